Background: an optimization exercise with open tools, aiming at small area, a short achievable clock period and few clock cycles. Do not read the settings as production practice.
At most, simulation tests tie the RTL to the original design; equivalence was not proved.
Order is by start time. A run may have started before the one above it ended, and the first run may already hold edits.
Some runs may be left out. An edit can pass the tests and still lose a function that they never use.
Function not checked in runs 1 to 9 and 22: the RTL went through the layout flow alone.

$ cat flow/run.sh
#!/bin/bash
# synth_recipe.tcl (not shown) runs the flow's synth.tcl, then flattens the netlist and writes it again
# the make line also repeats each setting of config.mk as NAME=value (left out here)
make -C /OpenROAD-flow-scripts/flow DESIGN_CONFIG=/design/flow/config.mk WORK_HOME=/design/flow/orfs CLKGATE_MAP_FILE= SYNTH_SCRIPT=/design/flow/synth_recipe.tcl finish
$ cat flow/config.mk
export PLATFORM = sky130hd
export DESIGN_NAME = kmeans_top
export DESIGN_NICKNAME = kmeans_top
export VERILOG_FILES = /design/flow/design.v
export SDC_FILE = /design/flow/constraint.sdc
export NUM_CORES = 8
export LEC_CHECK = 0
export CAP_MARGIN = 20
export CORE_MARGIN = 2
export CORE_UTILIZATION = 40
export SLEW_MARGIN = 20
$ cat flow/constraint.sdc
create_clock -name core_clock -period 40.0 [get_ports {clk}]
set_input_delay 8.0000 -clock core_clock [delete_from_list [all_inputs] [get_ports {clk}]]
set_output_delay 8.0000 -clock core_clock [all_outputs]
set_load 0.01 [all_outputs]
$ cat flow/design.v
module kmeans_fsm #
(
    parameter N = 128
)
(
    input  wire        clk,
    input  wire        rst,
    input  wire        start,
    input  wire        converged,
    output reg         valid,
    output reg         compute_mean,
    output reg         clear_acc,
    output reg         done,
    output reg         load,
    output reg  [6:0]  point_idx
);
    localparam IDLE   = 2'd0,
               ASSIGN = 2'd1,
               UPDATE = 2'd2,
               CHECK  = 2'd3;
    reg [1:0] state, next_state;
    always @(posedge clk) begin
        if (rst) begin
            state     <= IDLE;
            point_idx <= 0;
        end else begin
            state <= next_state;
            if (state == IDLE && start)
                point_idx <= 0;
            else if (state == ASSIGN) begin
                if (point_idx < N-1)
                    point_idx <= point_idx + 1;
                else point_idx <= 0;    
            end
            else if (state == CHECK && !converged)
                point_idx <= 0;    
        end
    end
    always @(*) begin
        next_state = state;
        case (state)
            IDLE: begin
                if (start)
                    next_state = ASSIGN;
            end
            ASSIGN: begin
                if (point_idx == N-1)
                    next_state = UPDATE;
                else next_state = ASSIGN;    
            end
            UPDATE: begin
                next_state = CHECK;
            end
            CHECK: begin
                if (converged)
                    next_state = IDLE;
                else
                    next_state = ASSIGN;
            end
        endcase
    end
    always @(*) begin
        valid        = 0;
        compute_mean = 0;
        clear_acc    = 0;
        done         = 0;
        load         = 0;
        case (state)
            IDLE: begin
                load = start;        
            end
            ASSIGN: begin
                valid = 1;           
            end
            UPDATE: begin
                compute_mean = 1;    
            end
            CHECK: begin
                clear_acc = ~converged;
                done      = converged;  
            end
        endcase
    end
endmodule
module centroid_compare #
(
    parameter K = 8,
    parameter D = 4,
    parameter W = 8
)
(
    input  signed [K*D*W-1:0] old_c,
    input  signed [K*D*W-1:0] new_c,
    output reg converged
);
    integer i;
    always @(*) begin
        converged = 1;
        for (i=0;i<K*D;i=i+1)
            if (old_c[i*W +: W] != new_c[i*W +: W])
                converged = 0;
    end
endmodule
module distance_unit #
(
    parameter K = 8,
    parameter D = 4,
    parameter W = 8
)
(
    input  signed [D*W-1:0] point_flat,
    input  signed [K*D*W-1:0] centroid_flat,
    output reg [$clog2(K)-1:0] min_cluster
);
    integer i, j;
    reg signed [W-1:0] point   [0:D-1];
    reg signed [W-1:0] centroid[0:K-1][0:D-1];
    reg signed [2*W+4:0] min_dist;
    reg signed [2*W-1:0] diff;
    reg signed [W:0] diff_p1 [0:K-1][0:D-1];
    reg signed [2*W+4:0] dist_p2 [0:K-1];
    always @(*) begin
        for (j = 0; j < D; j = j + 1)
            point[j] = point_flat[j*W +: W];
        for (i = 0; i < K; i = i + 1)
            for (j = 0; j < D; j = j + 1)
                centroid[i][j] = centroid_flat[(i*D + j)*W +: W];
    end
    always @(*) begin
        for (i = 0; i < K; i = i + 1)
            for (j = 0; j < D; j = j + 1)
                diff_p1[i][j] = point[j] - centroid[i][j];
    end
    always @(*) begin
        for (i = 0; i < K; i = i + 1) begin
            dist_p2[i] =
                  diff_p1[i][0] * diff_p1[i][0]
                + diff_p1[i][1] * diff_p1[i][1]
                + diff_p1[i][2] * diff_p1[i][2]
                + diff_p1[i][3] * diff_p1[i][3];
        end
    end
    always @(*) begin
        min_dist    = dist_p2[0];
        min_cluster = 0;
        for (i = 1; i < K; i = i + 1) begin
            if (dist_p2[i] < min_dist) begin
                min_dist    = dist_p2[i];
                min_cluster = i[$clog2(K)-1:0];
            end
        end
    end
endmodule
module mean_accumulator #
(
    parameter K = 8,
    parameter D = 4,
    parameter W = 8
)
(
    input clk,
    input rst,
    input valid,
    input clear,
    input compute_mean,
    input load,
    input signed [K*D*W-1:0] init_centroids, 
    input [$clog2(K)-1:0] cluster_id,
    input signed [D*W-1:0] point_flat,
    output reg signed [K*D*W-1:0] centroid_flat
);
    integer i,j;
    reg signed [W-1:0] point[0:D-1];
    reg signed [W+7:0] sum[0:K-1][0:D-1];
    reg [7:0] count[0:K-1];
    always @(*) begin
        for (j=0;j<D;j=j+1)
            point[j] = point_flat[j*W +: W];
    end
    always @(posedge clk) begin
        if (rst) begin
            centroid_flat <= init_centroids; 
            for (i=0;i<K;i=i+1) begin
                count[i] <= 0;
                for (j=0;j<D;j=j+1)
                    sum[i][j] <= 0;
            end
        end
        else if (load) begin
            centroid_flat <= init_centroids;
            for (i=0;i<K;i=i+1) begin
                count[i] <= 0;
                for (j=0;j<D;j=j+1)
                    sum[i][j] <= 0;
            end
        end
        else if (clear) begin
            for (i=0;i<K;i=i+1) begin
                count[i] <= 0;
                for (j=0;j<D;j=j+1)
                    sum[i][j] <= 0;
            end
        end
        else if (valid) begin       
            count[cluster_id] <= count[cluster_id] + 1;
            for (j=0;j<D;j=j+1)
                sum[cluster_id][j] <= sum[cluster_id][j] + point[j];
        end
        else if (compute_mean) begin   
            for (i=0;i<K;i=i+1)
                for (j=0;j<D;j=j+1)
                    if (count[i] != 0)
                        centroid_flat[(i*D+j)*W +: W] <= sum[i][j] / $signed({1'b0, count[i]});
        end
    end
endmodule
module kmeans_top #
(
    parameter K = 8,
    parameter D = 4,
    parameter W = 8,
    parameter N = 128
)
(
    input clk,
    input rst,
    input start,
    input signed [D*W-1:0] point_flat,
    input signed [K*D*W-1:0] init_centroid_flat,
    output done,
    output [6:0] point_addr,
    output signed [K*D*W-1:0] final_centroid_flat
);
    wire [$clog2(K)-1:0] cluster_id;
    wire valid, compute_mean, clear_acc, converged, load;
    wire [6:0] point_idx;
    reg signed [K*D*W-1:0] old_centroid_flat;
    wire signed [K*D*W-1:0] centroid_flat;
    always @(posedge clk)
        old_centroid_flat <= centroid_flat;
    distance_unit DU (
        .point_flat(point_flat),
        .centroid_flat(centroid_flat),
        .min_cluster(cluster_id)
    );
    mean_accumulator MA (
        .clk(clk),
        .rst(rst),
        .valid(valid),
        .clear(clear_acc),
        .compute_mean(compute_mean),
        .load(load),
        .init_centroids(init_centroid_flat),
        .cluster_id(cluster_id),
        .point_flat(point_flat),
        .centroid_flat(centroid_flat)
    );
    centroid_compare CC (
        .old_c(old_centroid_flat),
        .new_c(centroid_flat),
        .converged(converged)
    );
    kmeans_fsm FSM (
        .clk(clk),
        .rst(rst),
        .start(start),
        .converged(converged),
        .valid(valid),
        .compute_mean(compute_mean),
        .clear_acc(clear_acc),
        .done(done),
        .load(load),
        .point_idx(point_idx)
    );
    assign point_addr = point_idx;
    assign final_centroid_flat = centroid_flat;
endmodule
==> results of run 1 <==
[sequential cells by signal, indices dropped and copies added, names as in the netlist, named ones only]
register and flops:
MA.sum 512, FSM.point_idx 7, old_centroid_flat 256, MA.centroid_flat 256, MA.count 64, FSM.state 1
[layout by cell type (no fill, tap or decap), types with 486 or more instances in the layout]
cell	n
sky130_fd_sc_hd__nor2_1	3932
sky130_fd_sc_hd__clkdlybuf4s50_1	526
sky130_fd_sc_hd__nor3_1	2121
sky130_fd_sc_hd__inv_1	4067
sky130_fd_sc_hd__o31ai_1	842
sky130_fd_sc_hd__o21ai_0	1868
sky130_fd_sc_hd__a21oi_1	1984
sky130_fd_sc_hd__a21o_1	784
sky130_fd_sc_hd__fa_1	2156
sky130_fd_sc_hd__xor2_1	734
sky130_fd_sc_hd__nand2_1	3133
sky130_fd_sc_hd__edfxtp_1	832
sky130_fd_sc_hd__buf_4	1407
sky130_fd_sc_hd__mux2_2	753
sky130_fd_sc_hd__nand3_1	486
sky130_fd_sc_hd__nand2b_1	503
sky130_fd_sc_hd__ha_1	5234
sky130_fd_sc_hd__xnor2_1	1642
sky130_fd_sc_hd__o21a_1	2033
[worst paths after layout]
check                                           from                     to  slack (ns)  depth (start not counted)
worst max register to register        MA.count[4][4]  MA.centroid_flat[134]        2.22                        155
worst max-delay path                  point_flat[16]          MA.sum[8][15]        1.85                        161
worst min register to register  MA.centroid_flat[23]  old_centroid_flat[23]        0.49                          0
worst min-delay path            MA.centroid_flat[23]  old_centroid_flat[23]        0.49                          0
[logic make-up (layout without fill, tap and decap cells)]
group           count (synthesis)  in the layout
compound gates              10450          10450
xor+xnor                     2474           2474
fa+ha+maj                    7405           7405
buf+inv                      4990           6456
flops                        1097           1097
mux                          1201           1201
other cells                     0            185
simple gates                13030          13030
[cell type report]
class / instances / area [µm²]
Antenna cell: 185 / 462.9
Timing Repair Buffer: 2032 / 17320
Tap cell: 10790 / 13500
Clock buffer: 163 / 3587
Clock inverter: 84 / 719.4
Multi-Input combinational cell: 34560 / 278000
Fill cell: 80410 / 448400
Inverter: 4177 / 15700
Sequential cell: 1097 / 30290
[routing by layer]
layer / GRT usage, % / vias up / part of all wire (%)
met4: 23.82 / 78 / 8.6
met1: 40.85 / 154300 / 40
met2: 50.84 / 12100 / 43
met3: 7.041 / 2803 / 8.6
met5: 0 / - / 0.039
li1: - / 148600 / -
[worst max-delay path, delay by kind of cell]
| family | cells | cell delay, ns |
|---|---|---|
| xor+xnor | 4 | 0.93 |
| buf+inv | 31 | 5.18 |
| simple gates | 30 | 4.51 |
| fa+ha+maj | 19 | 6.80 |
| mux | 4 | 1.10 |
| compound gates | 73 | 12.15 |
[timing repair]
item	CTS	global route
hold buffers	0	0
gates resized for setup	0	347
setup endpoints to repair	0	678
buffers inserted	0	106
[through the flow]
| stage | utilization [%] | setup TNS, ns | std cells | hold WS, ns |
|---|---|---|---|---|
| 3_5_place_dp | 43.62 | -24.91 | 52550 | 0.4678 |
| 5_1_grt | 44.45 | -0.5327 | 52920 | 0.5000 |
| 3_3_place_gp | 43.61 | -85.84 | 52540 | 0.4440 |
| 4_1_cts | 44.15 | 0 | 52790 | 0.4893 |
| 6_report | 44.50 | 0 | 53090 | 0.4934 |
| 2_1_floorplan | - | 0 | 40650 | 0.4354 |
==> results.txt, run 1 <==
GRT:
- The via count of the first global-routing pass is 304400.
- The total grt overflow is 0.
- The number of antenna violations at the first check in global routing is 224.
- For this run, the total global-route usage over all layers was measured as 32.99%.
- The global-route wire length before repair is 2023000 µm.
- The pin count of the biggest net entering global routing is 108.

Placement:
- The cell area after placement is 352500 µm².
- The detailed placer's ending HPWL is 1194000 µm.
- At the end of routability-driven placement, the weighted congestion stood at 1.032.
- Port buffering added 554 buffers.
- Before CTS, the worst setup slack after placement is -0.4574 ns.

Logic synthesis:
- In the post-synthesis netlist, the cell with the most instances is sky130_fd_sc_hd__ha_1.
- In the synthesized netlist, the cells that appear most often are sky130_fd_sc_hd__ha_1 (5234), sky130_fd_sc_hd__inv_1 (4135), sky130_fd_sc_hd__nor2_1 (3975), sky130_fd_sc_hd__nand2_1 (3166), sky130_fd_sc_hd__fa_1 (2156).
- The post-synthesis share of cell area spent on xor and xnor gates is 6.675%.
- The cell area after synthesis is 324600 µm².
- The synthesized design contains 1097 register bits.
- Yosys attributes the largest share of cell area to sky130_fd_sc_hd__ha_1 (20%), sky130_fd_sc_hd__fa_1 (13%), sky130_fd_sc_hd__edfxtp_1 (7.7%), sky130_fd_sc_hd__inv_1 (4.8%), sky130_fd_sc_hd__o21a_1 (4.7%).
- The fraction of post-synthesis cell area in the top cell type by area is 20.17%.
- The main combinational cell family by area after synthesis is adder cells.
- In the synthesized netlist the dominant register cell turns out to be sky130_fd_sc_hd__edfxtp_1.
- Summing the areas of all compound-gate instances in the mapped netlist gives 21.67% of the synthesized area.
- The mean post-synth cell area is 7.986 µm².
- The synthesized netlist devotes 33.52% of its cell area to adder and majority cells.
- Multiplexer cells account for 3.995% of the synthesized area.
- The number of nets in the synthesized netlist is 48330.
- The number of unique standard cell types used by synthesis is 129.
- After synthesis, flip-flops and latches occupy 9.331% of the total area.
- The cell taking the most area after synthesis is sky130_fd_sc_hd__ha_1.
- In this run, synthesis inferred 832 flip-flops with an integrated enable.
- The share of async-settable or async-resettable flops after synthesis is 0%.
- The synthesis warning total is 10.
- After Yosys synthesis, and, or, nand and nor cells account for 19.03% of the synthesized area.
- Synthesis produced 40650 cells.

Clocking:
- The tree is rooted in a sky130_fd_sc_hd__clkbuf_16.
- The clock tree from TritonCTS is built.
- TritonCTS created 137 clock buffers.
- The maximum level of the CTS H-tree is 4.
- The sink count of the clock tree is 1097.
- The clock passes through at most 4 buffers.
- The clock edge transition at the registers on the reported setup and hold paths is 0.07 ns.
- Clock latency on the worst-skew pair, taken at its later pin, is 0.97 ns.

Floorplan:
- The initial standard-cell utilization of the core is 40.17%.
- The floorplan step defined a die boundary enclosing 818800 µm².
- The floorplan has 330 rows.
- The placeable core region is 808000 µm².
- The count of boundary I/O pins is 555.
- The chip width is 904.9 µm.
- From bottom edge to top edge, the die measures 904.9 µm.

STA:
- The maximum clock rate is 0.02621 GHz.
- Subtracting the final worst setup slack from the clock period gives 38.15 ns.
- Setup repair after global routing could not meet its margin everywhere.
- The final hold violation count is 0.
- The max-slew violation count is 0.
- The actual slew at the worst max-slew pin is 1.347 ns.
- In the post-route analysis, the smallest setup slack over all paths is 1.850 ns.
- The worst path uses 95.38% of the clock period.
- The maximum clock skew at final layout is 0.1078 ns.
- Headroom to the max-slew limit came out at 9.557%.
- Setup violations remaining at the end of the flow were counted as 0.

Routing:
- The first-pass iteration count of the detailed router is 6.
- The number of antenna-violating nets in the routed design is 0.
- The routed design has 1408000 µm of wire.
- Using the TritonRoute via totals, the vias-per-cell ratio works out to 5.989.
- In the final routed layout, each cell accounts on average for 26.52 µm.
- In the routed design, unresolved DRC markers number 0.
- The DRC marker count from the first detailed-route iteration is 28060.
- The total via count in the routed design is 317900.

Setup path:
- The most numerous cell type found on the critical path is sky130_fd_sc_hd__a21o_1.
- STA puts the critical path data required time at 40.61 ns.
- The worst setup path is launched from a primary input.
- On the worst path, the slowest cell contributes a delay of 0.55 ns.
- The critical path arrival is 38.76 ns.
- The worst setup path is captured at a flip-flop.
- The highest-delay cell along the critical path is sky130_fd_sc_hd__fa_1.
- The maximum fanout along the worst path is 45.
- The type of the worst setup path is primary input to flip-flop.

Flow run:
- The max-capacitance violation count is 0.

Final layout:
- The net count of the finished layout is 49690.
- After routing the design area is 359600 µm².
- Compared with the post-synthesis result, the final layout area differs by 10.78%.
- Of the cells placed in the final design, the portion with a size suffix greater than 1 is 8.404%.

Run status:
- The run finished with no timing, DRC or antenna violations.

Hold path:
- The type of the tightest min-delay check is flip-flop to flip-flop.
Power of run 1 is not shown: default switching activity piles up to over one toggle a cycle in this logic, so the estimate is an artifact.
==> run 2: changes to the inputs <==
==> flow/design.v (replaced) <==
module sqdist (
    input  [31:0] p,
    input  [31:0] c,
    output [17:0] d
);
    wire [8:0] x0 = {p[7], p[7:0]} - {c[7], c[7:0]};
    wire [8:0] x1 = {p[15], p[15:8]} - {c[15], c[15:8]};
    wire [8:0] x2 = {p[23], p[23:16]} - {c[23], c[23:16]};
    wire [8:0] x3 = {p[31], p[31:24]} - {c[31], c[31:24]};
    wire w1 = x0[0] & x0[1];
    wire w2 = x0[0] & x0[2];
    wire w3 = x0[0] & x0[3];
    wire w4 = x0[0] & x0[4];
    wire w5 = x0[0] & x0[5];
    wire w6 = x0[0] & x0[6];
    wire w7 = x0[0] & x0[7];
    wire w8 = x0[1] & x0[2];
    wire w9 = x0[1] & x0[3];
    wire w10 = x0[1] & x0[4];
    wire w11 = x0[1] & x0[5];
    wire w12 = x0[1] & x0[6];
    wire w13 = x0[1] & x0[7];
    wire w14 = x0[2] & x0[3];
    wire w15 = x0[2] & x0[4];
    wire w16 = x0[2] & x0[5];
    wire w17 = x0[2] & x0[6];
    wire w18 = x0[2] & x0[7];
    wire w19 = x0[3] & x0[4];
    wire w20 = x0[3] & x0[5];
    wire w21 = x0[3] & x0[6];
    wire w22 = x0[3] & x0[7];
    wire w23 = x0[4] & x0[5];
    wire w24 = x0[4] & x0[6];
    wire w25 = x0[4] & x0[7];
    wire w26 = x0[5] & x0[6];
    wire w27 = x0[5] & x0[7];
    wire w28 = x0[6] & x0[7];
    wire w29 = ~(x0[8] & x0[0]);
    wire w30 = ~(x0[8] & x0[1]);
    wire w31 = ~(x0[8] & x0[2]);
    wire w32 = ~(x0[8] & x0[3]);
    wire w33 = ~(x0[8] & x0[4]);
    wire w34 = ~(x0[8] & x0[5]);
    wire w35 = ~(x0[8] & x0[6]);
    wire w36 = ~(x0[8] & x0[7]);
    wire w37 = x1[0] & x1[1];
    wire w38 = x1[0] & x1[2];
    wire w39 = x1[0] & x1[3];
    wire w40 = x1[0] & x1[4];
    wire w41 = x1[0] & x1[5];
    wire w42 = x1[0] & x1[6];
    wire w43 = x1[0] & x1[7];
    wire w44 = x1[1] & x1[2];
    wire w45 = x1[1] & x1[3];
    wire w46 = x1[1] & x1[4];
    wire w47 = x1[1] & x1[5];
    wire w48 = x1[1] & x1[6];
    wire w49 = x1[1] & x1[7];
    wire w50 = x1[2] & x1[3];
    wire w51 = x1[2] & x1[4];
    wire w52 = x1[2] & x1[5];
    wire w53 = x1[2] & x1[6];
    wire w54 = x1[2] & x1[7];
    wire w55 = x1[3] & x1[4];
    wire w56 = x1[3] & x1[5];
    wire w57 = x1[3] & x1[6];
    wire w58 = x1[3] & x1[7];
    wire w59 = x1[4] & x1[5];
    wire w60 = x1[4] & x1[6];
    wire w61 = x1[4] & x1[7];
    wire w62 = x1[5] & x1[6];
    wire w63 = x1[5] & x1[7];
    wire w64 = x1[6] & x1[7];
    wire w65 = ~(x1[8] & x1[0]);
    wire w66 = ~(x1[8] & x1[1]);
    wire w67 = ~(x1[8] & x1[2]);
    wire w68 = ~(x1[8] & x1[3]);
    wire w69 = ~(x1[8] & x1[4]);
    wire w70 = ~(x1[8] & x1[5]);
    wire w71 = ~(x1[8] & x1[6]);
    wire w72 = ~(x1[8] & x1[7]);
    wire w73 = x2[0] & x2[1];
    wire w74 = x2[0] & x2[2];
    wire w75 = x2[0] & x2[3];
    wire w76 = x2[0] & x2[4];
    wire w77 = x2[0] & x2[5];
    wire w78 = x2[0] & x2[6];
    wire w79 = x2[0] & x2[7];
    wire w80 = x2[1] & x2[2];
    wire w81 = x2[1] & x2[3];
    wire w82 = x2[1] & x2[4];
    wire w83 = x2[1] & x2[5];
    wire w84 = x2[1] & x2[6];
    wire w85 = x2[1] & x2[7];
    wire w86 = x2[2] & x2[3];
    wire w87 = x2[2] & x2[4];
    wire w88 = x2[2] & x2[5];
    wire w89 = x2[2] & x2[6];
    wire w90 = x2[2] & x2[7];
    wire w91 = x2[3] & x2[4];
    wire w92 = x2[3] & x2[5];
    wire w93 = x2[3] & x2[6];
    wire w94 = x2[3] & x2[7];
    wire w95 = x2[4] & x2[5];
    wire w96 = x2[4] & x2[6];
    wire w97 = x2[4] & x2[7];
    wire w98 = x2[5] & x2[6];
    wire w99 = x2[5] & x2[7];
    wire w100 = x2[6] & x2[7];
    wire w101 = ~(x2[8] & x2[0]);
    wire w102 = ~(x2[8] & x2[1]);
    wire w103 = ~(x2[8] & x2[2]);
    wire w104 = ~(x2[8] & x2[3]);
    wire w105 = ~(x2[8] & x2[4]);
    wire w106 = ~(x2[8] & x2[5]);
    wire w107 = ~(x2[8] & x2[6]);
    wire w108 = ~(x2[8] & x2[7]);
    wire w109 = x3[0] & x3[1];
    wire w110 = x3[0] & x3[2];
    wire w111 = x3[0] & x3[3];
    wire w112 = x3[0] & x3[4];
    wire w113 = x3[0] & x3[5];
    wire w114 = x3[0] & x3[6];
    wire w115 = x3[0] & x3[7];
    wire w116 = x3[1] & x3[2];
    wire w117 = x3[1] & x3[3];
    wire w118 = x3[1] & x3[4];
    wire w119 = x3[1] & x3[5];
    wire w120 = x3[1] & x3[6];
    wire w121 = x3[1] & x3[7];
    wire w122 = x3[2] & x3[3];
    wire w123 = x3[2] & x3[4];
    wire w124 = x3[2] & x3[5];
    wire w125 = x3[2] & x3[6];
    wire w126 = x3[2] & x3[7];
    wire w127 = x3[3] & x3[4];
    wire w128 = x3[3] & x3[5];
    wire w129 = x3[3] & x3[6];
    wire w130 = x3[3] & x3[7];
    wire w131 = x3[4] & x3[5];
    wire w132 = x3[4] & x3[6];
    wire w133 = x3[4] & x3[7];
    wire w134 = x3[5] & x3[6];
    wire w135 = x3[5] & x3[7];
    wire w136 = x3[6] & x3[7];
    wire w137 = ~(x3[8] & x3[0]);
    wire w138 = ~(x3[8] & x3[1]);
    wire w139 = ~(x3[8] & x3[2]);
    wire w140 = ~(x3[8] & x3[3]);
    wire w141 = ~(x3[8] & x3[4]);
    wire w142 = ~(x3[8] & x3[5]);
    wire w143 = ~(x3[8] & x3[6]);
    wire w144 = ~(x3[8] & x3[7]);
    wire w145 = x0[0] ^ x1[0] ^ x2[0];
    wire w146 = (x0[0] & x1[0]) | (x0[0] & x2[0]) | (x1[0] & x2[0]);
    wire w147 = x0[1] ^ x1[1] ^ x2[1];
    wire w148 = (x0[1] & x1[1]) | (x0[1] & x2[1]) | (x1[1] & x2[1]);
    wire w149 = x3[1] ^ w1 ^ w37;
    wire w150 = (x3[1] & w1) | (x3[1] & w37) | (w1 & w37);
    wire w151 = w73 ^ w109 ^ w147;
    wire w152 = (w73 & w109) | (w73 & w147) | (w109 & w147);
    wire w153 = w148 ^ w150 ^ w2;
    wire w154 = (w148 & w150) | (w148 & w2) | (w150 & w2);
    wire w155 = w38 ^ w74 ^ w110;
    wire w156 = (w38 & w74) | (w38 & w110) | (w74 & w110);
    wire w157 = w152 ^ w153 ^ w155;
    wire w158 = (w152 & w153) | (w152 & w155) | (w153 & w155);
    wire w159 = x0[2] ^ x1[2] ^ x2[2];
    wire w160 = (x0[2] & x1[2]) | (x0[2] & x2[2]) | (x1[2] & x2[2]);
    wire w161 = x3[2] ^ w8 ^ w44;
    wire w162 = (x3[2] & w8) | (x3[2] & w44) | (w8 & w44);
    wire w163 = w80 ^ w116 ^ w159;
    wire w164 = (w80 & w116) | (w80 & w159) | (w116 & w159);
    wire w165 = w3 ^ w39 ^ w75;
    wire w166 = (w3 & w39) | (w3 & w75) | (w39 & w75);
    wire w167 = w111 ^ w154 ^ w156;
    wire w168 = (w111 & w154) | (w111 & w156) | (w154 & w156);
    wire w169 = w161 ^ w163 ^ w158;
    wire w170 = (w161 & w163) | (w161 & w158) | (w163 & w158);
    wire w171 = w165 ^ w167 ^ w169;
    wire w172 = (w165 & w167) | (w165 & w169) | (w167 & w169);
    wire w173 = w160 ^ w9 ^ w45;
    wire w174 = (w160 & w9) | (w160 & w45) | (w9 & w45);
    wire w175 = w81 ^ w117 ^ w162;
    wire w176 = (w81 & w117) | (w81 & w162) | (w117 & w162);
    wire w177 = w164 ^ w4 ^ w40;
    wire w178 = (w164 & w4) | (w164 & w40) | (w4 & w40);
    wire w179 = w76 ^ w112 ^ w166;
    wire w180 = (w76 & w112) | (w76 & w166) | (w112 & w166);
    wire w181 = w168 ^ w173 ^ w175;
    wire w182 = (w168 & w173) | (w168 & w175) | (w173 & w175);
    wire w183 = w170 ^ w177 ^ w179;
    wire w184 = (w170 & w177) | (w170 & w179) | (w177 & w179);
    wire w185 = w181 ^ w172 ^ w183;
    wire w186 = (w181 & w172) | (w181 & w183) | (w172 & w183);
    wire w187 = x0[3] ^ x1[3] ^ x2[3];
    wire w188 = (x0[3] & x1[3]) | (x0[3] & x2[3]) | (x1[3] & x2[3]);
    wire w189 = x3[3] ^ w14 ^ w50;
    wire w190 = (x3[3] & w14) | (x3[3] & w50) | (w14 & w50);
    wire w191 = w86 ^ w122 ^ w187;
    wire w192 = (w86 & w122) | (w86 & w187) | (w122 & w187);
    wire w193 = w10 ^ w46 ^ w82;
    wire w194 = (w10 & w46) | (w10 & w82) | (w46 & w82);
    wire w195 = w118 ^ w174 ^ w176;
    wire w196 = (w118 & w174) | (w118 & w176) | (w174 & w176);
    wire w197 = w189 ^ w178 ^ w180;
    wire w198 = (w189 & w178) | (w189 & w180) | (w178 & w180);
    wire w199 = w5 ^ w41 ^ w77;
    wire w200 = (w5 & w41) | (w5 & w77) | (w41 & w77);
    wire w201 = w113 ^ w191 ^ w182;
    wire w202 = (w113 & w191) | (w113 & w182) | (w191 & w182);
    wire w203 = w193 ^ w195 ^ w184;
    wire w204 = (w193 & w195) | (w193 & w184) | (w195 & w184);
    wire w205 = w197 ^ w199 ^ w201;
    wire w206 = (w197 & w199) | (w197 & w201) | (w199 & w201);
    wire w207 = w186 ^ w203 ^ w205;
    wire w208 = (w186 & w203) | (w186 & w205) | (w203 & w205);
    wire w209 = w188 ^ w15 ^ w51;
    wire w210 = (w188 & w15) | (w188 & w51) | (w15 & w51);
    wire w211 = w87 ^ w123 ^ w190;
    wire w212 = (w87 & w123) | (w87 & w190) | (w123 & w190);
    wire w213 = w192 ^ w194 ^ w196;
    wire w214 = (w192 & w194) | (w192 & w196) | (w194 & w196);
    wire w215 = w11 ^ w47 ^ w83;
    wire w216 = (w11 & w47) | (w11 & w83) | (w47 & w83);
    wire w217 = w119 ^ w209 ^ w211;
    wire w218 = (w119 & w209) | (w119 & w211) | (w209 & w211);
    wire w219 = w198 ^ w6 ^ w42;
    wire w220 = (w198 & w6) | (w198 & w42) | (w6 & w42);
    wire w221 = w78 ^ w114 ^ w200;
    wire w222 = (w78 & w114) | (w78 & w200) | (w114 & w200);
    wire w223 = w202 ^ w213 ^ w215;
    wire w224 = (w202 & w213) | (w202 & w215) | (w213 & w215);
    wire w225 = w217 ^ w204 ^ w219;
    wire w226 = (w217 & w204) | (w217 & w219) | (w204 & w219);
    wire w227 = w221 ^ w206 ^ w223;
    wire w228 = (w221 & w206) | (w221 & w223) | (w206 & w223);
    wire w229 = w225 ^ w208 ^ w227;
    wire w230 = (w225 & w208) | (w225 & w227) | (w208 & w227);
    wire w231 = x0[4] ^ x1[4] ^ x2[4];
    wire w232 = (x0[4] & x1[4]) | (x0[4] & x2[4]) | (x1[4] & x2[4]);
    wire w233 = x3[4] ^ w19 ^ w55;
    wire w234 = (x3[4] & w19) | (x3[4] & w55) | (w19 & w55);
    wire w235 = w91 ^ w127 ^ w231;
    wire w236 = (w91 & w127) | (w91 & w231) | (w127 & w231);
    wire w237 = w210 ^ w212 ^ w16;
    wire w238 = (w210 & w212) | (w210 & w16) | (w212 & w16);
    wire w239 = w52 ^ w88 ^ w124;
    wire w240 = (w52 & w88) | (w52 & w124) | (w88 & w124);
    wire w241 = w233 ^ w214 ^ w12;
    wire w242 = (w233 & w214) | (w233 & w12) | (w214 & w12);
    wire w243 = w48 ^ w84 ^ w120;
    wire w244 = (w48 & w84) | (w48 & w120) | (w84 & w120);
    wire w245 = w216 ^ w235 ^ w218;
    wire w246 = (w216 & w235) | (w216 & w218) | (w235 & w218);
    wire w247 = w237 ^ w239 ^ w7;
    wire w248 = (w237 & w239) | (w237 & w7) | (w239 & w7);
    wire w249 = w43 ^ w79 ^ w115;
    wire w250 = (w43 & w79) | (w43 & w115) | (w79 & w115);
    wire w251 = w220 ^ w222 ^ w224;
    wire w252 = (w220 & w222) | (w220 & w224) | (w222 & w224);
    wire w253 = w241 ^ w243 ^ w245;
    wire w254 = (w241 & w243) | (w241 & w245) | (w243 & w245);
    wire w255 = w226 ^ w247 ^ w249;
    wire w256 = (w226 & w247) | (w226 & w249) | (w247 & w249);
    wire w257 = w228 ^ w251 ^ w253;
    wire w258 = (w228 & w251) | (w228 & w253) | (w251 & w253);
    wire w259 = w255 ^ w230 ^ w257;
    wire w260 = (w255 & w230) | (w255 & w257) | (w230 & w257);
    wire w261 = w232 ^ w234 ^ w20;
    wire w262 = (w232 & w234) | (w232 & w20) | (w234 & w20);
    wire w263 = w56 ^ w92 ^ w128;
    wire w264 = (w56 & w92) | (w56 & w128) | (w92 & w128);
    wire w265 = w236 ^ w17 ^ w53;
    wire w266 = (w236 & w17) | (w236 & w53) | (w17 & w53);
    wire w267 = w89 ^ w125 ^ w238;
    wire w268 = (w89 & w125) | (w89 & w238) | (w125 & w238);
    wire w269 = w240 ^ w261 ^ w263;
    wire w270 = (w240 & w261) | (w240 & w263) | (w261 & w263);
    wire w271 = w13 ^ w49 ^ w85;
    wire w272 = (w13 & w49) | (w13 & w85) | (w49 & w85);
    wire w273 = w121 ^ w242 ^ w244;
    wire w274 = (w121 & w242) | (w121 & w244) | (w242 & w244);
    wire w275 = w246 ^ w265 ^ w267;
    wire w276 = (w246 & w265) | (w246 & w267) | (w265 & w267);
    wire w277 = w269 ^ w29 ^ w65;
    wire w278 = (w269 & w29) | (w269 & w65) | (w29 & w65);
    wire w279 = w101 ^ w137 ^ w248;
    wire w280 = (w101 & w137) | (w101 & w248) | (w137 & w248);
    wire w281 = w250 ^ w252 ^ w271;
    wire w282 = (w250 & w252) | (w250 & w271) | (w252 & w271);
    wire w283 = w273 ^ w254 ^ w275;
    wire w284 = (w273 & w254) | (w273 & w275) | (w254 & w275);
    wire w285 = w256 ^ w277 ^ w279;
    wire w286 = (w256 & w277) | (w256 & w279) | (w277 & w279);
    wire w287 = w281 ^ w258 ^ w283;
    wire w288 = (w281 & w258) | (w281 & w283) | (w258 & w283);
    wire w289 = w285 ^ w260 ^ w287;
    wire w290 = (w285 & w260) | (w285 & w287) | (w260 & w287);
    wire w291 = x0[5] ^ x1[5] ^ x2[5];
    wire w292 = (x0[5] & x1[5]) | (x0[5] & x2[5]) | (x1[5] & x2[5]);
    wire w293 = x3[5] ^ w23 ^ w59;
    wire w294 = (x3[5] & w23) | (x3[5] & w59) | (w23 & w59);
    wire w295 = w95 ^ w131 ^ w291;
    wire w296 = (w95 & w131) | (w95 & w291) | (w131 & w291);
    wire w297 = w21 ^ w57 ^ w93;
    wire w298 = (w21 & w57) | (w21 & w93) | (w57 & w93);
    wire w299 = w129 ^ w262 ^ w264;
    wire w300 = (w129 & w262) | (w129 & w264) | (w262 & w264);
    wire w301 = w293 ^ w18 ^ w54;
    wire w302 = (w293 & w18) | (w293 & w54) | (w18 & w54);
    wire w303 = w90 ^ w126 ^ w266;
    wire w304 = (w90 & w126) | (w90 & w266) | (w126 & w266);
    wire w305 = w268 ^ w295 ^ w270;
    wire w306 = (w268 & w295) | (w268 & w270) | (w295 & w270);
    wire w307 = w297 ^ w299 ^ w30;
    wire w308 = (w297 & w299) | (w297 & w30) | (w299 & w30);
    wire w309 = w66 ^ w102 ^ w138;
    wire w310 = (w66 & w102) | (w66 & w138) | (w102 & w138);
    wire w311 = w272 ^ w274 ^ w276;
    wire w312 = (w272 & w274) | (w272 & w276) | (w274 & w276);
    wire w313 = w301 ^ w303 ^ w305;
    wire w314 = (w301 & w303) | (w301 & w305) | (w303 & w305);
    wire w315 = w278 ^ w280 ^ w282;
    wire w316 = (w278 & w280) | (w278 & w282) | (w280 & w282);
    wire w317 = w307 ^ w309 ^ w311;
    wire w318 = (w307 & w309) | (w307 & w311) | (w309 & w311);
    wire w319 = w284 ^ w313 ^ w286;
    wire w320 = (w284 & w313) | (w284 & w286) | (w313 & w286);
    wire w321 = w315 ^ w317 ^ w288;
    wire w322 = (w315 & w317) | (w315 & w288) | (w317 & w288);
    wire w323 = w319 ^ w290 ^ w321;
    wire w324 = (w319 & w290) | (w319 & w321) | (w290 & w321);
    wire w325 = 1'b1 ^ w292 ^ w24;
    wire w326 = (1'b1 & w292) | (1'b1 & w24) | (w292 & w24);
    wire w327 = w60 ^ w96 ^ w132;
    wire w328 = (w60 & w96) | (w60 & w132) | (w96 & w132);
    wire w329 = w294 ^ w296 ^ w22;
    wire w330 = (w294 & w296) | (w294 & w22) | (w296 & w22);
    wire w331 = w58 ^ w94 ^ w130;
    wire w332 = (w58 & w94) | (w58 & w130) | (w94 & w130);
    wire w333 = w298 ^ w300 ^ w325;
    wire w334 = (w298 & w300) | (w298 & w325) | (w300 & w325);
    wire w335 = w327 ^ w31 ^ w67;
    wire w336 = (w327 & w31) | (w327 & w67) | (w31 & w67);
    wire w337 = w103 ^ w139 ^ w302;
    wire w338 = (w103 & w139) | (w103 & w302) | (w139 & w302);
    wire w339 = w304 ^ w306 ^ w329;
    wire w340 = (w304 & w306) | (w304 & w329) | (w306 & w329);
    wire w341 = w331 ^ w333 ^ w308;
    wire w342 = (w331 & w333) | (w331 & w308) | (w333 & w308);
    wire w343 = w310 ^ w312 ^ w335;
    wire w344 = (w310 & w312) | (w310 & w335) | (w312 & w335);
    wire w345 = w337 ^ w339 ^ w314;
    wire w346 = (w337 & w339) | (w337 & w314) | (w339 & w314);
    wire w347 = w316 ^ w341 ^ w318;
    wire w348 = (w316 & w341) | (w316 & w318) | (w341 & w318);
    wire w349 = w343 ^ w345 ^ w320;
    wire w350 = (w343 & w345) | (w343 & w320) | (w345 & w320);
    wire w351 = w347 ^ w322 ^ w349;
    wire w352 = (w347 & w322) | (w347 & w349) | (w322 & w349);
    wire w353 = x0[6] ^ x1[6] ^ x2[6];
    wire w354 = (x0[6] & x1[6]) | (x0[6] & x2[6]) | (x1[6] & x2[6]);
    wire w355 = x3[6] ^ w26 ^ w62;
    wire w356 = (x3[6] & w26) | (x3[6] & w62) | (w26 & w62);
    wire w357 = w98 ^ w134 ^ w353;
    wire w358 = (w98 & w134) | (w98 & w353) | (w134 & w353);
    wire w359 = w25 ^ w61 ^ w97;
    wire w360 = (w25 & w61) | (w25 & w97) | (w61 & w97);
    wire w361 = w133 ^ w326 ^ w328;
    wire w362 = (w133 & w326) | (w133 & w328) | (w326 & w328);
    wire w363 = w355 ^ w32 ^ w68;
    wire w364 = (w355 & w32) | (w355 & w68) | (w32 & w68);
    wire w365 = w104 ^ w140 ^ w330;
    wire w366 = (w104 & w140) | (w104 & w330) | (w140 & w330);
    wire w367 = w332 ^ w357 ^ w334;
    wire w368 = (w332 & w357) | (w332 & w334) | (w357 & w334);
    wire w369 = w359 ^ w361 ^ w336;
    wire w370 = (w359 & w361) | (w359 & w336) | (w361 & w336);
    wire w371 = w338 ^ w340 ^ w363;
    wire w372 = (w338 & w340) | (w338 & w363) | (w340 & w363);
    wire w373 = w365 ^ w367 ^ w342;
    wire w374 = (w365 & w367) | (w365 & w342) | (w367 & w342);
    wire w375 = w344 ^ w369 ^ w371;
    wire w376 = (w344 & w369) | (w344 & w371) | (w369 & w371);
    wire w377 = w346 ^ w373 ^ w348;
    wire w378 = (w346 & w373) | (w346 & w348) | (w373 & w348);
    wire w379 = w375 ^ w350 ^ w377;
    wire w380 = (w375 & w350) | (w375 & w377) | (w350 & w377);
    wire w381 = w354 ^ w27 ^ w63;
    wire w382 = (w354 & w27) | (w354 & w63) | (w27 & w63);
    wire w383 = w99 ^ w135 ^ w356;
    wire w384 = (w99 & w135) | (w99 & w356) | (w135 & w356);
    wire w385 = w358 ^ w33 ^ w69;
    wire w386 = (w358 & w33) | (w358 & w69) | (w33 & w69);
    wire w387 = w105 ^ w141 ^ w360;
    wire w388 = (w105 & w141) | (w105 & w360) | (w141 & w360);
    wire w389 = w362 ^ w381 ^ w383;
    wire w390 = (w362 & w381) | (w362 & w383) | (w381 & w383);
    wire w391 = w364 ^ w366 ^ w368;
    wire w392 = (w364 & w366) | (w364 & w368) | (w366 & w368);
    wire w393 = w385 ^ w387 ^ w389;
    wire w394 = (w385 & w387) | (w385 & w389) | (w387 & w389);
    wire w395 = w370 ^ w372 ^ w391;
    wire w396 = (w370 & w372) | (w370 & w391) | (w372 & w391);
    wire w397 = w393 ^ w374 ^ w376;
    wire w398 = (w393 & w374) | (w393 & w376) | (w374 & w376);
    wire w399 = w395 ^ w378 ^ w397;
    wire w400 = (w395 & w378) | (w395 & w397) | (w378 & w397);
    wire w401 = x0[7] ^ x1[7] ^ x2[7];
    wire w402 = (x0[7] & x1[7]) | (x0[7] & x2[7]) | (x1[7] & x2[7]);
    wire w403 = x3[7] ^ w28 ^ w64;
    wire w404 = (x3[7] & w28) | (x3[7] & w64) | (w28 & w64);
    wire w405 = w100 ^ w136 ^ w401;
    wire w406 = (w100 & w136) | (w100 & w401) | (w136 & w401);
    wire w407 = w34 ^ w70 ^ w106;
    wire w408 = (w34 & w70) | (w34 & w106) | (w70 & w106);
    wire w409 = w142 ^ w382 ^ w384;
    wire w410 = (w142 & w382) | (w142 & w384) | (w382 & w384);
    wire w411 = w403 ^ w386 ^ w388;
    wire w412 = (w403 & w386) | (w403 & w388) | (w386 & w388);
    wire w413 = w405 ^ w390 ^ w407;
    wire w414 = (w405 & w390) | (w405 & w407) | (w390 & w407);
    wire w415 = w409 ^ w392 ^ w411;
    wire w416 = (w409 & w392) | (w409 & w411) | (w392 & w411);
    wire w417 = w394 ^ w413 ^ w396;
    wire w418 = (w394 & w413) | (w394 & w396) | (w413 & w396);
    wire w419 = w415 ^ w398 ^ w417;
    wire w420 = (w415 & w398) | (w415 & w417) | (w398 & w417);
    wire w421 = w402 ^ w35 ^ w71;
    wire w422 = (w402 & w35) | (w402 & w71) | (w35 & w71);
    wire w423 = w107 ^ w143 ^ w404;
    wire w424 = (w107 & w143) | (w107 & w404) | (w143 & w404);
    wire w425 = w406 ^ w408 ^ w410;
    wire w426 = (w406 & w408) | (w406 & w410) | (w408 & w410);
    wire w427 = w421 ^ w423 ^ w412;
    wire w428 = (w421 & w423) | (w421 & w412) | (w423 & w412);
    wire w429 = w414 ^ w425 ^ w416;
    wire w430 = (w414 & w425) | (w414 & w416) | (w425 & w416);
    wire w431 = w427 ^ w418 ^ w429;
    wire w432 = (w427 & w418) | (w427 & w429) | (w418 & w429);
    wire w433 = x0[8] ^ x1[8] ^ x2[8];
    wire w434 = (x0[8] & x1[8]) | (x0[8] & x2[8]) | (x1[8] & x2[8]);
    wire w435 = x3[8] ^ w36 ^ w72;
    wire w436 = (x3[8] & w36) | (x3[8] & w72) | (w36 & w72);
    wire w437 = w108 ^ w144 ^ w433;
    wire w438 = (w108 & w144) | (w108 & w433) | (w144 & w433);
    wire w439 = w422 ^ w424 ^ w435;
    wire w440 = (w422 & w424) | (w422 & w435) | (w424 & w435);
    wire w441 = w437 ^ w426 ^ w439;
    wire w442 = (w437 & w426) | (w437 & w439) | (w426 & w439);
    wire w443 = w428 ^ w441 ^ w430;
    wire w444 = (w428 & w441) | (w428 & w430) | (w441 & w430);
    wire w445 = w434 ^ w436 ^ w438;
    wire w446 = (w434 & w436) | (w434 & w438) | (w436 & w438);
    wire w447 = w440 ^ w445 ^ w442;
    wire w448 = (w440 & w445) | (w440 & w442) | (w445 & w442);
    wire [17:0] ra = {w444, w432, w420, w400, w380, w352, w324, w323, w289, w259, w229, w207, w185, w171, w157, w149, w146, x3[0]};
    wire [17:0] rb = {w447, w443, w431, w419, w399, w379, w351, 1'b0, 1'b0, 1'b0, 1'b0, 1'b0, 1'b0, 1'b0, 1'b0, w151, 1'b0, w145};
    assign d = ra + rb;
endmodule
module kmeans_top #
(
    parameter K = 8,
    parameter D = 4,
    parameter W = 8,
    parameter N = 128
)
(
    input clk,
    input rst,
    input start,
    input signed [D*W-1:0] point_flat,
    input signed [K*D*W-1:0] init_centroid_flat,
    output done,
    output [6:0] point_addr,
    output signed [K*D*W-1:0] final_centroid_flat
);
    localparam PASS_LEN = 139;    
    reg        run;        
    reg        done_r;
    reg [7:0]  t;          
    wire idle = ~run & ~done_r;
    wire load = idle & start;
    reg [K*D*W-1:0] cen;
    assign final_centroid_flat = cen;
    assign done = done_r;
    assign point_addr = t[6:0];
    reg [31:0] p0;
    reg        v1;         
    always @(posedge clk) p0 <= point_flat;
    wire [17:0] dst [0:K-1];
    genvar gk, gd;
    generate for (gk = 0; gk < K; gk = gk + 1) begin : g_dist
        sqdist u_sq (.p(p0), .c(cen[gk*32 +: 32]), .d(dst[gk]));
    end endgenerate
    reg [17:0] l1d [0:3];
    reg        l1s [0:3];
    reg [31:0] p1;
    reg        v2;
    integer i;
    always @(posedge clk) begin
        for (i = 0; i < 4; i = i + 1) begin
            if (dst[2*i+1] < dst[2*i]) begin
                l1d[i] <= dst[2*i+1]; l1s[i] <= 1'b1;
            end else begin
                l1d[i] <= dst[2*i];   l1s[i] <= 1'b0;
            end
        end
        p1 <= p0;
    end
    wire        c2a = l1d[1] < l1d[0];
    wire        c2b = l1d[3] < l1d[2];
    wire [17:0] m2a = c2a ? l1d[1] : l1d[0];
    wire [17:0] m2b = c2b ? l1d[3] : l1d[2];
    wire [1:0]  i2a = c2a ? {1'b1, l1s[1]} : {1'b0, l1s[0]};
    wire [1:0]  i2b = c2b ? {1'b1, l1s[3]} : {1'b0, l1s[2]};
    wire        c3  = m2b < m2a;
    wire [2:0]  best = c3 ? {1'b1, i2b} : {1'b0, i2a};
    reg  [2:0]  id;
    reg  [31:0] p2;
    reg         v3;
    always @(posedge clk) begin
        id <= best;
        p2 <= p1;
    end
    reg [14:0] sum [0:K-1][0:D-1];
    reg [6:0]  m   [0:K-1];
    reg [K-1:0] fresh;
    wire [2:0] rsel;               
    wire       dr = run & (t >= 131) & (t <= 138);
    wire [2:0] dj = t[2:0] - 3'd3;    
    assign rsel = v3 ? id : dj;
    wire [14:0] rs [0:D-1];
    generate for (gd = 0; gd < D; gd = gd + 1) begin : g_rs
        assign rs[gd] = sum[rsel][gd];
    end endgenerate
    wire [6:0] rm = m[rsel];
    wire       rf = fresh[rsel];
    integer k, d;
    always @(posedge clk) begin
        if (v3) begin
            for (d = 0; d < D; d = d + 1)
                sum[id][d] <= (rf ? 15'd0 : rs[d]) + {7'd0, p2[d*8+7] ^ 1'b1, p2[d*8 +: 7]};
            m[id] <= rf ? 7'd0 : rm + 7'd1;
        end
    end
    function [14:0] divstep;    
        input [14:0] r;        
        input [6:0]  mm;       
        reg [8:0] diff;
        begin
            diff = {1'b0, r[14:7]} + {1'b0, ~{1'b0, mm}};
            if (diff[8]) divstep = {diff[6:0], r[6:0], 1'b1};
            else         divstep = {r[13:7], r[6:0], 1'b0};
        end
    endfunction
    reg [14:0] dva [0:D-1];
    reg [6:0]  dvm;
    reg        dve;
    reg        dvv;
    reg [2:0]  dvj;
    always @(posedge clk) begin : g_dva
        reg [14:0] r;
        integer s;
        for (d = 0; d < D; d = d + 1) begin
            r = rs[d];
            for (s = 0; s < 4; s = s + 1) r = divstep(r, rm);
            dva[d] <= r;
        end
        dvm <= rm;
        dve <= rf;
        dvj <= dj;
    end
    reg [7:0] cnew [0:D-1];
    reg       chg;         
    wire [31:0] c0 = cen[31:0];
    reg [31:0] cin;
    always @(*) begin : g_dvb
        reg [14:0] r;
        reg [7:0]  q;
        integer s;
        for (d = 0; d < D; d = d + 1) begin
            r = dva[d];
            for (s = 0; s < 4; s = s + 1) r = divstep(r, dvm);
            q = r[7:0];
            cnew[d] = {~q[7], q[6:0]} + {7'd0, ~q[7] & (r[14:8] != 7'd0)};
            cin[d*8 +: 8] = dve ? c0[d*8 +: 8] : cnew[d];
        end
    end
    wire cmp_now = (cin != c0);
    wire last_shift = dvv & (dvj == 3'd7);
    always @(posedge clk) begin
        if (load)
            cen <= init_centroid_flat;
        else if (dvv)
            cen <= {cin, cen[K*D*W-1:32]};
    end
    always @(posedge clk) begin
        if (rst) begin
            run <= 1'b0; done_r <= 1'b0; t <= 8'd0;
            v1 <= 1'b0; v2 <= 1'b0; v3 <= 1'b0; dvv <= 1'b0;
        end else begin
            done_r <= 1'b0;
            if (load) begin
                run <= 1'b1; t <= 8'd0;
                v1 <= 1'b0; v2 <= 1'b0; v3 <= 1'b0; dvv <= 1'b0;
            end else if (run) begin
                if (last_shift && !(chg | cmp_now)) begin
                    run <= 1'b0; done_r <= 1'b1;
                    v1 <= 1'b0; v2 <= 1'b0; v3 <= 1'b0; dvv <= 1'b0;
                end else begin
                    t  <= (t == PASS_LEN-1) ? 8'd0 : t + 8'd1;
                    v1 <= (t < 128);
                    v2 <= v1;
                    v3 <= v2;
                    dvv <= dr;
                end
            end
        end
    end
    always @(posedge clk) begin
        if (run && t == 0) fresh <= {K{1'b1}};
        else if (v3) fresh[id] <= 1'b0;
        if (dvv) chg <= (dvj == 3'd0) ? cmp_now : (chg | cmp_now);
    end
endmodule
--- a/flow/config.mk
+++ b/flow/config.mk
@@ -7,2 +7,3 @@
 export LEC_CHECK = 0
+export ABC_CLOCK_PERIOD_IN_PS = 9000
 export CAP_MARGIN = 20
==> run 2 against run 1 <==
  * Still clean
  * First-iteration DRC count is 76% lower
  * Global-route usage is 2.9 points lower
  * Synthesized area is 69% lower
  * Worst setup slack better by 25 ns
  * Via count is 76% lower
  * Worst hold slack worse by 0.19 ns
  * Critical endpoint is now t[5]
  * Highest routed layer unchanged
==> results.txt, run 2 <==
Run status:
- Status: no timing/DRC/antenna violations (unchanged).

Hold path:
- The cell depth of the worst hold path is 0 (unchanged).
- The type of the tightest min-delay check is flip-flop to flip-flop (unchanged).

Logic synthesis:
- Most numerous cell types in the synthesized netlist: sky130_fd_sc_hd__inv_1 (1909), sky130_fd_sc_hd__fa_1 (1260), sky130_fd_sc_hd__nor2_1 (913), sky130_fd_sc_hd__nand2_1 (850), sky130_fd_sc_hd__edfxtp_1 (793) (was sky130_fd_sc_hd__ha_1 (5234), sky130_fd_sc_hd__inv_1 (4135), sky130_fd_sc_hd__nor2_1 (3975), sky130_fd_sc_hd__nand2_1 (3166), sky130_fd_sc_hd__fa_1 (2156)).
- The number of unique standard cell types used by synthesis is 93 (was 129).
- The number of synthesized flops with an enable pin was 793 (was 832).
- Biggest area contributors in the synthesized netlist: sky130_fd_sc_hd__fa_1 (25%), sky130_fd_sc_hd__edfxtp_1 (23%), sky130_fd_sc_hd__ha_1 (8.9%), sky130_fd_sc_hd__inv_1 (7.1%), sky130_fd_sc_hd__dfxtp_1 (5.3%) (was sky130_fd_sc_hd__ha_1 (20%), sky130_fd_sc_hd__fa_1 (13%), sky130_fd_sc_hd__edfxtp_1 (7.7%), sky130_fd_sc_hd__inv_1 (4.8%), sky130_fd_sc_hd__o21a_1 (4.7%)).
- The net count of the mapped netlist is 12170 (was 48330).
- The cell taking the most area after synthesis was sky130_fd_sc_hd__fa_1 (was sky130_fd_sc_hd__ha_1).
- The instance count of the mapped netlist is 9892 (was 40650).
- The synthesis warning total is 9 (was 10).
- The share of async-settable or async-resettable flops after synthesis was 0% (unchanged).
- The part of the Yosys area used for sequential elements is 28.75% (was 9.331%).
- The cell area after synthesis is 101500 µm² (was 324600 µm²).
- The commonest register cell after synthesis is sky130_fd_sc_hd__edfxtp_1 (unchanged).
- The most repeated cell in the gate-level netlist after synthesis is sky130_fd_sc_hd__inv_1 (was sky130_fd_sc_hd__ha_1).
- The mean post-synth cell area is 10.26 µm² (was 7.986 µm²).
- The fraction of post-synthesis cell area in the top cell type by area is 24.85% (was 20.17%).
- The post-synthesis sequential element count came to 1061 (was 1097).

Setup path:
- The data required time of the worst path is 40.73 ns (was 40.61 ns).
- The cell repeated most along the worst path is sky130_fd_sc_hd__ha_1 (was sky130_fd_sc_hd__a21o_1).
- The startpoint type of the worst setup path is a flip-flop (was primary input).
- The maximum fanout along the worst path is 18 (was 45).
- The highest-delay cell along the critical path is sky130_fd_sc_hd__nor4_1 (was sky130_fd_sc_hd__fa_1).
- The critical path arrival is 13.39 ns (was 38.76 ns).
- The type of the worst setup path is flip-flop to flip-flop (was primary input to flip-flop).
- The type of destination of the critical path was a flip-flop (unchanged).
- The longest individual stage delay on the worst path came to 0.65 ns (was 0.55 ns).
- The depth of the most critical reg-to-reg path is 44 (was 155).

STA:
- The final clock period utilization by the worst path was 31.65% (was 95.38%).
- The maximum clock skew at final layout is 0.1261 ns (was 0.1078 ns).
- The actual slew at the worst max-slew pin was 1.329 ns (was 1.347 ns).
- The final-layout setup total negative slack is 0 ns (unchanged).
- The final hold violation count is 0 (unchanged).
- The max-slew violation count was 0 (unchanged).
- The relative slew slack is 10.45% (was 9.557%).
- Unrepaired setup endpoints after global routing: false (was true).
- The final worst-path setup slack came to 27.34 ns (was 1.850 ns).
- The setup violation total in the final timing report is 0 (unchanged).
- The maximum clock rate is 0.07899 GHz (was 0.02621 GHz).
- The final period demand of the worst path was 12.66 ns (was 38.15 ns).

GRT:
- The total routing resource utilization after global routing was 30.13% (was 32.99%).
- The via count of the first global-routing pass was 78870 (was 304400).
- The number of antenna violations at the first check in global routing is 45 (was 224).
- The pin count of the biggest net entering global routing is 193 (was 108).
- The global-route wire length before repair is 556800 µm (was 2023000 µm).
- The total grt overflow came to 0 (unchanged).

Floorplan:
- The chip width is 507.7 µm (was 904.9 µm).
- The initial standard-cell utilization of the core is 40.30% (was 40.17%).
- The number of rows created at floorplan is 184 (was 330).
- The count of boundary I/O pins is 555 (unchanged).
- The placeable core region is 251900 µm² (was 808000 µm²).
- The chip height is 507.7 µm (was 904.9 µm).
- The total die area is 257800 µm² (was 818800 µm²).

Clocking:
- The number of buffers inserted for hold repair after clock tree synthesis is 0 (unchanged).
- The sink count of the clock tree is 1061 (was 1097).
- The maximum level of the CTS H-tree is 3 (was 4).
- The number of gates resized after cts is 0 (unchanged).
- The clock edge transition at the registers on the reported setup and hold paths is 0.07 ns (about the same).
- The clock tree from TritonCTS was built (unchanged).
- The maximum root-to-sink buffer count was 3 (was 4).
- The setup fix buffers added after clock tree synthesis came to 0 (unchanged).
- The clock latency on the worst-skew pair is 0.85 ns (was 0.97 ns).
- The number of CTS-inserted buffers is 116 (was 137).
- The clock tree root driver cell is sky130_fd_sc_hd__clkbuf_16 (unchanged).

Routing:
- The number of design rule violations left after detail routing is 0 (unchanged).
- The first-pass iteration count of the detailed router is 6 (unchanged).
- The total via count in the routed design is 76340 (was 317900).
- The routed via count divided by cell count came to 5.413 (was 5.989).
- The routed length per instance came to 27.72 µm (was 26.52 µm).
- The DRC marker count from the first detailed-route iteration is 6761 (was 28060).
- The wire length reported by the detailed router came to 390900 µm (was 1408000 µm).
- The number of antenna-violating nets in the routed design is 0 (unchanged).

Placement:
- The quantity of I/O buffers inserted on ports came to 554 (unchanged).
- The weighted congestion at the end of routability-driven global placement was 0.9944 (was 1.032).
- The worst slack after detailed placement came to 27.62 ns (was -0.4574 ns).
- The detailed placer's ending HPWL came to 313000 µm (was 1194000 µm).

Final layout:
- The share of cells above drive strength 1 was 7.358% (was 8.404%).
- Largest registers: sum x480, cen x256, l1d x72 (was MA.sum x512, MA.centroid_flat x256, old_centroid_flat x256).
- The area of the multi-input gates is 64610 µm² (was 278000 µm²).
- The most common cell after layout, fill and taps aside is sky130_fd_sc_hd__inv_1 (was sky130_fd_sc_hd__ha_1).
- The fill cell instance count of the final layout is 23600 (was 80410).
- The flip-flop count of the largest register after layout was 480 (was 512).
- The largest register by flop count is sum (was MA.sum).
- Most frequent cells in the layout: sky130_fd_sc_hd__inv_1 (1909), sky130_fd_sc_hd__fa_1 (1260), sky130_fd_sc_hd__nor2_1 (907), sky130_fd_sc_hd__nand2_1 (848), sky130_fd_sc_hd__edfxtp_1 (793) (was sky130_fd_sc_hd__ha_1 (5234), sky130_fd_sc_hd__inv_1 (4067), sky130_fd_sc_hd__nor2_1 (3932), sky130_fd_sc_hd__nand2_1 (3133), sky130_fd_sc_hd__fa_1 (2156)).
- The number of nets in the finished design was 12900 (was 49690).
- The area added between synthesis and finish is 14.80% (was 10.78%).
- The final core utilization is 46.26% (was 44.50%).
- The area taken by flip-flops and latches came to 29200 µm² (was 30290 µm²).

Flow run:
- The max-capacitance violation count is 0 (unchanged).
==> run 2: cell types whose count changed in the layout (fill, tap and decap cells not counted), moves of 1512 or more <==
cell / change
sky130_fd_sc_hd__nor2_1: -3025
sky130_fd_sc_hd__ha_1: -4508
sky130_fd_sc_hd__inv_1: -2158
sky130_fd_sc_hd__a21oi_1: -1538
sky130_fd_sc_hd__nor3_1: -2036
sky130_fd_sc_hd__o21ai_0: -1512
sky130_fd_sc_hd__nand2_1: -2285
sky130_fd_sc_hd__o21a_1: -2000
==> run 2: critical path: cells and delay by family, from the launching register on <==
family          cells  cell delay (ns)
compound gates     16             4.48
simple gates       12             3.42
fa+ha+maj           7             2.41
mux                 3             0.89
buf+inv             4             0.77
flops               1             0.30
xor+xnor            2             0.24
==> run 2: cell type report <==
type | count | area share, %
antenna | 31 | 0.06658
clock buffer | 146 | 2.683
clock inverter | 71 | 0.6883
inverter | 1911 | 6.156
multi-input combinational | 6745 | 55.45
sequential | 1061 | 25.06
tap | 3348 | 3.595
timing repair buffer | 789 | 6.295
==> run 2: final timing paths <==
check	start	endpoint	slack, ns
worst max-delay path	dvm[0]	t[5]	27.34
worst max register to register	dvm[0]	t[5]	27.34
worst min-delay path	p1[12]	p2[12]	0.30
worst min register to register	p1[12]	p2[12]	0.30
==> run 2: logic make-up after synthesis <==
logic type | count (synthesis) | share of synthesized area (%)
and+or+nand+nor | 2367 | 10.18
xor gates and xnor gates | 583 | 5.112
adders and majority gates | 1987 | 33.81
buffers and inverters | 2086 | 7.809
AOI/OAI and AO/OA | 1401 | 8.573
DFF | 1061 | 28.75
muxes | 407 | 5.762
==> run 2: routing by layer <==
layer | up-vias | global-route usage [%] | part of all wire [%]
met2 | 3147 | 48.24 | 46
met5 | - | 0 | 0.026
met3 | 747 | 5.478 | 7.4
met4 | 16 | 18.05 | 7.0
met1 | 38870 | 38.04 | 39
li1 | 33560 | - | -
==> run 2: metrics by stage <==
step,hold slack [ns],cells,cell area (µm²)
final,0.2989,14100,116500
after global routing,0.2881,14080,116500
after CTS,0.2799,14070,116400
after detailed placement,0.3121,13850,112500
after global placement,0.3100,13850,112500
after floorplan,0.3096,9892,101500
Power of run 2 is left out for the same reason.
==> run 3: changes to the inputs <==
==> flow/design.v (replaced) <==
module sqdist (
    input  [31:0] pn,    
    input  [31:0] c,
    output [17:0] d
);
    wire w1 = ~(c[0] ^ pn[0]);
    wire w2 = c[0] | pn[0];
    wire w3, w4;
    kfa f5 (.a(c[1]), .b(pn[1]), .c(w2), .s(w3), .co(w4));
    wire w6, w7;
    kfa f8 (.a(c[2]), .b(pn[2]), .c(w4), .s(w6), .co(w7));
    wire w9, w10;
    kfa f11 (.a(c[3]), .b(pn[3]), .c(w7), .s(w9), .co(w10));
    wire w12, w13;
    kfa f14 (.a(c[4]), .b(pn[4]), .c(w10), .s(w12), .co(w13));
    wire w15, w16;
    kfa f17 (.a(c[5]), .b(pn[5]), .c(w13), .s(w15), .co(w16));
    wire w18, w19;
    kfa f20 (.a(c[6]), .b(pn[6]), .c(w16), .s(w18), .co(w19));
    wire w21, w22;
    kfa f23 (.a(c[7]), .b(pn[7]), .c(w19), .s(w21), .co(w22));
    wire w24 = c[7] ^ pn[7] ^ w22;
    wire w25 = w1 & w3;
    wire w26 = w1 & w6;
    wire w27 = w1 & w9;
    wire w28 = w1 & w12;
    wire w29 = w1 & w15;
    wire w30 = w1 & w18;
    wire w31 = w1 & w21;
    wire w32 = w3 & w6;
    wire w33 = w3 & w9;
    wire w34 = w3 & w12;
    wire w35 = w3 & w15;
    wire w36 = w3 & w18;
    wire w37 = w3 & w21;
    wire w38 = w6 & w9;
    wire w39 = w6 & w12;
    wire w40 = w6 & w15;
    wire w41 = w6 & w18;
    wire w42 = w6 & w21;
    wire w43 = w9 & w12;
    wire w44 = w9 & w15;
    wire w45 = w9 & w18;
    wire w46 = w9 & w21;
    wire w47 = w12 & w15;
    wire w48 = w12 & w18;
    wire w49 = w12 & w21;
    wire w50 = w15 & w18;
    wire w51 = w15 & w21;
    wire w52 = w18 & w21;
    wire w53 = ~(w24 & w1);
    wire w54 = ~(w24 & w3);
    wire w55 = ~(w24 & w6);
    wire w56 = ~(w24 & w9);
    wire w57 = ~(w24 & w12);
    wire w58 = ~(w24 & w15);
    wire w59 = ~(w24 & w18);
    wire w60 = ~(w24 & w21);
    wire w61 = ~(c[8] ^ pn[8]);
    wire w62 = c[8] | pn[8];
    wire w63, w64;
    kfa f65 (.a(c[9]), .b(pn[9]), .c(w62), .s(w63), .co(w64));
    wire w66, w67;
    kfa f68 (.a(c[10]), .b(pn[10]), .c(w64), .s(w66), .co(w67));
    wire w69, w70;
    kfa f71 (.a(c[11]), .b(pn[11]), .c(w67), .s(w69), .co(w70));
    wire w72, w73;
    kfa f74 (.a(c[12]), .b(pn[12]), .c(w70), .s(w72), .co(w73));
    wire w75, w76;
    kfa f77 (.a(c[13]), .b(pn[13]), .c(w73), .s(w75), .co(w76));
    wire w78, w79;
    kfa f80 (.a(c[14]), .b(pn[14]), .c(w76), .s(w78), .co(w79));
    wire w81, w82;
    kfa f83 (.a(c[15]), .b(pn[15]), .c(w79), .s(w81), .co(w82));
    wire w84 = c[15] ^ pn[15] ^ w82;
    wire w85 = w61 & w63;
    wire w86 = w61 & w66;
    wire w87 = w61 & w69;
    wire w88 = w61 & w72;
    wire w89 = w61 & w75;
    wire w90 = w61 & w78;
    wire w91 = w61 & w81;
    wire w92 = w63 & w66;
    wire w93 = w63 & w69;
    wire w94 = w63 & w72;
    wire w95 = w63 & w75;
    wire w96 = w63 & w78;
    wire w97 = w63 & w81;
    wire w98 = w66 & w69;
    wire w99 = w66 & w72;
    wire w100 = w66 & w75;
    wire w101 = w66 & w78;
    wire w102 = w66 & w81;
    wire w103 = w69 & w72;
    wire w104 = w69 & w75;
    wire w105 = w69 & w78;
    wire w106 = w69 & w81;
    wire w107 = w72 & w75;
    wire w108 = w72 & w78;
    wire w109 = w72 & w81;
    wire w110 = w75 & w78;
    wire w111 = w75 & w81;
    wire w112 = w78 & w81;
    wire w113 = ~(w84 & w61);
    wire w114 = ~(w84 & w63);
    wire w115 = ~(w84 & w66);
    wire w116 = ~(w84 & w69);
    wire w117 = ~(w84 & w72);
    wire w118 = ~(w84 & w75);
    wire w119 = ~(w84 & w78);
    wire w120 = ~(w84 & w81);
    wire w121 = ~(c[16] ^ pn[16]);
    wire w122 = c[16] | pn[16];
    wire w123, w124;
    kfa f125 (.a(c[17]), .b(pn[17]), .c(w122), .s(w123), .co(w124));
    wire w126, w127;
    kfa f128 (.a(c[18]), .b(pn[18]), .c(w124), .s(w126), .co(w127));
    wire w129, w130;
    kfa f131 (.a(c[19]), .b(pn[19]), .c(w127), .s(w129), .co(w130));
    wire w132, w133;
    kfa f134 (.a(c[20]), .b(pn[20]), .c(w130), .s(w132), .co(w133));
    wire w135, w136;
    kfa f137 (.a(c[21]), .b(pn[21]), .c(w133), .s(w135), .co(w136));
    wire w138, w139;
    kfa f140 (.a(c[22]), .b(pn[22]), .c(w136), .s(w138), .co(w139));
    wire w141, w142;
    kfa f143 (.a(c[23]), .b(pn[23]), .c(w139), .s(w141), .co(w142));
    wire w144 = c[23] ^ pn[23] ^ w142;
    wire w145 = w121 & w123;
    wire w146 = w121 & w126;
    wire w147 = w121 & w129;
    wire w148 = w121 & w132;
    wire w149 = w121 & w135;
    wire w150 = w121 & w138;
    wire w151 = w121 & w141;
    wire w152 = w123 & w126;
    wire w153 = w123 & w129;
    wire w154 = w123 & w132;
    wire w155 = w123 & w135;
    wire w156 = w123 & w138;
    wire w157 = w123 & w141;
    wire w158 = w126 & w129;
    wire w159 = w126 & w132;
    wire w160 = w126 & w135;
    wire w161 = w126 & w138;
    wire w162 = w126 & w141;
    wire w163 = w129 & w132;
    wire w164 = w129 & w135;
    wire w165 = w129 & w138;
    wire w166 = w129 & w141;
    wire w167 = w132 & w135;
    wire w168 = w132 & w138;
    wire w169 = w132 & w141;
    wire w170 = w135 & w138;
    wire w171 = w135 & w141;
    wire w172 = w138 & w141;
    wire w173 = ~(w144 & w121);
    wire w174 = ~(w144 & w123);
    wire w175 = ~(w144 & w126);
    wire w176 = ~(w144 & w129);
    wire w177 = ~(w144 & w132);
    wire w178 = ~(w144 & w135);
    wire w179 = ~(w144 & w138);
    wire w180 = ~(w144 & w141);
    wire w181 = ~(c[24] ^ pn[24]);
    wire w182 = c[24] | pn[24];
    wire w183, w184;
    kfa f185 (.a(c[25]), .b(pn[25]), .c(w182), .s(w183), .co(w184));
    wire w186, w187;
    kfa f188 (.a(c[26]), .b(pn[26]), .c(w184), .s(w186), .co(w187));
    wire w189, w190;
    kfa f191 (.a(c[27]), .b(pn[27]), .c(w187), .s(w189), .co(w190));
    wire w192, w193;
    kfa f194 (.a(c[28]), .b(pn[28]), .c(w190), .s(w192), .co(w193));
    wire w195, w196;
    kfa f197 (.a(c[29]), .b(pn[29]), .c(w193), .s(w195), .co(w196));
    wire w198, w199;
    kfa f200 (.a(c[30]), .b(pn[30]), .c(w196), .s(w198), .co(w199));
    wire w201, w202;
    kfa f203 (.a(c[31]), .b(pn[31]), .c(w199), .s(w201), .co(w202));
    wire w204 = c[31] ^ pn[31] ^ w202;
    wire w205 = w181 & w183;
    wire w206 = w181 & w186;
    wire w207 = w181 & w189;
    wire w208 = w181 & w192;
    wire w209 = w181 & w195;
    wire w210 = w181 & w198;
    wire w211 = w181 & w201;
    wire w212 = w183 & w186;
    wire w213 = w183 & w189;
    wire w214 = w183 & w192;
    wire w215 = w183 & w195;
    wire w216 = w183 & w198;
    wire w217 = w183 & w201;
    wire w218 = w186 & w189;
    wire w219 = w186 & w192;
    wire w220 = w186 & w195;
    wire w221 = w186 & w198;
    wire w222 = w186 & w201;
    wire w223 = w189 & w192;
    wire w224 = w189 & w195;
    wire w225 = w189 & w198;
    wire w226 = w189 & w201;
    wire w227 = w192 & w195;
    wire w228 = w192 & w198;
    wire w229 = w192 & w201;
    wire w230 = w195 & w198;
    wire w231 = w195 & w201;
    wire w232 = w198 & w201;
    wire w233 = ~(w204 & w181);
    wire w234 = ~(w204 & w183);
    wire w235 = ~(w204 & w186);
    wire w236 = ~(w204 & w189);
    wire w237 = ~(w204 & w192);
    wire w238 = ~(w204 & w195);
    wire w239 = ~(w204 & w198);
    wire w240 = ~(w204 & w201);
    wire w241, w242;
    kfa f243 (.a(w1), .b(w61), .c(w121), .s(w241), .co(w242));
    wire w244, w245;
    kfa f246 (.a(w3), .b(w63), .c(w123), .s(w244), .co(w245));
    wire w247, w248;
    kfa f249 (.a(w183), .b(w25), .c(w85), .s(w247), .co(w248));
    wire w250, w251;
    kfa f252 (.a(w145), .b(w205), .c(w244), .s(w250), .co(w251));
    wire w253, w254;
    kfa f255 (.a(w245), .b(w248), .c(w26), .s(w253), .co(w254));
    wire w256, w257;
    kfa f258 (.a(w86), .b(w146), .c(w206), .s(w256), .co(w257));
    wire w259, w260;
    kfa f261 (.a(w251), .b(w253), .c(w256), .s(w259), .co(w260));
    wire w262, w263;
    kfa f264 (.a(w6), .b(w66), .c(w126), .s(w262), .co(w263));
    wire w265, w266;
    kfa f267 (.a(w186), .b(w32), .c(w92), .s(w265), .co(w266));
    wire w268, w269;
    kfa f270 (.a(w152), .b(w212), .c(w262), .s(w268), .co(w269));
    wire w271, w272;
    kfa f273 (.a(w27), .b(w87), .c(w147), .s(w271), .co(w272));
    wire w274, w275;
    kfa f276 (.a(w207), .b(w254), .c(w257), .s(w274), .co(w275));
    wire w277, w278;
    kfa f279 (.a(w265), .b(w268), .c(w260), .s(w277), .co(w278));
    wire w280, w281;
    kfa f282 (.a(w271), .b(w274), .c(w277), .s(w280), .co(w281));
    wire w283, w284;
    kfa f285 (.a(w263), .b(w33), .c(w93), .s(w283), .co(w284));
    wire w286, w287;
    kfa f288 (.a(w153), .b(w213), .c(w266), .s(w286), .co(w287));
    wire w289, w290;
    kfa f291 (.a(w269), .b(w28), .c(w88), .s(w289), .co(w290));
    wire w292, w293;
    kfa f294 (.a(w148), .b(w208), .c(w272), .s(w292), .co(w293));
    wire w295, w296;
    kfa f297 (.a(w275), .b(w283), .c(w286), .s(w295), .co(w296));
    wire w298, w299;
    kfa f300 (.a(w278), .b(w289), .c(w292), .s(w298), .co(w299));
    wire w301, w302;
    kfa f303 (.a(w295), .b(w281), .c(w298), .s(w301), .co(w302));
    wire w304, w305;
    kfa f306 (.a(w9), .b(w69), .c(w129), .s(w304), .co(w305));
    wire w307, w308;
    kfa f309 (.a(w189), .b(w38), .c(w98), .s(w307), .co(w308));
    wire w310, w311;
    kfa f312 (.a(w158), .b(w218), .c(w304), .s(w310), .co(w311));
    wire w313, w314;
    kfa f315 (.a(w34), .b(w94), .c(w154), .s(w313), .co(w314));
    wire w316, w317;
    kfa f318 (.a(w214), .b(w284), .c(w287), .s(w316), .co(w317));
    wire w319, w320;
    kfa f321 (.a(w307), .b(w29), .c(w89), .s(w319), .co(w320));
    wire w322, w323;
    kfa f324 (.a(w149), .b(w209), .c(w290), .s(w322), .co(w323));
    wire w325, w326;
    kfa f327 (.a(w293), .b(w310), .c(w296), .s(w325), .co(w326));
    wire w328, w329;
    kfa f330 (.a(w313), .b(w316), .c(w299), .s(w328), .co(w329));
    wire w331, w332;
    kfa f333 (.a(w319), .b(w322), .c(w325), .s(w331), .co(w332));
    wire w334, w335;
    kfa f336 (.a(w302), .b(w328), .c(w331), .s(w334), .co(w335));
    wire w337, w338;
    kfa f339 (.a(w305), .b(w39), .c(w99), .s(w337), .co(w338));
    wire w340, w341;
    kfa f342 (.a(w159), .b(w219), .c(w308), .s(w340), .co(w341));
    wire w343, w344;
    kfa f345 (.a(w311), .b(w35), .c(w95), .s(w343), .co(w344));
    wire w346, w347;
    kfa f348 (.a(w155), .b(w215), .c(w314), .s(w346), .co(w347));
    wire w349, w350;
    kfa f351 (.a(w317), .b(w337), .c(w340), .s(w349), .co(w350));
    wire w352, w353;
    kfa f354 (.a(w30), .b(w90), .c(w150), .s(w352), .co(w353));
    wire w355, w356;
    kfa f357 (.a(w210), .b(w320), .c(w323), .s(w355), .co(w356));
    wire w358, w359;
    kfa f360 (.a(w326), .b(w343), .c(w346), .s(w358), .co(w359));
    wire w361, w362;
    kfa f363 (.a(w349), .b(w329), .c(w352), .s(w361), .co(w362));
    wire w364, w365;
    kfa f366 (.a(w355), .b(w332), .c(w358), .s(w364), .co(w365));
    wire w367, w368;
    kfa f369 (.a(w361), .b(w335), .c(w364), .s(w367), .co(w368));
    wire w370, w371;
    kfa f372 (.a(w12), .b(w72), .c(w132), .s(w370), .co(w371));
    wire w373, w374;
    kfa f375 (.a(w192), .b(w43), .c(w103), .s(w373), .co(w374));
    wire w376, w377;
    kfa f378 (.a(w163), .b(w223), .c(w370), .s(w376), .co(w377));
    wire w379, w380;
    kfa f381 (.a(w40), .b(w100), .c(w160), .s(w379), .co(w380));
    wire w382, w383;
    kfa f384 (.a(w220), .b(w338), .c(w341), .s(w382), .co(w383));
    wire w385, w386;
    kfa f387 (.a(w373), .b(w36), .c(w96), .s(w385), .co(w386));
    wire w388, w389;
    kfa f390 (.a(w156), .b(w216), .c(w344), .s(w388), .co(w389));
    wire w391, w392;
    kfa f393 (.a(w347), .b(w376), .c(w350), .s(w391), .co(w392));
    wire w394, w395;
    kfa f396 (.a(w379), .b(w382), .c(w31), .s(w394), .co(w395));
    wire w397, w398;
    kfa f399 (.a(w91), .b(w151), .c(w211), .s(w397), .co(w398));
    wire w400, w401;
    kfa f402 (.a(w353), .b(w356), .c(w359), .s(w400), .co(w401));
    wire w403, w404;
    kfa f405 (.a(w385), .b(w388), .c(w391), .s(w403), .co(w404));
    wire w406, w407;
    kfa f408 (.a(w362), .b(w394), .c(w397), .s(w406), .co(w407));
    wire w409, w410;
    kfa f411 (.a(w365), .b(w400), .c(w403), .s(w409), .co(w410));
    wire w412, w413;
    kfa f414 (.a(w406), .b(w368), .c(w409), .s(w412), .co(w413));
    wire w415, w416;
    kfa f417 (.a(w371), .b(w44), .c(w104), .s(w415), .co(w416));
    wire w418, w419;
    kfa f420 (.a(w164), .b(w224), .c(w374), .s(w418), .co(w419));
    wire w421, w422;
    kfa f423 (.a(w377), .b(w41), .c(w101), .s(w421), .co(w422));
    wire w424, w425;
    kfa f426 (.a(w161), .b(w221), .c(w380), .s(w424), .co(w425));
    wire w427, w428;
    kfa f429 (.a(w383), .b(w415), .c(w418), .s(w427), .co(w428));
    wire w430, w431;
    kfa f432 (.a(w37), .b(w97), .c(w157), .s(w430), .co(w431));
    wire w433, w434;
    kfa f435 (.a(w217), .b(w386), .c(w389), .s(w433), .co(w434));
    wire w436, w437;
    kfa f438 (.a(w392), .b(w421), .c(w424), .s(w436), .co(w437));
    wire w439, w440;
    kfa f441 (.a(w427), .b(w53), .c(w113), .s(w439), .co(w440));
    wire w442, w443;
    kfa f444 (.a(w173), .b(w233), .c(w395), .s(w442), .co(w443));
    wire w445, w446;
    kfa f447 (.a(w398), .b(w401), .c(w430), .s(w445), .co(w446));
    wire w448, w449;
    kfa f450 (.a(w433), .b(w404), .c(w436), .s(w448), .co(w449));
    wire w451, w452;
    kfa f453 (.a(w439), .b(w442), .c(w407), .s(w451), .co(w452));
    wire w454, w455;
    kfa f456 (.a(w445), .b(w448), .c(w410), .s(w454), .co(w455));
    wire w457, w458;
    kfa f459 (.a(w451), .b(w413), .c(w454), .s(w457), .co(w458));
    wire w460, w461;
    kfa f462 (.a(w15), .b(w75), .c(w135), .s(w460), .co(w461));
    wire w463, w464;
    kfa f465 (.a(w195), .b(w47), .c(w107), .s(w463), .co(w464));
    wire w466, w467;
    kfa f468 (.a(w167), .b(w227), .c(w460), .s(w466), .co(w467));
    wire w469, w470;
    kfa f471 (.a(w45), .b(w105), .c(w165), .s(w469), .co(w470));
    wire w472, w473;
    kfa f474 (.a(w225), .b(w416), .c(w419), .s(w472), .co(w473));
    wire w475, w476;
    kfa f477 (.a(w463), .b(w42), .c(w102), .s(w475), .co(w476));
    wire w478, w479;
    kfa f480 (.a(w162), .b(w222), .c(w422), .s(w478), .co(w479));
    wire w481, w482;
    kfa f483 (.a(w425), .b(w466), .c(w428), .s(w481), .co(w482));
    wire w484, w485;
    kfa f486 (.a(w469), .b(w472), .c(w54), .s(w484), .co(w485));
    wire w487, w488;
    kfa f489 (.a(w114), .b(w174), .c(w234), .s(w487), .co(w488));
    wire w490, w491;
    kfa f492 (.a(w431), .b(w434), .c(w437), .s(w490), .co(w491));
    wire w493, w494;
    kfa f495 (.a(w475), .b(w478), .c(w481), .s(w493), .co(w494));
    wire w496, w497;
    kfa f498 (.a(w440), .b(w443), .c(w484), .s(w496), .co(w497));
    wire w499, w500;
    kfa f501 (.a(w487), .b(w446), .c(w449), .s(w499), .co(w500));
    wire w502, w503;
    kfa f504 (.a(w490), .b(w493), .c(w452), .s(w502), .co(w503));
    wire w505, w506;
    kfa f507 (.a(w496), .b(w499), .c(w455), .s(w505), .co(w506));
    wire w508, w509;
    kfa f510 (.a(w502), .b(w458), .c(w505), .s(w508), .co(w509));
    wire w511, w512;
    kfa f513 (.a(1'b1), .b(w461), .c(w48), .s(w511), .co(w512));
    wire w514, w515;
    kfa f516 (.a(w108), .b(w168), .c(w228), .s(w514), .co(w515));
    wire w517, w518;
    kfa f519 (.a(w464), .b(w467), .c(w46), .s(w517), .co(w518));
    wire w520, w521;
    kfa f522 (.a(w106), .b(w166), .c(w226), .s(w520), .co(w521));
    wire w523, w524;
    kfa f525 (.a(w470), .b(w473), .c(w511), .s(w523), .co(w524));
    wire w526, w527;
    kfa f528 (.a(w514), .b(w55), .c(w115), .s(w526), .co(w527));
    wire w529, w530;
    kfa f531 (.a(w175), .b(w235), .c(w476), .s(w529), .co(w530));
    wire w532, w533;
    kfa f534 (.a(w479), .b(w482), .c(w517), .s(w532), .co(w533));
    wire w535, w536;
    kfa f537 (.a(w520), .b(w523), .c(w485), .s(w535), .co(w536));
    wire w538, w539;
    kfa f540 (.a(w488), .b(w526), .c(w529), .s(w538), .co(w539));
    wire w541, w542;
    kfa f543 (.a(w491), .b(w494), .c(w532), .s(w541), .co(w542));
    wire w544, w545;
    kfa f546 (.a(w497), .b(w535), .c(w538), .s(w544), .co(w545));
    wire w547, w548;
    kfa f549 (.a(w500), .b(w541), .c(w503), .s(w547), .co(w548));
    wire w550, w551;
    kfa f552 (.a(w544), .b(w506), .c(w547), .s(w550), .co(w551));
    wire w553, w554;
    kfa f555 (.a(w18), .b(w78), .c(w138), .s(w553), .co(w554));
    wire w556, w557;
    kfa f558 (.a(w198), .b(w50), .c(w110), .s(w556), .co(w557));
    wire w559, w560;
    kfa f561 (.a(w170), .b(w230), .c(w553), .s(w559), .co(w560));
    wire w562, w563;
    kfa f564 (.a(w49), .b(w109), .c(w169), .s(w562), .co(w563));
    wire w565, w566;
    kfa f567 (.a(w229), .b(w512), .c(w515), .s(w565), .co(w566));
    wire w568, w569;
    kfa f570 (.a(w556), .b(w56), .c(w116), .s(w568), .co(w569));
    wire w571, w572;
    kfa f573 (.a(w176), .b(w236), .c(w518), .s(w571), .co(w572));
    wire w574, w575;
    kfa f576 (.a(w521), .b(w559), .c(w524), .s(w574), .co(w575));
    wire w577, w578;
    kfa f579 (.a(w562), .b(w565), .c(w527), .s(w577), .co(w578));
    wire w580, w581;
    kfa f582 (.a(w530), .b(w568), .c(w571), .s(w580), .co(w581));
    wire w583, w584;
    kfa f585 (.a(w533), .b(w574), .c(w536), .s(w583), .co(w584));
    wire w586, w587;
    kfa f588 (.a(w539), .b(w577), .c(w580), .s(w586), .co(w587));
    wire w589, w590;
    kfa f591 (.a(w542), .b(w583), .c(w545), .s(w589), .co(w590));
    wire w592, w593;
    kfa f594 (.a(w586), .b(w548), .c(w589), .s(w592), .co(w593));
    wire w595, w596;
    kfa f597 (.a(w554), .b(w51), .c(w111), .s(w595), .co(w596));
    wire w598, w599;
    kfa f600 (.a(w171), .b(w231), .c(w557), .s(w598), .co(w599));
    wire w601, w602;
    kfa f603 (.a(w560), .b(w57), .c(w117), .s(w601), .co(w602));
    wire w604, w605;
    kfa f606 (.a(w177), .b(w237), .c(w563), .s(w604), .co(w605));
    wire w607, w608;
    kfa f609 (.a(w566), .b(w595), .c(w598), .s(w607), .co(w608));
    wire w610, w611;
    kfa f612 (.a(w569), .b(w572), .c(w601), .s(w610), .co(w611));
    wire w613, w614;
    kfa f615 (.a(w604), .b(w575), .c(w607), .s(w613), .co(w614));
    wire w616, w617;
    kfa f618 (.a(w578), .b(w581), .c(w610), .s(w616), .co(w617));
    wire w619, w620;
    kfa f621 (.a(w613), .b(w584), .c(w587), .s(w619), .co(w620));
    wire w622, w623;
    kfa f624 (.a(w616), .b(w590), .c(w619), .s(w622), .co(w623));
    wire w625, w626;
    kfa f627 (.a(w21), .b(w81), .c(w141), .s(w625), .co(w626));
    wire w628, w629;
    kfa f630 (.a(w201), .b(w52), .c(w112), .s(w628), .co(w629));
    wire w631, w632;
    kfa f633 (.a(w172), .b(w232), .c(w625), .s(w631), .co(w632));
    wire w634, w635;
    kfa f636 (.a(w58), .b(w118), .c(w178), .s(w634), .co(w635));
    wire w637, w638;
    kfa f639 (.a(w238), .b(w596), .c(w599), .s(w637), .co(w638));
    wire w640, w641;
    kfa f642 (.a(w628), .b(w602), .c(w605), .s(w640), .co(w641));
    wire w643, w644;
    kfa f645 (.a(w631), .b(w634), .c(w637), .s(w643), .co(w644));
    wire w646, w647;
    kfa f648 (.a(w608), .b(w611), .c(w640), .s(w646), .co(w647));
    wire w649, w650;
    kfa f651 (.a(w643), .b(w614), .c(w617), .s(w649), .co(w650));
    wire w652, w653;
    kfa f654 (.a(w646), .b(w620), .c(w649), .s(w652), .co(w653));
    wire w655, w656;
    kfa f657 (.a(w626), .b(w59), .c(w119), .s(w655), .co(w656));
    wire w658, w659;
    kfa f660 (.a(w179), .b(w239), .c(w629), .s(w658), .co(w659));
    wire w661, w662;
    kfa f663 (.a(w632), .b(w635), .c(w638), .s(w661), .co(w662));
    wire w664, w665;
    kfa f666 (.a(w655), .b(w658), .c(w641), .s(w664), .co(w665));
    wire w667, w668;
    kfa f669 (.a(w644), .b(w661), .c(w647), .s(w667), .co(w668));
    wire w670, w671;
    kfa f672 (.a(w664), .b(w650), .c(w667), .s(w670), .co(w671));
    wire w673, w674;
    kfa f675 (.a(w24), .b(w84), .c(w144), .s(w673), .co(w674));
    wire w676, w677;
    kfa f678 (.a(w204), .b(w60), .c(w120), .s(w676), .co(w677));
    wire w679, w680;
    kfa f681 (.a(w180), .b(w240), .c(w673), .s(w679), .co(w680));
    wire w682, w683;
    kfa f684 (.a(w656), .b(w659), .c(w676), .s(w682), .co(w683));
    wire w685, w686;
    kfa f687 (.a(w662), .b(w679), .c(w682), .s(w685), .co(w686));
    wire w688, w689;
    kfa f690 (.a(w665), .b(w685), .c(w668), .s(w688), .co(w689));
    wire w691, w692;
    kfa f693 (.a(w674), .b(w677), .c(w680), .s(w691), .co(w692));
    wire w694, w695;
    kfa f696 (.a(w683), .b(w691), .c(w686), .s(w694), .co(w695));
    wire [17:0] ra = {w689, w671, w653, w623, w593, w551, w509, w508, w457, w412, w367, w334, w301, w280, w259, w247, w242, w181};
    wire [17:0] rb = {w694, w688, w670, w652, w622, w592, w550, 1'b0, 1'b0, 1'b0, 1'b0, 1'b0, 1'b0, 1'b0, 1'b0, w250, 1'b0, w241};
    assign d = ra + rb;
endmodule
module kfa (input a, input b, input c, output s, output co);
    assign s = a ^ b ^ c;
    assign co = (a & b) | (a & c) | (b & c);
endmodule
module kmeans_top #
(
    parameter K = 8,
    parameter D = 4,
    parameter W = 8,
    parameter N = 128
)
(
    input clk,
    input rst,
    input start,
    input signed [D*W-1:0] point_flat,
    input signed [K*D*W-1:0] init_centroid_flat,
    output done,
    output [6:0] point_addr,
    output signed [K*D*W-1:0] final_centroid_flat
);
    localparam PASS_LEN = 139;    
    reg        run;        
    reg        done_r;
    reg        conv_q;     
    reg [7:0]  t;          
    wire idle = ~run & ~done_r;
    wire load = idle & start;
    reg [K*D*W-1:0] cen;   
    assign final_centroid_flat = cen;
    assign done = done_r;
    assign point_addr = t[6:0];
    reg [31:0] p0;
    reg        v1;         
    always @(posedge clk) p0 <= point_flat;
    wire [31:0] pn = ~p0;
    wire [17:0] dst [0:K-1];
    genvar gk, gd;
    generate for (gk = 0; gk < K; gk = gk + 1) begin : g_dist
        sqdist u_sq (.pn(pn), .c(cen[gk*32 +: 32]), .d(dst[gk]));
    end endgenerate
    reg [17:0] l1d [0:3];
    reg        l1s [0:3];
    reg [31:0] p1;
    reg        v2;
    integer i;
    always @(posedge clk) begin
        for (i = 0; i < 4; i = i + 1) begin
            if (dst[2*i+1] < dst[2*i]) begin
                l1d[i] <= dst[2*i+1]; l1s[i] <= 1'b1;
            end else begin
                l1d[i] <= dst[2*i];   l1s[i] <= 1'b0;
            end
        end
        p1 <= p0;
    end
    wire        c2a = l1d[1] < l1d[0];
    wire        c2b = l1d[3] < l1d[2];
    wire [17:0] m2a = c2a ? l1d[1] : l1d[0];
    wire [17:0] m2b = c2b ? l1d[3] : l1d[2];
    wire [1:0]  i2a = c2a ? {1'b1, l1s[1]} : {1'b0, l1s[0]};
    wire [1:0]  i2b = c2b ? {1'b1, l1s[3]} : {1'b0, l1s[2]};
    wire        c3  = m2b < m2a;
    wire [2:0]  best = c3 ? {1'b1, i2b} : {1'b0, i2a};
    reg  [2:0]  rsel;
    reg  [31:0] p2;
    reg         v3;
    reg         drv;       
    always @(posedge clk) begin
        rsel <= v2 ? best : (t[2:0] - 3'd2);    
        p2 <= p1;
    end
    reg [14:0]  sum [0:K-1][0:D-1];
    reg [6:0]   m   [0:K-1];
    reg [K-1:0] fresh;
    wire [14:0] rs [0:D-1];
    generate for (gd = 0; gd < D; gd = gd + 1) begin : g_rs
        assign rs[gd] = sum[rsel][gd];
    end endgenerate
    wire [6:0] rm = m[rsel];
    wire       rf = fresh[rsel];
    integer d;
    always @(posedge clk) begin
        if (v3) begin
            for (d = 0; d < D; d = d + 1)
                sum[rsel][d] <= (rf ? 15'd0 : rs[d]) + {7'd0, ~p2[d*8+7], p2[d*8 +: 7]};
            m[rsel] <= rf ? 7'd0 : rm + 7'd1;
        end
    end
    function [14:0] divstep;
        input [14:0] r;
        input [6:0]  mm;       
        reg [8:0] diff;
        begin
            diff = {1'b0, r[14:7]} + {1'b0, ~{1'b0, mm}};    
            if (diff[8]) divstep = {diff[6:0], r[6:0], 1'b1};
            else         divstep = {r[13:7],   r[6:0], 1'b0};
        end
    endfunction
    reg [14:0] dva [0:D-1];
    reg [6:0]  dvm;
    reg        dve;        
    reg        dvv;
    reg [2:0]  dvj;
    always @(posedge clk) begin : g_dva
        reg [14:0] r;
        integer s;
        for (d = 0; d < D; d = d + 1) begin
            r = rs[d];
            for (s = 0; s < 4; s = s + 1) r = divstep(r, rm);
            dva[d] <= r;
        end
        dvm <= rm;
        dve <= rf;
        dvj <= rsel;
    end
    wire [31:0] c0 = cen[31:0];
    reg  [31:0] cin;
    always @(*) begin : g_dvb
        reg [14:0] r;
        reg [7:0]  q;
        integer s;
        for (d = 0; d < D; d = d + 1) begin
            r = dva[d];
            for (s = 0; s < 4; s = s + 1) r = divstep(r, dvm);
            q = r[7:0];    
            cin[d*8 +: 8] = dve ? c0[d*8 +: 8]
                          : {~q[7], q[6:0]} + {7'd0, ~q[7] & (r[14:8] != 7'd0)};
        end
    end
    reg  chg;              
    wire cmp_now = (cin != c0);
    wire last_shift = dvv & (dvj == 3'd7);
    always @(posedge clk) begin
        if (load)
            cen <= init_centroid_flat;
        else if (dvv)
            cen <= {cin, cen[K*D*W-1:32]};
    end
    always @(posedge clk) begin
        if (rst) begin
            run <= 1'b0; done_r <= 1'b0; conv_q <= 1'b0; t <= 8'd0;
            v1 <= 1'b0; v2 <= 1'b0; v3 <= 1'b0; drv <= 1'b0; dvv <= 1'b0;
        end else begin
            done_r <= 1'b0;
            conv_q <= run & last_shift & ~(chg | cmp_now);
            if (load) begin
                run <= 1'b1; t <= 8'd0;
                v1 <= 1'b0; v2 <= 1'b0; v3 <= 1'b0; drv <= 1'b0; dvv <= 1'b0;
            end else if (run) begin
                if (conv_q) begin
                    run <= 1'b0; done_r <= 1'b1;
                    v1 <= 1'b0; v2 <= 1'b0; v3 <= 1'b0; drv <= 1'b0; dvv <= 1'b0;
                end else begin
                    t   <= (t == PASS_LEN-1) ? 8'd0 : t + 8'd1;
                    v1  <= (t < 128);
                    v2  <= v1;
                    v3  <= v2;
                    drv <= (t >= 130) & (t <= 137);
                    dvv <= drv;
                end
            end
        end
    end
    always @(posedge clk) begin
        if (run && t == 0) fresh <= {K{1'b1}};
        else if (v3) fresh[rsel] <= 1'b0;
        if (dvv) chg <= (dvj == 3'd0) ? cmp_now : (chg | cmp_now);
    end
endmodule
--- a/flow/config.mk
+++ b/flow/config.mk
@@ -12 +12,2 @@
 export SLEW_MARGIN = 20
+export SYNTH_HIERARCHICAL = 1
==> run 3 against run 2 <==
  * Via count down 8.1%
  * Routed wire length is 4.9% lower
  * Die area is 3.9% lower
  * Clock-buffer cell count rose by 10
  * Design area shrank 3.9%
  * Maximum frequency up 4.1%
  * Still clean on timing, DRC and antenna
  * Worst hold slack improved by 0.019 ns
  * Clock skew decreased by 0.039 ns
  * Register-to-register slack better by 0.49 ns
  * Sequential cell count increased by 2
  * Critical endpoint is now chg
  * Global-route usage is 0.30 points lower
==> results.txt, run 3 <==
Run status:
- Status: no timing/DRC/antenna violations (unchanged).

Final layout:
- The share of cells above drive strength 1 is 7.893% (was 7.358%).
- The area added between synthesis and finish is 14.80% (about the same).
- The number of nets in the finished design is 11410 (was 12900).
- The largest register by flop count is sum (unchanged).
- Most frequent cells in the layout: sky130_fd_sc_hd__fa_1 (1476), sky130_fd_sc_hd__nand2_1 (1191), sky130_fd_sc_hd__edfxtp_1 (793), sky130_fd_sc_hd__and2_1 (723), sky130_fd_sc_hd__clkdlybuf4s50_1 (554) (was sky130_fd_sc_hd__inv_1 (1909), sky130_fd_sc_hd__fa_1 (1260), sky130_fd_sc_hd__nor2_1 (907), sky130_fd_sc_hd__nand2_1 (848), sky130_fd_sc_hd__edfxtp_1 (793)).
- The most common cell after layout, fill and taps aside is sky130_fd_sc_hd__fa_1 (was sky130_fd_sc_hd__inv_1).
- The final standard cell count with taps included and fillers excluded is 12470 (was 14100).
- The fill cell instance count of the final layout is 22230 (was 23600).
- The flip-flop count of the largest register after layout came to 480 (unchanged).
- Largest registers: sum x480, cen x256, l1d x72 (unchanged).

Logic synthesis:
- The cell area after synthesis was 97550 µm² (was 101500 µm²).
- The number of unique standard cell types used by synthesis was 101 (was 93).
- The number of synthesized flops with an enable pin came to 793 (unchanged).
- The cell taking the most area after synthesis is sky130_fd_sc_hd__fa_1 (unchanged).
- The share of async-settable or async-resettable flops after synthesis is 0% (unchanged).
- Biggest area contributors in the synthesized netlist: sky130_fd_sc_hd__fa_1 (30%), sky130_fd_sc_hd__edfxtp_1 (24%), sky130_fd_sc_hd__ha_1 (6.4%), sky130_fd_sc_hd__dfxtp_1 (5.5%), sky130_fd_sc_hd__and2_1 (4.6%) (was sky130_fd_sc_hd__fa_1 (25%), sky130_fd_sc_hd__edfxtp_1 (23%), sky130_fd_sc_hd__ha_1 (8.9%), sky130_fd_sc_hd__inv_1 (7.1%), sky130_fd_sc_hd__dfxtp_1 (5.3%)).
- The most repeated cell in the gate-level netlist after synthesis is sky130_fd_sc_hd__fa_1 (was sky130_fd_sc_hd__inv_1).
- The post-synthesis sequential element count came to 1063 (was 1061).
- The synthesis warning total came to 13 (was 9).
- The commonest register cell after synthesis was sky130_fd_sc_hd__edfxtp_1 (unchanged).
- Most numerous cell types in the synthesized netlist: sky130_fd_sc_hd__fa_1 (1476), sky130_fd_sc_hd__nand2_1 (1192), sky130_fd_sc_hd__edfxtp_1 (793), sky130_fd_sc_hd__and2_1 (725), sky130_fd_sc_hd__ha_1 (499) (was sky130_fd_sc_hd__inv_1 (1909), sky130_fd_sc_hd__fa_1 (1260), sky130_fd_sc_hd__nor2_1 (913), sky130_fd_sc_hd__nand2_1 (850), sky130_fd_sc_hd__edfxtp_1 (793)).
- The instance count of the mapped netlist is 8501 (was 9892).
- The net count of the mapped netlist was 10770 (was 12170).
- The mean post-synth cell area is 11.48 µm² (was 10.26 µm²).
- The fraction of post-synthesis cell area in the top cell type by area is 30.29% (was 24.85%).
- The part of the Yosys area used for sequential elements is 29.95% (was 28.75%).

GRT:
- The total grt overflow was 0 (unchanged).
- The pin count of the biggest net entering global routing is 94 (was 193).
- The number of antenna violations at the first check in global routing is 19 (was 45).
- The total routing resource utilization after global routing is 29.83% (was 30.13%).
- The global-route wire length before repair is 529000 µm (was 556800 µm).
- The via count of the first global-routing pass came to 73940 (was 78870).

Clocking:
- The maximum root-to-sink buffer count is 3 (unchanged).
- The clock latency on the worst-skew pair came to 0.83 ns (was 0.85 ns).
- The number of CTS-inserted buffers is 120 (was 116).
- The clock edge transition at the registers on the reported setup and hold paths is 0.07 ns (about the same).
- The clock tree from TritonCTS was built (unchanged).
- The number of buffers inserted for hold repair after clock tree synthesis is 0 (unchanged).
- The number of gates resized after cts was 0 (unchanged).
- The maximum level of the CTS H-tree was 3 (unchanged).
- The setup fix buffers added after clock tree synthesis is 0 (unchanged).
- The clock tree root driver cell is sky130_fd_sc_hd__clkbuf_16 (unchanged).
- The sink count of the clock tree came to 1063 (was 1061).

Hold path:
- The cell depth of the worst hold path was 0 (unchanged).
- The capture endpoint of the worst hold path is p2[27] (was p2[12]).
- The type of the tightest min-delay check is flip-flop to flip-flop (unchanged).
- The launch point of the worst hold path is p1[27] (was p1[12]).

Floorplan:
- The number of rows created at floorplan came to 181 (was 184).
- The placeable core region is 242800 µm² (was 251900 µm²).
- The initial standard-cell utilization of the core came to 40.18% (was 40.30%).
- The chip height is 497.8 µm (was 507.7 µm).
- The chip width was 497.8 µm (was 507.7 µm).
- The count of boundary I/O pins was 555 (unchanged).
- The total die area is 247900 µm² (was 257800 µm²).

Setup path:
- The depth of the most critical reg-to-reg path is 42 (was 44).
- The type of destination of the critical path was a flip-flop (unchanged).
- The worst reg2reg path endpoint is chg (was t[5]).
- The flop-to-flop setup slack is 27.83 ns (was 27.34 ns).
- The highest-delay cell along the critical path is sky130_fd_sc_hd__nor4_2 (was sky130_fd_sc_hd__nor4_1).
- The critical path arrival came to 12.64 ns (was 13.39 ns).
- The beginning of the worst register-to-register path is dvm[0] (unchanged).
- The startpoint type of the worst setup path was a flip-flop (unchanged).
- The maximum fanout along the worst path is 16 (was 18).
- The longest individual stage delay on the worst path is 0.88 ns (was 0.65 ns).
- The data required time of the worst path came to 40.47 ns (was 40.73 ns).
- The type of the worst setup path is flip-flop to flip-flop (unchanged).

STA:
- The final period demand of the worst path is 12.17 ns (was 12.66 ns).
- The worst-case hold slack is 0.3183 ns (was 0.2989 ns).
- The final hold violation count is 0 (unchanged).
- The final-layout setup total negative slack is 0 ns (unchanged).
- Unrepaired setup endpoints after global routing: false (unchanged).
- The setup violation total in the final timing report came to 0 (unchanged).
- The maximum clock skew at final layout is 0.08757 ns (was 0.1261 ns).
- The max-slew violation count is 0 (unchanged).
- The maximum clock rate came to 0.08219 GHz (was 0.07899 GHz).
- The relative slew slack is 19.94% (was 10.45%).
- The actual slew at the worst max-slew pin was 1.192 ns (was 1.329 ns).
- The final clock period utilization by the worst path is 30.42% (was 31.65%).

Routing:
- The first-pass iteration count of the detailed router is 6 (unchanged).
- The total via count in the routed design is 70170 (was 76340).
- The wire length reported by the detailed router is 371900 µm (was 390900 µm).
- The routed via count divided by cell count was 5.629 (was 5.413).
- The routed length per instance is 29.83 µm (was 27.72 µm).
- The DRC marker count from the first detailed-route iteration is 6182 (was 6761).
- The number of design rule violations left after detail routing is 0 (unchanged).
- The number of antenna-violating nets in the routed design was 0 (unchanged).

Placement:
- The quantity of I/O buffers inserted on ports is 554 (unchanged).
- The instance count after placement with tap cells included is 12220 (was 13850).
- The detailed placer's ending HPWL was 286800 µm (was 313000 µm).
- The weighted congestion at the end of routability-driven global placement is 0.9708 (was 0.9944).

Flow run:
- The max-capacitance violation count was 0 (unchanged).
-- run 3: changes by cell type after synthesis, moves of 178 or more --
cell	change
sky130_fd_sc_hd__o21ai_0	-178
sky130_fd_sc_hd__fa_1	+216
sky130_fd_sc_hd__nor2_1	-535
sky130_fd_sc_hd__inv_1	-1441
sky130_fd_sc_hd__and2_1	+686
sky130_fd_sc_hd__nand2_1	+342
sky130_fd_sc_hd__ha_1	-227
-- run 3: how the worst max path moves through the flow --
stage          startpoint  endpoint  slack, ns  cells after the start
2_1_floorplan       start    cen[0]      25.20                      3
3_3_place_gp       dvm[0]       chg      28.04                     42
3_5_place_dp       dvm[0]       chg      28.01                     42
4_1_cts            dvm[0]       chg      27.88                     42
5_1_grt            dvm[0]       chg      26.84                     47
6_report           dvm[0]       chg      27.83                     42
-- run 3: cell families after synthesis --
family,Yosys count,share of synthesized area [%]
flops,1063,29.95
mux,424,4.853
simple gates,2918,15.01
xor+xnor,418,3.796
fa+ha+maj,1975,36.69
other cells,8,0.03078
buf+inv,655,2.687
compound gates,1040,6.986
-- run 3: layer usage --
layer	routed length, µm	vias up	global-route usage (%)	share of wire (%)
li1	-	30020	-	-
met1	136200	36080	35.23	37
met2	169700	3150	47.01	46
met3	31870	913	7.338	8.6
met4	34000	6	22.57	9.1
met5	157	-	0.3666	0.042
-- run 3: worst max-delay path: cells and delay by family, from the launching register on --
kind | cells | cell delay [ns]
AOI/OAI and AO/OA | 18 | 4.55
and+or+nand+nor | 10 | 2.82
adders and majority gates | 7 | 2.41
muxes | 3 | 1.24
buffers and inverters | 3 | 0.38
DFF | 1 | 0.30
xor gates and xnor gates | 1 | 0.15
-- run 3: metrics by stage --
| step | utilization [%] | setup WS [ns] | area (µm²) |
|---|---|---|---|
| global route | 46.12 | 26.84 | 112000 |
| floorplan | - | 25.20 | 97550 |
| CTS | 46.09 | 27.88 | 111900 |
| finish | 46.13 | 27.83 | 112000 |
| global placement | 44.30 | 28.04 | 107500 |
| detailed placement | 44.32 | 28.01 | 107600 |
-- run 3: layout make-up --
cell class                      instances  area, µm²  area share [%]
Multi-Input combinational cell       6783      65970           58.91
Tap cell                             3202       4006           3.578
Inverter                              471       1768           1.579
Sequential cell                      1063      29230           26.10
Clock inverter                         72       1023          0.9139
Antenna cell                           15      37.54         0.03352
Clock buffer                          156       3283           2.932
Timing Repair Buffer                  704       6671           5.957
-- run 3: Yosys stat by module (local to each module, per instance) --
| module | cells | flip-flops and latches | area (µm²) | copies in the design |
|---|---|---|---|---|
| kmeans_top | 5093 | 1063 | 56050 | 1 |
| kfa | 1 | 0 | 20.02 | 1440 |
| sqdist | 246 | 0 | 1584 | 8 |
Power of run 3 is left out for the same reason.
==> run 4: changes to the inputs <==
==> flow/flow/run.sh (new file) <==
#!/bin/bash
# Layout flow: the standard synthesis unchanged, then the standard
# layout steps with the timing repair asked to leave setup slack
# SETUP_SLACK_MARGIN ns, i.e. to aim at a shorter period than the clock's.
set -euo pipefail
MARGIN=${MARGIN:-30}
bash standard.sh synth > synth.log 2>&1
sed "s|CLKGATE_MAP_FILE= |CLKGATE_MAP_FILE= SETUP_SLACK_MARGIN=$MARGIN |" standard.sh > layout.sh
bash layout.sh > layout.log 2>&1
==> flow/standard.sh (new file) <==
#!/bin/bash
# synth_recipe.tcl (not shown) runs the flow's synth.tcl, then flattens the netlist and writes it again
# the make line also repeats each setting of config.mk as NAME=value (left out here)
make -C /OpenROAD-flow-scripts/flow DESIGN_CONFIG=/design/flow/config.mk WORK_HOME=/design/flow/orfs CLKGATE_MAP_FILE= SYNTH_SCRIPT=/design/flow/synth_recipe.tcl "${@:-finish}"
removed: flow/run.sh
==> run 4 against run 3 <==
  * Sequential share of layout area shrank 1.4 points
  * Clock skew rose by 0.0016 ns
  * Critical path depth down 41
  * Non-clock buffer count increased by 441
  * Global-route usage increased by 0.32 points
  * First-iteration DRC count decreased by 3.4%
==> results.txt, run 4 <==
Routing:
- The number of antenna-violating nets in the routed design is 0 (unchanged).
- The number of design rule violations left after detail routing is 0 (unchanged).
- The wire length reported by the detailed router is 379100 µm (was 371900 µm).
- The total via count in the routed design is 72360 (was 70170).
- The routed via count divided by cell count was 5.603 (was 5.629).
- The routed length per instance is 29.36 µm (was 29.83 µm).
- The first-pass iteration count of the detailed router is 8 (was 6).
- The DRC marker count from the first detailed-route iteration was 5973 (was 6182).

STA:
- The final period demand of the worst path is 9.980 ns (was 12.17 ns).
- The actual slew at the worst max-slew pin is 1.135 ns (was 1.192 ns).
- The relative slew slack was 24.33% (was 19.94%).
- The final hold violation count is 0 (unchanged).
- The maximum clock rate is 0.1002 GHz (was 0.08219 GHz).
- Unrepaired setup endpoints after global routing: true (was false).
- The max-slew violation count was 0 (unchanged).
- The final-layout setup total negative slack is 0 ns (unchanged).
- The maximum clock skew at final layout came to 0.08916 ns (was 0.08757 ns).
- The final clock period utilization by the worst path is 24.95% (was 30.42%).
- The setup violation total in the final timing report came to 0 (unchanged).

Floorplan:
- The count of boundary I/O pins is 555 (unchanged).
- The initial standard-cell utilization of the core came to 40.18% (unchanged).
- The chip width is 497.8 µm (unchanged).
- The placeable core region is 242800 µm² (unchanged).
- The total die area is 247900 µm² (unchanged).
- The chip height was 497.8 µm (unchanged).
- The number of rows created at floorplan is 181 (unchanged).

Logic synthesis:
- Most numerous cell types in the synthesized netlist: sky130_fd_sc_hd__fa_1 (1476), sky130_fd_sc_hd__nand2_1 (1192), sky130_fd_sc_hd__edfxtp_1 (793), sky130_fd_sc_hd__and2_1 (725), sky130_fd_sc_hd__ha_1 (499) (unchanged).
- The synthesis warning total is 13 (unchanged).
- The part of the Yosys area used for sequential elements came to 29.95% (unchanged).
- The number of unique standard cell types used by synthesis is 101 (unchanged).
- The most repeated cell in the gate-level netlist after synthesis is sky130_fd_sc_hd__fa_1 (unchanged).
- The instance count of the mapped netlist is 8501 (unchanged).
- The fraction of post-synthesis cell area in the top cell type by area was 30.29% (unchanged).
- The net count of the mapped netlist is 10770 (unchanged).
- The number of synthesized flops with an enable pin was 793 (unchanged).
- The cell area after synthesis is 97550 µm² (unchanged).
- The post-synthesis sequential element count is 1063 (unchanged).
- The commonest register cell after synthesis is sky130_fd_sc_hd__edfxtp_1 (unchanged).
- The cell taking the most area after synthesis is sky130_fd_sc_hd__fa_1 (unchanged).
- The share of async-settable or async-resettable flops after synthesis was 0% (unchanged).
- Biggest area contributors in the synthesized netlist: sky130_fd_sc_hd__fa_1 (30%), sky130_fd_sc_hd__edfxtp_1 (24%), sky130_fd_sc_hd__ha_1 (6.4%), sky130_fd_sc_hd__dfxtp_1 (5.5%), sky130_fd_sc_hd__and2_1 (4.6%) (unchanged).
- The mean post-synth cell area was 11.48 µm² (unchanged).

Clocking:
- The number of CTS-inserted buffers is 119 (was 120).
- The sink count of the clock tree is 1063 (unchanged).
- The clock edge transition at the registers on the reported setup and hold paths is 0.07 ns (about the same).
- The maximum level of the CTS H-tree came to 3 (unchanged).
- The clock tree root driver cell is sky130_fd_sc_hd__clkbuf_16 (unchanged).
- The number of buffers inserted for hold repair after clock tree synthesis is 0 (unchanged).
- The clock latency on the worst-skew pair is 0.84 ns (was 0.83 ns).
- The maximum root-to-sink buffer count is 3 (unchanged).
- The clock tree from TritonCTS is built (unchanged).

Setup path:
- The startpoint type of the worst setup path is a flip-flop (unchanged).
- Walking the worst path, the cells encountered are clkdlybuf4s50_1.
- The type of the worst setup path is flip-flop to output port (was flip-flop to flip-flop).
- The beginning of the worst register-to-register path is p0[0] (was dvm[0]).
- The start point of the critical path is cen[124] (was dvm[0]).
- The data required time of the worst path is 32.00 ns (was 40.47 ns).
- The sum of buffers and inverters on the critical path is 1 (was 3).
- The family with the most delay on the worst path is buffers and inverters (was compound AO/OA/AOI/OAI gates).
- The longest individual stage delay on the worst path came to 0.62 ns (was 0.88 ns).
- The type of destination of the critical path is an output port (was flip-flop).
- The highest-delay cell along the critical path is sky130_fd_sc_hd__clkdlybuf4s50_1 (was sky130_fd_sc_hd__nor4_2).
- The maximum fanout along the worst path was 2 (was 16).
- The critical path arrival was 1.98 ns (was 12.64 ns).

GRT:
- The via count of the first global-routing pass is 75270 (was 73940).
- The global-route wire length before repair is 535000 µm (was 529000 µm).
- The total grt overflow is 0 (unchanged).
- The pin count of the biggest net entering global routing came to 92 (was 94).
- The total routing resource utilization after global routing was 30.15% (was 29.83%).
- The number of antenna violations at the first check in global routing came to 39 (was 19).

Placement:
- The detailed placer's ending HPWL came to 276700 µm (was 286800 µm).
- The quantity of I/O buffers inserted on ports is 554 (unchanged).
- The weighted congestion at the end of routability-driven global placement came to 0.9592 (was 0.9708).

Final layout:
- The most common cell after layout, fill and taps aside is sky130_fd_sc_hd__fa_1 (unchanged).
- The largest register by flop count is sum (unchanged).
- Most frequent cells in the layout: sky130_fd_sc_hd__fa_1 (1275), sky130_fd_sc_hd__nand2_1 (1191), sky130_fd_sc_hd__edfxtp_1 (793), sky130_fd_sc_hd__and2_1 (722), sky130_fd_sc_hd__clkdlybuf4s50_1 (524) (was sky130_fd_sc_hd__fa_1 (1476), sky130_fd_sc_hd__nand2_1 (1191), sky130_fd_sc_hd__edfxtp_1 (793), sky130_fd_sc_hd__and2_1 (723), sky130_fd_sc_hd__clkdlybuf4s50_1 (554)).
- Largest registers: sum x480, cen x256, l1d x72 (unchanged).
- The area added between synthesis and finish was 21.40% (was 14.80%).
- The flip-flop count of the largest register after layout was 480 (unchanged).
- The number of nets in the finished design is 11850 (was 11410).
- The share of cells above drive strength 1 is 16.09% (was 7.893%).

Hold path:
- The launch point of the worst hold path is p1[8] (was p1[27]).
- The type of the tightest min-delay check is flip-flop to flip-flop (unchanged).

Flow run:
- The max-capacitance violation count came to 0 (unchanged).

Run status:
- Status: no timing/DRC/antenna violations (unchanged).
-- run 4: cell counts after synthesis --
Identical to the previous run, type by type.
-- run 4: final cells by class --
type | instances | area, µm²
Antenna cell | 22 | 55.05
Clock buffer | 172 | 3402
Inverter | 471 | 1785
Clock inverter | 55 | 598.1
Sequential cell | 1063 | 29240
Fill cell | 21750 | 124300
Timing Repair Buffer | 1145 | 11310
Multi-Input combinational cell | 6785 | 68040
Tap cell | 3202 | 4006
-- run 4: final timing paths --
kind | cells past startpoint | end | slack [ns]
worst max-delay path | 1 | final_centroid_flat[124] | 30.02
worst min-delay path | 0 | p2[8] | 0.30
worst max register to register | 34 | l1d[0][9] | 30.12
worst min register to register | 0 | p2[8] | 0.30
-- run 4: metrics by stage --
stage | utilization (%) | instances | instance area, µm² | hold WS, ns | setup WS, ns
3_5_place_dp | 44.34 | 12210 | 107700 | 0.3121 | 27.84
3_3_place_gp | 44.33 | 12210 | 107600 | 0.3130 | 28.00
5_1_grt | 48.76 | 12900 | 118400 | 0.2900 | 29.85
2_1_floorplan | - | 8501 | 97790 | 0.3096 | 29.59
6_report | 48.78 | 12920 | 118400 | 0.2972 | 30.02
4_1_cts | 47.53 | 12730 | 115400 | 0.2798 | 29.76
-- run 4: timing repair --
item | 4_1_cts | 5_1_grt
endpoints found under the setup margin | 617 | 200
gates cloned | 3 | 9
pin swaps | 40 | 164
buffers inserted | 288 | 153
gates resized for setup | 233 | 425
-- run 4: cells by family (layout without fill, tap and decap cells) --
family,Yosys count,in the layout,share of synthesized area (%)
compound gates,1040,1040,6.986
xor+xnor,418,418,3.796
fa+ha+maj,1975,1975,36.69
buf+inv,655,1843,2.687
flops,1063,1063,29.95
mux,424,424,4.853
other cells,8,30,0.03078
simple gates,2918,2920,15.01
-- run 4: per-layer routing --
layer / vias up / wire length, µm / track usage, %
met5: - / 116 / 0
met3: 909 / 29410 / 6.485
met4: 20 / 34940 / 23.63
met1: 37430 / 136600 / 34.87
li1: 30930 / - / -
met2: 3072 / 178100 / 48.74
-- run 4: per-module statistics from Yosys, one instance, submodules excluded --
module      copies in the design  flip-flops and latches
sqdist                         8                       0
kmeans_top                     1                    1063
kfa                         1440                       0
Power of run 4 is left out for the same reason.
==> run 5: changes to the inputs <==
==> flow/flow/run.sh (replaced) <==
#!/bin/bash
# Layout flow: the standard synthesis unchanged, then the standard
# layout steps, with
#  - the timing repair asked to leave SETUP_SLACK_MARGIN ns of setup slack,
#    i.e. to aim at a shorter period than the constraint's 40 ns;
#  - small port buffers (every port still gets its own buffer).
set -euo pipefail
MARGIN=31.5
bash standard.sh synth > synth.log 2>&1
sed "s|CLKGATE_MAP_FILE= |CLKGATE_MAP_FILE= SETUP_SLACK_MARGIN=$MARGIN 'BUFFER_PORTS_ARGS=-buffer_cell sky130_fd_sc_hd__buf_1' |" standard.sh > layout.sh
bash layout.sh > layout.log 2>&1
--- a/flow/config.mk
+++ b/flow/config.mk
@@ -10,3 +10,5 @@
 export CORE_MARGIN = 2
-export CORE_UTILIZATION = 40
+export CORE_UTILIZATION = 55
+export CTS_BUF_LIST = sky130_fd_sc_hd__clkbuf_8
+export CTS_CLUSTER_SIZE = 20
 export SLEW_MARGIN = 20
==> run 5 against run 4 <==
  * Critical path depth stayed put
  * Highest routed layer unchanged
  * Still clean
  * Sequential cell count stayed put
  * Clock skew is 0.010 ns lower
  * Worst setup slack better by 0.21 ns
  * Non-clock buffer count is 681 higher
  * Sequential share of layout area is 1.1 points lower
  * Utilization is 22 points higher
  * Routed wire length is 1.9% higher
==> results.txt, run 5 <==
Clocking:
- The number of buffers inserted for hold repair after clock tree synthesis is 0 (unchanged).
- The maximum level of the CTS H-tree is 4 (was 3).
- The number of CTS-inserted buffers was 183 (was 119).
- The maximum root-to-sink buffer count is 3 (unchanged).
- The clock latency on the worst-skew pair is 0.99 ns (was 0.84 ns).
- The clock edge transition at the registers on the reported setup and hold paths is 0.06 ns (was 0.07 ns).
- The sink count of the clock tree came to 1063 (unchanged).
- The clock tree root driver cell was sky130_fd_sc_hd__clkbuf_8 (was sky130_fd_sc_hd__clkbuf_16).
- The clock tree from TritonCTS was built (unchanged).

Setup path:
- The highest-delay cell along the critical path is sky130_fd_sc_hd__edfxtp_1 (was sky130_fd_sc_hd__clkdlybuf4s50_1).
- The critical path capture point is final_centroid_flat[218] (was final_centroid_flat[124]).
- The critical path arrival was 1.77 ns (was 1.98 ns).
- The sum of buffers and inverters on the critical path came to 1 (unchanged).
- The flop-to-flop setup slack was 30.30 ns (was 30.12 ns).
- The startpoint type of the worst setup path is a flip-flop (unchanged).
- The maximum fanout along the worst path is 2 (unchanged).
- The worst reg2reg path endpoint was l1d[0][15] (was l1d[0][9]).
- The data required time of the worst path is 32.00 ns (about the same).
- Cells along the critical path: buf_2 (was clkdlybuf4s50_1).
- The type of destination of the critical path was an output port (unchanged).
- The type of the worst setup path is flip-flop to output port (unchanged).
- The start point of the critical path is cen[218] (was cen[124]).
- The depth of the most critical reg-to-reg path came to 34 (unchanged).
- The beginning of the worst register-to-register path is p0[16] (was p0[0]).
- The family with the most delay on the worst path is flip-flops (was buffers and inverters).
- The number of gates on the worst path with buffers counted is 1 (unchanged).
- The longest individual stage delay on the worst path is 0.59 ns (was 0.62 ns).

Floorplan:
- The chip width came to 425.2 µm (was 497.8 µm).
- The initial standard-cell utilization of the core is 55.39% (was 40.18%).
- The placeable core region came to 176100 µm² (was 242800 µm²).
- The number of rows created at floorplan is 154 (was 181).
- The chip height was 425.2 µm (was 497.8 µm).
- The count of boundary I/O pins was 555 (unchanged).
- The total die area is 180800 µm² (was 247900 µm²).

STA:
- The maximum clock rate is 0.1023 GHz (was 0.1002 GHz).
- The final period demand of the worst path is 9.772 ns (was 9.980 ns).
- Unrepaired setup endpoints after global routing: true (unchanged).
- The worst-case hold slack is 0.3240 ns (was 0.2972 ns).
- The relative slew slack is 12.78% (was 24.33%).
- The max-slew violation count is 0 (unchanged).
- The final-layout setup total negative slack is 0 ns (unchanged).
- The maximum clock skew at final layout is 0.07895 ns (was 0.08916 ns).
- The setup violation total in the final timing report was 0 (unchanged).
- The final clock period utilization by the worst path came to 24.43% (was 24.95%).
- The actual slew at the worst max-slew pin is 1.308 ns (was 1.135 ns).
- The final hold violation count is 0 (unchanged).

Hold path:
- The type of the tightest min-delay check is flip-flop to flip-flop (unchanged).
- The cell depth of the worst hold path is 0 (unchanged).

Final layout:
- The largest register by flop count is sum (unchanged).
- Largest registers: sum x480, cen x256, l1d x72 (unchanged).
- Most frequent cells in the layout: sky130_fd_sc_hd__nand2_1 (1180), sky130_fd_sc_hd__fa_1 (1080), sky130_fd_sc_hd__buf_4 (1005), sky130_fd_sc_hd__edfxtp_1 (793), sky130_fd_sc_hd__and2_1 (712) (was sky130_fd_sc_hd__fa_1 (1275), sky130_fd_sc_hd__nand2_1 (1191), sky130_fd_sc_hd__edfxtp_1 (793), sky130_fd_sc_hd__and2_1 (722), sky130_fd_sc_hd__clkdlybuf4s50_1 (524)).
- The share of cells above drive strength 1 came to 30.00% (was 16.09%).
- The flip-flop count of the largest register after layout is 480 (unchanged).
- The most common cell after layout, fill and taps aside was sky130_fd_sc_hd__nand2_1 (was sky130_fd_sc_hd__fa_1).
- The area added between synthesis and finish is 27.52% (was 21.40%).
- The number of nets in the finished design is 12600 (was 11850).

GRT:
- The number of antenna violations at the first check in global routing is 25 (was 39).
- The total grt overflow is 0 (unchanged).
- The global-route wire length before repair is 539700 µm (was 535000 µm).
- The pin count of the biggest net entering global routing is 106 (was 92).
- The total routing resource utilization after global routing is 42.08% (was 30.15%).
- The via count of the first global-routing pass is 77790 (was 75270).

Logic synthesis:
- The cell area after synthesis came to 97550 µm² (unchanged).
- Most numerous cell types in the synthesized netlist: sky130_fd_sc_hd__fa_1 (1476), sky130_fd_sc_hd__nand2_1 (1192), sky130_fd_sc_hd__edfxtp_1 (793), sky130_fd_sc_hd__and2_1 (725), sky130_fd_sc_hd__ha_1 (499) (unchanged).
- The commonest register cell after synthesis is sky130_fd_sc_hd__edfxtp_1 (unchanged).
- The most repeated cell in the gate-level netlist after synthesis is sky130_fd_sc_hd__fa_1 (unchanged).
- Biggest area contributors in the synthesized netlist: sky130_fd_sc_hd__fa_1 (30%), sky130_fd_sc_hd__edfxtp_1 (24%), sky130_fd_sc_hd__ha_1 (6.4%), sky130_fd_sc_hd__dfxtp_1 (5.5%), sky130_fd_sc_hd__and2_1 (4.6%) (unchanged).
- The number of synthesized flops with an enable pin is 793 (unchanged).
- The instance count of the mapped netlist is 8501 (unchanged).
- The post-synthesis sequential element count is 1063 (unchanged).
- The net count of the mapped netlist was 10770 (unchanged).
- The synthesis warning total is 13 (unchanged).
- The mean post-synth cell area is 11.48 µm² (unchanged).
- The cell taking the most area after synthesis is sky130_fd_sc_hd__fa_1 (unchanged).
- The fraction of post-synthesis cell area in the top cell type by area is 30.29% (unchanged).
- The part of the Yosys area used for sequential elements is 29.95% (unchanged).
- The share of async-settable or async-resettable flops after synthesis came to 0% (unchanged).
- The number of unique standard cell types used by synthesis came to 101 (unchanged).

Placement:
- The weighted congestion at the end of routability-driven global placement came to 0.9985 (was 0.9592).
- The quantity of I/O buffers inserted on ports is 554 (unchanged).
- The detailed placer's ending HPWL is 261900 µm (was 276700 µm).

Routing:
- The DRC marker count from the first detailed-route iteration was 7590 (was 5973).
- The number of design rule violations left after detail routing was 0 (unchanged).
- The routed via count divided by cell count came to 6.037 (was 5.603).
- The first-pass iteration count of the detailed router is 8 (unchanged).
- The routed length per instance is 30.08 µm (was 29.36 µm).
- The number of antenna-violating nets in the routed design is 0 (unchanged).
- The wire length reported by the detailed router is 386400 µm (was 379100 µm).
- The total via count in the routed design came to 77550 (was 72360).

Flow run:
- The max-capacitance violation count is 0 (unchanged).

Run status:
- Status: no timing/DRC/antenna violations (unchanged).
run 5: cell count changes in the layout (fill, tap and decap cells not counted), sizes merged, moves of 5 or more:
cell           delta
clkbuf          +160
clkinvlp          +5
inv              +63
bufbuf           +23
clkinv            +8
clkdlybuf4s50   -524
buf            +1081
dlygate4sd2      -28
run 5: kinds of logic (layout without fill, tap and decap cells):
family / count (synthesis) / count (layout) / synth area share (%)
other: 8 / 30 / 0.03078
XOR/XNOR: 418 / 418 / 3.796
flip-flops: 1063 / 1063 / 29.95
buffers and inverters: 655 / 2629 / 2.687
AND/OR/NAND/NOR: 2918 / 2927 / 15.01
multiplexers: 424 / 424 / 4.853
AO/OA/AOI/OAI: 1040 / 1040 / 6.986
adder cells (fa/ha/maj): 1975 / 1975 / 36.69
run 5: per-stage QoR:
stage | utilization [%] | cells | setup slack, ns | instance area (µm²)
2_1_floorplan | - | 8501 | 29.59 | 100400
3_3_place_gp | 59.66 | 11330 | 28.40 | 105100
3_5_place_dp | 59.67 | 11330 | 28.40 | 105100
4_1_cts | 67.64 | 12470 | 30.18 | 119100
5_1_grt | 70.63 | 12840 | 30.11 | 124400
6_report | 70.64 | 12850 | 30.23 | 124400
run 5: worst min-delay path by stage:
stage                     slack [ns]     end  startpoint
final                           0.32   p2[6]       p1[6]
after global routing            0.32  p2[18]      p1[18]
after CTS                       0.32   p2[6]       p1[6]
after floorplan                 0.31   p2[0]       p1[0]
after global placement          0.31  p2[27]      p1[27]
after detailed placement        0.31   p2[3]       p1[3]
run 5: per-module statistics from Yosys, one instance, submodules excluded:
module	flops+latches	times used	cells inside	area (µm²)
kfa	0	1440	1	20.02
kmeans_top	1063	1	5093	56050
sqdist	0	8	246	1584
run 5: layout make-up:
class,instances,area [µm²]
Antenna cell,22,55.05
Clock inverter,131,894.6
Tap cell,2340,2928
Multi-Input combinational cell,6792,71640
Sequential cell,1063,29280
Clock buffer,201,2766
Timing Repair Buffer,1826,14960
Fill cell,12840,51710
Inverter,471,1877
run 5: per-layer routing:
metal  track usage [%]  vias up  wire length (µm)
met5                 0        -                99
met4             35.27       14             41400
met3             11.66     1363             39520
met2             63.91     4286            172400
met1             49.84    39410            133000
li1                  -    32480                 -
run 5: what timing repair did:
action,4_1_cts,5_1_grt
buffers inserted,771,348
gates cloned,39,2
endpoints found under the setup margin,884,438
resized for setup,759,671
pin swaps,243,382
Power of run 5 is left out for the same reason.
==> run 6: changes to the inputs <==
--- a/flow/config.mk
+++ b/flow/config.mk
@@ -10,5 +10,3 @@
 export CORE_MARGIN = 2
-export CORE_UTILIZATION = 55
-export CTS_BUF_LIST = sky130_fd_sc_hd__clkbuf_8
-export CTS_CLUSTER_SIZE = 20
+export CORE_UTILIZATION = 40
 export SLEW_MARGIN = 20
==> run 6 against run 5 <==
  * Still clean on timing, DRC and antenna
  * Worst setup slack gained 0.14 ns
  * Synthesized area is the same
  * Routed wire length grew 7.7%
  * Cell count grew 6.3%
==> results.txt, run 6 <==
Logic synthesis:
- The cell area after synthesis is 97550 µm² (unchanged).
- The commonest register cell after synthesis was sky130_fd_sc_hd__edfxtp_1 (unchanged).
- The fraction of post-synthesis cell area in the top cell type by area came to 30.29% (unchanged).
- Most numerous cell types in the synthesized netlist: sky130_fd_sc_hd__fa_1 (1476), sky130_fd_sc_hd__nand2_1 (1192), sky130_fd_sc_hd__edfxtp_1 (793), sky130_fd_sc_hd__and2_1 (725), sky130_fd_sc_hd__ha_1 (499) (unchanged).
- The part of the Yosys area used for sequential elements is 29.95% (unchanged).
- Biggest area contributors in the synthesized netlist: sky130_fd_sc_hd__fa_1 (30%), sky130_fd_sc_hd__edfxtp_1 (24%), sky130_fd_sc_hd__ha_1 (6.4%), sky130_fd_sc_hd__dfxtp_1 (5.5%), sky130_fd_sc_hd__and2_1 (4.6%) (unchanged).
- The share of async-settable or async-resettable flops after synthesis was 0% (unchanged).
- The number of synthesized flops with an enable pin came to 793 (unchanged).
- The mean post-synth cell area is 11.48 µm² (unchanged).
- The number of unique standard cell types used by synthesis is 101 (unchanged).
- The instance count of the mapped netlist is 8501 (unchanged).
- The post-synthesis sequential element count is 1063 (unchanged).
- The synthesis warning total was 13 (unchanged).
- The cell taking the most area after synthesis is sky130_fd_sc_hd__fa_1 (unchanged).
- The most repeated cell in the gate-level netlist after synthesis is sky130_fd_sc_hd__fa_1 (unchanged).
- The net count of the mapped netlist is 10770 (unchanged).

Setup path:
- The beginning of the worst register-to-register path was p0[16] (unchanged).
- The sum of buffers and inverters on the critical path was 2 (was 1).
- The startpoint type of the worst setup path is a flip-flop (unchanged).
- The longest individual stage delay on the worst path is 0.53 ns (was 0.59 ns).
- The critical path capture point is final_centroid_flat[160] (was final_centroid_flat[218]).
- The start point of the critical path is cen[160] (was cen[218]).
- The type of the worst setup path is flip-flop to output port (unchanged).
- The highest-delay cell along the critical path was sky130_fd_sc_hd__edfxtp_1 (unchanged).
- The family with the most delay on the worst path is flip-flops (unchanged).
- Cells along the critical path: buf_6 -> buf_6 (was buf_2).
- The worst reg2reg path endpoint is l1d[1][9] (was l1d[0][15]).
- The maximum fanout along the worst path is 3 (was 2).
- The depth of the most critical reg-to-reg path is 34 (unchanged).
- The number of gates on the worst path with buffers counted came to 2 (was 1).
- The flop-to-flop setup slack is 30.37 ns (was 30.30 ns).
- The type of destination of the critical path is an output port (unchanged).
- Among the stages of the critical path, the cell type that occurs most often is sky130_fd_sc_hd__buf_6.
- The data required time of the worst path was 32.00 ns (about the same).
- The critical path arrival is 1.63 ns (was 1.77 ns).

STA:
- The setup violation total in the final timing report is 0 (unchanged).
- The maximum clock skew at final layout is 0.08016 ns (was 0.07895 ns).
- The final hold violation count is 0 (unchanged).
- The final-layout setup total negative slack is 0 ns (unchanged).
- The final clock period utilization by the worst path is 24.09% (was 24.43%).
- Unrepaired setup endpoints after global routing: true (unchanged).
- The relative slew slack is 23.21% (was 12.78%).
- The actual slew at the worst max-slew pin is 1.140 ns (was 1.308 ns).
- The final period demand of the worst path was 9.634 ns (was 9.772 ns).
- The maximum clock rate is 0.1038 GHz (was 0.1023 GHz).
- The max-slew violation count is 0 (unchanged).

GRT:
- The pin count of the biggest net entering global routing is 90 (was 106).
- The via count of the first global-routing pass came to 79280 (was 77790).
- The global-route wire length before repair came to 576500 µm (was 539700 µm).
- The total grt overflow was 0 (unchanged).
- The number of antenna violations at the first check in global routing is 27 (was 25).
- The total routing resource utilization after global routing is 32.57% (was 42.08%).

Flow run:
- The max-capacitance violation count was 0 (unchanged).

Floorplan:
- The count of boundary I/O pins is 555 (unchanged).
- The placeable core region came to 242800 µm² (was 176100 µm²).
- The number of rows created at floorplan was 181 (was 154).
- The chip width is 497.8 µm (was 425.2 µm).
- The total die area is 247900 µm² (was 180800 µm²).
- The initial standard-cell utilization of the core is 40.18% (was 55.39%).
- The chip height is 497.8 µm (was 425.2 µm).

Clocking:
- The clock latency on the worst-skew pair is 0.85 ns (was 0.99 ns).
- The clock tree from TritonCTS is built (unchanged).
- The clock edge transition at the registers on the reported setup and hold paths was 0.07 ns (was 0.06 ns).
- The maximum root-to-sink buffer count was 3 (unchanged).
- The clock tree root driver cell is sky130_fd_sc_hd__clkbuf_16 (was sky130_fd_sc_hd__clkbuf_8).
- The number of buffers inserted for hold repair after clock tree synthesis was 0 (unchanged).
- The maximum level of the CTS H-tree is 3 (was 4).
- The sink count of the clock tree is 1063 (unchanged).
- The number of CTS-inserted buffers is 118 (was 183).

Hold path:
- The type of the tightest min-delay check is flip-flop to flip-flop (unchanged).

Final layout:
- The area added between synthesis and finish came to 31.39% (was 27.52%).
- The share of cells above drive strength 1 is 31.18% (was 30.00%).
- Largest registers: sum x480, cen x256, l1d x72 (unchanged).
- The fill cell instance count of the final layout is 20610 (was 12840).
- Most frequent cells in the layout: sky130_fd_sc_hd__nand2_1 (1129), sky130_fd_sc_hd__fa_1 (1027), sky130_fd_sc_hd__buf_4 (1003), sky130_fd_sc_hd__edfxtp_1 (793), sky130_fd_sc_hd__and2_1 (707) (was sky130_fd_sc_hd__nand2_1 (1180), sky130_fd_sc_hd__fa_1 (1080), sky130_fd_sc_hd__buf_4 (1005), sky130_fd_sc_hd__edfxtp_1 (793), sky130_fd_sc_hd__and2_1 (712)).
- The flip-flop count of the largest register after layout is 480 (unchanged).
- The largest register by flop count is sum (unchanged).
- The number of nets in the finished design is 12620 (was 12600).
- The most common cell after layout, fill and taps aside is sky130_fd_sc_hd__nand2_1 (unchanged).

Routing:
- The DRC marker count from the first detailed-route iteration was 7627 (was 7590).
- The routed length per instance came to 30.48 µm (was 30.08 µm).
- The number of design rule violations left after detail routing is 0 (unchanged).
- The routed via count divided by cell count is 5.673 (was 6.037).
- The number of antenna-violating nets in the routed design is 0 (unchanged).
- The wire length reported by the detailed router is 416300 µm (was 386400 µm).
- The first-pass iteration count of the detailed router is 6 (was 8).
- The total via count in the routed design was 77510 (was 77550).

Placement:
- The quantity of I/O buffers inserted on ports is 554 (unchanged).
- The weighted congestion at the end of routability-driven global placement is 0.9567 (was 0.9985).
- The detailed placer's ending HPWL came to 279000 µm (was 261900 µm).

Run status:
- Status: no timing/DRC/antenna violations (unchanged).
-- run 6: cell counts after synthesis --
Identical to the previous run, type by type.
-- run 6: timing repair --
item,in CTS,in global routing
resized for setup,938,684
pin swaps,321,368
cloned,58,21
setup buffers,862,307
setup endpoints to repair,894,650
-- run 6: per-module statistics from Yosys (local to each module, per instance) --
module / cells / area (µm²)
kmeans_top: 5093 / 56050
sqdist: 246 / 1584
kfa: 1 / 20.02
-- run 6: area by class of cell --
class                   count  area [µm²]  share of cell area [%]
multi-input cells        6792       72150                   56.28
flip-flops and latches   1063       29280                   22.84
repair buffers           1903       16670                   13.00
well taps                3202        4006                   3.126
clock buffers             141        3133                   2.444
inverters                 471        1911                   1.491
clock inverters            82        1018                  0.7946
diodes                      7       17.52                 0.01367
-- run 6: worst register-to-register path: cells and delay by family, from the launching register on --
kind	cells	cell delay [ns]
flops	1	0.33
fa+ha+maj	16	6.10
compound gates	3	0.74
mux	1	0.31
simple gates	5	0.94
buf+inv	9	1.03
-- run 6: how the worst min path moves through the flow --
stage           start     end  slack [ns]  cells after the start
2_1_floorplan   p1[0]   p2[0]        0.31                      0
3_5_place_dp    p1[5]   p2[5]        0.31                      0
6_report       p1[28]  p2[28]        0.28                      0
3_3_place_gp   p1[29]  p2[29]        0.32                      0
4_1_cts        p1[28]  p2[28]        0.30                      0
5_1_grt        p1[28]  p2[28]        0.29                      0
-- run 6: routing by layer --
layer  vias to the layer above  GRT usage (%)  share of wire (%)
met2                      3936          50.10                 45
met4                        22          25.48                 10
met5                         -              0              0.037
met3                      1272          8.436                9.5
met1                     39790          38.94                 36
li1                      32490              -                  -
-- run 6: logic make-up (layout without fill, tap and decap cells) --
group	Yosys count	count (layout)	share of synthesized area, %
compound gates	1040	1040	6.986
buf+inv	655	2597	2.687
xor+xnor	418	418	3.796
mux	424	424	4.853
other cells	8	15	0.03078
fa+ha+maj	1975	1975	36.69
flops	1063	1063	29.95
simple gates	2918	2927	15.01
-- run 6: per-stage QoR --
step	setup WS, ns	cell area (µm²)	utilization (%)	hold WS [ns]	cells
after floorplan	29.59	100400	-	0.3096	8501
after global placement	28.34	106100	43.69	0.3150	12180
after detailed placement	28.32	106100	43.69	0.3128	12180
after CTS	30.36	122700	50.53	0.2973	13330
after global routing	30.20	128200	52.79	0.2917	13660
final	30.37	128200	52.80	0.2806	13660
Power of run 6 is left out for the same reason.
==> run 7: changes to the inputs <==
--- a/flow/design.v
+++ b/flow/design.v
@@ -546,3 +546,3 @@
 );
-    localparam PASS_LEN = 139;    
+    localparam PASS_LEN = 140;    
     reg        run;        
@@ -566,4 +566,3 @@
     end endgenerate
-    reg [17:0] l1d [0:3];
-    reg        l1s [0:3];
+    reg [17:0] dq [0:K-1];
     reg [31:0] p1;
@@ -572,17 +571,19 @@
     always @(posedge clk) begin
-        for (i = 0; i < 4; i = i + 1) begin
-            if (dst[2*i+1] < dst[2*i]) begin
-                l1d[i] <= dst[2*i+1]; l1s[i] <= 1'b1;
-            end else begin
-                l1d[i] <= dst[2*i];   l1s[i] <= 1'b0;
-            end
-        end
+        for (i = 0; i < K; i = i + 1) dq[i] <= dst[i];
         p1 <= p0;
     end
-    wire        c2a = l1d[1] < l1d[0];
-    wire        c2b = l1d[3] < l1d[2];
-    wire [17:0] m2a = c2a ? l1d[1] : l1d[0];
-    wire [17:0] m2b = c2b ? l1d[3] : l1d[2];
-    wire [1:0]  i2a = c2a ? {1'b1, l1s[1]} : {1'b0, l1s[0]};
-    wire [1:0]  i2b = c2b ? {1'b1, l1s[3]} : {1'b0, l1s[2]};
+    wire        c1a = dq[1] < dq[0];
+    wire        c1b = dq[3] < dq[2];
+    wire        c1c = dq[5] < dq[4];
+    wire        c1d = dq[7] < dq[6];
+    wire [17:0] m1a = c1a ? dq[1] : dq[0];
+    wire [17:0] m1b = c1b ? dq[3] : dq[2];
+    wire [17:0] m1c = c1c ? dq[5] : dq[4];
+    wire [17:0] m1d = c1d ? dq[7] : dq[6];
+    wire        c2a = m1b < m1a;
+    wire        c2b = m1d < m1c;
+    wire [17:0] m2a = c2a ? m1b : m1a;
+    wire [17:0] m2b = c2b ? m1d : m1c;
+    wire [1:0]  i2a = c2a ? {1'b1, c1b} : {1'b0, c1a};
+    wire [1:0]  i2b = c2b ? {1'b1, c1d} : {1'b0, c1c};
     wire        c3  = m2b < m2a;
@@ -624,8 +625,8 @@
     endfunction
-    reg [14:0] dva [0:D-1];
-    reg [6:0]  dvm;
-    reg        dve;        
-    reg        dvv;
-    reg [2:0]  dvj;
-    always @(posedge clk) begin : g_dva
+    reg [14:0] da [0:D-1];
+    reg [6:0]  dam;
+    reg        dae;        
+    reg        dav;
+    reg [2:0]  daj;
+    always @(posedge clk) begin : g_da
         reg [14:0] r;
@@ -634,8 +635,25 @@
             r = rs[d];
-            for (s = 0; s < 4; s = s + 1) r = divstep(r, rm);
-            dva[d] <= r;
+            for (s = 0; s < 3; s = s + 1) r = divstep(r, rm);
+            da[d] <= r;
         end
-        dvm <= rm;
-        dve <= rf;
-        dvj <= rsel;
+        dam <= rm;
+        dae <= rf;
+        daj <= rsel;
+    end
+    reg [14:0] db [0:D-1];
+    reg [6:0]  dbm;
+    reg        dbe;
+    reg        dbv;
+    reg [2:0]  dbj;
+    always @(posedge clk) begin : g_db
+        reg [14:0] r;
+        integer s;
+        for (d = 0; d < D; d = d + 1) begin
+            r = da[d];
+            for (s = 0; s < 3; s = s + 1) r = divstep(r, dam);
+            db[d] <= r;
+        end
+        dbm <= dam;
+        dbe <= dae;
+        dbj <= daj;
     end
@@ -643,3 +661,3 @@
     reg  [31:0] cin;
-    always @(*) begin : g_dvb
+    always @(*) begin : g_dc
         reg [14:0] r;
@@ -648,6 +666,6 @@
         for (d = 0; d < D; d = d + 1) begin
-            r = dva[d];
-            for (s = 0; s < 4; s = s + 1) r = divstep(r, dvm);
+            r = db[d];
+            for (s = 0; s < 2; s = s + 1) r = divstep(r, dbm);
             q = r[7:0];    
-            cin[d*8 +: 8] = dve ? c0[d*8 +: 8]
+            cin[d*8 +: 8] = dbe ? c0[d*8 +: 8]
                           : {~q[7], q[6:0]} + {7'd0, ~q[7] & (r[14:8] != 7'd0)};
@@ -657,3 +675,3 @@
     wire cmp_now = (cin != c0);
-    wire last_shift = dvv & (dvj == 3'd7);
+    wire last_shift = dbv & (dbj == 3'd7);
     always @(posedge clk) begin
@@ -661,3 +679,3 @@
             cen <= init_centroid_flat;
-        else if (dvv)
+        else if (dbv)
             cen <= {cin, cen[K*D*W-1:32]};
@@ -667,3 +685,3 @@
             run <= 1'b0; done_r <= 1'b0; conv_q <= 1'b0; t <= 8'd0;
-            v1 <= 1'b0; v2 <= 1'b0; v3 <= 1'b0; drv <= 1'b0; dvv <= 1'b0;
+            v1 <= 1'b0; v2 <= 1'b0; v3 <= 1'b0; drv <= 1'b0; dav <= 1'b0; dbv <= 1'b0;
         end else begin
@@ -673,3 +691,3 @@
                 run <= 1'b1; t <= 8'd0;
-                v1 <= 1'b0; v2 <= 1'b0; v3 <= 1'b0; drv <= 1'b0; dvv <= 1'b0;
+                v1 <= 1'b0; v2 <= 1'b0; v3 <= 1'b0; drv <= 1'b0; dav <= 1'b0; dbv <= 1'b0;
             end else if (run) begin
@@ -677,3 +695,3 @@
                     run <= 1'b0; done_r <= 1'b1;
-                    v1 <= 1'b0; v2 <= 1'b0; v3 <= 1'b0; drv <= 1'b0; dvv <= 1'b0;
+                    v1 <= 1'b0; v2 <= 1'b0; v3 <= 1'b0; drv <= 1'b0; dav <= 1'b0; dbv <= 1'b0;
                 end else begin
@@ -684,3 +702,4 @@
                     drv <= (t >= 130) & (t <= 137);
-                    dvv <= drv;
+                    dav <= drv;
+                    dbv <= dav;
                 end
@@ -692,3 +711,3 @@
         else if (v3) fresh[rsel] <= 1'b0;
-        if (dvv) chg <= (dvj == 3'd0) ? cmp_now : (chg | cmp_now);
+        if (dbv) chg <= (dbj == 3'd0) ? cmp_now : (chg | cmp_now);
     end
--- a/flow/flow/run.sh
+++ b/flow/flow/run.sh
@@ -7,3 +7,3 @@
 set -euo pipefail
-MARGIN=31.5
+MARGIN=30.5
 bash standard.sh synth > synth.log 2>&1
==> run 7 against run 6 <==
  * Still clean on timing, DRC and antenna
  * Worst hold slack gained 0.019 ns
  * Design area down 11%
  * Worst setup slack worse by 0.097 ns
  * Register-to-register slack gained 0.68 ns
  * Sequential cell count increased by 140
  * Clock skew grew 0.0069 ns
  * Synthesized cell count shrank 8.9%
  * Critical path depth decreased by 1
  * Global-route usage fell by 5.2 points
==> results.txt, run 7 <==
Setup path:
- The type of the worst setup path is flip-flop to output port (unchanged).
- The critical path arrival was 1.73 ns (was 1.63 ns).
- The longest individual stage delay on the worst path came to 0.69 ns (was 0.53 ns).
- The worst reg2reg path endpoint is dq[5][17] (was l1d[1][9]).
- The type of destination of the critical path is an output port (unchanged).
- The maximum fanout along the worst path is 2 (was 3).
- Cells along the critical path: buf_1 (was buf_6 -> buf_6).
- The startpoint type of the worst setup path is a flip-flop (unchanged).
- The data required time of the worst path is 32.00 ns (about the same).
- The highest-delay cell along the critical path is sky130_fd_sc_hd__edfxtp_1 (unchanged).
- The flop-to-flop setup slack came to 31.05 ns (was 30.37 ns).
- The sum of buffers and inverters on the critical path is 1 (was 2).
- The critical path capture point is final_centroid_flat[38] (was final_centroid_flat[160]).
- The depth of the most critical reg-to-reg path was 22 (was 34).
- The beginning of the worst register-to-register path is p0[1] (was p0[16]).
- The number of gates on the worst path with buffers counted is 1 (was 2).
- The start point of the critical path is cen[38] (was cen[160]).
- The family with the most delay on the worst path is flip-flops (unchanged).

Final layout:
- The share of cells above drive strength 1 is 14.71% (was 31.18%).
- The area added between synthesis and finish is 15.09% (was 31.39%).
- The most common cell after layout, fill and taps aside is sky130_fd_sc_hd__fa_1 (was sky130_fd_sc_hd__nand2_1).
- Most frequent cells in the layout: sky130_fd_sc_hd__fa_1 (1476), sky130_fd_sc_hd__edfxtp_1 (793), sky130_fd_sc_hd__and2_1 (697), sky130_fd_sc_hd__nand2_1 (587) (was sky130_fd_sc_hd__nand2_1 (1129), sky130_fd_sc_hd__fa_1 (1027), sky130_fd_sc_hd__buf_4 (1003), sky130_fd_sc_hd__edfxtp_1 (793), sky130_fd_sc_hd__and2_1 (707)).
- The flip-flop count of the largest register after layout is 480 (unchanged).
- The number of nets in the finished design is 10980 (was 12620).
- The largest register by flop count is sum (unchanged).
- Largest registers: sum x480, cen x256, dq x144 (was sum x480, cen x256, l1d x72).

Placement:
- The weighted congestion at the end of routability-driven global placement is 0.9598 (was 0.9567).
- The detailed placer's ending HPWL came to 255300 µm (was 279000 µm).
- The quantity of I/O buffers inserted on ports is 554 (unchanged).

Clocking:
- The number of CTS-inserted buffers is 142 (was 118).
- The maximum root-to-sink buffer count is 3 (unchanged).
- The clock tree root driver cell is sky130_fd_sc_hd__clkbuf_16 (unchanged).
- The maximum level of the CTS H-tree is 4 (was 3).
- The sink count of the clock tree is 1203 (was 1063).
- The clock tree from TritonCTS is built (unchanged).
- The clock latency on the worst-skew pair is 0.87 ns (was 0.85 ns).
- The clock edge transition at the registers on the reported setup and hold paths was 0.06 ns (was 0.07 ns).
- The number of buffers inserted for hold repair after clock tree synthesis is 0 (unchanged).

Routing:
- The DRC marker count from the first detailed-route iteration is 5227 (was 7627).
- The routed length per instance is 27.96 µm (was 30.48 µm).
- The total via count in the routed design is 66250 (was 77510).
- The first-pass iteration count of the detailed router is 6 (unchanged).
- The routed via count divided by cell count came to 5.446 (was 5.673).
- The number of antenna-violating nets in the routed design is 0 (unchanged).
- The wire length reported by the detailed router came to 340100 µm (was 416300 µm).
- The number of design rule violations left after detail routing is 0 (unchanged).

STA:
- The final hold violation count was 0 (unchanged).
- The worst-case hold slack is 0.2997 ns (was 0.2806 ns).
- The maximum clock skew at final layout is 0.08705 ns (was 0.08016 ns).
- The final-layout setup total negative slack was 0 ns (unchanged).
- The actual slew at the worst max-slew pin came to 1.189 ns (was 1.140 ns).
- The relative slew slack came to 20.19% (was 23.21%).
- Unrepaired setup endpoints after global routing: true (unchanged).
- The final period demand of the worst path came to 9.731 ns (was 9.634 ns).
- The max-slew violation count is 0 (unchanged).
- The maximum clock rate is 0.1028 GHz (was 0.1038 GHz).
- The setup violation total in the final timing report is 0 (unchanged).
- The final clock period utilization by the worst path is 24.33% (was 24.09%).

Hold path:
- The type of the tightest min-delay check is flip-flop to flip-flop (unchanged).

Logic synthesis:
- The number of synthesized flops with an enable pin was 793 (unchanged).
- Biggest area contributors in the synthesized netlist: sky130_fd_sc_hd__fa_1 (30%), sky130_fd_sc_hd__edfxtp_1 (24%), sky130_fd_sc_hd__dfxtp_1 (8.3%), sky130_fd_sc_hd__ha_1 (6.3%), sky130_fd_sc_hd__and2_1 (4.4%) (was sky130_fd_sc_hd__fa_1 (30%), sky130_fd_sc_hd__edfxtp_1 (24%), sky130_fd_sc_hd__ha_1 (6.4%), sky130_fd_sc_hd__dfxtp_1 (5.5%), sky130_fd_sc_hd__and2_1 (4.6%)).
- The post-synthesis sequential element count is 1203 (was 1063).
- The number of unique standard cell types used by synthesis is 87 (was 101).
- The cell taking the most area after synthesis was sky130_fd_sc_hd__fa_1 (unchanged).
- The part of the Yosys area used for sequential elements came to 32.33% (was 29.95%).
- The commonest register cell after synthesis is sky130_fd_sc_hd__edfxtp_1 (unchanged).
- The mean post-synth cell area is 12.79 µm² (was 11.48 µm²).
- The most repeated cell in the gate-level netlist after synthesis was sky130_fd_sc_hd__fa_1 (unchanged).
- The instance count of the mapped netlist was 7741 (was 8501).
- Most numerous cell types in the synthesized netlist: sky130_fd_sc_hd__fa_1 (1476), sky130_fd_sc_hd__edfxtp_1 (793), sky130_fd_sc_hd__and2_1 (698), sky130_fd_sc_hd__nand2_1 (587), sky130_fd_sc_hd__inv_1 (507) (was sky130_fd_sc_hd__fa_1 (1476), sky130_fd_sc_hd__nand2_1 (1192), sky130_fd_sc_hd__edfxtp_1 (793), sky130_fd_sc_hd__and2_1 (725), sky130_fd_sc_hd__ha_1 (499)).
- The share of async-settable or async-resettable flops after synthesis is 0% (unchanged).
- The net count of the mapped netlist is 10010 (was 10770).
- The fraction of post-synthesis cell area in the top cell type by area came to 29.84% (was 30.29%).
- The synthesis warning total came to 13 (unchanged).
- The cell area after synthesis is 99040 µm² (was 97550 µm²).

Run status:
- Status: no timing/DRC/antenna violations (unchanged).

GRT:
- The total routing resource utilization after global routing is 27.35% (was 32.57%).
- The via count of the first global-routing pass is 71770 (was 79280).
- The pin count of the biggest net entering global routing is 141 (was 90).
- The total grt overflow is 0 (unchanged).
- The number of antenna violations at the first check in global routing is 21 (was 27).
- The global-route wire length before repair came to 493200 µm (was 576500 µm).

Floorplan:
- The chip width is 501.6 µm (was 497.8 µm).
- The count of boundary I/O pins is 555 (unchanged).
- The placeable core region came to 246200 µm² (was 242800 µm²).
- The number of rows created at floorplan is 182 (was 181).
- The chip height is 501.6 µm (was 497.8 µm).
- The total die area is 251600 µm² (was 247900 µm²).
- The initial standard-cell utilization of the core is 40.23% (was 40.18%).

Flow run:
- The max-capacitance violation count is 0 (unchanged).
run 7: changes by cell type after synthesis, moves of 22 or more:
cell / previous run / this run
sky130_fd_sc_hd__and2_1: 725 / 698
sky130_fd_sc_hd__nor2_1: 378 / 242
sky130_fd_sc_hd__mux2i_1: 167 / 132
sky130_fd_sc_hd__a21oi_1: 393 / 275
sky130_fd_sc_hd__o21ai_0: 181 / 154
sky130_fd_sc_hd__inv_1: 468 / 507
sky130_fd_sc_hd__nand2_1: 1192 / 587
sky130_fd_sc_hd__mux2_2: 211 / 365
sky130_fd_sc_hd__dfxtp_1: 270 / 410
sky130_fd_sc_hd__mux4_2: 8 / 127
sky130_fd_sc_hd__o221ai_1: 51 / 2
sky130_fd_sc_hd__a21o_1: 119 / 97
sky130_fd_sc_hd__clkbuf_1: 117 / 64
run 7: worst min-delay path by stage:
stage          startpoint       end  depth (start not counted)
2_1_floorplan    da[0][0]  db[0][3]                          0
3_3_place_gp     da[1][4]  db[1][7]                          0
3_5_place_dp        p1[3]     p2[3]                          0
4_1_cts            p1[29]    p2[29]                          0
5_1_grt            p1[29]    p2[29]                          0
6_report           p1[29]    p2[29]                          0
run 7: logic make-up after synthesis:
family | Yosys count | share of synthesized area [%]
xor+xnor | 424 | 3.833
other cells | 8 | 0.03032
compound gates | 749 | 4.921
simple gates | 2122 | 11.68
mux | 633 | 8.611
fa+ha+maj | 1973 | 36.11
buf+inv | 629 | 2.484
flops | 1203 | 32.33
run 7: what timing repair did:
action                                  in CTS  in global routing
buffers inserted                           261                 35
pin swaps                                    0                  2
gates cloned                                 0                  1
endpoints found under the hold margin        0                  0
endpoints found under the setup margin     468                234
resized for setup                          145                 42
run 7: layout make-up:
class | instances | area, µm²
sequential | 1203 | 32040
timing repair buffer | 950 | 6091
antenna | 16 | 40.04
clock inverter | 74 | 1070
inverter | 510 | 1918
tap | 3312 | 4144
multi-input combinational | 5910 | 64790
fill | 22140 | 132200
clock buffer | 190 | 3890
run 7: layer usage:
layer | track usage, % | routed length [µm]
met5 | 0 | 86
met4 | 22.77 | 32950
met3 | 6.653 | 24700
met2 | 43.70 | 159700
met1 | 31.02 | 122700
run 7: metrics by stage:
step                      utilization, %  setup WS [ns]  cells  instance area, µm²
final                              46.30          30.27  12170              114000
after global placement             42.90          29.39  11580              105600
after CTS                          46.10          30.33  12110              113500
after global routing               46.29          30.28  12150              113900
after detailed placement           42.94          29.39  11590              105700
after floorplan                        -          29.05   7741               99090
run 7: per-module statistics from Yosys, one instance, submodules excluded:
module | flip-flops and latches | times used | area, µm²
sqdist | 0 | 8 | 1584
kfa | 0 | 1440 | 20.02
kmeans_top | 1203 | 1 | 57540
Power of run 7 is left out for the same reason.
==> run 8: changes to the inputs <==
--- a/flow/flow/run.sh
+++ b/flow/flow/run.sh
@@ -7,3 +7,3 @@
 set -euo pipefail
-MARGIN=30.5
+MARGIN=31
 bash standard.sh synth > synth.log 2>&1
==> run 8 against run 7 <==
  * Via count grew 1.6%
  * Critical path depth unchanged
  * Maximum frequency down 0.41%
  * Largest cell class unchanged
==> results.txt, run 8 <==
Logic synthesis:
- The part of the Yosys area used for sequential elements is 32.33% (unchanged).
- The synthesis warning total is 13 (unchanged).
- The fraction of post-synthesis cell area in the top cell type by area came to 29.84% (unchanged).
- The post-synthesis sequential element count is 1203 (unchanged).
- The share of async-settable or async-resettable flops after synthesis came to 0% (unchanged).
- The instance count of the mapped netlist was 7741 (unchanged).
- The number of synthesized flops with an enable pin is 793 (unchanged).
- The cell area after synthesis is 99040 µm² (unchanged).
- The number of unique standard cell types used by synthesis was 87 (unchanged).
- Biggest area contributors in the synthesized netlist: sky130_fd_sc_hd__fa_1 (30%), sky130_fd_sc_hd__edfxtp_1 (24%), sky130_fd_sc_hd__dfxtp_1 (8.3%), sky130_fd_sc_hd__ha_1 (6.3%), sky130_fd_sc_hd__and2_1 (4.4%) (unchanged).
- Most numerous cell types in the synthesized netlist: sky130_fd_sc_hd__fa_1 (1476), sky130_fd_sc_hd__edfxtp_1 (793), sky130_fd_sc_hd__and2_1 (698), sky130_fd_sc_hd__nand2_1 (587), sky130_fd_sc_hd__inv_1 (507) (unchanged).
- The net count of the mapped netlist is 10010 (unchanged).
- The most repeated cell in the gate-level netlist after synthesis was sky130_fd_sc_hd__fa_1 (unchanged).
- The mean post-synth cell area is 12.79 µm² (unchanged).
- The commonest register cell after synthesis was sky130_fd_sc_hd__edfxtp_1 (unchanged).
- The cell taking the most area after synthesis is sky130_fd_sc_hd__fa_1 (unchanged).

Final layout:
- The final core utilization came to 46.81% (was 46.30%).
- The number of nets in the finished design is 11100 (was 10980).
- The share of cells above drive strength 1 was 17.82% (was 14.71%).
- The area added between synthesis and finish is 16.35% (was 15.09%).
- The fill cell instance count of the final layout is 21790 (was 22140).
- The largest register by flop count is sum (unchanged).
- The flip-flop count of the largest register after layout is 480 (unchanged).
- Largest registers: sum x480, cen x256, dq x144 (unchanged).
- The final standard cell count with taps included and fillers excluded is 12280 (was 12170).
- The most common cell after layout, fill and taps aside is sky130_fd_sc_hd__fa_1 (unchanged).
- Most frequent cells in the layout: sky130_fd_sc_hd__fa_1 (1476), sky130_fd_sc_hd__edfxtp_1 (793), sky130_fd_sc_hd__and2_1 (697), sky130_fd_sc_hd__nand2_1 (586), sky130_fd_sc_hd__ha_1 (497) (was sky130_fd_sc_hd__fa_1 (1476), sky130_fd_sc_hd__edfxtp_1 (793), sky130_fd_sc_hd__and2_1 (697), sky130_fd_sc_hd__nand2_1 (587)).

Setup path:
- The maximum fanout along the worst path came to 2 (unchanged).
- The sum of buffers and inverters on the critical path is 1 (unchanged).
- The data required time of the worst path is 32.00 ns (about the same).
- The beginning of the worst register-to-register path is cen[48] (was p0[1]).
- The type of the worst setup path was flip-flop to output port (unchanged).
- The flop-to-flop setup slack is 31.20 ns (was 31.05 ns).
- The depth of the most critical reg-to-reg path was 24 (was 22).
- The family with the most delay on the worst path is flip-flops (unchanged).
- Cells along the critical path: buf_1 (unchanged).
- The critical path arrival is 1.77 ns (was 1.73 ns).
- The longest individual stage delay on the worst path is 0.70 ns (was 0.69 ns).
- The type of destination of the critical path is an output port (unchanged).
- The highest-delay cell along the critical path is sky130_fd_sc_hd__edfxtp_1 (unchanged).
- The worst reg2reg path endpoint was dq[1][16] (was dq[5][17]).
- The number of gates on the worst path with buffers counted is 1 (unchanged).
- The start point of the critical path is cen[45] (was cen[38]).
- The critical path capture point is final_centroid_flat[45] (was final_centroid_flat[38]).
- The startpoint type of the worst setup path is a flip-flop (unchanged).

GRT:
- The highest-utilization routing layer at the global route stage is met2 (unchanged).
- The met2 usage is 43.73% (was 43.70%).
- The via count of the first global-routing pass is 71230 (was 71770).
- The total routing resource utilization after global routing was 27.44% (was 27.35%).
- The total grt overflow is 0 (unchanged).
- The global-route wire length before repair was 494800 µm (was 493200 µm).
- The global routing met1 resource utilization is 31.25% (was 31.02%).
- The number of antenna violations at the first check in global routing is 30 (was 21).
- The pin count of the biggest net entering global routing is 85 (was 141).
- The met3 global-route usage is 6.535% (was 6.653%).

Clocking:
- The clock tree root driver cell is sky130_fd_sc_hd__clkbuf_16 (unchanged).
- The clock latency on the worst-skew pair is 0.87 ns (about the same).
- The maximum level of the CTS H-tree is 4 (unchanged).
- The sink count of the clock tree was 1203 (unchanged).
- The maximum root-to-sink buffer count is 3 (unchanged).
- The number of CTS-inserted buffers is 142 (unchanged).
- The number of buffers inserted for hold repair after clock tree synthesis came to 0 (unchanged).
- The clock edge transition at the registers on the reported setup and hold paths was 0.07 ns (was 0.06 ns).
- The clock tree from TritonCTS was built (unchanged).

Floorplan:
- The chip width is 501.6 µm (unchanged).
- The total die area came to 251600 µm² (unchanged).
- The initial standard-cell utilization of the core was 40.23% (unchanged).
- The number of rows created at floorplan is 182 (unchanged).
- The count of boundary I/O pins came to 555 (unchanged).
- The chip height was 501.6 µm (unchanged).
- The placeable core region came to 246200 µm² (unchanged).

STA:
- The max-slew violation count was 0 (unchanged).
- The setup violation total in the final timing report came to 0 (unchanged).
- The final hold violation count came to 0 (unchanged).
- The actual slew at the worst max-slew pin is 1.211 ns (was 1.189 ns).
- The final period demand of the worst path is 9.770 ns (was 9.731 ns).
- Unrepaired setup endpoints after global routing: true (unchanged).
- The relative slew slack is 19.25% (was 20.19%).
- The maximum clock rate is 0.1023 GHz (was 0.1028 GHz).
- The final-layout setup total negative slack was 0 ns (unchanged).
- The final worst-path setup slack is 30.23 ns (was 30.27 ns).
- The maximum clock skew at final layout is 0.1146 ns (was 0.08705 ns).
- The final clock period utilization by the worst path is 24.43% (was 24.33%).

Routing:
- The DRC marker count from the first detailed-route iteration was 5470 (was 5227).
- The number of design rule violations left after detail routing was 0 (unchanged).
- The first-pass iteration count of the detailed router is 6 (unchanged).
- The routed via count divided by cell count is 5.482 (was 5.446).
- The wire length reported by the detailed router came to 346000 µm (was 340100 µm).
- The routed length per instance is 28.18 µm (was 27.96 µm).
- The number of antenna-violating nets in the routed design is 0 (unchanged).
- The total via count in the routed design came to 67310 (was 66250).

Flow run:
- The max-capacitance violation count was 0 (unchanged).

Placement:
- The weighted congestion at the end of routability-driven global placement is 0.9453 (was 0.9598).
- The worst slack after detailed placement came to 28.54 ns (was 29.39 ns).
- The instance count after placement with tap cells included is 11590 (about the same).
- The quantity of I/O buffers inserted on ports is 554 (unchanged).
- The detailed placer's ending HPWL is 254700 µm (was 255300 µm).

Run status:
- Status: no timing/DRC/antenna violations (unchanged).

Hold path:
- The launch point of the worst hold path is p1[24] (was p1[29]).
- The type of the tightest min-delay check is flip-flop to flip-flop (unchanged).
## run 8: stage by stage
step | hold WS [ns] | instance area, µm²
2_1_floorplan | 0.3096 | 99120
3_3_place_gp | 0.3140 | 105600
3_5_place_dp | 0.3128 | 105700
4_1_cts | 0.2945 | 113700
5_1_grt | 0.3051 | 115200
6_report | 0.2923 | 115200
## run 8: logic make-up after synthesis
| group | count (synthesis) | synth area share [%] |
|---|---|---|
| and+or+nand+nor | 2122 | 11.68 |
| adders and majority gates | 1973 | 36.11 |
| DFF | 1203 | 32.33 |
| AOI/OAI and AO/OA | 749 | 4.921 |
| muxes | 633 | 8.611 |
| buffers and inverters | 629 | 2.484 |
| xor gates and xnor gates | 424 | 3.833 |
| other | 8 | 0.03032 |
## run 8: worst min-delay path by stage
stage          endpoint  slack [ns]  depth (start not counted)
4_1_cts          p2[24]        0.29                          0
5_1_grt          p2[24]        0.31                          0
6_report         p2[24]        0.29                          0
2_1_floorplan  db[0][3]        0.31                          0
3_3_place_gp   db[2][6]        0.31                          0
3_5_place_dp   db[2][6]        0.31                          0
## run 8: repair_timing
action,4_1_cts,5_1_grt
buffers inserted,290,119
endpoints found under the setup margin,679,452
gates cloned,6,4
gates resized for setup,206,215
pin swaps,0,3
## run 8: layout make-up
type                       instances  area [µm²]  area share [%]
clock inverter                    74       907.1          0.7872
timing repair buffer            1070        7421           6.440
antenna                           14       35.03         0.03040
clock buffer                     184        3821           3.316
multi-input combinational       5911       64920           56.34
inverter                         510        1922           1.668
sequential                      1203       32060           27.82
tap                             3312        4144           3.596
## run 8: Yosys stat by module, one instance, submodules excluded
module	cells	cell area [µm²]	flops+latches
kfa	1	20.02	0
kmeans_top	4333	57540	1203
sqdist	246	1584	0
## run 8: layer usage
layer	vias up	routed length, µm
met3	921	27410
met4	10	34760
li1	28710	-
met1	34920	123100
met2	2740	160700
met5	-	72
Power of run 8 is left out for the same reason.
==> run 9: changes to the inputs <==
==> flow/flow/run.sh (replaced) <==
#!/bin/bash
# Layout flow: the standard synthesis unchanged, then the standard
# layout steps, with
#  - the timing repair asked to leave SETUP_SLACK_MARGIN ns of setup slack,
#    i.e. to aim at a shorter period than the constraint's 40 ns;
#  - small port buffers (every port still gets its own buffer);
#  - clock tree synthesis without dummy loads.
set -euo pipefail
MARGIN=31
CTS="-sink_clustering_enable -repair_clock_nets -dont_use_dummy_load"
bash standard.sh synth > synth.log 2>&1
sed "s|CLKGATE_MAP_FILE= |CLKGATE_MAP_FILE= SETUP_SLACK_MARGIN=$MARGIN 'BUFFER_PORTS_ARGS=-buffer_cell sky130_fd_sc_hd__buf_1' 'CTS_ARGS=$CTS' |" standard.sh > layout.sh
bash layout.sh > layout.log 2>&1
--- a/flow/config.mk
+++ b/flow/config.mk
@@ -10,3 +10,4 @@
 export CORE_MARGIN = 2
-export CORE_UTILIZATION = 40
+export CORE_UTILIZATION = 65
+export PLACE_DENSITY = 0.75
 export SLEW_MARGIN = 20
==> run 9 against run 8 <==
  * Worst setup slack gained 0.19 ns
  * Design area is 2.2% lower
  * Non-clock buffer count rose by 12
  * Clock-buffer cell count is 52 lower
  * Die area down 38%
  * Routed wire length is 3.1% higher
  * Sequential share of layout area increased by 0.61 points
  * Via count grew 6.2%
  * Maximum frequency rose by 2.0%
  * Synthesized cell count did not move
  * Clock skew rose by 0.014 ns
  * Critical path type unchanged
  * Largest cell class unchanged
==> results.txt, run 9 <==
Final layout:
- Most frequent cells in the layout: sky130_fd_sc_hd__fa_1 (1463), sky130_fd_sc_hd__edfxtp_1 (793), sky130_fd_sc_hd__and2_1 (697), sky130_fd_sc_hd__nand2_1 (586), sky130_fd_sc_hd__inv_1 (502) (was sky130_fd_sc_hd__fa_1 (1476), sky130_fd_sc_hd__edfxtp_1 (793), sky130_fd_sc_hd__and2_1 (697), sky130_fd_sc_hd__nand2_1 (586), sky130_fd_sc_hd__ha_1 (497)).
- The number of nets in the finished design is 11100 (about the same).
- Largest registers: sum x480, cen x256, dq x144 (unchanged).
- The share of cells above drive strength 1 is 17.10% (was 17.82%).
- The most common cell after layout, fill and taps aside was sky130_fd_sc_hd__fa_1 (unchanged).
- The finished layout cell area came to 112700 µm² (was 115200 µm²).
- The largest register by flop count is sum (unchanged).
- The area added between synthesis and finish is 13.84% (was 16.35%).
- The fill cell instance count of the final layout is 9868 (was 21790).
- The flip-flop count of the largest register after layout is 480 (unchanged).
- The final core utilization came to 74.40% (was 46.81%).

Placement:
- The cell area after placement is 104000 µm² (was 105700 µm²).
- The weighted congestion at the end of routability-driven global placement came to 1.031 (was 0.9453).
- The quantity of I/O buffers inserted on ports was 554 (unchanged).
- The worst slack after detailed placement was 27.68 ns (was 28.54 ns).
- The detailed placer's ending HPWL came to 261600 µm (was 254700 µm).

STA:
- The final period demand of the worst path came to 9.582 ns (was 9.770 ns).
- The maximum clock rate is 0.1044 GHz (was 0.1023 GHz).
- The setup violation total in the final timing report is 0 (unchanged).
- The maximum clock skew at final layout is 0.1282 ns (was 0.1146 ns).
- The final-layout setup total negative slack is 0 ns (unchanged).
- The max-slew violation count is 0 (unchanged).
- The actual slew at the worst max-slew pin came to 1.150 ns (was 1.211 ns).
- The final clock period utilization by the worst path is 23.95% (was 24.43%).
- The final worst-path setup slack was 30.42 ns (was 30.23 ns).
- Unrepaired setup endpoints after global routing: true (unchanged).
- The relative slew slack is 22.55% (was 19.25%).
- The final hold violation count is 0 (unchanged).

GRT:
- The via count of the first global-routing pass came to 73380 (was 71230).
- The pin count of the biggest net entering global routing is 87 (was 85).
- The number of antenna violations at the first check in global routing is 59 (was 30).
- The global-route wire length before repair is 503600 µm (was 494800 µm).
- The total routing resource utilization after global routing is 45.95% (was 27.44%).
- The total grt overflow is 0 (unchanged).

Clocking:
- The clock latency on the worst-skew pair came to 0.83 ns (was 0.87 ns).
- The clock edge transition at the registers on the reported setup and hold paths is 0.06 ns (was 0.07 ns).
- The sink count of the clock tree is 1203 (unchanged).
- The maximum root-to-sink buffer count is 3 (unchanged).
- The clock tree from TritonCTS is built (unchanged).
- The number of buffers inserted for hold repair after clock tree synthesis came to 0 (unchanged).
- The maximum level of the CTS H-tree was 4 (unchanged).
- The number of CTS-inserted buffers is 132 (was 142).
- The clock tree root driver cell is sky130_fd_sc_hd__clkbuf_16 (unchanged).

Setup path:
- The beginning of the worst register-to-register path is p0[8] (was cen[48]).
- The data required time of the worst path is 32.00 ns (about the same).
- The sum of buffers and inverters on the critical path came to 1 (unchanged).
- The startpoint type of the worst setup path is a flip-flop (unchanged).
- The highest-delay cell along the critical path is sky130_fd_sc_hd__edfxtp_1 (unchanged).
- The type of destination of the critical path is an output port (unchanged).
- The family with the most delay on the worst path is flip-flops (unchanged).
- The flop-to-flop setup slack is 31.14 ns (was 31.20 ns).
- The start point of the critical path is cen[241] (was cen[45]).
- Cells along the critical path: buf_1 (unchanged).
- The critical path arrival was 1.58 ns (was 1.77 ns).
- The type of the worst setup path is flip-flop to output port (unchanged).
- The longest individual stage delay on the worst path is 0.63 ns (was 0.70 ns).
- The maximum fanout along the worst path came to 2 (unchanged).

Hold path:
- The type of the tightest min-delay check is flip-flop to flip-flop (unchanged).
- The launch point of the worst hold path is p1[13] (was p1[24]).

Logic synthesis:
- The cell area after synthesis is 99040 µm² (unchanged).
- The instance count of the mapped netlist is 7741 (unchanged).
- The fraction of post-synthesis cell area in the top cell type by area is 29.84% (unchanged).
- The post-synthesis sequential element count is 1203 (unchanged).
- The share of async-settable or async-resettable flops after synthesis is 0% (unchanged).
- The cell taking the most area after synthesis is sky130_fd_sc_hd__fa_1 (unchanged).
- The net count of the mapped netlist is 10010 (unchanged).
- The most repeated cell in the gate-level netlist after synthesis is sky130_fd_sc_hd__fa_1 (unchanged).
- The synthesis warning total was 13 (unchanged).
- The mean post-synth cell area is 12.79 µm² (unchanged).
- Most numerous cell types in the synthesized netlist: sky130_fd_sc_hd__fa_1 (1476), sky130_fd_sc_hd__edfxtp_1 (793), sky130_fd_sc_hd__and2_1 (698), sky130_fd_sc_hd__nand2_1 (587), sky130_fd_sc_hd__inv_1 (507) (unchanged).
- Biggest area contributors in the synthesized netlist: sky130_fd_sc_hd__fa_1 (30%), sky130_fd_sc_hd__edfxtp_1 (24%), sky130_fd_sc_hd__dfxtp_1 (8.3%), sky130_fd_sc_hd__ha_1 (6.3%), sky130_fd_sc_hd__and2_1 (4.4%) (unchanged).
- The number of synthesized flops with an enable pin was 793 (unchanged).
- The commonest register cell after synthesis is sky130_fd_sc_hd__edfxtp_1 (unchanged).
- The number of unique standard cell types used by synthesis is 87 (unchanged).
- The part of the Yosys area used for sequential elements is 32.33% (unchanged).

Floorplan:
- The initial standard-cell utilization of the core came to 65.35% (was 40.23%).
- The chip height came to 394.3 µm (was 501.6 µm).
- The chip width was 394.3 µm (was 501.6 µm).
- The placeable core region is 151500 µm² (was 246200 µm²).
- The total die area is 155500 µm² (was 251600 µm²).
- The number of rows created at floorplan is 143 (was 182).
- The count of boundary I/O pins is 555 (unchanged).

Routing:
- The first-pass iteration count of the detailed router is 13 (was 6).
- The DRC marker count from the first detailed-route iteration is 8577 (was 5470).
- The number of design rule violations left after detail routing is 0 (unchanged).
- The total via count in the routed design was 71500 (was 67310).
- The number of antenna-violating nets in the routed design is 0 (unchanged).
- The routed via count divided by cell count is 6.561 (was 5.482).
- The routed length per instance is 32.73 µm (was 28.18 µm).
- The wire length reported by the detailed router is 356700 µm (was 346000 µm).

Run status:
- Status: no timing/DRC/antenna violations (unchanged).

Flow run:
- The max-capacitance violation count is 0 (unchanged).
-- run 9: cell counts after synthesis --
Identical to the previous run, type by type.
-- run 9: cell families after synthesis --
family                     share of synthesized area [%]
other                                            0.03032
DFF                                                32.33
buffers and inverters                              2.484
muxes                                              8.611
adders and majority gates                          36.11
xor gates and xnor gates                           3.833
AOI/OAI and AO/OA                                  4.921
and+or+nand+nor                                    11.68
-- run 9: area by class of cell --
class | count | area [µm²] | area share, %
Antenna cell | 30 | 75.07 | 0.06659
Clock buffer | 132 | 3303 | 2.930
Inverter | 510 | 1926 | 1.708
Multi-Input combinational cell | 5911 | 64990 | 57.64
Sequential cell | 1203 | 32060 | 28.44
Tap cell | 2030 | 2540 | 2.253
Timing Repair Buffer | 1082 | 7851 | 6.964
-- run 9: what timing repair did --
action,4_1_cts,5_1_grt
buffers inserted,318,100
pin swaps,2,2
resized for setup,289,193
gates cloned,11,3
setup endpoints to repair,851,555
-- run 9: modules after synthesis, one instance, submodules excluded --
module	cell area, µm²	flops+latches
kmeans_top	57540	1203
sqdist	1584	0
kfa	20.02	0
-- run 9: metrics by stage --
step | hold slack, ns | cells
6_report | 0.3039 | 10900
3_3_place_gp | 0.3105 | 10300
4_1_cts | 0.3064 | 10770
5_1_grt | 0.3046 | 10870
3_5_place_dp | 0.3121 | 10300
2_1_floorplan | 0.3096 | 7741
-- run 9: routing by layer --
metal	wire [µm]	vias up	part of all wire (%)	GRT usage, %
met5	606	-	0.17	0.9852
met4	34090	50	9.6	32.83
met3	49380	1416	14	16.99
met2	151400	4932	42	65.86
met1	121300	36450	34	57.69
li1	-	28650	-	-
-- run 9: worst reg2reg max path, stage by stage, from the launching register on --
cell	delay, ns
sky130_fd_sc_hd__dfxtp_1	0.37
sky130_fd_sc_hd__clkinvlp_4	0.29
sky130_fd_sc_hd__inv_1	0.15
sky130_fd_sc_hd__ha_1	0.18
sky130_fd_sc_hd__inv_1	0.06
sky130_fd_sc_hd__fa_1	0.39
sky130_fd_sc_hd__fa_1	0.40
sky130_fd_sc_hd__fa_1	0.42
sky130_fd_sc_hd__fa_1	0.43
sky130_fd_sc_hd__fa_1	0.39
sky130_fd_sc_hd__fa_1	0.39
sky130_fd_sc_hd__fa_1	0.40
sky130_fd_sc_hd__xnor2_1	0.15
sky130_fd_sc_hd__xnor2_1	0.89
sky130_fd_sc_hd__nand2_1	0.18
sky130_fd_sc_hd__fa_1	0.51
sky130_fd_sc_hd__fa_1	0.44
sky130_fd_sc_hd__fa_1	0.38
sky130_fd_sc_hd__fa_1	0.51
sky130_fd_sc_hd__fa_1	0.42
sky130_fd_sc_hd__ha_1	0.37
sky130_fd_sc_hd__nand4_4	0.14
sky130_fd_sc_hd__nor4_4	0.36
sky130_fd_sc_hd__o221ai_2	0.16
sky130_fd_sc_hd__xnor2_1	0.33
-- run 9: worst paths after layout --
path / endpoint / cells after the start
worst min register to register: p2[13] / 0
worst min-delay path: p2[13] / 0
worst max-delay path: final_centroid_flat[241] / 1
worst max register to register: dq[1][16] / 24
Power of run 9 is left out for the same reason.
==> run 10: changes to the inputs <==
--- a/flow/design.v
+++ b/flow/design.v
@@ -615,12 +615,3 @@
     end
-    function [14:0] divstep;
-        input [14:0] r;
-        input [6:0]  mm;       
-        reg [8:0] diff;
-        begin
-            diff = {1'b0, r[14:7]} + {1'b0, ~{1'b0, mm}};    
-            if (diff[8]) divstep = {diff[6:0], r[6:0], 1'b1};
-            else         divstep = {r[13:7],   r[6:0], 1'b0};
-        end
-    endfunction
+    localparam [7:0] FASTMASK = 8'b00001011;
     reg [14:0] da [0:D-1];
@@ -630,14 +621,2 @@
     reg [2:0]  daj;
-    always @(posedge clk) begin : g_da
-        reg [14:0] r;
-        integer s;
-        for (d = 0; d < D; d = d + 1) begin
-            r = rs[d];
-            for (s = 0; s < 3; s = s + 1) r = divstep(r, rm);
-            da[d] <= r;
-        end
-        dam <= rm;
-        dae <= rf;
-        daj <= rsel;
-    end
     reg [14:0] db [0:D-1];
@@ -647,13 +626,38 @@
     reg [2:0]  dbj;
-    always @(posedge clk) begin : g_db
-        reg [14:0] r;
-        integer s;
-        for (d = 0; d < D; d = d + 1) begin
-            r = da[d];
-            for (s = 0; s < 3; s = s + 1) r = divstep(r, dam);
-            db[d] <= r;
+    wire [14:0] dq_out [0:D-1];    
+    genvar gs, gb;
+    generate for (gd = 0; gd < D; gd = gd + 1) begin : g_div
+        wire [14:0] ch [0:8];      
+        assign ch[0] = rs[gd];
+        for (gs = 0; gs < 8; gs = gs + 1) begin : g_step
+            wire [14:0] r  = (gs == 3) ? da[gd] : (gs == 6) ? db[gd] : ch[gs];
+            wire [6:0]  mn = (gs < 3) ? ~rm : (gs < 6) ? ~dam : ~dbm;    
+            wire [7:0]  tt = r[14:7];                                    
+            wire [6:0]  df;        
+            wire        q;         
+            if (FASTMASK[gs]) begin : g_fast
+                wire [8:0] sm = {1'b0, tt} + {2'b01, mn};
+                assign df = sm[6:0];
+                assign q  = sm[8];
+            end else begin : g_ripple
+                wire [7:0] k;
+                assign df[0] = tt[0] ^ mn[0];
+                assign k[1]  = tt[0] & mn[0];
+                for (gb = 1; gb < 7; gb = gb + 1) begin : g_b
+                    kfa u_fa (.a(tt[gb]), .b(mn[gb]), .c(k[gb]), .s(df[gb]), .co(k[gb+1]));
+                end
+                assign k[0] = 1'b0;
+                assign q = tt[7] | k[7];
+            end
+            assign ch[gs+1] = q ? {df, r[6:0], 1'b1} : {r[13:7], r[6:0], 1'b0};
         end
-        dbm <= dam;
-        dbe <= dae;
-        dbj <= daj;
+        assign dq_out[gd] = ch[8];
+        always @(posedge clk) begin
+            da[gd] <= ch[3];
+            db[gd] <= ch[6];
+        end
+    end endgenerate
+    always @(posedge clk) begin
+        dam <= rm;  dae <= rf;  daj <= rsel;
+        dbm <= dam; dbe <= dae; dbj <= daj;
     end
@@ -662,11 +666,7 @@
     always @(*) begin : g_dc
-        reg [14:0] r;
-        reg [7:0]  q;
-        integer s;
+        reg [7:0] q;
         for (d = 0; d < D; d = d + 1) begin
-            r = db[d];
-            for (s = 0; s < 2; s = s + 1) r = divstep(r, dbm);
-            q = r[7:0];    
+            q = dq_out[d][7:0];    
             cin[d*8 +: 8] = dbe ? c0[d*8 +: 8]
-                          : {~q[7], q[6:0]} + {7'd0, ~q[7] & (r[14:8] != 7'd0)};
+                          : {~q[7], q[6:0]} + {7'd0, ~q[7] & (dq_out[d][14:8] != 7'd0)};
         end
@@ -676,8 +676,8 @@
     wire last_shift = dbv & (dbj == 3'd7);
-    always @(posedge clk) begin
-        if (load)
-            cen <= init_centroid_flat;
-        else if (dbv)
-            cen <= {cin, cen[K*D*W-1:32]};
-    end
+    wire cen_sh   = dbv & ~load;
+    wire cen_hold = ~load & ~dbv;
+    always @(posedge clk)
+        cen <= (init_centroid_flat & {K*D*W{load}})
+             | ({cin, cen[K*D*W-1:32]} & {K*D*W{cen_sh}})
+             | (cen & {K*D*W{cen_hold}});
     always @(posedge clk) begin
==> run 10 against run 9 <==
  * Worst setup slack better by 0.11 ns
  * Register-to-register slack about the same
  * Maximum frequency up 1.1%
  * Clock-buffer cell count down 1
  * Routed wire length up 3.6%
  * Via count up 2.7%
  * First-iteration DRC count up 2.1%
  * Synthesized area down 2.2%
==> results.txt, run 10 <==
Logic synthesis:
- The part of the Yosys area used for sequential elements is 30.42% (was 32.33%).
- The fraction of post-synthesis cell area in the top cell type by area came to 32.58% (was 29.84%).
- The post-synthesis sequential element count was 1203 (unchanged).
- Biggest area contributors in the synthesized netlist: sky130_fd_sc_hd__fa_1 (33%), sky130_fd_sc_hd__edfxtp_1 (17%), sky130_fd_sc_hd__dfxtp_1 (14%), sky130_fd_sc_hd__ha_1 (4.9%), sky130_fd_sc_hd__and2_1 (4.7%) (was sky130_fd_sc_hd__fa_1 (30%), sky130_fd_sc_hd__edfxtp_1 (24%), sky130_fd_sc_hd__dfxtp_1 (8.3%), sky130_fd_sc_hd__ha_1 (6.3%), sky130_fd_sc_hd__and2_1 (4.4%)).
- The commonest register cell after synthesis is sky130_fd_sc_hd__dfxtp_1 (was sky130_fd_sc_hd__edfxtp_1).
- The cell taking the most area after synthesis is sky130_fd_sc_hd__fa_1 (unchanged).
- The cell area after synthesis is 96840 µm² (was 99040 µm²).
- The share of async-settable or async-resettable flops after synthesis is 0% (unchanged).
- The most repeated cell in the gate-level netlist after synthesis is sky130_fd_sc_hd__fa_1 (unchanged).
- The instance count of the mapped netlist is 8173 (was 7741).
- The mean post-synth cell area is 11.85 µm² (was 12.79 µm²).
- The synthesis warning total is 13 (unchanged).
- The number of synthesized flops with an enable pin is 537 (was 793).
- The number of unique standard cell types used by synthesis is 86 (was 87).
- Most numerous cell types in the synthesized netlist: sky130_fd_sc_hd__fa_1 (1576), sky130_fd_sc_hd__and2_1 (730), sky130_fd_sc_hd__nand2_1 (723), sky130_fd_sc_hd__dfxtp_1 (666), sky130_fd_sc_hd__edfxtp_1 (537) (was sky130_fd_sc_hd__fa_1 (1476), sky130_fd_sc_hd__edfxtp_1 (793), sky130_fd_sc_hd__and2_1 (698), sky130_fd_sc_hd__nand2_1 (587), sky130_fd_sc_hd__inv_1 (507)).
- The net count of the mapped netlist came to 10420 (was 10010).

STA:
- The setup violation total in the final timing report came to 0 (unchanged).
- The maximum clock skew at final layout came to 0.1079 ns (was 0.1282 ns).
- The final clock period utilization by the worst path is 23.69% (was 23.95%).
- The final-layout setup total negative slack is 0 ns (unchanged).
- The final worst-path setup slack is 30.52 ns (was 30.42 ns).
- The final period demand of the worst path is 9.476 ns (was 9.582 ns).
- The max-slew violation count is 0 (unchanged).
- The actual slew at the worst max-slew pin is 1.259 ns (was 1.150 ns).
- Unrepaired setup endpoints after global routing: true (unchanged).
- The final hold violation count is 0 (unchanged).
- The maximum clock rate came to 0.1055 GHz (was 0.1044 GHz).
- The relative slew slack is 16.05% (was 22.55%).

Routing:
- The number of antenna-violating nets in the routed design is 0 (unchanged).
- The first-pass iteration count of the detailed router was 8 (was 13).
- The wire length reported by the detailed router is 369600 µm (was 356700 µm).
- The number of design rule violations left after detail routing is 0 (unchanged).
- The DRC marker count from the first detailed-route iteration came to 8754 (was 8577).
- The routed length per instance is 33.18 µm (was 32.73 µm).
- The total via count in the routed design is 73460 (was 71500).
- The routed via count divided by cell count is 6.594 (was 6.561).

Placement:
- The quantity of I/O buffers inserted on ports is 554 (unchanged).
- The worst slack after detailed placement is 29.23 ns (was 27.68 ns).
- The weighted congestion at the end of routability-driven global placement is 1.007 (was 1.031).
- The detailed placer's ending HPWL came to 259200 µm (was 261600 µm).
- The instance count after placement with tap cells included is 10620 (was 10300).

Final layout:
- The final standard cell count with taps included and fillers excluded was 11140 (was 10900).
- The area added between synthesis and finish was 16.08% (was 13.84%).
- Largest registers: sum x480, cen x256, dq x144 (unchanged).
- The fill cell instance count of the final layout is 9548 (was 9868).
- The share of cells above drive strength 1 was 18.50% (was 17.10%).
- The most common cell after layout, fill and taps aside is sky130_fd_sc_hd__fa_1 (unchanged).
- Most frequent cells in the layout: sky130_fd_sc_hd__fa_1 (1510), sky130_fd_sc_hd__and2_1 (723), sky130_fd_sc_hd__nand2_1 (716), sky130_fd_sc_hd__edfxtp_1 (537), sky130_fd_sc_hd__buf_4 (445) (was sky130_fd_sc_hd__fa_1 (1463), sky130_fd_sc_hd__edfxtp_1 (793), sky130_fd_sc_hd__and2_1 (697), sky130_fd_sc_hd__nand2_1 (586), sky130_fd_sc_hd__inv_1 (502)).
- The final core utilization is 76.03% (was 74.40%).
- The flip-flop count of the largest register after layout is 480 (unchanged).
- The number of nets in the finished design was 11430 (was 11100).
- The largest register by flop count was sum (unchanged).

GRT:
- The pin count of the biggest net entering global routing is 113 (was 87).
- The number of antenna violations at the first check in global routing was 47 (was 59).
- The global-route wire length before repair is 524100 µm (was 503600 µm).
- The via count of the first global-routing pass is 76290 (was 73380).
- The total grt overflow was 0 (unchanged).
- The total routing resource utilization after global routing is 48.75% (was 45.95%).

Run status:
- Status: no timing/DRC/antenna violations (unchanged).

Setup path:
- The critical path arrival is 1.48 ns (was 1.58 ns).
- The type of destination of the critical path is an output port (unchanged).
- The maximum fanout along the worst path is 4 (was 2).
- The startpoint type of the worst setup path is a flip-flop (unchanged).
- The depth of the most critical reg-to-reg path is 29 (was 24).
- The type of the worst setup path is flip-flop to output port (unchanged).
- The data required time of the worst path is 32.00 ns (about the same).

Clocking:
- The clock tree root driver cell is sky130_fd_sc_hd__clkbuf_16 (unchanged).
- The clock tree from TritonCTS is built (unchanged).
- The clock edge transition at the registers on the reported setup and hold paths is 0.06 ns (about the same).
- The clock latency on the worst-skew pair is 0.81 ns (was 0.83 ns).
- The number of buffers inserted for hold repair after clock tree synthesis is 0 (unchanged).
- The maximum level of the CTS H-tree is 4 (unchanged).
- The maximum root-to-sink buffer count is 3 (unchanged).
- The number of CTS-inserted buffers is 131 (was 132).
- The sink count of the clock tree came to 1203 (unchanged).

Hold path:
- The cell depth of the worst hold path was 0 (unchanged).
- The type of the tightest min-delay check is flip-flop to flip-flop (unchanged).

Floorplan:
- The count of boundary I/O pins is 555 (unchanged).
- The initial standard-cell utilization of the core is 65.50% (was 65.35%).
- The total die area is 152100 µm² (was 155500 µm²).
- The chip width is 390.0 µm (was 394.3 µm).
- The chip height is 390.0 µm (was 394.3 µm).
- The placeable core region came to 147800 µm² (was 151500 µm²).
- The number of rows created at floorplan is 141 (was 143).

Flow run:
- The max-capacitance violation count is 0 (unchanged).
run 10: cell count changes after synthesis, sizes merged, moves of 100 or more:
cell and delta:
ha -120, dfxtp +256, mux4 -134, mux2i +245
nand2 +136, edfxtp -256, fa +100, mux2 -115
o21ai +247
run 10: repair_timing:
item                       in CTS  in global routing
setup buffers                 288                 64
setup endpoints to repair     543                430
pin swaps                      20                 23
cloned                          6                  5
resized for setup            1206                155
run 10: cells by family (layout without fill, tap and decap cells):
family	after synthesis	after routing	share of synthesized area, %
and+or+nand+nor	2361	2364	12.85
adders and majority gates	1953	1953	37.45
DFF	1203	1203	30.42
AOI/OAI and AO/OA	1054	1054	6.824
muxes	629	629	6.850
buffers and inverters	629	1636	2.539
xor gates and xnor gates	336	336	3.039
other	8	34	0.03101
run 10: per-layer routing:
metal  track usage [%]  routed length, µm  part of all wire [%]  up-vias
met5             1.085                620                  0.17        -
met4             43.08              41420                    11       46
met3             19.98              52810                    14     1670
met2             69.08             155700                    42     5275
met1             56.96             119000                    32    36880
li1                  -                  -                     -    29590
run 10: critical path: stages (launching register included):
cell	delay [ns]
sky130_fd_sc_hd__dfxtp_2	0.35
sky130_fd_sc_hd__buf_12	0.20
sky130_fd_sc_hd__buf_6	0.13
run 10: cell type report:
cell class,count,area [µm²],area share [%]
Timing Repair Buffer,1081,8822,7.848
Clock buffer,131,3278,2.916
Multi-Input combinational cell,6344,65850,58.58
Antenna cell,26,65.06,0.05788
Tap cell,1930,2415,2.148
Inverter,423,1614,1.436
Sequential cell,1203,30360,27.01
Timing Repair inverter,1,5.005,0.004452
run 10: per-module statistics from Yosys, one instance, submodules excluded:
module,flops+latches,times used,cells
kfa,0,1560,1
kmeans_top,1203,1,4645
sqdist,0,8,246
run 10: stage by stage:
step                hold slack, ns  cell area (µm²)
global route                0.3025           112400
global placement            0.3112           101900
finish                      0.2964           112400
floorplan                   0.3096            96900
detailed placement          0.3121           101900
CTS                         0.2907           111100
run 10: path summary, 6_finish.rpt:
kind,slack [ns],endpoint,startpoint
worst max-delay path,30.52,final_centroid_flat[179],cen[179]
worst min-delay path,0.30,db[1][6],da[1][3]
worst max register to register,31.15,db[1][9],dam[0]
worst min register to register,0.30,db[1][6],da[1][3]
Testbench counts for the RTL of run 10, summed over its fixed seeds: cycles 132,252.
Power of run 10 is left out for the same reason.
==> run 11: changes to the inputs <==
--- a/flow/flow/run.sh
+++ b/flow/flow/run.sh
@@ -9,3 +9,3 @@
 MARGIN=31
-CTS="-sink_clustering_enable -repair_clock_nets -dont_use_dummy_load"
+CTS="-sink_clustering_enable -repair_clock_nets -dont_use_dummy_load -sink_clustering_size 20 -sink_clustering_max_diameter 100"
 bash standard.sh synth > synth.log 2>&1
==> run 11 against run 10 <==
  * Design area is 1.1% lower
  * Global-route usage is 0.10 points lower
  * Sequential share of layout area is 0.29 points higher
  * Non-clock buffer count is 23 higher
  * Via count is 0.44% lower
  * Sequential cell count stayed put
  * Routed wire length is 0.26% lower
  * Worst setup slack better by 0.039 ns
  * Cell count is 0.25% lower
  * Utilization is 0.80 points lower
  * First-iteration DRC count is 2.1% lower
  * Maximum frequency is 0.42% higher
  * Critical path type unchanged
  * Largest cell class unchanged
  * Highest routed layer unchanged
==> results.txt, run 11 <==
Run status:
- Status: no timing/DRC/antenna violations (unchanged).

Final layout:
- The largest register by flop count is sum (unchanged).
- The number of nets in the finished design is 11390 (was 11430).
- Most frequent cells in the layout: sky130_fd_sc_hd__fa_1 (1518), sky130_fd_sc_hd__and2_1 (723), sky130_fd_sc_hd__nand2_1 (716), sky130_fd_sc_hd__edfxtp_1 (537), sky130_fd_sc_hd__buf_4 (452) (was sky130_fd_sc_hd__fa_1 (1510), sky130_fd_sc_hd__and2_1 (723), sky130_fd_sc_hd__nand2_1 (716), sky130_fd_sc_hd__edfxtp_1 (537), sky130_fd_sc_hd__buf_4 (445)).
- The flip-flop count of the largest register after layout is 480 (unchanged).
- The area added between synthesis and finish is 14.85% (was 16.08%).
- The most common cell after layout, fill and taps aside was sky130_fd_sc_hd__fa_1 (unchanged).
- Largest registers: sum x480, cen x256, dq x144 (unchanged).
- The final core utilization was 75.23% (was 76.03%).
- The share of cells above drive strength 1 is 18.05% (was 18.50%).

Logic synthesis:
- The commonest register cell after synthesis is sky130_fd_sc_hd__dfxtp_1 (unchanged).
- The mean post-synth cell area is 11.85 µm² (unchanged).
- The cell taking the most area after synthesis is sky130_fd_sc_hd__fa_1 (unchanged).
- The net count of the mapped netlist is 10420 (unchanged).
- The multiplexer area fraction after synthesis is 6.850% (unchanged).
- The post-synthesis compound-gate area fraction came to 6.824% (unchanged).
- The post-synthesis share of cell area spent on xor and xnor gates is 3.039% (unchanged).
- The simple-gate area share of the yosys netlist is 12.85% (unchanged).
- The adder-cell share of the synthesized area is 37.45% (unchanged).
- The post-synthesis sequential element count is 1203 (unchanged).
- The most repeated cell in the gate-level netlist after synthesis is sky130_fd_sc_hd__fa_1 (unchanged).
- Most numerous cell types in the synthesized netlist: sky130_fd_sc_hd__fa_1 (1576), sky130_fd_sc_hd__and2_1 (730), sky130_fd_sc_hd__nand2_1 (723), sky130_fd_sc_hd__dfxtp_1 (666), sky130_fd_sc_hd__edfxtp_1 (537) (unchanged).
- The number of unique standard cell types used by synthesis is 86 (unchanged).
- The fraction of post-synthesis cell area in the top cell type by area is 32.58% (unchanged).
- The main combinational cell family by area after synthesis is adder cells (unchanged).
- The share of async-settable or async-resettable flops after synthesis is 0% (unchanged).
- The instance count of the mapped netlist is 8173 (unchanged).
- The number of synthesized flops with an enable pin is 537 (unchanged).
- The part of the Yosys area used for sequential elements is 30.42% (unchanged).
- The cell area after synthesis is 96840 µm² (unchanged).
- Biggest area contributors in the synthesized netlist: sky130_fd_sc_hd__fa_1 (33%), sky130_fd_sc_hd__edfxtp_1 (17%), sky130_fd_sc_hd__dfxtp_1 (14%), sky130_fd_sc_hd__ha_1 (4.9%), sky130_fd_sc_hd__and2_1 (4.7%) (unchanged).
- The synthesis warning total was 13 (unchanged).

STA:
- The max-slew violation count is 0 (unchanged).
- The relative slew slack is 14.26% (was 16.05%).
- The final-layout setup total negative slack came to 0 ns (unchanged).
- The final hold violation count is 0 (unchanged).
- The setup violation total in the final timing report came to 0 (unchanged).
- The maximum clock rate is 0.1060 GHz (was 0.1055 GHz).
- The actual slew at the worst max-slew pin was 1.286 ns (was 1.259 ns).
- The final clock period utilization by the worst path was 23.59% (was 23.69%).
- The maximum clock skew at final layout is 0.1228 ns (was 0.1079 ns).
- Unrepaired setup endpoints after global routing: true (unchanged).
- The final period demand of the worst path is 9.437 ns (was 9.476 ns).

Routing:
- The DRC marker count from the first detailed-route iteration is 8574 (was 8754).
- The first-pass iteration count of the detailed router is 7 (was 8).
- The routed length per instance was 33.18 µm (about the same).
- The routed via count divided by cell count is 6.582 (was 6.594).
- The total via count in the routed design is 73140 (was 73460).
- The number of antenna-violating nets in the routed design is 0 (unchanged).
- The wire length reported by the detailed router is 368600 µm (was 369600 µm).
- The number of design rule violations left after detail routing came to 0 (unchanged).

Setup path:
- The worst reg2reg path endpoint is dq[0][17] (was db[1][9]).
- The type of the worst setup path is flip-flop to output port (unchanged).
- The depth of the most critical reg-to-reg path came to 23 (was 29).
- The type of destination of the critical path is an output port (unchanged).
- The highest-delay cell along the critical path is sky130_fd_sc_hd__dfxtp_2 (unchanged).
- The beginning of the worst register-to-register path is p0[8] (was dam[0]).
- The startpoint type of the worst setup path is a flip-flop (unchanged).
- Cells along the critical path: buf_12 -> buf_6 (unchanged).
- The maximum fanout along the worst path is 3 (was 4).
- The data required time of the worst path is 32.00 ns (about the same).
- The critical path arrival is 1.44 ns (was 1.48 ns).
- The flop-to-flop setup slack is 31.07 ns (was 31.15 ns).
- The longest individual stage delay on the worst path is 0.36 ns (was 0.35 ns).

Hold path:
- The launch point of the worst hold path is p0[0] (was da[1][3]).
- The type of the tightest min-delay check is flip-flop to flip-flop (unchanged).
- The capture endpoint of the worst hold path is p1[0] (was db[1][6]).
- The cell depth of the worst hold path is 0 (unchanged).

Placement:
- The weighted congestion at the end of routability-driven global placement is 1.007 (unchanged).
- The detailed placer's ending HPWL was 259200 µm (unchanged).
- The quantity of I/O buffers inserted on ports is 554 (unchanged).

Clocking:
- The sink count of the clock tree is 1203 (unchanged).
- The clock latency on the worst-skew pair was 0.77 ns (was 0.81 ns).
- The maximum root-to-sink buffer count was 3 (unchanged).
- The clock tree from TritonCTS is built (unchanged).
- The number of CTS-inserted buffers is 74 (was 131).
- The maximum level of the CTS H-tree is 3 (was 4).
- The clock edge transition at the registers on the reported setup and hold paths is 0.08 ns (was 0.06 ns).
- The clock tree root driver cell was sky130_fd_sc_hd__clkbuf_16 (unchanged).

Floorplan:
- The chip width came to 390.0 µm (unchanged).
- The initial standard-cell utilization of the core is 65.50% (unchanged).
- The total die area was 152100 µm² (unchanged).
- The chip height is 390.0 µm (unchanged).
- The number of rows created at floorplan is 141 (unchanged).
- The placeable core region is 147800 µm² (unchanged).
- The count of boundary I/O pins is 555 (unchanged).

GRT:
- The via count of the first global-routing pass is 76100 (was 76290).
- The total grt overflow is 0 (unchanged).
- The pin count of the biggest net entering global routing is 113 (unchanged).
- The global-route wire length before repair came to 523400 µm (was 524100 µm).
- The number of antenna violations at the first check in global routing came to 45 (was 47).
- The total routing resource utilization after global routing is 48.65% (was 48.75%).

Flow run:
- The max-capacitance violation count came to 0 (unchanged).
==> run 11: cell counts after synthesis <==
No cell type changed its count.
==> run 11: modules after synthesis (local to each module, per instance) <==
module | cells inside | copies in the design | area, µm²
sqdist | 246 | 8 | 1584
kmeans_top | 4645 | 1 | 52940
kfa | 1 | 1560 | 20.02
==> run 11: repair_timing <==
item                        CTS  global route
hold buffers                  0             0
pin swaps                    20            42
buffers inserted            315            57
gates resized for setup    1197           173
cloned                        6             7
setup endpoints to repair   543           405
==> run 11: layout make-up <==
class / instances / area [µm²]
multi-input cells: 6344 / 65760
fillers: 9741 / 36620
flip-flops and latches: 1203 / 30360
repair buffers: 1104 / 9131
well taps: 1930 / 2415
clock buffers: 74 / 1852
inverters: 423 / 1617
diodes: 33 / 82.58
==> run 11: worst max path at each step <==
stage	startpoint	to	slack, ns	cells past startpoint
3_3_place_gp	start	cen[97]	29.30	5
2_1_floorplan	start	cen[100]	31.03	6
4_1_cts	cen[179]	final_centroid_flat[179]	30.58	2
5_1_grt	cen[179]	final_centroid_flat[179]	30.56	2
3_5_place_dp	start	cen[75]	29.23	5
6_report	cen[179]	final_centroid_flat[179]	30.56	2
==> run 11: cell families after synthesis <==
group                      Yosys count
adders and majority gates         1953
other                                8
DFF                               1203
AOI/OAI and AO/OA                 1054
muxes                              629
and+or+nand+nor                   2361
buffers and inverters              629
xor gates and xnor gates           336
==> run 11: stage by stage <==
step	cell area, µm²	hold slack [ns]	instances	worst slack [ns]
2_1_floorplan	96900	0.3096	8173	31.03
3_3_place_gp	101900	0.3112	10620	29.30
3_5_place_dp	101900	0.3121	10620	29.23
4_1_cts	109800	0.3188	11010	30.58
5_1_grt	111200	0.3223	11100	30.56
6_report	111200	0.3169	11110	30.56
==> run 11: per-layer routing <==
metal / track usage, % / up-vias / routed length [µm]
li1: - / 29510 / -
met1: 56.42 / 36830 / 119100
met2: 68.98 / 5078 / 155000
met3: 20.22 / 1678 / 51330
met4: 43.51 / 38 / 42700
met5: 0.7974 / - / 465
==> run 11: worst max-delay path: cells and delay by family, from the launching register on <==
family	cells	cell delay [ns]
buffers and inverters	2	0.33
DFF	1	0.36
Power of run 11 is left out for the same reason.
==> run 12: changes to the inputs <==
--- a/flow/flow/run.sh
+++ b/flow/flow/run.sh
@@ -8,3 +8,3 @@
 set -euo pipefail
-MARGIN=31
+MARGIN=30.3
 CTS="-sink_clustering_enable -repair_clock_nets -dont_use_dummy_load -sink_clustering_size 20 -sink_clustering_max_diameter 100"
==> run 12 against run 11 <==
  * Still clean on timing, DRC and antenna
  * Critical path depth shrank 1
  * Die area is the same
  * Worst hold slack lost 0.0033 ns
  * Global-route usage shrank 5.0 points
  * Synthesized area is the same
  * Worst setup slack lost 0.27 ns
  * Register-to-register slack lost 0.47 ns
==> results.txt, run 12 <==
STA:
- The maximum clock rate is 0.1031 GHz (was 0.1060 GHz).
- The setup violation total in the final timing report is 0 (unchanged).
- The final-layout setup total negative slack was 0 ns (unchanged).
- Unrepaired setup endpoints after global routing: false (was true).
- The max-slew violation count was 0 (unchanged).
- The actual slew at the worst max-slew pin was 1.207 ns (was 1.286 ns).
- The maximum clock skew at final layout was 0.1008 ns (was 0.1228 ns).
- The relative slew slack is 18.93% (was 14.26%).
- The final clock period utilization by the worst path is 24.26% (was 23.59%).
- The final hold violation count is 0 (unchanged).
- The final period demand of the worst path was 9.702 ns (was 9.437 ns).

Logic synthesis:
- The cell area after synthesis is 96840 µm² (unchanged).
- The synthesis warning total is 13 (unchanged).
- The simple-gate area share of the yosys netlist is 12.85% (unchanged).
- Biggest area contributors in the synthesized netlist: sky130_fd_sc_hd__fa_1 (33%), sky130_fd_sc_hd__edfxtp_1 (17%), sky130_fd_sc_hd__dfxtp_1 (14%), sky130_fd_sc_hd__ha_1 (4.9%), sky130_fd_sc_hd__and2_1 (4.7%) (unchanged).
- The part of the Yosys area used for sequential elements is 30.42% (unchanged).
- The post-synthesis share of cell area spent on xor and xnor gates is 3.039% (unchanged).
- The adder-cell share of the synthesized area is 37.45% (unchanged).
- The commonest register cell after synthesis was sky130_fd_sc_hd__dfxtp_1 (unchanged).
- The cell taking the most area after synthesis is sky130_fd_sc_hd__fa_1 (unchanged).
- The number of synthesized flops with an enable pin was 537 (unchanged).
- The number of unique standard cell types used by synthesis is 86 (unchanged).
- The share of async-settable or async-resettable flops after synthesis is 0% (unchanged).
- The post-synthesis compound-gate area fraction came to 6.824% (unchanged).
- The multiplexer area fraction after synthesis is 6.850% (unchanged).
- The mean post-synth cell area is 11.85 µm² (unchanged).
- The most repeated cell in the gate-level netlist after synthesis is sky130_fd_sc_hd__fa_1 (unchanged).
- Most numerous cell types in the synthesized netlist: sky130_fd_sc_hd__fa_1 (1576), sky130_fd_sc_hd__and2_1 (730), sky130_fd_sc_hd__nand2_1 (723), sky130_fd_sc_hd__dfxtp_1 (666), sky130_fd_sc_hd__edfxtp_1 (537) (unchanged).
- The main combinational cell family by area after synthesis is adder cells (unchanged).
- The fraction of post-synthesis cell area in the top cell type by area is 32.58% (unchanged).
- The net count of the mapped netlist came to 10420 (unchanged).
- The post-synthesis sequential element count is 1203 (unchanged).
- The instance count of the mapped netlist is 8173 (unchanged).

Final layout:
- The area taken by flip-flops and latches is 29500 µm² (was 30360 µm²).
- The number of nets in the finished design is 11040 (was 11390).
- The share of cells above drive strength 1 is 7.752% (was 18.05%).
- The area of the multi-input gates is 65280 µm² (was 65760 µm²).
- The largest register by flop count was sum (unchanged).
- The flip-flop count of the largest register after layout is 480 (unchanged).
- Largest registers: sum x480, cen x256, dq x144 (unchanged).
- The area added between synthesis and finish is 7.952% (was 14.85%).
- The fill cell instance count of the final layout was 10730 (was 9741).
- Most frequent cells in the layout: sky130_fd_sc_hd__fa_1 (1576), sky130_fd_sc_hd__and2_1 (727), sky130_fd_sc_hd__nand2_1 (718), sky130_fd_sc_hd__dfxtp_1 (642), sky130_fd_sc_hd__buf_1 (552) (was sky130_fd_sc_hd__fa_1 (1518), sky130_fd_sc_hd__and2_1 (723), sky130_fd_sc_hd__nand2_1 (716), sky130_fd_sc_hd__edfxtp_1 (537), sky130_fd_sc_hd__buf_4 (452)).
- The most common cell after layout, fill and taps aside is sky130_fd_sc_hd__fa_1 (unchanged).

Setup path:
- The type of destination of the critical path is an output port (unchanged).
- The data required time of the worst path was 32.00 ns (about the same).
- Cells along the critical path: buf_1 (was buf_12 -> buf_6).
- The maximum fanout along the worst path is 4 (was 3).
- The family with the most delay on the worst path was flip-flops (unchanged).
- The worst reg2reg path endpoint is db[0][14] (was dq[0][17]).
- The beginning of the worst register-to-register path is dam[0] (was p0[8]).
- The longest individual stage delay on the worst path came to 0.55 ns (was 0.36 ns).
- The depth of the most critical reg-to-reg path was 26 (was 23).
- The startpoint type of the worst setup path is a flip-flop (unchanged).
- The critical path arrival was 1.70 ns (was 1.44 ns).
- The highest-delay cell along the critical path is sky130_fd_sc_hd__dfxtp_1 (was sky130_fd_sc_hd__dfxtp_2).
- The sum of buffers and inverters on the critical path is 1 (was 2).
- The flop-to-flop setup slack is 30.60 ns (was 31.07 ns).
- The type of the worst setup path is flip-flop to output port (unchanged).

GRT:
- The total grt overflow is 0 (unchanged).
- The global-route wire length before repair came to 475400 µm (was 523400 µm).
- The number of antenna violations at the first check in global routing came to 15 (was 45).
- The total routing resource utilization after global routing came to 43.67% (was 48.65%).
- The via count of the first global-routing pass came to 71730 (was 76100).
- The met2 usage came to 64.81% (was 68.98%).
- The global routing met1 resource utilization is 53.99% (was 56.42%).
- The highest-utilization routing layer at the global route stage is met2 (unchanged).
- The pin count of the biggest net entering global routing is 237 (was 113).
- The met3 global-route usage was 13.24% (was 20.22%).

Routing:
- The routed via count divided by cell count is 6.433 (was 6.582).
- The first-pass iteration count of the detailed router is 7 (unchanged).
- The DRC marker count from the first detailed-route iteration is 7462 (was 8574).
- The total via count in the routed design is 69080 (was 73140).
- The wire length reported by the detailed router was 331400 µm (was 368600 µm).
- The routed length per instance is 30.86 µm (was 33.18 µm).
- The number of antenna-violating nets in the routed design is 0 (unchanged).
- The number of design rule violations left after detail routing is 0 (unchanged).

Floorplan:
- The count of boundary I/O pins is 555 (unchanged).
- The chip height is 390.0 µm (unchanged).
- The total die area is 152100 µm² (unchanged).
- The number of rows created at floorplan came to 141 (unchanged).
- The placeable core region is 147800 µm² (unchanged).
- The chip width is 390.0 µm (unchanged).
- The initial standard-cell utilization of the core is 65.50% (unchanged).

Clocking:
- The number of CTS-inserted buffers is 75 (was 74).
- The maximum level of the CTS H-tree is 3 (unchanged).
- The maximum root-to-sink buffer count is 3 (unchanged).
- The sink count of the clock tree is 1203 (unchanged).
- The clock latency on the worst-skew pair is 0.75 ns (was 0.77 ns).
- The clock edge transition at the registers on the reported setup and hold paths is 0.09 ns (was 0.08 ns).
- The clock tree root driver cell is sky130_fd_sc_hd__clkbuf_16 (unchanged).
- The number of buffers inserted for hold repair after clock tree synthesis is 0 (unchanged).
- The clock tree from TritonCTS is built (unchanged).

Hold path:
- The launch point of the worst hold path is da[2][0] (was p0[0]).
- The cell depth of the worst hold path is 0 (unchanged).
- The type of the tightest min-delay check is flip-flop to flip-flop (unchanged).
- The capture endpoint of the worst hold path is db[2][3] (was p1[0]).

Flow run:
- The max-capacitance violation count is 0 (unchanged).

Placement:
- The detailed placer's ending HPWL is 252000 µm (was 259200 µm).
- The quantity of I/O buffers inserted on ports is 554 (unchanged).
- The weighted congestion at the end of routability-driven global placement is 1.012 (was 1.007).

Run status:
- Status: no timing/DRC/antenna violations (unchanged).
run 12: cell counts after synthesis:
Identical to the previous run, type by type.
run 12: how the worst max path moves through the flow:
stage	slack, ns	to	startpoint	cells past startpoint
after global placement	29.50	cen[59]	start	5
after detailed placement	29.40	da[0][8]	rsel[1]	32
after CTS	30.30	da[3][14]	rsel[2]	29
after global routing	30.28	chg	dbm[0]	31
final	30.30	final_centroid_flat[195]	cen[195]	1
after floorplan	30.37	da[0][10]	rsel[1]	31
run 12: layout make-up:
class / count / share of cell area [%]
diodes: 11 / 0.02633
clock buffers: 75 / 1.795
inverters: 423 / 1.537
multi-input cells: 6342 / 62.44
flip-flops and latches: 1203 / 28.22
well taps: 1930 / 2.310
repair buffers: 755 / 3.671
run 12: per-stage QoR:
stage / utilization, % / cells / hold WS (ns) / instance area [µm²] / worst slack [ns]
2_1_floorplan: - / 8173 / 0.3096 / 96840 / 30.37
3_3_place_gp: 68.80 / 10600 / 0.3103 / 101700 / 29.50
3_5_place_dp: 68.82 / 10600 / 0.3121 / 101700 / 29.40
4_1_cts: 70.21 / 10680 / 0.3173 / 103800 / 30.30
5_1_grt: 70.70 / 10730 / 0.3189 / 104500 / 30.28
6_report: 70.71 / 10740 / 0.3136 / 104500 / 30.30
run 12: logic make-up (layout without fill, tap and decap cells):
group,count (synthesis),count (layout)
DFF,1203,1203
buffers and inverters,629,1253
xor gates and xnor gates,336,336
AOI/OAI and AO/OA,1054,1054
muxes,629,629
and+or+nand+nor,2361,2362
other,8,19
adders and majority gates,1953,1953
run 12: modules after synthesis (local to each module, per instance):
module | cell area, µm² | flip-flops and latches | times used
kfa | 20.02 | 0 | 1560
kmeans_top | 52940 | 1203 | 1
sqdist | 1584 | 0 | 8
run 12: layer usage:
layer	vias up	wire [µm]
met2	3969	145900
met1	35290	115200
li1	28770	-
met5	-	214
met4	12	31270
met3	1042	38870
run 12: timing repair:
| item | 4_1_cts | 5_1_grt |
|---|---|---|
| gates resized for setup | 51 | 52 |
| buffers inserted | 4 | 44 |
| cloned | 1 | 4 |
| pin swaps | 3 | 11 |
| endpoints found under the setup margin | 164 | 178 |
| endpoints found under the hold margin | 0 | 0 |
Power of run 12 is left out for the same reason.
==> run 13: changes to the inputs <==
--- a/flow/flow/run.sh
+++ b/flow/flow/run.sh
@@ -8,3 +8,3 @@
 set -euo pipefail
-MARGIN=30.3
+MARGIN=30.8
 CTS="-sink_clustering_enable -repair_clock_nets -dont_use_dummy_load -sink_clustering_size 20 -sink_clustering_max_diameter 100"
==> run 13 against run 12 <==
  * Non-clock buffer count up 282
  * Via count rose by 4.1%
  * Worst setup slack improved by 0.36 ns
  * Routed wire length rose by 7.1%
  * Clock skew up 0.017 ns
  * Synthesized cell count stayed put
  * First-iteration DRC count grew 12%
  * Design area is 5.1% higher
  * Sequential cell count unchanged
==> results.txt, run 13 <==
Run status:
- Status: no timing/DRC/antenna violations (unchanged).

Logic synthesis:
- The cell area after synthesis is 96840 µm² (unchanged).
- The mean post-synth cell area is 11.85 µm² (unchanged).
- The fraction of post-synthesis cell area in the top cell type by area was 32.58% (unchanged).
- The synthesis warning total was 13 (unchanged).
- The most repeated cell in the gate-level netlist after synthesis is sky130_fd_sc_hd__fa_1 (unchanged).
- The multiplexer area fraction after synthesis is 6.850% (unchanged).
- The post-synthesis compound-gate area fraction is 6.824% (unchanged).
- The part of the Yosys area used for sequential elements was 30.42% (unchanged).
- The instance count of the mapped netlist is 8173 (unchanged).
- The main combinational cell family by area after synthesis is adder cells (unchanged).
- The simple-gate area share of the yosys netlist is 12.85% (unchanged).
- Most numerous cell types in the synthesized netlist: sky130_fd_sc_hd__fa_1 (1576), sky130_fd_sc_hd__and2_1 (730), sky130_fd_sc_hd__nand2_1 (723), sky130_fd_sc_hd__dfxtp_1 (666), sky130_fd_sc_hd__edfxtp_1 (537) (unchanged).
- The net count of the mapped netlist is 10420 (unchanged).
- The number of synthesized flops with an enable pin was 537 (unchanged).
- The post-synthesis sequential element count came to 1203 (unchanged).
- The cell taking the most area after synthesis was sky130_fd_sc_hd__fa_1 (unchanged).
- Biggest area contributors in the synthesized netlist: sky130_fd_sc_hd__fa_1 (33%), sky130_fd_sc_hd__edfxtp_1 (17%), sky130_fd_sc_hd__dfxtp_1 (14%), sky130_fd_sc_hd__ha_1 (4.9%), sky130_fd_sc_hd__and2_1 (4.7%) (unchanged).
- The commonest register cell after synthesis is sky130_fd_sc_hd__dfxtp_1 (unchanged).
- The share of async-settable or async-resettable flops after synthesis is 0% (unchanged).
- The post-synthesis share of cell area spent on xor and xnor gates was 3.039% (unchanged).
- The number of unique standard cell types used by synthesis came to 86 (unchanged).
- The adder-cell share of the synthesized area was 37.45% (unchanged).

Routing:
- The uppermost metal layer occupied by signal nets is met5 (unchanged).
- The total met2 wirelength after detailed routing was 151200 µm (was 145900 µm).
- The routed via count divided by cell count was 6.517 (was 6.433).
- The wire length reported by the detailed router came to 355100 µm (was 331400 µm).
- The total met3 wirelength after detailed routing is 47300 µm (was 38870 µm).
- The length of routed wiring on met1 is 116100 µm (was 115200 µm).
- The first-pass iteration count of the detailed router is 7 (unchanged).
- The routed length per instance was 32.19 µm (was 30.86 µm).
- The number of design rule violations left after detail routing is 0 (unchanged).
- The number of antenna-violating nets in the routed design is 0 (unchanged).
- The total via count in the routed design was 71890 (was 69080).
- The DRC marker count from the first detailed-route iteration is 8369 (was 7462).

Final layout:
- Largest registers: sum x480, cen x256, dq x144 (unchanged).
- The share of cells above drive strength 1 is 16.84% (was 7.752%).
- Most frequent cells in the layout: sky130_fd_sc_hd__fa_1 (1561), sky130_fd_sc_hd__and2_1 (723), sky130_fd_sc_hd__nand2_1 (718), sky130_fd_sc_hd__edfxtp_1 (537), sky130_fd_sc_hd__buf_4 (423) (was sky130_fd_sc_hd__fa_1 (1576), sky130_fd_sc_hd__and2_1 (727), sky130_fd_sc_hd__nand2_1 (718), sky130_fd_sc_hd__dfxtp_1 (642), sky130_fd_sc_hd__buf_1 (552)).
- The area added between synthesis and finish is 13.45% (was 7.952%).
- The final core utilization is 74.31% (was 70.71%).
- The number of nets in the finished design came to 11330 (was 11040).
- The largest register by flop count is sum (unchanged).
- The flip-flop count of the largest register after layout came to 480 (unchanged).
- The final standard cell count with taps included and fillers excluded came to 11030 (was 10740).
- The most common cell after layout, fill and taps aside is sky130_fd_sc_hd__fa_1 (unchanged).

Floorplan:
- The initial standard-cell utilization of the core is 65.50% (unchanged).
- The total die area is 152100 µm² (unchanged).
- The chip width came to 390.0 µm (unchanged).
- The chip height came to 390.0 µm (unchanged).
- The placeable core region was 147800 µm² (unchanged).
- The number of rows created at floorplan is 141 (unchanged).
- The count of boundary I/O pins came to 555 (unchanged).

STA:
- Unrepaired setup endpoints after global routing: true (was false).
- The final clock period utilization by the worst path was 23.36% (was 24.26%).
- The final hold violation count is 0 (unchanged).
- The final-layout setup total negative slack was 0 ns (unchanged).
- The worst-case hold slack is 0.2748 ns (was 0.3136 ns).
- The max-slew violation count is 0 (unchanged).
- The final period demand of the worst path was 9.344 ns (was 9.702 ns).
- The relative slew slack is 10.42% (was 18.93%).
- The maximum clock rate is 0.1070 GHz (was 0.1031 GHz).
- The actual slew at the worst max-slew pin is 1.306 ns (was 1.207 ns).
- The setup violation total in the final timing report is 0 (unchanged).
- The maximum clock skew at final layout is 0.1177 ns (was 0.1008 ns).

Setup path:
- The highest-delay cell along the critical path is sky130_fd_sc_hd__dfxtp_4 (was sky130_fd_sc_hd__dfxtp_1).
- Cells along the critical path: buf_6 (was buf_1).
- The data required time of the worst path was 32.00 ns (about the same).
- The family with the most delay on the worst path is flip-flops (unchanged).
- The longest individual stage delay on the worst path is 0.49 ns (was 0.55 ns).
- The type of destination of the critical path was an output port (unchanged).
- The sum of buffers and inverters on the critical path is 1 (unchanged).
- The critical path arrival is 1.34 ns (was 1.70 ns).
- The type of the worst setup path is flip-flop to output port (unchanged).
- The startpoint type of the worst setup path is a flip-flop (unchanged).
- The maximum fanout along the worst path is 2 (was 4).

Placement:
- The detailed placer's ending HPWL is 252100 µm (was 252000 µm).
- The instance count after placement with tap cells included is 10600 (about the same).
- The quantity of I/O buffers inserted on ports is 554 (unchanged).
- The weighted congestion at the end of routability-driven global placement came to 1.009 (was 1.012).

Clocking:
- The maximum level of the CTS H-tree is 3 (unchanged).
- The clock edge transition at the registers on the reported setup and hold paths is 0.09 ns (about the same).
- The maximum root-to-sink buffer count is 3 (unchanged).
- The clock tree root driver cell is sky130_fd_sc_hd__clkbuf_16 (unchanged).
- The number of CTS-inserted buffers is 74 (was 75).
- The sink count of the clock tree is 1203 (unchanged).
- The clock tree from TritonCTS was built (unchanged).
- The number of buffers inserted for hold repair after clock tree synthesis is 0 (unchanged).
- The clock latency on the worst-skew pair was 0.77 ns (was 0.75 ns).

GRT:
- The pin count of the biggest net entering global routing is 127 (was 237).
- The via count of the first global-routing pass was 74410 (was 71730).
- The total routing resource utilization after global routing came to 46.72% (was 43.67%).
- The number of antenna violations at the first check in global routing is 27 (was 15).
- The total grt overflow came to 0 (unchanged).
- The global-route wire length before repair came to 504300 µm (was 475400 µm).

Flow run:
- The max-capacitance violation count is 0 (unchanged).

Hold path:
- The type of the tightest min-delay check is flip-flop to flip-flop (unchanged).
## run 13: cell types whose count changed in the layout (fill, tap and decap cells not counted), moves of 43 or more
cell / delta
sky130_fd_sc_hd__buf_1: -261
sky130_fd_sc_hd__dfxtp_1: -244
sky130_fd_sc_hd__buf_4: +245
sky130_fd_sc_hd__buf_6: +236
sky130_fd_sc_hd__dfxtp_4: +229
sky130_fd_sc_hd__buf_2: +43
## run 13: modules after synthesis (local to each module, per instance)
module	cell area, µm²	flops+latches	cells inside
sqdist	1584	0	246
kfa	20.02	0	1
kmeans_top	52940	1203	4645
## run 13: worst reg2reg max path, delay by kind of cell (launching register included)
kind | cells | cell delay [ns]
AO/OA/AOI/OAI | 3 | 0.75
XOR/XNOR | 1 | 0.12
adder cells (fa/ha/maj) | 15 | 5.54
buffers and inverters | 2 | 0.26
flip-flops | 1 | 0.36
multiplexers | 1 | 0.38
AND/OR/NAND/NOR | 8 | 1.37
## run 13: what timing repair did
action	CTS	global route
pin swaps	11	16
cloned	3	6
endpoints found under the setup margin	506	430
gates resized for setup	1108	119
buffers inserted	283	45
## run 13: cells by family after synthesis
kind of cell             count (synthesis)
other                                    8
buffers and inverters                  629
AO/OA/AOI/OAI                         1054
adder cells (fa/ha/maj)               1953
multiplexers                           629
XOR/XNOR                               336
flip-flops                            1203
AND/OR/NAND/NOR                       2361
## run 13: cell type report
| cell class | count | area (µm²) |
|---|---|---|
| multi-input cells | 6344 | 65600 |
| fillers | 10000 | 37980 |
| flip-flops and latches | 1203 | 30380 |
| repair buffers | 1037 | 7958 |
| well taps | 1930 | 2415 |
| clock buffers | 74 | 1852 |
| inverters | 423 | 1614 |
| diodes | 19 | 47.55 |
## run 13: routing by layer
| metal | GRT usage (%) | vias up |
|---|---|---|
| li1 | - | 29360 |
| met1 | 55.00 | 36340 |
| met2 | 66.82 | 4749 |
| met3 | 17.46 | 1419 |
| met4 | 41.90 | 22 |
| met5 | 0.5742 | - |
## run 13: per-stage QoR
step / instance area [µm²] / setup WS (ns)
floorplan: 96850 / 30.81
global placement: 101700 / 29.50
detailed placement: 101700 / 29.39
CTS: 108800 / 30.64
global route: 109800 / 30.65
finish: 109900 / 30.66
## run 13: path summary, 6_finish.rpt
path           start                 endpoint  slack, ns  cells after the start
max reg2reg   dbm[0]                      chg      31.00                     30
min reg2reg    p1[1]                    p2[1]       0.27                      0
min            p1[1]                    p2[1]       0.27                      0
max          cen[56]  final_centroid_flat[56]      30.66                      1
Power of run 13 is left out for the same reason.
==> run 14: changes to the inputs <==
--- a/flow/flow/run.sh
+++ b/flow/flow/run.sh
@@ -8,3 +8,3 @@
 set -euo pipefail
-MARGIN=30.8
+MARGIN=30.6
 CTS="-sink_clustering_enable -repair_clock_nets -dont_use_dummy_load -sink_clustering_size 20 -sink_clustering_max_diameter 100"
==> run 14 against run 13 <==
  * Non-clock buffer count down 221
  * Maximum frequency down 0.85%
  * Highest routed layer unchanged
  * Still clean
  * Routed wire length shrank 6.1%
==> results.txt, run 14 <==
STA:
- The actual slew at the worst max-slew pin is 1.220 ns (was 1.306 ns).
- The final clock period utilization by the worst path is 23.56% (was 23.36%).
- The setup violation total in the final timing report is 0 (unchanged).
- The final-layout setup total negative slack is 0 ns (unchanged).
- The final hold violation count is 0 (unchanged).
- The max-slew violation count is 0 (unchanged).
- The maximum clock rate is 0.1061 GHz (was 0.1070 GHz).
- The relative slew slack is 16.35% (was 10.42%).
- Unrepaired setup endpoints after global routing: true (unchanged).
- The final period demand of the worst path came to 9.424 ns (was 9.344 ns).
- The maximum clock skew at final layout came to 0.08403 ns (was 0.1177 ns).

Logic synthesis:
- The most repeated cell in the gate-level netlist after synthesis is sky130_fd_sc_hd__fa_1 (unchanged).
- The fraction of post-synthesis cell area in the top cell type by area is 32.58% (unchanged).
- The number of synthesized flops with an enable pin came to 537 (unchanged).
- The commonest register cell after synthesis is sky130_fd_sc_hd__dfxtp_1 (unchanged).
- The cell taking the most area after synthesis is sky130_fd_sc_hd__fa_1 (unchanged).
- The mean post-synth cell area is 11.85 µm² (unchanged).
- The synthesis warning total was 13 (unchanged).
- The share of async-settable or async-resettable flops after synthesis came to 0% (unchanged).
- Most numerous cell types in the synthesized netlist: sky130_fd_sc_hd__fa_1 (1576), sky130_fd_sc_hd__and2_1 (730), sky130_fd_sc_hd__nand2_1 (723), sky130_fd_sc_hd__dfxtp_1 (666), sky130_fd_sc_hd__edfxtp_1 (537) (unchanged).
- The net count of the mapped netlist is 10420 (unchanged).
- Biggest area contributors in the synthesized netlist: sky130_fd_sc_hd__fa_1 (33%), sky130_fd_sc_hd__edfxtp_1 (17%), sky130_fd_sc_hd__dfxtp_1 (14%), sky130_fd_sc_hd__ha_1 (4.9%), sky130_fd_sc_hd__and2_1 (4.7%) (unchanged).
- The part of the Yosys area used for sequential elements is 30.42% (unchanged).
- The post-synthesis sequential element count is 1203 (unchanged).
- The number of unique standard cell types used by synthesis was 86 (unchanged).
- The instance count of the mapped netlist is 8173 (unchanged).
- The cell area after synthesis is 96840 µm² (unchanged).

GRT:
- The total routing resource utilization after global routing was 43.96% (was 46.72%).
- The number of antenna violations at the first check in global routing is 25 (was 27).
- The global-route wire length before repair came to 478600 µm (was 504300 µm).
- The via count of the first global-routing pass is 72800 (was 74410).
- The pin count of the biggest net entering global routing is 120 (was 127).
- The total grt overflow was 0 (unchanged).

Final layout:
- The share of cells above drive strength 1 came to 11.68% (was 16.84%).
- The largest register by flop count is sum (unchanged).
- Most frequent cells in the layout: sky130_fd_sc_hd__fa_1 (1555), sky130_fd_sc_hd__and2_1 (726), sky130_fd_sc_hd__nand2_1 (718), sky130_fd_sc_hd__edfxtp_1 (537), sky130_fd_sc_hd__buf_1 (500) (was sky130_fd_sc_hd__fa_1 (1561), sky130_fd_sc_hd__and2_1 (723), sky130_fd_sc_hd__nand2_1 (718), sky130_fd_sc_hd__edfxtp_1 (537), sky130_fd_sc_hd__buf_4 (423)).
- Largest registers: sum x480, cen x256, dq x144 (unchanged).
- The number of nets in the finished design was 11110 (was 11330).
- The area added between synthesis and finish is 9.577% (was 13.45%).
- The most common cell after layout, fill and taps aside is sky130_fd_sc_hd__fa_1 (unchanged).
- The flip-flop count of the largest register after layout is 480 (unchanged).

Routing:
- The wire length reported by the detailed router is 333600 µm (was 355100 µm).
- The routed length per instance is 30.88 µm (was 32.19 µm).
- The number of antenna-violating nets in the routed design is 0 (unchanged).
- The total via count in the routed design is 69830 (was 71890).
- The number of design rule violations left after detail routing came to 0 (unchanged).
- The routed via count divided by cell count was 6.464 (was 6.517).
- The DRC marker count from the first detailed-route iteration is 7243 (was 8369).
- The first-pass iteration count of the detailed router is 6 (was 7).

Run status:
- Status: no timing/DRC/antenna violations (unchanged).

Flow run:
- The max-capacitance violation count is 0 (unchanged).

Floorplan:
- The chip width was 390.0 µm (unchanged).
- The total die area is 152100 µm² (unchanged).
- The initial standard-cell utilization of the core is 65.50% (unchanged).
- The count of boundary I/O pins is 555 (unchanged).
- The placeable core region is 147800 µm² (unchanged).
- The number of rows created at floorplan is 141 (unchanged).
- The chip height is 390.0 µm (unchanged).

Setup path:
- The longest individual stage delay on the worst path is 0.53 ns (was 0.49 ns).
- The beginning of the worst register-to-register path is dam[0] (was dbm[0]).
- The maximum fanout along the worst path came to 4 (was 2).
- Cells along the critical path: buf_1 (was buf_6).
- The type of destination of the critical path is an output port (unchanged).
- The data required time of the worst path is 32.00 ns (about the same).
- The highest-delay cell along the critical path is sky130_fd_sc_hd__dfxtp_2 (was sky130_fd_sc_hd__dfxtp_4).
- The flop-to-flop setup slack was 30.76 ns (was 31.00 ns).
- The depth of the most critical reg-to-reg path came to 29 (was 30).
- The worst reg2reg path endpoint is db[3][10] (was chg).
- The sum of buffers and inverters on the critical path is 1 (unchanged).
- The startpoint type of the worst setup path is a flip-flop (unchanged).
- The type of the worst setup path is flip-flop to output port (unchanged).
- The family with the most delay on the worst path is flip-flops (unchanged).
- The critical path arrival is 1.42 ns (was 1.34 ns).

Clocking:
- The number of buffers inserted for hold repair after clock tree synthesis was 0 (unchanged).
- The number of CTS-inserted buffers is 75 (was 74).
- The sink count of the clock tree is 1203 (unchanged).
- The maximum level of the CTS H-tree is 3 (unchanged).
- The maximum root-to-sink buffer count is 3 (unchanged).
- The clock tree root driver cell is sky130_fd_sc_hd__clkbuf_16 (unchanged).
- The clock edge transition at the registers on the reported setup and hold paths is 0.08 ns (was 0.09 ns).
- The clock tree from TritonCTS is built (unchanged).
- The clock latency on the worst-skew pair is 0.74 ns (was 0.77 ns).

Placement:
- The quantity of I/O buffers inserted on ports is 554 (unchanged).
- The weighted congestion at the end of routability-driven global placement is 0.9899 (was 1.009).
- The detailed placer's ending HPWL came to 250500 µm (was 252100 µm).

Hold path:
- The cell depth of the worst hold path is 0 (unchanged).
- The launch point of the worst hold path is p1[9] (was p1[1]).
- The type of the tightest min-delay check is flip-flop to flip-flop (unchanged).
- The capture endpoint of the worst hold path is p2[9] (was p2[1]).
[run 14: what timing repair did]
| item | 4_1_cts | 5_1_grt |
|---|---|---|
| resized for setup | 375 | 147 |
| pin swaps | 14 | 25 |
| cloned | 4 | 4 |
| endpoints found under the setup margin | 369 | 175 |
| setup buffers | 37 | 69 |
[run 14: metal layers]
layer	GRT usage (%)	part of all wire [%]	up-vias
met4	35.77	10	24
met2	65.15	44	4199
met1	53.21	34	35570
met5	0.2871	0.058	-
met3	13.55	12	1133
li1	-	-	28910
[run 14: worst max path at each step]
| stage | start | slack [ns] | to | depth (start not counted) |
|---|---|---|---|---|
| floorplan | rsel[1] | 30.62 | da[0][10] | 34 |
| global placement | start | 28.44 | cen[93] | 6 |
| detailed placement | start | 28.36 | cen[76] | 6 |
| CTS | rsel[1] | 30.58 | da[0][8] | 32 |
| global route | dam[0] | 30.53 | db[2][11] | 28 |
| finish | cen[217] | 30.58 | final_centroid_flat[217] | 1 |
[run 14: area by class of cell]
type	instances	area, µm²
multi-input combinational	6344	65620
fill	10570	41720
sequential	1203	29860
timing repair buffer	816	4688
tap	1930	2415
clock buffer	75	1877
inverter	423	1628
antenna	11	27.53
[run 14: worst reg2reg max path, delay by kind of cell (launching register included)]
kind	cells	cell delay (ns)
AOI/OAI and AO/OA	6	1.02
and+or+nand+nor	2	0.35
buffers and inverters	4	0.66
DFF	1	0.37
muxes	3	1.12
adders and majority gates	14	5.61
[run 14: Yosys stat by module (local to each module, per instance)]
module      area (µm²)  flip-flops and latches  copies in the design  cells inside
kmeans_top       52940                    1203                     1          4645
sqdist            1584                       0                     8           246
kfa              20.02                       0                  1560             1
[run 14: metrics by stage]
step / utilization (%) / setup WS [ns] / cell area [µm²] / cells / hold WS (ns)
2_1_floorplan: - / 30.62 / 96840 / 8173 / 0.3096
3_3_place_gp: 68.80 / 28.44 / 101700 / 10600 / 0.3120
3_5_place_dp: 68.82 / 28.36 / 101700 / 10600 / 0.3121
4_1_cts: 70.90 / 30.58 / 104800 / 10720 / 0.3224
5_1_grt: 71.76 / 30.53 / 106100 / 10790 / 0.3262
6_report: 71.78 / 30.58 / 106100 / 10800 / 0.3289
[run 14: cell families (layout without fill, tap and decap cells)]
family / after synthesis / after routing / share of synthesized area, %
AOI/OAI and AO/OA: 1054 / 1054 / 6.824
xor gates and xnor gates: 336 / 336 / 3.039
adders and majority gates: 1953 / 1953 / 37.45
buffers and inverters: 629 / 1314 / 2.539
DFF: 1203 / 1203 / 30.42
muxes: 629 / 629 / 6.850
other: 8 / 19 / 0.03101
and+or+nand+nor: 2361 / 2364 / 12.85
Power of run 14 is left out for the same reason.
==> run 15: changes to the inputs <==
--- a/flow/config.mk
+++ b/flow/config.mk
@@ -10,4 +10,4 @@
 export CORE_MARGIN = 2
-export CORE_UTILIZATION = 65
-export PLACE_DENSITY = 0.75
+export CORE_UTILIZATION = 75
+export PLACE_DENSITY = 0.85
 export SLEW_MARGIN = 20
==> run 15 against run 14 <==
  * Still clean
  * Sequential cell count is the same
  * Non-clock buffer count shrank 8
  * Synthesized cell count is the same
  * Critical endpoint is now chg
==> results.txt, run 15 <==
Routing:
- The routed via count divided by cell count is 6.980 (was 6.464).
- The number of antenna-violating nets in the routed design is 0 (unchanged).
- The wire length reported by the detailed router is 344700 µm (was 333600 µm).
- The first-pass iteration count of the detailed router is 9 (was 6).
- The total met2 wirelength after detailed routing is 145900 µm (was 147000 µm).
- The total met3 wirelength after detailed routing was 52790 µm (was 40160 µm).
- The number of design rule violations left after detail routing is 0 (unchanged).
- The total via count in the routed design came to 73600 (was 69830).
- The DRC marker count from the first detailed-route iteration is 9691 (was 7243).
- The routed length per instance was 32.69 µm (was 30.88 µm).
- The uppermost metal layer occupied by signal nets is met5 (unchanged).
- The length of routed wiring on met1 is 104500 µm (was 112900 µm).

STA:
- The maximum clock rate came to 0.1061 GHz (about the same).
- The final-layout setup total negative slack is 0 ns (unchanged).
- Unrepaired setup endpoints after global routing: true (unchanged).
- The relative slew slack came to 5.487% (was 16.35%).
- The actual slew at the worst max-slew pin came to 1.412 ns (was 1.220 ns).
- The final hold violation count came to 0 (unchanged).
- The final period demand of the worst path is 9.424 ns (about the same).
- The setup violation total in the final timing report is 0 (unchanged).
- The maximum clock skew at final layout is 0.07511 ns (was 0.08403 ns).
- The worst-case hold slack is 0.3283 ns (was 0.3289 ns).
- The max-slew violation count is 0 (unchanged).
- The final clock period utilization by the worst path came to 23.56% (about the same).

GRT:
- The via count of the first global-routing pass came to 75230 (was 72800).
- The number of antenna violations at the first check in global routing is 41 (was 25).
- The total grt overflow is 0 (unchanged).
- The pin count of the biggest net entering global routing is 136 (was 120).
- The global-route wire length before repair is 489100 µm (was 478600 µm).
- The total routing resource utilization after global routing is 52.15% (was 43.96%).

Logic synthesis:
- The number of synthesized flops with an enable pin is 537 (unchanged).
- The part of the Yosys area used for sequential elements is 30.42% (unchanged).
- The most repeated cell in the gate-level netlist after synthesis is sky130_fd_sc_hd__fa_1 (unchanged).
- The instance count of the mapped netlist is 8173 (unchanged).
- The cell taking the most area after synthesis is sky130_fd_sc_hd__fa_1 (unchanged).
- The number of unique standard cell types used by synthesis is 86 (unchanged).
- Most numerous cell types in the synthesized netlist: sky130_fd_sc_hd__fa_1 (1576), sky130_fd_sc_hd__and2_1 (730), sky130_fd_sc_hd__nand2_1 (723), sky130_fd_sc_hd__dfxtp_1 (666), sky130_fd_sc_hd__edfxtp_1 (537) (unchanged).
- The cell area after synthesis is 96840 µm² (unchanged).
- The commonest register cell after synthesis was sky130_fd_sc_hd__dfxtp_1 (unchanged).
- The synthesis warning total came to 13 (unchanged).
- The net count of the mapped netlist is 10420 (unchanged).
- The mean post-synth cell area is 11.85 µm² (unchanged).
- Biggest area contributors in the synthesized netlist: sky130_fd_sc_hd__fa_1 (33%), sky130_fd_sc_hd__edfxtp_1 (17%), sky130_fd_sc_hd__dfxtp_1 (14%), sky130_fd_sc_hd__ha_1 (4.9%), sky130_fd_sc_hd__and2_1 (4.7%) (unchanged).
- The fraction of post-synthesis cell area in the top cell type by area is 32.58% (unchanged).
- The post-synthesis sequential element count was 1203 (unchanged).
- The share of async-settable or async-resettable flops after synthesis came to 0% (unchanged).

Final layout:
- The fill cell instance count of the final layout is 7127 (was 10570).
- The largest register by flop count is sum (unchanged).
- The final core utilization is 82.52% (was 71.78%).
- The flip-flop count of the largest register after layout is 480 (unchanged).
- Largest registers: sum x480, cen x256, dq x144 (unchanged).
- The most common cell after layout, fill and taps aside is sky130_fd_sc_hd__fa_1 (unchanged).
- The area added between synthesis and finish is 8.941% (was 9.577%).
- Most frequent cells in the layout: sky130_fd_sc_hd__fa_1 (1575), sky130_fd_sc_hd__and2_1 (725), sky130_fd_sc_hd__nand2_1 (717), sky130_fd_sc_hd__edfxtp_1 (537), sky130_fd_sc_hd__buf_1 (507) (was sky130_fd_sc_hd__fa_1 (1555), sky130_fd_sc_hd__and2_1 (726), sky130_fd_sc_hd__nand2_1 (718), sky130_fd_sc_hd__edfxtp_1 (537), sky130_fd_sc_hd__buf_1 (500)).
- The share of cells above drive strength 1 was 10.94% (was 11.68%).
- The finished layout cell area came to 105500 µm² (was 106100 µm²).
- The number of nets in the finished design is 11100 (was 11110).

Placement:
- The detailed placer's ending HPWL came to 249600 µm (was 250500 µm).
- The weighted congestion at the end of routability-driven global placement is 1.034 (was 0.9899).
- The cell area after placement is 101300 µm² (was 101700 µm²).
- The quantity of I/O buffers inserted on ports came to 554 (unchanged).

Run status:
- Status: no timing/DRC/antenna violations (unchanged).

Clocking:
- The clock latency on the worst-skew pair is 0.74 ns (about the same).
- The sink count of the clock tree was 1203 (unchanged).
- The maximum root-to-sink buffer count was 3 (unchanged).
- The maximum level of the CTS H-tree is 3 (unchanged).
- The number of CTS-inserted buffers was 75 (unchanged).
- The clock edge transition at the registers on the reported setup and hold paths is 0.10 ns (was 0.08 ns).
- The clock tree from TritonCTS was built (unchanged).
- The clock tree root driver cell is sky130_fd_sc_hd__clkbuf_16 (unchanged).

Floorplan:
- The total die area is 132000 µm² (was 152100 µm²).
- The placeable core region was 127800 µm² (was 147800 µm²).
- The number of rows created at floorplan is 131 (was 141).
- The count of boundary I/O pins is 555 (unchanged).
- The chip height was 363.3 µm (was 390.0 µm).
- The chip width is 363.3 µm (was 390.0 µm).
- The initial standard-cell utilization of the core is 75.75% (was 65.50%).

Hold path:
- The type of the tightest min-delay check is flip-flop to flip-flop (unchanged).

Setup path:
- The maximum fanout along the worst path is 8 (was 4).
- The data required time of the worst path is 40.41 ns (was 32.00 ns).
- The cell repeated most along the worst path is sky130_fd_sc_hd__fa_1.
- The critical path arrival is 9.84 ns (was 1.42 ns).
- The startpoint type of the worst setup path is a flip-flop (unchanged).
- The longest individual stage delay on the worst path is 0.46 ns (was 0.53 ns).
- The type of the worst setup path was flip-flop to flip-flop (was flip-flop to output port).
- The type of destination of the critical path is a flip-flop (was output port).
- The highest-delay cell along the critical path is sky130_fd_sc_hd__fa_1 (was sky130_fd_sc_hd__dfxtp_2).

Flow run:
- The max-capacitance violation count came to 0 (unchanged).
## run 15: cell counts after synthesis
No cell type changed its count.
## run 15: path summary, 6_finish.rpt
kind | startpoint | endpoint | slack [ns] | cells past startpoint
worst max-delay path | dbm[0] | chg | 30.58 | 32
worst min-delay path | p1[7] | p2[7] | 0.33 | 0
worst max register to register | dbm[0] | chg | 30.58 | 32
worst min register to register | p1[7] | p2[7] | 0.33 | 0
## run 15: through the flow
stage | cells | setup WS, ns
after floorplan | 8173 | 30.62
final | 10550 | 30.58
after global routing | 10520 | 30.44
after CTS | 10450 | 30.60
after detailed placement | 10330 | 29.21
after global placement | 10320 | 29.42
## run 15: per-layer routing
| metal | track usage [%] | vias up |
|---|---|---|
| li1 | - | 28920 |
| met1 | 59.33 | 36330 |
| met2 | 74.52 | 6260 |
| met3 | 21.91 | 2053 |
| met4 | 48.54 | 40 |
| met5 | 0 | - |
## run 15: critical path, delay by kind of cell, from the launching register on
kind,cells,cell delay (ns)
AND/OR/NAND/NOR,8,1.31
flip-flops,1,0.35
AO/OA/AOI/OAI,4,0.70
multiplexers,1,0.41
adder cells (fa/ha/maj),14,5.37
XOR/XNOR,2,0.49
buffers and inverters,3,0.46
## run 15: area by class of cell
cell class | count | area [µm²] | share of cell area [%]
Inverter | 423 | 1613 | 1.529
Antenna cell | 29 | 72.57 | 0.06879
Clock buffer | 75 | 1877 | 1.779
Timing Repair Buffer | 808 | 4537 | 4.300
Tap cell | 1662 | 2079 | 1.971
Multi-Input combinational cell | 6345 | 65430 | 62.01
Sequential cell | 1203 | 29900 | 28.34
## run 15: cells by family after synthesis
kind of cell,after synthesis,share of synthesized area [%]
fa+ha+maj,1953,37.45
other cells,8,0.03101
simple gates,2361,12.85
compound gates,1054,6.824
buf+inv,629,2.539
mux,629,6.850
xor+xnor,336,3.039
flops,1203,30.42
## run 15: timing repair
item | CTS | global route
setup endpoints to repair | 440 | 299
pin swaps | 10 | 14
gates resized for setup | 366 | 118
cloned | 2 | 4
hold buffers | 0 | 0
buffers inserted | 48 | 60
## run 15: per-module statistics from Yosys, one instance, submodules excluded
module,cell area [µm²],cells inside,copies in the design
kfa,20.02,1,1560
kmeans_top,52940,4645,1
sqdist,1584,246,8
Power of run 15 is left out for the same reason.
==> run 16: changes to the inputs <==
--- a/flow/design.v
+++ b/flow/design.v
@@ -529,2 +529,6 @@
 endmodule
+module kha (input a, input b, output s, output co);
+    assign s = a ^ b;
+    assign co = a & b;
+endmodule
 module kmeans_top #
@@ -591,2 +595,3 @@
     reg  [2:0]  rsel;
+    reg  [K-1:0] roh;      
     reg  [31:0] p2;
@@ -596,4 +601,6 @@
         rsel <= v2 ? best : (t[2:0] - 3'd2);    
+        roh  <= {{K-1{1'b0}}, 1'b1} << (v2 ? best : (t[2:0] - 3'd2));
         p2 <= p1;
     end
+    integer d;
     reg [14:0]  sum [0:K-1][0:D-1];
@@ -601,15 +608,39 @@
     reg [K-1:0] fresh;
-    wire [14:0] rs [0:D-1];
-    generate for (gd = 0; gd < D; gd = gd + 1) begin : g_rs
-        assign rs[gd] = sum[rsel][gd];
+    wire [K-1:0] rsg = roh & ~fresh;
+    reg  [14:0] rs [0:D-1];
+    reg  [6:0]  rm;
+    integer rk;
+    always @(*) begin
+        for (d = 0; d < D; d = d + 1) begin
+            rs[d] = 15'd0;
+            for (rk = 0; rk < K; rk = rk + 1)
+                rs[d] = rs[d] | (sum[rk][d] & {15{rsg[rk]}});
+        end
+        rm = 7'd0;
+        for (rk = 0; rk < K; rk = rk + 1)
+            rm = rm | (m[rk] & {7{rsg[rk]}});
+    end
+    wire       rf = |(roh & fresh);
+    wire [14:0] acc [0:D-1];
+    genvar ga;
+    generate for (gd = 0; gd < D; gd = gd + 1) begin : g_acc
+        wire [14:0] x  = rs[gd];
+        wire [7:0]  pu = {~p2[gd*8+7], p2[gd*8 +: 7]};
+        wire [15:0] k;
+        kha u_h0 (.a(x[0]), .b(pu[0]), .s(acc[gd][0]), .co(k[1]));
+        for (ga = 1; ga < 8; ga = ga + 1) begin : g_lo
+            kfa u_fa (.a(x[ga]), .b(pu[ga]), .c(k[ga]), .s(acc[gd][ga]), .co(k[ga+1]));
+        end
+        for (ga = 8; ga < 15; ga = ga + 1) begin : g_hi
+            kha u_ha (.a(x[ga]), .b(k[ga]), .s(acc[gd][ga]), .co(k[ga+1]));
+        end
+        assign k[0] = 1'b0;
     end endgenerate
-    wire [6:0] rm = m[rsel];
-    wire       rf = fresh[rsel];
-    integer d;
     always @(posedge clk) begin
-        if (v3) begin
-            for (d = 0; d < D; d = d + 1)
-                sum[rsel][d] <= (rf ? 15'd0 : rs[d]) + {7'd0, ~p2[d*8+7], p2[d*8 +: 7]};
-            m[rsel] <= rf ? 7'd0 : rm + 7'd1;
-        end
+        for (rk = 0; rk < K; rk = rk + 1)
+            if (v3 && roh[rk]) begin
+                for (d = 0; d < D; d = d + 1)
+                    sum[rk][d] <= acc[d];
+                m[rk] <= rf ? 7'd0 : rm + 7'd1;
+            end
     end
@@ -710,3 +741,3 @@
         if (run && t == 0) fresh <= {K{1'b1}};
-        else if (v3) fresh[rsel] <= 1'b0;
+        else if (v3) fresh <= fresh & ~roh;
         if (dbv) chg <= (dbj == 3'd0) ? cmp_now : (chg | cmp_now);
--- a/flow/config.mk
+++ b/flow/config.mk
@@ -10,4 +10,4 @@
 export CORE_MARGIN = 2
-export CORE_UTILIZATION = 75
-export PLACE_DENSITY = 0.85
+export CORE_UTILIZATION = 65
+export PLACE_DENSITY = 0.75
 export SLEW_MARGIN = 20
==> run 16 against run 15 <==
  * Worst hold slack better by 0.0022 ns
  * Still clean
  * Worst setup slack got worse by 0.023 ns
  * Critical path type is now primary input to flip-flop
  * Register-to-register slack improved by 0.12 ns
  * Cell count decreased by 2.1%
  * Design area down 1.8%
  * Non-clock buffer count up 21
  * Maximum frequency is 0.25% lower
==> results.txt, run 16 <==
GRT:
- The global-route wire length before repair is 475100 µm (was 489100 µm).
- The via count of the first global-routing pass is 69010 (was 75230).
- The total routing resource utilization after global routing is 45.74% (was 52.15%).
- The number of antenna violations at the first check in global routing came to 43 (was 41).
- The total grt overflow is 0 (unchanged).
- The pin count of the biggest net entering global routing is 137 (was 136).

Logic synthesis:
- The part of the Yosys area used for sequential elements is 31.35% (was 30.42%).
- Biggest area contributors in the synthesized netlist: sky130_fd_sc_hd__fa_1 (34%), sky130_fd_sc_hd__edfxtp_1 (17%), sky130_fd_sc_hd__dfxtp_1 (14%), sky130_fd_sc_hd__ha_1 (5.0%), sky130_fd_sc_hd__and2_1 (4.6%) (was sky130_fd_sc_hd__fa_1 (33%), sky130_fd_sc_hd__edfxtp_1 (17%), sky130_fd_sc_hd__dfxtp_1 (14%), sky130_fd_sc_hd__ha_1 (4.9%), sky130_fd_sc_hd__and2_1 (4.7%)).
- The most repeated cell in the gate-level netlist after synthesis was sky130_fd_sc_hd__fa_1 (unchanged).
- The share of async-settable or async-resettable flops after synthesis was 0% (unchanged).
- The commonest register cell after synthesis was sky130_fd_sc_hd__dfxtp_1 (unchanged).
- The net count of the mapped netlist is 9932 (was 10420).
- The post-synthesis sequential element count is 1211 (was 1203).
- The fraction of post-synthesis cell area in the top cell type by area is 33.91% (was 32.58%).
- The cell area after synthesis is 94460 µm² (was 96840 µm²).
- The number of unique standard cell types used by synthesis is 92 (was 86).
- The synthesis warning total is 19 (was 13).
- The cell taking the most area after synthesis is sky130_fd_sc_hd__fa_1 (unchanged).
- Most numerous cell types in the synthesized netlist: sky130_fd_sc_hd__fa_1 (1600), sky130_fd_sc_hd__and2_1 (691), sky130_fd_sc_hd__dfxtp_1 (674), sky130_fd_sc_hd__nand2_1 (642), sky130_fd_sc_hd__edfxtp_1 (537) (was sky130_fd_sc_hd__fa_1 (1576), sky130_fd_sc_hd__and2_1 (730), sky130_fd_sc_hd__nand2_1 (723), sky130_fd_sc_hd__dfxtp_1 (666), sky130_fd_sc_hd__edfxtp_1 (537)).
- The mean post-synth cell area came to 12.32 µm² (was 11.85 µm²).
- The instance count of the mapped netlist is 7667 (was 8173).
- The number of synthesized flops with an enable pin is 537 (unchanged).

Clocking:
- The number of buffers inserted for hold repair after clock tree synthesis is 0 (unchanged).
- The sink count of the clock tree came to 1211 (was 1203).
- The maximum root-to-sink buffer count is 3 (unchanged).
- The clock latency on the worst-skew pair was 0.75 ns (was 0.74 ns).
- The maximum level of the CTS H-tree is 3 (unchanged).
- The clock edge transition at the registers on the reported setup and hold paths is 0.08 ns (was 0.10 ns).
- The number of CTS-inserted buffers was 77 (was 75).
- The clock tree from TritonCTS is built (unchanged).
- The clock tree root driver cell is sky130_fd_sc_hd__clkbuf_16 (unchanged).

STA:
- The final hold violation count is 0 (unchanged).
- The worst-case hold slack is 0.3305 ns (was 0.3283 ns).
- Unrepaired setup endpoints after global routing: true (unchanged).
- The final period demand of the worst path is 9.447 ns (was 9.424 ns).
- The final clock period utilization by the worst path is 23.62% (was 23.56%).
- The setup violation total in the final timing report is 0 (unchanged).
- The final-layout setup total negative slack came to 0 ns (unchanged).
- The maximum clock rate is 0.1059 GHz (was 0.1061 GHz).
- The actual slew at the worst max-slew pin came to 1.175 ns (was 1.412 ns).
- The max-slew violation count is 0 (unchanged).
- The maximum clock skew at final layout is 0.09648 ns (was 0.07511 ns).
- The relative slew slack is 21.68% (was 5.487%).

Setup path:
- The startpoint type of the worst setup path is a primary input (was flip-flop).
- The type of the worst setup path is primary input to flip-flop (was flip-flop to flip-flop).
- The maximum fanout along the worst path is 115 (was 8).
- The critical path arrival is 10.01 ns (was 9.84 ns).
- The sum of buffers and inverters on the critical path came to 3 (unchanged).
- The highest-delay cell along the critical path is sky130_fd_sc_hd__and2_4 (was sky130_fd_sc_hd__fa_1).
- The family with the most delay on the worst path is buffers and inverters (was adder cells).
- The type of destination of the critical path is a flip-flop (unchanged).
- Traced cell by cell, the critical path runs through buf_1 -> and2_4 -> buf_8 -> buf_16 -> o21ai_0.
- The longest individual stage delay on the worst path was 0.45 ns (was 0.46 ns).
- The data required time of the worst path is 40.56 ns (was 40.41 ns).

Routing:
- The number of design rule violations left after detail routing is 0 (unchanged).
- The wire length reported by the detailed router is 334700 µm (was 344700 µm).
- The total via count in the routed design is 67170 (was 73600).
- The first-pass iteration count of the detailed router is 6 (was 9).
- The routed length per instance is 32.42 µm (was 32.69 µm).
- The routed via count divided by cell count is 6.506 (was 6.980).
- The DRC marker count from the first detailed-route iteration is 7284 (was 9691).
- The number of antenna-violating nets in the routed design was 0 (unchanged).

Flow run:
- The max-capacitance violation count is 0 (unchanged).

Final layout:
- The largest register by flop count is sum (unchanged).
- Largest registers: sum x480, cen x256, dq x144 (unchanged).
- Most frequent cells in the layout: sky130_fd_sc_hd__fa_1 (1599), sky130_fd_sc_hd__and2_1 (680), sky130_fd_sc_hd__nand2_1 (639), sky130_fd_sc_hd__edfxtp_1 (537), sky130_fd_sc_hd__buf_1 (501) (was sky130_fd_sc_hd__fa_1 (1575), sky130_fd_sc_hd__and2_1 (725), sky130_fd_sc_hd__nand2_1 (717), sky130_fd_sc_hd__edfxtp_1 (537), sky130_fd_sc_hd__buf_1 (507)).
- The area added between synthesis and finish is 9.698% (was 8.941%).
- The flip-flop count of the largest register after layout was 480 (unchanged).
- The number of nets in the finished design is 10670 (was 11100).
- The fill cell instance count of the final layout is 10190 (was 7127).
- The share of cells above drive strength 1 came to 10.92% (was 10.94%).
- The most common cell after layout, fill and taps aside is sky130_fd_sc_hd__fa_1 (unchanged).

Placement:
- The quantity of I/O buffers inserted on ports is 554 (unchanged).
- The weighted congestion at the end of routability-driven global placement is 1.005 (was 1.034).
- The detailed placer's ending HPWL is 247800 µm (was 249600 µm).

Floorplan:
- The chip height was 385.2 µm (was 363.3 µm).
- The initial standard-cell utilization of the core is 65.60% (was 75.75%).
- The chip width is 385.2 µm (was 363.3 µm).
- The total die area is 148400 µm² (was 132000 µm²).
- The count of boundary I/O pins is 555 (unchanged).
- The number of rows created at floorplan is 139 (was 131).
- The placeable core region is 144000 µm² (was 127800 µm²).

Hold path:
- The type of the tightest min-delay check is flip-flop to flip-flop (unchanged).

Run status:
- Status: no timing/DRC/antenna violations (unchanged).
run 16: cell type report:
type | count | area (µm²) | area share [%]
Antenna cell | 21 | 52.55 | 0.05071
Clock buffer | 77 | 1927 | 1.859
Inverter | 386 | 1473 | 1.421
Multi-Input combinational cell | 5897 | 63000 | 60.80
Sequential cell | 1211 | 30010 | 28.96
Tap cell | 1903 | 2381 | 2.298
Timing Repair Buffer | 829 | 4772 | 4.605
run 16: per-stage QoR:
| step | utilization, % | cells | instance area, µm² | setup slack, ns |
|---|---|---|---|---|
| final | 71.96 | 10320 | 103600 | 30.55 |
| after detailed placement | 68.98 | 10090 | 99330 | 29.60 |
| after CTS | 71.25 | 10220 | 102600 | 30.52 |
| after global routing | 71.93 | 10310 | 103600 | 30.49 |
| after global placement | 68.96 | 10090 | 99300 | 29.74 |
| after floorplan | - | 7667 | 94480 | 30.61 |
run 16: modules after synthesis (local to each module, per instance):
module      cells  area (µm²)  copies in the design  flip-flops and latches
sqdist        245        1568                     8                       0
kmeans_top   4087       49730                     1                    1211
kha             1       12.51                    32                       0
kfa             1       20.02                  1588                       0
run 16: worst reg2reg max path, delay by kind of cell (launching register included):
kind	cells	cell delay [ns]
AO/OA/AOI/OAI	6	1.22
flip-flops	1	0.39
multiplexers	3	1.11
buffers and inverters	2	0.43
adder cells (fa/ha/maj)	14	5.61
AND/OR/NAND/NOR	2	0.41
run 16: final timing paths:
path	startpoint	end	cells after the start	slack, ns
setup / recovery	start	cen[109]	5	30.55
hold / removal	p1[23]	p2[23]	0	0.33
setup reg to reg	dam[0]	db[2][14]	27	30.70
hold reg to reg	p1[23]	p2[23]	0	0.33
run 16: per-layer routing:
metal	share of wire, %	up-vias	global-route usage, %
li1	-	27430	-
met1	34	34270	55.69
met2	43	4291	65.31
met3	13	1137	16.19
met4	10	42	38.53
met5	0.078	-	0
run 16: timing repair:
item / in CTS / in global routing
resized for setup: 384 / 86
endpoints found under the setup margin: 383 / 203
buffers inserted: 51 / 81
pin swaps: 3 / 18
gates cloned: 5 / 2
run 16: cell families after synthesis:
kind of cell / synth area share, %
flip-flops: 31.35
buffers and inverters: 2.330
AND/OR/NAND/NOR: 11.81
XOR/XNOR: 2.689
AO/OA/AOI/OAI: 7.420
other: 0.03179
adder cells (fa/ha/maj): 38.86
multiplexers: 5.505
Testbench counts for the RTL of run 16, summed over its fixed seeds: cycles 132,252.
Power of run 16 is left out for the same reason.
==> run 17: changes to the inputs <==
--- a/flow/flow/run.sh
+++ b/flow/flow/run.sh
@@ -9,3 +9,3 @@
 MARGIN=30.6
-CTS="-sink_clustering_enable -repair_clock_nets -dont_use_dummy_load -sink_clustering_size 20 -sink_clustering_max_diameter 100"
+CTS="-sink_clustering_enable -repair_clock_nets -dont_use_dummy_load -sink_clustering_size 24 -sink_clustering_max_diameter 120"
 bash standard.sh synth > synth.log 2>&1
==> run 17 against run 16 <==
  * First-iteration DRC count fell by 2.0%
  * Die area is the same
  * Via count grew 0.17%
  * Worst hold slack got worse by 0.0019 ns
  * Global-route usage shrank 0.20 points
  * Cell count is 0.12% lower
  * Sequential share of layout area increased by 0.17 points
  * Register-to-register slack hardly changed
  * Design area fell by 0.40%
  * Non-clock buffer count is 4 lower
  * Clock skew grew 0.038 ns
==> results.txt, run 17 <==
Run status:
- Status: no timing/DRC/antenna violations (unchanged).

Placement:
- The quantity of I/O buffers inserted on ports is 554 (unchanged).
- The detailed placer's ending HPWL is 247800 µm (unchanged).
- The weighted congestion at the end of routability-driven global placement is 1.005 (unchanged).

GRT:
- The pin count of the biggest net entering global routing is 137 (unchanged).
- The number of antenna violations at the first check in global routing came to 49 (was 43).
- The via count of the first global-routing pass is 68780 (was 69010).
- The total routing resource utilization after global routing came to 45.54% (was 45.74%).
- The global-route wire length before repair is 474400 µm (was 475100 µm).
- The total grt overflow is 0 (unchanged).

STA:
- The maximum clock rate came to 0.1057 GHz (was 0.1059 GHz).
- The max-slew violation count was 0 (unchanged).
- The setup violation total in the final timing report came to 0 (unchanged).
- The final period demand of the worst path came to 9.462 ns (was 9.447 ns).
- The actual slew at the worst max-slew pin is 1.183 ns (was 1.175 ns).
- The final hold violation count came to 0 (unchanged).
- The maximum clock skew at final layout is 0.1348 ns (was 0.09648 ns).
- The final-layout setup total negative slack is 0 ns (unchanged).
- Unrepaired setup endpoints after global routing: true (unchanged).
- The final clock period utilization by the worst path came to 23.65% (was 23.62%).
- The worst-case hold slack is 0.3286 ns (was 0.3305 ns).
- The relative slew slack is 21.12% (was 21.68%).

Logic synthesis:
- The post-synthesis share of cell area spent on xor and xnor gates is 2.689% (unchanged).
- The most repeated cell in the gate-level netlist after synthesis is sky130_fd_sc_hd__fa_1 (unchanged).
- The commonest register cell after synthesis is sky130_fd_sc_hd__dfxtp_1 (unchanged).
- The cell area after synthesis was 94460 µm² (unchanged).
- The post-synthesis compound-gate area fraction is 7.420% (unchanged).
- The mean post-synth cell area came to 12.32 µm² (unchanged).
- The part of the Yosys area used for sequential elements is 31.35% (unchanged).
- The number of unique standard cell types used by synthesis is 92 (unchanged).
- The main combinational cell family by area after synthesis is adder cells (unchanged).
- The net count of the mapped netlist was 9932 (unchanged).
- The share of async-settable or async-resettable flops after synthesis is 0% (unchanged).
- Biggest area contributors in the synthesized netlist: sky130_fd_sc_hd__fa_1 (34%), sky130_fd_sc_hd__edfxtp_1 (17%), sky130_fd_sc_hd__dfxtp_1 (14%), sky130_fd_sc_hd__ha_1 (5.0%), sky130_fd_sc_hd__and2_1 (4.6%) (unchanged).
- The adder-cell share of the synthesized area is 38.86% (unchanged).
- The fraction of post-synthesis cell area in the top cell type by area is 33.91% (unchanged).
- The cell taking the most area after synthesis is sky130_fd_sc_hd__fa_1 (unchanged).
- The simple-gate area share of the yosys netlist was 11.81% (unchanged).
- The multiplexer area fraction after synthesis came to 5.505% (unchanged).
- The post-synthesis sequential element count is 1211 (unchanged).
- The synthesis warning total is 19 (unchanged).
- The instance count of the mapped netlist came to 7667 (unchanged).
- Most numerous cell types in the synthesized netlist: sky130_fd_sc_hd__fa_1 (1600), sky130_fd_sc_hd__and2_1 (691), sky130_fd_sc_hd__dfxtp_1 (674), sky130_fd_sc_hd__nand2_1 (642), sky130_fd_sc_hd__edfxtp_1 (537) (unchanged).
- The number of synthesized flops with an enable pin is 537 (unchanged).

Routing:
- The number of design rule violations left after detail routing is 0 (unchanged).
- The first-pass iteration count of the detailed router was 6 (unchanged).
- The DRC marker count from the first detailed-route iteration was 7136 (was 7284).
- The number of antenna-violating nets in the routed design is 0 (unchanged).
- The total via count in the routed design is 67280 (was 67170).
- The routed via count divided by cell count came to 6.524 (was 6.506).
- The routed length per instance is 32.42 µm (about the same).
- The wire length reported by the detailed router is 334300 µm (was 334700 µm).

Clocking:
- The number of CTS-inserted buffers is 60 (was 77).
- The clock latency on the worst-skew pair was 0.77 ns (was 0.75 ns).
- The sink count of the clock tree came to 1211 (unchanged).
- The clock edge transition at the registers on the reported setup and hold paths is 0.10 ns (was 0.08 ns).
- The clock tree from TritonCTS was built (unchanged).
- The maximum level of the CTS H-tree came to 2 (was 3).
- The clock tree root driver cell is sky130_fd_sc_hd__clkbuf_16 (unchanged).
- The maximum root-to-sink buffer count was 3 (unchanged).

Floorplan:
- The number of rows created at floorplan is 139 (unchanged).
- The count of boundary I/O pins is 555 (unchanged).
- The initial standard-cell utilization of the core came to 65.60% (unchanged).
- The chip width is 385.2 µm (unchanged).
- The placeable core region is 144000 µm² (unchanged).
- The total die area is 148400 µm² (unchanged).
- The chip height came to 385.2 µm (unchanged).

Setup path:
- The critical path arrival is 1.46 ns (was 10.01 ns).
- The family with the most delay on the worst path is flip-flops (was buffers and inverters).
- The beginning of the worst register-to-register path is dam[0] (unchanged).
- The data required time of the worst path is 32.00 ns (was 40.56 ns).
- The type of destination of the critical path is an output port (was flip-flop).
- The depth of the most critical reg-to-reg path was 28 (was 27).
- The startpoint type of the worst setup path was a flip-flop (was primary input).
- The type of the worst setup path is flip-flop to output port (was primary input to flip-flop).
- The maximum fanout along the worst path is 2 (was 115).
- Cells along the critical path: buf_6 (was buf_1 -> and2_4 -> buf_8 -> buf_16 -> o21ai_0).
- The flop-to-flop setup slack is 30.71 ns (was 30.70 ns).
- The sum of buffers and inverters on the critical path is 1 (was 3).
- The longest individual stage delay on the worst path is 0.56 ns (was 0.45 ns).
- The worst reg2reg path endpoint is db[2][8] (was db[2][14]).
- The highest-delay cell along the critical path is sky130_fd_sc_hd__dfxtp_4 (was sky130_fd_sc_hd__and2_4).

Final layout:
- The most common cell after layout, fill and taps aside is sky130_fd_sc_hd__fa_1 (unchanged).
- The share of cells above drive strength 1 is 10.87% (was 10.92%).
- The area of the multi-input gates is 63010 µm² (was 63000 µm²).
- The area added between synthesis and finish came to 9.261% (was 9.698%).
- Most frequent cells in the layout: sky130_fd_sc_hd__fa_1 (1598), sky130_fd_sc_hd__and2_1 (681), sky130_fd_sc_hd__nand2_1 (639), sky130_fd_sc_hd__edfxtp_1 (537), sky130_fd_sc_hd__buf_1 (507) (was sky130_fd_sc_hd__fa_1 (1599), sky130_fd_sc_hd__and2_1 (680), sky130_fd_sc_hd__nand2_1 (639), sky130_fd_sc_hd__edfxtp_1 (537), sky130_fd_sc_hd__buf_1 (501)).
- The area taken by flip-flops and latches is 30070 µm² (was 30010 µm²).
- The flip-flop count of the largest register after layout is 480 (unchanged).
- Largest registers: sum x480, cen x256, dq x144 (unchanged).
- The largest register by flop count is sum (unchanged).
- The number of nets in the finished design is 10650 (was 10670).
- The fill cell instance count of the final layout is 10270 (was 10190).

Hold path:
- The capture endpoint of the worst hold path is p2[0] (was p2[23]).
- The cell depth of the worst hold path was 0 (unchanged).
- The type of the tightest min-delay check is flip-flop to flip-flop (unchanged).
- The launch point of the worst hold path is p1[0] (was p1[23]).

Flow run:
- The max-capacitance violation count came to 0 (unchanged).
## run 17: cell families (layout without fill, tap and decap cells)
logic type	count (synthesis)	in the layout
other	8	38
muxes	495	495
xor gates and xnor gates	290	290
and+or+nand+nor	2091	2096
AOI/OAI and AO/OA	1034	1034
buffers and inverters	564	1271
DFF	1211	1211
adders and majority gates	1974	1974
## run 17: how the worst max path moves through the flow
stage          startpoint                        to  slack [ns]  cells after the start
3_3_place_gp        start                   cen[77]       29.74                      5
5_1_grt            dam[0]                  db[2][8]       30.50                     28
4_1_cts          cen[186]  final_centroid_flat[186]       30.47                      1
2_1_floorplan       start                  cen[172]       30.61                      8
6_report         cen[188]  final_centroid_flat[188]       30.54                      1
3_5_place_dp        start                  cen[109]       29.60                      5
## run 17: timing repair
| action | in CTS | in global routing |
|---|---|---|
| pin swaps | 6 | 14 |
| buffers inserted | 59 | 70 |
| gates resized for setup | 397 | 94 |
| endpoints found under the setup margin | 383 | 161 |
| gates cloned | 5 | 1 |
| hold buffers | 0 | 0 |
## run 17: per-layer routing
metal	part of all wire (%)	GRT usage [%]	wire, µm	vias to the layer above
met1	34	55.35	113500	34400
met2	43	65.55	143100	4316
met5	0.090	0	302	-
met4	10	37.54	34110	44
li1	-	-	-	27380
met3	13	16.09	43390	1145
## run 17: per-module statistics from Yosys, one instance, submodules excluded
module / cell area (µm²) / flip-flops and latches / copies in the design
kmeans_top: 49730 / 1211 / 1
sqdist: 1568 / 0 / 8
kha: 12.51 / 0 / 32
kfa: 20.02 / 0 / 1588
## run 17: area by class of cell
type	instances	area share, %
Antenna cell	30	0.07274
Timing Repair Buffer	825	4.557
Sequential cell	1211	29.13
Multi-Input combinational cell	5897	61.05
Tap cell	1903	2.307
Clock buffer	60	1.455
Inverter	386	1.427
## run 17: through the flow
stage                     setup WS [ns]  instance area [µm²]  utilization, %  cells
after detailed placement          29.60                99330           68.98  10090
after global routing              30.50               103100           71.62  10280
after global placement            29.74                99300           68.96  10090
after CTS                         30.47               102200           71.00  10210
final                             30.54               103200           71.67  10310
after floorplan                   30.61                94480               -   7667
Power of run 17 is left out for the same reason.
==> run 18: changes to the inputs <==
--- a/flow/config.mk
+++ b/flow/config.mk
@@ -11,2 +11,3 @@
 export CORE_UTILIZATION = 65
+export GPL_ROUTABILITY_DRIVEN = 0
 export PLACE_DENSITY = 0.75
==> run 18 against run 17 <==
  * Die area unchanged
  * Clock skew down 0.026 ns
  * Routed wire length down 1.2%
  * Synthesized area unchanged
==> results.txt, run 18 <==
Routing:
- The total met3 wirelength after detailed routing is 47430 µm (was 43390 µm).
- The total met2 wirelength after detailed routing came to 138900 µm (was 143100 µm).
- The uppermost metal layer occupied by signal nets is met5 (unchanged).
- The number of antenna-violating nets in the routed design is 0 (unchanged).
- The routed via count divided by cell count is 6.529 (was 6.524).
- The DRC marker count from the first detailed-route iteration was 7363 (was 7136).
- The routed length per instance came to 31.97 µm (was 32.42 µm).
- The number of design rule violations left after detail routing is 0 (unchanged).
- The wire length reported by the detailed router is 330200 µm (was 334300 µm).
- The length of routed wiring on met1 came to 108200 µm (was 113500 µm).
- The total via count in the routed design is 67440 (was 67280).
- The first-pass iteration count of the detailed router is 7 (was 6).

Placement:
- The instance count after placement with tap cells included is 10080 (was 10090).
- The detailed placer's ending HPWL is 242500 µm (was 247800 µm).
- The worst slack after detailed placement is 28.94 ns (was 29.60 ns).
- The quantity of I/O buffers inserted on ports is 554 (unchanged).

STA:
- The setup violation total in the final timing report is 0 (unchanged).
- The maximum clock skew at final layout is 0.1087 ns (was 0.1348 ns).
- The final period demand of the worst path is 9.442 ns (was 9.462 ns).
- The max-slew violation count is 0 (unchanged).
- The final hold violation count is 0 (unchanged).
- The maximum clock rate was 0.1059 GHz (was 0.1057 GHz).
- Unrepaired setup endpoints after global routing: true (unchanged).
- The actual slew at the worst max-slew pin is 1.299 ns (was 1.183 ns).
- The final clock period utilization by the worst path was 23.60% (was 23.65%).
- The final-layout setup total negative slack is 0 ns (unchanged).
- The relative slew slack is 13.11% (was 21.12%).
- The final worst-path setup slack is 30.56 ns (was 30.54 ns).

Floorplan:
- The number of rows created at floorplan came to 139 (unchanged).
- The chip width is 385.2 µm (unchanged).
- The chip height was 385.2 µm (unchanged).
- The initial standard-cell utilization of the core is 65.60% (unchanged).
- The placeable core region is 144000 µm² (unchanged).
- The count of boundary I/O pins is 555 (unchanged).
- The total die area came to 148400 µm² (unchanged).

Setup path:
- The type of destination of the critical path is an output port (unchanged).
- The type of the worst setup path is flip-flop to output port (unchanged).
- The maximum fanout along the worst path came to 2 (unchanged).
- The critical path arrival was 1.44 ns (was 1.46 ns).
- Cells along the critical path: buf_6 (unchanged).
- The highest-delay cell along the critical path was sky130_fd_sc_hd__dfxtp_4 (unchanged).
- The sum of buffers and inverters on the critical path is 1 (unchanged).
- The longest individual stage delay on the worst path is 0.52 ns (was 0.56 ns).
- The startpoint type of the worst setup path is a flip-flop (unchanged).
- The data required time of the worst path is 32.00 ns (about the same).
- The family with the most delay on the worst path is flip-flops (unchanged).

GRT:
- The total grt overflow is 0 (unchanged).
- The via count of the first global-routing pass is 69750 (was 68780).
- The total routing resource utilization after global routing is 45.02% (was 45.54%).
- The global-route wire length before repair is 471700 µm (was 474400 µm).
- The number of antenna violations at the first check in global routing is 44 (was 49).
- The pin count of the biggest net entering global routing came to 121 (was 137).

Final layout:
- The flip-flop count of the largest register after layout came to 480 (unchanged).
- The largest register by flop count is sum (unchanged).
- The area of the multi-input gates came to 63080 µm² (was 63010 µm²).
- Largest registers: sum x480, cen x256, dq x144 (unchanged).
- The fill cell instance count of the final layout is 10040 (was 10270).
- The final standard cell count with taps included and fillers excluded is 10330 (was 10310).
- The area taken by flip-flops and latches is 30080 µm² (was 30070 µm²).
- The share of cells above drive strength 1 is 11.31% (was 10.87%).
- The number of nets in the finished design came to 10670 (was 10650).
- The area added between synthesis and finish was 9.530% (was 9.261%).
- The most common cell after layout, fill and taps aside is sky130_fd_sc_hd__fa_1 (unchanged).
- Most frequent cells in the layout: sky130_fd_sc_hd__fa_1 (1600), sky130_fd_sc_hd__and2_1 (681), sky130_fd_sc_hd__nand2_1 (639), sky130_fd_sc_hd__edfxtp_1 (537), sky130_fd_sc_hd__buf_1 (490) (was sky130_fd_sc_hd__fa_1 (1598), sky130_fd_sc_hd__and2_1 (681), sky130_fd_sc_hd__nand2_1 (639), sky130_fd_sc_hd__edfxtp_1 (537), sky130_fd_sc_hd__buf_1 (507)).

Logic synthesis:
- The cell area after synthesis came to 94460 µm² (unchanged).
- The post-synthesis sequential element count came to 1211 (unchanged).
- The number of synthesized flops with an enable pin came to 537 (unchanged).
- The instance count of the mapped netlist is 7667 (unchanged).
- The synthesis warning total is 19 (unchanged).
- The mean post-synth cell area is 12.32 µm² (unchanged).
- Biggest area contributors in the synthesized netlist: sky130_fd_sc_hd__fa_1 (34%), sky130_fd_sc_hd__edfxtp_1 (17%), sky130_fd_sc_hd__dfxtp_1 (14%), sky130_fd_sc_hd__ha_1 (5.0%), sky130_fd_sc_hd__and2_1 (4.6%) (unchanged).
- The number of unique standard cell types used by synthesis is 92 (unchanged).
- The most repeated cell in the gate-level netlist after synthesis was sky130_fd_sc_hd__fa_1 (unchanged).
- The cell taking the most area after synthesis was sky130_fd_sc_hd__fa_1 (unchanged).
- Most numerous cell types in the synthesized netlist: sky130_fd_sc_hd__fa_1 (1600), sky130_fd_sc_hd__and2_1 (691), sky130_fd_sc_hd__dfxtp_1 (674), sky130_fd_sc_hd__nand2_1 (642), sky130_fd_sc_hd__edfxtp_1 (537) (unchanged).
- The part of the Yosys area used for sequential elements came to 31.35% (unchanged).
- The commonest register cell after synthesis was sky130_fd_sc_hd__dfxtp_1 (unchanged).
- The fraction of post-synthesis cell area in the top cell type by area is 33.91% (unchanged).
- The net count of the mapped netlist is 9932 (unchanged).
- The share of async-settable or async-resettable flops after synthesis came to 0% (unchanged).

Clocking:
- The clock edge transition at the registers on the reported setup and hold paths is 0.11 ns (was 0.10 ns).
- The number of buffers inserted for hold repair after clock tree synthesis is 0 (unchanged).
- The clock latency on the worst-skew pair is 0.76 ns (was 0.77 ns).
- The clock tree from TritonCTS is built (unchanged).
- The maximum level of the CTS H-tree is 2 (unchanged).
- The number of CTS-inserted buffers is 61 (was 60).
- The sink count of the clock tree was 1211 (unchanged).
- The clock tree root driver cell is sky130_fd_sc_hd__clkbuf_16 (unchanged).
- The maximum root-to-sink buffer count was 3 (unchanged).

Run status:
- Status: no timing/DRC/antenna violations (unchanged).

Flow run:
- The max-capacitance violation count was 0 (unchanged).

Hold path:
- The type of the tightest min-delay check was flip-flop to flip-flop (unchanged).
-- run 18: per-module statistics from Yosys (local to each module, per instance) --
module	times used	area, µm²
kmeans_top	1	49730
kfa	1588	20.02
sqdist	8	1568
kha	32	12.51
-- run 18: metal layers --
metal	track usage, %	vias up
met2	63.42	4473
met3	19.04	1284
met4	38.86	58
li1	-	27430
met5	0	-
met1	53.07	34200
-- run 18: timing repair --
action                                  in CTS  in global routing
buffers inserted                            54                104
cloned                                       6                  2
gates resized for setup                    395                124
endpoints found under the setup margin     386                277
pin swaps                                    4                 19
-- run 18: through the flow --
stage / hold slack, ns / util [%] / cell area, µm²
finish: 0.3310 / 71.85 / 103500
global route: 0.3316 / 71.81 / 103400
CTS: 0.3073 / 70.91 / 102100
detailed placement: 0.3121 / 68.91 / 99240
global placement: 0.3100 / 68.90 / 99220
floorplan: 0.3096 / - / 94480
-- run 18: cells by family after synthesis --
| kind of cell | Yosys count | share of synthesized area [%] |
|---|---|---|
| flops | 1211 | 31.35 |
| buf+inv | 564 | 2.330 |
| other cells | 8 | 0.03179 |
| simple gates | 2091 | 11.81 |
| xor+xnor | 290 | 2.689 |
| compound gates | 1034 | 7.420 |
| mux | 495 | 5.505 |
| fa+ha+maj | 1974 | 38.86 |
-- run 18: layout make-up --
class,instances,area share [%]
tap,1903,2.301
clock buffer,61,1.475
antenna,25,0.06047
timing repair buffer,843,4.699
sequential,1211,29.07
inverter,386,1.419
multi-input combinational,5900,60.97
-- run 18: final timing paths --
check          start  slack (ns)  cells after the start                 endpoint
min reg2reg   p1[22]        0.33                      0                   p2[22]
max          cen[85]       30.56                      1  final_centroid_flat[85]
min           p1[22]        0.33                      0                   p2[22]
max reg2reg   dam[0]       30.78                     26                db[3][10]
Power of run 18 is left out for the same reason.
==> run 19: changes to the inputs <==
--- a/flow/config.mk
+++ b/flow/config.mk
@@ -12,3 +12,3 @@
 export GPL_ROUTABILITY_DRIVEN = 0
-export PLACE_DENSITY = 0.75
+export PLACE_DENSITY = 0.85
 export SLEW_MARGIN = 20
==> run 19 against run 18 <==
  * Largest cell class unchanged
  * Cell count down 0.25%
  * Register-to-register slack worse by 0.16 ns
  * Non-clock buffer count down 50
==> results.txt, run 19 <==
Run status:
- Status: no timing/DRC/antenna violations (unchanged).

Routing:
- The routed via count divided by cell count is 6.825 (was 6.529).
- The wire length reported by the detailed router is 338900 µm (was 330200 µm).
- The routed length per instance is 32.90 µm (was 31.97 µm).
- The DRC marker count from the first detailed-route iteration is 9464 (was 7363).
- The first-pass iteration count of the detailed router is 10 (was 7).
- The number of design rule violations left after detail routing is 0 (unchanged).
- The total via count in the routed design is 70320 (was 67440).
- The number of antenna-violating nets in the routed design is 0 (unchanged).

Logic synthesis:
- The share of async-settable or async-resettable flops after synthesis was 0% (unchanged).
- The post-synthesis sequential element count is 1211 (unchanged).
- The net count of the mapped netlist is 9932 (unchanged).
- Biggest area contributors in the synthesized netlist: sky130_fd_sc_hd__fa_1 (34%), sky130_fd_sc_hd__edfxtp_1 (17%), sky130_fd_sc_hd__dfxtp_1 (14%), sky130_fd_sc_hd__ha_1 (5.0%), sky130_fd_sc_hd__and2_1 (4.6%) (unchanged).
- The mean post-synth cell area came to 12.32 µm² (unchanged).
- The cell taking the most area after synthesis is sky130_fd_sc_hd__fa_1 (unchanged).
- The fraction of post-synthesis cell area in the top cell type by area is 33.91% (unchanged).
- The part of the Yosys area used for sequential elements came to 31.35% (unchanged).
- The number of synthesized flops with an enable pin is 537 (unchanged).
- The number of unique standard cell types used by synthesis is 92 (unchanged).
- Most numerous cell types in the synthesized netlist: sky130_fd_sc_hd__fa_1 (1600), sky130_fd_sc_hd__and2_1 (691), sky130_fd_sc_hd__dfxtp_1 (674), sky130_fd_sc_hd__nand2_1 (642), sky130_fd_sc_hd__edfxtp_1 (537) (unchanged).
- The synthesis warning total is 19 (unchanged).
- The instance count of the mapped netlist came to 7667 (unchanged).
- The commonest register cell after synthesis is sky130_fd_sc_hd__dfxtp_1 (unchanged).
- The cell area after synthesis came to 94460 µm² (unchanged).
- The most repeated cell in the gate-level netlist after synthesis is sky130_fd_sc_hd__fa_1 (unchanged).

Final layout:
- Most frequent cells in the layout: sky130_fd_sc_hd__fa_1 (1600), sky130_fd_sc_hd__and2_1 (680), sky130_fd_sc_hd__nand2_1 (639), sky130_fd_sc_hd__edfxtp_1 (537), sky130_fd_sc_hd__buf_1 (495) (was sky130_fd_sc_hd__fa_1 (1600), sky130_fd_sc_hd__and2_1 (681), sky130_fd_sc_hd__nand2_1 (639), sky130_fd_sc_hd__edfxtp_1 (537), sky130_fd_sc_hd__buf_1 (490)).
- The fill cell instance count of the final layout came to 9203 (was 10040).
- The flip-flop count of the largest register after layout is 480 (unchanged).
- The share of cells above drive strength 1 is 10.99% (was 11.31%).
- The final standard cell count with taps included and fillers excluded was 10300 (was 10330).
- The final core utilization is 71.65% (was 71.85%).
- Largest registers: sum x480, cen x256, dq x144 (unchanged).
- The largest register by flop count is sum (unchanged).
- The area added between synthesis and finish is 9.228% (was 9.530%).
- The number of nets in the finished design is 10620 (was 10670).
- The most common cell after layout, fill and taps aside is sky130_fd_sc_hd__fa_1 (unchanged).

Setup path:
- The type of destination of the critical path is an output port (unchanged).
- The maximum fanout along the worst path was 4 (was 2).
- The type of the worst setup path is flip-flop to output port (unchanged).
- The start point of the critical path is cen[204] (was cen[85]).
- The highest-delay cell along the critical path is sky130_fd_sc_hd__dfxtp_4 (unchanged).
- The critical path arrival came to 1.47 ns (was 1.44 ns).
- The startpoint type of the worst setup path was a flip-flop (unchanged).
- The beginning of the worst register-to-register path was dbm[0] (was dam[0]).
- The family with the most delay on the worst path is flip-flops (unchanged).
- Cells along the critical path: clkbuf_4 (was buf_6).
- The sum of buffers and inverters on the critical path is 1 (unchanged).
- The longest individual stage delay on the worst path is 0.50 ns (was 0.52 ns).
- The data required time of the worst path is 32.00 ns (about the same).

Floorplan:
- The number of rows created at floorplan is 139 (unchanged).
- The placeable core region is 144000 µm² (unchanged).
- The count of boundary I/O pins is 555 (unchanged).
- The total die area came to 148400 µm² (unchanged).
- The initial standard-cell utilization of the core is 65.60% (unchanged).
- The chip height is 385.2 µm (unchanged).
- The chip width is 385.2 µm (unchanged).

STA:
- The max-slew violation count is 0 (unchanged).
- The setup violation total in the final timing report is 0 (unchanged).
- The final clock period utilization by the worst path was 23.67% (was 23.60%).
- The relative slew slack is 15.78% (was 13.11%).
- The final-layout setup total negative slack was 0 ns (unchanged).
- The final period demand of the worst path came to 9.468 ns (was 9.442 ns).
- The maximum clock skew at final layout was 0.1212 ns (was 0.1087 ns).
- The final hold violation count is 0 (unchanged).
- The actual slew at the worst max-slew pin is 1.253 ns (was 1.299 ns).
- Unrepaired setup endpoints after global routing: true (unchanged).
- The maximum clock rate is 0.1056 GHz (was 0.1059 GHz).

GRT:
- The global-route wire length before repair came to 477500 µm (was 471700 µm).
- The highest-utilization routing layer at the global route stage is met2 (unchanged).
- The total grt overflow is 0 (unchanged).
- The global routing met1 resource utilization is 49.86% (was 53.07%).
- The total routing resource utilization after global routing came to 45.41% (was 45.02%).
- The via count of the first global-routing pass is 72430 (was 69750).
- The met2 usage is 62.63% (was 63.42%).
- The number of antenna violations at the first check in global routing is 54 (was 44).
- The met3 global-route usage is 25.24% (was 19.04%).
- The pin count of the biggest net entering global routing came to 138 (was 121).

Clocking:
- The sink count of the clock tree is 1211 (unchanged).
- The number of buffers inserted for hold repair after clock tree synthesis is 0 (unchanged).
- The clock tree from TritonCTS is built (unchanged).
- The clock edge transition at the registers on the reported setup and hold paths is 0.10 ns (was 0.11 ns).
- The maximum root-to-sink buffer count was 3 (unchanged).
- The maximum level of the CTS H-tree is 3 (was 2).
- The number of CTS-inserted buffers came to 66 (was 61).
- The clock tree root driver cell is sky130_fd_sc_hd__clkbuf_16 (unchanged).
- The clock latency on the worst-skew pair is 0.77 ns (was 0.76 ns).

Placement:
- The quantity of I/O buffers inserted on ports was 554 (unchanged).
- The instance count after placement with tap cells included is 10060 (was 10080).
- The detailed placer's ending HPWL was 249200 µm (was 242500 µm).

Hold path:
- The launch point of the worst hold path was p1[30] (was p1[22]).
- The type of the tightest min-delay check is flip-flop to flip-flop (unchanged).

Flow run:
- The max-capacitance violation count is 0 (unchanged).
run 19: area by class of cell:
| cell class | instances | area (µm²) | share of cell area [%] |
|---|---|---|---|
| diodes | 50 | 125.1 | 0.1213 |
| clock buffers | 66 | 1652 | 1.601 |
| inverters | 386 | 1479 | 1.433 |
| multi-input cells | 5894 | 63030 | 61.09 |
| flip-flops and latches | 1211 | 30150 | 29.22 |
| well taps | 1903 | 2381 | 2.308 |
| repair buffers | 793 | 4360 | 4.226 |
run 19: path summary, 6_finish.rpt:
check | to | slack [ns] | cells past startpoint
hold reg to reg | p2[30] | 0.29 | 0
hold / removal | p2[30] | 0.29 | 0
setup / recovery | final_centroid_flat[204] | 30.53 | 1
setup reg to reg | chg | 30.62 | 30
run 19: kinds of logic after synthesis:
family | share of synthesized area [%]
AND/OR/NAND/NOR | 11.81
adder cells (fa/ha/maj) | 38.86
flip-flops | 31.35
AO/OA/AOI/OAI | 7.420
buffers and inverters | 2.330
multiplexers | 5.505
XOR/XNOR | 2.689
other | 0.03179
run 19: Yosys stat by module (local to each module, per instance):
module,copies in the design,cells,area (µm²)
kha,32,1,12.51
sqdist,8,245,1568
kfa,1588,1,20.02
kmeans_top,1,4087,49730
run 19: layer usage:
| layer | vias up | routed length (µm) | part of all wire (%) |
|---|---|---|---|
| met1 | 34740 | 101300 | 30 |
| li1 | 27350 | - | - |
| met5 | - | 1311 | 0.39 |
| met2 | 6234 | 138300 | 41 |
| met4 | 64 | 39200 | 12 |
| met3 | 1933 | 58810 | 17 |
run 19: worst reg2reg max path: cells and delay by family, from the launching register on:
family	cells	cell delay, ns
buffers and inverters	1	0.27
and+or+nand+nor	9	1.57
DFF	1	0.39
AOI/OAI and AO/OA	2	0.21
xor gates and xnor gates	2	0.51
adders and majority gates	15	5.76
muxes	1	0.40
run 19: stage by stage:
stage / cell area (µm²) / setup slack [ns] / hold slack, ns
detailed placement: 99120 / 29.39 / 0.3121
global placement: 99120 / 29.50 / 0.3126
global route: 103100 / 30.42 / 0.2825
floorplan: 94480 / 30.61 / 0.3096
CTS: 101800 / 30.60 / 0.2782
finish: 103200 / 30.53 / 0.2855
run 19: repair_timing:
| item | in CTS | in global routing |
|---|---|---|
| gates cloned | 1 | 2 |
| endpoints found under the setup margin | 407 | 338 |
| buffers inserted | 30 | 90 |
| pin swaps | 6 | 17 |
| resized for setup | 386 | 155 |
| hold endpoints to repair | 0 | 0 |
Power of run 19 is left out for the same reason.
==> run 20: changes to the inputs <==
--- a/flow/config.mk
+++ b/flow/config.mk
@@ -12,3 +12,3 @@
 export GPL_ROUTABILITY_DRIVEN = 0
-export PLACE_DENSITY = 0.85
+export PLACE_DENSITY = 0.95
 export SLEW_MARGIN = 20
==> run 20 against run 19 <==
  * Synthesized cell count unchanged
  * The run now fails in 5_1_grt
  * Synthesized area unchanged
==> results.txt, run 20 <==
Run status:
- Status: stopped before the end (was no timing/DRC/antenna violations).
- The flow halted during 5_1_grt.
- The tool reported: "[ERROR GRT-0232] Routing congestion too high. Check the congestion heatmap in the GUI".

Clocking:
- The clock tree root driver cell is sky130_fd_sc_hd__clkbuf_16 (unchanged).
- The maximum level of the CTS H-tree is 2 (was 3).
- The maximum root-to-sink buffer count was 3 (unchanged).
- The sink count of the clock tree is 1211 (unchanged).
- The number of CTS-inserted buffers was 60 (was 66).

Logic synthesis:
- The share of async-settable or async-resettable flops after synthesis was 0% (unchanged).
- The most repeated cell in the gate-level netlist after synthesis is sky130_fd_sc_hd__fa_1 (unchanged).
- The number of synthesized flops with an enable pin is 537 (unchanged).
- The part of the Yosys area used for sequential elements is 31.35% (unchanged).
- Most numerous cell types in the synthesized netlist: sky130_fd_sc_hd__fa_1 (1600), sky130_fd_sc_hd__and2_1 (691), sky130_fd_sc_hd__dfxtp_1 (674), sky130_fd_sc_hd__nand2_1 (642), sky130_fd_sc_hd__edfxtp_1 (537) (unchanged).
- The post-synthesis sequential element count is 1211 (unchanged).
- The cell taking the most area after synthesis is sky130_fd_sc_hd__fa_1 (unchanged).
- The number of unique standard cell types used by synthesis is 92 (unchanged).
- The mean post-synth cell area is 12.32 µm² (unchanged).
- The instance count of the mapped netlist is 7667 (unchanged).
- The cell area after synthesis is 94460 µm² (unchanged).
- The net count of the mapped netlist is 9932 (unchanged).
- The synthesis warning total was 19 (unchanged).
- The commonest register cell after synthesis is sky130_fd_sc_hd__dfxtp_1 (unchanged).
- The fraction of post-synthesis cell area in the top cell type by area is 33.91% (unchanged).
- Biggest area contributors in the synthesized netlist: sky130_fd_sc_hd__fa_1 (34%), sky130_fd_sc_hd__edfxtp_1 (17%), sky130_fd_sc_hd__dfxtp_1 (14%), sky130_fd_sc_hd__ha_1 (5.0%), sky130_fd_sc_hd__and2_1 (4.6%) (unchanged).

STA:
- After the last repair the worst path ends at a primary output.
- The worst endpoint after global-route timing repair is final_centroid_flat[180].

GRT:
- Entering global routing, the biggest net connects 119 pins.
- In the global route stage, overall resource usage came out at 61.75%.
- The total grt overflow is 97.

Floorplan:
- The chip height is 385.2 µm (unchanged).
- The number of rows created at floorplan was 139 (unchanged).
- The chip width is 385.2 µm (unchanged).
- The initial standard-cell utilization of the core came to 65.60% (unchanged).
- The count of boundary I/O pins was 555 (unchanged).

Placement:
- The worst slack after detailed placement is 29.07 ns (was 29.39 ns).
- The detailed placer's ending HPWL came to 261700 µm (was 249200 µm).
- The cell area after placement came to 99200 µm² (was 99120 µm²).
- The quantity of I/O buffers inserted on ports was 554 (unchanged).
## run 20: cell counts after synthesis
No cell type changed its count.
## run 20: how the worst max path moves through the flow
stage,from,end,slack [ns],cells past startpoint
after CTS,cen[183],final_centroid_flat[183],30.58,1
after global placement,start,cen[46],29.25,6
after detailed placement,start,cen[37],29.07,6
after floorplan,start,cen[172],30.61,8
## run 20: cell families after synthesis
group	after synthesis	share of synthesized area, %
simple gates	2091	11.81
fa+ha+maj	1974	38.86
flops	1211	31.35
compound gates	1034	7.420
buf+inv	564	2.330
mux	495	5.505
xor+xnor	290	2.689
other cells	8	0.03179
## run 20: Yosys stat by module (local to each module, per instance)
module / cells inside / copies in the design
kfa: 1 / 1588
kmeans_top: 4087 / 1
sqdist: 245 / 8
kha: 1 / 32
## run 20: per-layer routing
layer / global-route usage (%) / overflow
met5: 32.55 / 0
met4: 58.84 / 48
met3: 51.21 / 9
met2: 76.55 / 37
met1: 59.47 / 3
## run 20: what timing repair did
action                                  CTS
hold buffers                              0
pin swaps                                 9
buffers inserted                         59
endpoints found under the setup margin  398
resized for setup                       480
cloned                                    3
## run 20: stage by stage
| step | std cells | util, % |
|---|---|---|
| 4_1_cts | 10200 | 71.05 |
| 3_5_place_dp | 10080 | 68.89 |
| 3_3_place_gp | 10080 | 68.89 |
| 2_1_floorplan | 7667 | - |
==> run 21: changes to the inputs <==
--- a/flow/config.mk
+++ b/flow/config.mk
@@ -11,4 +11,3 @@
 export CORE_UTILIZATION = 65
-export GPL_ROUTABILITY_DRIVEN = 0
-export PLACE_DENSITY = 0.95
+export PLACE_DENSITY = 0.85
 export SLEW_MARGIN = 20
==> run 21 against run 20 <==
  * The run now finishes clean
  * Synthesized cell count unchanged
  * Synthesized area is the same
==> results.txt, run 21 <==
Logic synthesis:
- The number of synthesized flops with an enable pin is 537 (unchanged).
- The mean post-synth cell area is 12.32 µm² (unchanged).
- The most repeated cell in the gate-level netlist after synthesis is sky130_fd_sc_hd__fa_1 (unchanged).
- The simple-gate area share of the yosys netlist is 11.81% (unchanged).
- The cell taking the most area after synthesis is sky130_fd_sc_hd__fa_1 (unchanged).
- The multiplexer area fraction after synthesis is 5.505% (unchanged).
- Biggest area contributors in the synthesized netlist: sky130_fd_sc_hd__fa_1 (34%), sky130_fd_sc_hd__edfxtp_1 (17%), sky130_fd_sc_hd__dfxtp_1 (14%), sky130_fd_sc_hd__ha_1 (5.0%), sky130_fd_sc_hd__and2_1 (4.6%) (unchanged).
- The net count of the mapped netlist came to 9932 (unchanged).
- The instance count of the mapped netlist is 7667 (unchanged).
- The commonest register cell after synthesis is sky130_fd_sc_hd__dfxtp_1 (unchanged).
- The main combinational cell family by area after synthesis is adder cells (unchanged).
- The post-synthesis sequential element count is 1211 (unchanged).
- The post-synthesis compound-gate area fraction is 7.420% (unchanged).
- The number of unique standard cell types used by synthesis is 92 (unchanged).
- Most numerous cell types in the synthesized netlist: sky130_fd_sc_hd__fa_1 (1600), sky130_fd_sc_hd__and2_1 (691), sky130_fd_sc_hd__dfxtp_1 (674), sky130_fd_sc_hd__nand2_1 (642), sky130_fd_sc_hd__edfxtp_1 (537) (unchanged).
- The synthesis warning total is 19 (unchanged).
- The cell area after synthesis is 94460 µm² (unchanged).
- The fraction of post-synthesis cell area in the top cell type by area was 33.91% (unchanged).
- The share of async-settable or async-resettable flops after synthesis is 0% (unchanged).
- The adder-cell share of the synthesized area is 38.86% (unchanged).
- The part of the Yosys area used for sequential elements came to 31.35% (unchanged).
- The post-synthesis share of cell area spent on xor and xnor gates was 2.689% (unchanged).

Flow run:
- The max-capacitance violation count is 0.

Final layout:
- The flip-flop count of the largest register after layout is 480.
- At the end of the flow the core is filled with cells to 71.41%.
- In the layout the commonest cells are sky130_fd_sc_hd__fa_1 (1600), sky130_fd_sc_hd__and2_1 (681), sky130_fd_sc_hd__nand2_1 (639), sky130_fd_sc_hd__edfxtp_1 (537), sky130_fd_sc_hd__buf_1 (504).
- sum holds more flip-flops than any other register.
- The largest registers in the layout are sum x480, cen x256, dq x144.
- The library cell used most frequently in the layout, excluding fill and tap cells, is sky130_fd_sc_hd__fa_1.
- In the final design database the tool counted 10600 nets.
- Relative to the synthesized area, the layout overhead comes to 8.856%.
- The post-route netlist has 10.70% of its cells at a drive strength greater than 1.

Routing:
- The routed design has 337700 µm of wire.
- Before antenna repair, the detailed router went through 8 iterations.
- The DRC marker count from the first detailed-route iteration is 7938.
- The routed via count divided by cell count is 6.667.
- Dividing the detail-routed wire length by the instance count gives 32.84 µm.
- The routed layout has 68560 vias.
- The number of design rule violations left after detail routing is 0.
- The number of antenna-violating nets in the routed design is 0.

Setup path:
- In this run the number of cells on the critical path is 1.
- The worst setup path is captured at an output port.
- The beginning of the worst register-to-register path is dam[0].
- The depth of the most critical reg-to-reg path is 27.
- The startpoint type of the worst setup path is a flip-flop.
- The type of the worst setup path is flip-flop to output port.
- The maximum fanout along the worst path is 4.
- On the worst path, the slowest cell contributes a delay of 0.47 ns.
- The highest-delay cell along the critical path is sky130_fd_sc_hd__dfxtp_2.
- The endpoint identified for the worst register-to-register timing path is db[2][11].
- The critical path arrival is 1.41 ns.
- For flop-to-flop paths, the worst setup slack is 30.77 ns.
- The number of buffers and inverters on the critical path is 1.
- Walking the worst path, the cells encountered are buf_1.
- The family with the most delay on the worst path is flip-flops.
- The most critical setup path has its startpoint at cen[216].
- The critical path capture point is final_centroid_flat[216].
- STA puts the critical path data required time at 32.00 ns.

Floorplan:
- The initial standard-cell utilization of the core was 65.60% (unchanged).
- The region available for standard cell placement spans 144000 µm².
- The chip width was 385.2 µm (unchanged).
- The number of rows created at floorplan is 139 (unchanged).
- The count of boundary I/O pins is 555 (unchanged).
- The chip height came to 385.2 µm (unchanged).
- The floorplan step defined a die boundary enclosing 148400 µm².

STA:
- The final hold violation count was 0.
- In this run the tightest slew margin relative to its limit is 18.20%.
- For the pin with the worst max-slew slack, the measured transition is 1.218 ns.
- Setup repair after global routing left no endpoint under its margin.
- The max-slew violation count is 0.
- Adding up every negative setup slack in the final design gives 0 ns.
- The maximum clock skew at final layout is 0.1033 ns.
- The final clock period utilization by the worst path is 23.52%.
- Setup violations remaining at the end of the flow were counted as 0.
- The worst-case hold slack is 0.2755 ns.
- Counting I/O delays and the setup requirement, the final critical path takes 9.409 ns.
- The maximum clock rate is 0.1063 GHz.

GRT:
- The via count of the first global-routing pass is 70460.
- The first global-routing pass estimated 481400 µm of wire.
- The number of antenna violations at the first check in global routing was 51.
- Across every metal layer, demand over resource in global routing totals 45.91%.
- The total overflow left after global routing is 0.
- The pin count of the biggest net entering global routing is 226.

Clocking:
- The clock latency on the worst-skew pair is 0.77 ns.
- The number of CTS-inserted buffers is 60 (unchanged).
- The clock tree root driver cell is sky130_fd_sc_hd__clkbuf_16 (unchanged).
- The maximum level of the CTS H-tree was 2 (unchanged).
- The sink count of the clock tree is 1211 (unchanged).
- Clock-pin slew was measured on the worst setup and hold paths at 0.11 ns.
- The maximum root-to-sink buffer count was 3 (unchanged).
- The clock tree from TritonCTS is built.
- The number of buffers inserted for hold repair after clock tree synthesis is 0 (unchanged).

Hold path:
- The min-delay analysis places its worst path in the category flip-flop to flip-flop.

Placement:
- The congestion estimate from routability-driven global placement came to 1.044.
- The quantity of I/O buffers inserted on ports is 554 (unchanged).
- The detailed placer's ending HPWL came to 254400 µm (was 261700 µm).

Run status:
- Status: no timing/DRC/antenna violations (was stopped before the end).
[run 21: cell counts after synthesis]
Identical to the previous run, type by type.
[run 21: worst min path at each step]
stage,slack (ns),from,depth (start not counted),end
6_report,0.28,daj[0],0,dbj[0]
5_1_grt,0.31,daj[0],0,dbj[0]
4_1_cts,0.29,daj[0],0,dbj[0]
3_5_place_dp,0.31,p1[22],0,p2[22]
3_3_place_gp,0.31,p1[27],0,p2[27]
2_1_floorplan,0.31,rsel[0],0,daj[0]
[run 21: area by class of cell]
cell class / count / area, µm²
Multi-Input combinational cell: 5894 / 62960
Inverter: 386 / 1475
Clock buffer: 60 / 1501
Tap cell: 1903 / 2381
Antenna cell: 44 / 110.1
Fill cell: 9691 / 41180
Sequential cell: 1211 / 30140
Timing Repair Buffer: 785 / 4263
[run 21: cells by family after synthesis]
kind of cell | after synthesis
simple gates | 2091
flops | 1211
compound gates | 1034
buf+inv | 564
fa+ha+maj | 1974
mux | 495
xor+xnor | 290
other cells | 8
[run 21: what timing repair did]
action / in CTS / in global routing
cloned: 2 / 0
gates resized for setup: 385 / 115
pin swaps: 2 / 13
setup endpoints to repair: 277 / 198
buffers inserted: 35 / 75
[run 21: layer usage]
layer  share of wire [%]  global-route usage [%]
met1                  33                   55.12
met2                  41                   63.66
met3                  15                   20.57
met4                  10                   37.56
met5                0.16                       0
[run 21: Yosys stat by module (local to each module, per instance)]
module,flip-flops and latches,times used
kfa,0,1588
kha,0,32
kmeans_top,1211,1
sqdist,0,8
[run 21: stage by stage]
stage	area, µm²	cells	setup WS [ns]
after floorplan	94480	7667	30.61
after global placement	99160	10070	30.10
after detailed placement	99170	10070	29.84
after CTS	101700	10160	30.60
after global routing	102700	10250	30.52
final	102800	10280	30.59
Power of run 21 is left out for the same reason.
==> run 22: changes to the inputs <==
==> flow/design.v (replaced) <==
module sqdist (
    input  [31:0] pn,    
    input  [31:0] c,
    output [17:0] d
);
    wire w1 = c[0] ^ pn[0];
    wire w2 = c[0] & pn[0];
    wire w3, w4;
    kfa f5 (.a(c[1]), .b(pn[1]), .c(w2), .s(w3), .co(w4));
    wire w6, w7;
    kfa f8 (.a(c[2]), .b(pn[2]), .c(w4), .s(w6), .co(w7));
    wire w9, w10;
    kfa f11 (.a(c[3]), .b(pn[3]), .c(w7), .s(w9), .co(w10));
    wire w12, w13;
    kfa f14 (.a(c[4]), .b(pn[4]), .c(w10), .s(w12), .co(w13));
    wire w15, w16;
    kfa f17 (.a(c[5]), .b(pn[5]), .c(w13), .s(w15), .co(w16));
    wire w18, w19;
    kfa f20 (.a(c[6]), .b(pn[6]), .c(w16), .s(w18), .co(w19));
    wire w21, w22;
    kfa f23 (.a(c[7]), .b(pn[7]), .c(w19), .s(w21), .co(w22));
    wire w24 = c[7] ^ pn[7] ^ w22;
    wire w25 = ~w1;
    wire w26 = ~w3;
    wire w27 = ~w6;
    wire w28 = ~w9;
    wire w29 = ~w12;
    wire w30 = ~w15;
    wire w31 = ~w18;
    wire w32 = ~w21;
    wire w33 = ~w24;
    wire w34 = ~(w1 | w3);
    wire w35 = ~(w1 | w6);
    wire w36 = ~(w1 | w9);
    wire w37 = ~(w1 | w12);
    wire w38 = ~(w1 | w15);
    wire w39 = ~(w1 | w18);
    wire w40 = ~(w1 | w21);
    wire w41 = ~(w3 | w6);
    wire w42 = ~(w3 | w9);
    wire w43 = ~(w3 | w12);
    wire w44 = ~(w3 | w15);
    wire w45 = ~(w3 | w18);
    wire w46 = ~(w3 | w21);
    wire w47 = ~(w6 | w9);
    wire w48 = ~(w6 | w12);
    wire w49 = ~(w6 | w15);
    wire w50 = ~(w6 | w18);
    wire w51 = ~(w6 | w21);
    wire w52 = ~(w9 | w12);
    wire w53 = ~(w9 | w15);
    wire w54 = ~(w9 | w18);
    wire w55 = ~(w9 | w21);
    wire w56 = ~(w12 | w15);
    wire w57 = ~(w12 | w18);
    wire w58 = ~(w12 | w21);
    wire w59 = ~(w15 | w18);
    wire w60 = ~(w15 | w21);
    wire w61 = ~(w18 | w21);
    wire w62 = ~(w33 & w25);
    wire w63 = ~(w33 & w26);
    wire w64 = ~(w33 & w27);
    wire w65 = ~(w33 & w28);
    wire w66 = ~(w33 & w29);
    wire w67 = ~(w33 & w30);
    wire w68 = ~(w33 & w31);
    wire w69 = ~(w33 & w32);
    wire w70 = c[8] ^ pn[8];
    wire w71 = c[8] & pn[8];
    wire w72, w73;
    kfa f74 (.a(c[9]), .b(pn[9]), .c(w71), .s(w72), .co(w73));
    wire w75, w76;
    kfa f77 (.a(c[10]), .b(pn[10]), .c(w73), .s(w75), .co(w76));
    wire w78, w79;
    kfa f80 (.a(c[11]), .b(pn[11]), .c(w76), .s(w78), .co(w79));
    wire w81, w82;
    kfa f83 (.a(c[12]), .b(pn[12]), .c(w79), .s(w81), .co(w82));
    wire w84, w85;
    kfa f86 (.a(c[13]), .b(pn[13]), .c(w82), .s(w84), .co(w85));
    wire w87, w88;
    kfa f89 (.a(c[14]), .b(pn[14]), .c(w85), .s(w87), .co(w88));
    wire w90, w91;
    kfa f92 (.a(c[15]), .b(pn[15]), .c(w88), .s(w90), .co(w91));
    wire w93 = c[15] ^ pn[15] ^ w91;
    wire w94 = ~w70;
    wire w95 = ~w72;
    wire w96 = ~w75;
    wire w97 = ~w78;
    wire w98 = ~w81;
    wire w99 = ~w84;
    wire w100 = ~w87;
    wire w101 = ~w90;
    wire w102 = ~w93;
    wire w103 = ~(w70 | w72);
    wire w104 = ~(w70 | w75);
    wire w105 = ~(w70 | w78);
    wire w106 = ~(w70 | w81);
    wire w107 = ~(w70 | w84);
    wire w108 = ~(w70 | w87);
    wire w109 = ~(w70 | w90);
    wire w110 = ~(w72 | w75);
    wire w111 = ~(w72 | w78);
    wire w112 = ~(w72 | w81);
    wire w113 = ~(w72 | w84);
    wire w114 = ~(w72 | w87);
    wire w115 = ~(w72 | w90);
    wire w116 = ~(w75 | w78);
    wire w117 = ~(w75 | w81);
    wire w118 = ~(w75 | w84);
    wire w119 = ~(w75 | w87);
    wire w120 = ~(w75 | w90);
    wire w121 = ~(w78 | w81);
    wire w122 = ~(w78 | w84);
    wire w123 = ~(w78 | w87);
    wire w124 = ~(w78 | w90);
    wire w125 = ~(w81 | w84);
    wire w126 = ~(w81 | w87);
    wire w127 = ~(w81 | w90);
    wire w128 = ~(w84 | w87);
    wire w129 = ~(w84 | w90);
    wire w130 = ~(w87 | w90);
    wire w131 = ~(w102 & w94);
    wire w132 = ~(w102 & w95);
    wire w133 = ~(w102 & w96);
    wire w134 = ~(w102 & w97);
    wire w135 = ~(w102 & w98);
    wire w136 = ~(w102 & w99);
    wire w137 = ~(w102 & w100);
    wire w138 = ~(w102 & w101);
    wire w139 = c[16] ^ pn[16];
    wire w140 = c[16] & pn[16];
    wire w141, w142;
    kfa f143 (.a(c[17]), .b(pn[17]), .c(w140), .s(w141), .co(w142));
    wire w144, w145;
    kfa f146 (.a(c[18]), .b(pn[18]), .c(w142), .s(w144), .co(w145));
    wire w147, w148;
    kfa f149 (.a(c[19]), .b(pn[19]), .c(w145), .s(w147), .co(w148));
    wire w150, w151;
    kfa f152 (.a(c[20]), .b(pn[20]), .c(w148), .s(w150), .co(w151));
    wire w153, w154;
    kfa f155 (.a(c[21]), .b(pn[21]), .c(w151), .s(w153), .co(w154));
    wire w156, w157;
    kfa f158 (.a(c[22]), .b(pn[22]), .c(w154), .s(w156), .co(w157));
    wire w159, w160;
    kfa f161 (.a(c[23]), .b(pn[23]), .c(w157), .s(w159), .co(w160));
    wire w162 = c[23] ^ pn[23] ^ w160;
    wire w163 = ~w139;
    wire w164 = ~w141;
    wire w165 = ~w144;
    wire w166 = ~w147;
    wire w167 = ~w150;
    wire w168 = ~w153;
    wire w169 = ~w156;
    wire w170 = ~w159;
    wire w171 = ~w162;
    wire w172 = ~(w139 | w141);
    wire w173 = ~(w139 | w144);
    wire w174 = ~(w139 | w147);
    wire w175 = ~(w139 | w150);
    wire w176 = ~(w139 | w153);
    wire w177 = ~(w139 | w156);
    wire w178 = ~(w139 | w159);
    wire w179 = ~(w141 | w144);
    wire w180 = ~(w141 | w147);
    wire w181 = ~(w141 | w150);
    wire w182 = ~(w141 | w153);
    wire w183 = ~(w141 | w156);
    wire w184 = ~(w141 | w159);
    wire w185 = ~(w144 | w147);
    wire w186 = ~(w144 | w150);
    wire w187 = ~(w144 | w153);
    wire w188 = ~(w144 | w156);
    wire w189 = ~(w144 | w159);
    wire w190 = ~(w147 | w150);
    wire w191 = ~(w147 | w153);
    wire w192 = ~(w147 | w156);
    wire w193 = ~(w147 | w159);
    wire w194 = ~(w150 | w153);
    wire w195 = ~(w150 | w156);
    wire w196 = ~(w150 | w159);
    wire w197 = ~(w153 | w156);
    wire w198 = ~(w153 | w159);
    wire w199 = ~(w156 | w159);
    wire w200 = ~(w171 & w163);
    wire w201 = ~(w171 & w164);
    wire w202 = ~(w171 & w165);
    wire w203 = ~(w171 & w166);
    wire w204 = ~(w171 & w167);
    wire w205 = ~(w171 & w168);
    wire w206 = ~(w171 & w169);
    wire w207 = ~(w171 & w170);
    wire w208 = c[24] ^ pn[24];
    wire w209 = c[24] & pn[24];
    wire w210, w211;
    kfa f212 (.a(c[25]), .b(pn[25]), .c(w209), .s(w210), .co(w211));
    wire w213, w214;
    kfa f215 (.a(c[26]), .b(pn[26]), .c(w211), .s(w213), .co(w214));
    wire w216, w217;
    kfa f218 (.a(c[27]), .b(pn[27]), .c(w214), .s(w216), .co(w217));
    wire w219, w220;
    kfa f221 (.a(c[28]), .b(pn[28]), .c(w217), .s(w219), .co(w220));
    wire w222, w223;
    kfa f224 (.a(c[29]), .b(pn[29]), .c(w220), .s(w222), .co(w223));
    wire w225, w226;
    kfa f227 (.a(c[30]), .b(pn[30]), .c(w223), .s(w225), .co(w226));
    wire w228, w229;
    kfa f230 (.a(c[31]), .b(pn[31]), .c(w226), .s(w228), .co(w229));
    wire w231 = c[31] ^ pn[31] ^ w229;
    wire w232 = ~w208;
    wire w233 = ~w210;
    wire w234 = ~w213;
    wire w235 = ~w216;
    wire w236 = ~w219;
    wire w237 = ~w222;
    wire w238 = ~w225;
    wire w239 = ~w228;
    wire w240 = ~w231;
    wire w241 = ~(w208 | w210);
    wire w242 = ~(w208 | w213);
    wire w243 = ~(w208 | w216);
    wire w244 = ~(w208 | w219);
    wire w245 = ~(w208 | w222);
    wire w246 = ~(w208 | w225);
    wire w247 = ~(w208 | w228);
    wire w248 = ~(w210 | w213);
    wire w249 = ~(w210 | w216);
    wire w250 = ~(w210 | w219);
    wire w251 = ~(w210 | w222);
    wire w252 = ~(w210 | w225);
    wire w253 = ~(w210 | w228);
    wire w254 = ~(w213 | w216);
    wire w255 = ~(w213 | w219);
    wire w256 = ~(w213 | w222);
    wire w257 = ~(w213 | w225);
    wire w258 = ~(w213 | w228);
    wire w259 = ~(w216 | w219);
    wire w260 = ~(w216 | w222);
    wire w261 = ~(w216 | w225);
    wire w262 = ~(w216 | w228);
    wire w263 = ~(w219 | w222);
    wire w264 = ~(w219 | w225);
    wire w265 = ~(w219 | w228);
    wire w266 = ~(w222 | w225);
    wire w267 = ~(w222 | w228);
    wire w268 = ~(w225 | w228);
    wire w269 = ~(w240 & w232);
    wire w270 = ~(w240 & w233);
    wire w271 = ~(w240 & w234);
    wire w272 = ~(w240 & w235);
    wire w273 = ~(w240 & w236);
    wire w274 = ~(w240 & w237);
    wire w275 = ~(w240 & w238);
    wire w276 = ~(w240 & w239);
    wire w277, w278;
    kfa f279 (.a(w25), .b(w94), .c(w163), .s(w277), .co(w278));
    wire w280, w281;
    kfa f282 (.a(w26), .b(w95), .c(w164), .s(w280), .co(w281));
    wire w283, w284;
    kfa f285 (.a(w233), .b(w34), .c(w103), .s(w283), .co(w284));
    wire w286, w287;
    kfa f288 (.a(w172), .b(w241), .c(w280), .s(w286), .co(w287));
    wire w289, w290;
    kfa f291 (.a(w281), .b(w284), .c(w35), .s(w289), .co(w290));
    wire w292, w293;
    kfa f294 (.a(w104), .b(w173), .c(w242), .s(w292), .co(w293));
    wire w295, w296;
    kfa f297 (.a(w287), .b(w289), .c(w292), .s(w295), .co(w296));
    wire w298, w299;
    kfa f300 (.a(w27), .b(w96), .c(w165), .s(w298), .co(w299));
    wire w301, w302;
    kfa f303 (.a(w234), .b(w41), .c(w110), .s(w301), .co(w302));
    wire w304, w305;
    kfa f306 (.a(w179), .b(w248), .c(w36), .s(w304), .co(w305));
    wire w307, w308;
    kfa f309 (.a(w105), .b(w174), .c(w243), .s(w307), .co(w308));
    wire w310, w311;
    kfa f312 (.a(w290), .b(w293), .c(w298), .s(w310), .co(w311));
    wire w313, w314;
    kfa f315 (.a(w301), .b(w296), .c(w304), .s(w313), .co(w314));
    wire w316, w317;
    kfa f318 (.a(w307), .b(w310), .c(w313), .s(w316), .co(w317));
    wire w319, w320;
    kfa f321 (.a(w299), .b(w42), .c(w111), .s(w319), .co(w320));
    wire w322, w323;
    kfa f324 (.a(w180), .b(w249), .c(w302), .s(w322), .co(w323));
    wire w325, w326;
    kfa f327 (.a(w37), .b(w106), .c(w175), .s(w325), .co(w326));
    wire w328, w329;
    kfa f330 (.a(w244), .b(w305), .c(w308), .s(w328), .co(w329));
    wire w331, w332;
    kfa f333 (.a(w311), .b(w319), .c(w322), .s(w331), .co(w332));
    wire w334, w335;
    kfa f336 (.a(w314), .b(w325), .c(w328), .s(w334), .co(w335));
    wire w337, w338;
    kfa f339 (.a(w331), .b(w317), .c(w334), .s(w337), .co(w338));
    wire w340, w341;
    kfa f342 (.a(w28), .b(w97), .c(w166), .s(w340), .co(w341));
    wire w343, w344;
    kfa f345 (.a(w235), .b(w47), .c(w116), .s(w343), .co(w344));
    wire w346, w347;
    kfa f348 (.a(w185), .b(w254), .c(w43), .s(w346), .co(w347));
    wire w349, w350;
    kfa f351 (.a(w112), .b(w181), .c(w250), .s(w349), .co(w350));
    wire w352, w353;
    kfa f354 (.a(w320), .b(w323), .c(w340), .s(w352), .co(w353));
    wire w355, w356;
    kfa f357 (.a(w343), .b(w38), .c(w107), .s(w355), .co(w356));
    wire w358, w359;
    kfa f360 (.a(w176), .b(w245), .c(w326), .s(w358), .co(w359));
    wire w361, w362;
    kfa f363 (.a(w329), .b(w332), .c(w346), .s(w361), .co(w362));
    wire w364, w365;
    kfa f366 (.a(w349), .b(w352), .c(w335), .s(w364), .co(w365));
    wire w367, w368;
    kfa f369 (.a(w355), .b(w358), .c(w361), .s(w367), .co(w368));
    wire w370, w371;
    kfa f372 (.a(w338), .b(w364), .c(w367), .s(w370), .co(w371));
    wire w373, w374;
    kfa f375 (.a(w341), .b(w48), .c(w117), .s(w373), .co(w374));
    wire w376, w377;
    kfa f378 (.a(w186), .b(w255), .c(w344), .s(w376), .co(w377));
    wire w379, w380;
    kfa f381 (.a(w44), .b(w113), .c(w182), .s(w379), .co(w380));
    wire w382, w383;
    kfa f384 (.a(w251), .b(w347), .c(w350), .s(w382), .co(w383));
    wire w385, w386;
    kfa f387 (.a(w353), .b(w373), .c(w376), .s(w385), .co(w386));
    wire w388, w389;
    kfa f390 (.a(w39), .b(w108), .c(w177), .s(w388), .co(w389));
    wire w391, w392;
    kfa f393 (.a(w246), .b(w356), .c(w359), .s(w391), .co(w392));
    wire w394, w395;
    kfa f396 (.a(w362), .b(w379), .c(w382), .s(w394), .co(w395));
    wire w397, w398;
    kfa f399 (.a(w385), .b(w365), .c(w388), .s(w397), .co(w398));
    wire w400, w401;
    kfa f402 (.a(w391), .b(w368), .c(w394), .s(w400), .co(w401));
    wire w403, w404;
    kfa f405 (.a(w397), .b(w371), .c(w400), .s(w403), .co(w404));
    wire w406, w407;
    kfa f408 (.a(w29), .b(w98), .c(w167), .s(w406), .co(w407));
    wire w409, w410;
    kfa f411 (.a(w236), .b(w52), .c(w121), .s(w409), .co(w410));
    wire w412, w413;
    kfa f414 (.a(w190), .b(w259), .c(w49), .s(w412), .co(w413));
    wire w415, w416;
    kfa f417 (.a(w118), .b(w187), .c(w256), .s(w415), .co(w416));
    wire w418, w419;
    kfa f420 (.a(w374), .b(w377), .c(w406), .s(w418), .co(w419));
    wire w421, w422;
    kfa f423 (.a(w409), .b(w45), .c(w114), .s(w421), .co(w422));
    wire w424, w425;
    kfa f426 (.a(w183), .b(w252), .c(w380), .s(w424), .co(w425));
    wire w427, w428;
    kfa f429 (.a(w383), .b(w386), .c(w412), .s(w427), .co(w428));
    wire w430, w431;
    kfa f432 (.a(w415), .b(w418), .c(w40), .s(w430), .co(w431));
    wire w433, w434;
    kfa f435 (.a(w109), .b(w178), .c(w247), .s(w433), .co(w434));
    wire w436, w437;
    kfa f438 (.a(w389), .b(w392), .c(w395), .s(w436), .co(w437));
    wire w439, w440;
    kfa f441 (.a(w421), .b(w424), .c(w427), .s(w439), .co(w440));
    wire w442, w443;
    kfa f444 (.a(w398), .b(w430), .c(w433), .s(w442), .co(w443));
    wire w445, w446;
    kfa f447 (.a(w401), .b(w436), .c(w439), .s(w445), .co(w446));
    wire w448, w449;
    kfa f450 (.a(w442), .b(w404), .c(w445), .s(w448), .co(w449));
    wire w451, w452;
    kfa f453 (.a(w407), .b(w53), .c(w122), .s(w451), .co(w452));
    wire w454, w455;
    kfa f456 (.a(w191), .b(w260), .c(w410), .s(w454), .co(w455));
    wire w457, w458;
    kfa f459 (.a(w50), .b(w119), .c(w188), .s(w457), .co(w458));
    wire w460, w461;
    kfa f462 (.a(w257), .b(w413), .c(w416), .s(w460), .co(w461));
    wire w463, w464;
    kfa f465 (.a(w419), .b(w451), .c(w454), .s(w463), .co(w464));
    wire w466, w467;
    kfa f468 (.a(w46), .b(w115), .c(w184), .s(w466), .co(w467));
    wire w469, w470;
    kfa f471 (.a(w253), .b(w422), .c(w425), .s(w469), .co(w470));
    wire w472, w473;
    kfa f474 (.a(w428), .b(w457), .c(w460), .s(w472), .co(w473));
    wire w475, w476;
    kfa f477 (.a(w463), .b(w431), .c(w434), .s(w475), .co(w476));
    wire w478, w479;
    kfa f480 (.a(w437), .b(w466), .c(w469), .s(w478), .co(w479));
    wire w481, w482;
    kfa f483 (.a(w62), .b(w131), .c(w200), .s(w481), .co(w482));
    wire w484, w485;
    kfa f486 (.a(w269), .b(w440), .c(w472), .s(w484), .co(w485));
    wire w487, w488;
    kfa f489 (.a(w475), .b(w443), .c(w478), .s(w487), .co(w488));
    wire w490, w491;
    kfa f492 (.a(w481), .b(w484), .c(w446), .s(w490), .co(w491));
    wire w493, w494;
    kfa f495 (.a(w487), .b(w449), .c(w490), .s(w493), .co(w494));
    wire w496, w497;
    kfa f498 (.a(w30), .b(w99), .c(w168), .s(w496), .co(w497));
    wire w499, w500;
    kfa f501 (.a(w237), .b(w56), .c(w125), .s(w499), .co(w500));
    wire w502, w503;
    kfa f504 (.a(w194), .b(w263), .c(w54), .s(w502), .co(w503));
    wire w505, w506;
    kfa f507 (.a(w123), .b(w192), .c(w261), .s(w505), .co(w506));
    wire w508, w509;
    kfa f510 (.a(w452), .b(w455), .c(w496), .s(w508), .co(w509));
    wire w511, w512;
    kfa f513 (.a(w499), .b(w51), .c(w120), .s(w511), .co(w512));
    wire w514, w515;
    kfa f516 (.a(w189), .b(w258), .c(w458), .s(w514), .co(w515));
    wire w517, w518;
    kfa f519 (.a(w461), .b(w464), .c(w502), .s(w517), .co(w518));
    wire w520, w521;
    kfa f522 (.a(w505), .b(w508), .c(w467), .s(w520), .co(w521));
    wire w523, w524;
    kfa f525 (.a(w470), .b(w473), .c(w511), .s(w523), .co(w524));
    wire w526, w527;
    kfa f528 (.a(w514), .b(w63), .c(w132), .s(w526), .co(w527));
    wire w529, w530;
    kfa f531 (.a(w201), .b(w270), .c(w517), .s(w529), .co(w530));
    wire w532, w533;
    kfa f534 (.a(w476), .b(w520), .c(w479), .s(w532), .co(w533));
    wire w535, w536;
    kfa f537 (.a(w482), .b(w485), .c(w523), .s(w535), .co(w536));
    wire w538, w539;
    kfa f540 (.a(w526), .b(w529), .c(w488), .s(w538), .co(w539));
    wire w541, w542;
    kfa f543 (.a(w532), .b(w535), .c(w491), .s(w541), .co(w542));
    wire w544, w545;
    kfa f546 (.a(w538), .b(w494), .c(w541), .s(w544), .co(w545));
    wire w547, w548;
    kfa f549 (.a(1'b1), .b(w497), .c(w57), .s(w547), .co(w548));
    wire w550, w551;
    kfa f552 (.a(w126), .b(w195), .c(w264), .s(w550), .co(w551));
    wire w553, w554;
    kfa f555 (.a(w500), .b(w55), .c(w124), .s(w553), .co(w554));
    wire w556, w557;
    kfa f558 (.a(w193), .b(w262), .c(w503), .s(w556), .co(w557));
    wire w559, w560;
    kfa f561 (.a(w506), .b(w509), .c(w547), .s(w559), .co(w560));
    wire w562, w563;
    kfa f564 (.a(w550), .b(w512), .c(w515), .s(w562), .co(w563));
    wire w565, w566;
    kfa f567 (.a(w518), .b(w553), .c(w556), .s(w565), .co(w566));
    wire w568, w569;
    kfa f570 (.a(w64), .b(w133), .c(w202), .s(w568), .co(w569));
    wire w571, w572;
    kfa f573 (.a(w271), .b(w559), .c(w521), .s(w571), .co(w572));
    wire w574, w575;
    kfa f576 (.a(w562), .b(w524), .c(w527), .s(w574), .co(w575));
    wire w577, w578;
    kfa f579 (.a(w530), .b(w565), .c(w568), .s(w577), .co(w578));
    wire w580, w581;
    kfa f582 (.a(w571), .b(w533), .c(w536), .s(w580), .co(w581));
    wire w583, w584;
    kfa f585 (.a(w574), .b(w577), .c(w539), .s(w583), .co(w584));
    wire w586, w587;
    kfa f588 (.a(w580), .b(w542), .c(w583), .s(w586), .co(w587));
    wire w589, w590;
    kfa f591 (.a(w31), .b(w100), .c(w169), .s(w589), .co(w590));
    wire w592, w593;
    kfa f594 (.a(w238), .b(w59), .c(w128), .s(w592), .co(w593));
    wire w595, w596;
    kfa f597 (.a(w197), .b(w266), .c(w58), .s(w595), .co(w596));
    wire w598, w599;
    kfa f600 (.a(w127), .b(w196), .c(w265), .s(w598), .co(w599));
    wire w601, w602;
    kfa f603 (.a(w548), .b(w551), .c(w589), .s(w601), .co(w602));
    wire w604, w605;
    kfa f606 (.a(w592), .b(w554), .c(w557), .s(w604), .co(w605));
    wire w607, w608;
    kfa f609 (.a(w560), .b(w595), .c(w598), .s(w607), .co(w608));
    wire w610, w611;
    kfa f612 (.a(w601), .b(w65), .c(w134), .s(w610), .co(w611));
    wire w613, w614;
    kfa f615 (.a(w203), .b(w272), .c(w563), .s(w613), .co(w614));
    wire w616, w617;
    kfa f618 (.a(w604), .b(w566), .c(w569), .s(w616), .co(w617));
    wire w619, w620;
    kfa f621 (.a(w607), .b(w610), .c(w572), .s(w619), .co(w620));
    wire w622, w623;
    kfa f624 (.a(w613), .b(w575), .c(w578), .s(w622), .co(w623));
    wire w625, w626;
    kfa f627 (.a(w616), .b(w619), .c(w581), .s(w625), .co(w626));
    wire w628, w629;
    kfa f630 (.a(w622), .b(w584), .c(w625), .s(w628), .co(w629));
    wire w631, w632;
    kfa f633 (.a(w590), .b(w60), .c(w129), .s(w631), .co(w632));
    wire w634, w635;
    kfa f636 (.a(w198), .b(w267), .c(w593), .s(w634), .co(w635));
    wire w637, w638;
    kfa f639 (.a(w596), .b(w599), .c(w602), .s(w637), .co(w638));
    wire w640, w641;
    kfa f642 (.a(w631), .b(w634), .c(w66), .s(w640), .co(w641));
    wire w643, w644;
    kfa f645 (.a(w135), .b(w204), .c(w273), .s(w643), .co(w644));
    wire w646, w647;
    kfa f648 (.a(w605), .b(w637), .c(w608), .s(w646), .co(w647));
    wire w649, w650;
    kfa f651 (.a(w611), .b(w640), .c(w643), .s(w649), .co(w650));
    wire w652, w653;
    kfa f654 (.a(w614), .b(w617), .c(w646), .s(w652), .co(w653));
    wire w655, w656;
    kfa f657 (.a(w649), .b(w620), .c(w623), .s(w655), .co(w656));
    wire w658, w659;
    kfa f660 (.a(w652), .b(w626), .c(w655), .s(w658), .co(w659));
    wire w661, w662;
    kfa f663 (.a(w32), .b(w101), .c(w170), .s(w661), .co(w662));
    wire w664, w665;
    kfa f666 (.a(w239), .b(w61), .c(w130), .s(w664), .co(w665));
    wire w667, w668;
    kfa f669 (.a(w199), .b(w268), .c(w632), .s(w667), .co(w668));
    wire w670, w671;
    kfa f672 (.a(w635), .b(w661), .c(w664), .s(w670), .co(w671));
    wire w673, w674;
    kfa f675 (.a(w67), .b(w136), .c(w205), .s(w673), .co(w674));
    wire w676, w677;
    kfa f678 (.a(w274), .b(w638), .c(w667), .s(w676), .co(w677));
    wire w679, w680;
    kfa f681 (.a(w641), .b(w644), .c(w670), .s(w679), .co(w680));
    wire w682, w683;
    kfa f684 (.a(w673), .b(w647), .c(w676), .s(w682), .co(w683));
    wire w685, w686;
    kfa f687 (.a(w650), .b(w679), .c(w653), .s(w685), .co(w686));
    wire w688, w689;
    kfa f690 (.a(w682), .b(w656), .c(w685), .s(w688), .co(w689));
    wire w691, w692;
    kfa f693 (.a(w662), .b(w665), .c(w68), .s(w691), .co(w692));
    wire w694, w695;
    kfa f696 (.a(w137), .b(w206), .c(w275), .s(w694), .co(w695));
    wire w697, w698;
    kfa f699 (.a(w668), .b(w671), .c(w674), .s(w697), .co(w698));
    wire w700, w701;
    kfa f702 (.a(w691), .b(w694), .c(w677), .s(w700), .co(w701));
    wire w703, w704;
    kfa f705 (.a(w680), .b(w697), .c(w683), .s(w703), .co(w704));
    wire w706, w707;
    kfa f708 (.a(w700), .b(w686), .c(w703), .s(w706), .co(w707));
    wire w709, w710;
    kfa f711 (.a(w33), .b(w102), .c(w171), .s(w709), .co(w710));
    wire w712, w713;
    kfa f714 (.a(w240), .b(w69), .c(w138), .s(w712), .co(w713));
    wire w715, w716;
    kfa f717 (.a(w207), .b(w276), .c(w709), .s(w715), .co(w716));
    wire w718, w719;
    kfa f720 (.a(w692), .b(w695), .c(w712), .s(w718), .co(w719));
    wire w721, w722;
    kfa f723 (.a(w715), .b(w698), .c(w718), .s(w721), .co(w722));
    wire w724, w725;
    kfa f726 (.a(w701), .b(w721), .c(w704), .s(w724), .co(w725));
    wire w727, w728;
    kfa f729 (.a(w710), .b(w713), .c(w716), .s(w727), .co(w728));
    wire w730, w731;
    kfa f732 (.a(w719), .b(w727), .c(w722), .s(w730), .co(w731));
    wire [17:0] ra = {w725, w707, w689, w659, w629, w587, w545, w544, w493, w448, w403, w370, w337, w316, w295, w283, w278, w232};
    wire [17:0] rb = {w730, w724, w706, w688, w658, w628, w586, 1'b0, 1'b0, 1'b0, 1'b0, 1'b0, 1'b0, 1'b0, 1'b0, w286, 1'b0, w277};
    assign d = ra + rb;
endmodule
module kfa (input a, input b, input c, output s, output co);
    assign s = a ^ b ^ c;
    assign co = (a & b) | (a & c) | (b & c);
endmodule
module kha (input a, input b, output s, output co);
    assign s = a ^ b;
    assign co = a & b;
endmodule
module kmeans_top #
(
    parameter K = 8,
    parameter D = 4,
    parameter W = 8,
    parameter N = 128
)
(
    input clk,
    input rst,
    input start,
    input signed [D*W-1:0] point_flat,
    input signed [K*D*W-1:0] init_centroid_flat,
    output done,
    output [6:0] point_addr,
    output signed [K*D*W-1:0] final_centroid_flat
);
    localparam PASS_LEN = 140;    
    reg        run;        
    reg        done_r;
    reg        conv_q;     
    reg [7:0]  t;          
    wire idle = ~run & ~done_r;
    wire load = idle & start;
    reg [K*D*W-1:0] cen;   
    assign final_centroid_flat = cen;
    assign done = done_r;
    assign point_addr = t[6:0];
    reg [31:0] p0;
    reg        v1;         
    always @(posedge clk) p0 <= point_flat;
    wire [31:0] pn = ~p0;
    wire [17:0] dst [0:K-1];
    genvar gk, gd;
    generate for (gk = 0; gk < K; gk = gk + 1) begin : g_dist
        sqdist u_sq (.pn(pn), .c(cen[gk*32 +: 32]), .d(dst[gk]));
    end endgenerate
    reg [17:0] dq [0:K-1];
    reg [31:0] p1;
    reg        v2;
    integer i;
    always @(posedge clk) begin
        for (i = 0; i < K; i = i + 1) dq[i] <= dst[i];
        p1 <= p0;
    end
    wire        c1a = dq[1] < dq[0];
    wire        c1b = dq[3] < dq[2];
    wire        c1c = dq[5] < dq[4];
    wire        c1d = dq[7] < dq[6];
    wire [17:0] m1a = c1a ? dq[1] : dq[0];
    wire [17:0] m1b = c1b ? dq[3] : dq[2];
    wire [17:0] m1c = c1c ? dq[5] : dq[4];
    wire [17:0] m1d = c1d ? dq[7] : dq[6];
    wire        c2a = m1b < m1a;
    wire        c2b = m1d < m1c;
    wire [17:0] m2a = c2a ? m1b : m1a;
    wire [17:0] m2b = c2b ? m1d : m1c;
    wire [1:0]  i2a = c2a ? {1'b1, c1b} : {1'b0, c1a};
    wire [1:0]  i2b = c2b ? {1'b1, c1d} : {1'b0, c1c};
    wire        c3  = m2b < m2a;
    wire [2:0]  best = c3 ? {1'b1, i2b} : {1'b0, i2a};
    reg  [2:0]  rsel;
    reg  [K-1:0] roh;      
    reg  [31:0] p2;
    reg         v3;
    reg         drv;       
    always @(posedge clk) begin
        rsel <= v2 ? best : (t[2:0] - 3'd2);    
        roh  <= {{K-1{1'b0}}, 1'b1} << (v2 ? best : (t[2:0] - 3'd2));
        p2 <= p1;
    end
    integer d;
    reg [14:0]  sum [0:K-1][0:D-1];
    reg [6:0]   m   [0:K-1];
    reg [K-1:0] fresh;
    wire [K-1:0] rsg = roh & ~fresh;
    reg  [14:0] rs [0:D-1];
    reg  [6:0]  rm;
    integer rk;
    always @(*) begin
        for (d = 0; d < D; d = d + 1) begin
            rs[d] = 15'd0;
            for (rk = 0; rk < K; rk = rk + 1)
                rs[d] = rs[d] | (sum[rk][d] & {15{rsg[rk]}});
        end
        rm = 7'd0;
        for (rk = 0; rk < K; rk = rk + 1)
            rm = rm | (m[rk] & {7{rsg[rk]}});
    end
    wire       rf = |(roh & fresh);
    wire [14:0] acc [0:D-1];
    genvar ga;
    generate for (gd = 0; gd < D; gd = gd + 1) begin : g_acc
        wire [14:0] x  = rs[gd];
        wire [7:0]  pu = {~p2[gd*8+7], p2[gd*8 +: 7]};
        wire [15:0] k;
        kha u_h0 (.a(x[0]), .b(pu[0]), .s(acc[gd][0]), .co(k[1]));
        for (ga = 1; ga < 8; ga = ga + 1) begin : g_lo
            kfa u_fa (.a(x[ga]), .b(pu[ga]), .c(k[ga]), .s(acc[gd][ga]), .co(k[ga+1]));
        end
        for (ga = 8; ga < 15; ga = ga + 1) begin : g_hi
            kha u_ha (.a(x[ga]), .b(k[ga]), .s(acc[gd][ga]), .co(k[ga+1]));
        end
        assign k[0] = 1'b0;
    end endgenerate
    always @(posedge clk) begin
        for (rk = 0; rk < K; rk = rk + 1)
            if (v3 && roh[rk]) begin
                for (d = 0; d < D; d = d + 1)
                    sum[rk][d] <= acc[d];
                m[rk] <= rf ? 7'd0 : rm + 7'd1;
            end
    end
    localparam [7:0] FASTMASK = 8'b00001011;
    reg [14:0] da [0:D-1];
    reg [6:0]  dam;
    reg        dae;        
    reg        dav;
    reg [2:0]  daj;
    reg [14:0] db [0:D-1];
    reg [6:0]  dbm;
    reg        dbe;
    reg        dbv;
    reg [2:0]  dbj;
    wire [14:0] dq_out [0:D-1];    
    genvar gs, gb;
    generate for (gd = 0; gd < D; gd = gd + 1) begin : g_div
        wire [14:0] ch [0:8];      
        assign ch[0] = rs[gd];
        for (gs = 0; gs < 8; gs = gs + 1) begin : g_step
            wire [14:0] r  = (gs == 3) ? da[gd] : (gs == 6) ? db[gd] : ch[gs];
            wire [6:0]  mn = (gs < 3) ? ~rm : (gs < 6) ? ~dam : ~dbm;    
            wire [7:0]  tt = r[14:7];                                    
            wire [6:0]  df;        
            wire        q;         
            if (FASTMASK[gs]) begin : g_fast
                wire [8:0] sm = {1'b0, tt} + {2'b01, mn};
                assign df = sm[6:0];
                assign q  = sm[8];
            end else begin : g_ripple
                wire [7:0] k;
                assign df[0] = tt[0] ^ mn[0];
                assign k[1]  = tt[0] & mn[0];
                for (gb = 1; gb < 7; gb = gb + 1) begin : g_b
                    kfa u_fa (.a(tt[gb]), .b(mn[gb]), .c(k[gb]), .s(df[gb]), .co(k[gb+1]));
                end
                assign k[0] = 1'b0;
                assign q = tt[7] | k[7];
            end
            assign ch[gs+1] = q ? {df, r[6:0], 1'b1} : {r[13:7], r[6:0], 1'b0};
        end
        assign dq_out[gd] = ch[8];
        always @(posedge clk) begin
            da[gd] <= ch[3];
            db[gd] <= ch[6];
        end
    end endgenerate
    always @(posedge clk) begin
        dam <= rm;  dae <= rf;  daj <= rsel;
        dbm <= dam; dbe <= dae; dbj <= daj;
    end
    wire [31:0] c0 = cen[31:0];
    reg  [31:0] cin;
    always @(*) begin : g_dc
        reg [7:0] q;
        for (d = 0; d < D; d = d + 1) begin
            q = dq_out[d][7:0];    
            cin[d*8 +: 8] = dbe ? c0[d*8 +: 8]
                          : {~q[7], q[6:0]} + {7'd0, ~q[7] & (dq_out[d][14:8] != 7'd0)};
        end
    end
    reg  chg;              
    wire cmp_now = (cin != c0);
    wire last_shift = dbv & (dbj == 3'd7);
    wire [K*D*W-1:0] cen_x = ({cin, cen[K*D*W-1:32]} & {K*D*W{dbv}})
                           | (cen & {K*D*W{~dbv}});
    always @(posedge clk)
        cen <= (init_centroid_flat & {K*D*W{load}})
             | (cen_x & {K*D*W{~load}});
    always @(posedge clk) begin
        if (rst) begin
            run <= 1'b0; done_r <= 1'b0; conv_q <= 1'b0; t <= 8'd0;
            v1 <= 1'b0; v2 <= 1'b0; v3 <= 1'b0; drv <= 1'b0; dav <= 1'b0; dbv <= 1'b0;
        end else begin
            done_r <= 1'b0;
            conv_q <= run & last_shift & ~(chg | cmp_now);
            if (load) begin
                run <= 1'b1; t <= 8'd0;
                v1 <= 1'b0; v2 <= 1'b0; v3 <= 1'b0; drv <= 1'b0; dav <= 1'b0; dbv <= 1'b0;
            end else if (run) begin
                if (conv_q) begin
                    run <= 1'b0; done_r <= 1'b1;
                    v1 <= 1'b0; v2 <= 1'b0; v3 <= 1'b0; drv <= 1'b0; dav <= 1'b0; dbv <= 1'b0;
                end else begin
                    t   <= (t == PASS_LEN-1) ? 8'd0 : t + 8'd1;
                    v1  <= (t < 128);
                    v2  <= v1;
                    v3  <= v2;
                    drv <= (t >= 130) & (t <= 137);
                    dav <= drv;
                    dbv <= dav;
                end
            end
        end
    end
    always @(posedge clk) begin
        if (run && t == 0) fresh <= {K{1'b1}};
        else if (v3) fresh <= fresh & ~roh;
        if (dbv) chg <= (dbj == 3'd0) ? cmp_now : (chg | cmp_now);
    end
endmodule
==> run 22 against run 21 <==
  * Sequential cell count is the same
  * Still clean
  * Routed wire length shrank 1.2%
  * Non-clock buffer count grew 259
  * Via count grew 3.2%
  * Worst hold slack gained 0.030 ns
  * Highest routed layer unchanged
  * First-iteration DRC count grew 28%
  * Synthesized area shrank 0.21%
  * Utilization grew 0.71 points
  * Critical path type unchanged
  * Die area shrank 0.21%
==> results.txt, run 22 <==
GRT:
- The global-route wire length before repair is 470600 µm (was 481400 µm).
- The number of antenna violations at the first check in global routing is 31 (was 51).
- The total routing resource utilization after global routing came to 44.88% (was 45.91%).
- The pin count of the biggest net entering global routing is 127 (was 226).
- The via count of the first global-routing pass is 70790 (was 70460).
- The total grt overflow came to 0 (unchanged).

Setup path:
- The longest individual stage delay on the worst path came to 0.70 ns (was 0.47 ns).
- The critical path arrival is 1.61 ns (was 1.41 ns).
- The flop-to-flop setup slack is 30.69 ns (was 30.77 ns).
- The family with the most delay on the worst path is flip-flops (unchanged).
- The beginning of the worst register-to-register path is roh[1] (was dam[0]).
- The depth of the most critical reg-to-reg path is 32 (was 27).
- The highest-delay cell along the critical path is sky130_fd_sc_hd__edfxtp_1 (was sky130_fd_sc_hd__dfxtp_2).
- Cells along the critical path: buf_1 (unchanged).
- The maximum fanout along the worst path is 2 (was 4).
- The type of destination of the critical path is an output port (unchanged).
- The data required time of the worst path is 32.00 ns (about the same).
- The sum of buffers and inverters on the critical path was 1 (unchanged).
- The type of the worst setup path is flip-flop to output port (unchanged).
- The worst reg2reg path endpoint was da[2][11] (was db[2][11]).
- The startpoint type of the worst setup path is a flip-flop (unchanged).

Flow run:
- The max-capacitance violation count came to 0 (unchanged).

STA:
- The final clock period utilization by the worst path was 24.03% (was 23.52%).
- The final-layout setup total negative slack is 0 ns (unchanged).
- The final period demand of the worst path is 9.611 ns (was 9.409 ns).
- The final worst-path setup slack is 30.39 ns (was 30.59 ns).
- The actual slew at the worst max-slew pin was 1.283 ns (was 1.218 ns).
- The max-slew violation count is 0 (unchanged).
- Unrepaired setup endpoints after global routing: true (was false).
- The final hold violation count is 0 (unchanged).
- The relative slew slack is 14.20% (was 18.20%).
- The setup violation total in the final timing report came to 0 (unchanged).
- The maximum clock rate was 0.1041 GHz (was 0.1063 GHz).
- The maximum clock skew at final layout was 0.07958 ns (was 0.1033 ns).

Routing:
- The total via count in the routed design is 70720 (was 68560).
- The routed length per instance came to 31.68 µm (was 32.84 µm).
- The number of design rule violations left after detail routing is 0 (unchanged).
- The DRC marker count from the first detailed-route iteration is 10190 (was 7938).
- The wire length reported by the detailed router is 333800 µm (was 337700 µm).
- The routed via count divided by cell count is 6.713 (was 6.667).
- The first-pass iteration count of the detailed router was 9 (was 8).
- The number of antenna-violating nets in the routed design came to 0 (unchanged).

Floorplan:
- The chip width is 384.8 µm (was 385.2 µm).
- The total die area came to 148100 µm² (was 148400 µm²).
- The placeable core region is 143800 µm² (was 144000 µm²).
- The count of boundary I/O pins is 555 (unchanged).
- The initial standard-cell utilization of the core was 65.54% (was 65.60%).
- The number of rows created at floorplan is 139 (unchanged).
- The chip height is 384.8 µm (was 385.2 µm).

Final layout:
- The most common cell after layout, fill and taps aside is sky130_fd_sc_hd__fa_1 (unchanged).
- The finished layout cell area is 103700 µm² (was 102800 µm²).
- The share of cells above drive strength 1 came to 11.29% (was 10.70%).
- Most frequent cells in the layout: sky130_fd_sc_hd__fa_1 (1598), sky130_fd_sc_hd__nor2_1 (1054), sky130_fd_sc_hd__nand2_1 (848), sky130_fd_sc_hd__edfxtp_1 (793), sky130_fd_sc_hd__buf_1 (488) (was sky130_fd_sc_hd__fa_1 (1600), sky130_fd_sc_hd__and2_1 (681), sky130_fd_sc_hd__nand2_1 (639), sky130_fd_sc_hd__edfxtp_1 (537), sky130_fd_sc_hd__buf_1 (504)).
- The final core utilization came to 72.11% (was 71.41%).
- The number of nets in the finished design was 10870 (was 10600).
- The area added between synthesis and finish was 10.03% (was 8.856%).

Placement:
- The worst slack after detailed placement was 28.82 ns (was 29.84 ns).
- The cell area after placement is 98010 µm² (was 99170 µm²).
- The detailed placer's ending HPWL is 234500 µm (was 254400 µm).
- The quantity of I/O buffers inserted on ports is 554 (unchanged).
- The weighted congestion at the end of routability-driven global placement is 1.014 (was 1.044).

Logic synthesis:
- The fraction of post-synthesis cell area in the top cell type by area was 33.98% (was 33.91%).
- The commonest register cell after synthesis is sky130_fd_sc_hd__edfxtp_1 (was sky130_fd_sc_hd__dfxtp_1).
- Most numerous cell types in the synthesized netlist: sky130_fd_sc_hd__fa_1 (1600), sky130_fd_sc_hd__nor2_1 (1058), sky130_fd_sc_hd__nand2_1 (852), sky130_fd_sc_hd__edfxtp_1 (793), sky130_fd_sc_hd__inv_1 (455) (was sky130_fd_sc_hd__fa_1 (1600), sky130_fd_sc_hd__and2_1 (691), sky130_fd_sc_hd__dfxtp_1 (674), sky130_fd_sc_hd__nand2_1 (642), sky130_fd_sc_hd__edfxtp_1 (537)).
- Biggest area contributors in the synthesized netlist: sky130_fd_sc_hd__fa_1 (34%), sky130_fd_sc_hd__edfxtp_1 (25%), sky130_fd_sc_hd__dfxtp_1 (8.9%), sky130_fd_sc_hd__ha_1 (5.0%), sky130_fd_sc_hd__nor2_1 (4.2%) (was sky130_fd_sc_hd__fa_1 (34%), sky130_fd_sc_hd__edfxtp_1 (17%), sky130_fd_sc_hd__dfxtp_1 (14%), sky130_fd_sc_hd__ha_1 (5.0%), sky130_fd_sc_hd__and2_1 (4.6%)).
- The cell taking the most area after synthesis is sky130_fd_sc_hd__fa_1 (unchanged).
- The number of unique standard cell types used by synthesis is 95 (was 92).
- The net count of the mapped netlist was 10200 (was 9932).
- The most repeated cell in the gate-level netlist after synthesis is sky130_fd_sc_hd__fa_1 (unchanged).
- The share of async-settable or async-resettable flops after synthesis is 0% (unchanged).
- The instance count of the mapped netlist is 7939 (was 7667).
- The synthesis warning total is 19 (unchanged).
- The mean post-synth cell area came to 11.87 µm² (was 12.32 µm²).
- The post-synthesis sequential element count is 1211 (unchanged).
- The cell area after synthesis is 94260 µm² (was 94460 µm²).
- The number of synthesized flops with an enable pin is 793 (was 537).
- The part of the Yosys area used for sequential elements is 34.14% (was 31.35%).

Clocking:
- The maximum level of the CTS H-tree is 2 (unchanged).
- The sink count of the clock tree was 1211 (unchanged).
- The number of CTS-inserted buffers was 60 (unchanged).
- The clock latency on the worst-skew pair was 0.76 ns (was 0.77 ns).
- The clock tree from TritonCTS is built (unchanged).
- The clock tree root driver cell is sky130_fd_sc_hd__clkbuf_16 (unchanged).
- The clock edge transition at the registers on the reported setup and hold paths came to 0.09 ns (was 0.11 ns).
- The maximum root-to-sink buffer count is 3 (unchanged).

Hold path:
- The type of the tightest min-delay check was flip-flop to flip-flop (unchanged).
- The cell depth of the worst hold path was 0 (unchanged).
- The capture endpoint of the worst hold path is dbj[0] (unchanged).
- The launch point of the worst hold path is daj[0] (unchanged).

Run status:
- Status: no timing/DRC/antenna violations (unchanged).
run 22: how the worst max path moves through the flow:
| stage | startpoint | end | slack (ns) | cells past startpoint |
|---|---|---|---|---|
| 4_1_cts | flip-flop | final_centroid_flat[28] | 30.45 | 2 |
| 3_5_place_dp | start | flip-flop | 28.82 | 6 |
| 2_1_floorplan | start | flip-flop | 28.90 | 5 |
| 6_report | flip-flop | final_centroid_flat[209] | 30.39 | 1 |
| 3_3_place_gp | start | flip-flop | 28.96 | 6 |
| 5_1_grt | flip-flop | final_centroid_flat[210] | 30.37 | 1 |
run 22: cell families (layout without fill, tap and decap cells):
family	count (synthesis)	in the layout	share of synthesized area, %
flops	1211	1211	34.14
simple gates	2282	2283	10.62
fa+ha+maj	1974	1974	38.94
xor+xnor	301	301	2.797
mux	206	206	2.475
other cells	8	35	0.03186
compound gates	1060	1060	7.348
buf+inv	897	1563	3.649
run 22: metal layers:
metal	GRT usage, %	share of wire (%)	up-vias
met2	61.22	41	6291
met5	3.346	0.35	-
met1	55.09	33	35160
met3	24.45	18	1462
met4	28.52	7.8	51
li1	-	-	27760
run 22: final cells by class:
| type | instances | area (µm²) |
|---|---|---|
| Inverter | 459 | 1747 |
| Multi-Input combinational cell | 5832 | 59010 |
| Clock buffer | 60 | 1501 |
| Sequential cell | 1211 | 32200 |
| Antenna cell | 27 | 67.56 |
| Tap cell | 1903 | 2381 |
| Fill cell | 9519 | 40110 |
| Timing Repair Buffer | 1044 | 6807 |
run 22: modules after synthesis, one instance, submodules excluded:
module | flip-flops and latches | cell area (µm²) | times used
kmeans_top | 1211 | 50620 | 1
sqdist | 0 | 1431 | 8
kfa | 0 | 20.02 | 1588
kha | 0 | 12.51 | 32
run 22: through the flow:
stage	std cells	hold slack (ns)
after floorplan	7939	0.3096
after global placement	10070	0.3101
after detailed placement	10070	0.3121
after CTS	10410	0.3009
after global routing	10510	0.2905
final	10540	0.3055
run 22: timing repair:
| item | CTS | global route |
|---|---|---|
| buffers inserted | 273 | 100 |
| hold buffers | 0 | 0 |
| endpoints found under the setup margin | 669 | 167 |
| gates cloned | 3 | 0 |
| gates resized for setup | 204 | 115 |
| pin swaps | 6 | 16 |
Power of run 22 is left out for the same reason.
==> run 23: changes to the inputs <==
--- a/flow/design.v
+++ b/flow/design.v
@@ -743,7 +743,8 @@
     wire last_shift = dbv & (dbj == 3'd7);
-    wire [K*D*W-1:0] cen_x = ({cin, cen[K*D*W-1:32]} & {K*D*W{dbv}})
-                           | (cen & {K*D*W{~dbv}});
+    wire cen_sh   = dbv & ~load;
+    wire cen_hold = ~load & ~dbv;
     always @(posedge clk)
         cen <= (init_centroid_flat & {K*D*W{load}})
-             | (cen_x & {K*D*W{~load}});
+             | ({cin, cen[K*D*W-1:32]} & {K*D*W{cen_sh}})
+             | (cen & {K*D*W{cen_hold}});
     always @(posedge clk) begin
==> run 23 against run 22 <==
  * Worst hold slack improved by 0.026 ns
  * Design area is 2.5% lower
  * Sequential share of layout area is 1.4 points lower
  * Die area decreased by 0.94%
  * Via count decreased by 2.7%
  * First-iteration DRC count down 15%
  * Sequential cell count unchanged
  * Clock skew grew 0.030 ns
  * Routed wire length rose by 0.47%
  * Non-clock buffer count decreased by 206
  * Register-to-register slack is essentially flat
  * Largest cell class unchanged
  * Highest routed layer unchanged
==> results.txt, run 23 <==
Final layout:
- The number of nets in the finished design is 10700 (was 10870).
- The fill cell instance count of the final layout is 9784 (was 9519).
- The share of cells above drive strength 1 is 10.68% (was 11.29%).
- sum holds more flip-flops than any other register.
- The largest registers in the layout are sum x480, cen x256, dq x144.
- The register with the most flip-flops in the layout has 480 of them.
- The finished layout cell area is 101200 µm² (was 103700 µm²).
- The final standard cell count with taps included and fillers excluded is 10360 (was 10540).
- The area added between synthesis and finish is 8.354% (was 10.03%).
- The most common cell after layout, fill and taps aside is sky130_fd_sc_hd__fa_1 (unchanged).
- Most frequent cells in the layout: sky130_fd_sc_hd__fa_1 (1597), sky130_fd_sc_hd__nor2_1 (1059), sky130_fd_sc_hd__nand2_1 (615), sky130_fd_sc_hd__edfxtp_1 (537), sky130_fd_sc_hd__buf_1 (514) (was sky130_fd_sc_hd__fa_1 (1598), sky130_fd_sc_hd__nor2_1 (1054), sky130_fd_sc_hd__nand2_1 (848), sky130_fd_sc_hd__edfxtp_1 (793), sky130_fd_sc_hd__buf_1 (488)).

Setup path:
- The data required time of the worst path is 32.00 ns (about the same).
- The number of gates on the worst path with buffers counted is 1 (unchanged).
- Cells along the critical path: buf_6 (was buf_1).
- The worst reg2reg path endpoint is chg (was da[2][11]).
- The critical path arrival is 1.44 ns (was 1.61 ns).
- The family with the most delay on the worst path is flip-flops (unchanged).
- The maximum fanout along the worst path is 2 (unchanged).
- The type of destination of the critical path is an output port (unchanged).
- The startpoint type of the worst setup path is a flip-flop (unchanged).
- The highest-delay cell along the critical path was sky130_fd_sc_hd__dfxtp_4 (was sky130_fd_sc_hd__edfxtp_1).
- The depth of the most critical reg-to-reg path came to 31 (was 32).
- The sum of buffers and inverters on the critical path was 1 (unchanged).
- The start point of the critical path is cen[171].
- The beginning of the worst register-to-register path was dbm[0] (was roh[1]).
- The critical path capture point is final_centroid_flat[171] (was final_centroid_flat[209]).
- The flop-to-flop setup slack came to 30.70 ns (was 30.69 ns).
- The type of the worst setup path is flip-flop to output port (unchanged).
- The longest individual stage delay on the worst path is 0.51 ns (was 0.70 ns).

Clocking:
- The clock edge transition at the registers on the reported setup and hold paths is 0.09 ns (about the same).
- The maximum level of the CTS H-tree is 2 (unchanged).
- The sink count of the clock tree is 1211 (unchanged).
- The clock latency on the worst-skew pair is 0.76 ns (about the same).
- The clock tree root driver cell is sky130_fd_sc_hd__clkbuf_16 (unchanged).
- The clock tree from TritonCTS is built (unchanged).
- The maximum root-to-sink buffer count is 3 (unchanged).
- The number of buffers inserted for hold repair after clock tree synthesis is 0 (unchanged).
- The number of CTS-inserted buffers is 59 (was 60).

Routing:
- The routed via count divided by cell count came to 6.642 (was 6.713).
- The routed length per instance came to 32.36 µm (was 31.68 µm).
- The number of antenna-violating nets in the routed design is 0 (unchanged).
- The number of design rule violations left after detail routing is 0 (unchanged).
- The first-pass iteration count of the detailed router is 9 (unchanged).
- The DRC marker count from the first detailed-route iteration is 8622 (was 10190).
- The wire length reported by the detailed router is 335300 µm (was 333800 µm).
- The total via count in the routed design is 68830 (was 70720).

STA:
- The final clock period utilization by the worst path is 23.60% (was 24.03%).
- The actual slew at the worst max-slew pin came to 1.238 ns (was 1.283 ns).
- The worst-case hold slack is 0.3312 ns (was 0.3055 ns).
- The final hold violation count is 0 (unchanged).
- Unrepaired setup endpoints after global routing: true (unchanged).
- The setup violation total in the final timing report is 0 (unchanged).
- The relative slew slack is 17.34% (was 14.20%).
- The final-layout setup total negative slack came to 0 ns (unchanged).
- The final period demand of the worst path is 9.441 ns (was 9.611 ns).
- The maximum clock rate is 0.1059 GHz (was 0.1041 GHz).
- The maximum clock skew at final layout is 0.1100 ns (was 0.07958 ns).
- The max-slew violation count is 0 (unchanged).

GRT:
- The pin count of the biggest net entering global routing came to 121 (was 127).
- The total routing resource utilization after global routing is 45.86% (was 44.88%).
- The number of antenna violations at the first check in global routing is 40 (was 31).
- The global-route wire length before repair is 479000 µm (was 470600 µm).
- The via count of the first global-routing pass was 70710 (was 70790).
- The total grt overflow is 0 (unchanged).

Logic synthesis:
- Most numerous cell types in the synthesized netlist: sky130_fd_sc_hd__fa_1 (1600), sky130_fd_sc_hd__nor2_1 (1064), sky130_fd_sc_hd__dfxtp_1 (674), sky130_fd_sc_hd__nand2_1 (618), sky130_fd_sc_hd__edfxtp_1 (537) (was sky130_fd_sc_hd__fa_1 (1600), sky130_fd_sc_hd__nor2_1 (1058), sky130_fd_sc_hd__nand2_1 (852), sky130_fd_sc_hd__edfxtp_1 (793), sky130_fd_sc_hd__inv_1 (455)).
- The commonest register cell after synthesis was sky130_fd_sc_hd__dfxtp_1 (was sky130_fd_sc_hd__edfxtp_1).
- The most repeated cell in the gate-level netlist after synthesis was sky130_fd_sc_hd__fa_1 (unchanged).
- The net count of the mapped netlist is 10230 (was 10200).
- The cell taking the most area after synthesis is sky130_fd_sc_hd__fa_1 (unchanged).
- The share of async-settable or async-resettable flops after synthesis is 0% (unchanged).
- The synthesis warning total is 19 (unchanged).
- The number of unique standard cell types used by synthesis was 94 (was 95).
- The fraction of post-synthesis cell area in the top cell type by area is 34.30% (was 33.98%).
- The part of the Yosys area used for sequential elements is 31.72% (was 34.14%).
- The number of synthesized flops with an enable pin is 537 (was 793).
- The cell area after synthesis is 93370 µm² (was 94260 µm²).
- Biggest area contributors in the synthesized netlist: sky130_fd_sc_hd__fa_1 (34%), sky130_fd_sc_hd__edfxtp_1 (17%), sky130_fd_sc_hd__dfxtp_1 (14%), sky130_fd_sc_hd__ha_1 (5.0%), sky130_fd_sc_hd__nor2_1 (4.3%) (was sky130_fd_sc_hd__fa_1 (34%), sky130_fd_sc_hd__edfxtp_1 (25%), sky130_fd_sc_hd__dfxtp_1 (8.9%), sky130_fd_sc_hd__ha_1 (5.0%), sky130_fd_sc_hd__nor2_1 (4.2%)).
- The instance count of the mapped netlist came to 7963 (was 7939).
- The mean post-synth cell area is 11.73 µm² (was 11.87 µm²).
- The post-synthesis sequential element count is 1211 (unchanged).

Floorplan:
- The number of rows created at floorplan is 139 (unchanged).
- The placeable core region is 143100 µm² (was 143800 µm²).
- The total die area is 146700 µm² (was 148100 µm²).
- The initial standard-cell utilization of the core is 65.23% (was 65.54%).
- The count of boundary I/O pins is 555 (unchanged).
- The chip width is 383.0 µm (was 384.8 µm).
- The chip height is 383.0 µm (was 384.8 µm).

Hold path:
- The type of the tightest min-delay check is flip-flop to flip-flop (unchanged).

Flow run:
- The max-capacitance violation count is 0 (unchanged).

Placement:
- The instance count after placement with tap cells included is 10150 (was 10070).
- The cell area after placement is 97390 µm² (was 98010 µm²).
- The detailed placer's ending HPWL is 252200 µm (was 234500 µm).
- The weighted congestion at the end of routability-driven global placement was 1.057 (was 1.014).
- The quantity of I/O buffers inserted on ports is 554 (unchanged).

Run status:
- Status: no timing/DRC/antenna violations (unchanged).
==> run 23: changes by cell type in the layout (fill, tap and decap cells not counted), sizes merged, moves of 19 or more <==
cell / change
mux2i: +281
dfxtp: +256
edfxtp: -256
nand2: -232
buf: -200
o21ai: -29
inv: +19
==> run 23: worst min-delay path by stage <==
stage | from | end | depth (start not counted)
global route | p1[25] | p2[25] | 0
CTS | p0[9] | p1[9] | 0
finish | p1[25] | p2[25] | 0
detailed placement | p1[14] | p2[14] | 0
floorplan | rsel[0] | daj[0] | 0
global placement | p1[22] | p2[22] | 0
==> run 23: per-stage QoR <==
step	util (%)	worst slack, ns
4_1_cts	69.87	30.57
3_5_place_dp	68.04	28.51
3_3_place_gp	68.04	28.65
2_1_floorplan	-	30.61
5_1_grt	70.64	30.48
6_report	70.68	30.56
==> run 23: metal layers <==
metal  share of wire, %  up-vias  track usage [%]  routed length, µm
met5              0.079        -                0                266
met4                8.8       42            32.43              29660
met3                 17     1424            22.12              57100
met2                 41     5650            63.73             138600
met1                 33    34300            55.99             109700
li1                   -    27410                -                  -
==> run 23: area by class of cell <==
type	instances	area [µm²]	area share (%)
diodes	30	75.07	0.07420
clock buffers	59	1476	1.459
inverters	482	1842	1.820
multi-input cells	5840	60590	59.89
flip-flops and latches	1211	29990	29.64
well taps	1903	2381	2.353
repair buffers	838	4816	4.760
==> run 23: repair_timing <==
action / CTS / global route
endpoints found under the setup margin: 360 / 180
resized for setup: 344 / 111
pin swaps: 7 / 13
setup buffers: 38 / 85
cloned: 4 / 1
==> run 23: cell families (layout without fill, tap and decap cells) <==
| logic type | Yosys count | after routing | synth area share (%) |
|---|---|---|---|
| flip-flops | 1211 | 1211 | 31.72 |
| multiplexers | 487 | 487 | 5.483 |
| AO/OA/AOI/OAI | 1018 | 1018 | 7.078 |
| buffers and inverters | 916 | 1379 | 3.772 |
| AND/OR/NAND/NOR | 2043 | 2047 | 9.726 |
| adder cells (fa/ha/maj) | 1974 | 1974 | 39.32 |
| XOR/XNOR | 306 | 306 | 2.870 |
| other | 8 | 38 | 0.03216 |
==> run 23: per-module statistics from Yosys, one instance, submodules excluded <==
module / cell area [µm²] / times used
kmeans_top: 49730 / 1
kha: 12.51 / 32
sqdist: 1431 / 8
kfa: 20.02 / 1588
Testbench counts for the RTL of run 23, summed over its fixed seeds: cycles 132,252.
Power of run 23 is left out for the same reason.
==> run 24: changes to the inputs <==
--- a/flow/flow/run.sh
+++ b/flow/flow/run.sh
@@ -8,3 +8,3 @@
 set -euo pipefail
-MARGIN=30.6
+MARGIN=30.75
 CTS="-sink_clustering_enable -repair_clock_nets -dont_use_dummy_load -sink_clustering_size 24 -sink_clustering_max_diameter 120"
==> run 24 against run 23 <==
  * Via count is 2.8% higher
  * Worst hold slack worse by 0.0018 ns
  * Synthesized area stayed put
  * Synthesized cell count stayed put
  * Register-to-register slack worse by 0.10 ns
  * First-iteration DRC count is 0.22% lower
  * Utilization is 2.1 points higher
  * Sequential share of layout area is 0.44 points lower
  * Sequential cell count stayed put
  * Non-clock buffer count is 168 higher
  * Critical path type unchanged
  * Largest cell class unchanged
==> results.txt, run 24 <==
Floorplan:
- The placeable core region is 143100 µm² (unchanged).
- The initial standard-cell utilization of the core was 65.23% (unchanged).
- The chip height is 383.0 µm (unchanged).
- The number of rows created at floorplan is 139 (unchanged).
- The count of boundary I/O pins is 555 (unchanged).
- The chip width is 383.0 µm (unchanged).
- The total die area is 146700 µm² (unchanged).

Logic synthesis:
- The mean post-synth cell area is 11.73 µm² (unchanged).
- The net count of the mapped netlist is 10230 (unchanged).
- The cell area after synthesis was 93370 µm² (unchanged).
- The share of async-settable or async-resettable flops after synthesis is 0% (unchanged).
- The synthesis warning total is 19 (unchanged).
- The fraction of post-synthesis cell area in the top cell type by area is 34.30% (unchanged).
- The number of synthesized flops with an enable pin came to 537 (unchanged).
- The commonest register cell after synthesis is sky130_fd_sc_hd__dfxtp_1 (unchanged).
- The instance count of the mapped netlist is 7963 (unchanged).
- The part of the Yosys area used for sequential elements is 31.72% (unchanged).
- The most repeated cell in the gate-level netlist after synthesis is sky130_fd_sc_hd__fa_1 (unchanged).
- The post-synthesis sequential element count is 1211 (unchanged).
- Most numerous cell types in the synthesized netlist: sky130_fd_sc_hd__fa_1 (1600), sky130_fd_sc_hd__nor2_1 (1064), sky130_fd_sc_hd__dfxtp_1 (674), sky130_fd_sc_hd__nand2_1 (618), sky130_fd_sc_hd__edfxtp_1 (537) (unchanged).
- The number of unique standard cell types used by synthesis is 94 (unchanged).
- Biggest area contributors in the synthesized netlist: sky130_fd_sc_hd__fa_1 (34%), sky130_fd_sc_hd__edfxtp_1 (17%), sky130_fd_sc_hd__dfxtp_1 (14%), sky130_fd_sc_hd__ha_1 (5.0%), sky130_fd_sc_hd__nor2_1 (4.3%) (unchanged).
- The cell taking the most area after synthesis is sky130_fd_sc_hd__fa_1 (unchanged).

Routing:
- The number of antenna-violating nets in the routed design is 0 (unchanged).
- The routed length per instance is 33.41 µm (was 32.36 µm).
- The total via count in the routed design is 70760 (was 68830).
- The number of design rule violations left after detail routing came to 0 (unchanged).
- The routed via count divided by cell count is 6.711 (was 6.642).
- The first-pass iteration count of the detailed router is 13 (was 9).
- The DRC marker count from the first detailed-route iteration was 8603 (was 8622).
- The wire length reported by the detailed router is 352300 µm (was 335300 µm).

Final layout:
- The most common cell after layout, fill and taps aside is sky130_fd_sc_hd__fa_1 (unchanged).
- The area added between synthesis and finish was 11.60% (was 8.354%).
- The share of cells above drive strength 1 is 16.32% (was 10.68%).
- Largest registers: sum x480, cen x256, dq x144 (unchanged).
- The largest register by flop count is sum (unchanged).
- The number of nets in the finished design was 10870 (was 10700).
- The flip-flop count of the largest register after layout came to 480 (unchanged).
- The finished layout cell area is 104200 µm² (was 101200 µm²).
- The final core utilization is 72.80% (was 70.68%).
- The fill cell instance count of the final layout came to 9353 (was 9784).
- Most frequent cells in the layout: sky130_fd_sc_hd__fa_1 (1571), sky130_fd_sc_hd__nor2_1 (1059), sky130_fd_sc_hd__nand2_1 (614), sky130_fd_sc_hd__edfxtp_1 (537), sky130_fd_sc_hd__inv_1 (458) (was sky130_fd_sc_hd__fa_1 (1597), sky130_fd_sc_hd__nor2_1 (1059), sky130_fd_sc_hd__nand2_1 (615), sky130_fd_sc_hd__edfxtp_1 (537), sky130_fd_sc_hd__buf_1 (514)).

Hold path:
- The launch point of the worst hold path was p1[14] (was p1[25]).
- The capture endpoint of the worst hold path is p2[14] (was p2[25]).
- The type of the tightest min-delay check was flip-flop to flip-flop (unchanged).
- The cell depth of the worst hold path was 0 (unchanged).

Setup path:
- Cells along the critical path: buf_6 (unchanged).
- The family with the most delay on the worst path is flip-flops (unchanged).
- The highest-delay cell along the critical path is sky130_fd_sc_hd__dfxtp_4 (unchanged).
- The worst reg2reg path endpoint was da[2][13] (was chg).
- The data required time of the worst path is 32.00 ns (about the same).
- The flop-to-flop setup slack is 30.60 ns (was 30.70 ns).
- The beginning of the worst register-to-register path is roh[4] (was dbm[0]).
- The maximum fanout along the worst path came to 3 (was 2).
- The type of the worst setup path is flip-flop to output port (unchanged).
- The critical path arrival is 1.47 ns (was 1.44 ns).
- The longest individual stage delay on the worst path is 0.54 ns (was 0.51 ns).
- The sum of buffers and inverters on the critical path is 1 (unchanged).
- The startpoint type of the worst setup path is a flip-flop (unchanged).
- The type of destination of the critical path is an output port (unchanged).
- The depth of the most critical reg-to-reg path was 31 (unchanged).

Placement:
- The worst slack after detailed placement was 28.73 ns (was 28.51 ns).
- The detailed placer's ending HPWL is 251900 µm (was 252200 µm).
- The cell area after placement is 97440 µm² (was 97390 µm²).
- The weighted congestion at the end of routability-driven global placement is 1.031 (was 1.057).
- The quantity of I/O buffers inserted on ports is 554 (unchanged).

Clocking:
- The sink count of the clock tree is 1211 (unchanged).
- The clock latency on the worst-skew pair is 0.78 ns (was 0.76 ns).
- The maximum root-to-sink buffer count is 3 (unchanged).
- The clock tree root driver cell is sky130_fd_sc_hd__clkbuf_16 (unchanged).
- The maximum level of the CTS H-tree is 2 (unchanged).
- The clock edge transition at the registers on the reported setup and hold paths was 0.10 ns (was 0.09 ns).
- The clock tree from TritonCTS was built (unchanged).
- The number of CTS-inserted buffers came to 60 (was 59).

GRT:
- The number of antenna violations at the first check in global routing is 36 (was 40).
- The via count of the first global-routing pass is 71350 (was 70710).
- The pin count of the biggest net entering global routing is 136 (was 121).
- The total grt overflow is 0 (unchanged).
- The global-route wire length before repair is 495500 µm (was 479000 µm).
- The total routing resource utilization after global routing is 47.84% (was 45.86%).

STA:
- The final hold violation count was 0 (unchanged).
- Unrepaired setup endpoints after global routing: true (unchanged).
- The final clock period utilization by the worst path is 23.68% (was 23.60%).
- The actual slew at the worst max-slew pin is 1.223 ns (was 1.238 ns).
- The final-layout setup total negative slack is 0 ns (unchanged).
- The final period demand of the worst path is 9.473 ns (was 9.441 ns).
- The maximum clock rate came to 0.1056 GHz (was 0.1059 GHz).
- The max-slew violation count is 0 (unchanged).
- The setup violation total in the final timing report was 0 (unchanged).
- The final worst-path setup slack is 30.53 ns (was 30.56 ns).
- The relative slew slack came to 18.47% (was 17.34%).
- The maximum clock skew at final layout is 0.1540 ns (was 0.1100 ns).

Flow run:
- The max-capacitance violation count is 0 (unchanged).

Run status:
- Status: no timing/DRC/antenna violations (unchanged).
[run 24: cell types whose count changed in the layout (fill, tap and decap cells not counted), sizes merged]
cell	delta
diode	+12
buf	+163
nor2b	-2
clkinvlp	+1
inv	-1
and2b	+1
and2	+1
clkbuf	+6
[run 24: stage by stage]
stage	cells	hold WS, ns
floorplan	7963	0.3096
global placement	10140	0.3098
detailed placement	10140	0.3121
CTS	10400	0.3259
global route	10510	0.3261
finish	10540	0.3294
[run 24: metal layers]
metal  routed length [µm]  track usage (%)  part of all wire, %  vias to the layer above
li1                     -                -                    -                    27770
met1               112700            55.99                   32                    35320
met2               144000            65.22                   41                     5976
met3                61770            27.26                   18                     1653
met4                32270            34.28                  9.2                       50
met5                 1549            4.927                 0.44                        -
[run 24: area by class of cell]
| type | instances | area, µm² | share of cell area, % |
|---|---|---|---|
| diodes | 42 | 105.1 | 0.1009 |
| well taps | 1903 | 2381 | 2.285 |
| inverters | 482 | 1847 | 1.772 |
| flip-flops and latches | 1211 | 30430 | 29.20 |
| repair buffers | 1006 | 7157 | 6.868 |
| clock buffers | 60 | 1501 | 1.441 |
| multi-input cells | 5840 | 60780 | 58.33 |
[run 24: what timing repair did]
item                       4_1_cts  5_1_grt
hold endpoints to repair         0        0
hold buffers                     0        0
setup endpoints to repair      522      263
buffers inserted               197       97
gates resized for setup        919      151
cloned                           3        2
pin swaps                        5       30
[run 24: cells by family (layout without fill, tap and decap cells)]
family                   after synthesis  count (layout)  share of synthesized area [%]
XOR/XNOR                             306             306                          2.870
adder cells (fa/ha/maj)             1974            1974                          39.32
AO/OA/AOI/OAI                       1018            1018                          7.078
multiplexers                         487             487                          5.483
AND/OR/NAND/NOR                     2043            2047                          9.726
buffers and inverters                916            1548                          3.772
flip-flops                          1211            1211                          31.72
other                                  8              50                        0.03216
[run 24: worst max-delay path by stage]
stage                  start                        to  slack, ns  cells past startpoint
CTS                 cen[192]  final_centroid_flat[192]      30.58                      1
detailed placement     start                   cen[59]      28.73                      5
floorplan              start                  cen[100]      30.79                      8
global route          roh[4]                 da[2][14]      30.54                     31
finish              cen[192]  final_centroid_flat[192]      30.53                      1
global placement       start                   cen[15]      28.83                      5
[run 24: per-module statistics from Yosys, one instance, submodules excluded]
module | times used | flip-flops and latches | area, µm² | cells inside
kmeans_top | 1 | 1211 | 49730 | 4087
sqdist | 8 | 0 | 1431 | 282
kfa | 1588 | 0 | 20.02 | 1
kha | 32 | 0 | 12.51 | 1
Power of run 24 is left out for the same reason.
==> run 25: changes to the inputs <==
--- a/flow/flow/run.sh
+++ b/flow/flow/run.sh
@@ -8,3 +8,3 @@
 set -euo pipefail
-MARGIN=30.75
+MARGIN=30.45
 CTS="-sink_clustering_enable -repair_clock_nets -dont_use_dummy_load -sink_clustering_size 24 -sink_clustering_max_diameter 120"
==> run 25 against run 24 <==
  * Highest routed layer unchanged
  * Synthesized area did not move
  * Design area fell by 3.9%
  * Still clean
  * Routed wire length fell by 6.9%
  * Cell count fell by 2.4%
==> results.txt, run 25 <==
GRT:
- The number of antenna violations at the first check in global routing is 25 (was 36).
- The total grt overflow was 0 (unchanged).
- The global-route wire length before repair is 472300 µm (was 495500 µm).
- The pin count of the biggest net entering global routing is 140 (was 136).
- The via count of the first global-routing pass is 70390 (was 71350).
- The total routing resource utilization after global routing was 45.20% (was 47.84%).

Final layout:
- The area taken by flip-flops and latches is 29720 µm² (was 30430 µm²).
- The flip-flop count of the largest register after layout was 480 (unchanged).
- Most frequent cells in the layout: sky130_fd_sc_hd__fa_1 (1599), sky130_fd_sc_hd__nor2_1 (1059), sky130_fd_sc_hd__dfxtp_1 (617), sky130_fd_sc_hd__nand2_1 (615), sky130_fd_sc_hd__buf_1 (549) (was sky130_fd_sc_hd__fa_1 (1571), sky130_fd_sc_hd__nor2_1 (1059), sky130_fd_sc_hd__nand2_1 (614), sky130_fd_sc_hd__edfxtp_1 (537), sky130_fd_sc_hd__inv_1 (458)).
- The largest register by flop count is sum (unchanged).
- The share of cells above drive strength 1 is 8.139% (was 16.32%).
- The fill cell instance count of the final layout is 9991 (was 9353).
- Largest registers: sum x480, cen x256, dq x144 (unchanged).
- The area of the multi-input gates is 60570 µm² (was 60780 µm²).
- The number of nets in the finished design was 10630 (was 10870).
- The most common cell after layout, fill and taps aside was sky130_fd_sc_hd__fa_1 (unchanged).
- The area added between synthesis and finish is 7.206% (was 11.60%).
- The final core utilization is 69.93% (was 72.80%).

Logic synthesis:
- The instance count of the mapped netlist was 7963 (unchanged).
- The number of synthesized flops with an enable pin is 537 (unchanged).
- The cell taking the most area after synthesis is sky130_fd_sc_hd__fa_1 (unchanged).
- The number of unique standard cell types used by synthesis was 94 (unchanged).
- The post-synthesis sequential element count is 1211 (unchanged).
- Most numerous cell types in the synthesized netlist: sky130_fd_sc_hd__fa_1 (1600), sky130_fd_sc_hd__nor2_1 (1064), sky130_fd_sc_hd__dfxtp_1 (674), sky130_fd_sc_hd__nand2_1 (618), sky130_fd_sc_hd__edfxtp_1 (537) (unchanged).
- The synthesis warning total is 19 (unchanged).
- The commonest register cell after synthesis was sky130_fd_sc_hd__dfxtp_1 (unchanged).
- The share of async-settable or async-resettable flops after synthesis is 0% (unchanged).
- The part of the Yosys area used for sequential elements is 31.72% (unchanged).
- The mean post-synth cell area is 11.73 µm² (unchanged).
- The net count of the mapped netlist is 10230 (unchanged).
- The fraction of post-synthesis cell area in the top cell type by area was 34.30% (unchanged).
- Biggest area contributors in the synthesized netlist: sky130_fd_sc_hd__fa_1 (34%), sky130_fd_sc_hd__edfxtp_1 (17%), sky130_fd_sc_hd__dfxtp_1 (14%), sky130_fd_sc_hd__ha_1 (5.0%), sky130_fd_sc_hd__nor2_1 (4.3%) (unchanged).
- The cell area after synthesis is 93370 µm² (unchanged).
- The most repeated cell in the gate-level netlist after synthesis is sky130_fd_sc_hd__fa_1 (unchanged).

Clocking:
- The maximum root-to-sink buffer count is 3 (unchanged).
- The clock tree from TritonCTS is built (unchanged).
- The sink count of the clock tree came to 1211 (unchanged).
- The clock edge transition at the registers on the reported setup and hold paths is 0.10 ns (about the same).
- The maximum level of the CTS H-tree came to 3 (was 2).
- The clock tree root driver cell is sky130_fd_sc_hd__clkbuf_16 (unchanged).
- The number of buffers inserted for hold repair after clock tree synthesis came to 0 (unchanged).
- The clock latency on the worst-skew pair is 0.75 ns (was 0.78 ns).
- The number of CTS-inserted buffers came to 66 (was 60).

STA:
- The final-layout setup total negative slack came to 0 ns (unchanged).
- The setup violation total in the final timing report came to 0 (unchanged).
- Unrepaired setup endpoints after global routing: false (was true).
- The maximum clock rate is 0.1045 GHz (was 0.1056 GHz).
- The maximum clock skew at final layout is 0.1274 ns (was 0.1540 ns).
- The relative slew slack is 16.56% (was 18.47%).
- The actual slew at the worst max-slew pin was 1.243 ns (was 1.223 ns).
- The max-slew violation count came to 0 (unchanged).
- The final hold violation count came to 0 (unchanged).
- The final period demand of the worst path is 9.573 ns (was 9.473 ns).
- The final clock period utilization by the worst path is 23.93% (was 23.68%).

Flow run:
- The max-capacitance violation count was 0 (unchanged).

Floorplan:
- The placeable core region is 143100 µm² (unchanged).
- The chip width is 383.0 µm (unchanged).
- The initial standard-cell utilization of the core is 65.23% (unchanged).
- The count of boundary I/O pins is 555 (unchanged).
- The total die area was 146700 µm² (unchanged).
- The number of rows created at floorplan is 139 (unchanged).
- The chip height was 383.0 µm (unchanged).

Hold path:
- The type of the tightest min-delay check is flip-flop to flip-flop (unchanged).

Placement:
- The detailed placer's ending HPWL came to 249900 µm (was 251900 µm).
- The weighted congestion at the end of routability-driven global placement is 1.035 (was 1.031).
- The quantity of I/O buffers inserted on ports was 554 (unchanged).

Routing:
- The wire length reported by the detailed router was 328100 µm (was 352300 µm).
- The routed length per instance was 31.90 µm (was 33.41 µm).
- The number of antenna-violating nets in the routed design is 0 (unchanged).
- The total via count in the routed design was 68090 (was 70760).
- The number of design rule violations left after detail routing is 0 (unchanged).
- The routed via count divided by cell count is 6.619 (was 6.711).
- The DRC marker count from the first detailed-route iteration is 9030 (was 8603).
- The first-pass iteration count of the detailed router is 9 (was 13).

Run status:
- Status: no timing/DRC/antenna violations (unchanged).

Setup path:
- The critical path arrival is 1.57 ns (was 1.47 ns).
- The data required time of the worst path is 32.00 ns (about the same).
- The startpoint type of the worst setup path is a flip-flop (unchanged).
- The family with the most delay on the worst path is flip-flops (unchanged).
- The highest-delay cell along the critical path was sky130_fd_sc_hd__dfxtp_1 (was sky130_fd_sc_hd__dfxtp_4).
- Cells along the critical path: buf_1 (was buf_6).
- The longest individual stage delay on the worst path came to 0.66 ns (was 0.54 ns).
- The sum of buffers and inverters on the critical path came to 1 (unchanged).
- The maximum fanout along the worst path came to 4 (was 3).
- The type of the worst setup path was flip-flop to output port (unchanged).
- The type of destination of the critical path is an output port (unchanged).
run 25: changes by cell type in the layout (fill, tap and decap cells not counted), moves of 95 or more:
cell,change
sky130_fd_sc_hd__buf_1,+230
sky130_fd_sc_hd__buf_2,-95
sky130_fd_sc_hd__buf_4,-194
sky130_fd_sc_hd__dfxtp_1,+203
sky130_fd_sc_hd__buf_6,-127
sky130_fd_sc_hd__dfxtp_4,-183
run 25: worst reg2reg max path, stage by stage, from the launching register on:
cell	delay [ns]
sky130_fd_sc_hd__dfxtp_1	0.36
sky130_fd_sc_hd__inv_1	0.48
sky130_fd_sc_hd__buf_4	0.44
sky130_fd_sc_hd__ha_1	0.22
sky130_fd_sc_hd__fa_1	0.78
sky130_fd_sc_hd__inv_1	0.17
sky130_fd_sc_hd__fa_1	0.49
sky130_fd_sc_hd__fa_1	0.47
sky130_fd_sc_hd__fa_1	0.50
sky130_fd_sc_hd__fa_1	0.47
sky130_fd_sc_hd__fa_1	0.43
sky130_fd_sc_hd__fa_1	0.47
sky130_fd_sc_hd__fa_1	0.42
sky130_fd_sc_hd__fa_1	0.53
sky130_fd_sc_hd__fa_1	0.39
sky130_fd_sc_hd__fa_1	0.39
sky130_fd_sc_hd__fa_1	0.51
sky130_fd_sc_hd__fa_1	0.41
sky130_fd_sc_hd__ha_1	0.42
sky130_fd_sc_hd__nand4_1	0.17
sky130_fd_sc_hd__nor4b_4	0.32
sky130_fd_sc_hd__nor4_2	0.10
sky130_fd_sc_hd__o31ai_2	0.30
sky130_fd_sc_hd__xor2_1	0.19
run 25: cell type report:
type	instances	share of cell area, %
Antenna cell	16	0.04000
Clock buffer	66	1.650
Inverter	482	1.835
Multi-Input combinational cell	5838	60.51
Sequential cell	1211	29.69
Tap cell	1903	2.379
Timing Repair Buffer	769	3.891
Timing Repair inverter	1	0.005000
run 25: Yosys stat by module (local to each module, per instance):
module / cells inside / times used
kmeans_top: 4087 / 1
sqdist: 282 / 8
kha: 1 / 32
kfa: 1 / 1588
run 25: per-layer routing:
| metal | up-vias | track usage (%) | wire [µm] |
|---|---|---|---|
| li1 | 27230 | - | - |
| met1 | 34120 | 54.83 | 108500 |
| met2 | 5362 | 62.68 | 135200 |
| met3 | 1358 | 22.98 | 55280 |
| met4 | 22 | 31.02 | 28610 |
| met5 | - | 0.3307 | 508 |
run 25: worst paths after layout:
| kind | startpoint | to | slack, ns | depth (start not counted) |
|---|---|---|---|---|
| max | cen[234] | final_centroid_flat[234] | 30.43 | 1 |
| max reg2reg | p0[0] | dq[1][16] | 30.52 | 23 |
| min | p1[9] | p2[9] | 0.29 | 0 |
| min reg2reg | p1[9] | p2[9] | 0.29 | 0 |
run 25: timing repair:
action | in CTS | in global routing
pin swaps | 5 | 11
endpoints found under the setup margin | 202 | 240
cloned | 2 | 1
resized for setup | 88 | 65
buffers inserted | 14 | 40
run 25: cells by family (layout without fill, tap and decap cells):
family,Yosys count,after routing,share of synthesized area (%)
fa+ha+maj,1974,1974,39.32
flops,1211,1211,31.72
other cells,8,24,0.03216
simple gates,2043,2045,9.726
compound gates,1018,1018,7.078
xor+xnor,306,306,2.870
buf+inv,916,1318,3.772
mux,487,487,5.483
run 25: per-stage QoR:
| stage | cell area [µm²] | instances | setup WS [ns] | hold slack [ns] |
|---|---|---|---|---|
| 2_1_floorplan | 93370 | 7963 | 30.46 | 0.3096 |
| 3_3_place_gp | 97380 | 10150 | 28.65 | 0.3102 |
| 3_5_place_dp | 97410 | 10150 | 28.52 | 0.3128 |
| 4_1_cts | 99390 | 10230 | 30.45 | 0.2782 |
| 5_1_grt | 100100 | 10270 | 30.34 | 0.2904 |
| 6_report | 100100 | 10290 | 30.43 | 0.2854 |
Power of run 25 is left out for the same reason.
==> run 26: changes to the inputs <==
--- a/flow/flow/run.sh
+++ b/flow/flow/run.sh
@@ -8,4 +8,4 @@
 set -euo pipefail
-MARGIN=30.45
-CTS="-sink_clustering_enable -repair_clock_nets -dont_use_dummy_load -sink_clustering_size 24 -sink_clustering_max_diameter 120"
+MARGIN=30.6
+CTS="-sink_clustering_enable -repair_clock_nets -dont_use_dummy_load -sink_clustering_size 20 -sink_clustering_max_diameter 100"
 bash standard.sh synth > synth.log 2>&1
==> run 26 against run 25 <==
  * Synthesized area is the same
  * Clock skew shrank 0.020 ns
  * Global-route usage grew 1.3 points
  * Critical endpoint is now final_centroid_flat[171]
  * Largest cell class unchanged
==> results.txt, run 26 <==
Placement:
- The cell area after placement is 97390 µm² (was 97410 µm²).
- The detailed placer's ending HPWL is 252200 µm (was 249900 µm).
- The worst slack after detailed placement is 28.51 ns (was 28.52 ns).
- The weighted congestion at the end of routability-driven global placement is 1.057 (was 1.035).
- The quantity of I/O buffers inserted on ports came to 554 (unchanged).

Logic synthesis:
- Biggest area contributors in the synthesized netlist: sky130_fd_sc_hd__fa_1 (34%), sky130_fd_sc_hd__edfxtp_1 (17%), sky130_fd_sc_hd__dfxtp_1 (14%), sky130_fd_sc_hd__ha_1 (5.0%), sky130_fd_sc_hd__nor2_1 (4.3%) (unchanged).
- The synthesis warning total is 19 (unchanged).
- The cell taking the most area after synthesis is sky130_fd_sc_hd__fa_1 (unchanged).
- The mean post-synth cell area came to 11.73 µm² (unchanged).
- The instance count of the mapped netlist was 7963 (unchanged).
- The post-synthesis sequential element count came to 1211 (unchanged).
- The cell area after synthesis is 93370 µm² (unchanged).
- The fraction of post-synthesis cell area in the top cell type by area came to 34.30% (unchanged).
- The part of the Yosys area used for sequential elements is 31.72% (unchanged).
- The number of unique standard cell types used by synthesis was 94 (unchanged).
- Most numerous cell types in the synthesized netlist: sky130_fd_sc_hd__fa_1 (1600), sky130_fd_sc_hd__nor2_1 (1064), sky130_fd_sc_hd__dfxtp_1 (674), sky130_fd_sc_hd__nand2_1 (618), sky130_fd_sc_hd__edfxtp_1 (537) (unchanged).
- The commonest register cell after synthesis is sky130_fd_sc_hd__dfxtp_1 (unchanged).
- The most repeated cell in the gate-level netlist after synthesis is sky130_fd_sc_hd__fa_1 (unchanged).
- The share of async-settable or async-resettable flops after synthesis was 0% (unchanged).
- The number of synthesized flops with an enable pin was 537 (unchanged).
- The net count of the mapped netlist came to 10230 (unchanged).

Final layout:
- The most common cell after layout, fill and taps aside is sky130_fd_sc_hd__fa_1 (unchanged).
- The finished layout cell area is 101900 µm² (was 100100 µm²).
- Most frequent cells in the layout: sky130_fd_sc_hd__fa_1 (1594), sky130_fd_sc_hd__nor2_1 (1058), sky130_fd_sc_hd__nand2_1 (615), sky130_fd_sc_hd__edfxtp_1 (537), sky130_fd_sc_hd__buf_1 (499) (was sky130_fd_sc_hd__fa_1 (1599), sky130_fd_sc_hd__nor2_1 (1059), sky130_fd_sc_hd__dfxtp_1 (617), sky130_fd_sc_hd__nand2_1 (615), sky130_fd_sc_hd__buf_1 (549)).
- The area added between synthesis and finish is 9.139% (was 7.206%).
- The fill cell instance count of the final layout came to 9691 (was 9991).
- The number of nets in the finished design is 10740 (was 10630).
- The share of cells above drive strength 1 is 11.61% (was 8.139%).
- Largest registers: sum x480, cen x256, dq x144 (unchanged).
- The final core utilization is 71.20% (was 69.93%).
- The largest register by flop count was sum (unchanged).
- The flip-flop count of the largest register after layout is 480 (unchanged).

Clocking:
- The maximum level of the CTS H-tree is 3 (unchanged).
- The clock tree root driver cell is sky130_fd_sc_hd__clkbuf_16 (unchanged).
- The sink count of the clock tree was 1211 (unchanged).
- The clock latency on the worst-skew pair is 0.75 ns (about the same).
- The clock tree from TritonCTS is built (unchanged).
- The number of CTS-inserted buffers came to 75 (was 66).
- The maximum root-to-sink buffer count is 3 (unchanged).
- The clock edge transition at the registers on the reported setup and hold paths is 0.09 ns (was 0.10 ns).

Floorplan:
- The number of rows created at floorplan is 139 (unchanged).
- The placeable core region came to 143100 µm² (unchanged).
- The initial standard-cell utilization of the core is 65.23% (unchanged).
- The chip width is 383.0 µm (unchanged).
- The total die area is 146700 µm² (unchanged).
- The chip height came to 383.0 µm (unchanged).
- The count of boundary I/O pins is 555 (unchanged).

Setup path:
- The flop-to-flop setup slack is 30.65 ns (was 30.52 ns).
- The highest-delay cell along the critical path is sky130_fd_sc_hd__dfxtp_4 (was sky130_fd_sc_hd__dfxtp_1).
- The worst reg2reg path endpoint is chg (was dq[1][16]).
- The startpoint type of the worst setup path is a flip-flop (unchanged).
- The type of destination of the critical path is an output port (unchanged).
- The family with the most delay on the worst path was flip-flops (unchanged).
- The beginning of the worst register-to-register path is dbm[0] (was p0[0]).
- The data required time of the worst path is 32.00 ns (about the same).
- The sum of buffers and inverters on the critical path came to 1 (unchanged).
- The longest individual stage delay on the worst path is 0.51 ns (was 0.66 ns).
- The critical path arrival is 1.44 ns (was 1.57 ns).
- The maximum fanout along the worst path is 2 (was 4).
- Cells along the critical path: buf_6 (was buf_1).
- The type of the worst setup path is flip-flop to output port (unchanged).
- The depth of the most critical reg-to-reg path is 31 (was 23).

Routing:
- The first-pass iteration count of the detailed router is 9 (unchanged).
- The routed length per instance is 32.52 µm (was 31.90 µm).
- The DRC marker count from the first detailed-route iteration was 8781 (was 9030).
- The wire length reported by the detailed router is 338900 µm (was 328100 µm).
- The routed via count divided by cell count is 6.672 (was 6.619).
- The number of design rule violations left after detail routing is 0 (unchanged).
- The number of antenna-violating nets in the routed design is 0 (unchanged).
- The total via count in the routed design is 69530 (was 68090).

STA:
- The maximum clock skew at final layout was 0.1073 ns (was 0.1274 ns).
- The actual slew at the worst max-slew pin was 1.282 ns (was 1.243 ns).
- The final worst-path setup slack came to 30.56 ns (was 30.43 ns).
- The final-layout setup total negative slack is 0 ns (unchanged).
- The final hold violation count is 0 (unchanged).
- The setup violation total in the final timing report is 0 (unchanged).
- The final period demand of the worst path was 9.440 ns (was 9.573 ns).
- Unrepaired setup endpoints after global routing: true (was false).
- The final clock period utilization by the worst path is 23.60% (was 23.93%).
- The maximum clock rate came to 0.1059 GHz (was 0.1045 GHz).
- The max-slew violation count was 0 (unchanged).
- The relative slew slack is 13.93% (was 16.56%).

Hold path:
- The capture endpoint of the worst hold path is p2[17] (was p2[9]).
- The type of the tightest min-delay check is flip-flop to flip-flop (unchanged).
- The launch point of the worst hold path is p1[17] (was p1[9]).
- The cell depth of the worst hold path came to 0 (unchanged).

GRT:
- The total grt overflow was 0 (unchanged).
- The pin count of the biggest net entering global routing was 121 (was 140).
- The total routing resource utilization after global routing is 46.50% (was 45.20%).
- The via count of the first global-routing pass was 71070 (was 70390).
- The global-route wire length before repair came to 483600 µm (was 472300 µm).
- The number of antenna violations at the first check in global routing came to 44 (was 25).

Flow run:
- The max-capacitance violation count came to 0 (unchanged).

Run status:
- Status: no timing/DRC/antenna violations (unchanged).
## run 26: changes by cell type in the layout (fill, tap and decap cells not counted), moves of 7 or more
cell	before	now
sky130_fd_sc_hd__dfxtp_1	617	486
sky130_fd_sc_hd__dfxtp_2	46	126
sky130_fd_sc_hd__buf_4	193	246
sky130_fd_sc_hd__dfxtp_4	11	62
sky130_fd_sc_hd__buf_1	549	499
sky130_fd_sc_hd__buf_2	4	40
sky130_fd_sc_hd__buf_6	8	40
sky130_fd_sc_hd__diode_2	16	46
sky130_fd_sc_hd__buf_8	5	18
sky130_fd_sc_hd__clkbuf_16	66	76
sky130_fd_sc_hd__buf_12	7	15
sky130_fd_sc_hd__xnor2_1	179	186
sky130_fd_sc_hd__xnor2_2	11	4
## run 26: per-stage QoR
step	cells	hold slack, ns
2_1_floorplan	7963	0.3096
3_3_place_gp	10150	0.3100
3_5_place_dp	10150	0.3121
4_1_cts	10280	0.3090
5_1_grt	10380	0.2963
6_report	10420	0.3107
## run 26: cell type report
cell class              count  area [µm²]  share of cell area, %
diodes                     46       115.1                 0.1130
inverters                 482        1841                  1.806
clock buffers              75        1877                  1.842
well taps                1903        2381                  2.337
multi-input cells        5840       60650                  59.51
flip-flops and latches   1211       30010                  29.45
repair buffers            864        5036                  4.942
## run 26: layer usage
layer	vias up	track usage [%]	routed length (µm)
met5	-	0	119
met4	20	33.25	28720
met3	1376	22.84	57950
met2	5914	64.11	141000
met1	34690	56.79	111000
li1	27530	-	-
## run 26: cells by family after synthesis
kind of cell / synth area share (%)
compound gates: 7.078
simple gates: 9.726
fa+ha+maj: 39.32
buf+inv: 3.772
flops: 31.72
mux: 5.483
other cells: 0.03216
xor+xnor: 2.870
## run 26: how the worst max path moves through the flow
stage,from,to,slack (ns),depth (start not counted)
2_1_floorplan,start,cen[172],30.61,8
3_3_place_gp,start,cen[7],28.65,6
3_5_place_dp,start,cen[7],28.51,6
4_1_cts,cen[188],final_centroid_flat[188],30.57,2
5_1_grt,dbm[0],chg,30.43,31
6_report,cen[171],final_centroid_flat[171],30.56,1
## run 26: per-module statistics from Yosys, one instance, submodules excluded
module / area, µm² / flip-flops and latches / copies in the design / cells
kha: 12.51 / 0 / 32 / 1
kmeans_top: 49730 / 1211 / 1 / 4087
kfa: 20.02 / 0 / 1588 / 1
sqdist: 1431 / 0 / 8 / 282
## run 26: what timing repair did
| action | 4_1_cts | 5_1_grt |
|---|---|---|
| hold buffers | 0 | 0 |
| gates cloned | 4 | 1 |
| setup endpoints to repair | 383 | 154 |
| buffers inserted | 57 | 92 |
| gates resized for setup | 390 | 108 |
| pin swaps | 7 | 12 |
Power of run 26 is left out for the same reason.
==> run 27: changes to the inputs <==
--- a/flow/flow/run.sh
+++ b/flow/flow/run.sh
@@ -9,3 +9,3 @@
 MARGIN=30.6
-CTS="-sink_clustering_enable -repair_clock_nets -dont_use_dummy_load -sink_clustering_size 20 -sink_clustering_max_diameter 100"
+CTS="-sink_clustering_enable -repair_clock_nets -dont_use_dummy_load -sink_clustering_size 24 -sink_clustering_max_diameter 120"
 bash standard.sh synth > synth.log 2>&1
--- a/flow/config.mk
+++ b/flow/config.mk
@@ -10,3 +10,3 @@
 export CORE_MARGIN = 2
-export CORE_UTILIZATION = 65
+export CORE_UTILIZATION = 70
 export PLACE_DENSITY = 0.85
==> run 27 against run 26 <==
  * Critical path depth stayed put
  * Still clean on timing, DRC and antenna
  * Highest routed layer unchanged
  * Clock-buffer cell count shrank 14
  * Critical endpoint is now final_centroid_flat[138]
  * Worst hold slack better by 0.016 ns
==> results.txt, run 27 <==
Run status:
- Status: no timing/DRC/antenna violations (unchanged).

Final layout:
- The largest register by flop count is sum (unchanged).
- Largest registers: sum x480, cen x256, dq x144 (unchanged).
- Most frequent cells in the layout: sky130_fd_sc_hd__fa_1 (1588), sky130_fd_sc_hd__nor2_1 (1058), sky130_fd_sc_hd__nand2_1 (615), sky130_fd_sc_hd__edfxtp_1 (537), sky130_fd_sc_hd__buf_1 (498) (was sky130_fd_sc_hd__fa_1 (1594), sky130_fd_sc_hd__nor2_1 (1058), sky130_fd_sc_hd__nand2_1 (615), sky130_fd_sc_hd__edfxtp_1 (537), sky130_fd_sc_hd__buf_1 (499)).
- The area taken by flip-flops and latches is 30130 µm² (was 30010 µm²).
- The fill cell instance count of the final layout is 8478 (was 9691).
- The flip-flop count of the largest register after layout is 480 (unchanged).
- The area of the multi-input gates is 60590 µm² (was 60650 µm²).
- The finished layout cell area came to 101000 µm² (was 101900 µm²).
- The most common cell after layout, fill and taps aside is sky130_fd_sc_hd__fa_1 (unchanged).
- The area added between synthesis and finish is 8.163% (was 9.139%).
- The number of nets in the finished design is 10680 (was 10740).
- The share of cells above drive strength 1 is 11.13% (was 11.61%).

Placement:
- The detailed placer's ending HPWL came to 251900 µm (was 252200 µm).
- The quantity of I/O buffers inserted on ports came to 554 (unchanged).
- The weighted congestion at the end of routability-driven global placement is 1.072 (was 1.057).
- The cell area after placement is 97130 µm² (was 97390 µm²).

Routing:
- The routed via count divided by cell count is 6.846 (was 6.672).
- The number of antenna-violating nets in the routed design is 0 (unchanged).
- The routed length per instance is 33.15 µm (was 32.52 µm).
- The wire length reported by the detailed router was 338900 µm (about the same).
- The number of design rule violations left after detail routing is 0 (unchanged).
- The first-pass iteration count of the detailed router was 7 (was 9).
- The total via count in the routed design was 69980 (was 69530).
- The DRC marker count from the first detailed-route iteration is 9226 (was 8781).

GRT:
- The pin count of the biggest net entering global routing is 103 (was 121).
- The global-route wire length before repair was 481900 µm (was 483600 µm).
- The via count of the first global-routing pass is 70410 (was 71070).
- The total grt overflow is 0 (unchanged).
- The total routing resource utilization after global routing is 50.02% (was 46.50%).
- The number of antenna violations at the first check in global routing is 50 (was 44).

Logic synthesis:
- The post-synthesis sequential element count is 1211 (unchanged).
- The mean post-synth cell area is 11.73 µm² (unchanged).
- The cell taking the most area after synthesis is sky130_fd_sc_hd__fa_1 (unchanged).
- The fraction of post-synthesis cell area in the top cell type by area is 34.30% (unchanged).
- Biggest area contributors in the synthesized netlist: sky130_fd_sc_hd__fa_1 (34%), sky130_fd_sc_hd__edfxtp_1 (17%), sky130_fd_sc_hd__dfxtp_1 (14%), sky130_fd_sc_hd__ha_1 (5.0%), sky130_fd_sc_hd__nor2_1 (4.3%) (unchanged).
- The cell area after synthesis is 93370 µm² (unchanged).
- The number of unique standard cell types used by synthesis is 94 (unchanged).
- The number of synthesized flops with an enable pin was 537 (unchanged).
- The most repeated cell in the gate-level netlist after synthesis was sky130_fd_sc_hd__fa_1 (unchanged).
- The part of the Yosys area used for sequential elements came to 31.72% (unchanged).
- The synthesis warning total is 19 (unchanged).
- The instance count of the mapped netlist is 7963 (unchanged).
- Most numerous cell types in the synthesized netlist: sky130_fd_sc_hd__fa_1 (1600), sky130_fd_sc_hd__nor2_1 (1064), sky130_fd_sc_hd__dfxtp_1 (674), sky130_fd_sc_hd__nand2_1 (618), sky130_fd_sc_hd__edfxtp_1 (537) (unchanged).
- The share of async-settable or async-resettable flops after synthesis came to 0% (unchanged).
- The commonest register cell after synthesis is sky130_fd_sc_hd__dfxtp_1 (unchanged).
- The net count of the mapped netlist is 10230 (unchanged).

STA:
- The final clock period utilization by the worst path came to 23.60% (about the same).
- The setup violation total in the final timing report is 0 (unchanged).
- The final hold violation count came to 0 (unchanged).
- Unrepaired setup endpoints after global routing: true (unchanged).
- The final-layout setup total negative slack was 0 ns (unchanged).
- The maximum clock skew at final layout came to 0.09982 ns (was 0.1073 ns).
- The max-slew violation count was 0 (unchanged).
- The actual slew at the worst max-slew pin is 1.216 ns (was 1.282 ns).
- The final period demand of the worst path came to 9.439 ns (was 9.440 ns).
- The maximum clock rate was 0.1059 GHz (about the same).
- The relative slew slack was 18.26% (was 13.93%).

Hold path:
- The capture endpoint of the worst hold path is p2[6] (was p2[17]).
- The type of the tightest min-delay check is flip-flop to flip-flop (unchanged).
- The launch point of the worst hold path is p1[6] (was p1[17]).
- The cell depth of the worst hold path is 0 (unchanged).

Floorplan:
- The count of boundary I/O pins is 555 (unchanged).
- The initial standard-cell utilization of the core was 70.23% (was 65.23%).
- The placeable core region is 133000 µm² (was 143100 µm²).
- The number of rows created at floorplan is 134 (was 139).
- The total die area is 136300 µm² (was 146700 µm²).
- The chip width is 369.2 µm (was 383.0 µm).
- The chip height is 369.2 µm (was 383.0 µm).

Setup path:
- The worst reg2reg path endpoint is chg (unchanged).
- The sum of buffers and inverters on the critical path came to 1 (unchanged).
- The depth of the most critical reg-to-reg path is 29 (was 31).
- The data required time of the worst path is 32.00 ns (about the same).
- The longest individual stage delay on the worst path is 0.54 ns (was 0.51 ns).
- The family with the most delay on the worst path is flip-flops (unchanged).
- The maximum fanout along the worst path is 4 (was 2).
- Cells along the critical path: buf_1 (was buf_6).
- The beginning of the worst register-to-register path is dbm[0] (unchanged).
- The type of the worst setup path is flip-flop to output port (unchanged).
- The startpoint type of the worst setup path is a flip-flop (unchanged).
- The highest-delay cell along the critical path is sky130_fd_sc_hd__dfxtp_2 (was sky130_fd_sc_hd__dfxtp_4).
- The critical path arrival was 1.44 ns (about the same).
- The type of destination of the critical path is an output port (unchanged).
- The flop-to-flop setup slack is 30.63 ns (was 30.65 ns).

Clocking:
- The clock latency on the worst-skew pair was 0.76 ns (was 0.75 ns).
- The number of CTS-inserted buffers was 61 (was 75).
- The clock edge transition at the registers on the reported setup and hold paths came to 0.10 ns (was 0.09 ns).
- The maximum level of the CTS H-tree is 2 (was 3).
- The sink count of the clock tree is 1211 (unchanged).
- The maximum root-to-sink buffer count is 3 (unchanged).
- The clock tree root driver cell is sky130_fd_sc_hd__clkbuf_16 (unchanged).
- The clock tree from TritonCTS is built (unchanged).

Flow run:
- The max-capacitance violation count is 0 (unchanged).
==> run 27: worst max path at each step <==
stage,start,end,cells past startpoint
final,cen[138],final_centroid_flat[138],1
after detailed placement,start,cen[143],6
after global placement,start,cen[125],6
after CTS,cen[183],final_centroid_flat[183],2
after global routing,dbm[0],chg,29
after floorplan,start,cen[172],8
==> run 27: routing by layer <==
| metal | vias to the layer above | wire (µm) | GRT usage, % |
|---|---|---|---|
| met1 | 34990 | 110500 | 60.45 |
| met4 | 59 | 30870 | 34.36 |
| met2 | 6001 | 136500 | 67.33 |
| met5 | - | 608 | 1.674 |
| li1 | 27390 | - | - |
| met3 | 1543 | 60400 | 28.42 |
==> run 27: logic make-up after synthesis <==
| kind of cell | count (synthesis) | share of synthesized area (%) |
|---|---|---|
| other | 8 | 0.03216 |
| AOI/OAI and AO/OA | 1018 | 7.078 |
| muxes | 487 | 5.483 |
| and+or+nand+nor | 2043 | 9.726 |
| buffers and inverters | 916 | 3.772 |
| xor gates and xnor gates | 306 | 2.870 |
| DFF | 1211 | 31.72 |
| adders and majority gates | 1974 | 39.32 |
==> run 27: modules after synthesis (local to each module, per instance) <==
module | cell area, µm² | flip-flops and latches | times used
sqdist | 1431 | 0 | 8
kha | 12.51 | 0 | 32
kmeans_top | 49730 | 1211 | 1
kfa | 20.02 | 0 | 1588
==> run 27: metrics by stage <==
| stage | cells | utilization [%] | setup slack (ns) | hold slack, ns |
|---|---|---|---|---|
| floorplan | 7963 | - | 30.61 | 0.3096 |
| global placement | 9999 | 73.05 | 28.76 | 0.3110 |
| detailed placement | 9999 | 73.06 | 28.66 | 0.3121 |
| CTS | 10100 | 75.10 | 30.59 | 0.3299 |
| global route | 10180 | 75.89 | 30.36 | 0.3313 |
| finish | 10220 | 75.96 | 30.56 | 0.3263 |
==> run 27: final cells by class <==
type                    instances  share of cell area, %
clock buffers                  61                  1.511
multi-input cells            5839                  59.99
inverters                     482                  1.810
diodes                         45                 0.1115
flip-flops and latches       1211                  29.83
well taps                    1768                  2.190
repair buffers                816                  4.549
==> run 27: repair_timing <==
item	4_1_cts	5_1_grt
cloned	3	1
buffers inserted	38	75
resized for setup	404	137
endpoints found under the hold margin	0	0
hold buffers	0	0
endpoints found under the setup margin	376	197
pin swaps	6	14
Power of run 27 is left out for the same reason.
==> run 28: changes to the inputs <==
--- a/flow/config.mk
+++ b/flow/config.mk
@@ -10,4 +10,4 @@
 export CORE_MARGIN = 2
-export CORE_UTILIZATION = 70
-export PLACE_DENSITY = 0.85
+export CORE_UTILIZATION = 65
+export PLACE_DENSITY = 0.8
 export SLEW_MARGIN = 20
==> run 28 against run 27 <==
  * Via count is 2.6% lower
  * First-iteration DRC count is 14% lower
  * Still clean
  * Largest cell class unchanged
  * Critical path depth stayed put
  * Worst hold slack better by 0.0055 ns
  * Global-route usage is 3.2 points lower
  * Worst setup slack worse by 0.0078 ns
  * Routed wire length is 0.66% higher
==> results.txt, run 28 <==
Run status:
- Status: no timing/DRC/antenna violations (unchanged).

Setup path:
- The highest-delay cell along the critical path is sky130_fd_sc_hd__dfxtp_4 (was sky130_fd_sc_hd__dfxtp_2).
- The critical path capture point is final_centroid_flat[184] (was final_centroid_flat[138]).
- The maximum fanout along the worst path is 2 (was 4).
- The number of gates on the worst path with buffers counted is 1 (unchanged).
- The critical path arrival came to 1.45 ns (was 1.44 ns).
- The start point of the critical path is cen[184] (was cen[138]).
- The longest individual stage delay on the worst path is 0.53 ns (was 0.54 ns).
- The sum of buffers and inverters on the critical path is 1 (unchanged).
- The startpoint type of the worst setup path is a flip-flop (unchanged).
- The family with the most delay on the worst path is flip-flops (unchanged).
- The type of destination of the critical path is an output port (unchanged).
- The type of the worst setup path is flip-flop to output port (unchanged).
- The worst reg2reg path endpoint is chg (unchanged).
- Cells along the critical path: buf_6 (was buf_1).
- The beginning of the worst register-to-register path is dbm[0] (unchanged).
- The depth of the most critical reg-to-reg path was 29 (unchanged).
- The flop-to-flop setup slack is 30.64 ns (was 30.63 ns).
- The data required time of the worst path is 32.00 ns (about the same).

GRT:
- The via count of the first global-routing pass is 69490 (was 70410).
- The global-route wire length before repair came to 484100 µm (was 481900 µm).
- The total routing resource utilization after global routing is 46.82% (was 50.02%).
- The pin count of the biggest net entering global routing was 131 (was 103).
- The total grt overflow was 0 (unchanged).
- The number of antenna violations at the first check in global routing came to 41 (was 50).

Final layout:
- The area added between synthesis and finish came to 8.548% (was 8.163%).
- The share of cells above drive strength 1 is 11.34% (was 11.13%).
- The most common cell after layout, fill and taps aside is sky130_fd_sc_hd__fa_1 (unchanged).
- The final core utilization is 70.81% (was 75.96%).
- The fill cell instance count of the final layout was 10150 (was 8478).
- Most frequent cells in the layout: sky130_fd_sc_hd__fa_1 (1589), sky130_fd_sc_hd__nor2_1 (1059), sky130_fd_sc_hd__nand2_1 (615), sky130_fd_sc_hd__edfxtp_1 (537), sky130_fd_sc_hd__buf_1 (492) (was sky130_fd_sc_hd__fa_1 (1588), sky130_fd_sc_hd__nor2_1 (1058), sky130_fd_sc_hd__nand2_1 (615), sky130_fd_sc_hd__edfxtp_1 (537), sky130_fd_sc_hd__buf_1 (498)).
- The flip-flop count of the largest register after layout is 480 (unchanged).
- The number of nets in the finished design is 10710 (was 10680).
- Largest registers: sum x480, cen x256, dq x144 (unchanged).
- The largest register by flop count was sum (unchanged).
- The final standard cell count with taps included and fillers excluded is 10360 (was 10220).

Routing:
- The wire length reported by the detailed router is 341100 µm (was 338900 µm).
- The total via count in the routed design is 68180 (was 69980).
- The routed length per instance is 32.92 µm (was 33.15 µm).
- The number of antenna-violating nets in the routed design came to 0 (unchanged).
- The uppermost metal layer occupied by signal nets is met5 (unchanged).
- The length of routed wiring on met1 is 116200 µm (was 110500 µm).
- The first-pass iteration count of the detailed router is 8 (was 7).
- The total met2 wirelength after detailed routing is 143100 µm (was 136500 µm).
- The routed via count divided by cell count is 6.580 (was 6.846).
- The total met3 wirelength after detailed routing came to 53940 µm (was 60400 µm).
- The DRC marker count from the first detailed-route iteration is 7936 (was 9226).
- The number of design rule violations left after detail routing came to 0 (unchanged).

STA:
- The final period demand of the worst path is 9.446 ns (was 9.439 ns).
- The maximum clock rate is 0.1059 GHz (about the same).
- The final clock period utilization by the worst path was 23.62% (was 23.60%).
- The worst-case hold slack is 0.3318 ns (was 0.3263 ns).
- The actual slew at the worst max-slew pin is 1.177 ns (was 1.216 ns).
- The final-layout setup total negative slack was 0 ns (unchanged).
- The final hold violation count is 0 (unchanged).
- The max-slew violation count is 0 (unchanged).
- The maximum clock skew at final layout was 0.09095 ns (was 0.09982 ns).
- The relative slew slack is 21.00% (was 18.26%).
- The setup violation total in the final timing report came to 0 (unchanged).
- Unrepaired setup endpoints after global routing: true (unchanged).

Hold path:
- The type of the tightest min-delay check is flip-flop to flip-flop (unchanged).
- The cell depth of the worst hold path is 0 (unchanged).

Logic synthesis:
- The cell taking the most area after synthesis was sky130_fd_sc_hd__fa_1 (unchanged).
- The fraction of post-synthesis cell area in the top cell type by area is 34.30% (unchanged).
- The number of unique standard cell types used by synthesis is 94 (unchanged).
- The post-synthesis sequential element count is 1211 (unchanged).
- The cell area after synthesis is 93370 µm² (unchanged).
- The commonest register cell after synthesis is sky130_fd_sc_hd__dfxtp_1 (unchanged).
- The number of synthesized flops with an enable pin is 537 (unchanged).
- The net count of the mapped netlist was 10230 (unchanged).
- The part of the Yosys area used for sequential elements is 31.72% (unchanged).
- The mean post-synth cell area is 11.73 µm² (unchanged).
- Biggest area contributors in the synthesized netlist: sky130_fd_sc_hd__fa_1 (34%), sky130_fd_sc_hd__edfxtp_1 (17%), sky130_fd_sc_hd__dfxtp_1 (14%), sky130_fd_sc_hd__ha_1 (5.0%), sky130_fd_sc_hd__nor2_1 (4.3%) (unchanged).
- The instance count of the mapped netlist is 7963 (unchanged).
- The share of async-settable or async-resettable flops after synthesis is 0% (unchanged).
- The most repeated cell in the gate-level netlist after synthesis is sky130_fd_sc_hd__fa_1 (unchanged).
- Most numerous cell types in the synthesized netlist: sky130_fd_sc_hd__fa_1 (1600), sky130_fd_sc_hd__nor2_1 (1064), sky130_fd_sc_hd__dfxtp_1 (674), sky130_fd_sc_hd__nand2_1 (618), sky130_fd_sc_hd__edfxtp_1 (537) (unchanged).
- The synthesis warning total is 19 (unchanged).

Clocking:
- The clock tree root driver cell is sky130_fd_sc_hd__clkbuf_16 (unchanged).
- The maximum root-to-sink buffer count is 3 (unchanged).
- The number of CTS-inserted buffers was 59 (was 61).
- The clock tree from TritonCTS was built (unchanged).
- The maximum level of the CTS H-tree is 2 (unchanged).
- The number of buffers inserted for hold repair after clock tree synthesis came to 0 (unchanged).
- The clock edge transition at the registers on the reported setup and hold paths is 0.10 ns (about the same).
- The clock latency on the worst-skew pair is 0.76 ns (about the same).
- The sink count of the clock tree was 1211 (unchanged).

Floorplan:
- The chip height came to 383.0 µm (was 369.2 µm).
- The total die area is 146700 µm² (was 136300 µm²).
- The placeable core region is 143100 µm² (was 133000 µm²).
- The chip width was 383.0 µm (was 369.2 µm).
- The number of rows created at floorplan is 139 (was 134).
- The count of boundary I/O pins is 555 (unchanged).
- The initial standard-cell utilization of the core came to 65.23% (was 70.23%).

Placement:
- The detailed placer's ending HPWL is 256500 µm (was 251900 µm).
- The instance count after placement with tap cells included is 10140 (was 9999).
- The quantity of I/O buffers inserted on ports is 554 (unchanged).
- The weighted congestion at the end of routability-driven global placement is 1.048 (was 1.072).

Flow run:
- The max-capacitance violation count came to 0 (unchanged).
==> run 28: cell types whose count changed in the layout (fill, tap and decap cells not counted), sizes merged <==
cell,change
buf,+32
diode,-26
clkbuf,-2
clkinv,-1
inv,+1
nor2b,+1
==> run 28: stage by stage <==
| step | area, µm² | worst slack (ns) |
|---|---|---|
| after floorplan | 93390 | 30.61 |
| after global placement | 97370 | 29.31 |
| after detailed placement | 97390 | 29.23 |
| after CTS | 100400 | 30.58 |
| after global routing | 101300 | 30.39 |
| final | 101400 | 30.55 |
==> run 28: final cells by class <==
cell class	count	area, µm²	area share [%]
well taps	1903	2381	2.349
repair buffers	848	4933	4.868
clock buffers	59	1476	1.457
flip-flops and latches	1211	30080	29.68
diodes	19	47.55	0.04691
inverters	482	1828	1.804
multi-input cells	5840	60610	59.80
==> run 28: worst min path at each step <==
stage                  from      to  slack, ns
global placement      p1[7]   p2[7]       0.31
detailed placement   p1[29]  p2[29]       0.31
global route         p1[10]  p2[10]       0.33
finish               p1[13]  p2[13]       0.33
floorplan           rsel[0]  daj[0]       0.31
CTS                  p1[10]  p2[10]       0.33
==> run 28: kinds of logic after synthesis <==
family | Yosys count | synth area share (%)
buf+inv | 916 | 3.772
compound gates | 1018 | 7.078
simple gates | 2043 | 9.726
flops | 1211 | 31.72
other cells | 8 | 0.03216
mux | 487 | 5.483
fa+ha+maj | 1974 | 39.32
xor+xnor | 306 | 2.870
==> run 28: modules after synthesis (local to each module, per instance) <==
module / flip-flops and latches / times used / cells / cell area (µm²)
kmeans_top: 1211 / 1 / 4087 / 49730
sqdist: 0 / 8 / 282 / 1431
kfa: 0 / 1588 / 1 / 20.02
kha: 0 / 32 / 1 / 12.51
==> run 28: metal layers <==
layer,vias up,track usage [%]
met1,34670,58.74
met3,1160,20.73
met5,-,0
met2,4899,66.05
met4,40,30.29
li1,27410,-
==> run 28: what timing repair did <==
action	CTS	global route
buffers inserted	63	73
resized for setup	430	104
endpoints found under the setup margin	336	214
cloned	3	1
pin swaps	4	11
Power of run 28 is left out for the same reason.
==> run 29: changes to the inputs <==
--- a/flow/config.mk
+++ b/flow/config.mk
@@ -11,3 +11,3 @@
 export CORE_UTILIZATION = 65
-export PLACE_DENSITY = 0.8
+export PLACE_DENSITY = 0.9
 export SLEW_MARGIN = 20
==> run 29 against run 28 <==
  * Routed wire length grew 0.49%
  * Largest cell class unchanged
  * Cell count is essentially flat
  * Design area shrank 0.18%
  * Via count grew 3.0%
  * Maximum frequency shrank 1.9%
  * First-iteration DRC count grew 13%
  * Global-route usage shrank 0.60 points
==> results.txt, run 29 <==
Floorplan:
- The number of rows created at floorplan is 139 (unchanged).
- The chip width is 383.0 µm (unchanged).
- The placeable core region is 143100 µm² (unchanged).
- The count of boundary I/O pins came to 555 (unchanged).
- The initial standard-cell utilization of the core is 65.23% (unchanged).
- The total die area came to 146700 µm² (unchanged).
- The chip height is 383.0 µm (unchanged).

STA:
- The actual slew at the worst max-slew pin is 1.219 ns (was 1.177 ns).
- The max-slew violation count is 0 (unchanged).
- Unrepaired setup endpoints after global routing: true (unchanged).
- The final period demand of the worst path is 9.626 ns (was 9.446 ns).
- The setup violation total in the final timing report is 0 (unchanged).
- The relative slew slack is 18.73% (was 21.00%).
- The final hold violation count is 0 (unchanged).
- The final-layout setup total negative slack was 0 ns (unchanged).
- The maximum clock rate came to 0.1039 GHz (was 0.1059 GHz).
- The final clock period utilization by the worst path is 24.07% (was 23.62%).
- The maximum clock skew at final layout is 0.1342 ns (was 0.09095 ns).

Setup path:
- The number of gates on the worst path with buffers counted is 31 (was 1).
- The cell repeated most along the worst path is sky130_fd_sc_hd__fa_1.
- The startpoint type of the worst setup path was a flip-flop (unchanged).
- The depth of the most critical reg-to-reg path is 31 (was 29).
- The sum of buffers and inverters on the critical path is 3 (was 1).
- The longest individual stage delay on the worst path came to 0.44 ns (was 0.53 ns).
- The maximum fanout along the worst path is 41 (was 2).
- The family with the most delay on the worst path was adder cells (was flip-flops).
- The critical path arrival is 10.28 ns (was 1.45 ns).
- The highest-delay cell along the critical path is sky130_fd_sc_hd__buf_8 (was sky130_fd_sc_hd__dfxtp_4).
- The type of the worst setup path is flip-flop to flip-flop (was flip-flop to output port).
- The type of destination of the critical path is a flip-flop (was output port).
- The data required time of the worst path is 40.66 ns (was 32.00 ns).

Routing:
- The total via count in the routed design is 70230 (was 68180).
- The DRC marker count from the first detailed-route iteration is 8935 (was 7936).
- The routed length per instance is 33.10 µm (was 32.92 µm).
- The routed via count divided by cell count is 6.782 (was 6.580).
- The wire length reported by the detailed router is 342800 µm (was 341100 µm).
- The number of antenna-violating nets in the routed design is 0 (unchanged).
- The number of design rule violations left after detail routing was 0 (unchanged).
- The first-pass iteration count of the detailed router is 8 (unchanged).

Final layout:
- The area added between synthesis and finish is 8.350% (was 8.548%).
- Largest registers: sum x480, cen x256, dq x144 (unchanged).
- The most common cell after layout, fill and taps aside is sky130_fd_sc_hd__fa_1 (unchanged).
- Most frequent cells in the layout: sky130_fd_sc_hd__fa_1 (1597), sky130_fd_sc_hd__nor2_1 (1059), sky130_fd_sc_hd__nand2_1 (614), sky130_fd_sc_hd__edfxtp_1 (537), sky130_fd_sc_hd__buf_1 (499) (was sky130_fd_sc_hd__fa_1 (1589), sky130_fd_sc_hd__nor2_1 (1059), sky130_fd_sc_hd__nand2_1 (615), sky130_fd_sc_hd__edfxtp_1 (537), sky130_fd_sc_hd__buf_1 (492)).
- The number of nets in the finished design is 10690 (was 10710).
- The share of cells above drive strength 1 came to 10.96% (was 11.34%).
- The largest register by flop count was sum (unchanged).
- The flip-flop count of the largest register after layout was 480 (unchanged).
- The final standard cell count with taps included and fillers excluded was 10360 (about the same).

Logic synthesis:
- The main combinational cell family by area after synthesis was adder cells (unchanged).
- Biggest area contributors in the synthesized netlist: sky130_fd_sc_hd__fa_1 (34%), sky130_fd_sc_hd__edfxtp_1 (17%), sky130_fd_sc_hd__dfxtp_1 (14%), sky130_fd_sc_hd__ha_1 (5.0%), sky130_fd_sc_hd__nor2_1 (4.3%) (unchanged).
- The instance count of the mapped netlist is 7963 (unchanged).
- Most numerous cell types in the synthesized netlist: sky130_fd_sc_hd__fa_1 (1600), sky130_fd_sc_hd__nor2_1 (1064), sky130_fd_sc_hd__dfxtp_1 (674), sky130_fd_sc_hd__nand2_1 (618), sky130_fd_sc_hd__edfxtp_1 (537) (unchanged).
- The post-synthesis sequential element count is 1211 (unchanged).
- The mean post-synth cell area is 11.73 µm² (unchanged).
- The multiplexer area fraction after synthesis is 5.483% (unchanged).
- The simple-gate area share of the yosys netlist is 9.726% (unchanged).
- The number of unique standard cell types used by synthesis was 94 (unchanged).
- The adder-cell share of the synthesized area is 39.32% (unchanged).
- The synthesis warning total is 19 (unchanged).
- The part of the Yosys area used for sequential elements is 31.72% (unchanged).
- The post-synthesis share of cell area spent on xor and xnor gates is 2.870% (unchanged).
- The fraction of post-synthesis cell area in the top cell type by area is 34.30% (unchanged).
- The post-synthesis compound-gate area fraction is 7.078% (unchanged).
- The share of async-settable or async-resettable flops after synthesis came to 0% (unchanged).
- The net count of the mapped netlist is 10230 (unchanged).
- The most repeated cell in the gate-level netlist after synthesis is sky130_fd_sc_hd__fa_1 (unchanged).
- The cell taking the most area after synthesis is sky130_fd_sc_hd__fa_1 (unchanged).
- The number of synthesized flops with an enable pin came to 537 (unchanged).
- The commonest register cell after synthesis was sky130_fd_sc_hd__dfxtp_1 (unchanged).
- The cell area after synthesis is 93370 µm² (unchanged).

GRT:
- The via count of the first global-routing pass came to 71490 (was 69490).
- The total grt overflow came to 0 (unchanged).
- The number of antenna violations at the first check in global routing is 44 (was 41).
- The pin count of the biggest net entering global routing is 116 (was 131).
- The total routing resource utilization after global routing is 46.22% (was 46.82%).
- The global-route wire length before repair is 483000 µm (was 484100 µm).

Clocking:
- The maximum root-to-sink buffer count is 3 (unchanged).
- The maximum level of the CTS H-tree was 2 (unchanged).
- The sink count of the clock tree is 1211 (unchanged).
- The clock tree from TritonCTS is built (unchanged).
- The clock edge transition at the registers on the reported setup and hold paths is 0.10 ns (about the same).
- The number of CTS-inserted buffers is 61 (was 59).
- The number of buffers inserted for hold repair after clock tree synthesis is 0 (unchanged).
- The clock tree root driver cell is sky130_fd_sc_hd__clkbuf_16 (unchanged).
- The clock latency on the worst-skew pair came to 0.77 ns (was 0.76 ns).

Placement:
- The weighted congestion at the end of routability-driven global placement is 1.062 (was 1.048).
- The instance count after placement with tap cells included came to 10140 (about the same).
- The detailed placer's ending HPWL was 253900 µm (was 256500 µm).
- The quantity of I/O buffers inserted on ports was 554 (unchanged).

Hold path:
- The cell depth of the worst hold path was 0 (unchanged).
- The type of the tightest min-delay check is flip-flop to flip-flop (unchanged).

Flow run:
- The max-capacitance violation count is 0 (unchanged).

Run status:
- Status: no timing/DRC/antenna violations (unchanged).
==> run 29: layout make-up <==
| type | instances | area [µm²] |
|---|---|---|
| flip-flops and latches | 1211 | 30030 |
| fillers | 9557 | 41970 |
| inverters | 482 | 1836 |
| clock buffers | 61 | 1526 |
| diodes | 28 | 70.07 |
| repair buffers | 832 | 4722 |
| well taps | 1903 | 2381 |
| multi-input cells | 5838 | 60600 |
==> run 29: modules after synthesis, one instance, submodules excluded <==
module / flops+latches / area, µm² / cells / times used
kfa: 0 / 20.02 / 1 / 1588
kha: 0 / 12.51 / 1 / 32
kmeans_top: 1211 / 49730 / 4087 / 1
sqdist: 0 / 1431 / 282 / 8
==> run 29: metrics by stage <==
stage	hold slack (ns)	setup WS (ns)	instance area, µm²	utilization (%)
6_report	0.3276	30.37	101200	70.68
4_1_cts	0.3214	30.60	99920	69.81
3_3_place_gp	0.3106	28.68	97370	68.03
5_1_grt	0.3261	30.26	101100	70.64
2_1_floorplan	0.3096	30.61	93390	-
3_5_place_dp	0.3121	28.56	97390	68.04
==> run 29: worst paths after layout <==
check	from	endpoint	slack (ns)
worst max-delay path	roh[4]	da[2][12]	30.37
worst min-delay path	p0[11]	p1[11]	0.33
worst max register to register	roh[4]	da[2][12]	30.37
worst min register to register	p0[11]	p1[11]	0.33
==> run 29: metal layers <==
layer	track usage, %	share of wire, %	up-vias
met5	1.257	0.28	-
met1	56.23	32	35010
met2	63.92	42	6214
li1	-	-	27360
met4	31.54	8.6	52
met3	23.53	17	1598
==> run 29: cell families (layout without fill, tap and decap cells) <==
family          count (synthesis)  in the layout
fa+ha+maj                    1974           1974
simple gates                 2043           2045
xor+xnor                      306            306
buf+inv                       916           1375
mux                           487            487
compound gates               1018           1018
other cells                     8             36
flops                        1211           1211
==> run 29: timing repair <==
item	in CTS	in global routing
setup endpoints to repair	430	254
pin swaps	7	14
gates resized for setup	338	132
setup buffers	32	90
gates cloned	1	2
Power of run 29 is left out for the same reason.

==> afterwards: timing with drivers on the ports <==
How much do the figures lean on ideal ports? The routed layouts below were timed once more, with nothing changed but the port constraints. Step 1, drivers: a clkbuf_16 drives clk and a buf_2 each remaining input, both assumed. Step 2, shift: input delay + t, output delay - t, t = (earliest + latest rising clock arrival at the registers) / 2. This alone moves slack from input paths to output paths. a / b / c = no drivers / after step 1 / after step 2; a / b = the first two.
| run | shift t [ns] | slack for setup (ns) | latest minus earliest clock arrival (ns) |
|---|---|---|---|
| run 1 | 1.016 | 1.850 / 1.919 / 0.903 | 0.108 / 0.108 |
| run 2 | 0.879 | 27.340 / 27.340 / 27.340 | 0.136 / 0.137 |
| run 3 | 0.879 | 27.833 / 27.833 / 27.833 | 0.088 / 0.088 |
| run 4 | 0.889 | 30.020 / 29.923 / 29.281 | 0.089 / 0.089 |
| run 5 | 1.049 | 30.228 / 30.130 / 30.300 | 0.081 / 0.080 |
| run 6 | 0.914 | 30.366 / 30.268 / 30.225 | 0.085 / 0.086 |
| run 7 | 0.905 | 30.269 / 30.183 / 29.530 | 0.096 / 0.097 |
| run 8 | 0.889 | 30.230 / 30.148 / 30.142 | 0.120 / 0.120 |
| run 9 | 0.860 | 30.418 / 30.329 / 30.132 | 0.128 / 0.129 |
| run 10 | 0.843 | 30.524 / 30.435 / 30.259 | 0.110 / 0.110 |
| run 11 | 0.789 | 30.563 / 30.472 / 30.323 | 0.147 / 0.147 |
| run 12 | 0.786 | 30.298 / 30.216 / 29.643 | 0.104 / 0.104 |
| run 13 | 0.797 | 30.656 / 30.568 / 29.985 | 0.123 / 0.123 |
| run 14 | 0.787 | 30.576 / 30.488 / 29.970 | 0.094 / 0.095 |
| run 15 | 0.791 | 30.576 / 30.491 / 29.848 | 0.077 / 0.077 |
| run 16 | 0.788 | 30.553 / 30.497 / 29.819 | 0.099 / 0.100 |
| run 17 | 0.785 | 30.538 / 30.453 / 29.857 | 0.139 / 0.139 |
| run 18 | 0.803 | 30.559 / 30.467 / 29.969 | 0.110 / 0.110 |
| run 19 | 0.798 | 30.532 / 30.439 / 29.960 | 0.130 / 0.129 |
| run 21 | 0.803 | 30.591 / 30.502 / 29.920 | 0.105 / 0.104 |
| run 22 | 0.803 | 30.389 / 30.307 / 29.963 | 0.088 / 0.089 |
| run 23 | 0.788 | 30.559 / 30.474 / 29.893 | 0.113 / 0.113 |
| run 24 | 0.798 | 30.527 / 30.436 / 30.057 | 0.155 / 0.155 |
| run 25 | 0.773 | 30.427 / 30.336 / 29.787 | 0.142 / 0.142 |
| run 26 | 0.785 | 30.560 / 30.474 / 30.055 | 0.108 / 0.108 |
| run 27 | 0.800 | 30.561 / 30.474 / 29.885 | 0.103 / 0.103 |
| run 28 | 0.805 | 30.554 / 30.464 / 29.934 | 0.092 / 0.091 |
| run 29 | 0.800 | 30.374 / 30.374 / 29.978 | 0.142 / 0.142 |
After both steps setup and hold are still met in every run listed. The setup slack of run 1, which loses most, moves by +0.069 ns with the drivers and by -0.947 ns with both steps.
